What follows belongs to an exercise in optimizing a design on an open flow for small area, a short achievable clock period and few clock cycles; a production flow would make more cautious choices. Where RTL was checked, it was by simulation tests only, not by an equivalence proof against the original. Runs are listed by start time; runs that overlapped did not see each other's results, and the first one shown may already differ from the original design. Some runs may be left out. An edit can pass the tests and still lose a function that they never use. Only the layout flow was run in runs 9, 10, 24 and 25; the RTL was not checked for function there. The clock port is modelled as an ideal driver, which makes a skipped or thinned clock tree look cheaper than it is; a real chip needs a root buffer or a tree. No activity file was given, so power comes from the tool's default toggle rates.

[design/flow/design.v]
`timescale 1ns / 1ps
`default_nettype none
module blur_unit #(
    parameter W = 16,
    parameter FREE = 0
) (
    input wire clk_in,
    input wire rst_in,
    input wire in_v,
    input wire [7:0] in_d,
    output logic out_v,
    output logic [7:0] out_d,
    output logic [2*$clog2(W)-1:0] out_addr,
    output logic sub_v  
);
    localparam XW = $clog2(W);
    logic [XW-1:0] ix, iy, fx;
    logic flushing;
    wire tok = in_v | flushing;
    logic [7:0] lb1 [0:W-1];
    logic [7:0] lb2 [0:W-1];
    always_ff @(posedge clk_in) begin
        if (FREE || tok) begin
            lb1[0] <= in_d;
            lb2[0] <= lb1[W-1];
            for (int k = 1; k < W; k++) begin
                lb1[k] <= lb1[k-1];
                lb2[k] <= lb2[k-1];
            end
        end
    end
    wire [7:0] mid = lb1[W-1];
    wire [7:0] top = (in_v && iy == 1) ? mid : lb2[W-1];
    wire [7:0] bot = flushing ? mid : in_d;
    wire [9:0] vsum = {2'b00, top} + {1'b0, mid, 1'b0} + {2'b00, bot};
    wire vtok = (in_v && iy != 0) || flushing;
    logic [9:0] vr;
    logic vv;
    logic [XW-1:0] vx;
    always_ff @(posedge clk_in) begin
        vr <= vsum;
        vx <= flushing ? fx : ix;
        if (rst_in) begin
            ix <= 0;
            iy <= 0;
            fx <= 0;
            flushing <= 0;
            vv <= 0;
        end else begin
            vv <= vtok;
            if (in_v) begin
                ix <= ix + 1'b1;
                if (ix == W-1) begin
                    iy <= iy + 1'b1;
                    if (iy == W-1) flushing <= 1;
                end
            end
            if (flushing) begin
                fx <= fx + 1'b1;
                if (fx == W-1) flushing <= 0;
            end
        end
    end
    logic [9:0] ha, hb;
    logic pend;
    wire [9:0] ta = (vx == 1) ? hb : ha;
    wire [9:0] tc = pend ? hb : vr;
    wire [11:0] hsum = {2'b00, ta} + {1'b0, hb, 1'b0} + {2'b00, tc};
    wire htok = (vv && vx != 0) || pend;
    wire [2*XW-1:0] next_addr = out_addr + out_v;
    always_ff @(posedge clk_in) begin
        if (FREE || vv) begin
            ha <= hb;
            hb <= vr;
        end
        out_d <= hsum[11:4];
        if (rst_in) begin
            pend <= 0;
            out_v <= 0;
            sub_v <= 0;
            out_addr <= 0;
        end else begin
            pend <= vv && vx == W-1;
            out_v <= htok;
            sub_v <= htok && !next_addr[0] && !next_addr[XW];
            out_addr <= next_addr;
        end
    end
endmodule
`default_nettype wire
`timescale 1ns / 1ps
`default_nettype none
module gaussian_pyramid #(
                    parameter BIT_DEPTH = 8,
                    parameter TOP_WIDTH = 16,
                    parameter TOP_HEIGHT = 16
                    ) (
                    input wire clk_in,
                    input wire rst_in,
                    output logic [$clog2(TOP_WIDTH * TOP_HEIGHT)-1:0] ext_read_addr,
                    output logic ext_read_addr_valid,
                    input wire [BIT_DEPTH-1:0] ext_pixel_in,
                    output logic [$clog2(TOP_WIDTH * TOP_HEIGHT)-1:0] O1L1_write_addr,
                    output logic O1L1_write_valid,
                    output logic [BIT_DEPTH-1:0] O1L1_pixel_out,
                    output logic [$clog2(TOP_WIDTH * TOP_HEIGHT)-1:0] O1L2_write_addr,
                    output logic O1L2_write_valid,
                    output logic [BIT_DEPTH-1:0] O1L2_pixel_out,
                    output logic [$clog2(TOP_WIDTH * TOP_HEIGHT)-1:0] O1L3_write_addr,
                    output logic O1L3_write_valid,
                    output logic [BIT_DEPTH-1:0] O1L3_pixel_out,
                    output logic [$clog2(TOP_WIDTH / 2 * TOP_HEIGHT / 2)-1:0] O2L1_write_addr,
                    output logic O2L1_write_valid,
                    output logic [BIT_DEPTH-1:0] O2L1_pixel_out,
                    output logic [$clog2(TOP_WIDTH / 2 * TOP_HEIGHT / 2)-1:0] O2L2_write_addr,
                    output logic O2L2_write_valid,
                    output logic [BIT_DEPTH-1:0] O2L2_pixel_out,
                    output logic [$clog2(TOP_WIDTH / 2 * TOP_HEIGHT / 2)-1:0] O2L3_write_addr,
                    output logic O2L3_write_valid,
                    output logic [BIT_DEPTH-1:0] O2L3_pixel_out,
                    output logic [$clog2(TOP_WIDTH / 4 * TOP_HEIGHT / 4)-1:0] O3L1_write_addr,
                    output logic O3L1_write_valid,
                    output logic [BIT_DEPTH-1:0] O3L1_pixel_out,
                    output logic [$clog2(TOP_WIDTH / 4 * TOP_HEIGHT / 4)-1:0] O3L2_write_addr,
                    output logic O3L2_write_valid,
                    output logic [BIT_DEPTH-1:0] O3L2_pixel_out,
                    output logic [$clog2(TOP_WIDTH / 4 * TOP_HEIGHT / 4)-1:0] O3L3_write_addr,
                    output logic O3L3_write_valid,
                    output logic [BIT_DEPTH-1:0] O3L3_pixel_out,
                    input wire start_in,
                    output logic pyramid_done
                    );
    logic rd_v1, rd_v2;
    always_ff @(posedge clk_in) begin
        if (rst_in) begin
            ext_read_addr_valid <= 0;
            ext_read_addr <= 0;
            rd_v1 <= 0;
            rd_v2 <= 0;
            O1L1_write_valid <= 0;
            O1L1_write_addr <= 0;
        end else begin
            if (start_in) ext_read_addr_valid <= 1;
            else if (ext_read_addr == 8'hff) ext_read_addr_valid <= 0;
            ext_read_addr <= ext_read_addr + ext_read_addr_valid;
            rd_v1 <= ext_read_addr_valid;
            rd_v2 <= rd_v1;
            O1L1_write_valid <= rd_v2;
            O1L1_write_addr <= O1L1_write_addr + O1L1_write_valid;
        end
        O1L1_pixel_out <= ext_pixel_in;
    end
    logic o1_sub, o1l2_sub, o2_sub, o2l2_sub, o3l2_sub, o3l3_sub;
    blur_unit #(.W(16), .FREE(1)) b1 (
        .clk_in(clk_in), .rst_in(rst_in),
        .in_v(O1L1_write_valid), .in_d(O1L1_pixel_out),
        .out_v(O1L2_write_valid), .out_d(O1L2_pixel_out), .out_addr(O1L2_write_addr),
        .sub_v(o1l2_sub));
    blur_unit #(.W(16), .FREE(1)) b2 (
        .clk_in(clk_in), .rst_in(rst_in),
        .in_v(O1L2_write_valid), .in_d(O1L2_pixel_out),
        .out_v(O1L3_write_valid), .out_d(O1L3_pixel_out), .out_addr(O1L3_write_addr),
        .sub_v(o1_sub));
    assign O2L1_write_valid = o1_sub;
    assign O2L1_pixel_out = O1L3_pixel_out;
    assign O2L1_write_addr = {O1L3_write_addr[7:5], O1L3_write_addr[3:1]};
    blur_unit #(.W(8), .FREE(0)) b3 (
        .clk_in(clk_in), .rst_in(rst_in),
        .in_v(o1_sub), .in_d(O1L3_pixel_out),
        .out_v(O2L2_write_valid), .out_d(O2L2_pixel_out), .out_addr(O2L2_write_addr),
        .sub_v(o2l2_sub));
    blur_unit #(.W(8), .FREE(0)) b4 (
        .clk_in(clk_in), .rst_in(rst_in),
        .in_v(O2L2_write_valid), .in_d(O2L2_pixel_out),
        .out_v(O2L3_write_valid), .out_d(O2L3_pixel_out), .out_addr(O2L3_write_addr),
        .sub_v(o2_sub));
    assign O3L1_write_valid = o2_sub;
    assign O3L1_pixel_out = O2L3_pixel_out;
    assign O3L1_write_addr = {O2L3_write_addr[5:4], O2L3_write_addr[2:1]};
    blur_unit #(.W(4), .FREE(0)) b5 (
        .clk_in(clk_in), .rst_in(rst_in),
        .in_v(o2_sub), .in_d(O2L3_pixel_out),
        .out_v(O3L2_write_valid), .out_d(O3L2_pixel_out), .out_addr(O3L2_write_addr),
        .sub_v(o3l2_sub));
    blur_unit #(.W(4), .FREE(0)) b6 (
        .clk_in(clk_in), .rst_in(rst_in),
        .in_v(O3L2_write_valid), .in_d(O3L2_pixel_out),
        .out_v(O3L3_write_valid), .out_d(O3L3_pixel_out), .out_addr(O3L3_write_addr),
        .sub_v(o3l3_sub));
    always_ff @(posedge clk_in) begin
        if (rst_in) pyramid_done <= 0;
        else pyramid_done <= O3L3_write_valid && O3L3_write_addr == 4'hf;
    end
endmodule
`default_nettype wire
[design/flow/run.sh]
#!/bin/bash
# synth_recipe.tcl (not shown) runs the flow's synth.tcl, then flattens the netlist and writes it again
# the make line also repeats each setting of config.mk as NAME=value (left out here)
make -C /OpenROAD-flow-scripts/flow DESIGN_CONFIG=/design/flow/config.mk WORK_HOME=/design/flow/orfs CLKGATE_MAP_FILE= SYNTH_SCRIPT=/design/flow/synth_recipe.tcl finish
[design/flow/config.mk]
export PLATFORM = sky130hd
export DESIGN_NAME = gaussian_pyramid
export DESIGN_NICKNAME = gaussian_pyramid
export VERILOG_FILES = /design/flow/design.v
export SDC_FILE = /design/flow/constraint.sdc
export NUM_CORES = 8
export LEC_CHECK = 0
export CAP_MARGIN = 20
export CORE_MARGIN = 2
export CORE_UTILIZATION = 40
export SLEW_MARGIN = 20
export SYNTH_MEMORY_MAX_BITS = 16384
[design/flow/constraint.sdc]
create_clock -name core_clock -period 10.0 [get_ports {clk_in}]
set_input_delay 2.0000 -clock core_clock [delete_from_list [all_inputs] [get_ports {clk_in}]]
set_output_delay 2.0000 -clock core_clock [all_outputs]
set_load 0.01 [all_outputs]
==> results of run 1 <==
worst register-to-register path: cells and delay by family, from the launching register on:
family                     cells  cell delay, ps
muxes                          1             410
AOI/OAI and AO/OA              5             910
adders and majority gates      3            1120
DFF                            1             660
and+or+nand+nor                1             540
registers in the layout, summed over array words and instances (netlist names), 32 cells and up:
register	cells
b2.lb2	128
b6.lb2	32
b2.lb1	128
b6.lb1	32
b4.lb1	64
b3.lb2	64
b4.lb2	64
b5.lb2	32
b5.lb1	32
b1.lb1	128
b1.lb2	128
b3.lb1	64
metal layers:
layer,up-vias,track usage,part of all wire
met1,9957,0.160,0.45
met2,333,0.202,0.47
met4,0,0.0514,0.026
met3,131,0.0291,0.045
li1,9848,-,-
met5,-,0,0
stage by stage:
stage / util / worst slack (ps) / cell area, um^2
global route: 0.474 / 5810 / 49800
detailed placement: 0.430 / 6160 / 45200
finish: 0.474 / 5940 / 49800
global placement: 0.430 / 6190 / 45200
CTS: 0.474 / 5860 / 49800
floorplan: - / 6630 / 42300
final cells by class:
| type | instances | area, um^2 |
|---|---|---|
| well taps | 1391 | 1740 |
| clock buffers | 184 | 3800 |
| multi-input cells | 1195 | 10800 |
| clock inverters | 57 | 820 |
| repair buffers | 162 | 1610 |
| fillers | 9002 | 55300 |
| flip-flops and latches | 1287 | 30400 |
| inverters | 186 | 698 |
path summary, 6_finish.rpt:
check | end | slack [ps] | cells after the start
setup reg to reg | b2.vr[9] | 6260 | 10
hold reg to reg | b2.lb2[7][0] | 310 | 0
hold / removal | b2.lb2[7][0] | 310 | 0
setup / recovery | O1L2_write_valid | 5940 | 1
power groups by stage:
stage | Combinational (mW) | Clock (mW) | Sequential, mW
2_1_floorplan | 2.33 | 0 | 6.74
3_3_place_gp | 3.04 | 0 | 6.96
3_5_place_dp | 3.11 | 0 | 6.98
4_1_cts | 3.15 | 5.22 | 6.90
5_1_grt | 3.55 | 5.42 | 6.96
6_report | 3.11 | 5.07 | 6.85
layout by cell type, fill, tap and decap left out, types with 23 or more instances in the layout:
cell             Yosys  final
clkbuf_1            31     30
nor2_1             162    162
nand2_1             52     52
o21ai_0             33     33
mux2_2             116    116
dfxtp_1            823    823
edfxtp_1           464    464
clkdlybuf4s50_1      0    154
nand3_1             39     39
ha_1               160    160
fa_1               102    102
inv_1              186    186
a21oi_1             77     77
a21o_1              23     23
xnor2_1             77     77
clkbuf_16            0    139
nor2b_1             30     30
mux2i_1            108    108
xor2_1              57     57
logic make-up after synthesis:
logic type                 synth area share
adders and majority gates            0.0956
DFF                                   0.719
muxes                                0.0565
AOI/OAI and AO/OA                    0.0324
xor gates and xnor gates             0.0278
and+or+nand+nor                      0.0424
buffers and inverters                0.0262
Yosys cell counts, drive strengths merged, types with 4 or more instances:
master | instances | share of area
a21o | 23 | 0.0041
a21oi | 79 | 0.0097
and3 | 11 | 0.0016
buf | 47 | 0.0070
clkbuf | 31 | 0.0028
dfxtp | 823 | 0.39
edfxtp | 464 | 0.33
fa | 102 | 0.048
ha | 160 | 0.047
inv | 186 | 0.017
mux2 | 116 | 0.031
mux2i | 108 | 0.026
nand2 | 52 | 0.0046
nand2b | 12 | 0.0018
nand3 | 39 | 0.0046
nand3b | 4 | 0.00071
nand4 | 12 | 0.0018
nor2 | 162 | 0.014
nor2b | 30 | 0.0044
nor3 | 16 | 0.0020
nor3b | 4 | 0.00083
nor4b | 4 | 0.0013
o21a | 12 | 0.0021
o21ai | 35 | 0.0041
o21bai | 13 | 0.0023
o31ai | 5 | 0.0017
o41ai | 4 | 0.00083
or2 | 7 | 0.0010
xnor2 | 77 | 0.016
xor2 | 57 | 0.012
==> impl_results.md, run 1 <==
- Relative slew margins: 0.300
- Max_cap viols: 0
- HP Start: b2.lb2[6][0]
- Buf/Inv on CP: 1
- Worst-path maximum fanout: 9
- Post-CTS Resized: 0
- Synth Instances: about 2.7k
- Layout area overhead: 17.9%
- DRT Pass-1 Iters: 4
- Reg2Reg Launch Point: b1.out_v
- Switching pwr: about 4 mW
- Share of layout cells above drive strength 1: 0.114
- Synth async-reset ratio: 0
- Max Transition Viols Final: 0
- Num CTS Buffers: roughly 130
- Vias: just over 20k
- Syn_nets: slightly above 3k
- Total gr overflow: 0
- Largest net degree at the start of global routing: 91
- Clock power frac: 0.337
- FF+latch count, synth: about 1.3k
- Post-synth EDFFs: between 400 and 500
- CP Cell Sequence: clkdlybuf4s50_1
- Critical Path Start: b1.out_v
- Crit path kind: reg -> out
- Hold buffers post-CTS: 0
- Worst Path Arrival: between 2000 and 2500 ps
- Vias/cell: approximately 4.5
- Setup_tns: 0 ps
- RSZ-0062 raised after global routing: no
- Core ar.: between 100,000 and 150,000 um^2
- Boundary Pins: between 150 and 200
- Req. time, crit path: roughly 8000 ps
- Total track usage: 0.124
- Yosys warnings: 10
- Max frequency: about 250 MHz
- Top FF cell, synth: dfxtp_1
- # DRC: 0
- Mapped Avg Cell Area: roughly 15 um^2
- PwrDens: about 300 nW/um^2
- Seq/Total Area, Yosys: 0.719
- Maximum vdd ir drop: between 0.2 and 0.3 mV
- IO Port Bufs: approximately 160
- Final setup violation count: 0
- Die area: around 110,000 um^2
- Layout Nets: ~3.2k
- Largest stage delay, worst path: approximately 670 ps
- Top Family by Delay on Critical Path: buffers and inverters
- Final cell count without fillers: around 4.5k
- CTS clk-pin slew, worst paths: approximately 60 ps
- Post-DRT Antenna Nets: 0
- Num Clock Sinks: about 1.3k
- Reg power frac: 0.456
- Initial drt markers: just under 900
- Clock Skew: ~22 ps
- DP HPWL: around 43 mm
- Int Pwr: about 11 mW
- CP max stage cell: clkdlybuf4s50_1
- Distinct cell type count after synthesis: 73
- Status: complete, no violations
- Vias in the first global route: roughly 21k
- Hold Fails Final Rpt: 0
- Startpoint Class: flop
- Placed cell count: 4,221
- Final GP Congestion: 0.775
- Setup bufs post-CTS: 0
- Total Power: 15.0 mW
- Antenna violations before repair: 2
- Worst-skew pair later-pin latency: 720 ps
- LEAKAGE: between 15 and 20 nW
- Horiz. Die Dim: around 330 um
- DRT Wirelength: about 66 mm
- Row count: about 120
- Worst Hold Slack: a little over 300 ps
- WL per Instance: roughly 15 um
- CTS tree: done
- Root Buffer: clkbuf_16
- Worst Tran Pin Value: 1050 ps
- Final min period: slightly above 4000 ps
- Initial Utilization: 0.402
- Buffer levels on the longest clock path: 3
- First-pass GRT wire length: around 110 mm
- Period Utilization, post-route: 0.406
- CP endpoint kind: output port
- Die height: 329 um
- Hold Crit Class: reg -> reg
- H-tree Lvls: 4
- Logic pwr share: 0.207
- Post-Syn Area: approximately 42,000 um^2
- Sw frac: 0.272
- N_diodes: 0
Testbench counts, summed over its fixed seeds: cycles 7,392.
==> inputs of run 2 (changes only) <==
--- a/design/flow/design.v
+++ b/design/flow/design.v
@@ -8,13 +8,16 @@
     input wire rst_in,
     input wire in_v,
     input wire [7:0] in_d,
+    input wire [2*$clog2(W)-1:0] in_addr,  
     output logic out_v,
     output logic [7:0] out_d,
     output logic [2*$clog2(W)-1:0] out_addr,
     output logic sub_v  
 );
     localparam XW = $clog2(W);
-    logic [XW-1:0] ix, iy, fx;
+    wire [XW-1:0] ix = in_addr[XW-1:0];
+    wire [XW-1:0] iy = in_addr[2*XW-1:XW];
+    logic [XW-1:0] fx;
     logic flushing;
     wire tok = in_v | flushing;
     logic [7:0] lb1 [0:W-1];
@@ -22,7 +25,7 @@
     always_ff @(posedge clk_in) begin
         if (FREE || tok) begin
             lb1[0] <= in_d;
-            lb2[0] <= lb1[W-1];
+            lb2[0] <= (iy == 0) ? in_d : lb1[W-1];
             for (int k = 1; k < W; k++) begin
                 lb1[k] <= lb1[k-1];
                 lb2[k] <= lb2[k-1];
@@ -30,31 +33,24 @@
         end
     end
     wire [7:0] mid = lb1[W-1];
-    wire [7:0] top = (in_v && iy == 1) ? mid : lb2[W-1];
+    wire [7:0] top = lb2[W-1];
     wire [7:0] bot = flushing ? mid : in_d;
     wire [9:0] vsum = {2'b00, top} + {1'b0, mid, 1'b0} + {2'b00, bot};
     wire vtok = (in_v && iy != 0) || flushing;
+    wire [XW-1:0] vxn = flushing ? fx : ix;
     logic [9:0] vr;
-    logic vv;
-    logic [XW-1:0] vx;
+    logic vv, vx0, vxl;
     always_ff @(posedge clk_in) begin
         vr <= vsum;
-        vx <= flushing ? fx : ix;
+        vx0 <= vxn == 0;
+        vxl <= vxn == W-1;
         if (rst_in) begin
-            ix <= 0;
-            iy <= 0;
             fx <= 0;
             flushing <= 0;
             vv <= 0;
         end else begin
             vv <= vtok;
-            if (in_v) begin
-                ix <= ix + 1'b1;
-                if (ix == W-1) begin
-                    iy <= iy + 1'b1;
-                    if (iy == W-1) flushing <= 1;
-                end
-            end
+            if (in_v && ix == W-1 && iy == W-1) flushing <= 1;
             if (flushing) begin
                 fx <= fx + 1'b1;
                 if (fx == W-1) flushing <= 0;
@@ -63,14 +59,13 @@
     end
     logic [9:0] ha, hb;
     logic pend;
-    wire [9:0] ta = (vx == 1) ? hb : ha;
     wire [9:0] tc = pend ? hb : vr;
-    wire [11:0] hsum = {2'b00, ta} + {1'b0, hb, 1'b0} + {2'b00, tc};
-    wire htok = (vv && vx != 0) || pend;
+    wire [11:0] hsum = {2'b00, ha} + {1'b0, hb, 1'b0} + {2'b00, tc};
+    wire htok = (vv && !vx0) || pend;
     wire [2*XW-1:0] next_addr = out_addr + out_v;
     always_ff @(posedge clk_in) begin
         if (FREE || vv) begin
-            ha <= hb;
+            ha <= vx0 ? vr : hb;
             hb <= vr;
         end
         out_d <= hsum[11:4];
@@ -80,7 +75,7 @@
             sub_v <= 0;
             out_addr <= 0;
         end else begin
-            pend <= vv && vx == W-1;
+            pend <= vv && vxl;
             out_v <= htok;
             sub_v <= htok && !next_addr[0] && !next_addr[XW];
             out_addr <= next_addr;
@@ -153,12 +148,12 @@
     logic o1_sub, o1l2_sub, o2_sub, o2l2_sub, o3l2_sub, o3l3_sub;
     blur_unit #(.W(16), .FREE(1)) b1 (
         .clk_in(clk_in), .rst_in(rst_in),
-        .in_v(O1L1_write_valid), .in_d(O1L1_pixel_out),
+        .in_v(O1L1_write_valid), .in_d(O1L1_pixel_out), .in_addr(O1L1_write_addr),
         .out_v(O1L2_write_valid), .out_d(O1L2_pixel_out), .out_addr(O1L2_write_addr),
         .sub_v(o1l2_sub));
     blur_unit #(.W(16), .FREE(1)) b2 (
         .clk_in(clk_in), .rst_in(rst_in),
-        .in_v(O1L2_write_valid), .in_d(O1L2_pixel_out),
+        .in_v(O1L2_write_valid), .in_d(O1L2_pixel_out), .in_addr(O1L2_write_addr),
         .out_v(O1L3_write_valid), .out_d(O1L3_pixel_out), .out_addr(O1L3_write_addr),
         .sub_v(o1_sub));
     assign O2L1_write_valid = o1_sub;
@@ -166,12 +161,12 @@
     assign O2L1_write_addr = {O1L3_write_addr[7:5], O1L3_write_addr[3:1]};
     blur_unit #(.W(8), .FREE(0)) b3 (
         .clk_in(clk_in), .rst_in(rst_in),
-        .in_v(o1_sub), .in_d(O1L3_pixel_out),
+        .in_v(o1_sub), .in_d(O1L3_pixel_out), .in_addr(O2L1_write_addr),
         .out_v(O2L2_write_valid), .out_d(O2L2_pixel_out), .out_addr(O2L2_write_addr),
         .sub_v(o2l2_sub));
     blur_unit #(.W(8), .FREE(0)) b4 (
         .clk_in(clk_in), .rst_in(rst_in),
-        .in_v(O2L2_write_valid), .in_d(O2L2_pixel_out),
+        .in_v(O2L2_write_valid), .in_d(O2L2_pixel_out), .in_addr(O2L2_write_addr),
         .out_v(O2L3_write_valid), .out_d(O2L3_pixel_out), .out_addr(O2L3_write_addr),
         .sub_v(o2_sub));
     assign O3L1_write_valid = o2_sub;
@@ -179,12 +174,12 @@
     assign O3L1_write_addr = {O2L3_write_addr[5:4], O2L3_write_addr[2:1]};
     blur_unit #(.W(4), .FREE(0)) b5 (
         .clk_in(clk_in), .rst_in(rst_in),
-        .in_v(o2_sub), .in_d(O2L3_pixel_out),
+        .in_v(o2_sub), .in_d(O2L3_pixel_out), .in_addr(O3L1_write_addr),
         .out_v(O3L2_write_valid), .out_d(O3L2_pixel_out), .out_addr(O3L2_write_addr),
         .sub_v(o3l2_sub));
     blur_unit #(.W(4), .FREE(0)) b6 (
         .clk_in(clk_in), .rst_in(rst_in),
-        .in_v(O3L2_write_valid), .in_d(O3L2_pixel_out),
+        .in_v(O3L2_write_valid), .in_d(O3L2_pixel_out), .in_addr(O3L2_write_addr),
         .out_v(O3L3_write_valid), .out_d(O3L3_pixel_out), .out_addr(O3L3_write_addr),
         .sub_v(o3l3_sub));
     always_ff @(posedge clk_in) begin
==> impl_results.md, run 2 <==
- RSZ-0062 raised after global routing: no (unchanged)
- Hold buffers post-CTS: 0 (unchanged)
- Dominant cell by count in the synthesized netlist: dfxtp_1 (unchanged)
- Layout area overhead: 17.1% (was 17.9%)
- Distinct cell type count after synthesis: 54 (was 73)
- Relative slew margins: 0.360 (was 0.300)
- Yosys warnings: 10 (unchanged)
- Req. time, crit path: 8000 ps (about the same)
- Post-CTS Resized: 0 (unchanged)
- Buffer levels on the longest clock path: 3 (unchanged)
- Hold Crit Class: reg -> reg (unchanged)
- CTS clk-pin slew, worst paths: 60 ps (about the same)
- Period Utilization, post-route: 0.397 (was 0.406)
- PwrDens: 309 nW/um^2 (was 301 nW/um^2)
- Ranking of synthesized cells by area: dfxtp_1, edfxtp_1, mux2_2, fa_1, ha_1 (was dfxtp_1, edfxtp_1, fa_1, ha_1, mux2_2)
- Horiz. Die Dim: 320 um (was 329 um)
- CP endpoint kind: output port (unchanged)
- Max frequency: 252 MHz (was 247 MHz)
- Num CTS Buffers: 120 (was 131)
- DP HPWL: 43.4 mm (was 42.7 mm)
- Total gr overflow: 0 (unchanged)
- Initial Utilization: 0.405 (was 0.402)
- Max_cap viols: 0 (unchanged)
- Maximum vdd ir drop: 0.189 mV (was 0.285 mV)
- Vias in the first global route: 19.4k (was 21.1k)
- Most frequent cells in the layout: dfxtp_1, edfxtp_1, mux2_2, clkdlybuf4s50_1, nor2_1 (was dfxtp_1, edfxtp_1, inv_1, nor2_1, ha_1)
- Commonest non-fill, non-tap cell in the layout: dfxtp_1 (unchanged)
- Post-DRT Antenna Nets: 0 (unchanged)
- Root Buffer: clkbuf_16 (unchanged)
- Largest stage delay, worst path: 800 ps (was 670 ps)
- Yosys top cell by area: dfxtp_1 (unchanged)
- Worst-path maximum fanout: 5 (was 9)
- Crit path kind: reg -> out (unchanged)
- LEAKAGE: 17.7 nW (was 19.3 nW)
- Top FF cell, synth: dfxtp_1 (unchanged)
- Hold Fails Final Rpt: 0 (unchanged)
- Post-Syn Area: 40,000 um^2 (was 42,300 um^2)
- Status: complete, no violations (unchanged)
- CP Cell Sequence: clkdlybuf4s50_1 (unchanged)
- Final Util: 0.474 (about the same)
- Multi-input gate area: 9790 um^2 (was 10,800 um^2)
- Synth async-reset ratio: 0 (unchanged)
- # DRC: 0 (unchanged)
- Commonest cells post-synth: dfxtp_1, edfxtp_1, mux2_2 (was dfxtp_1, edfxtp_1, inv_1)
- Mapped Avg Cell Area: 16.3 um^2 (was 15.4 um^2)
- Startpoint Class: flop (unchanged)
- Final setup violation count: 0 (unchanged)
- Final min period: 3970 ps (was 4060 ps)
- Antenna violations before repair: 2 (unchanged)
- FF+latch count, synth: 1,245 (was 1,287)
- Top-area cell type share of the netlist area: 0.391 (was 0.390)
- Syn_nets: 2,701 (was 3,019)
- Total track usage: 0.128 (was 0.124)
- Vias: 18.6k (was 20.3k)
- Row count: 115 (was 119)
- CTS tree: done (unchanged)
- Final GP Congestion: 0.774 (was 0.775)
- WL per Instance: 15.9 um (was 14.8 um)
- Boundary Pins: 156 (unchanged)
- Fill cell count: 8,319 (was 9,002)
- Buf/Inv on CP: 1 (unchanged)
- Core ar.: 98,700 um^2 (was 105,000 um^2)
- Vias/cell: 4.58 (was 4.54)
- Reg area: 29,600 um^2 (was 30,400 um^2)
- Num Clock Sinks: 1,245 (was 1,287)
- Die height: 320 um (was 329 um)
- Clock Skew: 35.9 ps (was 21.6 ps)
- First-pass GRT wire length: 104 mm (was 108 mm)
- Synth Instances: 2,456 (was 2,746)
- Initial drt markers: 980 (was 895)
- Worst-skew pair later-pin latency: 700 ps (was 720 ps)
- Largest net degree at the start of global routing: 94 (was 91)
- Max Transition Viols Final: 0 (unchanged)
- CP max stage cell: clkdlybuf4s50_1 (unchanged)
- IO Port Bufs: 155 (unchanged)
- Post-synth EDFFs: 464 (unchanged)
- DRT Pass-1 Iters: 4 (unchanged)
- Seq/Total Area, Yosys: 0.740 (was 0.719)
- Setup bufs post-CTS: 0 (unchanged)
- Worst Path Arrival: 1970 ps (was 2060 ps)
- Die area: 102,000 um^2 (was 108,000 um^2)
- Top Family by Delay on Critical Path: buffers and inverters (unchanged)
- Layout Nets: 2,925 (was 3,236)
- Worst Tran Pin Value: 958 ps (was 1050 ps)
- Share of layout cells above drive strength 1: 0.143 (was 0.114)
- Setup_tns: 0 ps (unchanged)
- DRT Wirelength: 64.6 mm (was 65.9 mm)
- H-tree Lvls: 3 (was 4)
[run 2: kinds of logic (layout without fill, tap and decap cells)]
group / count (synthesis) / after routing / share of synthesized area
other: 0 / 1 / 0
adders and majority gates: 234 / 234 / 0.0924
buffers and inverters: 139 / 460 / 0.0155
DFF: 1245 / 1245 / 0.740
xor gates and xnor gates: 115 / 115 / 0.0252
muxes: 216 / 216 / 0.0600
AOI/OAI and AO/OA: 192 / 192 / 0.0303
and+or+nand+nor: 315 / 315 / 0.0370
[run 2: layer usage]
metal / wire, um / global-route usage / vias up / share of wire
li1: - / - / 9028 / -
met1: 29200 / 0.168 / 9158 / 0.45
met2: 29600 / 0.205 / 325 / 0.46
met3: 4090 / 0.0370 / 121 / 0.063
met4: 1740 / 0.0423 / 0 / 0.027
met5: 0 / 0 / - / 0
[run 2: where the power goes]
part	total [mW]	switching [mW]	internal (mW)
logic	3.30	1.67	1.63
clock network	4.41	1.84	2.57
registers	6.75	0.479	6.27
total	14.5	3.99	10.5
[run 2: path summary, 6_finish.rpt]
kind | start | end | slack, ps | cells past startpoint
worst min-delay path | b1.lb2[4][6] | b1.lb2[5][6] | 290 | 0
worst max register to register | b4.flushing | b4.vr[7] | 6580 | 9
worst max-delay path | b4.out_d[4] | O3L1_pixel_out[4] | 6030 | 1
worst min register to register | b1.lb2[4][6] | b1.lb2[5][6] | 290 | 0
[run 2: final cells by class]
cell class,count,area share
flip-flops and latches,1245,0.632
multi-input cells,1072,0.209
clock buffers,165,0.0722
repair buffers,163,0.0345
well taps,1287,0.0344
clock inverters,54,0.0116
inverters,78,0.00626
diodes,1,0.0000535
[run 2: per-stage QoR]
stage          cells  area [um^2]  setup slack (ps)  total power [mW]  hold slack, ps
2_1_floorplan   2456        40000              6960              9.07             310
3_3_place_gp    3845        42900              6640              10.2             310
3_5_place_dp    3845        42900              6600              10.2             312
4_1_cts         4064        46800              5940              14.7             299
5_1_grt         4064        46800              5870              15.4             308
6_report        4065        46800              6030              14.5             293
Testbench counts for the RTL of run 2, summed over its fixed seeds: cycles 7,392.
==> inputs of run 3 (changes only) <==
==> design/flow/flow/run.sh (new file) <==
#!/bin/bash
set -euo pipefail
bash standard.sh \
  SETUP_SLACK_MARGIN=7 \
  "BUFFER_PORTS_ARGS=-buffer_cell sky130_fd_sc_hd__buf_2" \
  "CTS_ARGS=-sink_clustering_enable -repair_clock_nets -dont_use_dummy_load" \
  finish > standard_flow.log 2>&1
==> design/flow/standard.sh (new file) <==
#!/bin/bash
# synth_recipe.tcl (not shown) runs the flow's synth.tcl, then flattens the netlist and writes it again
# the make line also repeats each setting of config.mk as NAME=value (left out here)
make -C /OpenROAD-flow-scripts/flow DESIGN_CONFIG=/design/flow/config.mk WORK_HOME=/design/flow/orfs CLKGATE_MAP_FILE= SYNTH_SCRIPT=/design/flow/synth_recipe.tcl "${@:-finish}"
removed: design/flow/run.sh
==> impl_results.md, run 3 <==
- PwrDens: 294 nW/um^2 (was 309 nW/um^2)
- H-tree Lvls: 3 (unchanged)
- Antenna violations before repair: 0 (was 2)
- CP endpoint kind: output port (unchanged)
- Die area: 102,000 um^2 (unchanged)
- Max_cap viols: 0 (unchanged)
- First-pass GRT wire length: 107 mm (was 104 mm)
- Commonest non-fill, non-tap cell in the layout: dfxtp_1 (unchanged)
- DP Area: 42,100 um^2 (was 42,900 um^2)
- Yosys warnings: 10 (unchanged)
- Boundary Pins: 156 (unchanged)
- Ranking of synthesized cells by area: dfxtp_1, edfxtp_1, mux2_2, fa_1, ha_1 (unchanged)
- CP Cell Sequence: buf_8 (was clkdlybuf4s50_1)
- Final min period: 3240 ps (was 3970 ps)
- Final Util: 0.480 (was 0.474)
- Root Buffer: clkbuf_16 (unchanged)
- CTS tree: done (unchanged)
- Vias in the first global route: 19.6k (was 19.4k)
- Clock Skew: 38.9 ps (was 35.9 ps)
- Top-area cell type share of the netlist area: 0.391 (unchanged)
- LEAKAGE: 18.3 nW (was 17.7 nW)
- Worst-skew pair later-pin latency: 670 ps (was 700 ps)
- Buffer levels on the longest clock path: 3 (unchanged)
- Yosys top cell by area: dfxtp_1 (unchanged)
- Startpoint Class: flop (unchanged)
- Hold buffers post-CTS: 0 (unchanged)
- Max Transition Viols Final: 0 (unchanged)
- Synth async-reset ratio: 0 (unchanged)
- Total gr overflow: 0 (unchanged)
- Distinct cell type count after synthesis: 54 (unchanged)
- Design area: 47,300 um^2 (was 46,800 um^2)
- Maximum vdd ir drop: 0.161 mV (was 0.189 mV)
- Row count: 115 (unchanged)
- Crit Reg-Reg Endpoint: b3.vr[7] (was b4.vr[7])
- Synth Instances: 2,456 (unchanged)
- # DRC: 0 (unchanged)
- Hold Crit Class: reg -> reg (unchanged)
- RSZ-0062 raised after global routing: yes (was no)
- WL per Instance: 16.4 um (was 15.9 um)
- Mapped Avg Cell Area: 16.3 um^2 (unchanged)
- Worst-path maximum fanout: 5 (unchanged)
- Layout area overhead: 18.4% (was 17.1%)
- Multi-input gate area: 9840 um^2 (was 9790 um^2)
- Core ar.: 98,700 um^2 (unchanged)
- Fill cell count: 8,291 (was 8,319)
- Num CTS Buffers: 116 (was 120)
- Syn_nets: 2,701 (unchanged)
- Seq/Total Area, Yosys: 0.740 (unchanged)
- Initial drt markers: 992 (was 980)
- Max frequency: 308 MHz (was 252 MHz)
- DRT Pass-1 Iters: 6 (was 4)
- Buf/Inv on CP: 1 (unchanged)
- Top Family by Delay on Critical Path: flip-flops (was buffers and inverters)
- Vias: 19.1k (was 18.6k)
- Horiz. Die Dim: 320 um (unchanged)
- Worst Tran Pin Value: 1010 ps (was 958 ps)
- Die height: 320 um (unchanged)
- Worst Path Arrival: 1240 ps (was 1970 ps)
- Num Clock Sinks: 1,245 (unchanged)
- R2R cell count: 9 (unchanged)
- Critical path depth: 1 (unchanged)
- Status: complete, no violations (unchanged)
- Reg2Reg Launch Point: b3.lb1[7][1] (was b4.flushing)
- Period Utilization, post-route: 0.324 (was 0.397)
- Top FF cell, synth: dfxtp_1 (unchanged)
- Largest stage delay, worst path: 420 ps (was 800 ps)
- IO Port Bufs: 155 (unchanged)
- Crit path kind: reg -> out (unchanged)
- DRT Wirelength: 67.1 mm (was 64.6 mm)
- Post-DRT Antenna Nets: 0 (unchanged)
- Layout Nets: 3,051 (was 2,925)
- Most frequent cells in the layout: dfxtp_1, edfxtp_1, mux2_2, nor2_1, buf_4 (was dfxtp_1, edfxtp_1, mux2_2, clkdlybuf4s50_1, nor2_1)
- Total track usage: 0.133 (was 0.128)
- CP Capture Point: O3L1_pixel_out[3] (was O3L1_pixel_out[4])
- Share of layout cells above drive strength 1: 0.267 (was 0.143)
- Relative slew margins: 0.328 (was 0.360)
- Critical Path Start: b4.out_d[3] (was b4.out_d[4])
- Largest net degree at the start of global routing: 101 (was 94)
- Reg2Reg Setup Slack: 7120 ps (was 6580 ps)
- Commonest cells post-synth: dfxtp_1, edfxtp_1, mux2_2 (unchanged)
- DP HPWL: 43.1 mm (was 43.4 mm)
- Setup_tns: 0 ps (unchanged)
- CP max stage cell: dfxtp_4 (was clkdlybuf4s50_1)
- Final setup violation count: 0 (unchanged)
- Final GP Congestion: 0.766 (was 0.774)
- Req. time, crit path: 8000 ps (about the same)
- Initial Utilization: 0.405 (unchanged)
- N_diodes: 0 (was 1)
- Dominant cell by count in the synthesized netlist: dfxtp_1 (unchanged)
- CTS clk-pin slew, worst paths: 60 ps (about the same)
- Reg area: 30,000 um^2 (was 29,600 um^2)
- FF+latch count, synth: 1,245 (unchanged)
- Hold Fails Final Rpt: 0 (unchanged)
- Post-Syn Area: 40,000 um^2 (unchanged)
- Hold Path Depth: 0 (unchanged)
- Post-synth EDFFs: 464 (unchanged)
- Vias/cell: 4.67 (was 4.58)
-- run 3: cell counts after synthesis --
No cell type changed its count.
-- run 3: per-layer routing --
metal / vias up / routed length [um] / global-route usage
met5: - / 0 / 0
met4: 0 / 1620 / 0.0419
met3: 120 / 3800 / 0.0387
met2: 335 / 31000 / 0.211
met1: 9429 / 30700 / 0.175
li1: 9205 / - / -
-- run 3: how the worst min path moves through the flow --
stage / start / end / slack (ps)
finish: b2.lb1[5][4] / b2.lb1[6][4] / 300
global route: b2.lb2[6][6] / b2.lb2[7][6] / 310
CTS: b2.lb1[12][3] / b2.lb1[13][3] / 300
detailed placement: b2.lb2[14][1] / b2.lb2[15][1] / 310
global placement: b2.lb1[6][5] / b2.lb1[7][5] / 310
floorplan: b1.lb1[9][0] / b1.lb1[10][0] / 310
-- run 3: repair_timing --
item,4_1_cts,5_1_grt
gates resized for setup,389,26
setup endpoints to repair,177,171
setup buffers,108,22
-- run 3: final cells by class --
cell class,count,share of cell area
Clock buffer,116,0.0613
Inverter,78,0.00619
Multi-Input combinational cell,1072,0.208
Sequential cell,1245,0.633
Tap cell,1287,0.0340
Timing Repair Buffer,293,0.0574
-- run 3: worst register-to-register path, stage by stage (launching register included) --
cell and delay [ps]:
edfxtp_1 450, mux2_2 320, fa_1 440, ha_1 240, fa_1 410, a21o_1 190, a21oi_1 210, nor2_1 110
o31ai_2 230, a21boi_1 210
-- run 3: through the flow --
step	setup slack, ps	total power, mW	hold WS [ps]	cells
2_1_floorplan	7030	9.07	310	2456
3_3_place_gp	6630	9.93	310	3844
3_5_place_dp	6580	10.0	312	3844
4_1_cts	6650	14.1	300	4068
5_1_grt	6670	14.8	311	4091
6_report	6760	13.9	305	4091
-- run 3: kinds of logic after synthesis --
| family | after synthesis | synth area share |
|---|---|---|
| flip-flops | 1245 | 0.740 |
| AO/OA/AOI/OAI | 192 | 0.0303 |
| XOR/XNOR | 115 | 0.0252 |
| AND/OR/NAND/NOR | 315 | 0.0370 |
| multiplexers | 216 | 0.0600 |
| buffers and inverters | 139 | 0.0155 |
| adder cells (fa/ha/maj) | 234 | 0.0924 |
-- run 3: report_power, final --
group          leakage (nW)  switching [mW]  total (mW)  internal, mW
registers              10.8           0.474        6.79          6.32
clock network          1.43            1.62        3.63          2.02
logic                  6.08            1.74        3.49          1.75
==> inputs of run 4 (changes only) <==
==> design/flow/flow/run.sh (replaced) <==
#!/bin/bash
set -euo pipefail
bash standard.sh SETUP_SLACK_MARGIN=7 BUFFER_PORTS_ARGS=-buffer_cell\ sky130_fd_sc_hd__buf_2 CTS_ARGS=-sink_clustering_enable\ -repair_clock_nets\ -dont_use_dummy_load finish > standard_flow.log 2>&1
--- a/design/flow/config.mk
+++ b/design/flow/config.mk
@@ -7,6 +7,6 @@
 export LEC_CHECK = 0
 export CAP_MARGIN = 20
 export CORE_MARGIN = 2
-export CORE_UTILIZATION = 40
+export CORE_UTILIZATION = 60
 export SLEW_MARGIN = 20
 export SYNTH_MEMORY_MAX_BITS = 16384
==> impl_results.md, run 4 <==
- Max frequency: 316 MHz (was 308 MHz)
- Largest net degree at the start of global routing: 92 (was 101)
- Synth Instances: 2,456 (unchanged)
- Worst-skew pair later-pin latency: 680 ps (was 670 ps)
- Critical Path Start: b2.out_d[7] (was b4.out_d[3])
- Mapped Avg Cell Area: 16.3 um^2 (unchanged)
- Post-synth EDFFs: 464 (unchanged)
- Root Buffer: clkbuf_16 (unchanged)
- Die area: 68,700 um^2 (was 102,000 um^2)
- H-tree Lvls: 3 (unchanged)
- CP Cell Sequence: buf_6 (was buf_8)
- Yosys warnings: 10 (unchanged)
- Synth async-reset ratio: 0 (unchanged)
- Vias/cell: 5.19 (was 4.67)
- Vias: 19.0k (was 19.1k)
- Top FF cell, synth: dfxtp_1 (unchanged)
- Fill cell count: 4,185 (was 8,291)
- # DRC: 0 (unchanged)
- Status: complete, no violations (unchanged)
- Worst Tran Pin Value: 1040 ps (was 1010 ps)
- First-pass GRT wire length: 102 mm (was 107 mm)
- Hold Crit Class: reg -> reg (unchanged)
- Dominant cell by count in the synthesized netlist: dfxtp_1 (unchanged)
- Top-area cell type share of the netlist area: 0.391 (unchanged)
- RSZ-0062 raised after global routing: yes (unchanged)
- Initial drt markers: 1,046 (was 992)
- Met3 WL post-DR: 2.97 mm (was 3.80 mm)
- Startpoint Class: flop (unchanged)
- Max_cap viols: 0 (unchanged)
- Commonest cells post-synth: dfxtp_1, edfxtp_1, mux2_2 (unchanged)
- Total track usage: 0.190 (was 0.133)
- Reg2Reg Launch Point: O1L1_pixel_out[1] (was b3.lb1[7][1])
- Most frequent cells in the layout: dfxtp_1, edfxtp_1, mux2_2, nor2_1, buf_6 (was dfxtp_1, edfxtp_1, mux2_2, nor2_1, buf_4)
- CP max stage cell: dfxtp_4 (unchanged)
- WL per Instance: 17.5 um (was 16.4 um)
- IO Port Bufs: 155 (unchanged)
- Syn_nets: 2,701 (unchanged)
- Buf/Inv on CP: 1 (unchanged)
- WL met2: 31.1 mm (was 31.0 mm)
- Req. time, crit path: 8000 ps (about the same)
- DP HPWL: 40.2 mm (was 43.1 mm)
- Post-Syn Area: 40,000 um^2 (unchanged)
- Ranking of synthesized cells by area: dfxtp_1, edfxtp_1, mux2_2, fa_1, ha_1 (unchanged)
- Total gr overflow: 0 (unchanged)
- Antenna violations before repair: 1 (was 0)
- Vias in the first global route: 19.3k (was 19.6k)
- Initial Utilization: 0.607 (was 0.405)
- Worst-path maximum fanout: 5 (unchanged)
- Placed cell count: 3,421 (was 3,844)
- Final cell count without fillers: 3,662 (was 4,091)
- Crit path kind: reg -> out (unchanged)
- Final min period: 3170 ps (was 3240 ps)
- Maximum vdd ir drop: 0.196 mV (was 0.161 mV)
- Yosys top cell by area: dfxtp_1 (unchanged)
- CTS clk-pin slew, worst paths: 60 ps (about the same)
- CTS tree: done (unchanged)
- Fin worst setup slack: 6830 ps (was 6760 ps)
- Relative slew margins: 0.307 (was 0.328)
- Hold Fails Final Rpt: 0 (unchanged)
- Layout Nets: 3,045 (was 3,051)
- Period Utilization, post-route: 0.317 (was 0.324)
- PwrDens: 295 nW/um^2 (was 294 nW/um^2)
- CP endpoint kind: output port (unchanged)
- Die height: 262 um (was 320 um)
- Num Clock Sinks: 1,245 (unchanged)
- Pre-CTS WS: 6560 ps (was 6580 ps)
- Buffer levels on the longest clock path: 3 (unchanged)
- Largest stage delay, worst path: 420 ps (about the same)
- Share of layout cells above drive strength 1: 0.267 (about the same)
- Layout area overhead: 16.9% (was 18.4%)
- Num CTS Buffers: 114 (was 116)
- Distinct cell type count after synthesis: 54 (unchanged)
- Setup_tns: 0 ps (unchanged)
- Top Family by Delay on Critical Path: flip-flops (unchanged)
- Boundary Pins: 156 (unchanged)
- Top layer in use: met4 (unchanged)
- Max Transition Viols Final: 0 (unchanged)
- Row count: 94 (was 115)
- Clock Skew: 75.9 ps (was 38.9 ps)
- Seq/Total Area, Yosys: 0.740 (unchanged)
- Hold buffers post-CTS: 0 (unchanged)
- Worst Path Arrival: 1170 ps (was 1240 ps)
- FF+latch count, synth: 1,245 (unchanged)
- Final setup violation count: 0 (unchanged)
- Final GP Congestion: 0.776 (was 0.766)
- Core ar.: 65,900 um^2 (was 98,700 um^2)
- DRT Wirelength: 64.2 mm (was 67.1 mm)
- N_diodes: 0 (unchanged)
- Horiz. Die Dim: 262 um (was 320 um)
- HP Start: b1.lb2[3][3] (was b2.lb1[5][4])
- Post-DRT Antenna Nets: 0 (unchanged)
- Metal1 wirelength: 29.0 mm (was 30.7 mm)
- Commonest non-fill, non-tap cell in the layout: dfxtp_1 (unchanged)
- DRT Pass-1 Iters: 5 (was 6)
- LEAKAGE: 18.2 nW (was 18.3 nW)
[run 4: worst paths after layout]
kind	to	slack [ps]	cells after the start
setup / recovery	O2L1_pixel_out[7]	6830	1
hold / removal	b1.lb2[4][3]	280	0
setup reg to reg	b1.vr[7]	7110	11
hold reg to reg	b1.lb2[4][3]	280	0
[run 4: cells by family (layout without fill, tap and decap cells)]
family,Yosys count,count (layout),share of synthesized area
flops,1245,1245,0.740
simple gates,315,315,0.0370
fa+ha+maj,234,234,0.0924
mux,216,216,0.0600
compound gates,192,192,0.0303
buf+inv,139,481,0.0155
xor+xnor,115,115,0.0252
[run 4: metrics by stage]
step / hold slack, ps / total power [mW] / util / instance area [um^2]
after global routing: 280 / 14.6 / 0.709 / 46700
after detailed placement: 312 / 9.97 / 0.631 / 41600
after CTS: 272 / 13.9 / 0.705 / 46400
after global placement: 310 / 9.89 / 0.631 / 41600
final: 278 / 13.8 / 0.709 / 46700
after floorplan: 310 / 9.07 / - / 40000
[run 4: what timing repair did]
action / CTS / global route
pin swaps: 0 / 2
setup endpoints to repair: 168 / 171
resized for setup: 360 / 32
buffers inserted: 104 / 23
[run 4: metal layers]
layer	track usage	vias up
met5	0	-
met2	0.313	329
met4	0.0568	0
met1	0.260	9402
met3	0.0340	96
li1	-	9174
[run 4: area by class of cell]
cell class | instances | area (um^2) | area share
timing repair buffer | 289 | 2710 | 0.0580
multi-input combinational | 1072 | 9820 | 0.210
clock buffer | 114 | 2850 | 0.0611
tap | 864 | 1080 | 0.0231
inverter | 78 | 293 | 0.00627
sequential | 1245 | 30000 | 0.641
[run 4: report_power, final]
part           leakage [nW]  switching, mW  internal (mW)
sequential             10.8          0.473           6.32
combinational          6.06           1.66           1.74
clock                  1.40           1.61           1.98
==> inputs of run 5 (changes only) <==
--- a/design/flow/config.mk
+++ b/design/flow/config.mk
@@ -8,5 +8,6 @@
 export CAP_MARGIN = 20
 export CORE_MARGIN = 2
 export CORE_UTILIZATION = 60
+export PLACE_DENSITY = 0.75
 export SLEW_MARGIN = 20
 export SYNTH_MEMORY_MAX_BITS = 16384
==> impl_results.md, run 5 <==
- Largest stage delay, worst path: 410 ps (was 420 ps)
- Design area: 46,700 um^2 (about the same)
- Row count: 94 (unchanged)
- Vias in the first global route: 20.1k (was 19.3k)
- Commonest non-fill, non-tap cell in the layout: dfxtp_1 (unchanged)
- Horiz. Die Dim: 262 um (unchanged)
- Placed cell count: 3,420 (was 3,421)
- Yosys warnings: 10 (unchanged)
- Max_cap viols: 0 (unchanged)
- Crit path kind: reg -> out (unchanged)
- Setup_tns: 0 ps (unchanged)
- IO Port Bufs: 155 (unchanged)
- Synth Instances: 2,456 (unchanged)
- DRT Pass-1 Iters: 5 (unchanged)
- First-pass GRT wire length: 104 mm (was 102 mm)
- Worst Tran Pin Value: 1030 ps (was 1040 ps)
- Post-synth EDFFs: 464 (unchanged)
- CP endpoint kind: output port (unchanged)
- Buf/Inv on CP: 1 (unchanged)
- Hold Crit Class: reg -> reg (unchanged)
- Post-synthesis mux area share: 0.0600 (unchanged)
- Dominant cell by count in the synthesized netlist: dfxtp_1 (unchanged)
- CP max stage cell: dfxtp_4 (unchanged)
- Seq/Total Area, Yosys: 0.740 (unchanged)
- Yosys top cell by area: dfxtp_1 (unchanged)
- Relative slew margins: 0.310 (was 0.307)
- FF+latch count, synth: 1,245 (unchanged)
- Reg area: 30,000 um^2 (about the same)
- Total gr overflow: 0 (unchanged)
- Final min period: 3190 ps (was 3170 ps)
- Startpoint Class: flop (unchanged)
- Worst-path maximum fanout: 5 (unchanged)
- Total Power: 13.9 mW (was 13.8 mW)
- Top-area cell type share of the netlist area: 0.391 (unchanged)
- Top Family by Delay on Critical Path: flip-flops (unchanged)
- Hold Fails Final Rpt: 0 (unchanged)
- LEAKAGE: 18.3 nW (was 18.2 nW)
- Buffer levels on the longest clock path: 3 (unchanged)
- CTS tree: done (unchanged)
- # DRC: 0 (unchanged)
- Most frequent cells in the layout: dfxtp_1, edfxtp_1, mux2_2, nor2_1, buf_6 (unchanged)
- Die area: 68,700 um^2 (unchanged)
- CTS clk-pin slew, worst paths: 70 ps (was 60 ps)
- Worst-skew pair later-pin latency: 660 ps (was 680 ps)
- Layout Nets: 3,049 (was 3,045)
- Ranking of synthesized cells by area: dfxtp_1, edfxtp_1, mux2_2, fa_1, ha_1 (unchanged)
- Commonest cells post-synth: dfxtp_1, edfxtp_1, mux2_2 (unchanged)
- Multi-input gate area: 9860 um^2 (was 9820 um^2)
- Final setup violation count: 0 (unchanged)
- Largest family of logic cells by synthesized area: adder cells (unchanged)
- Distinct cell type count after synthesis: 54 (unchanged)
- Total track usage: 0.194 (was 0.190)
- Post-DRT Antenna Nets: 0 (unchanged)
- Adder-cell share of the synthesized area: 0.0924 (unchanged)
- Worst Hold Slack: 298 ps (was 278 ps)
- Initial drt markers: 1,179 (was 1,046)
- DP Area: 41,600 um^2 (about the same)
- Met2 Usage GRT: 0.332 (was 0.313)
- Vias: 19.3k (was 19.0k)
- RSZ-0062 raised after global routing: yes (unchanged)
- Max Transition Viols Final: 0 (unchanged)
- Num Clock Sinks: 1,245 (unchanged)
- Worst Path Arrival: 1190 ps (was 1170 ps)
- Num CTS Buffers: 113 (was 114)
- Gr busiest metal: met2 (unchanged)
- Final cell count without fillers: 3,666 (was 3,662)
- Layout area overhead: 16.9% (about the same)
- Root Buffer: clkbuf_16 (unchanged)
- Synth Area in XOR/XNOR: 0.0252 (unchanged)
- Top FF cell, synth: dfxtp_1 (unchanged)
- Fill cell count: 3,995 (was 4,185)
- CP Cell Sequence: buf_6 (unchanged)
- Final GP Congestion: 0.770 (was 0.776)
- Status: complete, no violations (unchanged)
- Largest net degree at the start of global routing: 101 (was 92)
- Met3 usage: 0.0346 (was 0.0340)
- DRT Wirelength: 65.6 mm (was 64.2 mm)
- Synth async-reset ratio: 0 (unchanged)
- Compound-Gate Fraction of Synth Area: 0.0303 (unchanged)
- Boundary Pins: 156 (unchanged)
- DP HPWL: 38.7 mm (was 40.2 mm)
- Syn_nets: 2,701 (unchanged)
- Antenna violations before repair: 1 (unchanged)
- PwrDens: 297 nW/um^2 (was 295 nW/um^2)
- Synth Area in Simple Gates: 0.0370 (unchanged)
- Core ar.: 65,900 um^2 (unchanged)
- N_diodes: 0 (unchanged)
- H-tree Lvls: 3 (unchanged)
- Die height: 262 um (unchanged)
- GRT met1 Usage: 0.254 (was 0.260)
- Maximum vdd ir drop: 0.216 mV (was 0.196 mV)
- Vias/cell: 5.27 (was 5.19)
- Mapped Avg Cell Area: 16.3 um^2 (unchanged)
- Initial Utilization: 0.607 (unchanged)
- Post-Syn Area: 40,000 um^2 (unchanged)
- WL per Instance: 17.9 um (was 17.5 um)
- Req. time, crit path: 8000 ps (about the same)
- Clock Skew: 46.4 ps (was 75.9 ps)
- Share of layout cells above drive strength 1: 0.268 (was 0.267)
- Max frequency: 313 MHz (was 316 MHz)
- Period Utilization, post-route: 0.319 (was 0.317)
==> run 5: cell counts after synthesis <==
Identical to the previous run, type by type.
==> run 5: layer usage <==
metal  routed length (um)  vias to the layer above
li1                     -                     9177
met3                 3140                      108
met5                    0                        -
met4                 1370                        0
met2                32500                      413
met1                28600                     9631
==> run 5: power breakdown <==
part	internal, mW	total, mW	switching, mW
registers	6.32	6.80	0.481
logic	1.75	3.49	1.74
clock network	1.97	3.58	1.61
==> run 5: cell families after synthesis <==
logic type | count (synthesis)
XOR/XNOR | 115
multiplexers | 216
buffers and inverters | 139
AND/OR/NAND/NOR | 315
flip-flops | 1245
adder cells (fa/ha/maj) | 234
AO/OA/AOI/OAI | 192
==> run 5: what timing repair did <==
item                                    in CTS  in global routing
hold buffers                                 0                  0
buffers inserted                           110                 22
hold endpoints to repair                     0                  0
resized for setup                          344                 36
pin swaps                                    0                  2
endpoints found under the setup margin     176                173
==> run 5: worst paths after layout <==
kind	start	end	slack, ps	depth (start not counted)
worst max-delay path	b2.out_d[1]	O1L3_pixel_out[1]	6810	1
worst min-delay path	b1.lb1[7][1]	b1.lb1[8][1]	300	0
worst max register to register	b3.out_d[1]	b4.vr[7]	7050	11
worst min register to register	b1.lb1[7][1]	b1.lb1[8][1]	300	0
==> run 5: layout make-up <==
type | instances | share of cell area
sequential | 1245 | 0.641
clock buffer | 113 | 0.0605
tap | 864 | 0.0231
timing repair buffer | 294 | 0.0584
multi-input combinational | 1072 | 0.211
inverter | 78 | 0.00626
==> run 5: per-stage QoR <==
step           worst slack (ps)  utilization
4_1_cts                    6770        0.705
2_1_floorplan              7030            -
6_report                   6810        0.710
3_3_place_gp               6690        0.631
5_1_grt                    6760        0.710
3_5_place_dp               6600        0.631
==> inputs of run 6 (changes only) <==
==> design/flow/flow/run.sh (replaced) <==
#!/bin/bash
set -euo pipefail
bash standard.sh SETUP_SLACK_MARGIN=7 BUFFER_PORTS_ARGS=-buffer_cell\ sky130_fd_sc_hd__buf_2 CTS_ARGS=-sink_clustering_enable\ -repair_clock_nets\ -dont_use_dummy_load\ -sink_clustering_size\ 25\ -sink_clustering_max_diameter\ 50 finish > standard_flow.log 2>&1
--- a/design/flow/config.mk
+++ b/design/flow/config.mk
@@ -7,7 +7,6 @@
 export LEC_CHECK = 0
 export CAP_MARGIN = 20
 export CORE_MARGIN = 2
-export CORE_UTILIZATION = 60
-export PLACE_DENSITY = 0.75
+export CORE_UTILIZATION = 70
 export SLEW_MARGIN = 20
 export SYNTH_MEMORY_MAX_BITS = 16384
==> impl_results.md, run 6 <==
- Worst Tran Pin Value: 1040 ps (was 1030 ps)
- Critical Path Start: b4.out_d[4] (was b2.out_d[1])
- Crit path kind: reg -> out (unchanged)
- CTS clk-pin slew, worst paths: 90 ps (was 70 ps)
- Vias/cell: 5.46 (was 5.27)
- Root Buffer: clkbuf_16 (unchanged)
- Logic pwr share: 0.264 (was 0.252)
- Share of layout cells above drive strength 1: 0.260 (was 0.268)
- DP HPWL: 40.0 mm (was 38.7 mm)
- Final cell count without fillers: 3,535 (was 3,666)
- Hold Fails Final Rpt: 0 (unchanged)
- Max_cap viols: 0 (unchanged)
- Top-area cell type share of the netlist area: 0.391 (unchanged)
- Max Transition Viols Final: 0 (unchanged)
- Buffer levels on the longest clock path: 3 (unchanged)
- Boundary Pins: 156 (unchanged)
- WL per Instance: 19.6 um (was 17.9 um)
- CP endpoint kind: output port (unchanged)
- Total track usage: 0.239 (was 0.194)
- Mapped Avg Cell Area: 16.3 um^2 (unchanged)
- Worst-path maximum fanout: 5 (unchanged)
- Sw frac: 0.283 (was 0.276)
- Distinct cell type count after synthesis: 54 (unchanged)
- Vias: 19.3k (about the same)
- Num Clock Sinks: 1,245 (unchanged)
- Synth Instances: 2,456 (unchanged)
- Core ar.: 56,400 um^2 (was 65,900 um^2)
- Num CTS Buffers: 83 (was 113)
- Commonest cells post-synth: dfxtp_1, edfxtp_1, mux2_2 (unchanged)
- Hold Crit Class: reg -> reg (unchanged)
- Most frequent cells in the layout: dfxtp_1, edfxtp_1, mux2_2, nor2_1, buf_4 (was dfxtp_1, edfxtp_1, mux2_2, nor2_1, buf_6)
- Initial drt markers: 1,062 (was 1,179)
- CP max stage cell: dfxtp_4 (unchanged)
- Post-synth EDFFs: 464 (unchanged)
- Max frequency: 315 MHz (was 313 MHz)
- Switching pwr: 3.76 mW (was 3.82 mW)
- Antenna violations before repair: 0 (was 1)
- N_diodes: 0 (unchanged)
- CP Cell Sequence: buf_6 (unchanged)
- Final GP Congestion: 0.787 (was 0.770)
- HP Start: b1.lb2[1][2] (was b1.lb1[7][1])
- Setup_tns: 0 ps (unchanged)
- Top FF cell, synth: dfxtp_1 (unchanged)
- Yosys warnings: 10 (unchanged)
- DRT Wirelength: 69.4 mm (was 65.6 mm)
- Layout Nets: 3,026 (was 3,049)
- Post-Syn Area: 40,000 um^2 (unchanged)
- Commonest non-fill, non-tap cell in the layout: dfxtp_1 (unchanged)
- Syn_nets: 2,701 (unchanged)
- Vias in the first global route: 20.1k (about the same)
- Final min period: 3170 ps (was 3190 ps)
- Synth async-reset ratio: 0 (unchanged)
- Dominant cell by count in the synthesized netlist: dfxtp_1 (unchanged)
- Initial Utilization: 0.709 (was 0.607)
- DRT Pass-1 Iters: 4 (was 5)
- Row count: 87 (was 94)
- Largest net degree at the start of global routing: 101 (unchanged)
- Worst-skew pair later-pin latency: 620 ps (was 660 ps)
- Die area: 59,000 um^2 (was 68,700 um^2)
- Top Family by Delay on Critical Path: flip-flops (unchanged)
- Relative slew margins: 0.304 (was 0.310)
- Post-DRT Antenna Nets: 0 (unchanged)
- Largest stage delay, worst path: 430 ps (was 410 ps)
- H-tree Lvls: 3 (unchanged)
- RSZ-0062 raised after global routing: yes (unchanged)
- Reg2Reg Launch Point: O1L1_pixel_out[1] (was b3.out_d[1])
- CTS tree: done (unchanged)
- Worst Hold Slack: 299 ps (was 298 ps)
- Req. time, crit path: 8000 ps (about the same)
- Die height: 243 um (was 262 um)
- Yosys top cell by area: dfxtp_1 (unchanged)
- Layout area overhead: 14.8% (was 16.9%)
- Maximum vdd ir drop: 0.221 mV (was 0.216 mV)
- Total gr overflow: 0 (unchanged)
- Period Utilization, post-route: 0.317 (was 0.319)
- Worst Path Arrival: 1170 ps (was 1190 ps)
- First-pass GRT wire length: 110 mm (was 104 mm)
- Horiz. Die Dim: 243 um (was 262 um)
- Final setup violation count: 0 (unchanged)
- LEAKAGE: 17.9 nW (was 18.3 nW)
- Status: complete, no violations (unchanged)
- Reg power frac: 0.511 (was 0.490)
- Clock power frac: 0.224 (was 0.258)
- Int Pwr: 9.54 mW (was 10.0 mW)
- Buf/Inv on CP: 1 (unchanged)
- PwrDens: 290 nW/um^2 (was 297 nW/um^2)
- Seq/Total Area, Yosys: 0.740 (unchanged)
- Startpoint Class: flop (unchanged)
- Ranking of synthesized cells by area: dfxtp_1, edfxtp_1, mux2_2, fa_1, ha_1 (unchanged)
- # DRC: 0 (unchanged)
- Clock Skew: 63.2 ps (was 46.4 ps)
- Hold buffers post-CTS: 0 (unchanged)
- FF+latch count, synth: 1,245 (unchanged)
- Placed cell count: 3,312 (was 3,420)
- IO Port Bufs: 155 (unchanged)
## run 6: cell count changes in the layout (fill, tap and decap cells not counted), moves of 4 or more
cell,previous run,this run
buf_6,143,137
clkbuf_16,113,83
buf_4,137,146
dfxtp_1,654,658
dfxtp_2,35,29
buf_2,13,17
## run 6: path summary, 6_finish.rpt
| kind | depth (start not counted) | to | slack, ps |
|---|---|---|---|
| worst max-delay path | 1 | O3L1_pixel_out[4] | 6830 |
| worst min-delay path | 0 | b1.lb2[2][2] | 300 |
| worst max register to register | 10 | b1.vr[7] | 7090 |
| worst min register to register | 0 | b1.lb2[2][2] | 300 |
## run 6: metrics by stage
step                      setup WS (ps)  utilization  area, um^2  total power, mW
final                              6830        0.814       45900             13.3
after global routing               6770        0.814       45900             14.0
after CTS                          6780        0.808       45600             13.3
after detailed placement           6670        0.735       41400             9.98
after global placement             6760        0.735       41400             9.86
after floorplan                    7030            -       40000             9.07
## run 6: layout make-up
class / instances / area (um^2)
Sequential cell: 1245 / 30000
Multi-Input combinational cell: 1072 / 9860
Clock buffer: 83 / 2080
Timing Repair Buffer: 301 / 2750
Tap cell: 756 / 946
Fill cell: 2918 / 10500
Inverter: 78 / 293
## run 6: repair_timing
item	4_1_cts	5_1_grt
resized for setup	361	21
buffers inserted	110	29
endpoints found under the setup margin	173	173
hold endpoints to repair	0	0
## run 6: cells by family after synthesis
| group | after synthesis | synth area share |
|---|---|---|
| adder cells (fa/ha/maj) | 234 | 0.0924 |
| XOR/XNOR | 115 | 0.0252 |
| multiplexers | 216 | 0.0600 |
| AND/OR/NAND/NOR | 315 | 0.0370 |
| flip-flops | 1245 | 0.740 |
| buffers and inverters | 139 | 0.0155 |
| AO/OA/AOI/OAI | 192 | 0.0303 |
## run 6: layer usage
layer,GRT usage,wire (um)
met5,0,0
met3,0.0414,3120
met1,0.317,29700
met4,0.0633,1710
met2,0.413,34900
## run 6: power groups by stage
stage / Sequential (mW) / Combinational (mW) / Clock, mW
after floorplan: 6.68 / 2.39 / 0
after global placement: 6.85 / 3.01 / 0
after detailed placement: 6.89 / 3.09 / 0
after CTS: 6.82 / 3.48 / 3.03
after global routing: 6.90 / 3.93 / 3.21
final: 6.80 / 3.52 / 2.98
==> inputs of run 7 (changes only) <==
==> design/flow/flow/run.sh (replaced) <==
#!/bin/bash
set -euo pipefail
bash standard.sh SETUP_SLACK_MARGIN=7 BUFFER_PORTS_ARGS=-buffer_cell\ sky130_fd_sc_hd__buf_2 CTS_ARGS=-sink_clustering_enable\ -repair_clock_nets\ -dont_use_dummy_load finish > standard_flow.log 2>&1
--- a/design/flow/config.mk
+++ b/design/flow/config.mk
@@ -7,6 +7,6 @@
 export LEC_CHECK = 0
 export CAP_MARGIN = 20
 export CORE_MARGIN = 2
-export CORE_UTILIZATION = 70
+export CORE_UTILIZATION = 75
 export SLEW_MARGIN = 20
 export SYNTH_MEMORY_MAX_BITS = 16384
==> impl_results.md, run 7 <==
- Final Util: 0.884 (was 0.814)
- WL per Instance: 25.3 um (was 19.6 um)
- Period Utilization, post-route: 0.326 (was 0.317)
- CP endpoint kind: output port (unchanged)
- Buffer levels on the longest clock path: 3 (unchanged)
- Crit path kind: reg -> out (unchanged)
- Worst-path maximum fanout: 4 (was 5)
- CP max stage cell: dfxtp_4 (unchanged)
- Final setup violation count: 0 (unchanged)
- Distinct cell type count after synthesis: 54 (unchanged)
- Final cell count without fillers: 3,499 (was 3,535)
- DP Area: 41,300 um^2 (was 41,400 um^2)
- Max Transition Viols Final: 0 (unchanged)
- RSZ-0062 raised after global routing: yes (unchanged)
- Hold buffers post-CTS: 0 (unchanged)
- Layout area overhead: 16.4% (was 14.8%)
- Num CTS Buffers: 109 (was 83)
- Hold Crit Class: reg -> reg (unchanged)
- Seq/Total Area, Yosys: 0.740 (unchanged)
- Top Family by Delay on Critical Path: flip-flops (unchanged)
- Boundary Pins: 156 (unchanged)
- Vias: 20.9k (was 19.3k)
- Vias in the first global route: 22.1k (was 20.1k)
- DP HPWL: 42.0 mm (was 40.0 mm)
- Dominant cell by count in the synthesized netlist: dfxtp_1 (unchanged)
- Root Buffer: clkbuf_16 (unchanged)
- Max_cap viols: 0 (unchanged)
- Total gr overflow: 0 (unchanged)
- Core ar.: 52,700 um^2 (was 56,400 um^2)
- Num Clock Sinks: 1,245 (unchanged)
- Row count: 84 (was 87)
- HP Start: b2.lb2[11][3] (was b1.lb2[1][2])
- # DRC: 0 (unchanged)
- Final min period: 3260 ps (was 3170 ps)
- Commonest non-fill, non-tap cell in the layout: dfxtp_1 (unchanged)
- Mapped Avg Cell Area: 16.3 um^2 (unchanged)
- Worst Tran Pin Value: 1040 ps (about the same)
- Vias/cell: 5.96 (was 5.46)
- Post-DRT Antenna Nets: 0 (unchanged)
- Maximum vdd ir drop: 0.270 mV (was 0.221 mV)
- Req. time, crit path: 8000 ps (about the same)
- DRT Pass-1 Iters: 6 (was 4)
- Status: complete, no violations (unchanged)
- CTS tree: done (unchanged)
- Syn_nets: 2,701 (unchanged)
- Initial Utilization: 0.759 (was 0.709)
- Relative slew margins: 0.309 (was 0.304)
- Worst-skew pair later-pin latency: 660 ps (was 620 ps)
- Die area: 55,200 um^2 (was 59,000 um^2)
- DRT Wirelength: 88.6 mm (was 69.4 mm)
- Placed cell count: 3,245 (was 3,312)
- IO Port Bufs: 155 (unchanged)
- Yosys warnings: 10 (unchanged)
- PwrDens: 311 nW/um^2 (was 290 nW/um^2)
- Reg2Reg Launch Point: O1L1_pixel_out[1] (unchanged)
- Hold Fails Final Rpt: 0 (unchanged)
- Horiz. Die Dim: 235 um (was 243 um)
- Largest net degree at the start of global routing: 87 (was 101)
- Most frequent cells in the layout: dfxtp_1, edfxtp_1, mux2_2, nor2_1, buf_4 (unchanged)
- Antenna violations before repair: 5 (was 0)
- Share of layout cells above drive strength 1: 0.273 (was 0.260)
- Pre-CTS WS: 6480 ps (was 6670 ps)
- Initial drt markers: 1,714 (was 1,062)
- Post-Syn Area: 40,000 um^2 (unchanged)
- Commonest cells post-synth: dfxtp_1, edfxtp_1, mux2_2 (unchanged)
- Synth async-reset ratio: 0 (unchanged)
- Fin worst setup slack: 6740 ps (was 6830 ps)
- H-tree Lvls: 3 (unchanged)
- Setup_tns: 0 ps (unchanged)
- Final GP Congestion: 0.775 (was 0.787)
- Top FF cell, synth: dfxtp_1 (unchanged)
- Yosys top cell by area: dfxtp_1 (unchanged)
- Layout Nets: 3,057 (was 3,026)
- Clock Skew: 70.9 ps (was 63.2 ps)
- Max frequency: 307 MHz (was 315 MHz)
- Ranking of synthesized cells by area: dfxtp_1, edfxtp_1, mux2_2, fa_1, ha_1 (unchanged)
- First-pass GRT wire length: 128 mm (was 110 mm)
- Worst Path Arrival: 1260 ps (was 1170 ps)
- Total Power: 14.5 mW (was 13.3 mW)
- Post-synth EDFFs: 464 (unchanged)
- Synth Instances: 2,456 (unchanged)
- CP Cell Sequence: buf_6 (unchanged)
- Critical Path Start: b2.out_d[4] (was b4.out_d[4])
- Worst Hold Slack: 284 ps (was 299 ps)
- CTS clk-pin slew, worst paths: 60 ps (was 90 ps)
- Total track usage: 0.306 (was 0.239)
- Buf/Inv on CP: 1 (unchanged)
- Startpoint Class: flop (unchanged)
- FF+latch count, synth: 1,245 (unchanged)
- Largest stage delay, worst path: 450 ps (was 430 ps)
- Die height: 235 um (was 243 um)
- LEAKAGE: 18.3 nW (was 17.9 nW)
- Design area: 46,500 um^2 (was 45,900 um^2)
- Top-area cell type share of the netlist area: 0.391 (unchanged)
## run 7: cell counts after synthesis
No cell type changed its count.
## run 7: cells by family (layout without fill, tap and decap cells)
kind of cell,Yosys count,after routing,synth area share
fa+ha+maj,234,234,0.0924
buf+inv,139,493,0.0155
flops,1245,1245,0.740
compound gates,192,192,0.0303
xor+xnor,115,115,0.0252
simple gates,315,315,0.0370
other cells,0,1,0
mux,216,216,0.0600
## run 7: final cells by class
class                   count  area (um^2)
clock buffers             109         2730
multi-input cells        1072         9880
flip-flops and latches   1245        30000
well taps                 688          861
diodes                      1         2.50
repair buffers            306         2800
inverters                  78          293
fillers                  1940         6110
## run 7: per-layer routing
metal  vias to the layer above  track usage  part of all wire
met5                         -            0           0.00030
met4                         4        0.135             0.056
met3                       361       0.0538             0.058
met2                       905        0.543              0.52
met1                     10400        0.367              0.37
li1                       9196            -                 -
## run 7: report_power, final
group / internal [mW] / total [mW] / switching [mW]
clock network: 1.91 / 3.63 / 1.72
logic: 1.83 / 3.92 / 2.09
registers: 6.31 / 6.90 / 0.585
total: 10.1 / 14.5 / 4.40
## run 7: worst paths after layout
check | slack (ps) | endpoint | depth (start not counted)
hold / removal | 280 | b2.lb2[12][3] | 0
setup / recovery | 6740 | O2L1_pixel_out[4] | 1
setup reg to reg | 6860 | b1.vr[7] | 10
hold reg to reg | 280 | b2.lb2[12][3] | 0
## run 7: what timing repair did
| item | 4_1_cts | 5_1_grt |
|---|---|---|
| gates resized for setup | 379 | 35 |
| pin swaps | 0 | 3 |
| endpoints found under the setup margin | 187 | 176 |
| setup buffers | 119 | 25 |
| cloned | 0 | 0 |
==> inputs of run 8 (changes only) <==
==> design/flow/flow/run.sh (replaced) <==
#!/bin/bash
set -euo pipefail
bash standard.sh SETUP_SLACK_MARGIN=7 BUFFER_PORTS_ARGS=-buffer_cell\ sky130_fd_sc_hd__buf_2 CTS_ARGS=-sink_clustering_enable\ -repair_clock_nets\ -dont_use_dummy_load\ -sink_clustering_size\ 30\ -sink_clustering_max_diameter\ 60 finish > standard_flow.log 2>&1
--- a/design/flow/config.mk
+++ b/design/flow/config.mk
@@ -7,6 +7,6 @@
 export LEC_CHECK = 0
 export CAP_MARGIN = 20
 export CORE_MARGIN = 2
-export CORE_UTILIZATION = 75
+export CORE_UTILIZATION = 60
 export SLEW_MARGIN = 20
 export SYNTH_MEMORY_MAX_BITS = 16384
==> impl_results.md, run 8 <==
- Reg area: 30,000 um^2 (about the same)
- Layout Nets: 2,997 (was 3,057)
- Final cell count without fillers: 3,615 (was 3,499)
- Die area: 68,700 um^2 (was 55,200 um^2)
- Crit path kind: reg -> out (unchanged)
- CTS clk-pin slew, worst paths: 100 ps (was 60 ps)
- Vias: 18.6k (was 20.9k)
- # DRC: 0 (unchanged)
- Multi-input gate area: 9830 um^2 (was 9880 um^2)
- Critical path depth: 1 (unchanged)
- Core ar.: 65,900 um^2 (was 52,700 um^2)
- Setup_tns: 0 ps (unchanged)
- Syn_nets: 2,701 (unchanged)
- Boundary Pins: 156 (unchanged)
- Max frequency: 316 MHz (was 307 MHz)
- RSZ-0062 raised after global routing: yes (unchanged)
- Distinct cell type count after synthesis: 54 (unchanged)
- Top Family by Delay on Critical Path: flip-flops (unchanged)
- DRT Wirelength: 62.5 mm (was 88.6 mm)
- Dominant cell by count in the synthesized netlist: dfxtp_1 (unchanged)
- Share of layout cells above drive strength 1: 0.255 (was 0.273)
- Placed cell count: 3,421 (was 3,245)
- Hold buffers post-CTS: 0 (unchanged)
- Yosys top cell by area: dfxtp_1 (unchanged)
- Top FF cell, synth: dfxtp_1 (unchanged)
- Largest net degree at the start of global routing: 92 (was 87)
- Mapped Avg Cell Area: 16.3 um^2 (unchanged)
- CP max stage cell: dfxtp_4 (unchanged)
- Req. time, crit path: 8000 ps (about the same)
- Synth Instances: 2,456 (unchanged)
- Layout area overhead: 13.9% (was 16.4%)
- Max Transition Viols Final: 0 (unchanged)
- Vias in the first global route: 18.8k (was 22.1k)
- Period Utilization, post-route: 0.317 (was 0.326)
- Startpoint Class: flop (unchanged)
- Post-synth EDFFs: 464 (unchanged)
- Pre-CTS WS: 6560 ps (was 6480 ps)
- Ranking of synthesized cells by area: dfxtp_1, edfxtp_1, mux2_2, fa_1, ha_1 (unchanged)
- Synth async-reset ratio: 0 (unchanged)
- H-tree Lvls: 3 (unchanged)
- Clock Skew: 55.5 ps (was 70.9 ps)
- Relative slew margins: 0.315 (was 0.309)
- Commonest non-fill, non-tap cell in the layout: dfxtp_1 (unchanged)
- Fill cell count: 4,351 (was 1,940)
- Row count: 94 (was 84)
- Buffer levels on the longest clock path: 3 (unchanged)
- Total Power: 12.8 mW (was 14.5 mW)
- Initial Utilization: 0.607 (was 0.759)
- Maximum vdd ir drop: 0.190 mV (was 0.270 mV)
- Most frequent cells in the layout: dfxtp_1, edfxtp_1, mux2_2, nor2_1, buf_6 (was dfxtp_1, edfxtp_1, mux2_2, nor2_1, buf_4)
- Worst-skew pair later-pin latency: 620 ps (was 660 ps)
- Final setup violation count: 0 (unchanged)
- Compound-Gate Fraction of Synth Area: 0.0303 (unchanged)
- Fin worst setup slack: 6830 ps (was 6740 ps)
- CP Cell Sequence: buf_6 (unchanged)
- Status: complete, no violations (unchanged)
- Worst-path maximum fanout: 3 (was 4)
- PwrDens: 282 nW/um^2 (was 311 nW/um^2)
- CP endpoint kind: output port (unchanged)
- Vias/cell: 5.15 (was 5.96)
- R2R cell count: 10 (unchanged)
- Max_cap viols: 0 (unchanged)
- Synth Area in Simple Gates: 0.0370 (unchanged)
- Buf/Inv on CP: 1 (unchanged)
- IO Port Bufs: 155 (unchanged)
- Largest stage delay, worst path: 420 ps (was 450 ps)
- Worst Path Arrival: 1170 ps (was 1260 ps)
- Initial drt markers: 1,037 (was 1,714)
- FF+latch count, synth: 1,245 (unchanged)
- Worst Hold Slack: 288 ps (was 284 ps)
- Total gr overflow: 0 (unchanged)
- DP HPWL: 40.2 mm (was 42.0 mm)
- CTS tree: done (unchanged)
- Root Buffer: clkbuf_16 (unchanged)
- Post-Syn Area: 40,000 um^2 (unchanged)
- WL per Instance: 17.3 um (was 25.3 um)
- Hold Fails Final Rpt: 0 (unchanged)
- Post-synthesis mux area share: 0.0600 (unchanged)
- LEAKAGE: 17.7 nW (was 18.3 nW)
- Post-DRT Antenna Nets: 0 (unchanged)
- Num CTS Buffers: 68 (was 109)
- Adder-cell share of the synthesized area: 0.0924 (unchanged)
- Die height: 262 um (was 235 um)
- Commonest cells post-synth: dfxtp_1, edfxtp_1, mux2_2 (unchanged)
- Synth Area in XOR/XNOR: 0.0252 (unchanged)
- Hold Path Depth: 0 (unchanged)
- Num Clock Sinks: 1,245 (unchanged)
- Final GP Congestion: 0.776 (was 0.775)
- Seq/Total Area, Yosys: 0.740 (unchanged)
- Hold Crit Class: reg -> reg (unchanged)
- First-pass GRT wire length: 99.1 mm (was 128 mm)
- Horiz. Die Dim: 262 um (was 235 um)
- Top-area cell type share of the netlist area: 0.391 (unchanged)
- Yosys warnings: 10 (unchanged)
- Largest family of logic cells by synthesized area: adder cells (unchanged)
- Antenna violations before repair: 1 (was 5)
- Worst Tran Pin Value: 1030 ps (was 1040 ps)
- DRT Pass-1 Iters: 6 (unchanged)
- Final min period: 3170 ps (was 3260 ps)
- Total track usage: 0.185 (was 0.306)
==> run 8: cell types whose count changed in the layout (fill, tap and decap cells not counted), moves of 3 or more <==
cell / before / now
fa_1: 99 / 102
a21oi_1: 63 / 66
clkbuf_16: 109 / 68
dfxtp_2: 28 / 41
dfxtp_1: 653 / 650
dfxtp_4: 100 / 90
buf_4: 151 / 131
fa_2: 3 / 0
==> run 8: timing repair <==
item                                    in CTS  in global routing
gates resized for setup                    362                 28
endpoints found under the setup margin     173                171
buffers inserted                           106                 19
pin swaps                                    0                  2
==> run 8: logic make-up (layout without fill, tap and decap cells) <==
logic type      count (synthesis)  count (layout)
mux                           216             216
flops                        1245            1245
xor+xnor                      115             115
compound gates                192             192
buf+inv                       139             433
fa+ha+maj                     234             234
other cells                     0               1
simple gates                  315             315
==> run 8: cell type report <==
type                            instances  share of cell area
Antenna cell                            1           0.0000549
Clock buffer                           68              0.0374
Inverter                               78             0.00643
Multi-Input combinational cell       1072               0.216
Sequential cell                      1245               0.658
Tap cell                              864              0.0237
Timing Repair Buffer                  287              0.0588
==> run 8: final timing paths <==
kind | to | from | slack (ps)
min reg2reg | b2.lb2[9][0] | b2.lb2[8][0] | 290
max | O1L3_pixel_out[4] | b2.out_d[4] | 6830
min | b2.lb2[9][0] | b2.lb2[8][0] | 290
max reg2reg | b5.vr[7] | b4.out_d[1] | 7110
==> run 8: through the flow <==
stage	instance area (um^2)	util
CTS	45300	0.688
finish	45500	0.692
floorplan	40000	-
global placement	41600	0.631
global route	45500	0.692
detailed placement	41600	0.631
==> run 8: layer usage <==
| layer | up-vias | track usage | wire, um |
|---|---|---|---|
| met4 | 0 | 0.0512 | 1150 |
| met2 | 255 | 0.305 | 29800 |
| li1 | 9079 | - | - |
| met1 | 9195 | 0.258 | 29200 |
| met5 | - | 0 | 0 |
| met3 | 79 | 0.0299 | 2320 |
==> run 8: power breakdown <==
group / leakage, nW / switching (mW) / total [mW] / internal, mW
Combinational: 6.04 / 1.67 / 3.41 / 1.74
Sequential: 10.8 / 0.470 / 6.78 / 6.31
Clock: 0.838 / 1.44 / 2.66 / 1.22
==> inputs of run 9 (changes only) <==
--- a/design/flow/design.v
+++ b/design/flow/design.v
@@ -21,35 +21,29 @@
     logic flushing;
     wire tok = in_v | flushing;
     logic [7:0] lb1 [0:W-1];
-    logic [7:0] lb2 [0:W-1];
+    logic [7:0] lb2 [0:W-2];
+    logic [9:0] p;
     always_ff @(posedge clk_in) begin
         if (FREE || tok) begin
             lb1[0] <= in_d;
             lb2[0] <= (iy == 0) ? in_d : lb1[W-1];
-            for (int k = 1; k < W; k++) begin
-                lb1[k] <= lb1[k-1];
-                lb2[k] <= lb2[k-1];
-            end
+            for (int k = 1; k < W; k++) lb1[k] <= lb1[k-1];
+            for (int k = 1; k < W-1; k++) lb2[k] <= lb2[k-1];
+            p <= {2'b00, lb2[W-2]} + {1'b0, lb1[W-2], 1'b0};
         end
     end
     wire [7:0] mid = lb1[W-1];
-    wire [7:0] top = lb2[W-1];
     wire [7:0] bot = flushing ? mid : in_d;
-    wire [9:0] vsum = {2'b00, top} + {1'b0, mid, 1'b0} + {2'b00, bot};
+    wire [9:0] v = p + {2'b00, bot};
     wire vtok = (in_v && iy != 0) || flushing;
-    wire [XW-1:0] vxn = flushing ? fx : ix;
-    logic [9:0] vr;
-    logic vv, vx0, vxl;
+    wire [XW-1:0] vx = flushing ? fx : ix;
+    wire vx0 = vx == 0;
+    wire vxl = vx == W-1;
     always_ff @(posedge clk_in) begin
-        vr <= vsum;
-        vx0 <= vxn == 0;
-        vxl <= vxn == W-1;
         if (rst_in) begin
             fx <= 0;
             flushing <= 0;
-            vv <= 0;
         end else begin
-            vv <= vtok;
             if (in_v && ix == W-1 && iy == W-1) flushing <= 1;
             if (flushing) begin
                 fx <= fx + 1'b1;
@@ -57,16 +51,17 @@
             end
         end
     end
-    logic [9:0] ha, hb;
+    logic [11:0] q;
+    logic [9:0] hb;
     logic pend;
-    wire [9:0] tc = pend ? hb : vr;
-    wire [11:0] hsum = {2'b00, ha} + {1'b0, hb, 1'b0} + {2'b00, tc};
-    wire htok = (vv && !vx0) || pend;
+    wire [9:0] tc = pend ? 10'd0 : v;
+    wire [11:0] hsum = q + {2'b00, tc};
+    wire htok = (vtok && !vx0) || pend;
     wire [2*XW-1:0] next_addr = out_addr + out_v;
     always_ff @(posedge clk_in) begin
-        if (FREE || vv) begin
-            ha <= vx0 ? vr : hb;
-            hb <= vr;
+        if (FREE || vtok) begin
+            q <= (vx0 ? 12'd0 : {2'b00, hb}) + {1'b0, v, 1'b0} + ((vx0 || vxl) ? {2'b00, v} : 12'd0);
+            hb <= v;
         end
         out_d <= hsum[11:4];
         if (rst_in) begin
@@ -75,7 +70,7 @@
             sub_v <= 0;
             out_addr <= 0;
         end else begin
-            pend <= vv && vxl;
+            pend <= vtok && vxl;
             out_v <= htok;
             sub_v <= htok && !next_addr[0] && !next_addr[XW];
             out_addr <= next_addr;
==> impl_results.md, run 9 <==
- Status: complete, no violations (unchanged)
- RSZ-0062 raised after global routing: yes (unchanged)
- Root Buffer: clkbuf_16 (unchanged)
- N_diodes: 0 (was 1)
- Layout area overhead: 21.1% (was 13.9%)
- Buffer levels on the longest clock path: 3 (unchanged)
- Design area: 52,000 um^2 (was 45,500 um^2)
- Num Clock Sinks: 1,191 (was 1,245)
- Total Power: 19.7 mW (was 12.8 mW)
- Boundary Pins: 156 (unchanged)
- Post-synth EDFFs: 480 (was 464)
- Top FF cell, synth: dfxtp_1 (unchanged)
- Hold Fails Final Rpt: 0 (unchanged)
- Final cell count without fillers: 4,480 (was 3,615)
- Final setup violation count: 0 (unchanged)
- Yosys warnings: 10 (unchanged)
- CP max stage cell: fa_1 (was dfxtp_4)
- Mapped Avg Cell Area: 13.7 um^2 (was 16.3 um^2)
- Synth Instances: 3,123 (was 2,456)
- Maximum vdd ir drop: 0.724 mV (was 0.190 mV)
- Total track usage: 0.210 (was 0.185)
- LEAKAGE: 20.7 nW (was 17.7 nW)
- Initial drt markers: 1,178 (was 1,037)
- Max frequency: 240 MHz (was 316 MHz)
- # DRC: 0 (unchanged)
- Horiz. Die Dim: 272 um (was 262 um)
- Worst Tran Pin Value: 1040 ps (was 1030 ps)
- Num CTS Buffers: 70 (was 68)
- Die area: 73,700 um^2 (was 68,700 um^2)
- Synth async-reset ratio: 0 (unchanged)
- Largest net degree at the start of global routing: 93 (was 92)
- Startpoint Class: flop (unchanged)
- First-pass GRT wire length: 124 mm (was 99.1 mm)
- Post-DRT Antenna Nets: 0 (unchanged)
- CTS clk-pin slew, worst paths: 100 ps (about the same)
- Req. time, crit path: 10,410 ps (was 8000 ps)
- Hold buffers post-CTS: 0 (unchanged)
- DRT Wirelength: 78.7 mm (was 62.5 mm)
- Top-area cell type share of the netlist area: 0.336 (was 0.391)
- PwrDens: 378 nW/um^2 (was 282 nW/um^2)
- DP Area: 45,600 um^2 (was 41,600 um^2)
- Layout Nets: 3,853 (was 2,997)
- Commonest cells post-synth: dfxtp_1, edfxtp_1, nor2_1 (was dfxtp_1, edfxtp_1, mux2_2)
- Seq/Total Area, Yosys: 0.667 (was 0.740)
- Most frequent cells in the layout: dfxtp_1, edfxtp_1, nor2_1, buf_4, ha_1 (was dfxtp_1, edfxtp_1, mux2_2, nor2_1, buf_6)
- Fill cell count: 4,523 (was 4,351)
- Worst Path Arrival: 4560 ps (was 1170 ps)
- Crit path kind: reg -> reg (was reg -> out)
- Max Transition Viols Final: 0 (unchanged)
- WL per Instance: 17.6 um (was 17.3 um)
- Core ar.: 71,100 um^2 (was 65,900 um^2)
- Max_cap viols: 0 (unchanged)
- Final GP Congestion: 0.823 (was 0.776)
- Yosys top cell by area: edfxtp_1 (was dfxtp_1)
- Vias in the first global route: 24.2k (was 18.8k)
- Largest registers: b1.lb1 (128), b2.lb1 (128)
- DP HPWL: 49.5 mm (was 40.2 mm)
- Top Family by Delay on Critical Path: adder cells (was flip-flops)
- Buf/Inv on CP: 1 (unchanged)
- DRT Pass-1 Iters: 5 (was 6)
- CP endpoint kind: flop (was output port)
- Period Utilization, post-route: 0.416 (was 0.317)
- Worst-path maximum fanout: 5 (was 3)
- Share of layout cells above drive strength 1: 0.325 (was 0.255)
- CTS tree: done (unchanged)
- Vias: 23.8k (was 18.6k)
- Antenna violations before repair: 0 (was 1)
- Row count: 98 (was 94)
- H-tree Lvls: 3 (unchanged)
- Dominant cell by count in the synthesized netlist: dfxtp_1 (unchanged)
- Post-Syn Area: 42,900 um^2 (was 40,000 um^2)
- Setup_tns: 0 ps (unchanged)
- Pre-CTS WS: 5270 ps (was 6560 ps)
- Vias/cell: 5.31 (was 5.15)
- Total gr overflow: 0 (unchanged)
- Clock Skew: 84.6 ps (was 55.5 ps)
- Hold Crit Class: reg -> reg (unchanged)
- Placed cell count: 4,172 (was 3,421)
- Die height: 272 um (was 262 um)
- FF+latch count, synth: 1,191 (was 1,245)
- Fin worst setup slack: 5840 ps (was 6830 ps)
- Initial Utilization: 0.604 (was 0.607)
- Distinct cell type count after synthesis: 76 (was 54)
- Relative slew margins: 0.304 (was 0.315)
- Commonest non-fill, non-tap cell in the layout: dfxtp_1 (unchanged)
- CP Cell Sequence: mux2_4 > ha_4 > inv_2 > fa_2 > nor2b_1 > o21ai_1 > nand2_1 > xnor2_2 > nor2_1 > fa_1 > ha_1 > nand2_2 > o21ai_2 > or4_4 > a2111o_1 > o311ai_1 (was buf_6)
- Ranking of synthesized cells by area: edfxtp_1, dfxtp_1, ha_1, fa_1, mux2_2 (was dfxtp_1, edfxtp_1, mux2_2, fa_1, ha_1)
- Worst-skew pair later-pin latency: 650 ps (was 620 ps)
- IO Port Bufs: 155 (unchanged)
- Final min period: 4160 ps (was 3170 ps)
- Largest stage delay, worst path: 450 ps (was 420 ps)
- Syn_nets: 3,444 (was 2,701)
[run 9: report_power, final]
group          total [mW]  internal (mW)  leakage, nW  switching, mW
Combinational        10.4           5.44         9.52           4.97
Clock                2.68           1.25        0.863           1.43
Sequential           6.57           6.18         10.3          0.389
[run 9: worst paths after layout]
check	from	end	slack, ps	depth (start not counted)
setup / recovery	b5.flushing	b5.q[10]	5840	16
hold / removal	b2.lb1[9][3]	b2.lb1[10][3]	300	0
setup reg to reg	b5.flushing	b5.q[10]	5840	16
hold reg to reg	b2.lb1[9][3]	b2.lb1[10][3]	300	0
[run 9: timing repair]
| item | in CTS | in global routing |
|---|---|---|
| buffers inserted | 170 | 68 |
| pin swaps | 165 | 196 |
| endpoints found under the setup margin | 262 | 251 |
| gates resized for setup | 460 | 257 |
[run 9: through the flow]
| stage | hold WS [ps] | utilization |
|---|---|---|
| after floorplan | 310 | - |
| after global placement | 310 | 0.641 |
| after detailed placement | 312 | 0.641 |
| after CTS | 297 | 0.707 |
| after global routing | 296 | 0.731 |
| final | 299 | 0.731 |
[run 9: layout make-up]
| type | instances | area, um^2 | area share |
|---|---|---|---|
| Clock buffer | 70 | 1750 | 0.0337 |
| Multi-Input combinational cell | 1667 | 15800 | 0.304 |
| Tap cell | 950 | 1190 | 0.0229 |
| Inverter | 198 | 743 | 0.0143 |
| Sequential cell | 1191 | 29000 | 0.558 |
| Timing Repair Buffer | 404 | 3510 | 0.0676 |
[run 9: per-layer routing]
metal,vias to the layer above,share of wire,track usage
met4,0,0.024,0.0584
met5,-,0,0
met1,11800,0.46,0.290
li1,11500,-,-
met3,133,0.032,0.0299
met2,355,0.49,0.350
[run 9: kinds of logic after synthesis]
| group | synth area share |
|---|---|
| muxes | 0.0329 |
| buffers and inverters | 0.0257 |
| AOI/OAI and AO/OA | 0.0527 |
| DFF | 0.667 |
| adders and majority gates | 0.103 |
| xor gates and xnor gates | 0.0357 |
| and+or+nand+nor | 0.0829 |
==> inputs of run 10 (changes only) <==
--- a/design/flow/design.v
+++ b/design/flow/design.v
@@ -51,16 +51,15 @@
             end
         end
     end
-    logic [11:0] q;
-    logic [9:0] hb;
+    logic [9:0] ha, hb;
     logic pend;
-    wire [9:0] tc = pend ? 10'd0 : v;
-    wire [11:0] hsum = q + {2'b00, tc};
+    wire [9:0] tc = pend ? hb : v;
+    wire [11:0] hsum = {2'b00, ha} + {1'b0, hb, 1'b0} + {2'b00, tc};
     wire htok = (vtok && !vx0) || pend;
     wire [2*XW-1:0] next_addr = out_addr + out_v;
     always_ff @(posedge clk_in) begin
         if (FREE || vtok) begin
-            q <= (vx0 ? 12'd0 : {2'b00, hb}) + {1'b0, v, 1'b0} + ((vx0 || vxl) ? {2'b00, v} : 12'd0);
+            ha <= vx0 ? v : hb;
             hb <= v;
         end
         out_d <= hsum[11:4];
==> impl_results.md, run 10 <==
- Status: complete, no violations (unchanged)
- Synth async-reset ratio: 0 (unchanged)
- Logic pwr share: 0.410 (was 0.530)
- DRT Pass-1 Iters: 5 (unchanged)
- Sw frac: 0.313 (was 0.345)
- Distinct cell type count after synthesis: 61 (was 76)
- Worst Hold Slack: 276 ps (was 299 ps)
- Setup_tns: 0 ps (unchanged)
- Row count: 95 (was 98)
- Post-Syn Area: 40,500 um^2 (was 42,900 um^2)
- CTS tree: done (unchanged)
- Seq/Total Area, Yosys: 0.700 (was 0.667)
- Vias/cell: 5.21 (was 5.31)
- Boundary Pins: 156 (unchanged)
- Startpoint Class: flop (unchanged)
- Post-synthesis mux area share: 0.0499 (was 0.0329)
- Vias: 21.0k (was 23.8k)
- Hold buffers post-CTS: 0 (unchanged)
- Antenna violations before repair: 1 (was 0)
- Final Util: 0.718 (was 0.731)
- Buffer levels on the longest clock path: 3 (unchanged)
- Worst Path Arrival: 4360 ps (was 4560 ps)
- Core ar.: 66,900 um^2 (was 71,100 um^2)
- CP Cell Sequence: mux2_4 > ha_4 > inv_2 > fa_2 > nor2b_2 > o21ai_2 > a21boi_2 > o21ai_2 > nor3b_4 > o31a_1 > fa_1 > inv_2 > ha_4 > and3_4 > a221o_1 > a21oi_2 > o21bai_1 > xor2_1 (was mux2_4 > ha_4 > inv_2 > fa_2 > nor2b_1 > o21ai_1 > nand2_1 > xnor2_2 > nor2_1 > fa_1 > ha_1 > nand2_2 > o21ai_2 > or4_4 > a2111o_1 > o311ai_1)
- CP max stage cell: fa_1 (unchanged)
- Relative slew margins: 0.328 (was 0.304)
- IO Port Bufs: 155 (unchanged)
- Crit path kind: reg -> reg (unchanged)
- Initial Utilization: 0.605 (was 0.604)
- Horiz. Die Dim: 264 um (was 272 um)
- Maximum vdd ir drop: 0.278 mV (was 0.724 mV)
- Worst-path maximum fanout: 5 (unchanged)
- Synth Area in Simple Gates: 0.0533 (was 0.0829)
- GRT met1 Usage: 0.282 (was 0.290)
- Clock Skew: 72.3 ps (was 84.6 ps)
- Hold Crit Class: reg -> reg (unchanged)
- Largest family of logic cells by synthesized area: adder cells (unchanged)
- DRT Wirelength: 69.0 mm (was 78.7 mm)
- Period Utilization, post-route: 0.388 (was 0.416)
- Adder-cell share of the synthesized area: 0.0846 (was 0.103)
- Post-DRT Antenna Nets: 0 (unchanged)
- DP Area: 42,700 um^2 (was 45,600 um^2)
- Yosys top cell by area: edfxtp_1 (unchanged)
- Clock power frac: 0.169 (was 0.136)
- Share of layout cells above drive strength 1: 0.290 (was 0.325)
- Met3 usage: 0.0313 (was 0.0299)
- Final cell count without fillers: 4,040 (was 4,480)
- Dominant cell by count in the synthesized netlist: dfxtp_1 (unchanged)
- Design area: 48,000 um^2 (was 52,000 um^2)
- Num CTS Buffers: 66 (was 70)
- LEAKAGE: 19.0 nW (was 20.7 nW)
- Reg power frac: 0.421 (was 0.334)
- Layout Nets: 3,413 (was 3,853)
- Compound-Gate Fraction of Synth Area: 0.0490 (was 0.0527)
- Largest registers: b1.lb1 (128), b2.lb1 (128) (unchanged)
- Most frequent cells in the layout: dfxtp_1, edfxtp_1, inv_1, buf_4, nor2_1 (was dfxtp_1, edfxtp_1, nor2_1, buf_4, ha_1)
- Yosys warnings: 10 (unchanged)
- Synth Instances: 2,821 (was 3,123)
- Max frequency: 258 MHz (was 240 MHz)
- Max Transition Viols Final: 0 (unchanged)
- Placed cell count: 3,790 (was 4,172)
- DP HPWL: 43.5 mm (was 49.5 mm)
- Max_cap viols: 0 (unchanged)
- Int Pwr: 10.4 mW (was 12.9 mW)
- Synth Area in XOR/XNOR: 0.0301 (was 0.0357)
- Top-area cell type share of the netlist area: 0.350 (was 0.336)
- PwrDens: 316 nW/um^2 (was 378 nW/um^2)
- Vias in the first global route: 21.4k (was 24.2k)
- Ranking of synthesized cells by area: edfxtp_1, dfxtp_1, ha_1, mux2_2, fa_1 (was edfxtp_1, dfxtp_1, ha_1, fa_1, mux2_2)
- Syn_nets: 3,066 (was 3,444)
- Hold Fails Final Rpt: 0 (unchanged)
- # DRC: 0 (unchanged)
- Worst-skew pair later-pin latency: 640 ps (was 650 ps)
- WL per Instance: 17.1 um (was 17.6 um)
- Post-synth EDFFs: 472 (was 480)
- Largest stage delay, worst path: 500 ps (was 450 ps)
- Gr busiest metal: met2 (unchanged)
- Initial drt markers: 1,316 (was 1,178)
- Final GP Congestion: 0.816 (was 0.823)
- Final min period: 3880 ps (was 4160 ps)
- Top Family by Delay on Critical Path: compound AO/OA/AOI/OAI gates (was adder cells)
- Layout area overhead: 18.8% (was 21.1%)
- Die area: 69,500 um^2 (was 73,700 um^2)
- Mapped Avg Cell Area: 14.3 um^2 (was 13.7 um^2)
- H-tree Lvls: 3 (unchanged)
- CTS clk-pin slew, worst paths: 110 ps (was 100 ps)
- Largest net degree at the start of global routing: 83 (was 93)
- Met2 Usage GRT: 0.327 (was 0.350)
- Req. time, crit path: 10,480 ps (was 10,410 ps)
- Reg2Reg Setup Slack: 6120 ps (was 5840 ps)
- First-pass GRT wire length: 111 mm (was 124 mm)
- Switching pwr: 4.75 mW (was 6.79 mW)
- Buf/Inv on CP: 2 (was 1)
- FF+latch count, synth: 1,179 (was 1,191)
- RSZ-0062 raised after global routing: yes (unchanged)
- Root Buffer: clkbuf_16 (unchanged)
- Die height: 264 um (was 272 um)
- Worst Tran Pin Value: 1010 ps (was 1040 ps)
- Num Clock Sinks: 1,179 (was 1,191)
- Commonest non-fill, non-tap cell in the layout: dfxtp_1 (unchanged)
- Total track usage: 0.199 (was 0.210)
- Total gr overflow: 0 (unchanged)
- Commonest cells post-synth: dfxtp_1, edfxtp_1, inv_1 (was dfxtp_1, edfxtp_1, nor2_1)
- Final setup violation count: 0 (unchanged)
- Top FF cell, synth: dfxtp_1 (unchanged)
- CP endpoint kind: flop (unchanged)
[run 10: cell types whose count changed after synthesis, moves of 30 or more]
cell / before / now
ha_1: 238 / 168
and2_1: 42 / 8
nor2_1: 270 / 159
nor2b_1: 76 / 45
xnor2_1: 115 / 85
mux2i_1: 25 / 62
inv_1: 198 / 256
[run 10: timing repair]
action | CTS | global route
resized for setup | 419 | 133
pin swaps | 99 | 73
endpoints found under the hold margin | 0 | 0
endpoints found under the setup margin | 196 | 195
setup buffers | 143 | 40
[run 10: cell type report]
cell class / instances / area [um^2]
diodes: 1 / 2.50
flip-flops and latches: 1179 / 28700
multi-input cells: 1318 / 12600
inverters: 256 / 961
repair buffers: 347 / 3020
well taps: 873 / 1090
fillers: 4356 / 18900
clock buffers: 66 / 1650
[run 10: final timing paths]
kind	start	to	cells past startpoint
worst max-delay path	b5.flushing	b5.out_d[5]	18
worst min-delay path	b1.lb2[12][1]	b1.lb2[13][1]	0
worst max register to register	b5.flushing	b5.out_d[5]	18
worst min register to register	b1.lb2[12][1]	b1.lb2[13][1]	0
[run 10: logic make-up after synthesis]
logic type	Yosys count
adder cells (fa/ha/maj)	234
XOR/XNOR	139
multiplexers	186
buffers and inverters	324
AO/OA/AOI/OAI	307
AND/OR/NAND/NOR	452
flip-flops	1179
[run 10: power groups by stage]
stage                     clock [mW]  sequential [mW]  combinational (mW)
after floorplan                    0             6.28                3.67
after global placement             0             6.43                4.45
after detailed placement           0             6.44                4.63
after CTS                       2.65             6.40                5.65
after global routing            2.81             6.47                6.90
final                           2.57             6.38                6.22
[run 10: metal layers]
metal | vias to the layer above | wire, um | part of all wire
met4 | 0 | 1450 | 0.021
li1 | 10300 | - | -
met1 | 10300 | 32400 | 0.47
met5 | - | 0 | 0
met2 | 313 | 32900 | 0.48
met3 | 97 | 2250 | 0.033
[run 10: through the flow]
stage | power (mW) | setup slack [ps]
after floorplan | 9.95 | 6080
after global placement | 10.9 | 5600
after detailed placement | 11.1 | 5490
after CTS | 14.7 | 6090
after global routing | 16.2 | 5960
final | 15.2 | 6120
==> inputs of run 11 (changes only) <==
==> design/flow/design.v: back to that of run 2 <==
==> design/flow/flow/run.sh (replaced) <==
#!/bin/bash
set -euo pipefail
bash standard.sh SETUP_SLACK_MARGIN=6.0 BUFFER_PORTS_ARGS=-buffer_cell\ sky130_fd_sc_hd__buf_2 CTS_ARGS=-sink_clustering_enable\ -repair_clock_nets\ -dont_use_dummy_load\ -sink_clustering_size\ 30\ -sink_clustering_max_diameter\ 60 finish > standard_flow.log 2>&1
==> impl_results.md, run 11 <==
- Status: complete, no violations (unchanged)
- Antenna violations before repair: 1 (unchanged)
- Max_cap viols: 0 (unchanged)
- Final GP Congestion: 0.796 (was 0.816)
- Synth Instances: 2,456 (was 2,821)
- Period Utilization, post-route: 0.345 (was 0.388)
- WL per Instance: 16.9 um (was 17.1 um)
- Initial drt markers: 1,047 (was 1,316)
- Syn_nets: 2,701 (was 3,066)
- Share of layout cells above drive strength 1: 0.166 (was 0.290)
- Hold buffers post-CTS: 0 (unchanged)
- Post-Syn Area: 40,000 um^2 (was 40,500 um^2)
- First-pass GRT wire length: 94.1 mm (was 111 mm)
- PwrDens: 287 nW/um^2 (was 316 nW/um^2)
- Mapped Avg Cell Area: 16.3 um^2 (was 14.3 um^2)
- CP max stage cell: dfxtp_1 (was fa_1)
- HP Start: b2.lb2[13][0] (was b1.lb2[12][1])
- Boundary Pins: 156 (unchanged)
- Num CTS Buffers: 67 (was 66)
- Top FF cell, synth: dfxtp_1 (unchanged)
- Root Buffer: clkbuf_16 (unchanged)
- Vias/cell: 5.18 (was 5.21)
- Reg2Reg Launch Point: b5.flushing (unchanged)
- Worst-skew pair later-pin latency: 620 ps (was 640 ps)
- Initial Utilization: 0.607 (was 0.605)
- Fill cell count: 4,641 (was 4,356)
- Yosys warnings: 10 (unchanged)
- Horiz. Die Dim: 262 um (was 264 um)
- Largest stage delay, worst path: 600 ps (was 500 ps)
- FF+latch count, synth: 1,245 (was 1,179)
- Max frequency: 290 MHz (was 258 MHz)
- Clock Skew: 59.8 ps (was 72.3 ps)
- CP endpoint kind: output port (was flop)
- Post-CTS Resized: 0 (was 419)
- Multi-input gate area: 9800 um^2 (was 12,600 um^2)
- Layout Nets: 2,871 (was 3,413)
- Layout area overhead: 8.18% (was 18.8%)
- Yosys top cell by area: dfxtp_1 (was edfxtp_1)
- Buf/Inv on CP: 1 (was 2)
- Num Clock Sinks: 1,245 (was 1,179)
- Distinct cell type count after synthesis: 54 (was 61)
- Hold Crit Class: reg -> reg (unchanged)
- Worst Path Arrival: 1450 ps (was 4360 ps)
- Top Family by Delay on Critical Path: flip-flops (was compound AO/OA/AOI/OAI gates)
- Crit path kind: reg -> out (was reg -> reg)
- Reg2Reg Setup Slack: 6670 ps (was 6120 ps)
- CP Cell Sequence: buf_2 (was mux2_4 > ha_4 > inv_2 > fa_2 > nor2b_2 > o21ai_2 > a21boi_2 > o21ai_2 > nor3b_4 > o31a_1 > fa_1 > inv_2 > ha_4 > and3_4 > a221o_1 > a21oi_2 > o21bai_1 > xor2_1)
- Vias in the first global route: 18.1k (was 21.4k)
- IO Port Bufs: 155 (unchanged)
- Die height: 262 um (was 264 um)
- Row count: 94 (was 95)
- Largest net degree at the start of global routing: 78 (was 83)
- Commonest non-fill, non-tap cell in the layout: dfxtp_1 (unchanged)
- Setup_tns: 0 ps (unchanged)
- CTS clk-pin slew, worst paths: 100 ps (was 110 ps)
- Ranking of synthesized cells by area: dfxtp_1, edfxtp_1, mux2_2, fa_1, ha_1 (was edfxtp_1, dfxtp_1, ha_1, mux2_2, fa_1)
- Post-synth EDFFs: 464 (was 472)
- RSZ-0062 raised after global routing: no (was yes)
- Setup bufs post-CTS: 0 (was 143)
- Req. time, crit path: 8000 ps (was 10,480 ps)
- Commonest cells post-synth: dfxtp_1, edfxtp_1, mux2_2 (was dfxtp_1, edfxtp_1, inv_1)
- Total track usage: 0.175 (was 0.199)
- DRT Wirelength: 58.8 mm (was 69.0 mm)
- Critical Path Start: b4.out_d[4] (was b5.flushing)
- Final min period: 3450 ps (was 3880 ps)
- Final setup violation count: 0 (unchanged)
- # DRC: 0 (unchanged)
- Worst-path maximum fanout: 5 (unchanged)
- Maximum vdd ir drop: 0.200 mV (was 0.278 mV)
- H-tree Lvls: 3 (unchanged)
- Post-DRT Antenna Nets: 0 (unchanged)
- Total gr overflow: 0 (unchanged)
- Relative slew margins: 0.328 (about the same)
- Dominant cell by count in the synthesized netlist: dfxtp_1 (unchanged)
- Top-area cell type share of the netlist area: 0.391 (was 0.350)
- N_diodes: 0 (was 1)
- DP HPWL: 39.8 mm (was 43.5 mm)
- CTS tree: done (unchanged)
- Vias: 18.1k (was 21.0k)
- Seq/Total Area, Yosys: 0.740 (was 0.700)
- Buffer levels on the longest clock path: 3 (unchanged)
- Worst Tran Pin Value: 1010 ps (about the same)
- Max Transition Viols Final: 0 (unchanged)
- Total Power: 12.4 mW (was 15.2 mW)
- DRT Pass-1 Iters: 4 (was 5)
- Most frequent cells in the layout: dfxtp_1, edfxtp_1, mux2_2, buf_2, nor2_1 (was dfxtp_1, edfxtp_1, inv_1, buf_4, nor2_1)
- Startpoint Class: flop (unchanged)
- Synth async-reset ratio: 0 (unchanged)
- LEAKAGE: 16.7 nW (was 19.0 nW)
- Die area: 68,700 um^2 (was 69,500 um^2)
- Hold Fails Final Rpt: 0 (unchanged)
- Core ar.: 65,900 um^2 (was 66,900 um^2)
- Reg area: 29,600 um^2 (was 28,700 um^2)
==> run 11: cell types whose count changed after synthesis, sizes merged, moves of 12 or more <==
| cell | previous run | this run |
|---|---|---|
| a21o | 43 | 13 |
| a21oi | 88 | 69 |
| dfxtp | 707 | 781 |
| fa | 66 | 102 |
| ha | 168 | 132 |
| inv | 256 | 78 |
| mux2 | 124 | 190 |
| mux2i | 62 | 26 |
| nand2 | 99 | 45 |
| nand2b | 20 | 2 |
| nand3 | 40 | 28 |
| nor2b | 45 | 21 |
| o21ai | 84 | 40 |
| xnor2 | 85 | 51 |
==> run 11: logic make-up (layout without fill, tap and decap cells) <==
logic type,after synthesis,in the layout,share of synthesized area
flip-flops,1245,1245,0.740
AND/OR/NAND/NOR,315,315,0.0370
adder cells (fa/ha/maj),234,234,0.0924
multiplexers,216,216,0.0600
AO/OA/AOI/OAI,192,192,0.0303
buffers and inverters,139,307,0.0155
XOR/XNOR,115,115,0.0252
==> run 11: final cells by class <==
cell class / instances / share of cell area
Clock buffer: 67 / 0.0388
Inverter: 78 / 0.00677
Multi-Input combinational cell: 1072 / 0.227
Sequential cell: 1245 / 0.684
Tap cell: 864 / 0.0250
Timing Repair Buffer: 162 / 0.0192
==> run 11: final timing paths <==
check | to | cells past startpoint
max | O3L1_pixel_out[4] | 1
min | b2.lb2[14][0] | 0
max reg2reg | b5.vr[9] | 9
min reg2reg | b2.lb2[14][0] | 0
==> run 11: per-stage QoR <==
step	instance area (um^2)	hold slack, ps	instances	utilization	setup slack [ps]
finish	43200	282	3488	0.657	6550
CTS	43200	285	3488	0.657	6490
global route	43200	290	3488	0.657	6400
floorplan	40000	310	2456	-	6960
global placement	41600	310	3421	0.631	6550
detailed placement	41600	312	3421	0.631	6510
==> run 11: per-layer routing <==
metal / global-route usage / part of all wire / vias to the layer above
li1: - / - / 8807
met1: 0.244 / 0.47 / 8907
met2: 0.284 / 0.47 / 240
met3: 0.0329 / 0.037 / 99
met4: 0.0494 / 0.024 / 0
met5: 0 / 0 / -
==> run 11: power by group <==
group	internal [mW]	total (mW)	switching [mW]	leakage, nW
Combinational	1.48	3.04	1.56	5.21
Clock	1.20	2.63	1.43	0.826
Sequential	6.26	6.76	0.493	10.7
Total	8.95	12.4	3.48	16.7
==> run 11: worst register-to-register path, cell delays in order, from the launching register on <==
cell and delay [ps]:
dfxtp_1 770, mux2_2 430, fa_1 480, ha_1 240, fa_1 410, a21o_1 170
a21oi_1 210, nor2_1 80, o31ai_1 260, a21oi_1 120
Testbench counts for the RTL of run 11, summed over its fixed seeds: cycles 7,392.
==> inputs of run 12 (changes only) <==
==> design/flow/flow/run.sh (replaced) <==
#!/bin/bash
set -euo pipefail
bash standard.sh SETUP_SLACK_MARGIN=6.5 BUFFER_PORTS_ARGS=-buffer_cell\ sky130_fd_sc_hd__buf_2 CTS_ARGS=-sink_clustering_enable\ -repair_clock_nets\ -dont_use_dummy_load\ -sink_clustering_size\ 30\ -sink_clustering_max_diameter\ 60 finish > standard_flow.log 2>&1
==> impl_results.md, run 12 <==
- Reg area: 29,600 um^2 (about the same)
- Root Buffer: clkbuf_16 (unchanged)
- Row count: 94 (unchanged)
- Num CTS Buffers: 67 (unchanged)
- Final GP Congestion: 0.796 (unchanged)
- Post-CTS Resized: 1 (was 0)
- Worst Tran Pin Value: 1010 ps (about the same)
- Post-synth EDFFs: 464 (unchanged)
- Crit Reg-Reg Endpoint: b4.out_d[6] (was b5.vr[9])
- Vias: 18.0k (was 18.1k)
- H-tree Lvls: 3 (unchanged)
- Yosys warnings: 10 (unchanged)
- Die area: 68,700 um^2 (unchanged)
- Critical path depth: 1 (unchanged)
- Vias/cell: 5.17 (was 5.18)
- Total track usage: 0.175 (unchanged)
- Crit path kind: reg -> out (unchanged)
- Reg2Reg Launch Point: b4.pend (was b5.flushing)
- R2R cell count: 8 (was 9)
- WL per Instance: 16.9 um (about the same)
- Synth Instances: 2,456 (unchanged)
- CTS tree: done (unchanged)
- Layout area overhead: 8.20% (was 8.18%)
- Post-DRT Antenna Nets: 0 (unchanged)
- Total gr overflow: 0 (unchanged)
- Setup_tns: 0 ps (unchanged)
- Synth async-reset ratio: 0 (unchanged)
- CP Capture Point: O2L3_pixel_out[5] (was O3L1_pixel_out[4])
- FF+latch count, synth: 1,245 (unchanged)
- Compound-Gate Fraction of Synth Area: 0.0303 (unchanged)
- Hold Fails Final Rpt: 0 (unchanged)
- DP HPWL: 39.8 mm (unchanged)
- Reg2Reg Setup Slack: 6870 ps (was 6670 ps)
- Die height: 262 um (unchanged)
- Fill cell count: 4,639 (was 4,641)
- Distinct cell type count after synthesis: 54 (unchanged)
- Antenna violations before repair: 1 (unchanged)
- Post-Syn Area: 40,000 um^2 (unchanged)
- Worst-skew pair later-pin latency: 620 ps (about the same)
- Dominant cell by count in the synthesized netlist: dfxtp_1 (unchanged)
- RSZ-0062 raised after global routing: no (unchanged)
- Synth Area in Simple Gates: 0.0370 (unchanged)
- CP max stage cell: dfxtp_1 (unchanged)
- Worst-path maximum fanout: 5 (unchanged)
- Num Clock Sinks: 1,245 (unchanged)
- Max frequency: 296 MHz (was 290 MHz)
- Horiz. Die Dim: 262 um (unchanged)
- # DRC: 0 (unchanged)
- Layout Nets: 2,871 (unchanged)
- Final setup violation count: 0 (unchanged)
- Status: complete, no violations (unchanged)
- DRT Wirelength: 58.8 mm (about the same)
- DRT Pass-1 Iters: 4 (unchanged)
- Boundary Pins: 156 (unchanged)
- Top Family by Delay on Critical Path: flip-flops (unchanged)
- Core ar.: 65,900 um^2 (unchanged)
- Buffer levels on the longest clock path: 3 (unchanged)
- Ranking of synthesized cells by area: dfxtp_1, edfxtp_1, mux2_2, fa_1, ha_1 (unchanged)
- Commonest non-fill, non-tap cell in the layout: dfxtp_1 (unchanged)
- Yosys top cell by area: dfxtp_1 (unchanged)
- Startpoint Class: flop (unchanged)
- Max Transition Viols Final: 0 (unchanged)
- Initial Utilization: 0.607 (unchanged)
- Clock Skew: 59.8 ps (about the same)
- IO Port Bufs: 155 (unchanged)
- Synth Area in XOR/XNOR: 0.0252 (unchanged)
- Max_cap viols: 0 (unchanged)
- Commonest cells post-synth: dfxtp_1, edfxtp_1, mux2_2 (unchanged)
- Mapped Avg Cell Area: 16.3 um^2 (unchanged)
- Buf/Inv on CP: 1 (unchanged)
- Adder-cell share of the synthesized area: 0.0924 (unchanged)
- Relative slew margins: 0.324 (was 0.328)
- Largest family of logic cells by synthesized area: adder cells (unchanged)
- Hold Crit Class: reg -> reg (unchanged)
- Req. time, crit path: 8000 ps (about the same)
- Worst Path Arrival: 1380 ps (was 1450 ps)
- Maximum vdd ir drop: 0.200 mV (unchanged)
- Top FF cell, synth: dfxtp_1 (unchanged)
- Post-synthesis mux area share: 0.0600 (unchanged)
- LEAKAGE: 16.7 nW (about the same)
- First-pass GRT wire length: 94.1 mm (unchanged)
- Initial drt markers: 1,041 (was 1,047)
- Vias in the first global route: 18.1k (unchanged)
- Largest stage delay, worst path: 580 ps (was 600 ps)
- Period Utilization, post-route: 0.338 (was 0.345)
- N_diodes: 0 (unchanged)
- Critical Path Start: b4.out_d[5] (was b4.out_d[4])
- Largest net degree at the start of global routing: 78 (unchanged)
- Syn_nets: 2,701 (unchanged)
- CTS clk-pin slew, worst paths: 100 ps (about the same)
- Total Power: 12.4 mW (about the same)
- Hold buffers post-CTS: 0 (unchanged)
- CP endpoint kind: output port (unchanged)
- Multi-input gate area: 9800 um^2 (unchanged)
- Seq/Total Area, Yosys: 0.740 (unchanged)
- Top-area cell type share of the netlist area: 0.391 (unchanged)
- PwrDens: 287 nW/um^2 (about the same)
- CP Cell Sequence: buf_2 (unchanged)
- Most frequent cells in the layout: dfxtp_1, edfxtp_1, mux2_2, buf_2, nor2_1 (unchanged)
- Setup bufs post-CTS: 0 (unchanged)
- Share of layout cells above drive strength 1: 0.169 (was 0.166)
- Final min period: 3380 ps (was 3450 ps)
## run 12: cell counts after synthesis
Identical to the previous run, type by type.
## run 12: logic make-up after synthesis
| family | count (synthesis) |
|---|---|
| xor+xnor | 115 |
| flops | 1245 |
| fa+ha+maj | 234 |
| buf+inv | 139 |
| compound gates | 192 |
| mux | 216 |
| simple gates | 315 |
## run 12: through the flow
step	utilization	hold WS (ps)	worst slack, ps	area (um^2)	cells
after floorplan	-	310	6960	40000	2456
after global placement	0.631	310	6550	41600	3421
after detailed placement	0.631	312	6510	41600	3421
after CTS	0.657	285	6520	43200	3488
after global routing	0.657	290	6540	43300	3488
final	0.657	282	6620	43300	3488
## run 12: layout make-up
class | instances | share of cell area
Clock buffer | 67 | 0.0388
Inverter | 78 | 0.00677
Multi-Input combinational cell | 1072 | 0.226
Sequential cell | 1245 | 0.684
Tap cell | 864 | 0.0250
Timing Repair Buffer | 162 | 0.0192
## run 12: where the power goes
part	internal [mW]	switching, mW	leakage [nW]
Combinational	1.48	1.56	5.21
Clock	1.20	1.43	0.826
Sequential	6.26	0.493	10.7
## run 12: how the worst min path moves through the flow
stage	startpoint	to	cells past startpoint
floorplan	b1.lb1[9][0]	b1.lb1[10][0]	0
global placement	b2.lb2[1][1]	b2.lb2[2][1]	0
detailed placement	b1.lb1[1][5]	b1.lb1[2][5]	0
CTS	b2.lb2[13][0]	b2.lb2[14][0]	0
global route	b1.lb2[5][2]	b1.lb2[6][2]	0
finish	b2.lb2[13][0]	b2.lb2[14][0]	0
## run 12: per-layer routing
| metal | GRT usage | share of wire |
|---|---|---|
| met5 | 0 | 0 |
| met4 | 0.0494 | 0.024 |
| met3 | 0.0329 | 0.037 |
| met2 | 0.284 | 0.47 |
| met1 | 0.244 | 0.47 |
==> inputs of run 13 (changes only) <==
==> design/flow/flow/run.sh (replaced) <==
#!/bin/bash
set -euo pipefail
bash standard.sh SETUP_SLACK_MARGIN=7.5 BUFFER_PORTS_ARGS=-buffer_cell\ sky130_fd_sc_hd__buf_2 CTS_ARGS=-sink_clustering_enable\ -repair_clock_nets\ -dont_use_dummy_load\ -sink_clustering_size\ 30\ -sink_clustering_max_diameter\ 60 finish > standard_flow.log 2>&1
==> impl_results.md, run 13 <==
- CP Cell Sequence: buf_6 (was buf_2)
- Worst-skew pair later-pin latency: 630 ps (was 620 ps)
- Core ar.: 65,900 um^2 (unchanged)
- Row count: 94 (unchanged)
- # DRC: 0 (unchanged)
- Post-DRT Antenna Nets: 0 (unchanged)
- Worst-path maximum fanout: 5 (unchanged)
- Total gr overflow: 0 (unchanged)
- Antenna violations before repair: 0 (was 1)
- Crit path kind: reg -> out (unchanged)
- Share of layout cells above drive strength 1: 0.338 (was 0.169)
- Compound-Gate Fraction of Synth Area: 0.0303 (unchanged)
- Fin worst setup slack: 6820 ps (was 6620 ps)
- Final setup violation count: 0 (unchanged)
- First-pass GRT wire length: 102 mm (was 94.1 mm)
- Synth Instances: 2,456 (unchanged)
- CTS clk-pin slew, worst paths: 100 ps (about the same)
- Vias/cell: 5.18 (was 5.17)
- Boundary Pins: 156 (unchanged)
- Worst Path Arrival: 1180 ps (was 1380 ps)
- N_diodes: 0 (unchanged)
- Post-Syn Area: 40,000 um^2 (unchanged)
- Largest family of logic cells by synthesized area: adder cells (unchanged)
- Layout area overhead: 19.1% (was 8.20%)
- Most frequent cells in the layout: dfxtp_1, edfxtp_1, buf_4, buf_6, mux2_2 (was dfxtp_1, edfxtp_1, mux2_2, buf_2, nor2_1)
- Req. time, crit path: 8000 ps (about the same)
- Initial Utilization: 0.607 (unchanged)
- Initial drt markers: 1,102 (was 1,041)
- Yosys warnings: 10 (unchanged)
- Layout Nets: 3,092 (was 2,871)
- Clock Skew: 63.3 ps (was 59.8 ps)
- Root Buffer: clkbuf_16 (unchanged)
- Horiz. Die Dim: 262 um (unchanged)
- Buffer levels on the longest clock path: 3 (unchanged)
- Final min period: 3180 ps (was 3380 ps)
- Reg area: 30,000 um^2 (was 29,600 um^2)
- WL per Instance: 17.9 um (was 16.9 um)
- RSZ-0062 raised after global routing: yes (was no)
- Max Transition Viols Final: 0 (unchanged)
- Post-synthesis mux area share: 0.0600 (unchanged)
- Setup_tns: 0 ps (unchanged)
- Mapped Avg Cell Area: 16.3 um^2 (unchanged)
- Largest net degree at the start of global routing: 101 (was 78)
- Fill cell count: 4,136 (was 4,639)
- Final GP Congestion: 0.770 (was 0.796)
- Pre-CTS WS: 6600 ps (was 6510 ps)
- Num Clock Sinks: 1,245 (unchanged)
- CTS tree: done (unchanged)
- Period Utilization, post-route: 0.318 (was 0.338)
- Total track usage: 0.192 (was 0.175)
- Hold Fails Final Rpt: 0 (unchanged)
- DRT Wirelength: 66.3 mm (was 58.8 mm)
- Top-area cell type share of the netlist area: 0.391 (unchanged)
- Commonest cells post-synth: dfxtp_1, edfxtp_1, mux2_2 (unchanged)
- IO Port Bufs: 155 (unchanged)
- Adder-cell share of the synthesized area: 0.0924 (unchanged)
- Worst Tran Pin Value: 1070 ps (was 1010 ps)
- Die height: 262 um (unchanged)
- DP HPWL: 40.2 mm (was 39.8 mm)
- H-tree Lvls: 3 (unchanged)
- Vias in the first global route: 19.4k (was 18.1k)
- PwrDens: 296 nW/um^2 (was 287 nW/um^2)
- Ranking of synthesized cells by area: dfxtp_1, edfxtp_1, mux2_2, fa_1, ha_1 (unchanged)
- Max_cap viols: 0 (unchanged)
- Die area: 68,700 um^2 (unchanged)
- Num CTS Buffers: 66 (was 67)
- FF+latch count, synth: 1,245 (unchanged)
- Hold buffers post-CTS: 0 (unchanged)
- Multi-input gate area: 11,000 um^2 (was 9800 um^2)
- Vias: 19.2k (was 18.0k)
- Top Family by Delay on Critical Path: flip-flops (unchanged)
- Syn_nets: 2,701 (unchanged)
- LEAKAGE: 18.3 nW (was 16.7 nW)
- Largest stage delay, worst path: 430 ps (was 580 ps)
- Startpoint Class: flop (unchanged)
- Synth Area in XOR/XNOR: 0.0252 (unchanged)
- Seq/Total Area, Yosys: 0.740 (unchanged)
- Synth Area in Simple Gates: 0.0370 (unchanged)
- Yosys top cell by area: dfxtp_1 (unchanged)
- Synth async-reset ratio: 0 (unchanged)
- Relative slew margins: 0.285 (was 0.324)
- Worst Hold Slack: 273 ps (was 282 ps)
- CP max stage cell: dfxtp_4 (was dfxtp_1)
- Hold Crit Class: reg -> reg (unchanged)
- Distinct cell type count after synthesis: 54 (unchanged)
- Top FF cell, synth: dfxtp_1 (unchanged)
- Status: complete, no violations (unchanged)
- Buf/Inv on CP: 1 (unchanged)
- Max frequency: 314 MHz (was 296 MHz)
- Commonest non-fill, non-tap cell in the layout: dfxtp_1 (unchanged)
- Post-synth EDFFs: 464 (unchanged)
- DRT Pass-1 Iters: 7 (was 4)
- Dominant cell by count in the synthesized netlist: dfxtp_1 (unchanged)
- Maximum vdd ir drop: 0.225 mV (was 0.200 mV)
- CP endpoint kind: output port (unchanged)
## run 13: worst paths after layout
path                            slack (ps)                end  cells past startpoint    startpoint
worst max-delay path                  6820  O2L1_pixel_out[6]                      1   b2.out_d[6]
worst min-delay path                   270       b1.lb2[6][5]                      0  b1.lb2[5][5]
worst max register to register        7220        b5.out_d[7]                      9       b5.pend
worst min register to register         270       b1.lb2[6][5]                      0  b1.lb2[5][5]
## run 13: routing by layer
layer / up-vias / global-route usage / routed length [um]
li1: 9258 / - / -
met1: 9561 / 0.265 / 30300
met2: 285 / 0.311 / 31600
met3: 94 / 0.0397 / 2770
met4: 0 / 0.0563 / 1630
met5: - / 0 / 0
## run 13: what timing repair did
item	in CTS	in global routing
gates resized for setup	408	174
setup endpoints to repair	478	203
cloned	0	0
setup buffers	172	50
pin swaps	57	108
## run 13: cell families (layout without fill, tap and decap cells)
kind of cell | count (synthesis) | after routing
DFF | 1245 | 1245
and+or+nand+nor | 315 | 315
adders and majority gates | 234 | 234
muxes | 216 | 216
AOI/OAI and AO/OA | 192 | 192
buffers and inverters | 139 | 528
xor gates and xnor gates | 115 | 115
## run 13: per-stage QoR
stage	power, mW	instances	util	area [um^2]
after global placement	9.99	3420	0.635	41800
final	14.1	3709	0.723	47600
after detailed placement	10.1	3420	0.635	41800
after CTS	13.4	3658	0.704	46300
after floorplan	9.22	2456	-	40400
after global routing	14.9	3709	0.723	47600
## run 13: cell type report
type                            count  area share
Sequential cell                  1245       0.629
Multi-Input combinational cell   1072       0.232
Timing Repair Buffer              384      0.0755
Clock buffer                       66      0.0347
Tap cell                          864      0.0227
Inverter                           78     0.00620
## run 13: report_power, final
part	total, mW	leakage (nW)	internal, mW	switching (mW)
logic	4.69	6.75	2.53	2.16
registers	6.77	10.8	6.31	0.469
clock network	2.62	0.813	1.18	1.44
==> inputs of run 14 (changes only) <==
==> design/flow/flow/run.sh (replaced) <==
#!/bin/bash
set -euo pipefail
bash standard.sh SETUP_SLACK_MARGIN=7 BUFFER_PORTS_ARGS=-buffer_cell\ sky130_fd_sc_hd__buf_2 CTS_ARGS=-sink_clustering_enable\ -repair_clock_nets\ -dont_use_dummy_load\ -sink_clustering_size\ 30\ -sink_clustering_max_diameter\ 60 finish > standard_flow.log 2>&1
--- a/design/flow/config.mk
+++ b/design/flow/config.mk
@@ -5,6 +5,7 @@
 export SDC_FILE = /design/flow/constraint.sdc
 export NUM_CORES = 8
 export LEC_CHECK = 0
+export ABC_AREA = 1
 export CAP_MARGIN = 20
 export CORE_MARGIN = 2
 export CORE_UTILIZATION = 60
==> impl_results.md, run 14 <==
- Max Transition Viols Final: 0 (unchanged)
- # DRC: 0 (unchanged)
- Hold buffers post-CTS: 0 (unchanged)
- First-pass GRT wire length: 108 mm (was 102 mm)
- Synth Area in XOR/XNOR: 0.0139 (was 0.0252)
- Final min period: 3140 ps (was 3180 ps)
- PwrDens: 288 nW/um^2 (was 296 nW/um^2)
- Mapped Avg Cell Area: 12.9 um^2 (was 16.3 um^2)
- Total track usage: 0.193 (was 0.192)
- Largest family of logic cells by synthesized area: adder cells (unchanged)
- Maximum vdd ir drop: 0.235 mV (was 0.225 mV)
- Final GP Congestion: 0.867 (was 0.770)
- Top Family by Delay on Critical Path: flip-flops (unchanged)
- Ranking of synthesized cells by area: dfxtp_1, edfxtp_1, fa_1, nand2_1, ha_1 (was dfxtp_1, edfxtp_1, mux2_2, fa_1, ha_1)
- Vias in the first global route: 21.7k (was 19.4k)
- CP Cell Sequence: buf_6 (unchanged)
- Compound-Gate Fraction of Synth Area: 0.0558 (was 0.0303)
- Horiz. Die Dim: 266 um (was 262 um)
- Worst-path maximum fanout: 4 (was 5)
- Final setup violation count: 0 (unchanged)
- Share of layout cells above drive strength 1: 0.140 (was 0.338)
- Setup_tns: 0 ps (unchanged)
- Fill cell count: 4,740 (was 4,136)
- Total Power: 13.3 mW (was 14.1 mW)
- Initial drt markers: 1,263 (was 1,102)
- Startpoint Class: flop (unchanged)
- DRT Wirelength: 66.7 mm (was 66.3 mm)
- Distinct cell type count after synthesis: 37 (was 54)
- Total gr overflow: 0 (unchanged)
- H-tree Lvls: 3 (unchanged)
- Status: complete, no violations (unchanged)
- Row count: 95 (was 94)
- CTS tree: done (unchanged)
- WL per Instance: 15.5 um (was 17.9 um)
- Adder-cell share of the synthesized area: 0.0900 (was 0.0924)
- Initial Utilization: 0.609 (was 0.607)
- Synth Instances: 3,172 (was 2,456)
- Layout Nets: 3,681 (was 3,092)
- Clock Skew: 66.9 ps (was 63.3 ps)
- Vias/cell: 5.08 (was 5.18)
- Max_cap viols: 0 (unchanged)
- DRT Pass-1 Iters: 7 (unchanged)
- Buffer levels on the longest clock path: 3 (unchanged)
- Root Buffer: clkbuf_16 (unchanged)
- Hold Fails Final Rpt: 0 (unchanged)
- FF+latch count, synth: 1,245 (unchanged)
- Post-DRT Antenna Nets: 0 (unchanged)
- Synth async-reset ratio: 0 (unchanged)
- Post-synth EDFFs: 464 (unchanged)
- Dominant cell by count in the synthesized netlist: dfxtp_1 (unchanged)
- Boundary Pins: 156 (unchanged)
- Relative slew margins: 0.269 (was 0.285)
- Layout area overhead: 12.7% (was 19.1%)
- Crit path kind: reg -> out (unchanged)
- Top-area cell type share of the netlist area: 0.381 (was 0.391)
- LEAKAGE: 19.1 nW (was 18.3 nW)
- DP HPWL: 44.1 mm (was 40.2 mm)
- Worst Path Arrival: 1140 ps (was 1180 ps)
- Commonest non-fill, non-tap cell in the layout: dfxtp_1 (unchanged)
- Antenna violations before repair: 2 (was 0)
- Period Utilization, post-route: 0.314 (was 0.318)
- Num Clock Sinks: 1,245 (unchanged)
- Yosys top cell by area: dfxtp_1 (unchanged)
- CP endpoint kind: output port (unchanged)
- Seq/Total Area, Yosys: 0.720 (was 0.740)
- Synth Area in Simple Gates: 0.0803 (was 0.0370)
- Worst-skew pair later-pin latency: 630 ps (about the same)
- Num CTS Buffers: 67 (was 66)
- Max frequency: 319 MHz (was 314 MHz)
- Post-synthesis mux area share: 0.000976 (was 0.0600)
- Core ar.: 67,400 um^2 (was 65,900 um^2)
- Hold Crit Class: reg -> reg (unchanged)
- Die area: 70,500 um^2 (was 68,700 um^2)
- Yosys warnings: 10 (unchanged)
- Syn_nets: 3,417 (was 2,701)
- CP max stage cell: dfxtp_4 (unchanged)
- IO Port Bufs: 155 (unchanged)
- Commonest cells post-synth: dfxtp_1, nand2_1, edfxtp_1 (was dfxtp_1, edfxtp_1, mux2_2)
- Largest stage delay, worst path: 410 ps (was 430 ps)
- Most frequent cells in the layout: dfxtp_1, nand2_1, edfxtp_1, inv_1, o21ai_0 (was dfxtp_1, edfxtp_1, buf_4, buf_6, mux2_2)
- CTS clk-pin slew, worst paths: 100 ps (about the same)
- Buf/Inv on CP: 1 (unchanged)
- Vias: 21.9k (was 19.2k)
- Top FF cell, synth: dfxtp_1 (unchanged)
- RSZ-0062 raised after global routing: yes (unchanged)
- Die height: 266 um (was 262 um)
- Worst Tran Pin Value: 1090 ps (was 1070 ps)
- Largest net degree at the start of global routing: 92 (was 101)
- Post-Syn Area: 41,000 um^2 (was 40,000 um^2)
- Req. time, crit path: 8000 ps (about the same)
## run 14: final timing paths
kind                startpoint           endpoint  slack (ps)  depth (start not counted)
setup / recovery   b2.out_d[3]  O2L1_pixel_out[3]        6860                          1
hold / removal    b1.lb2[8][5]       b1.lb2[9][5]         300                          0
setup reg to reg   b6.flushing           b6.vr[8]        7160                         10
hold reg to reg   b1.lb2[8][5]       b1.lb2[9][5]         300                          0
## run 14: metrics by stage
stage	cell area (um^2)	hold WS [ps]	setup WS, ps	std cells	util
after global routing	46200	309	6800	4308	0.686
after detailed placement	42600	312	6470	4130	0.632
final	46200	303	6860	4308	0.686
after floorplan	41000	310	7350	3172	-
after CTS	46100	300	6810	4292	0.684
after global placement	42600	310	6550	4130	0.632
## run 14: layout make-up
type	instances	area, um^2	share of cell area
Antenna cell	1	2.50	0.0000541
Clock buffer	67	1680	0.0363
Inverter	315	1190	0.0257
Multi-Input combinational cell	1536	9900	0.214
Sequential cell	1245	29900	0.646
Tap cell	873	1090	0.0236
Timing Repair Buffer	270	2510	0.0544
Timing Repair inverter	1	5.00	0.000108
## run 14: cells by family after synthesis
family / Yosys count
flops: 1245
simple gates: 803
compound gates: 430
buf+inv: 391
fa+ha+maj: 234
xor+xnor: 65
mux: 4
## run 14: timing repair
item | CTS | global route
endpoints found under the setup margin | 146 | 151
resized for setup | 320 | 15
buffers inserted | 95 | 14
gates cloned | 0 | 1
## run 14: layer usage
layer	global-route usage	vias up	part of all wire
met5	0	-	0
met2	0.309	330	0.46
li1	-	11000	-
met3	0.0404	115	0.043
met1	0.269	10500	0.47
met4	0.0557	0	0.024
## run 14: power by group
part | total (mW) | internal, mW | switching (mW)
logic | 3.93 | 1.69 | 2.25
registers | 6.75 | 6.31 | 0.437
clock network | 2.63 | 1.20 | 1.44
==> inputs of run 15 (changes only) <==
--- a/design/flow/config.mk
+++ b/design/flow/config.mk
@@ -5,7 +5,7 @@
 export SDC_FILE = /design/flow/constraint.sdc
 export NUM_CORES = 8
 export LEC_CHECK = 0
-export ABC_AREA = 1
+export ABC_CLOCK_PERIOD_IN_PS = 3000
 export CAP_MARGIN = 20
 export CORE_MARGIN = 2
 export CORE_UTILIZATION = 60
==> impl_results.md, run 15 <==
- Vias: 18.6k (was 21.9k)
- Total Power: 12.8 mW (was 13.3 mW)
- IO Port Bufs: 155 (unchanged)
- Initial drt markers: 1,037 (was 1,263)
- # DRC: 0 (unchanged)
- Largest net degree at the start of global routing: 92 (unchanged)
- First-pass GRT wire length: 99.1 mm (was 108 mm)
- Synth async-reset ratio: 0 (unchanged)
- Top-area cell type share of the netlist area: 0.391 (was 0.381)
- Syn_nets: 2,701 (was 3,417)
- Sw frac: 0.279 (was 0.309)
- Root Buffer: clkbuf_16 (unchanged)
- DP HPWL: 40.2 mm (was 44.1 mm)
- Period Utilization, post-route: 0.317 (was 0.314)
- Reg power frac: 0.528 (was 0.507)
- Yosys top cell by area: dfxtp_1 (unchanged)
- Layout area overhead: 13.9% (was 12.7%)
- Switching pwr: 3.58 mW (was 4.12 mW)
- Largest stage delay, worst path: 420 ps (was 410 ps)
- Buf/Inv on CP: 1 (unchanged)
- Total gr overflow: 0 (unchanged)
- Die area: 68,700 um^2 (was 70,500 um^2)
- Final min period: 3170 ps (was 3140 ps)
- Post-DRT Antenna Nets: 0 (unchanged)
- Commonest non-fill, non-tap cell in the layout: dfxtp_1 (unchanged)
- Yosys warnings: 10 (unchanged)
- Core ar.: 65,900 um^2 (was 67,400 um^2)
- Clock Skew: 55.5 ps (was 66.9 ps)
- Dominant cell by count in the synthesized netlist: dfxtp_1 (unchanged)
- FF+latch count, synth: 1,245 (unchanged)
- Layout Nets: 2,997 (was 3,681)
- Die height: 262 um (was 266 um)
- Antenna violations before repair: 1 (was 2)
- Max frequency: 316 MHz (was 319 MHz)
- Post-Syn Area: 40,000 um^2 (was 41,000 um^2)
- PwrDens: 282 nW/um^2 (was 288 nW/um^2)
- Final GP Congestion: 0.776 (was 0.867)
- Maximum vdd ir drop: 0.190 mV (was 0.235 mV)
- Hold Crit Class: reg -> reg (unchanged)
- Int Pwr: 9.26 mW (was 9.20 mW)
- Hold buffers post-CTS: 0 (unchanged)
- Synth Instances: 2,456 (was 3,172)
- CP max stage cell: dfxtp_4 (unchanged)
- Vias/cell: 5.15 (was 5.08)
- Final setup violation count: 0 (unchanged)
- Worst Tran Pin Value: 1030 ps (was 1090 ps)
- DRT Pass-1 Iters: 6 (was 7)
- Worst-path maximum fanout: 3 (was 4)
- CP Cell Sequence: buf_6 (unchanged)
- Relative slew margins: 0.315 (was 0.269)
- Crit path kind: reg -> out (unchanged)
- RSZ-0062 raised after global routing: yes (unchanged)
- Clock power frac: 0.207 (was 0.198)
- Max_cap viols: 0 (unchanged)
- Top FF cell, synth: dfxtp_1 (unchanged)
- Row count: 94 (was 95)
- Horiz. Die Dim: 262 um (was 266 um)
- Num Clock Sinks: 1,245 (unchanged)
- Req. time, crit path: 8000 ps (about the same)
- Post-synth EDFFs: 464 (unchanged)
- Mapped Avg Cell Area: 16.3 um^2 (was 12.9 um^2)
- DRT Wirelength: 62.5 mm (was 66.7 mm)
- Vias in the first global route: 18.8k (was 21.7k)
- Top Family by Delay on Critical Path: flip-flops (unchanged)
- CP endpoint kind: output port (unchanged)
- LEAKAGE: 17.7 nW (was 19.1 nW)
- Ranking of synthesized cells by area: dfxtp_1, edfxtp_1, mux2_2, fa_1, ha_1 (was dfxtp_1, edfxtp_1, fa_1, nand2_1, ha_1)
- Worst-skew pair later-pin latency: 620 ps (was 630 ps)
- Status: complete, no violations (unchanged)
- Total track usage: 0.185 (was 0.193)
- Startpoint Class: flop (unchanged)
- Share of layout cells above drive strength 1: 0.255 (was 0.140)
- Worst Path Arrival: 1170 ps (was 1140 ps)
- Setup_tns: 0 ps (unchanged)
- CTS tree: done (unchanged)
- Max Transition Viols Final: 0 (unchanged)
- WL per Instance: 17.3 um (was 15.5 um)
- Most frequent cells in the layout: dfxtp_1, edfxtp_1, mux2_2, nor2_1, buf_6 (was dfxtp_1, nand2_1, edfxtp_1, inv_1, o21ai_0)
- Hold Fails Final Rpt: 0 (unchanged)
- Num CTS Buffers: 68 (was 67)
- H-tree Lvls: 3 (unchanged)
- CTS clk-pin slew, worst paths: 100 ps (about the same)
- Initial Utilization: 0.607 (was 0.609)
- Commonest cells post-synth: dfxtp_1, edfxtp_1, mux2_2 (was dfxtp_1, nand2_1, edfxtp_1)
- Buffer levels on the longest clock path: 3 (unchanged)
- Logic pwr share: 0.265 (was 0.295)
- Seq/Total Area, Yosys: 0.740 (was 0.720)
- Distinct cell type count after synthesis: 54 (was 37)
- Boundary Pins: 156 (unchanged)
run 15: cell type report:
| class | count | area [um^2] |
|---|---|---|
| Timing Repair Buffer | 287 | 2680 |
| Sequential cell | 1245 | 30000 |
| Antenna cell | 1 | 2.50 |
| Inverter | 78 | 293 |
| Multi-Input combinational cell | 1072 | 9830 |
| Fill cell | 4351 | 20300 |
| Clock buffer | 68 | 1700 |
| Tap cell | 864 | 1080 |
run 15: final timing paths:
| kind | from | end | slack (ps) | depth (start not counted) |
|---|---|---|---|---|
| setup / recovery | b2.out_d[4] | O1L3_pixel_out[4] | 6830 | 1 |
| hold / removal | b2.lb2[8][0] | b2.lb2[9][0] | 290 | 0 |
| setup reg to reg | b4.out_d[1] | b5.vr[7] | 7110 | 10 |
| hold reg to reg | b2.lb2[8][0] | b2.lb2[9][0] | 290 | 0 |
run 15: layer usage:
layer,GRT usage,vias up,share of wire
li1,-,9079,-
met1,0.258,9195,0.47
met2,0.305,255,0.48
met3,0.0299,79,0.037
met4,0.0512,0,0.018
met5,0,-,0
run 15: per-stage QoR:
step | instance area (um^2) | instances | worst slack (ps) | util | hold slack [ps]
after floorplan | 40000 | 2456 | 7030 | - | 310
after global placement | 41600 | 3421 | 6610 | 0.631 | 310
after detailed placement | 41600 | 3421 | 6560 | 0.631 | 312
after CTS | 45300 | 3595 | 6780 | 0.688 | 288
after global routing | 45500 | 3614 | 6790 | 0.692 | 289
final | 45500 | 3615 | 6830 | 0.692 | 288
run 15: power groups by stage:
stage | clock (mW) | sequential [mW] | combinational, mW
floorplan | 0 | 6.68 | 2.39
global placement | 0 | 6.87 | 3.03
detailed placement | 0 | 6.90 | 3.07
CTS | 2.74 | 6.81 | 3.42
global route | 2.91 | 6.89 | 3.88
finish | 2.66 | 6.78 | 3.41
run 15: timing repair:
action / 4_1_cts / 5_1_grt
resized for setup: 362 / 28
setup endpoints to repair: 173 / 171
hold endpoints to repair: 0 / 0
buffers inserted: 106 / 19
pin swaps: 0 / 2
run 15: logic make-up after synthesis:
group / share of synthesized area
flip-flops: 0.740
AND/OR/NAND/NOR: 0.0370
adder cells (fa/ha/maj): 0.0924
multiplexers: 0.0600
AO/OA/AOI/OAI: 0.0303
buffers and inverters: 0.0155
XOR/XNOR: 0.0252
==> inputs of run 16 (changes only) <==
==> design/flow/flow/run.sh (replaced) <==
#!/bin/bash
set -euo pipefail
bash standard.sh SETUP_SLACK_MARGIN=7 BUFFER_PORTS_ARGS=-buffer_cell\ sky130_fd_sc_hd__buf_2 CTS_ARGS=-sink_clustering_enable\ -repair_clock_nets\ -dont_use_dummy_load\ -sink_clustering_size\ 20\ -sink_clustering_max_diameter\ 40 finish > standard_flow.log 2>&1
--- a/design/flow/config.mk
+++ b/design/flow/config.mk
@@ -5,7 +5,6 @@
 export SDC_FILE = /design/flow/constraint.sdc
 export NUM_CORES = 8
 export LEC_CHECK = 0
-export ABC_CLOCK_PERIOD_IN_PS = 3000
 export CAP_MARGIN = 20
 export CORE_MARGIN = 2
 export CORE_UTILIZATION = 60
==> impl_results.md, run 16 <==
- Worst Path Arrival: 1220 ps (was 1170 ps)
- Clock power frac: 0.280 (was 0.207)
- Mapped Avg Cell Area: 16.3 um^2 (unchanged)
- Share of layout cells above drive strength 1: 0.272 (was 0.255)
- Reg area: 30,000 um^2 (about the same)
- # DRC: 0 (unchanged)
- Antenna violations before repair: 1 (unchanged)
- Seq/Total Area, Yosys: 0.740 (unchanged)
- Top-area cell type share of the netlist area: 0.391 (unchanged)
- Vias in the first global route: 19.4k (was 18.8k)
- Boundary Pins: 156 (unchanged)
- Top FF cell, synth: dfxtp_1 (unchanged)
- Period Utilization, post-route: 0.322 (was 0.317)
- FF+latch count, synth: 1,245 (unchanged)
- Post-DRT Antenna Nets: 0 (unchanged)
- Max Transition Viols Final: 0 (unchanged)
- Placed cell count: 3,421 (unchanged)
- Setup_tns: 0 ps (unchanged)
- Int Pwr: 10.4 mW (was 9.26 mW)
- Horiz. Die Dim: 262 um (unchanged)
- Buffer levels on the longest clock path: 3 (unchanged)
- Initial drt markers: 1,074 (was 1,037)
- Logic pwr share: 0.241 (was 0.265)
- CTS clk-pin slew, worst paths: 60 ps (was 100 ps)
- WL per Instance: 17.4 um (was 17.3 um)
- Final min period: 3220 ps (was 3170 ps)
- Vias: 19.1k (was 18.6k)
- Fin worst setup slack: 6780 ps (was 6830 ps)
- PwrDens: 301 nW/um^2 (was 282 nW/um^2)
- Crit path kind: reg -> out (unchanged)
- Max frequency: 311 MHz (was 316 MHz)
- Reg power frac: 0.478 (was 0.528)
- CP max stage cell: dfxtp_4 (unchanged)
- Multi-input gate area: 9840 um^2 (was 9830 um^2)
- Post-synth EDFFs: 464 (unchanged)
- RSZ-0062 raised after global routing: yes (unchanged)
- Sw frac: 0.269 (was 0.279)
- Yosys warnings: 10 (unchanged)
- Largest stage delay, worst path: 400 ps (was 420 ps)
- Vias/cell: 5.18 (was 5.15)
- Switching pwr: 3.82 mW (was 3.58 mW)
- DRT Pass-1 Iters: 5 (was 6)
- Layout Nets: 3,066 (was 2,997)
- Row count: 94 (unchanged)
- Layout area overhead: 18.1% (was 13.9%)
- Most frequent cells in the layout: dfxtp_1, edfxtp_1, mux2_2, nor2_1, buf_6 (unchanged)
- Total gr overflow: 0 (unchanged)
- Status: complete, no violations (unchanged)
- Relative slew margins: 0.315 (about the same)
- Hold Crit Class: reg -> reg (unchanged)
- CP Cell Sequence: buf_6 (unchanged)
- Post-Syn Area: 40,000 um^2 (unchanged)
- Commonest non-fill, non-tap cell in the layout: dfxtp_1 (unchanged)
- CP endpoint kind: output port (unchanged)
- Num Clock Sinks: 1,245 (unchanged)
- Core ar.: 65,900 um^2 (unchanged)
- Req. time, crit path: 8000 ps (about the same)
- Hold Fails Final Rpt: 0 (unchanged)
- Num CTS Buffers: 133 (was 68)
- Buf/Inv on CP: 1 (unchanged)
- Synth Instances: 2,456 (unchanged)
- Initial Utilization: 0.607 (unchanged)
- Worst-path maximum fanout: 5 (was 3)
- Worst Tran Pin Value: 1030 ps (about the same)
- Final cell count without fillers: 3,683 (was 3,615)
- Distinct cell type count after synthesis: 54 (unchanged)
- H-tree Lvls: 4 (was 3)
- Total Power: 14.2 mW (was 12.8 mW)
- Fill cell count: 4,160 (was 4,351)
- LEAKAGE: 18.5 nW (was 17.7 nW)
- Yosys top cell by area: dfxtp_1 (unchanged)
- Maximum vdd ir drop: 0.195 mV (was 0.190 mV)
- Final setup violation count: 0 (unchanged)
- Largest net degree at the start of global routing: 92 (unchanged)
- Hold buffers post-CTS: 0 (unchanged)
- Total track usage: 0.191 (was 0.185)
- CTS tree: done (unchanged)
- Commonest cells post-synth: dfxtp_1, edfxtp_1, mux2_2 (unchanged)
- Final GP Congestion: 0.776 (unchanged)
- N_diodes: 0 (was 1)
- Startpoint Class: flop (unchanged)
- Syn_nets: 2,701 (unchanged)
- Clock Skew: 59.4 ps (was 55.5 ps)
- Die height: 262 um (unchanged)
- Worst-skew pair later-pin latency: 700 ps (was 620 ps)
- Dominant cell by count in the synthesized netlist: dfxtp_1 (unchanged)
- Die area: 68,700 um^2 (unchanged)
- DP HPWL: 40.2 mm (unchanged)
- Root Buffer: clkbuf_16 (unchanged)
- First-pass GRT wire length: 101 mm (was 99.1 mm)
- Max_cap viols: 0 (unchanged)
- Ranking of synthesized cells by area: dfxtp_1, edfxtp_1, mux2_2, fa_1, ha_1 (unchanged)
- Pre-CTS WS: 6560 ps (unchanged)
- Top Family by Delay on Critical Path: flip-flops (unchanged)
- IO Port Bufs: 155 (unchanged)
- DRT Wirelength: 64.1 mm (was 62.5 mm)
- Synth async-reset ratio: 0 (unchanged)
## run 16: cell counts after synthesis
Identical to the previous run, type by type.
## run 16: worst register-to-register path, stage by stage (launching register included)
cell and delay [ps]:
dfxtp_4 410, mux2_2 370, fa_1 440, ha_1 240, fa_1 420, a21o_1 170
a21oi_1 210, nor2_1 80, o31ai_1 270, a21boi_0 210
## run 16: power groups by stage
stage | Clock, mW | Sequential (mW) | Combinational, mW
3_5_place_dp | 0 | 6.90 | 3.07
5_1_grt | 4.28 | 6.90 | 3.89
4_1_cts | 4.08 | 6.83 | 3.43
3_3_place_gp | 0 | 6.87 | 3.03
2_1_floorplan | 0 | 6.68 | 2.39
6_report | 3.98 | 6.80 | 3.43
## run 16: final timing paths
path / cells after the start / end / slack, ps / startpoint
hold reg to reg: 0 / b2.lb2[14][7] / 290 / b2.lb2[13][7]
setup / recovery: 1 / O3L1_pixel_out[5] / 6780 / b4.out_d[5]
hold / removal: 0 / b2.lb2[14][7] / 290 / b2.lb2[13][7]
setup reg to reg: 9 / b2.vr[7] / 7100 / b2.flushing
## run 16: through the flow
step | util | hold slack (ps) | instance area [um^2]
4_1_cts | 0.712 | 282 | 46900
6_report | 0.717 | 286 | 47200
2_1_floorplan | - | 310 | 40000
3_5_place_dp | 0.631 | 312 | 41600
5_1_grt | 0.717 | 279 | 47200
3_3_place_gp | 0.631 | 310 | 41600
## run 16: final cells by class
type / instances / share of cell area
repair buffers: 291 / 0.0577
inverters: 78 / 0.00620
well taps: 864 / 0.0229
clock buffers: 133 / 0.0705
multi-input cells: 1072 / 0.208
flip-flops and latches: 1245 / 0.634
## run 16: per-layer routing
layer	up-vias	wire [um]	share of wire	track usage
met5	-	0	0	0
met4	0	1490	0.023	0.0725
met3	120	2810	0.044	0.0407
met2	335	30600	0.48	0.309
met1	9410	29100	0.45	0.257
li1	9222	-	-	-
## run 16: cell families (layout without fill, tap and decap cells)
group	Yosys count	after routing	share of synthesized area
and+or+nand+nor	315	315	0.0370
DFF	1245	1245	0.740
buffers and inverters	139	502	0.0155
adders and majority gates	234	234	0.0924
AOI/OAI and AO/OA	192	192	0.0303
xor gates and xnor gates	115	115	0.0252
muxes	216	216	0.0600
## run 16: timing repair
item,4_1_cts,5_1_grt
setup buffers,103,26
pin swaps,0,2
resized for setup,363,29
endpoints found under the setup margin,168,175
==> inputs of run 17 (changes only) <==
==> design/flow/flow/run.sh (replaced) <==
#!/bin/bash
set -euo pipefail
bash standard.sh SETUP_SLACK_MARGIN=7 BUFFER_PORTS_ARGS=-buffer_cell\ sky130_fd_sc_hd__buf_2 CTS_ARGS=-sink_clustering_enable\ -repair_clock_nets\ -dont_use_dummy_load\ -sink_clustering_size\ 30\ -sink_clustering_max_diameter\ 60\ -sink_clustering_levels\ 1 finish > standard_flow.log 2>&1
==> impl_results.md, run 17 <==
- CTS clk-pin slew, worst paths: 100 ps (was 60 ps)
- Relative slew margins: 0.315 (about the same)
- Share of layout cells above drive strength 1: 0.255 (was 0.272)
- Hold Crit Class: reg -> reg (unchanged)
- Core ar.: 65,900 um^2 (unchanged)
- Synth async-reset ratio: 0 (unchanged)
- Max Transition Viols Final: 0 (unchanged)
- Setup_tns: 0 ps (unchanged)
- Final GP Congestion: 0.776 (unchanged)
- Period Utilization, post-route: 0.317 (was 0.322)
- CP endpoint kind: output port (unchanged)
- Final setup violation count: 0 (unchanged)
- Max frequency: 316 MHz (was 311 MHz)
- Total track usage: 0.185 (was 0.191)
- Post-synth EDFFs: 464 (unchanged)
- Total gr overflow: 0 (unchanged)
- Largest family of logic cells by synthesized area: adder cells (unchanged)
- Commonest non-fill, non-tap cell in the layout: dfxtp_1 (unchanged)
- Boundary Pins: 156 (unchanged)
- Largest net degree at the start of global routing: 92 (unchanged)
- Worst Hold Slack: 288 ps (was 286 ps)
- Fill cell count: 4,351 (was 4,160)
- Num CTS Buffers: 68 (was 133)
- Post-synthesis mux area share: 0.0600 (unchanged)
- FF+latch count, synth: 1,245 (unchanged)
- Largest stage delay, worst path: 420 ps (was 400 ps)
- Hold Fails Final Rpt: 0 (unchanged)
- Worst-skew pair later-pin latency: 620 ps (was 700 ps)
- Num Clock Sinks: 1,245 (unchanged)
- H-tree Lvls: 3 (was 4)
- DP HPWL: 40.2 mm (unchanged)
- Distinct cell type count after synthesis: 54 (unchanged)
- Vias/cell: 5.15 (was 5.18)
- Max_cap viols: 0 (unchanged)
- Vias in the first global route: 18.8k (was 19.4k)
- Layout area overhead: 13.9% (was 18.1%)
- Top Family by Delay on Critical Path: flip-flops (unchanged)
- First-pass GRT wire length: 99.1 mm (was 101 mm)
- DRT Pass-1 Iters: 6 (was 5)
- CP Cell Sequence: buf_6 (unchanged)
- Vias: 18.6k (was 19.1k)
- Buffer levels on the longest clock path: 3 (unchanged)
- Clock Skew: 55.5 ps (was 59.4 ps)
- LEAKAGE: 17.7 nW (was 18.5 nW)
- Hold buffers post-CTS: 0 (unchanged)
- Synth Area in Simple Gates: 0.0370 (unchanged)
- Maximum vdd ir drop: 0.190 mV (was 0.195 mV)
- Worst-path maximum fanout: 3 (was 5)
- Final min period: 3170 ps (was 3220 ps)
- IO Port Bufs: 155 (unchanged)
- Worst Path Arrival: 1170 ps (was 1220 ps)
- Syn_nets: 2,701 (unchanged)
- CP max stage cell: dfxtp_4 (unchanged)
- Dominant cell by count in the synthesized netlist: dfxtp_1 (unchanged)
- Startpoint Class: flop (unchanged)
- Seq/Total Area, Yosys: 0.740 (unchanged)
- Buf/Inv on CP: 1 (unchanged)
- Initial drt markers: 1,037 (was 1,074)
- Most frequent cells in the layout: dfxtp_1, edfxtp_1, mux2_2, nor2_1, buf_6 (unchanged)
- Root Buffer: clkbuf_16 (unchanged)
- Synth Area in XOR/XNOR: 0.0252 (unchanged)
- # DRC: 0 (unchanged)
- PwrDens: 282 nW/um^2 (was 301 nW/um^2)
- Ranking of synthesized cells by area: dfxtp_1, edfxtp_1, mux2_2, fa_1, ha_1 (unchanged)
- Top-area cell type share of the netlist area: 0.391 (unchanged)
- Die area: 68,700 um^2 (unchanged)
- Mapped Avg Cell Area: 16.3 um^2 (unchanged)
- RSZ-0062 raised after global routing: yes (unchanged)
- Req. time, crit path: 8000 ps (about the same)
- Adder-cell share of the synthesized area: 0.0924 (unchanged)
- Status: complete, no violations (unchanged)
- Synth Instances: 2,456 (unchanged)
- WL per Instance: 17.3 um (was 17.4 um)
- Crit path kind: reg -> out (unchanged)
- Die height: 262 um (unchanged)
- Commonest cells post-synth: dfxtp_1, edfxtp_1, mux2_2 (unchanged)
- Post-Syn Area: 40,000 um^2 (unchanged)
- Top FF cell, synth: dfxtp_1 (unchanged)
- Compound-Gate Fraction of Synth Area: 0.0303 (unchanged)
- Horiz. Die Dim: 262 um (unchanged)
- Yosys top cell by area: dfxtp_1 (unchanged)
- DRT Wirelength: 62.5 mm (was 64.1 mm)
- Yosys warnings: 10 (unchanged)
- Antenna violations before repair: 1 (unchanged)
- Layout Nets: 2,997 (was 3,066)
- CTS tree: done (unchanged)
- Row count: 94 (unchanged)
- Initial Utilization: 0.607 (unchanged)
- Post-DRT Antenna Nets: 0 (unchanged)
- Worst Tran Pin Value: 1030 ps (about the same)
==> run 17: cell type report <==
class,count,area [um^2],area share
Multi-Input combinational cell,1072,9830,0.216
Sequential cell,1245,30000,0.658
Tap cell,864,1080,0.0237
Inverter,78,293,0.00643
Timing Repair Buffer,287,2680,0.0588
Clock buffer,68,1700,0.0374
Antenna cell,1,2.50,0.0000549
==> run 17: through the flow <==
stage / instance area, um^2 / cells / setup slack (ps) / power (mW) / util
final: 45500 / 3615 / 6830 / 12.8 / 0.692
after CTS: 45300 / 3595 / 6780 / 13.0 / 0.688
after global routing: 45500 / 3614 / 6790 / 13.7 / 0.692
after floorplan: 40000 / 2456 / 7030 / 9.07 / -
after detailed placement: 41600 / 3421 / 6560 / 9.97 / 0.631
after global placement: 41600 / 3421 / 6610 / 9.89 / 0.631
==> run 17: path summary, 6_finish.rpt <==
| check | from | endpoint | slack (ps) | depth (start not counted) |
|---|---|---|---|---|
| min reg2reg | b2.lb2[8][0] | b2.lb2[9][0] | 290 | 0 |
| min | b2.lb2[8][0] | b2.lb2[9][0] | 290 | 0 |
| max reg2reg | b4.out_d[1] | b5.vr[7] | 7110 | 10 |
| max | b2.out_d[4] | O1L3_pixel_out[4] | 6830 | 1 |
==> run 17: where the power goes <==
part / internal [mW] / switching, mW
Sequential: 6.31 / 0.470
Clock: 1.22 / 1.44
Combinational: 1.74 / 1.67
Total: 9.26 / 3.58
==> run 17: cells by family (layout without fill, tap and decap cells) <==
group                      after synthesis  count (layout)
DFF                                   1245            1245
adders and majority gates              234             234
buffers and inverters                  139             433
xor gates and xnor gates               115             115
muxes                                  216             216
and+or+nand+nor                        315             315
AOI/OAI and AO/OA                      192             192
other                                    0               1
==> run 17: repair_timing <==
item	4_1_cts	5_1_grt
cloned	0	0
endpoints found under the setup margin	173	171
gates resized for setup	362	28
pin swaps	0	2
buffers inserted	106	19
==> run 17: metal layers <==
layer  vias up  routed length (um)  global-route usage
met3        79                2320              0.0299
li1       9079                   -                   -
met2       255               29800               0.305
met4         0                1150              0.0512
met5         -                   0                   0
met1      9195               29200               0.258
==> inputs of run 18 (changes only) <==
==> design/flow/flow/run.sh (replaced) <==
#!/bin/bash
set -euo pipefail
bash standard.sh SETUP_SLACK_MARGIN=7 BUFFER_PORTS_ARGS=-buffer_cell\ sky130_fd_sc_hd__buf_2 CTS_ARGS=-sink_clustering_enable\ -repair_clock_nets\ -dont_use_dummy_load\ -sink_clustering_size\ 30\ -sink_clustering_max_diameter\ 60\ -distance_between_buffers\ 200 finish > standard_flow.log 2>&1
==> impl_results.md, run 18 <==
- Logic pwr share: 0.265 (about the same)
- Synth Instances: 2,456 (unchanged)
- CP max stage cell: dfxtp_4 (unchanged)
- Largest net degree at the start of global routing: 92 (unchanged)
- Total track usage: 0.185 (unchanged)
- Yosys warnings: 10 (unchanged)
- Core ar.: 65,900 um^2 (unchanged)
- Initial Utilization: 0.607 (unchanged)
- Syn_nets: 2,701 (unchanged)
- RSZ-0062 raised after global routing: yes (unchanged)
- Vias/cell: 5.15 (unchanged)
- Share of layout cells above drive strength 1: 0.255 (unchanged)
- Num CTS Buffers: 68 (unchanged)
- Commonest cells post-synth: dfxtp_1, edfxtp_1, mux2_2 (unchanged)
- Distinct cell type count after synthesis: 54 (unchanged)
- Relative slew margins: 0.315 (unchanged)
- Seq/Total Area, Yosys: 0.740 (unchanged)
- Layout area overhead: 13.9% (unchanged)
- Sw frac: 0.279 (unchanged)
- Commonest non-fill, non-tap cell in the layout: dfxtp_1 (unchanged)
- Most frequent cells in the layout: dfxtp_1, edfxtp_1, mux2_2, nor2_1, buf_6 (unchanged)
- Worst Path Arrival: 1170 ps (about the same)
- Horiz. Die Dim: 262 um (unchanged)
- Met3 WL post-DR: 2.32 mm (unchanged)
- Mapped Avg Cell Area: 16.3 um^2 (unchanged)
- DP HPWL: 40.2 mm (unchanged)
- WL per Instance: 17.3 um (unchanged)
- WL met2: 29.8 mm (unchanged)
- Worst-path maximum fanout: 3 (unchanged)
- Clock power frac: 0.207 (about the same)
- First-pass GRT wire length: 99.1 mm (unchanged)
- Vias: 18.6k (unchanged)
- Top Family by Delay on Critical Path: flip-flops (unchanged)
- DRT Pass-1 Iters: 6 (unchanged)
- Post-Syn Area: 40,000 um^2 (unchanged)
- Maximum vdd ir drop: 0.190 mV (unchanged)
- Post-DRT Antenna Nets: 0 (unchanged)
- Largest stage delay, worst path: 420 ps (about the same)
- Top FF cell, synth: dfxtp_1 (unchanged)
- Max Transition Viols Final: 0 (unchanged)
- H-tree Lvls: 3 (unchanged)
- Synth async-reset ratio: 0 (unchanged)
- LEAKAGE: 17.7 nW (unchanged)
- DRT Wirelength: 62.5 mm (unchanged)
- Critical Path Start: b2.out_d[4] (unchanged)
- Top-area cell type share of the netlist area: 0.391 (unchanged)
- # DRC: 0 (unchanged)
- Final min period: 3170 ps (unchanged)
- Hold Fails Final Rpt: 0 (unchanged)
- Num Clock Sinks: 1,245 (unchanged)
- Final GP Congestion: 0.776 (unchanged)
- Final setup violation count: 0 (unchanged)
- FF+latch count, synth: 1,245 (unchanged)
- IO Port Bufs: 155 (unchanged)
- Die height: 262 um (unchanged)
- Boundary Pins: 156 (unchanged)
- Dominant cell by count in the synthesized netlist: dfxtp_1 (unchanged)
- Clock Skew: 55.5 ps (unchanged)
- Yosys top cell by area: dfxtp_1 (unchanged)
- Row count: 94 (unchanged)
- Status: complete, no violations (unchanged)
- Antenna violations before repair: 1 (unchanged)
- Total gr overflow: 0 (unchanged)
- Vias in the first global route: 18.8k (unchanged)
- Buf/Inv on CP: 1 (unchanged)
- Reg power frac: 0.528 (about the same)
- Ranking of synthesized cells by area: dfxtp_1, edfxtp_1, mux2_2, fa_1, ha_1 (unchanged)
- HP Start: b2.lb2[8][0] (unchanged)
- Startpoint Class: flop (unchanged)
- Max frequency: 316 MHz (unchanged)
- Root Buffer: clkbuf_16 (unchanged)
- Worst Hold Slack: 288 ps (unchanged)
- Die area: 68,700 um^2 (unchanged)
- Top layer in use: met4 (unchanged)
- Post-synth EDFFs: 464 (unchanged)
- Max_cap viols: 0 (unchanged)
- Buffer levels on the longest clock path: 3 (unchanged)
- Worst-skew pair later-pin latency: 620 ps (about the same)
- Switching pwr: 3.58 mW (unchanged)
- Reg2Reg Launch Point: b4.out_d[1] (unchanged)
- CP Cell Sequence: buf_6 (unchanged)
- Crit path kind: reg -> out (unchanged)
- Initial drt markers: 1,037 (unchanged)
- CP endpoint kind: output port (unchanged)
- Setup_tns: 0 ps (unchanged)
- CTS tree: done (unchanged)
- Period Utilization, post-route: 0.317 (unchanged)
- Metal1 wirelength: 29.2 mm (unchanged)
- Req. time, crit path: 8000 ps (about the same)
- Worst Tran Pin Value: 1030 ps (unchanged)
- Hold Crit Class: reg -> reg (unchanged)
- CTS clk-pin slew, worst paths: 100 ps (about the same)
- Int Pwr: 9.26 mW (unchanged)
- PwrDens: 282 nW/um^2 (unchanged)
- Layout Nets: 2,997 (unchanged)
## run 18: cell counts after synthesis
Identical to the previous run, type by type.
## run 18: cell families (layout without fill, tap and decap cells)
kind of cell,after synthesis,count (layout),share of synthesized area
AOI/OAI and AO/OA,192,192,0.0303
xor gates and xnor gates,115,115,0.0252
adders and majority gates,234,234,0.0924
buffers and inverters,139,433,0.0155
DFF,1245,1245,0.740
muxes,216,216,0.0600
other,0,1,0
and+or+nand+nor,315,315,0.0370
## run 18: final timing paths
check | endpoint | slack, ps | depth (start not counted)
min reg2reg | b2.lb2[9][0] | 290 | 0
min | b2.lb2[9][0] | 290 | 0
max | O1L3_pixel_out[4] | 6830 | 1
max reg2reg | b5.vr[7] | 7110 | 10
## run 18: layer usage
metal  global-route usage  vias up
met3               0.0299       79
met5                    0        -
met1                0.258     9195
li1                     -     9079
met4               0.0512        0
met2                0.305      255
## run 18: area by class of cell
type	instances	area [um^2]
Sequential cell	1245	30000
Fill cell	4351	20300
Multi-Input combinational cell	1072	9830
Timing Repair Buffer	287	2680
Clock buffer	68	1700
Tap cell	864	1080
Inverter	78	293
Antenna cell	1	2.50
## run 18: power by group through the flow
stage | clock network, mW | registers, mW | logic [mW]
global route | 2.91 | 6.89 | 3.88
detailed placement | 0 | 6.90 | 3.07
floorplan | 0 | 6.68 | 2.39
global placement | 0 | 6.87 | 3.03
CTS | 2.74 | 6.81 | 3.42
finish | 2.66 | 6.78 | 3.41
## run 18: worst reg2reg max path, cell delays in order, from the launching register on
cell,delay (ps)
dfxtp_4,380
buf_4,140
mux2_2,270
fa_1,480
ha_1,240
fa_1,400
a21o_1,190
a21oi_2,170
nor2_1,80
o31ai_2,220
a21boi_0,220
## run 18: per-stage QoR
| stage | cell area, um^2 | power (mW) | worst slack [ps] | utilization | instances |
|---|---|---|---|---|---|
| 6_report | 45500 | 12.8 | 6830 | 0.692 | 3615 |
| 5_1_grt | 45500 | 13.7 | 6790 | 0.692 | 3614 |
| 4_1_cts | 45300 | 13.0 | 6780 | 0.688 | 3595 |
| 3_5_place_dp | 41600 | 9.97 | 6560 | 0.631 | 3421 |
| 3_3_place_gp | 41600 | 9.89 | 6610 | 0.631 | 3421 |
| 2_1_floorplan | 40000 | 9.07 | 7030 | - | 2456 |
## run 18: repair_timing
item	CTS	global route
cloned	0	0
gates resized for setup	362	28
setup endpoints to repair	173	171
pin swaps	0	2
hold buffers	0	0
buffers inserted	106	19
==> inputs of run 19 (changes only) <==
==> design/flow/flow/run.sh (replaced) <==
#!/bin/bash
set -euo pipefail
bash standard.sh SETUP_SLACK_MARGIN=6.8 BUFFER_PORTS_ARGS=-buffer_cell\ sky130_fd_sc_hd__buf_2 CTS_ARGS=-sink_clustering_enable\ -repair_clock_nets\ -dont_use_dummy_load\ -sink_clustering_size\ 30\ -sink_clustering_max_diameter\ 60 finish > standard_flow.log 2>&1
==> impl_results.md, run 19 <==
- CTS clk-pin slew, worst paths: 100 ps (about the same)
- CP max stage cell: dfxtp_4 (unchanged)
- Die height: 262 um (unchanged)
- Largest net degree at the start of global routing: 78 (was 92)
- Setup_tns: 0 ps (unchanged)
- Final setup violation count: 0 (unchanged)
- WL per Instance: 16.9 um (was 17.3 um)
- Row count: 94 (unchanged)
- Worst-skew pair later-pin latency: 620 ps (about the same)
- Worst Tran Pin Value: 1020 ps (was 1030 ps)
- Most frequent cells in the layout: dfxtp_1, edfxtp_1, mux2_2, nor2_1, ha_1 (was dfxtp_1, edfxtp_1, mux2_2, nor2_1, buf_6)
- Top FF cell, synth: dfxtp_1 (unchanged)
- Sw frac: 0.279 (about the same)
- IO Port Bufs: 155 (unchanged)
- Core ar.: 65,900 um^2 (unchanged)
- DRT Pass-1 Iters: 5 (was 6)
- Commonest non-fill, non-tap cell in the layout: dfxtp_1 (unchanged)
- Total gr overflow: 0 (unchanged)
- Yosys warnings: 10 (unchanged)
- Hold Path Depth: 0 (unchanged)
- Num Clock Sinks: 1,245 (unchanged)
- Mapped Avg Cell Area: 16.3 um^2 (unchanged)
- Synth Instances: 2,456 (unchanged)
- Startpoint Class: flop (unchanged)
- Buf/Inv on CP: 1 (unchanged)
- Int Pwr: 9.06 mW (was 9.26 mW)
- Max_cap viols: 0 (unchanged)
- Relative slew margins: 0.319 (was 0.315)
- Max frequency: 315 MHz (was 316 MHz)
- First-pass GRT wire length: 94.8 mm (was 99.1 mm)
- Distinct cell type count after synthesis: 54 (unchanged)
- Share of layout cells above drive strength 1: 0.215 (was 0.255)
- Vias/cell: 5.17 (was 5.15)
- Crit path kind: reg -> out (unchanged)
- Period Utilization, post-route: 0.317 (about the same)
- Num CTS Buffers: 67 (was 68)
- Post-DRT Antenna Nets: 0 (unchanged)
- Reg power frac: 0.539 (was 0.528)
- Antenna violations before repair: 0 (was 1)
- Layout Nets: 2,901 (was 2,997)
- Buffer levels on the longest clock path: 3 (unchanged)
- Largest stage delay, worst path: 440 ps (was 420 ps)
- Worst-path maximum fanout: 5 (was 3)
- Top Family by Delay on Critical Path: flip-flops (unchanged)
- Boundary Pins: 156 (unchanged)
- H-tree Lvls: 3 (unchanged)
- FF+latch count, synth: 1,245 (unchanged)
- Vias in the first global route: 18.2k (was 18.8k)
- LEAKAGE: 17.0 nW (was 17.7 nW)
- Ranking of synthesized cells by area: dfxtp_1, edfxtp_1, mux2_2, fa_1, ha_1 (unchanged)
- Post-Syn Area: 40,000 um^2 (unchanged)
- R2R cell count: 8 (was 10)
- PwrDens: 286 nW/um^2 (was 282 nW/um^2)
- Critical path depth: 1 (unchanged)
- Req. time, crit path: 8000 ps (about the same)
- Placed cell count: 3,421 (unchanged)
- Worst Path Arrival: 1170 ps (about the same)
- CP endpoint kind: output port (unchanged)
- Layout area overhead: 9.77% (was 13.9%)
- Root Buffer: clkbuf_16 (unchanged)
- Yosys top cell by area: dfxtp_1 (unchanged)
- Total track usage: 0.177 (was 0.185)
- Hold Crit Class: reg -> reg (unchanged)
- Syn_nets: 2,701 (unchanged)
- Die area: 68,700 um^2 (unchanged)
- DRT Wirelength: 59.5 mm (was 62.5 mm)
- Clock Skew: 58.9 ps (was 55.5 ps)
- Hold Fails Final Rpt: 0 (unchanged)
- # DRC: 0 (unchanged)
- Clock power frac: 0.209 (was 0.207)
- Hold buffers post-CTS: 0 (unchanged)
- Post-synth EDFFs: 464 (unchanged)
- CTS tree: done (unchanged)
- DP HPWL: 39.8 mm (was 40.2 mm)
- Commonest cells post-synth: dfxtp_1, edfxtp_1, mux2_2 (unchanged)
- Seq/Total Area, Yosys: 0.740 (unchanged)
- RSZ-0062 raised after global routing: yes (unchanged)
- Maximum vdd ir drop: 0.200 mV (was 0.190 mV)
- Status: complete, no violations (unchanged)
- Initial Utilization: 0.607 (unchanged)
- Top-area cell type share of the netlist area: 0.391 (unchanged)
- Initial drt markers: 962 (was 1,037)
- Logic pwr share: 0.252 (was 0.265)
- Horiz. Die Dim: 262 um (unchanged)
- CP Cell Sequence: buf_6 (unchanged)
- Final cell count without fillers: 3,518 (was 3,615)
- Dominant cell by count in the synthesized netlist: dfxtp_1 (unchanged)
- Final GP Congestion: 0.796 (was 0.776)
- Final min period: 3170 ps (about the same)
- Max Transition Viols Final: 0 (unchanged)
- Switching pwr: 3.50 mW (was 3.58 mW)
- Synth async-reset ratio: 0 (unchanged)
- N_diodes: 0 (was 1)
- Vias: 18.2k (was 18.6k)
run 19: cell counts after synthesis:
Identical to the previous run, type by type.
run 19: area by class of cell:
type,instances,area (um^2)
Clock buffer,67,1680
Fill cell,4571,22000
Inverter,78,293
Multi-Input combinational cell,1072,9800
Sequential cell,1245,29900
Tap cell,864,1080
Timing Repair Buffer,192,1170
run 19: final timing paths:
kind | to | slack (ps) | from
worst max-delay path | O3L1_pixel_out[4] | 6830 | b4.out_d[4]
worst min-delay path | b2.lb2[14][0] | 280 | b2.lb2[13][0]
worst max register to register | b2.out_d[6] | 6950 | b2.pend
worst min register to register | b2.lb2[14][0] | 280 | b2.lb2[13][0]
run 19: kinds of logic after synthesis:
logic type,after synthesis,synth area share
compound gates,192,0.0303
xor+xnor,115,0.0252
fa+ha+maj,234,0.0924
buf+inv,139,0.0155
flops,1245,0.740
mux,216,0.0600
simple gates,315,0.0370
run 19: metal layers:
| metal | wire length, um | share of wire | global-route usage | vias up |
|---|---|---|---|---|
| li1 | - | - | - | 8867 |
| met1 | 28100 | 0.47 | 0.246 | 8972 |
| met3 | 2100 | 0.035 | 0.0318 | 98 |
| met2 | 27900 | 0.47 | 0.287 | 251 |
| met4 | 1430 | 0.024 | 0.0493 | 0 |
| met5 | 0 | 0 | 0 | - |
run 19: timing repair:
item	in CTS	in global routing
hold endpoints to repair	0	0
buffers inserted	14	16
setup endpoints to repair	130	62
resized for setup	165	31
run 19: power by group through the flow:
stage               registers [mW]  logic [mW]  clock network [mW]
floorplan                     6.68        2.39                   0
global placement              6.88        3.03                   0
detailed placement            6.90        3.08                   0
CTS                           6.82        3.20                2.72
global route                  6.89        3.62                2.88
finish                        6.77        3.17                2.62
run 19: through the flow:
step	power (mW)	hold WS [ps]	util	setup slack [ps]	area, um^2
6_report	12.6	283	0.666	6830	43900
5_1_grt	13.4	290	0.666	6770	43900
4_1_cts	12.7	285	0.663	6780	43700
3_5_place_dp	9.99	312	0.631	6510	41600
3_3_place_gp	9.91	310	0.631	6550	41600
2_1_floorplan	9.07	310	-	6960	40000
==> inputs of run 20 (changes only) <==
==> design/flow/flow/run.sh (replaced) <==
#!/bin/bash
set -euo pipefail
bash standard.sh SETUP_SLACK_MARGIN=6.9 BUFFER_PORTS_ARGS=-buffer_cell\ sky130_fd_sc_hd__buf_2 CTS_ARGS=-sink_clustering_enable\ -repair_clock_nets\ -dont_use_dummy_load\ -sink_clustering_size\ 30\ -sink_clustering_max_diameter\ 60 finish > standard_flow.log 2>&1
==> impl_results.md, run 20 <==
- Vias: 18.6k (was 18.2k)
- Num Clock Sinks: 1,245 (unchanged)
- CP max stage cell: dfxtp_4 (unchanged)
- Initial drt markers: 1,046 (was 962)
- DP HPWL: 39.8 mm (unchanged)
- CP endpoint kind: output port (unchanged)
- Row count: 94 (unchanged)
- Distinct cell type count after synthesis: 54 (unchanged)
- Num CTS Buffers: 67 (unchanged)
- N_diodes: 0 (unchanged)
- FF+latch count, synth: 1,245 (unchanged)
- # DRC: 0 (unchanged)
- LEAKAGE: 17.6 nW (was 17.0 nW)
- Req. time, crit path: 8000 ps (about the same)
- CTS clk-pin slew, worst paths: 100 ps (about the same)
- Largest stage delay, worst path: 450 ps (was 440 ps)
- H-tree Lvls: 3 (unchanged)
- Core ar.: 65,900 um^2 (unchanged)
- CTS tree: done (unchanged)
- Yosys warnings: 10 (unchanged)
- Most frequent cells in the layout: dfxtp_1, edfxtp_1, mux2_2, nor2_1, ha_1 (unchanged)
- Relative slew margins: 0.320 (was 0.319)
- Final min period: 3190 ps (was 3170 ps)
- Max frequency: 314 MHz (was 315 MHz)
- Hold Crit Class: reg -> reg (unchanged)
- Setup_tns: 0 ps (unchanged)
- Boundary Pins: 156 (unchanged)
- Final setup violation count: 0 (unchanged)
- Share of layout cells above drive strength 1: 0.248 (was 0.215)
- Crit path kind: reg -> out (unchanged)
- Worst-skew pair later-pin latency: 620 ps (about the same)
- Die area: 68,700 um^2 (unchanged)
- Root Buffer: clkbuf_16 (unchanged)
- Post-Syn Area: 40,000 um^2 (unchanged)
- Worst Tran Pin Value: 1020 ps (about the same)
- Top-area cell type share of the netlist area: 0.391 (unchanged)
- Layout area overhead: 13.3% (was 9.77%)
- Vias in the first global route: 18.8k (was 18.2k)
- Antenna violations before repair: 0 (unchanged)
- Max Transition Viols Final: 0 (unchanged)
- Maximum vdd ir drop: 0.201 mV (was 0.200 mV)
- Largest net degree at the start of global routing: 78 (unchanged)
- First-pass GRT wire length: 98.2 mm (was 94.8 mm)
- Total track usage: 0.184 (was 0.177)
- Hold Fails Final Rpt: 0 (unchanged)
- Hold buffers post-CTS: 0 (unchanged)
- Syn_nets: 2,701 (unchanged)
- Max_cap viols: 0 (unchanged)
- Top FF cell, synth: dfxtp_1 (unchanged)
- Ranking of synthesized cells by area: dfxtp_1, edfxtp_1, mux2_2, fa_1, ha_1 (unchanged)
- Synth async-reset ratio: 0 (unchanged)
- RSZ-0062 raised after global routing: yes (unchanged)
- Buffer levels on the longest clock path: 3 (unchanged)
- Clock Skew: 60.8 ps (was 58.9 ps)
- Synth Instances: 2,456 (unchanged)
- WL per Instance: 17.2 um (was 16.9 um)
- Status: complete, no violations (unchanged)
- Worst Path Arrival: 1190 ps (was 1170 ps)
- DRT Wirelength: 62.1 mm (was 59.5 mm)
- Hold Path Depth: 0 (unchanged)
- R2R cell count: 7 (was 8)
- DRT Pass-1 Iters: 5 (unchanged)
- Period Utilization, post-route: 0.319 (was 0.317)
- Initial Utilization: 0.607 (unchanged)
- Mapped Avg Cell Area: 16.3 um^2 (unchanged)
- Vias/cell: 5.16 (was 5.17)
- Dominant cell by count in the synthesized netlist: dfxtp_1 (unchanged)
- PwrDens: 282 nW/um^2 (was 286 nW/um^2)
- Post-DRT Antenna Nets: 0 (unchanged)
- Horiz. Die Dim: 262 um (unchanged)
- Yosys top cell by area: dfxtp_1 (unchanged)
- Seq/Total Area, Yosys: 0.740 (unchanged)
- Total gr overflow: 0 (unchanged)
- Die height: 262 um (unchanged)
- Critical path depth: 1 (unchanged)
- Pre-CTS WS: 6510 ps (unchanged)
- Buf/Inv on CP: 1 (unchanged)
- CP Cell Sequence: buf_6 (unchanged)
- Final GP Congestion: 0.796 (unchanged)
- Commonest cells post-synth: dfxtp_1, edfxtp_1, mux2_2 (unchanged)
- Commonest non-fill, non-tap cell in the layout: dfxtp_1 (unchanged)
- Startpoint Class: flop (unchanged)
- Top Family by Delay on Critical Path: flip-flops (unchanged)
- Fin worst setup slack: 6810 ps (was 6830 ps)
- Layout Nets: 2,992 (was 2,901)
- Worst-path maximum fanout: 5 (unchanged)
- Post-synth EDFFs: 464 (unchanged)
- IO Port Bufs: 155 (unchanged)
run 20: final cells by class:
type	count	area (um^2)
clock buffers	67	1680
fillers	4391	20600
inverters	78	293
multi-input cells	1072	9810
flip-flops and latches	1245	29900
well taps	864	1080
repair buffers	283	2490
run 20: what timing repair did:
item	in CTS	in global routing
gates cloned	0	0
setup buffers	97	24
setup endpoints to repair	152	139
resized for setup	314	32
run 20: worst paths after layout:
check,startpoint,end,slack [ps]
max,b4.out_d[4],O3L1_pixel_out[4],6810
max reg2reg,b5.pend,b5.out_d[6],7060
min,b2.lb2[13][0],b2.lb2[14][0],280
min reg2reg,b2.lb2[13][0],b2.lb2[14][0],280
run 20: cells by family after synthesis:
| kind of cell | Yosys count | synth area share |
|---|---|---|
| and+or+nand+nor | 315 | 0.0370 |
| AOI/OAI and AO/OA | 192 | 0.0303 |
| DFF | 1245 | 0.740 |
| buffers and inverters | 139 | 0.0155 |
| xor gates and xnor gates | 115 | 0.0252 |
| adders and majority gates | 234 | 0.0924 |
| muxes | 216 | 0.0600 |
run 20: report_power, final:
group	internal, mW	total [mW]	switching (mW)
clock	1.20	2.63	1.43
sequential	6.30	6.77	0.466
combinational	1.71	3.38	1.66
run 20: stage by stage:
step | power [mW] | utilization | area, um^2 | hold WS [ps] | instances
2_1_floorplan | 9.07 | - | 40000 | 310 | 2456
6_report | 12.8 | 0.687 | 45300 | 283 | 3609
3_3_place_gp | 9.91 | 0.631 | 41600 | 310 | 3421
3_5_place_dp | 9.99 | 0.631 | 41600 | 312 | 3421
5_1_grt | 13.6 | 0.687 | 45300 | 290 | 3609
4_1_cts | 12.9 | 0.683 | 45000 | 285 | 3585
run 20: metal layers:
layer	vias to the layer above	GRT usage	part of all wire
met2	279	0.300	0.47
met5	-	0	0
met4	0	0.0516	0.024
li1	9063	-	-
met1	9191	0.254	0.46
met3	107	0.0347	0.039
==> inputs of run 21 (changes only) <==
==> design/flow/flow/run.sh (replaced) <==
#!/bin/bash
set -euo pipefail
bash standard.sh SETUP_SLACK_MARGIN=7 BUFFER_PORTS_ARGS=-buffer_cell\ sky130_fd_sc_hd__buf_4 CTS_ARGS=-sink_clustering_enable\ -repair_clock_nets\ -dont_use_dummy_load\ -sink_clustering_size\ 30\ -sink_clustering_max_diameter\ 60 finish > standard_flow.log 2>&1
==> impl_results.md, run 21 <==
- PwrDens: 279 nW/um^2 (was 282 nW/um^2)
- Design area: 45,500 um^2 (was 45,300 um^2)
- Row count: 94 (unchanged)
- Synth async-reset ratio: 0 (unchanged)
- Worst-skew pair later-pin latency: 670 ps (was 620 ps)
- Boundary Pins: 156 (unchanged)
- Distinct cell type count after synthesis: 54 (unchanged)
- Req. time, crit path: 8000 ps (about the same)
- N_diodes: 0 (unchanged)
- Status: complete, no violations (unchanged)
- Seq/Total Area, Yosys: 0.740 (unchanged)
- Max frequency: 310 MHz (was 314 MHz)
- DP Area: 42,000 um^2 (was 41,600 um^2)
- Largest stage delay, worst path: 430 ps (was 450 ps)
- Maximum vdd ir drop: 0.192 mV (was 0.201 mV)
- Share of layout cells above drive strength 1: 0.256 (was 0.248)
- H-tree Lvls: 2 (was 3)
- Mapped Avg Cell Area: 16.3 um^2 (unchanged)
- CP Cell Sequence: buf_6 (unchanged)
- Vias in the first global route: 18.8k (about the same)
- Final Util: 0.690 (was 0.687)
- Clock Skew: 79.0 ps (was 60.8 ps)
- Ranking of synthesized cells by area: dfxtp_1, edfxtp_1, mux2_2, fa_1, ha_1 (unchanged)
- FF+latch count, synth: 1,245 (unchanged)
- Final cell count without fillers: 3,616 (was 3,609)
- Total gr overflow: 0 (unchanged)
- Largest net degree at the start of global routing: 89 (was 78)
- Worst-path maximum fanout: 5 (unchanged)
- Layout Nets: 2,999 (was 2,992)
- CP max stage cell: dfxtp_4 (unchanged)
- CTS clk-pin slew, worst paths: 100 ps (about the same)
- DP HPWL: 40.0 mm (was 39.8 mm)
- Commonest cells post-synth: dfxtp_1, edfxtp_1, mux2_2 (unchanged)
- Final min period: 3220 ps (was 3190 ps)
- Syn_nets: 2,701 (unchanged)
- Worst Tran Pin Value: 1060 ps (was 1020 ps)
- Yosys warnings: 10 (unchanged)
- DRT Pass-1 Iters: 4 (was 5)
- Initial Utilization: 0.607 (unchanged)
- Reg area: 30,000 um^2 (was 29,900 um^2)
- First-pass GRT wire length: 99.4 mm (was 98.2 mm)
- Die height: 262 um (unchanged)
- Buffer levels on the longest clock path: 3 (unchanged)
- Num CTS Buffers: 59 (was 67)
- Root Buffer: clkbuf_16 (unchanged)
- Vias: 18.7k (was 18.6k)
- Synth Instances: 2,456 (unchanged)
- Placed cell count: 3,421 (unchanged)
- Fin worst setup slack: 6780 ps (was 6810 ps)
- Post-Syn Area: 40,000 um^2 (unchanged)
- Most frequent cells in the layout: dfxtp_1, edfxtp_1, mux2_2, nor2_1, buf_4 (was dfxtp_1, edfxtp_1, mux2_2, nor2_1, ha_1)
- Setup_tns: 0 ps (unchanged)
- Core ar.: 65,900 um^2 (unchanged)
- Post-DRT Antenna Nets: 0 (unchanged)
- CTS tree: done (unchanged)
- Post-synth EDFFs: 464 (unchanged)
- Dominant cell by count in the synthesized netlist: dfxtp_1 (unchanged)
- WL per Instance: 17.3 um (was 17.2 um)
- Yosys top cell by area: dfxtp_1 (unchanged)
- Fill cell count: 4,435 (was 4,391)
- Commonest non-fill, non-tap cell in the layout: dfxtp_1 (unchanged)
- DRT Wirelength: 62.4 mm (was 62.1 mm)
- Final setup violation count: 0 (unchanged)
- Vias/cell: 5.19 (was 5.16)
- Antenna violations before repair: 1 (was 0)
- LEAKAGE: 17.6 nW (about the same)
- Top FF cell, synth: dfxtp_1 (unchanged)
- RSZ-0062 raised after global routing: yes (unchanged)
- Period Utilization, post-route: 0.322 (was 0.319)
- Layout area overhead: 13.7% (was 13.3%)
- Crit path kind: reg -> out (unchanged)
- Hold Crit Class: reg -> reg (unchanged)
- Relative slew margins: 0.288 (was 0.320)
- # DRC: 0 (unchanged)
- IO Port Bufs: 155 (unchanged)
- Buf/Inv on CP: 1 (unchanged)
- Max_cap viols: 0 (unchanged)
- Initial drt markers: 1,080 (was 1,046)
- Worst Path Arrival: 1220 ps (was 1190 ps)
- Startpoint Class: flop (unchanged)
- Pre-CTS WS: 6580 ps (was 6510 ps)
- Final GP Congestion: 0.785 (was 0.796)
- Multi-input gate area: 9850 um^2 (was 9810 um^2)
- Total track usage: 0.184 (about the same)
- CP endpoint kind: output port (unchanged)
- Die area: 68,700 um^2 (unchanged)
- Hold Fails Final Rpt: 0 (unchanged)
- Max Transition Viols Final: 0 (unchanged)
- Top Family by Delay on Critical Path: flip-flops (unchanged)
- Num Clock Sinks: 1,245 (unchanged)
- Horiz. Die Dim: 262 um (unchanged)
- Top-area cell type share of the netlist area: 0.391 (unchanged)
==> run 21: cell types whose count changed in the layout (fill, tap and decap cells not counted), moves of 4 or more <==
cell	previous run	this run
buf_6	119	145
dfxtp_1	659	650
clkbuf_16	67	59
buf_4	130	152
dfxtp_4	85	93
buf_2	34	0
o31ai_1	9	5
o31ai_2	1	5
==> run 21: kinds of logic after synthesis <==
kind of cell | synth area share
XOR/XNOR | 0.0252
buffers and inverters | 0.0155
multiplexers | 0.0600
AO/OA/AOI/OAI | 0.0303
adder cells (fa/ha/maj) | 0.0924
flip-flops | 0.740
AND/OR/NAND/NOR | 0.0370
==> run 21: layer usage <==
| layer | wire length (um) | GRT usage | vias up |
|---|---|---|---|
| met2 | 29800 | 0.304 | 267 |
| met4 | 1400 | 0.0471 | 0 |
| met5 | 0 | 0 | - |
| li1 | - | - | 9081 |
| met3 | 2450 | 0.0304 | 94 |
| met1 | 28800 | 0.257 | 9307 |
==> run 21: through the flow <==
stage | hold slack (ps) | total power, mW
floorplan | 310 | 9.07
global placement | 310 | 9.98
detailed placement | 312 | 10.1
CTS | 278 | 12.8
global route | 287 | 13.5
finish | 281 | 12.7
==> run 21: final timing paths <==
path,slack [ps],to,start,cells after the start
setup / recovery,6780,O2L1_pixel_out[7],b2.out_d[7],1
hold reg to reg,280,b2.lb2[8][0],b2.lb2[7][0],0
setup reg to reg,7130,b2.vr[7],b2.flushing,9
hold / removal,280,b2.lb2[8][0],b2.lb2[7][0],0
==> run 21: repair_timing <==
action,in CTS,in global routing
hold buffers,0,0
resized for setup,362,24
buffers inserted,112,24
pin swaps,0,1
endpoints found under the setup margin,174,172
==> run 21: where the power goes <==
part / internal (mW) / switching, mW / total, mW
registers: 6.31 / 0.468 / 6.77
clock network: 1.05 / 1.41 / 2.46
logic: 1.76 / 1.69 / 3.46
==> run 21: area by class of cell <==
| cell class | instances | area share |
|---|---|---|
| inverter | 78 | 0.00644 |
| sequential | 1245 | 0.659 |
| clock buffer | 59 | 0.0325 |
| timing repair buffer | 298 | 0.0615 |
| multi-input combinational | 1072 | 0.217 |
| tap | 864 | 0.0238 |
==> inputs of run 22 (changes only) <==
==> design/flow/flow/run.sh (replaced) <==
#!/bin/bash
set -euo pipefail
bash standard.sh SETUP_SLACK_MARGIN=6.7 BUFFER_PORTS_ARGS=-buffer_cell\ sky130_fd_sc_hd__buf_2 CTS_ARGS=-sink_clustering_enable\ -repair_clock_nets\ -dont_use_dummy_load\ -sink_clustering_size\ 30\ -sink_clustering_max_diameter\ 60 finish > standard_flow.log 2>&1
==> impl_results.md, run 22 <==
- DP HPWL: 39.8 mm (was 40.0 mm)
- Reg area: 29,700 um^2 (was 30,000 um^2)
- Period Utilization, post-route: 0.324 (was 0.322)
- CP max stage cell: dfxtp_1 (was dfxtp_4)
- Commonest non-fill, non-tap cell in the layout: dfxtp_1 (unchanged)
- Worst-path maximum fanout: 4 (was 5)
- Ranking of synthesized cells by area: dfxtp_1, edfxtp_1, mux2_2, fa_1, ha_1 (unchanged)
- Syn_nets: 2,701 (unchanged)
- Yosys top cell by area: dfxtp_1 (unchanged)
- Boundary Pins: 156 (unchanged)
- DP Area: 41,600 um^2 (was 42,000 um^2)
- H-tree Lvls: 3 (was 2)
- Largest stage delay, worst path: 450 ps (was 430 ps)
- Total track usage: 0.175 (was 0.184)
- Initial Utilization: 0.607 (unchanged)
- Horiz. Die Dim: 262 um (unchanged)
- Post-synth EDFFs: 464 (unchanged)
- CTS tree: done (unchanged)
- WL per Instance: 16.9 um (was 17.3 um)
- Initial drt markers: 990 (was 1,080)
- DRT Wirelength: 58.8 mm (was 62.4 mm)
- Fill cell count: 4,641 (was 4,435)
- Startpoint Class: flop (unchanged)
- Num Clock Sinks: 1,245 (unchanged)
- Yosys warnings: 10 (unchanged)
- Max_cap viols: 0 (unchanged)
- IO Port Bufs: 155 (unchanged)
- Multi-input gate area: 9800 um^2 (was 9850 um^2)
- Vias in the first global route: 18.1k (was 18.8k)
- Status: complete, no violations (unchanged)
- Relative slew margins: 0.324 (was 0.288)
- CP Capture Point: O1L1_pixel_out[1] (was O2L1_pixel_out[7])
- Crit path kind: reg -> out (unchanged)
- Critical Path Start: O1L1_pixel_out[1] (was b2.out_d[7])
- Final Util: 0.658 (was 0.690)
- PwrDens: 287 nW/um^2 (was 279 nW/um^2)
- Buf/Inv on CP: 1 (unchanged)
- Worst Hold Slack: 283 ps (was 281 ps)
- RSZ-0062 raised after global routing: no (was yes)
- CP Cell Sequence: buf_2 (was buf_6)
- Req. time, crit path: 8000 ps (about the same)
- Most frequent cells in the layout: dfxtp_1, edfxtp_1, mux2_2, buf_2, nor2_1 (was dfxtp_1, edfxtp_1, mux2_2, nor2_1, buf_4)
- Layout Nets: 2,871 (was 2,999)
- Clock Skew: 59.9 ps (was 79.0 ps)
- Maximum vdd ir drop: 0.200 mV (was 0.192 mV)
- Max Transition Viols Final: 0 (unchanged)
- Final setup violation count: 0 (unchanged)
- Largest net degree at the start of global routing: 78 (was 89)
- Setup bufs post-CTS: 0 (was 112)
- Share of layout cells above drive strength 1: 0.186 (was 0.256)
- Crit Reg-Reg Endpoint: b4.out_d[6] (was b2.vr[7])
- Final min period: 3240 ps (was 3220 ps)
- Reg2Reg Launch Point: b4.pend (was b2.flushing)
- Post-Syn Area: 40,000 um^2 (unchanged)
- Dominant cell by count in the synthesized netlist: dfxtp_1 (unchanged)
- DRT Pass-1 Iters: 5 (was 4)
- Core ar.: 65,900 um^2 (unchanged)
- R2R cell count: 8 (was 9)
- Die height: 262 um (unchanged)
- Post-DRT Antenna Nets: 0 (unchanged)
- Synth Instances: 2,456 (unchanged)
- Hold Crit Class: reg -> reg (unchanged)
- Mapped Avg Cell Area: 16.3 um^2 (unchanged)
- Final GP Congestion: 0.796 (was 0.785)
- Seq/Total Area, Yosys: 0.740 (unchanged)
- Worst Path Arrival: 1240 ps (was 1220 ps)
- Total Power: 12.4 mW (was 12.7 mW)
- Design area: 43,300 um^2 (was 45,500 um^2)
- Top-area cell type share of the netlist area: 0.391 (unchanged)
- Layout area overhead: 8.42% (was 13.7%)
- Num CTS Buffers: 67 (was 59)
- Top Family by Delay on Critical Path: flip-flops (unchanged)
- CP endpoint kind: output port (unchanged)
- Commonest cells post-synth: dfxtp_1, edfxtp_1, mux2_2 (unchanged)
- Critical path depth: 1 (unchanged)
- Antenna violations before repair: 1 (unchanged)
- FF+latch count, synth: 1,245 (unchanged)
- Max frequency: 309 MHz (was 310 MHz)
- Synth async-reset ratio: 0 (unchanged)
- Vias/cell: 5.18 (was 5.19)
- CTS clk-pin slew, worst paths: 100 ps (about the same)
- Buffer levels on the longest clock path: 3 (unchanged)
- N_diodes: 0 (unchanged)
- Setup_tns: 0 ps (unchanged)
- Worst-skew pair later-pin latency: 620 ps (was 670 ps)
- Distinct cell type count after synthesis: 54 (unchanged)
- Hold Fails Final Rpt: 0 (unchanged)
- Reg2Reg Setup Slack: 6860 ps (was 7130 ps)
- Total gr overflow: 0 (unchanged)
- Vias: 18.1k (was 18.7k)
- Die area: 68,700 um^2 (unchanged)
- First-pass GRT wire length: 94.1 mm (was 99.4 mm)
- # DRC: 0 (unchanged)
- Root Buffer: clkbuf_16 (unchanged)
- Top FF cell, synth: dfxtp_1 (unchanged)
- Row count: 94 (unchanged)
- LEAKAGE: 16.8 nW (was 17.6 nW)
- Worst Tran Pin Value: 1010 ps (was 1060 ps)
[run 22: cell counts after synthesis]
Identical to the previous run, type by type.
[run 22: timing repair]
| item | 4_1_cts | 5_1_grt |
|---|---|---|
| cloned | 0 | 0 |
| gates resized for setup | 49 | 16 |
| hold buffers | 0 | 0 |
| pin swaps | 0 | 0 |
| setup endpoints to repair | 66 | 20 |
[run 22: logic make-up (layout without fill, tap and decap cells)]
| kind of cell | after synthesis | in the layout | share of synthesized area |
|---|---|---|---|
| adders and majority gates | 234 | 234 | 0.0924 |
| xor gates and xnor gates | 115 | 115 | 0.0252 |
| and+or+nand+nor | 315 | 315 | 0.0370 |
| AOI/OAI and AO/OA | 192 | 192 | 0.0303 |
| buffers and inverters | 139 | 307 | 0.0155 |
| muxes | 216 | 216 | 0.0600 |
| DFF | 1245 | 1245 | 0.740 |
[run 22: metal layers]
metal	routed length, um	GRT usage	share of wire
met1	27700	0.244	0.47
met2	27600	0.284	0.47
met3	2120	0.0329	0.036
met4	1440	0.0494	0.024
met5	0	0	0
[run 22: power by group]
group          leakage [nW]  internal, mW  switching, mW
Clock                 0.826          1.20           1.43
Sequential             10.7          6.28          0.491
Combinational          5.21          1.49           1.56
[run 22: how the worst min path moves through the flow]
stage,start,endpoint,slack [ps],cells after the start
after floorplan,b1.lb1[9][0],b1.lb1[10][0],310,0
after global placement,b2.lb2[1][1],b2.lb2[2][1],310,0
after detailed placement,b1.lb1[1][5],b1.lb1[2][5],310,0
after CTS,b2.lb2[13][0],b2.lb2[14][0],280,0
after global routing,b1.lb2[5][2],b1.lb2[6][2],290,0
final,b2.lb2[13][0],b2.lb2[14][0],280,0
[run 22: layout make-up]
type | instances | share of cell area
Sequential cell | 1245 | 0.684
Multi-Input combinational cell | 1072 | 0.226
Clock buffer | 67 | 0.0387
Tap cell | 864 | 0.0249
Timing Repair Buffer | 162 | 0.0192
Inverter | 78 | 0.00676
[run 22: metrics by stage]
stage / instances / worst slack (ps)
2_1_floorplan: 2456 / 6960
3_3_place_gp: 3421 / 6550
3_5_place_dp: 3421 / 6510
4_1_cts: 3488 / 6700
5_1_grt: 3488 / 6700
6_report: 3488 / 6760
==> inputs of run 23 (changes only) <==
==> design/flow/flow/run.sh (replaced) <==
#!/bin/bash
set -euo pipefail
bash standard.sh SETUP_SLACK_MARGIN=6.85 BUFFER_PORTS_ARGS=-buffer_cell\ sky130_fd_sc_hd__buf_2 CTS_ARGS=-sink_clustering_enable\ -repair_clock_nets\ -dont_use_dummy_load\ -sink_clustering_size\ 30\ -sink_clustering_max_diameter\ 60 finish > standard_flow.log 2>&1
==> impl_results.md, run 23 <==
- Vias in the first global route: 18.5k (was 18.1k)
- Most frequent cells in the layout: dfxtp_1, edfxtp_1, mux2_2, nor2_1, ha_1 (was dfxtp_1, edfxtp_1, mux2_2, buf_2, nor2_1)
- Reg area: 29,900 um^2 (was 29,700 um^2)
- CP max stage cell: dfxtp_4 (was dfxtp_1)
- Share of layout cells above drive strength 1: 0.237 (was 0.186)
- CP endpoint kind: output port (unchanged)
- Synth Area in Simple Gates: 0.0370 (unchanged)
- Setup_tns: 0 ps (unchanged)
- Post-DRT Antenna Nets: 0 (unchanged)
- Layout Nets: 2,963 (was 2,871)
- Final min period: 3180 ps (was 3240 ps)
- Die height: 262 um (unchanged)
- Largest family of logic cells by synthesized area: adder cells (unchanged)
- Commonest non-fill, non-tap cell in the layout: dfxtp_1 (unchanged)
- Dominant cell by count in the synthesized netlist: dfxtp_1 (unchanged)
- Logic pwr share: 0.260 (was 0.245)
- LEAKAGE: 17.4 nW (was 16.8 nW)
- Req. time, crit path: 8000 ps (about the same)
- Compound-Gate Fraction of Synth Area: 0.0303 (unchanged)
- Seq/Total Area, Yosys: 0.740 (unchanged)
- Crit Reg-Reg Endpoint: b4.out_d[6] (unchanged)
- Vias: 18.6k (was 18.1k)
- Total gr overflow: 0 (unchanged)
- Clock power frac: 0.207 (was 0.211)
- Int Pwr: 9.15 mW (was 8.96 mW)
- Worst Path Arrival: 1180 ps (was 1240 ps)
- HP Start: b2.lb2[13][0] (unchanged)
- Mapped Avg Cell Area: 16.3 um^2 (unchanged)
- Top FF cell, synth: dfxtp_1 (unchanged)
- DRT Wirelength: 61.1 mm (was 58.8 mm)
- Syn_nets: 2,701 (unchanged)
- Switching pwr: 3.54 mW (was 3.48 mW)
- Initial drt markers: 975 (was 990)
- Num CTS Buffers: 67 (unchanged)
- H-tree Lvls: 3 (unchanged)
- Startpoint Class: flop (unchanged)
- Buffer levels on the longest clock path: 3 (unchanged)
- Boundary Pins: 156 (unchanged)
- Top-area cell type share of the netlist area: 0.391 (unchanged)
- Synth Instances: 2,456 (unchanged)
- Max_cap viols: 0 (unchanged)
- Buf/Inv on CP: 1 (unchanged)
- Status: complete, no violations (unchanged)
- R2R cell count: 8 (unchanged)
- Synth async-reset ratio: 0 (unchanged)
- Max Transition Viols Final: 0 (unchanged)
- DP HPWL: 39.8 mm (unchanged)
- CTS clk-pin slew, worst paths: 100 ps (about the same)
- First-pass GRT wire length: 96.7 mm (was 94.1 mm)
- FF+latch count, synth: 1,245 (unchanged)
- Antenna violations before repair: 0 (was 1)
- Vias/cell: 5.18 (about the same)
- WL per Instance: 17.1 um (was 16.9 um)
- CTS tree: done (unchanged)
- Core ar.: 65,900 um^2 (unchanged)
- Final setup violation count: 0 (unchanged)
- PwrDens: 284 nW/um^2 (was 287 nW/um^2)
- Initial Utilization: 0.607 (unchanged)
- Final GP Congestion: 0.796 (unchanged)
- Reg2Reg Setup Slack: 7050 ps (was 6860 ps)
- Hold Fails Final Rpt: 0 (unchanged)
- Die area: 68,700 um^2 (unchanged)
- Hold Path Depth: 0 (unchanged)
- Ranking of synthesized cells by area: dfxtp_1, edfxtp_1, mux2_2, fa_1, ha_1 (unchanged)
- Yosys top cell by area: dfxtp_1 (unchanged)
- Commonest cells post-synth: dfxtp_1, edfxtp_1, mux2_2 (unchanged)
- Hold Crit Class: reg -> reg (unchanged)
- Post-synthesis mux area share: 0.0600 (unchanged)
- Synth Area in XOR/XNOR: 0.0252 (unchanged)
- Largest net degree at the start of global routing: 78 (unchanged)
- DRT Pass-1 Iters: 5 (unchanged)
- Top Family by Delay on Critical Path: flip-flops (unchanged)
- N_diodes: 0 (unchanged)
- Distinct cell type count after synthesis: 54 (unchanged)
- CP Cell Sequence: buf_6 (was buf_2)
- IO Port Bufs: 155 (unchanged)
- Crit path kind: reg -> out (unchanged)
- Period Utilization, post-route: 0.318 (was 0.324)
- Maximum vdd ir drop: 0.201 mV (was 0.200 mV)
- Largest stage delay, worst path: 440 ps (was 450 ps)
- Root Buffer: clkbuf_16 (unchanged)
- Clock Skew: 60.0 ps (was 59.9 ps)
- Worst-skew pair later-pin latency: 620 ps (about the same)
- Num Clock Sinks: 1,245 (unchanged)
- Endpoint, Worst Hold: b2.lb2[14][0] (unchanged)
- Layout area overhead: 11.8% (was 8.42%)
- Row count: 94 (unchanged)
- Horiz. Die Dim: 262 um (unchanged)
- Post-synth EDFFs: 464 (unchanged)
- Reg power frac: 0.533 (was 0.544)
- RSZ-0062 raised after global routing: yes (was no)
- Sw frac: 0.279 (was 0.280)
- Max frequency: 314 MHz (was 309 MHz)
- Reg2Reg Launch Point: b4.pend (unchanged)
- Worst-path maximum fanout: 5 (was 4)
- Relative slew margins: 0.323 (was 0.324)
- Worst Tran Pin Value: 1020 ps (was 1010 ps)
- Adder-cell share of the synthesized area: 0.0924 (unchanged)
- Total track usage: 0.181 (was 0.175)
- Final Util: 0.679 (was 0.658)
- Yosys warnings: 10 (unchanged)
- Fill cell count: 4,489 (was 4,641)
- Multi-input gate area: 9800 um^2 (unchanged)
- Post-Syn Area: 40,000 um^2 (unchanged)
- # DRC: 0 (unchanged)
[run 23: changes by cell type in the layout (fill, tap and decap cells not counted), sizes merged]
| cell | change |
|---|---|
| buf | +92 |
[run 23: worst reg2reg max path, cell delays in order (launching register included)]
cell and delay, ps:
dfxtp_2 510, mux2_2 400, fa_1 500, ha_1 290, nand2_1 60, o31a_1 290, o311a_1 380, nor3_2 250
xor2_1 200
[run 23: cells by family after synthesis]
kind of cell	count (synthesis)
AOI/OAI and AO/OA	192
xor gates and xnor gates	115
adders and majority gates	234
buffers and inverters	139
DFF	1245
muxes	216
and+or+nand+nor	315
[run 23: power by group through the flow]
| stage | clock [mW] | combinational (mW) | sequential [mW] |
|---|---|---|---|
| 5_1_grt | 2.88 | 3.75 | 6.88 |
| 2_1_floorplan | 0 | 2.39 | 6.68 |
| 6_report | 2.63 | 3.30 | 6.76 |
| 4_1_cts | 2.72 | 3.32 | 6.80 |
| 3_5_place_dp | 0 | 3.08 | 6.90 |
| 3_3_place_gp | 0 | 3.03 | 6.88 |
[run 23: worst max path at each step]
stage | startpoint | end | cells after the start
2_1_floorplan | b3.flushing | b3.lb1[0][0] | 3
3_3_place_gp | rst_in | b4.sub_v | 4
3_5_place_dp | rst_in | b4.sub_v | 4
4_1_cts | b2.out_d[1] | O1L3_pixel_out[1] | 1
5_1_grt | b4.out_d[4] | O3L1_pixel_out[4] | 1
6_report | b4.out_d[4] | O3L1_pixel_out[4] | 1
[run 23: what timing repair did]
item	4_1_cts	5_1_grt
resized for setup	230	46
buffers inserted	70	22
hold buffers	0	0
endpoints found under the setup margin	142	92
[run 23: layout make-up]
type                            count  area share
Clock buffer                       67      0.0375
Inverter                           78     0.00655
Multi-Input combinational cell   1072       0.219
Sequential cell                  1245       0.670
Tap cell                          864      0.0242
Timing Repair Buffer              254      0.0431
[run 23: metrics by stage]
| step | instance area, um^2 | setup slack, ps | power (mW) | std cells | hold slack, ps |
|---|---|---|---|---|---|
| after floorplan | 40000 | 6960 | 9.07 | 2456 | 310 |
| after global placement | 41600 | 6550 | 9.91 | 3421 | 310 |
| after detailed placement | 41600 | 6510 | 9.99 | 3421 | 312 |
| after CTS | 44400 | 6780 | 12.8 | 3558 | 285 |
| after global routing | 44700 | 6770 | 13.5 | 3580 | 290 |
| final | 44700 | 6820 | 12.7 | 3580 | 283 |
[run 23: layer usage]
layer  track usage  wire length (um)  up-vias
li1              -                 -     8998
met1         0.251             28400     9167
met2         0.294             28800      283
met3        0.0332              2360      104
met4        0.0508              1450        0
met5             0                 0        -
==> inputs of run 24 (changes only) <==
--- a/design/flow/design.v
+++ b/design/flow/design.v
@@ -21,35 +21,29 @@
     logic flushing;
     wire tok = in_v | flushing;
     logic [7:0] lb1 [0:W-1];
-    logic [7:0] lb2 [0:W-1];
+    logic [7:0] lb2 [0:W-2];
+    logic [9:0] p;
     always_ff @(posedge clk_in) begin
         if (FREE || tok) begin
             lb1[0] <= in_d;
             lb2[0] <= (iy == 0) ? in_d : lb1[W-1];
-            for (int k = 1; k < W; k++) begin
-                lb1[k] <= lb1[k-1];
-                lb2[k] <= lb2[k-1];
-            end
+            for (int k = 1; k < W; k++) lb1[k] <= lb1[k-1];
+            for (int k = 1; k < W-1; k++) lb2[k] <= lb2[k-1];
+            p <= {2'b00, lb2[W-2]} + {1'b0, lb1[W-2], 1'b0};
         end
     end
     wire [7:0] mid = lb1[W-1];
-    wire [7:0] top = lb2[W-1];
     wire [7:0] bot = flushing ? mid : in_d;
-    wire [9:0] vsum = {2'b00, top} + {1'b0, mid, 1'b0} + {2'b00, bot};
+    wire [9:0] v = p + {2'b00, bot};
     wire vtok = (in_v && iy != 0) || flushing;
-    wire [XW-1:0] vxn = flushing ? fx : ix;
-    logic [9:0] vr;
-    logic vv, vx0, vxl;
+    wire [XW-1:0] vx = flushing ? fx : ix;
+    wire vx0 = vx == 0;
+    wire vxl = vx == W-1;
     always_ff @(posedge clk_in) begin
-        vr <= vsum;
-        vx0 <= vxn == 0;
-        vxl <= vxn == W-1;
         if (rst_in) begin
             fx <= 0;
             flushing <= 0;
-            vv <= 0;
         end else begin
-            vv <= vtok;
             if (in_v && ix == W-1 && iy == W-1) flushing <= 1;
             if (flushing) begin
                 fx <= fx + 1'b1;
@@ -59,14 +53,15 @@
     end
     logic [9:0] ha, hb;
     logic pend;
-    wire [9:0] tc = pend ? hb : vr;
-    wire [11:0] hsum = {2'b00, ha} + {1'b0, hb, 1'b0} + {2'b00, tc};
-    wire htok = (vv && !vx0) || pend;
+    wire [9:0] t3 = pend ? hb : p;
+    wire [7:0] t4 = pend ? 8'd0 : bot;
+    wire [11:0] hsum = {2'b00, ha} + {1'b0, hb, 1'b0} + {2'b00, t3} + {4'b0000, t4};
+    wire htok = (vtok && !vx0) || pend;
     wire [2*XW-1:0] next_addr = out_addr + out_v;
     always_ff @(posedge clk_in) begin
-        if (FREE || vv) begin
-            ha <= vx0 ? vr : hb;
-            hb <= vr;
+        if (FREE || vtok) begin
+            ha <= vx0 ? v : hb;
+            hb <= v;
         end
         out_d <= hsum[11:4];
         if (rst_in) begin
@@ -75,7 +70,7 @@
             sub_v <= 0;
             out_addr <= 0;
         end else begin
-            pend <= vv && vxl;
+            pend <= vtok && vxl;
             out_v <= htok;
             sub_v <= htok && !next_addr[0] && !next_addr[XW];
             out_addr <= next_addr;
==> design/flow/flow/run.sh (replaced) <==
#!/bin/bash
set -euo pipefail
bash standard.sh SETUP_SLACK_MARGIN=6.75 BUFFER_PORTS_ARGS=-buffer_cell\ sky130_fd_sc_hd__buf_2 CTS_ARGS=-sink_clustering_enable\ -repair_clock_nets\ -dont_use_dummy_load\ -sink_clustering_size\ 30\ -sink_clustering_max_diameter\ 60 finish > standard_flow.log 2>&1
==> impl_results.md, run 24 <==
- Yosys warnings: 10 (unchanged)
- Status: complete, no violations (unchanged)
- WL met2: 34.5 mm (was 28.8 mm)
- DRT Pass-1 Iters: 6 (was 5)
- Total track usage: 0.197 (was 0.181)
- Met3 WL post-DR: 2.57 mm (was 2.36 mm)
- FF+latch count, synth: 1,179 (was 1,245)
- PwrDens: 289 nW/um^2 (was 284 nW/um^2)
- RSZ-0062 raised after global routing: yes (unchanged)
- IO Port Bufs: 155 (unchanged)
- Max_cap viols: 0 (unchanged)
- Mapped Avg Cell Area: 14.9 um^2 (was 16.3 um^2)
- Maximum vdd ir drop: 0.232 mV (was 0.201 mV)
- CP max stage cell: fa_1 (was dfxtp_4)
- Worst Tran Pin Value: 1020 ps (about the same)
- # DRC: 0 (unchanged)
- Relative slew margins: 0.318 (was 0.323)
- Startpoint Class: flop (unchanged)
- Boundary Pins: 156 (unchanged)
- Initial Utilization: 0.606 (was 0.607)
- Largest stage delay, worst path: 560 ps (was 440 ps)
- Commonest cells post-synth: dfxtp_1, edfxtp_1, mux2_2 (unchanged)
- Synth async-reset ratio: 0 (unchanged)
- Horiz. Die Dim: 267 um (was 262 um)
- Max frequency: 288 MHz (was 314 MHz)
- Distinct cell type count after synthesis: 77 (was 54)
- Final GP Congestion: 0.807 (was 0.796)
- Final min period: 3470 ps (was 3180 ps)
- Core ar.: 68,600 um^2 (was 65,900 um^2)
- Die height: 267 um (was 262 um)
- Most frequent cells in the layout: dfxtp_1, edfxtp_1, mux2_2, ha_1, nor2_1 (was dfxtp_1, edfxtp_1, mux2_2, nor2_1, ha_1)
- LEAKAGE: 18.2 nW (was 17.4 nW)
- Top FF cell, synth: dfxtp_1 (unchanged)
- Die area: 71,300 um^2 (was 68,700 um^2)
- Hold buffers post-CTS: 0 (unchanged)
- Largest registers: b1.lb1 (128), b2.lb1 (128)
- Top layer in use: met4 (unchanged)
- CTS tree: done (unchanged)
- DP HPWL: 46.1 mm (was 39.8 mm)
- Clock Skew: 73.2 ps (was 60.0 ps)
- Total gr overflow: 0 (unchanged)
- Layout Nets: 3,329 (was 2,963)
- Vias/cell: 5.26 (was 5.18)
- CP endpoint kind: flop (was output port)
- Initial drt markers: 1,032 (was 975)
- Critical Path Start: b3.flushing (was b4.out_d[4])
- Setup_tns: 0 ps (unchanged)
- Hold Crit Class: reg -> reg (unchanged)
- Max Transition Viols Final: 0 (unchanged)
- H-tree Lvls: 3 (unchanged)
- Post-Syn Area: 41,500 um^2 (was 40,000 um^2)
- Hold Fails Final Rpt: 0 (unchanged)
- DRT Wirelength: 69.3 mm (was 61.1 mm)
- Syn_nets: 3,101 (was 2,701)
- Dominant cell by count in the synthesized netlist: dfxtp_1 (unchanged)
- CTS clk-pin slew, worst paths: 100 ps (about the same)
- Yosys top cell by area: edfxtp_1 (was dfxtp_1)
- Vias in the first global route: 21.7k (was 18.5k)
- Crit path kind: reg -> reg (was reg -> out)
- Buffer levels on the longest clock path: 3 (unchanged)
- Largest net degree at the start of global routing: 86 (was 78)
- First-pass GRT wire length: 111 mm (was 96.7 mm)
- Post-DRT Antenna Nets: 0 (unchanged)
- Share of layout cells above drive strength 1: 0.235 (was 0.237)
- Req. time, crit path: 10,440 ps (was 8000 ps)
- Metal1 wirelength: 30.2 mm (was 28.4 mm)
- Top Family by Delay on Critical Path: adder cells (was flip-flops)
- Worst-skew pair later-pin latency: 640 ps (was 620 ps)
- Reg2Reg Launch Point: b3.flushing (was b4.pend)
- Buf/Inv on CP: 0 (was 1)
- CP Cell Sequence: mux2_4 > nor2b_4 > fa_1 > fa_1 > ha_4 > a21oi_2 > nor2b_1 > or3_4 > o31ai_4 > o21ai_2 > o311a_1 (was buf_6)
- WL per Instance: 17.5 um (was 17.1 um)
- Commonest non-fill, non-tap cell in the layout: dfxtp_1 (unchanged)
- Antenna violations before repair: 0 (unchanged)
- Seq/Total Area, Yosys: 0.682 (was 0.740)
- Num Clock Sinks: 1,179 (was 1,245)
- Top-area cell type share of the netlist area: 0.341 (was 0.391)
- Worst Path Arrival: 3920 ps (was 1180 ps)
- Row count: 96 (was 94)
- Final Util: 0.677 (was 0.679)
- HP Start: b1.lb2[14][0] (was b2.lb2[13][0])
- N_diodes: 0 (unchanged)
- Root Buffer: clkbuf_16 (unchanged)
- Ranking of synthesized cells by area: edfxtp_1, dfxtp_1, ha_1, mux2_2, fa_1 (was dfxtp_1, edfxtp_1, mux2_2, fa_1, ha_1)
- Vias: 20.8k (was 18.6k)
- Period Utilization, post-route: 0.347 (was 0.318)
- Worst-path maximum fanout: 5 (unchanged)
- Final setup violation count: 0 (unchanged)
- Layout area overhead: 11.8% (about the same)
- Synth Instances: 2,796 (was 2,456)
- Num CTS Buffers: 68 (was 67)
- Post-synth EDFFs: 472 (was 464)
- Most used cell, CP: fa_1
-- run 24: changes by cell type after synthesis, moves of 31 or more --
| cell | previous run | this run |
|---|---|---|
| dfxtp_1 | 781 | 707 |
| ha_1 | 132 | 192 |
| inv_1 | 78 | 141 |
| nand2_1 | 45 | 76 |
| nor2b_1 | 21 | 83 |
| xnor2_1 | 51 | 107 |
-- run 24: area by class of cell --
type	count	area (um^2)
multi-input cells	1405	13100
inverters	141	529
well taps	931	1160
fillers	4842	22200
clock buffers	68	1700
repair buffers	229	1390
flip-flops and latches	1179	28500
-- run 24: timing repair --
item / 4_1_cts / 5_1_grt
pin swaps: 43 / 66
buffers inserted: 35 / 30
setup endpoints to repair: 138 / 49
gates resized for setup: 179 / 84
-- run 24: cell families (layout without fill, tap and decap cells) --
kind of cell	Yosys count	in the layout	share of synthesized area
AOI/OAI and AO/OA	294	294	0.0463
xor gates and xnor gates	152	152	0.0321
adders and majority gates	294	294	0.107
buffers and inverters	212	438	0.0223
DFF	1179	1179	0.682
muxes	210	210	0.0565
and+or+nand+nor	455	455	0.0539
-- run 24: stage by stage --
| stage | power [mW] | area [um^2] | setup slack, ps | hold WS [ps] | instances |
|---|---|---|---|---|---|
| global placement | 10.1 | 43400 | 6040 | 309 | 3820 |
| floorplan | 9.22 | 41800 | 6650 | 310 | 2796 |
| finish | 13.4 | 46400 | 6530 | 276 | 3953 |
| detailed placement | 10.2 | 43400 | 5980 | 312 | 3820 |
| CTS | 13.2 | 45900 | 6520 | 273 | 3923 |
| global route | 14.3 | 46400 | 6450 | 270 | 3953 |
-- run 24: worst reg2reg max path, delay by kind of cell, from the launching register on --
kind            cells  cell delay, ps
fa+ha+maj           3            1280
compound gates      4             760
simple gates        3             580
flops               1             400
mux                 1             320
-- run 24: final timing paths --
kind | end | slack (ps) | depth (start not counted)
worst max-delay path | b3.out_d[7] | 6530 | 11
worst min-delay path | b1.p[0] | 280 | 0
worst max register to register | b3.out_d[7] | 6530 | 11
worst min register to register | b1.p[0] | 280 | 0
-- run 24: report_power, final --
group,switching [mW],internal [mW]
clock network,1.40,1.21
registers,0.397,5.92
logic,2.25,2.24
total,4.05,9.37
-- run 24: metal layers --
layer / GRT usage / vias to the layer above
li1: - / 10100
met1: 0.253 / 10300
met2: 0.341 / 299
met3: 0.0354 / 108
met4: 0.0613 / 0
met5: 0 / -
==> inputs of run 25 (changes only) <==
==> design/flow/flow/run.sh (replaced) <==
#!/bin/bash
set -euo pipefail
bash standard.sh SETUP_SLACK_MARGIN=7 BUFFER_PORTS_ARGS=-buffer_cell\ sky130_fd_sc_hd__buf_2 CTS_ARGS=-sink_clustering_enable\ -repair_clock_nets\ -dont_use_dummy_load\ -sink_clustering_size\ 30\ -sink_clustering_max_diameter\ 60 finish > standard_flow.log 2>&1
==> impl_results.md, run 25 <==
- Gr busiest metal: met2 (unchanged)
- First-pass GRT wire length: 116 mm (was 111 mm)
- WL per Instance: 17.9 um (was 17.5 um)
- Max Transition Viols Final: 0 (unchanged)
- Post-DRT Antenna Nets: 0 (unchanged)
- Vias in the first global route: 22.2k (was 21.7k)
- Total gr overflow: 0 (unchanged)
- Buffer levels on the longest clock path: 3 (unchanged)
- # DRC: 0 (unchanged)
- Antenna violations before repair: 0 (unchanged)
- Horiz. Die Dim: 267 um (unchanged)
- Worst-skew pair later-pin latency: 630 ps (was 640 ps)
- Core ar.: 68,600 um^2 (unchanged)
- Top-area cell type share of the netlist area: 0.341 (unchanged)
- DRT Pass-1 Iters: 5 (was 6)
- Boundary Pins: 156 (unchanged)
- Synth async-reset ratio: 0 (unchanged)
- Num CTS Buffers: 67 (was 68)
- CP endpoint kind: flop (unchanged)
- Period Utilization, post-route: 0.338 (was 0.347)
- Syn_nets: 3,101 (unchanged)
- Req. time, crit path: 10,520 ps (was 10,440 ps)
- Yosys warnings: 10 (unchanged)
- Final setup violation count: 0 (unchanged)
- Initial Utilization: 0.606 (unchanged)
- Worst Path Arrival: 3900 ps (was 3920 ps)
- Met2 Usage GRT: 0.360 (was 0.341)
- Largest net degree at the start of global routing: 78 (was 86)
- Maximum vdd ir drop: 0.230 mV (was 0.232 mV)
- N_diodes: 0 (unchanged)
- DRT Wirelength: 72.9 mm (was 69.3 mm)
- Startpoint Class: flop (unchanged)
- Commonest cells post-synth: dfxtp_1, edfxtp_1, mux2_2 (unchanged)
- Top FF cell, synth: dfxtp_1 (unchanged)
- Crit path kind: reg -> reg (unchanged)
- Max_cap viols: 0 (unchanged)
- Die area: 71,300 um^2 (unchanged)
- H-tree Lvls: 3 (unchanged)
- Hold Crit Class: reg -> reg (unchanged)
- IO Port Bufs: 155 (unchanged)
- Most frequent cells in the layout: dfxtp_1, edfxtp_1, mux2_2, ha_1, buf_6 (was dfxtp_1, edfxtp_1, mux2_2, ha_1, nor2_1)
- Vias: 21.4k (was 20.8k)
- Status: complete, no violations (unchanged)
- FF+latch count, synth: 1,179 (unchanged)
- Layout Nets: 3,447 (was 3,329)
- Met3 usage: 0.0337 (was 0.0354)
- Root Buffer: clkbuf_16 (unchanged)
- Placed cell count: 3,820 (unchanged)
- Setup_tns: 0 ps (unchanged)
- Relative slew margins: 0.359 (was 0.318)
- Die height: 267 um (unchanged)
- Seq/Total Area, Yosys: 0.682 (unchanged)
- Layout area overhead: 17.4% (was 11.8%)
- Mapped Avg Cell Area: 14.9 um^2 (unchanged)
- Worst-path maximum fanout: 7 (was 5)
- Distinct cell type count after synthesis: 77 (unchanged)
- Share of layout cells above drive strength 1: 0.290 (was 0.235)
- PwrDens: 294 nW/um^2 (was 289 nW/um^2)
- CTS clk-pin slew, worst paths: 110 ps (was 100 ps)
- Commonest non-fill, non-tap cell in the layout: dfxtp_1 (unchanged)
- Final cell count without fillers: 4,071 (was 3,953)
- Final min period: 3380 ps (was 3470 ps)
- Final GP Congestion: 0.809 (was 0.807)
- RSZ-0062 raised after global routing: yes (unchanged)
- Ranking of synthesized cells by area: edfxtp_1, dfxtp_1, ha_1, mux2_2, fa_1 (unchanged)
- Largest registers: b1.lb1 (128), b2.lb1 (128) (unchanged)
- Total track usage: 0.207 (was 0.197)
- GRT met1 Usage: 0.272 (was 0.253)
- LEAKAGE: 19.1 nW (was 18.2 nW)
- Post-Syn Area: 41,500 um^2 (unchanged)
- Max frequency: 296 MHz (was 288 MHz)
- Yosys top cell by area: edfxtp_1 (unchanged)
- Row count: 96 (unchanged)
- Post-synth EDFFs: 472 (unchanged)
- Vias/cell: 5.25 (was 5.26)
- Synth Instances: 2,796 (unchanged)
- Worst Tran Pin Value: 961 ps (was 1020 ps)
- CTS tree: done (unchanged)
- DP HPWL: 47.2 mm (was 46.1 mm)
- Initial drt markers: 954 (was 1,032)
- Clock Skew: 68.0 ps (was 73.2 ps)
- Num Clock Sinks: 1,179 (unchanged)
- Hold buffers post-CTS: 0 (unchanged)
- Dominant cell by count in the synthesized netlist: dfxtp_1 (unchanged)
- Hold Fails Final Rpt: 0 (unchanged)
## run 25: cell counts after synthesis
No cell type changed its count.
## run 25: area by class of cell
cell class | instances | area [um^2]
inverter | 141 | 529
timing repair buffer | 348 | 3270
fill | 4525 | 19800
tap | 931 | 1160
sequential | 1179 | 28700
clock buffer | 67 | 1680
multi-input combinational | 1405 | 13400
## run 25: metrics by stage
step / hold slack (ps) / setup WS (ps) / instance area [um^2] / total power, mW / utilization
after floorplan: 310 / 6650 / 42200 / 9.42 / -
after CTS: 281 / 6670 / 48000 / 13.9 / 0.700
final: 290 / 6620 / 48800 / 14.3 / 0.711
after detailed placement: 312 / 5950 / 43700 / 10.4 / 0.637
after global routing: 281 / 6520 / 48800 / 15.2 / 0.711
after global placement: 310 / 6050 / 43700 / 10.3 / 0.637
## run 25: cell families after synthesis
family / count (synthesis) / share of synthesized area
simple gates: 455 / 0.0539
buf+inv: 212 / 0.0223
xor+xnor: 152 / 0.0321
mux: 210 / 0.0565
fa+ha+maj: 294 / 0.107
flops: 1179 / 0.682
compound gates: 294 / 0.0463
## run 25: timing repair
action,4_1_cts,5_1_grt
gates resized for setup,439,90
buffers inserted,142,42
gates cloned,0,0
pin swaps,55,56
setup endpoints to repair,206,196
## run 25: worst max-delay path, cell delays in order, from the launching register on
cell     delay, ps
dfxtp_4        450
buf_12         120
mux2_4         300
nor2b_1        150
fa_1           530
inv_1           60
fa_1           520
inv_1           60
ha_4           260
a21oi_1        150
nor2_1          70
o31a_1         310
nor2_1         150
xnor2_1        130
## run 25: power breakdown
part / switching (mW) / leakage (nW) / total, mW / internal [mW]
Clock: 1.39 / 0.826 / 2.59 / 1.19
Sequential: 0.400 / 10.2 / 6.33 / 5.93
Combinational: 2.49 / 8.07 / 5.41 / 2.92
## run 25: worst paths after layout
path	from	endpoint	slack (ps)	depth (start not counted)
worst max-delay path	b2.flushing	b2.out_d[6]	6620	13
worst min-delay path	b2.lb2[12][7]	b2.lb2[13][7]	290	0
worst max register to register	b2.flushing	b2.out_d[6]	6620	13
worst min register to register	b2.lb2[12][7]	b2.lb2[13][7]	290	0
## run 25: routing by layer
| layer | share of wire | vias up | wire length [um] |
|---|---|---|---|
| met5 | 0 | - | 0 |
| met4 | 0.021 | 0 | 1540 |
| met3 | 0.032 | 109 | 2340 |
| met2 | 0.50 | 267 | 36600 |
| met1 | 0.44 | 10600 | 32400 |
| li1 | - | 10400 | - |
==> inputs of run 26 (changes only) <==
==> design/flow/design.v: back to that of run 2 <==
==> design/flow/flow/run.sh (replaced) <==
#!/bin/bash
set -euo pipefail
bash standard.sh SETUP_SLACK_MARGIN=6.75 BUFFER_PORTS_ARGS=-buffer_cell\ sky130_fd_sc_hd__buf_2 CTS_ARGS=-sink_clustering_enable\ -repair_clock_nets\ -dont_use_dummy_load\ -sink_clustering_size\ 30\ -sink_clustering_max_diameter\ 60 finish > standard_flow.log 2>&1
==> impl_results.md, run 26 <==
- Most frequent cells in the layout: dfxtp_1, edfxtp_1, mux2_2, nor2_1, buf_2 (was dfxtp_1, edfxtp_1, mux2_2, ha_1, buf_6)
- H-tree Lvls: 3 (unchanged)
- Logic pwr share: 0.245 (was 0.377)
- Setup_tns: 0 ps (unchanged)
- Hold Fails Final Rpt: 0 (unchanged)
- Yosys warnings: 10 (unchanged)
- Critical path depth: 1 (was 13)
- DRT Pass-1 Iters: 4 (was 5)
- DP Area: 41,600 um^2 (was 43,700 um^2)
- CP Capture Point: O3L1_pixel_out[4] (was b2.out_d[6])
- # DRC: 0 (unchanged)
- Row count: 94 (was 96)
- CTS clk-pin slew, worst paths: 100 ps (was 110 ps)
- CP max stage cell: dfxtp_4 (was fa_1)
- Die area: 68,700 um^2 (was 71,300 um^2)
- Period Utilization, post-route: 0.319 (was 0.338)
- Req. time, crit path: 8000 ps (was 10,520 ps)
- Worst-skew pair later-pin latency: 620 ps (was 630 ps)
- RSZ-0062 raised after global routing: no (was yes)
- Distinct cell type count after synthesis: 54 (was 77)
- Dominant cell by count in the synthesized netlist: dfxtp_1 (unchanged)
- Crit path kind: reg -> out (was reg -> reg)
- Vias/cell: 5.18 (was 5.25)
- Horiz. Die Dim: 262 um (was 267 um)
- Post-Syn Area: 40,000 um^2 (was 41,500 um^2)
- DP HPWL: 39.8 mm (was 47.2 mm)
- Top FF cell, synth: dfxtp_1 (unchanged)
- Total Power: 12.5 mW (was 14.3 mW)
- Antenna violations before repair: 1 (was 0)
- Reg power frac: 0.545 (was 0.442)
- Vias: 18.1k (was 21.4k)
- Maximum vdd ir drop: 0.200 mV (was 0.230 mV)
- IO Port Bufs: 155 (unchanged)
- Max_cap viols: 0 (unchanged)
- Die height: 262 um (was 267 um)
- Hold buffers post-CTS: 0 (unchanged)
- Buf/Inv on CP: 1 (was 3)
- Relative slew margins: 0.319 (was 0.359)
- Setup bufs post-CTS: 0 (was 142)
- Clock power frac: 0.211 (was 0.181)
- Yosys top cell by area: dfxtp_1 (was edfxtp_1)
- Reg2Reg Launch Point: b6.pend (was b2.flushing)
- Worst Path Arrival: 1190 ps (was 3900 ps)
- FF+latch count, synth: 1,245 (was 1,179)
- Reg2Reg Setup Slack: 6920 ps (was 6620 ps)
- CTS tree: done (unchanged)
- Commonest cells post-synth: dfxtp_1, edfxtp_1, mux2_2 (unchanged)
- Largest net degree at the start of global routing: 78 (unchanged)
- Initial Utilization: 0.607 (was 0.606)
- Syn_nets: 2,701 (was 3,101)
- Worst Hold Slack: 283 ps (was 290 ps)
- Pre-CTS WS: 6510 ps (was 5950 ps)
- Final Util: 0.660 (was 0.711)
- Vias in the first global route: 18.1k (was 22.2k)
- Seq/Total Area, Yosys: 0.740 (was 0.682)
- Mapped Avg Cell Area: 16.3 um^2 (was 14.9 um^2)
- Critical Path Start: b4.out_d[4] (was b2.flushing)
- Ranking of synthesized cells by area: dfxtp_1, edfxtp_1, mux2_2, fa_1, ha_1 (was edfxtp_1, dfxtp_1, ha_1, mux2_2, fa_1)
- Top Family by Delay on Critical Path: flip-flops (was adder cells)
- Core ar.: 65,900 um^2 (was 68,600 um^2)
- Fin worst setup slack: 6810 ps (was 6620 ps)
- Placed cell count: 3,421 (was 3,820)
- Final min period: 3190 ps (was 3380 ps)
- Boundary Pins: 156 (unchanged)
- Clock Skew: 60.0 ps (was 68.0 ps)
- N_diodes: 0 (unchanged)
- Share of layout cells above drive strength 1: 0.199 (was 0.290)
- Buffer levels on the longest clock path: 3 (unchanged)
- Max Transition Viols Final: 0 (unchanged)
- Max frequency: 314 MHz (was 296 MHz)
- Post-DRT Antenna Nets: 0 (unchanged)
- Startpoint Class: flop (unchanged)
- WL per Instance: 16.9 um (was 17.9 um)
- Initial drt markers: 1,021 (was 954)
- Synth async-reset ratio: 0 (unchanged)
- Status: complete, no violations (unchanged)
- Synth Instances: 2,456 (was 2,796)
- LEAKAGE: 16.8 nW (was 19.1 nW)
- CP endpoint kind: output port (was flop)
- Total gr overflow: 0 (unchanged)
- Top-area cell type share of the netlist area: 0.391 (was 0.341)
- R2R cell count: 8 (was 13)
- Design area: 43,400 um^2 (was 48,800 um^2)
- Final cell count without fillers: 3,488 (was 4,071)
- Final setup violation count: 0 (unchanged)
- Worst-path maximum fanout: 5 (was 7)
- Int Pwr: 8.98 mW (was 10.0 mW)
- First-pass GRT wire length: 94.1 mm (was 116 mm)
- Hold Crit Class: reg -> reg (unchanged)
- PwrDens: 287 nW/um^2 (was 294 nW/um^2)
- Crit Reg-Reg Endpoint: b6.out_d[5] (was b2.out_d[6])
- Num CTS Buffers: 67 (unchanged)
- Commonest non-fill, non-tap cell in the layout: dfxtp_1 (unchanged)
- Layout Nets: 2,871 (was 3,447)
- Root Buffer: clkbuf_16 (unchanged)
- Switching pwr: 3.48 mW (was 4.28 mW)
- Layout area overhead: 8.67% (was 17.4%)
- Worst Tran Pin Value: 1020 ps (was 961 ps)
- Total track usage: 0.175 (was 0.207)
- Largest stage delay, worst path: 430 ps (was 530 ps)
- Sw frac: 0.279 (was 0.299)
- CP Cell Sequence: buf_4 (was buf_12 > mux2_4 > nor2b_1 > fa_1 > inv_1 > fa_1 > inv_1 > ha_4 > a21oi_1 > nor2_1 > o31a_1 > nor2_1 > xnor2_1)
- Num Clock Sinks: 1,245 (was 1,179)
- Final GP Congestion: 0.796 (was 0.809)
- Post-synth EDFFs: 464 (was 472)
- DRT Wirelength: 58.8 mm (was 72.9 mm)
## run 26: changes by cell type after synthesis, sizes merged, moves of 14 or more
cell	delta
dfxtp	+74
inv	-63
nor2b	-62
ha	-60
xnor2	-56
nand2	-31
o21ai	-26
a21oi	-23
a21o	-20
xor2	+19
nand2b	-14
## run 26: what timing repair did
| action | CTS | global route |
|---|---|---|
| gates resized for setup | 83 | 40 |
| endpoints found under the setup margin | 100 | 48 |
| cloned | 0 | 0 |
## run 26: layout make-up
| cell class | count | area, um^2 |
|---|---|---|
| Fill cell | 4619 | 22400 |
| Clock buffer | 67 | 1680 |
| Tap cell | 864 | 1080 |
| Timing Repair Buffer | 162 | 841 |
| Sequential cell | 1245 | 29800 |
| Inverter | 78 | 293 |
| Multi-Input combinational cell | 1072 | 9800 |
## run 26: cell families (layout without fill, tap and decap cells)
kind of cell / after synthesis / count (layout) / share of synthesized area
buffers and inverters: 139 / 307 / 0.0155
xor gates and xnor gates: 115 / 115 / 0.0252
muxes: 216 / 216 / 0.0600
and+or+nand+nor: 315 / 315 / 0.0370
AOI/OAI and AO/OA: 192 / 192 / 0.0303
adders and majority gates: 234 / 234 / 0.0924
DFF: 1245 / 1245 / 0.740
## run 26: power by group through the flow
stage	logic, mW	registers, mW	clock network [mW]
2_1_floorplan	2.39	6.68	0
3_3_place_gp	3.03	6.88	0
3_5_place_dp	3.08	6.90	0
4_1_cts	3.11	6.83	2.72
5_1_grt	3.50	6.91	2.88
6_report	3.05	6.78	2.62
## run 26: per-layer routing
layer / track usage / vias up / wire, um
met5: 0 / - / 0
met4: 0.0493 / 0 / 1440
met3: 0.0329 / 98 / 2280
met2: 0.285 / 250 / 27500
met1: 0.243 / 8923 / 27500
li1: - / 8809 / -
## run 26: worst min-delay path by stage
stage	end	slack, ps	from	cells after the start
floorplan	b1.lb1[10][0]	310	b1.lb1[9][0]	0
global placement	b2.lb2[2][1]	310	b2.lb2[1][1]	0
detailed placement	b1.lb1[2][5]	310	b1.lb1[1][5]	0
CTS	b2.lb2[14][0]	280	b2.lb2[13][0]	0
global route	b1.lb2[6][2]	290	b1.lb2[5][2]	0
finish	b2.lb2[14][0]	280	b2.lb2[13][0]	0
## run 26: worst register-to-register path: cells and delay by family, from the launching register on
kind,cells,cell delay [ps]
simple gates,1,220
xor+xnor,1,130
flops,1,640
compound gates,3,840
mux,1,420
fa+ha+maj,2,770
Testbench counts for the RTL of run 26, summed over its fixed seeds: cycles 7,392.
==> inputs of run 27 (changes only) <==
--- a/design/flow/config.mk
+++ b/design/flow/config.mk
@@ -7,6 +7,6 @@
 export LEC_CHECK = 0
 export CAP_MARGIN = 20
 export CORE_MARGIN = 2
-export CORE_UTILIZATION = 60
+export CORE_UTILIZATION = 65
 export SLEW_MARGIN = 20
 export SYNTH_MEMORY_MAX_BITS = 16384
==> impl_results.md, run 27 <==
- DP HPWL: 39.8 mm (about the same)
- CP max stage cell: dfxtp_4 (unchanged)
- Max_cap viols: 0 (unchanged)
- Most frequent cells in the layout: dfxtp_1, edfxtp_1, mux2_2, nor2_1, ha_1 (was dfxtp_1, edfxtp_1, mux2_2, nor2_1, buf_2)
- Worst-path maximum fanout: 5 (unchanged)
- # DRC: 0 (unchanged)
- H-tree Lvls: 2 (was 3)
- Yosys warnings: 10 (unchanged)
- Crit Reg-Reg Endpoint: b4.out_d[7] (was b6.out_d[5])
- Hold Fails Final Rpt: 0 (unchanged)
- Pre-CTS WS: 6550 ps (was 6510 ps)
- Post-Syn Area: 40,000 um^2 (unchanged)
- Worst Path Arrival: 1210 ps (was 1190 ps)
- Final min period: 3210 ps (was 3190 ps)
- Relative slew margins: 0.314 (was 0.319)
- Vias in the first global route: 18.3k (was 18.1k)
- Num CTS Buffers: 56 (was 67)
- Horiz. Die Dim: 252 um (was 262 um)
- Top-area cell type share of the netlist area: 0.391 (unchanged)
- Hold Path Depth: 0 (unchanged)
- Startpoint Class: flop (unchanged)
- Die area: 63,500 um^2 (was 68,700 um^2)
- DRT Pass-1 Iters: 5 (was 4)
- Synth Instances: 2,456 (unchanged)
- Root Buffer: clkbuf_16 (unchanged)
- Ranking of synthesized cells by area: dfxtp_1, edfxtp_1, mux2_2, fa_1, ha_1 (unchanged)
- Post-synthesis mux area share: 0.0600 (unchanged)
- Buffer levels on the longest clock path: 3 (unchanged)
- Crit path kind: reg -> out (unchanged)
- Worst-skew pair later-pin latency: 650 ps (was 620 ps)
- CTS clk-pin slew, worst paths: 100 ps (about the same)
- Initial drt markers: 937 (was 1,021)
- Total gr overflow: 0 (unchanged)
- Post-DRT Antenna Nets: 0 (unchanged)
- Dominant cell by count in the synthesized netlist: dfxtp_1 (unchanged)
- Worst Hold Slack: 315 ps (was 283 ps)
- Die height: 252 um (was 262 um)
- RSZ-0062 raised after global routing: yes (was no)
- Setup_tns: 0 ps (unchanged)
- PwrDens: 284 nW/um^2 (was 287 nW/um^2)
- Top FF cell, synth: dfxtp_1 (unchanged)
- N_diodes: 0 (unchanged)
- CP Cell Sequence: buf_6 (was buf_4)
- CP endpoint kind: output port (unchanged)
- Share of layout cells above drive strength 1: 0.202 (was 0.199)
- Total track usage: 0.192 (was 0.175)
- Largest stage delay, worst path: 440 ps (was 430 ps)
- Top Family by Delay on Critical Path: flip-flops (unchanged)
- Core ar.: 60,600 um^2 (was 65,900 um^2)
- FF+latch count, synth: 1,245 (unchanged)
- Max frequency: 312 MHz (was 314 MHz)
- DRT Wirelength: 60.1 mm (was 58.8 mm)
- Mapped Avg Cell Area: 16.3 um^2 (unchanged)
- Boundary Pins: 156 (unchanged)
- Layout Nets: 2,870 (was 2,871)
- Status: complete, no violations (unchanged)
- HP Start: b2.lb2[9][1] (was b2.lb2[13][0])
- R2R cell count: 8 (unchanged)
- Hold Crit Class: reg -> reg (unchanged)
- Hold buffers post-CTS: 0 (unchanged)
- Adder-cell share of the synthesized area: 0.0924 (unchanged)
- Fin worst setup slack: 6790 ps (was 6810 ps)
- Commonest cells post-synth: dfxtp_1, edfxtp_1, mux2_2 (unchanged)
- Post-synth EDFFs: 464 (unchanged)
- Buf/Inv on CP: 1 (unchanged)
- Synth Area in Simple Gates: 0.0370 (unchanged)
- IO Port Bufs: 155 (unchanged)
- Syn_nets: 2,701 (unchanged)
- Seq/Total Area, Yosys: 0.740 (unchanged)
- Compound-Gate Fraction of Synth Area: 0.0303 (unchanged)
- First-pass GRT wire length: 96.2 mm (was 94.1 mm)
- Req. time, crit path: 8000 ps (about the same)
- Vias/cell: 5.34 (was 5.18)
- Vias: 18.2k (was 18.1k)
- Num Clock Sinks: 1,245 (unchanged)
- Antenna violations before repair: 1 (unchanged)
- Worst Tran Pin Value: 1020 ps (about the same)
- Yosys top cell by area: dfxtp_1 (unchanged)
- Total Power: 12.3 mW (was 12.5 mW)
- Maximum vdd ir drop: 0.234 mV (was 0.200 mV)
- Distinct cell type count after synthesis: 54 (unchanged)
- Final setup violation count: 0 (unchanged)
- Layout area overhead: 8.31% (was 8.67%)
- Initial Utilization: 0.660 (was 0.607)
- Largest net degree at the start of global routing: 98 (was 78)
- Endpoint, Worst Hold: b2.lb2[10][1] (was b2.lb2[14][0])
- Clock Skew: 72.5 ps (was 60.0 ps)
- Period Utilization, post-route: 0.321 (was 0.319)
- Commonest non-fill, non-tap cell in the layout: dfxtp_1 (unchanged)
- WL per Instance: 17.7 um (was 16.9 um)
- Largest family of logic cells by synthesized area: adder cells (unchanged)
- LEAKAGE: 16.7 nW (was 16.8 nW)
- Synth Area in XOR/XNOR: 0.0252 (unchanged)
- Row count: 90 (was 94)
- CTS tree: done (unchanged)
- Reg2Reg Launch Point: b4.pend (was b6.pend)
- Reg2Reg Setup Slack: 6910 ps (was 6920 ps)
- Final GP Congestion: 0.790 (was 0.796)
- Synth async-reset ratio: 0 (unchanged)
- Max Transition Viols Final: 0 (unchanged)
run 27: cell count changes in the layout (fill, tap and decap cells not counted), moves of 2 or more:
cell / change
buf_2: -20
buf_4: +18
buf_6: +14
clkbuf_16: -11
clkbuf_4: -2
dfxtp_1: -10
dfxtp_2: -5
dfxtp_4: +15
run 27: kinds of logic (layout without fill, tap and decap cells):
kind of cell / Yosys count / in the layout
buf+inv: 139 / 306
flops: 1245 / 1245
fa+ha+maj: 234 / 234
mux: 216 / 216
xor+xnor: 115 / 115
compound gates: 192 / 192
simple gates: 315 / 315
run 27: cell type report:
| class | count | area, um^2 |
|---|---|---|
| Sequential cell | 1245 | 29800 |
| Clock buffer | 56 | 1400 |
| Tap cell | 782 | 978 |
| Timing Repair Buffer | 172 | 1020 |
| Fill cell | 3932 | 17300 |
| Inverter | 78 | 293 |
| Multi-Input combinational cell | 1072 | 9800 |
run 27: worst max-delay path by stage:
stage	start	endpoint	cells after the start
2_1_floorplan	b3.flushing	b3.lb1[0][0]	3
3_3_place_gp	rst_in	b4.sub_v	4
3_5_place_dp	rst_in	b4.sub_v	4
4_1_cts	b2.out_d[1]	O2L1_pixel_out[1]	1
5_1_grt	b2.out_d[6]	O2L1_pixel_out[6]	1
6_report	b2.out_d[6]	O2L1_pixel_out[6]	1
run 27: report_power, final:
group	internal (mW)	switching (mW)	total, mW
Clock	0.998	1.39	2.39
Combinational	1.54	1.59	3.14
Sequential	6.29	0.499	6.79
Total	8.83	3.49	12.3
run 27: per-stage QoR:
step | instance area (um^2) | util | std cells
floorplan | 40000 | - | 2456
global placement | 41500 | 0.684 | 3338
CTS | 43200 | 0.713 | 3403
finish | 43300 | 0.715 | 3405
global route | 43300 | 0.715 | 3405
detailed placement | 41500 | 0.684 | 3338
run 27: per-layer routing:
metal | global-route usage | wire length [um] | share of wire
met1 | 0.268 | 27700 | 0.46
met2 | 0.320 | 28900 | 0.48
met3 | 0.0311 | 2360 | 0.039
met4 | 0.0465 | 1160 | 0.019
met5 | 0 | 0 | 0
run 27: what timing repair did:
action	CTS	global route
setup buffers	9	2
resized for setup	141	29
endpoints found under the setup margin	117	44
==> inputs of run 28 (changes only) <==
==> design/flow/flow/run.sh (replaced) <==
#!/bin/bash
set -euo pipefail
bash standard.sh SETUP_SLACK_MARGIN=6.75 BUFFER_PORTS_ARGS=-buffer_cell\ sky130_fd_sc_hd__buf_2 CTS_ARGS=-sink_clustering_enable\ -repair_clock_nets\ -dont_use_dummy_load\ -sink_clustering_size\ 35\ -sink_clustering_max_diameter\ 65 finish > standard_flow.log 2>&1
--- a/design/flow/config.mk
+++ b/design/flow/config.mk
@@ -7,6 +7,6 @@
 export LEC_CHECK = 0
 export CAP_MARGIN = 20
 export CORE_MARGIN = 2
-export CORE_UTILIZATION = 65
+export CORE_UTILIZATION = 60
 export SLEW_MARGIN = 20
 export SYNTH_MEMORY_MAX_BITS = 16384
==> impl_results.md, run 28 <==
- Status: complete, no violations (unchanged)
- Antenna violations before repair: 1 (unchanged)
- Reg power frac: 0.555 (was 0.551)
- CTS tree: done (unchanged)
- Worst Path Arrival: 1200 ps (was 1210 ps)
- CP endpoint kind: output port (unchanged)
- Clock Skew: 66.1 ps (was 72.5 ps)
- Post-DRT Antenna Nets: 0 (unchanged)
- # DRC: 0 (unchanged)
- Vias: 18.0k (was 18.2k)
- Placed cell count: 3,421 (was 3,338)
- Top FF cell, synth: dfxtp_1 (unchanged)
- GRT met1 Usage: 0.246 (was 0.268)
- Worst-skew pair later-pin latency: 650 ps (about the same)
- Die height: 262 um (was 252 um)
- Critical Path Start: b5.out_d[1] (was b2.out_d[6])
- Die area: 68,700 um^2 (was 63,500 um^2)
- Layout Nets: 2,871 (was 2,870)
- Commonest non-fill, non-tap cell in the layout: dfxtp_1 (unchanged)
- Met2 Usage GRT: 0.286 (was 0.320)
- Worst Tran Pin Value: 1020 ps (about the same)
- Total track usage: 0.174 (was 0.192)
- PwrDens: 282 nW/um^2 (was 284 nW/um^2)
- Worst-path maximum fanout: 4 (was 5)
- Worst Hold Slack: 289 ps (was 315 ps)
- FF+latch count, synth: 1,245 (unchanged)
- LEAKAGE: 16.7 nW (about the same)
- N_diodes: 0 (unchanged)
- RSZ-0062 raised after global routing: yes (unchanged)
- Final GP Congestion: 0.796 (was 0.790)
- Req. time, crit path: 8000 ps (about the same)
- Clock power frac: 0.191 (was 0.194)
- Max frequency: 313 MHz (was 312 MHz)
- IO Port Bufs: 155 (unchanged)
- Hold buffers post-CTS: 0 (unchanged)
- Buffer levels on the longest clock path: 3 (unchanged)
- Met3 usage: 0.0252 (was 0.0311)
- Row count: 94 (was 90)
- Root Buffer: clkbuf_16 (unchanged)
- Switching pwr: 3.45 mW (was 3.49 mW)
- Max_cap viols: 0 (unchanged)
- Gr busiest metal: met2 (unchanged)
- H-tree Lvls: 2 (unchanged)
- Period Utilization, post-route: 0.320 (was 0.321)
- Initial drt markers: 998 (was 937)
- Share of layout cells above drive strength 1: 0.204 (was 0.202)
- Final min period: 3200 ps (was 3210 ps)
- Yosys top cell by area: dfxtp_1 (unchanged)
- Int Pwr: 8.77 mW (was 8.83 mW)
- Max Transition Viols Final: 0 (unchanged)
- Design area: 43,300 um^2 (about the same)
- Boundary Pins: 156 (unchanged)
- Distinct cell type count after synthesis: 54 (unchanged)
- DRT Wirelength: 59.1 mm (was 60.1 mm)
- DRT Pass-1 Iters: 4 (was 5)
- Crit path kind: reg -> out (unchanged)
- Post-Syn Area: 40,000 um^2 (unchanged)
- Post-synth EDFFs: 464 (unchanged)
- CP Cell Sequence: buf_2 (was buf_6)
- Relative slew margins: 0.320 (was 0.314)
- Top-area cell type share of the netlist area: 0.391 (unchanged)
- Dominant cell by count in the synthesized netlist: dfxtp_1 (unchanged)
- WL per Instance: 16.9 um (was 17.7 um)
- Total gr overflow: 0 (unchanged)
- Buf/Inv on CP: 1 (unchanged)
- Ranking of synthesized cells by area: dfxtp_1, edfxtp_1, mux2_2, fa_1, ha_1 (unchanged)
- Layout area overhead: 8.34% (was 8.31%)
- Yosys warnings: 10 (unchanged)
- Vias/cell: 5.17 (was 5.34)
- Num Clock Sinks: 1,245 (unchanged)
- Horiz. Die Dim: 262 um (was 252 um)
- Synth async-reset ratio: 0 (unchanged)
- DP HPWL: 39.8 mm (about the same)
- Pre-CTS WS: 6510 ps (was 6550 ps)
- Vias in the first global route: 18.0k (was 18.3k)
- CP max stage cell: dfxtp_1 (was dfxtp_4)
- Num CTS Buffers: 53 (was 56)
- Synth Instances: 2,456 (unchanged)
- Largest net degree at the start of global routing: 78 (was 98)
- Final setup violation count: 0 (unchanged)
- Commonest cells post-synth: dfxtp_1, edfxtp_1, mux2_2 (unchanged)
- Core ar.: 65,900 um^2 (was 60,600 um^2)
- Startpoint Class: flop (unchanged)
- First-pass GRT wire length: 94.0 mm (was 96.2 mm)
- Hold Crit Class: reg -> reg (unchanged)
- Maximum vdd ir drop: 0.208 mV (was 0.234 mV)
- Reg2Reg Launch Point: b6.pend (was b4.pend)
- Fin worst setup slack: 6800 ps (was 6790 ps)
- Seq/Total Area, Yosys: 0.740 (unchanged)
- CTS clk-pin slew, worst paths: 120 ps (was 100 ps)
- Sw frac: 0.282 (was 0.283)
- Setup_tns: 0 ps (unchanged)
- Mapped Avg Cell Area: 16.3 um^2 (unchanged)
- Largest stage delay, worst path: 420 ps (was 440 ps)
- Most frequent cells in the layout: dfxtp_1, edfxtp_1, mux2_2, nor2_1, buf_2 (was dfxtp_1, edfxtp_1, mux2_2, nor2_1, ha_1)
- Hold Fails Final Rpt: 0 (unchanged)
- HP Start: b1.lb2[5][2] (was b2.lb2[9][1])
- Top Family by Delay on Critical Path: flip-flops (unchanged)
- Final cell count without fillers: 3,488 (was 3,405)
- Initial Utilization: 0.607 (was 0.660)
- Logic pwr share: 0.254 (was 0.255)
- DP Area: 41,600 um^2 (was 41,500 um^2)
- Syn_nets: 2,701 (unchanged)
[run 28: what timing repair did]
action / 4_1_cts / 5_1_grt
setup endpoints to repair: 117 / 39
pin swaps: 0 / 0
resized for setup: 134 / 24
setup buffers: 8 / 6
[run 28: metal layers]
metal	part of all wire	wire length [um]	vias to the layer above
met1	0.47	27800	8911
met4	0.022	1310	0
met2	0.47	27700	244
met5	0	0	-
met3	0.039	2290	79
li1	-	-	8807
[run 28: metrics by stage]
stage	power, mW	util
2_1_floorplan	9.07	-
3_3_place_gp	9.91	0.631
3_5_place_dp	9.99	0.631
4_1_cts	12.4	0.656
5_1_grt	13.0	0.658
6_report	12.2	0.658
[run 28: worst paths after layout]
path	end	slack (ps)	depth (start not counted)
max reg2reg	b6.out_d[5]	6920	8
max	O3L2_pixel_out[1]	6800	1
min reg2reg	b1.lb2[6][2]	290	0
min	b1.lb2[6][2]	290	0
[run 28: area by class of cell]
type / count / area [um^2]
timing repair buffer: 176 / 1020
multi-input combinational: 1072 / 9800
inverter: 78 / 293
clock buffer: 53 / 1330
tap: 864 / 1080
sequential: 1245 / 29800
fill: 4624 / 22600
[run 28: kinds of logic after synthesis]
family,after synthesis,share of synthesized area
DFF,1245,0.740
xor gates and xnor gates,115,0.0252
AOI/OAI and AO/OA,192,0.0303
adders and majority gates,234,0.0924
and+or+nand+nor,315,0.0370
buffers and inverters,139,0.0155
muxes,216,0.0600
[run 28: power by group through the flow]
stage | clock network [mW] | registers, mW | logic, mW
3_5_place_dp | 0 | 6.90 | 3.08
4_1_cts | 2.43 | 6.81 | 3.17
5_1_grt | 2.58 | 6.90 | 3.56
6_report | 2.33 | 6.78 | 3.11
2_1_floorplan | 0 | 6.68 | 2.39
3_3_place_gp | 0 | 6.88 | 3.03
==> inputs of run 29 (changes only) <==
==> design/flow/flow/run.sh (replaced) <==
#!/bin/bash
set -euo pipefail
bash standard.sh SETUP_SLACK_MARGIN=6.75 BUFFER_PORTS_ARGS=-buffer_cell\ sky130_fd_sc_hd__buf_2 CTS_ARGS=-sink_clustering_enable\ -repair_clock_nets\ -dont_use_dummy_load\ -sink_clustering_size\ 40\ -sink_clustering_max_diameter\ 55 finish > standard_flow.log 2>&1
==> impl_results.md, run 29 <==
- Req. time, crit path: 8000 ps (about the same)
- Root Buffer: clkbuf_16 (unchanged)
- Synth async-reset ratio: 0 (unchanged)
- Clock power frac: 0.221 (was 0.191)
- Row count: 94 (unchanged)
- Worst-skew pair later-pin latency: 650 ps (about the same)
- Num Clock Sinks: 1,245 (unchanged)
- Yosys top cell by area: dfxtp_1 (unchanged)
- Layout area overhead: 9.18% (was 8.34%)
- Initial drt markers: 990 (was 998)
- WL per Instance: 16.9 um (about the same)
- CP endpoint kind: output port (unchanged)
- PwrDens: 289 nW/um^2 (was 282 nW/um^2)
- Top FF cell, synth: dfxtp_1 (unchanged)
- Yosys warnings: 10 (unchanged)
- Top Family by Delay on Critical Path: flip-flops (unchanged)
- Final GP Congestion: 0.796 (unchanged)
- Ranking of synthesized cells by area: dfxtp_1, edfxtp_1, mux2_2, fa_1, ha_1 (unchanged)
- Switching pwr: 3.52 mW (was 3.45 mW)
- CP Cell Sequence: buf_2 (unchanged)
- Largest net degree at the start of global routing: 78 (unchanged)
- Vias: 18.2k (was 18.0k)
- Mapped Avg Cell Area: 16.3 um^2 (unchanged)
- Largest stage delay, worst path: 440 ps (was 420 ps)
- Commonest cells post-synth: dfxtp_1, edfxtp_1, mux2_2 (unchanged)
- IO Port Bufs: 155 (unchanged)
- Int Pwr: 9.11 mW (was 8.77 mW)
- Core ar.: 65,900 um^2 (unchanged)
- Antenna violations before repair: 1 (unchanged)
- # DRC: 0 (unchanged)
- Commonest non-fill, non-tap cell in the layout: dfxtp_1 (unchanged)
- DRT Pass-1 Iters: 6 (was 4)
- Reg2Reg Setup Slack: 6910 ps (was 6920 ps)
- Worst-path maximum fanout: 4 (unchanged)
- Status: complete, no violations (unchanged)
- Hold Fails Final Rpt: 0 (unchanged)
- Reg2Reg Launch Point: b6.pend (unchanged)
- Buffer levels on the longest clock path: 3 (unchanged)
- H-tree Lvls: 3 (was 2)
- Final setup violation count: 0 (unchanged)
- Max_cap viols: 0 (unchanged)
- Total gr overflow: 0 (unchanged)
- Dominant cell by count in the synthesized netlist: dfxtp_1 (unchanged)
- N_diodes: 0 (unchanged)
- CP max stage cell: dfxtp_1 (unchanged)
- DRT Wirelength: 59.1 mm (about the same)
- Horiz. Die Dim: 262 um (unchanged)
- Most frequent cells in the layout: dfxtp_1, edfxtp_1, mux2_2, nor2_1, buf_2 (unchanged)
- Critical Path Start: b3.out_d[3] (was b5.out_d[1])
- Sw frac: 0.278 (was 0.282)
- Hold Crit Class: reg -> reg (unchanged)
- Initial Utilization: 0.607 (unchanged)
- Setup_tns: 0 ps (unchanged)
- Boundary Pins: 156 (unchanged)
- Synth Instances: 2,456 (unchanged)
- Worst Tran Pin Value: 1010 ps (was 1020 ps)
- Max Transition Viols Final: 0 (unchanged)
- Distinct cell type count after synthesis: 54 (unchanged)
- Syn_nets: 2,701 (unchanged)
- LEAKAGE: 16.9 nW (was 16.7 nW)
- Startpoint Class: flop (unchanged)
- Crit path kind: reg -> out (unchanged)
- Period Utilization, post-route: 0.319 (was 0.320)
- Top-area cell type share of the netlist area: 0.391 (unchanged)
- HP Start: b2.lb2[1][0] (was b1.lb2[5][2])
- CTS tree: done (unchanged)
- Post-Syn Area: 40,000 um^2 (unchanged)
- DP HPWL: 39.8 mm (unchanged)
- Maximum vdd ir drop: 0.196 mV (was 0.208 mV)
- Final Util: 0.663 (was 0.658)
- CTS clk-pin slew, worst paths: 110 ps (was 120 ps)
- Layout Nets: 2,880 (was 2,871)
- Die height: 262 um (unchanged)
- Seq/Total Area, Yosys: 0.740 (unchanged)
- Post-synth EDFFs: 464 (unchanged)
- Vias/cell: 5.19 (was 5.17)
- Die area: 68,700 um^2 (unchanged)
- Reg power frac: 0.537 (was 0.555)
- FF+latch count, synth: 1,245 (unchanged)
- Vias in the first global route: 18.1k (was 18.0k)
- Buf/Inv on CP: 1 (unchanged)
- Final min period: 3190 ps (was 3200 ps)
- Num CTS Buffers: 75 (was 53)
- Share of layout cells above drive strength 1: 0.202 (was 0.204)
- First-pass GRT wire length: 94.4 mm (was 94.0 mm)
- Relative slew margins: 0.326 (was 0.320)
- RSZ-0062 raised after global routing: no (was yes)
- Total track usage: 0.176 (was 0.174)
- Worst Path Arrival: 1190 ps (was 1200 ps)
- Clock Skew: 60.7 ps (was 66.1 ps)
- Max frequency: 313 MHz (about the same)
- Post-DRT Antenna Nets: 0 (unchanged)
- Logic pwr share: 0.242 (was 0.254)
==> run 29: final cells by class <==
| type | count | area (um^2) |
|---|---|---|
| timing repair buffer | 163 | 848 |
| multi-input combinational | 1072 | 9800 |
| fill | 4592 | 22200 |
| sequential | 1245 | 29800 |
| inverter | 78 | 293 |
| tap | 864 | 1080 |
| clock buffer | 75 | 1880 |
==> run 29: cell families after synthesis <==
family | share of synthesized area
XOR/XNOR | 0.0252
flip-flops | 0.740
AO/OA/AOI/OAI | 0.0303
buffers and inverters | 0.0155
adder cells (fa/ha/maj) | 0.0924
AND/OR/NAND/NOR | 0.0370
multiplexers | 0.0600
==> run 29: repair_timing <==
| action | 4_1_cts | 5_1_grt |
|---|---|---|
| pin swaps | 0 | 0 |
| gates resized for setup | 80 | 42 |
| hold endpoints to repair | 0 | 0 |
| hold buffers | 0 | 0 |
| setup endpoints to repair | 98 | 51 |
| buffers inserted | 1 | 0 |
==> run 29: worst reg2reg max path, cell delays in order (launching register included) <==
cell,delay (ps)
dfxtp_1,650
mux2_2,420
fa_1,480
ha_1,290
and3b_1,220
a2111oi_4,430
o21ai_0,200
a21oi_1,210
xnor2_1,130
==> run 29: metal layers <==
layer / global-route usage / wire length (um) / vias to the layer above
met1: 0.244 / 27500 / 8974
met4: 0.0483 / 1270 / 0
met2: 0.286 / 27900 / 264
met5: 0 / 0 / -
met3: 0.0340 / 2490 / 91
li1: - / - / 8831
==> run 29: worst paths after layout <==
check | end | depth (start not counted)
worst min register to register | b2.lb2[2][0] | 0
worst max register to register | b6.out_d[5] | 8
worst max-delay path | O2L2_pixel_out[3] | 1
worst min-delay path | b2.lb2[2][0] | 0
==> run 29: power groups by stage <==
stage,Clock (mW),Combinational [mW],Sequential (mW)
final,2.79,3.05,6.79
after CTS,2.88,3.12,6.83
after global placement,0,3.03,6.88
after detailed placement,0,3.08,6.90
after floorplan,0,2.39,6.68
after global routing,3.05,3.50,6.90
==> run 29: metrics by stage <==
stage	setup WS (ps)	cells	instance area, um^2	hold slack [ps]	total power [mW]
floorplan	6960	2456	40000	310	9.07
global placement	6550	3421	41600	310	9.91
detailed placement	6510	3421	41600	312	9.99
CTS	6750	3497	43600	263	12.8
global route	6750	3497	43600	264	13.5
finish	6810	3497	43600	263	12.6
==> inputs of run 30 (changes only) <==
==> design/flow/flow/run.sh (replaced) <==
#!/bin/bash
set -euo pipefail
bash standard.sh SETUP_SLACK_MARGIN=6.75 BUFFER_PORTS_ARGS=-buffer_cell\ sky130_fd_sc_hd__buf_2 CTS_ARGS=-sink_clustering_enable\ -repair_clock_nets\ -dont_use_dummy_load\ -sink_clustering_size\ 30\ -sink_clustering_max_diameter\ 60\ -tree_buf\ sky130_fd_sc_hd__clkbuf_8 finish > standard_flow.log 2>&1
==> impl_results.md, run 30 <==
- Status: complete, no violations (unchanged)
- Vias: 18.1k (was 18.2k)
- Top-area cell type share of the netlist area: 0.391 (unchanged)
- CP max stage cell: dfxtp_4 (was dfxtp_1)
- Final min period: 3190 ps (about the same)
- PwrDens: 287 nW/um^2 (was 289 nW/um^2)
- Commonest non-fill, non-tap cell in the layout: dfxtp_1 (unchanged)
- Largest stage delay, worst path: 430 ps (was 440 ps)
- FF+latch count, synth: 1,245 (unchanged)
- Period Utilization, post-route: 0.319 (about the same)
- Largest net degree at the start of global routing: 78 (unchanged)
- Hold Fails Final Rpt: 0 (unchanged)
- Syn_nets: 2,701 (unchanged)
- DP HPWL: 39.8 mm (unchanged)
- Mapped Avg Cell Area: 16.3 um^2 (unchanged)
- Logic pwr share: 0.245 (was 0.242)
- Root Buffer: clkbuf_16 (unchanged)
- DP Area: 41,600 um^2 (unchanged)
- Boundary Pins: 156 (unchanged)
- Setup bufs post-CTS: 0 (was 1)
- Ranking of synthesized cells by area: dfxtp_1, edfxtp_1, mux2_2, fa_1, ha_1 (unchanged)
- Row count: 94 (unchanged)
- Worst-path maximum fanout: 5 (was 4)
- Top Family by Delay on Critical Path: flip-flops (unchanged)
- Switching pwr: 3.48 mW (was 3.52 mW)
- # DRC: 0 (unchanged)
- Die area: 68,700 um^2 (unchanged)
- Post-DRT Antenna Nets: 0 (unchanged)
- Final GP Congestion: 0.796 (unchanged)
- CP endpoint kind: output port (unchanged)
- Initial drt markers: 1,021 (was 990)
- Final setup violation count: 0 (unchanged)
- Post-synth EDFFs: 464 (unchanged)
- Num CTS Buffers: 67 (was 75)
- Int Pwr: 8.98 mW (was 9.11 mW)
- Sw frac: 0.279 (was 0.278)
- Distinct cell type count after synthesis: 54 (unchanged)
- Top FF cell, synth: dfxtp_1 (unchanged)
- Worst Tran Pin Value: 1020 ps (was 1010 ps)
- N_diodes: 0 (unchanged)
- Hold buffers post-CTS: 0 (unchanged)
- Req. time, crit path: 8000 ps (about the same)
- Worst-skew pair later-pin latency: 620 ps (was 650 ps)
- Yosys warnings: 10 (unchanged)
- Max_cap viols: 0 (unchanged)
- Initial Utilization: 0.607 (unchanged)
- Antenna violations before repair: 1 (unchanged)
- Seq/Total Area, Yosys: 0.740 (unchanged)
- Max Transition Viols Final: 0 (unchanged)
- Commonest cells post-synth: dfxtp_1, edfxtp_1, mux2_2 (unchanged)
- Max frequency: 314 MHz (was 313 MHz)
- Synth Instances: 2,456 (unchanged)
- WL per Instance: 16.9 um (about the same)
- First-pass GRT wire length: 94.1 mm (was 94.4 mm)
- Synth async-reset ratio: 0 (unchanged)
- Total track usage: 0.175 (was 0.176)
- Startpoint Class: flop (unchanged)
- CP Cell Sequence: buf_4 (was buf_2)
- Dominant cell by count in the synthesized netlist: dfxtp_1 (unchanged)
- Reg power frac: 0.545 (was 0.537)
- Crit path kind: reg -> out (unchanged)
- CTS clk-pin slew, worst paths: 100 ps (was 110 ps)
- IO Port Bufs: 155 (unchanged)
- Relative slew margins: 0.319 (was 0.326)
- CTS tree: done (unchanged)
- Post-Syn Area: 40,000 um^2 (unchanged)
- Share of layout cells above drive strength 1: 0.199 (was 0.202)
- Clock Skew: 60.0 ps (was 60.7 ps)
- RSZ-0062 raised after global routing: no (unchanged)
- H-tree Lvls: 3 (unchanged)
- Vias/cell: 5.18 (was 5.19)
- Worst Path Arrival: 1190 ps (about the same)
- Design area: 43,400 um^2 (was 43,600 um^2)
- Hold Crit Class: reg -> reg (unchanged)
- Setup_tns: 0 ps (unchanged)
- LEAKAGE: 16.8 nW (was 16.9 nW)
- Clock power frac: 0.211 (was 0.221)
- Layout area overhead: 8.67% (was 9.18%)
- Maximum vdd ir drop: 0.200 mV (was 0.196 mV)
- Die height: 262 um (unchanged)
- Num Clock Sinks: 1,245 (unchanged)
- DRT Wirelength: 58.8 mm (was 59.1 mm)
- Horiz. Die Dim: 262 um (unchanged)
- Core ar.: 65,900 um^2 (unchanged)
- DRT Pass-1 Iters: 4 (was 6)
- Buf/Inv on CP: 1 (unchanged)
- Yosys top cell by area: dfxtp_1 (unchanged)
- Total gr overflow: 0 (unchanged)
- Layout Nets: 2,871 (was 2,880)
- Most frequent cells in the layout: dfxtp_1, edfxtp_1, mux2_2, nor2_1, buf_2 (unchanged)
- Buffer levels on the longest clock path: 3 (unchanged)
- Vias in the first global route: 18.1k (about the same)
-- run 30: cell counts after synthesis --
No cell type changed its count.
-- run 30: layout make-up --
class	count	area, um^2
inverter	78	293
timing repair buffer	162	841
clock buffer	67	1680
fill	4619	22400
sequential	1245	29800
tap	864	1080
multi-input combinational	1072	9800
-- run 30: power by group through the flow --
stage                     sequential, mW  combinational (mW)  clock, mW
after floorplan                     6.68                2.39          0
after global routing                6.91                3.50       2.88
after CTS                           6.83                3.11       2.72
after detailed placement            6.90                3.08          0
after global placement              6.88                3.03          0
final                               6.78                3.05       2.62
-- run 30: cell families (layout without fill, tap and decap cells) --
family / Yosys count / after routing / synth area share
AO/OA/AOI/OAI: 192 / 192 / 0.0303
XOR/XNOR: 115 / 115 / 0.0252
flip-flops: 1245 / 1245 / 0.740
AND/OR/NAND/NOR: 315 / 315 / 0.0370
buffers and inverters: 139 / 307 / 0.0155
multiplexers: 216 / 216 / 0.0600
adder cells (fa/ha/maj): 234 / 234 / 0.0924
-- run 30: per-layer routing --
layer  part of all wire  vias to the layer above  track usage
met3              0.039                       98       0.0329
met4              0.025                        0       0.0493
li1                   -                     8809            -
met5                  0                        -            0
met2               0.47                      250        0.285
met1               0.47                     8923        0.243
-- run 30: final timing paths --
kind	depth (start not counted)	end	startpoint	slack (ps)
worst max register to register	8	b6.out_d[5]	b6.pend	6920
worst min register to register	0	b2.lb2[14][0]	b2.lb2[13][0]	280
worst min-delay path	0	b2.lb2[14][0]	b2.lb2[13][0]	280
worst max-delay path	1	O3L1_pixel_out[4]	b4.out_d[4]	6810
-- run 30: through the flow --
stage	utilization	total power, mW	hold slack [ps]	instances	setup WS [ps]
3_3_place_gp	0.631	9.91	310	3421	6550
4_1_cts	0.658	12.7	285	3488	6750
3_5_place_dp	0.631	9.99	312	3421	6510
2_1_floorplan	-	9.07	310	2456	6960
5_1_grt	0.660	13.3	290	3488	6750
6_report	0.660	12.5	283	3488	6810
-- run 30: repair_timing --
action,CTS,global route
pin swaps,0,0
resized for setup,83,40
setup endpoints to repair,100,48
==> inputs of run 31 (changes only) <==
==> design/flow/flow/run.sh (replaced) <==
#!/bin/bash
set -euo pipefail
bash standard.sh "POST_CTS_TCL=$PWD/flow/post_cts.tcl" SETUP_SLACK_MARGIN=6.9 BUFFER_PORTS_ARGS=-buffer_cell\ sky130_fd_sc_hd__buf_2 CTS_ARGS=-sink_clustering_enable\ -repair_clock_nets\ -dont_use_dummy_load\ -sink_clustering_size\ 30\ -sink_clustering_max_diameter\ 60 finish > standard_flow.log 2>&1
==> design/flow/flow/post_cts.tcl (new file) <==
# Rebuild the top of the clock tree with one buffer level less: the clock
# port drives four buffers (one per quadrant of the leaf buffers), each of
# which drives the leaf buffers of its quadrant directly. Leaf buffers and
# their flip-flops stay as CTS built them, so the tree stays balanced.
set block [ord::get_db_block]
set clk_port_net [[$block findBTerm clk_in] getNet]
set master [[ord::get_db] findMaster sky130_fd_sc_hd__clkbuf_16]

# the buffers the port drives, then every buffer level down to the leaves
proc drv_buffers {net} {
  set res {}
  foreach it [$net getITerms] {
    if {[$it isInputSignal]} {
      set inst [$it getInst]
      if {[string match "sky130_fd_sc_hd__clkbuf*" [[$inst getMaster] getName]]} { lappend res $inst }
    }
  }
  return $res
}
proc out_net {inst} {
  foreach it [$inst getITerms] { if {[$it isOutputSignal]} { return [$it getNet] } }
}
set upper {}
set level [drv_buffers $clk_port_net]
set leaves {}
# descend until the next level drives no more clock buffers
while {1} {
  set next {}
  foreach b $level { set next [concat $next [drv_buffers [out_net $b]]] }
  if {[llength $next] == 0} { set leaves $level; break }
  set upper [concat $upper $level]
  set level $next
}
puts "post_cts: [llength $upper] upper buffers, [llength $leaves] leaf buffers"
if {[llength $upper] == 0} { return }

# split leaves into four groups: by median x, then by median y in each half
proc med {vals} { set s [lsort -integer $vals]; return [lindex $s [expr {[llength $s]/2}]] }
proc cx {i} { set b [$i getBBox]; return [expr {([$b xMin]+[$b xMax])/2}] }
proc cy {i} { set b [$i getBBox]; return [expr {([$b yMin]+[$b yMax])/2}] }
set xs {}; foreach l $leaves { lappend xs [cx $l] }
set mx [med $xs]
set halves [list {} {}]
foreach l $leaves { if {[cx $l] < $mx} { lset halves 0 [concat [lindex $halves 0] $l] } else { lset halves 1 [concat [lindex $halves 1] $l] } }
set groups {}
foreach h $halves {
  set ys {}; foreach l $h { lappend ys [cy $l] }
  set my [med $ys]
  set lo {}; set hi {}
  foreach l $h { if {[cy $l] < $my} { lappend lo $l } else { lappend hi $l } }
  lappend groups $lo $hi
}

# remove the upper levels
foreach b $upper {
  set n [out_net $b]
  odb::dbInst_destroy $b
  if {$n ne "NULL" && $n ne ""} { odb::dbNet_destroy $n }
}
# new roots
set gi 0
foreach g $groups {
  if {[llength $g] == 0} { continue }
  set sx 0; set sy 0
  foreach l $g { set sx [expr {$sx + [cx $l]}]; set sy [expr {$sy + [cy $l]}] }
  set sx [expr {$sx / [llength $g]}]; set sy [expr {$sy / [llength $g]}]
  set name "clkroot_${gi}_clk_in"
  set inst [odb::dbInst_create $block $master $name]
  set net [odb::dbNet_create $block "clknet_root_${gi}_clk_in"]
  $net setSigType CLOCK
  $inst setLocation $sx $sy
  $inst setPlacementStatus PLACED
  foreach it [$inst getITerms] {
    set mt [[$it getMTerm] getName]
    if {$mt eq "A"} { $it connect $clk_port_net }
    if {$mt eq "X"} { $it connect $net }
  }
  foreach l $g {
    foreach it [$l getITerms] { if {[$it isInputSignal]} { $it disconnect; $it connect $net } }
  }
  incr gi
}
puts "post_cts: $gi root buffers"
detailed_placement
check_placement -verbose
estimate_parasitics -placement
==> impl_results.md, run 31 <==
- Status: complete, no violations (unchanged)
- Layout area overhead: 12.6% (was 8.67%)
- Vias: 18.5k (was 18.1k)
- Dominant cell by count in the synthesized netlist: dfxtp_1 (unchanged)
- Pre-CTS WS: 6510 ps (unchanged)
- Synth async-reset ratio: 0 (unchanged)
- Core ar.: 65,900 um^2 (unchanged)
- LEAKAGE: 17.5 nW (was 16.8 nW)
- CTS clk-pin slew, worst paths: 100 ps (about the same)
- RSZ-0062 raised after global routing: no (unchanged)
- Distinct cell type count after synthesis: 54 (unchanged)
- Row count: 94 (unchanged)
- DRT Wirelength: 61.6 mm (was 58.8 mm)
- Final GP Congestion: 0.796 (unchanged)
- Req. time, crit path: 8000 ps (about the same)
- Setup_tns: 0 ps (unchanged)
- Hold Path Depth: 0 (unchanged)
- Seq/Total Area, Yosys: 0.740 (unchanged)
- DP Area: 41,600 um^2 (unchanged)
- Largest net degree at the start of global routing: 78 (unchanged)
- Fin worst setup slack: 6940 ps (was 6810 ps)
- Ranking of synthesized cells by area: dfxtp_1, edfxtp_1, mux2_2, fa_1, ha_1 (unchanged)
- Worst Path Arrival: 1060 ps (was 1190 ps)
- Vias in the first global route: 18.7k (was 18.1k)
- Final setup violation count: 0 (unchanged)
- Final cell count without fillers: 3,596 (was 3,488)
- Max Transition Viols Final: 0 (unchanged)
- Crit path kind: reg -> out (unchanged)
- Share of layout cells above drive strength 1: 0.243 (was 0.199)
- Hold Fails Final Rpt: 0 (unchanged)
- Initial drt markers: 984 (was 1,021)
- WL per Instance: 17.1 um (was 16.9 um)
- Initial Utilization: 0.607 (unchanged)
- Largest stage delay, worst path: 450 ps (was 430 ps)
- Num Clock Sinks: 1,245 (unchanged)
- Layout Nets: 2,979 (was 2,871)
- CP Cell Sequence: buf_6 (was buf_4)
- Antenna violations before repair: 0 (was 1)
- Yosys top cell by area: dfxtp_1 (unchanged)
- N_diodes: 0 (unchanged)
- Syn_nets: 2,701 (unchanged)
- Worst-skew pair later-pin latency: 460 ps (was 620 ps)
- Top-area cell type share of the netlist area: 0.391 (unchanged)
- Total gr overflow: 0 (unchanged)
- Commonest cells post-synth: dfxtp_1, edfxtp_1, mux2_2 (unchanged)
- Mapped Avg Cell Area: 16.3 um^2 (unchanged)
- DRT Pass-1 Iters: 7 (was 4)
- Reg2Reg Setup Slack: 7060 ps (was 6920 ps)
- FF+latch count, synth: 1,245 (unchanged)
- Total track usage: 0.182 (was 0.175)
- Critical path depth: 1 (unchanged)
- Vias/cell: 5.16 (was 5.18)
- DP HPWL: 39.8 mm (unchanged)
- Placed cell count: 3,421 (unchanged)
- Hold Crit Class: reg -> reg (unchanged)
- Commonest non-fill, non-tap cell in the layout: dfxtp_1 (unchanged)
- Design area: 45,000 um^2 (was 43,400 um^2)
- CP endpoint kind: output port (unchanged)
- IO Port Bufs: 155 (unchanged)
- Most frequent cells in the layout: dfxtp_1, edfxtp_1, mux2_2, nor2_1, ha_1 (was dfxtp_1, edfxtp_1, mux2_2, nor2_1, buf_2)
- Die height: 262 um (unchanged)
- Boundary Pins: 156 (unchanged)
- Worst Hold Slack: 286 ps (was 283 ps)
- Worst Tran Pin Value: 1020 ps (about the same)
- CP max stage cell: dfxtp_4 (unchanged)
- Synth Instances: 2,456 (unchanged)
- Period Utilization, post-route: 0.306 (was 0.319)
- # DRC: 0 (unchanged)
- Startpoint Class: flop (unchanged)
- First-pass GRT wire length: 98.0 mm (was 94.1 mm)
- Max frequency: 327 MHz (was 314 MHz)
- Horiz. Die Dim: 262 um (unchanged)
- Max_cap viols: 0 (unchanged)
- Worst-path maximum fanout: 5 (unchanged)
- Final min period: 3060 ps (was 3190 ps)
- Top FF cell, synth: dfxtp_1 (unchanged)
- Relative slew margins: 0.317 (was 0.319)
- R2R cell count: 7 (was 8)
- Maximum vdd ir drop: 0.200 mV (about the same)
- Clock Skew: 46.6 ps (was 60.0 ps)
- Post-DRT Antenna Nets: 0 (unchanged)
- Buf/Inv on CP: 1 (unchanged)
- Post-Syn Area: 40,000 um^2 (unchanged)
- Die area: 68,700 um^2 (unchanged)
- Post-synth EDFFs: 464 (unchanged)
- Top Family by Delay on Critical Path: flip-flops (unchanged)
- Yosys warnings: 10 (unchanged)
- PwrDens: 280 nW/um^2 (was 287 nW/um^2)
run 31: cell type report, clock buffers not listed:
cell class / count / area, um^2
tap: 864 / 1080
multi-input combinational: 1072 / 9810
sequential: 1245 / 29900
timing repair buffer: 275 / 2350
buffer: 4 / 100
fill: 4423 / 20900
inverter: 78 / 293
run 31: worst paths after layout:
path                start           endpoint
min          b2.lb2[1][0]       b2.lb2[2][0]
max           b4.out_d[4]  O3L1_pixel_out[4]
min reg2reg  b2.lb2[1][0]       b2.lb2[2][0]
max reg2reg       b5.pend        b5.out_d[6]
run 31: per-stage QoR:
stage	power, mW	util
2_1_floorplan	9.07	-
3_3_place_gp	9.91	0.631
3_5_place_dp	9.99	0.631
5_1_grt	13.4	0.683
6_report	12.6	0.683
run 31: logic make-up (layout without fill, tap and decap cells):
group / count (synthesis) / count (layout) / share of synthesized area
AO/OA/AOI/OAI: 192 / 192 / 0.0303
XOR/XNOR: 115 / 115 / 0.0252
adder cells (fa/ha/maj): 234 / 234 / 0.0924
buffers and inverters: 139 / 415 / 0.0155
flip-flops: 1245 / 1245 / 0.740
multiplexers: 216 / 216 / 0.0600
AND/OR/NAND/NOR: 315 / 315 / 0.0370
run 31: power breakdown:
| group | internal (mW) | total, mW | switching (mW) |
|---|---|---|---|
| combinational | 1.70 | 3.36 | 1.66 |
| clock | 1.10 | 2.49 | 1.39 |
| sequential | 6.30 | 6.77 | 0.468 |
| total | 9.10 | 12.6 | 3.52 |
run 31: per-layer routing:
layer	vias up	track usage	part of all wire
li1	9035	-	-
met1	9152	0.254	0.47
met2	268	0.300	0.47
met3	89	0.0325	0.042
met4	0	0.0421	0.021
met5	-	0	0
==> inputs of run 32 (changes only) <==
==> design/flow/flow/run.sh (replaced) <==
#!/bin/bash
set -euo pipefail
bash standard.sh "POST_CTS_TCL=$PWD/flow/post_cts.tcl" SETUP_SLACK_MARGIN=7.0 BUFFER_PORTS_ARGS=-buffer_cell\ sky130_fd_sc_hd__buf_2 CTS_ARGS=-sink_clustering_enable\ -repair_clock_nets\ -dont_use_dummy_load\ -sink_clustering_size\ 30\ -sink_clustering_max_diameter\ 60 finish > standard_flow.log 2>&1
==> impl_results.md, run 32 <==
- Critical Path Start: b2.out_d[4] (was b4.out_d[4])
- CTS clk-pin slew, worst paths: 100 ps (about the same)
- Ranking of synthesized cells by area: dfxtp_1, edfxtp_1, mux2_2, fa_1, ha_1 (unchanged)
- Boundary Pins: 156 (unchanged)
- Top FF cell, synth: dfxtp_1 (unchanged)
- Worst Path Arrival: 1030 ps (was 1060 ps)
- Distinct cell type count after synthesis: 54 (unchanged)
- Post-DRT Antenna Nets: 0 (unchanged)
- DRT Wirelength: 62.3 mm (was 61.6 mm)
- Worst-path maximum fanout: 3 (was 5)
- Largest stage delay, worst path: 430 ps (was 450 ps)
- PwrDens: 280 nW/um^2 (about the same)
- # DRC: 0 (unchanged)
- Max_cap viols: 0 (unchanged)
- Antenna violations before repair: 1 (was 0)
- Period Utilization, post-route: 0.303 (was 0.306)
- Initial Utilization: 0.607 (unchanged)
- Vias in the first global route: 18.8k (was 18.7k)
- R2R cell count: 10 (was 7)
- N_diodes: 0 (unchanged)
- Post-Syn Area: 40,000 um^2 (unchanged)
- Layout area overhead: 13.4% (was 12.6%)
- Worst-skew pair later-pin latency: 470 ps (was 460 ps)
- CP Cell Sequence: buf_6 (unchanged)
- Vias/cell: 5.17 (was 5.16)
- Buf/Inv on CP: 1 (unchanged)
- Crit path kind: reg -> out (unchanged)
- LEAKAGE: 17.6 nW (was 17.5 nW)
- Mapped Avg Cell Area: 16.3 um^2 (unchanged)
- Top-area cell type share of the netlist area: 0.391 (unchanged)
- Commonest cells post-synth: dfxtp_1, edfxtp_1, mux2_2 (unchanged)
- Pre-CTS WS: 6560 ps (was 6510 ps)
- Initial drt markers: 1,030 (was 984)
- Horiz. Die Dim: 262 um (unchanged)
- First-pass GRT wire length: 99.0 mm (was 98.0 mm)
- IO Port Bufs: 155 (unchanged)
- Commonest non-fill, non-tap cell in the layout: dfxtp_1 (unchanged)
- Crit Reg-Reg Endpoint: b5.vr[7] (was b5.out_d[6])
- RSZ-0062 raised after global routing: yes (was no)
- FF+latch count, synth: 1,245 (unchanged)
- Die height: 262 um (unchanged)
- Critical path depth: 1 (unchanged)
- Clock Skew: 43.6 ps (was 46.6 ps)
- Yosys top cell by area: dfxtp_1 (unchanged)
- Maximum vdd ir drop: 0.257 mV (was 0.200 mV)
- Startpoint Class: flop (unchanged)
- DP Area: 41,600 um^2 (about the same)
- Vias: 18.6k (was 18.5k)
- Setup_tns: 0 ps (unchanged)
- Top Family by Delay on Critical Path: flip-flops (unchanged)
- CP Capture Point: O1L3_pixel_out[4] (was O3L1_pixel_out[4])
- Req. time, crit path: 8000 ps (about the same)
- Hold Crit Class: reg -> reg (unchanged)
- Syn_nets: 2,701 (unchanged)
- Post-synth EDFFs: 464 (unchanged)
- Status: complete, no violations (unchanged)
- Synth async-reset ratio: 0 (unchanged)
- Total gr overflow: 0 (unchanged)
- Num Clock Sinks: 1,245 (unchanged)
- Max Transition Viols Final: 0 (unchanged)
- DRT Pass-1 Iters: 5 (was 7)
- Share of layout cells above drive strength 1: 0.249 (was 0.243)
- Worst Hold Slack: 286 ps (about the same)
- Core ar.: 65,900 um^2 (unchanged)
- Die area: 68,700 um^2 (unchanged)
- Reg2Reg Launch Point: b4.out_d[1] (was b5.pend)
- Seq/Total Area, Yosys: 0.740 (unchanged)
- CP max stage cell: dfxtp_4 (unchanged)
- Final GP Congestion: 0.776 (was 0.796)
- Largest net degree at the start of global routing: 92 (was 78)
- Relative slew margins: 0.316 (was 0.317)
- Synth Instances: 2,456 (unchanged)
- DP HPWL: 40.2 mm (was 39.8 mm)
- Dominant cell by count in the synthesized netlist: dfxtp_1 (unchanged)
- Layout Nets: 2,985 (was 2,979)
- CP endpoint kind: output port (unchanged)
- HP Start: b2.lb2[8][0] (was b2.lb2[1][0])
- Most frequent cells in the layout: dfxtp_1, edfxtp_1, mux2_2, nor2_1, buf_6 (was dfxtp_1, edfxtp_1, mux2_2, nor2_1, ha_1)
- WL per Instance: 17.3 um (was 17.1 um)
- Placed cell count: 3,421 (unchanged)
- Total track usage: 0.184 (was 0.182)
- Max frequency: 330 MHz (was 327 MHz)
- Row count: 94 (unchanged)
- Hold Fails Final Rpt: 0 (unchanged)
- Worst Tran Pin Value: 1030 ps (was 1020 ps)
- Final setup violation count: 0 (unchanged)
- Final min period: 3030 ps (was 3060 ps)
- Final cell count without fillers: 3,602 (was 3,596)
- Fin worst setup slack: 6970 ps (was 6940 ps)
- Design area: 45,300 um^2 (was 45,000 um^2)
- Reg2Reg Setup Slack: 7120 ps (was 7060 ps)
- Yosys warnings: 10 (unchanged)
-- run 32: cell counts after synthesis --
No cell type changed its count.
-- run 32: how the worst min path moves through the flow --
| stage | endpoint | depth (start not counted) |
|---|---|---|
| 3_5_place_dp | b1.lb1[9][0] | 0 |
| 2_1_floorplan | b1.lb1[10][0] | 0 |
| 6_report | b2.lb2[9][0] | 0 |
| 3_3_place_gp | b2.lb1[6][1] | 0 |
| 5_1_grt | b2.lb2[9][0] | 0 |
-- run 32: kinds of logic after synthesis --
group | after synthesis | synth area share
xor+xnor | 115 | 0.0252
fa+ha+maj | 234 | 0.0924
simple gates | 315 | 0.0370
mux | 216 | 0.0600
flops | 1245 | 0.740
buf+inv | 139 | 0.0155
compound gates | 192 | 0.0303
-- run 32: final cells by class, clock buffers not listed --
class                           count  area, um^2
Tap cell                          864        1080
Fill cell                        4370       20500
Timing Repair Buffer              280        2600
Buffer                              4         100
Multi-Input combinational cell   1072        9830
Inverter                           78         293
Sequential cell                  1245       30000
-- run 32: metrics by stage --
step,total power [mW],util
2_1_floorplan,9.07,-
3_3_place_gp,9.89,0.631
3_5_place_dp,9.97,0.631
5_1_grt,13.5,0.688
6_report,12.7,0.688
-- run 32: report_power, final --
group | total [mW] | switching (mW) | leakage, nW | internal, mW
Sequential | 6.77 | 0.468 | 10.8 | 6.31
Clock | 2.52 | 1.41 | 0.776 | 1.11
Combinational | 3.40 | 1.67 | 6.00 | 1.73
Total | 12.7 | 3.54 | 17.6 | 9.15
-- run 32: metal layers --
metal / up-vias / part of all wire / track usage
met4: 0 / 0.021 / 0.0488
met5: - / 0 / 0
li1: 9052 / - / -
met2: 258 / 0.48 / 0.306
met3: 90 / 0.037 / 0.0258
met1: 9210 / 0.46 / 0.257
==> inputs of run 33 (changes only) <==
==> design/flow/flow/run.sh (replaced) <==
#!/bin/bash
set -euo pipefail
bash standard.sh "POST_CTS_TCL=$PWD/flow/post_cts.tcl" SETUP_SLACK_MARGIN=6.75 BUFFER_PORTS_ARGS=-buffer_cell\ sky130_fd_sc_hd__buf_2 CTS_ARGS=-sink_clustering_enable\ -repair_clock_nets\ -dont_use_dummy_load\ -sink_clustering_size\ 30\ -sink_clustering_max_diameter\ 60 finish > standard_flow.log 2>&1
==> impl_results.md, run 33 <==
- First-pass GRT wire length: 93.9 mm (was 99.0 mm)
- Total Power: 12.3 mW (was 12.7 mW)
- Layout area overhead: 8.21% (was 13.4%)
- Antenna violations before repair: 1 (unchanged)
- Buf/Inv on CP: 1 (unchanged)
- Initial drt markers: 954 (was 1,030)
- Vias: 18.0k (was 18.6k)
- Dominant cell by count in the synthesized netlist: dfxtp_1 (unchanged)
- CTS clk-pin slew, worst paths: 100 ps (about the same)
- Total track usage: 0.173 (was 0.184)
- Fin worst setup slack: 6920 ps (was 6970 ps)
- Seq/Total Area, Yosys: 0.740 (unchanged)
- Row count: 94 (unchanged)
- WL per Instance: 16.9 um (was 17.3 um)
- Worst Path Arrival: 1080 ps (was 1030 ps)
- Status: complete, no violations (unchanged)
- Boundary Pins: 156 (unchanged)
- Crit path kind: reg -> out (unchanged)
- Synth async-reset ratio: 0 (unchanged)
- Final Util: 0.657 (was 0.688)
- Final min period: 3080 ps (was 3030 ps)
- Top-area cell type share of the netlist area: 0.391 (unchanged)
- Worst Hold Slack: 287 ps (was 286 ps)
- Largest stage delay, worst path: 450 ps (was 430 ps)
- Core ar.: 65,900 um^2 (unchanged)
- Fill cell count: 4,645 (was 4,370)
- Yosys warnings: 10 (unchanged)
- Share of layout cells above drive strength 1: 0.191 (was 0.249)
- Commonest cells post-synth: dfxtp_1, edfxtp_1, mux2_2 (unchanged)
- Maximum vdd ir drop: 0.212 mV (was 0.257 mV)
- IO Port Bufs: 155 (unchanged)
- Post-synth EDFFs: 464 (unchanged)
- Max_cap viols: 0 (unchanged)
- Layout Nets: 2,866 (was 2,985)
- Period Utilization, post-route: 0.308 (was 0.303)
- Ranking of synthesized cells by area: dfxtp_1, edfxtp_1, mux2_2, fa_1, ha_1 (unchanged)
- Relative slew margins: 0.324 (was 0.316)
- Syn_nets: 2,701 (unchanged)
- Reg area: 29,700 um^2 (was 30,000 um^2)
- Sw frac: 0.279 (about the same)
- Clock Skew: 46.4 ps (was 43.6 ps)
- Logic pwr share: 0.247 (was 0.268)
- Top FF cell, synth: dfxtp_1 (unchanged)
- Reg power frac: 0.551 (was 0.534)
- Req. time, crit path: 8000 ps (about the same)
- Pre-CTS WS: 6510 ps (was 6560 ps)
- Vias in the first global route: 18.1k (was 18.8k)
- Worst Tran Pin Value: 1010 ps (was 1030 ps)
- Final GP Congestion: 0.796 (was 0.776)
- Final setup violation count: 0 (unchanged)
- Startpoint Class: flop (unchanged)
- Die height: 262 um (unchanged)
- FF+latch count, synth: 1,245 (unchanged)
- DP HPWL: 39.8 mm (was 40.2 mm)
- Setup_tns: 0 ps (unchanged)
- Top Family by Delay on Critical Path: flip-flops (unchanged)
- LEAKAGE: 16.7 nW (was 17.6 nW)
- CP Cell Sequence: buf_2 (was buf_6)
- N_diodes: 0 (unchanged)
- Num Clock Sinks: 1,245 (unchanged)
- Commonest non-fill, non-tap cell in the layout: dfxtp_1 (unchanged)
- Hold Crit Class: reg -> reg (unchanged)
- Die area: 68,700 um^2 (unchanged)
- Total gr overflow: 0 (unchanged)
- Max frequency: 324 MHz (was 330 MHz)
- Vias/cell: 5.17 (about the same)
- Max Transition Viols Final: 0 (unchanged)
- Post-Syn Area: 40,000 um^2 (unchanged)
- Most frequent cells in the layout: dfxtp_1, edfxtp_1, mux2_2, buf_2, nor2_1 (was dfxtp_1, edfxtp_1, mux2_2, nor2_1, buf_6)
- Worst-path maximum fanout: 4 (was 3)
- Post-DRT Antenna Nets: 0 (unchanged)
- RSZ-0062 raised after global routing: no (was yes)
- CP max stage cell: dfxtp_1 (was dfxtp_4)
- Mapped Avg Cell Area: 16.3 um^2 (unchanged)
- Horiz. Die Dim: 262 um (unchanged)
- Worst-skew pair later-pin latency: 450 ps (was 470 ps)
- Distinct cell type count after synthesis: 54 (unchanged)
- Switching pwr: 3.44 mW (was 3.54 mW)
- Largest net degree at the start of global routing: 78 (was 92)
- Yosys top cell by area: dfxtp_1 (unchanged)
- DRT Wirelength: 58.7 mm (was 62.3 mm)
- CP endpoint kind: output port (unchanged)
- PwrDens: 285 nW/um^2 (was 280 nW/um^2)
- Hold Fails Final Rpt: 0 (unchanged)
- Multi-input gate area: 9800 um^2 (was 9830 um^2)
- Clock power frac: 0.202 (was 0.198)
- Synth Instances: 2,456 (unchanged)
- Initial Utilization: 0.607 (unchanged)
- # DRC: 0 (unchanged)
- Int Pwr: 8.87 mW (was 9.15 mW)
- DRT Pass-1 Iters: 4 (was 5)
-- run 33: cell counts after synthesis --
No cell type changed its count.
-- run 33: worst paths after layout --
path                            cells after the start         start  slack, ps                to
worst max-delay path                                1      b4.sub_v       6920  O3L1_write_valid
worst min-delay path                                0  b2.lb2[1][0]        290      b2.lb2[2][0]
worst min register to register                      0  b2.lb2[1][0]        290      b2.lb2[2][0]
worst max register to register                      8       b6.pend       6920       b6.out_d[5]
-- run 33: final cells by class, clock buffers not listed --
type | count | area share
Inverter | 78 | 0.00677
Timing Repair Buffer | 162 | 0.0193
Sequential cell | 1245 | 0.687
Multi-Input combinational cell | 1072 | 0.226
Buffer | 4 | 0.00231
Tap cell | 864 | 0.0250
-- run 33: cells by family after synthesis --
kind of cell	after synthesis	synth area share
flip-flops	1245	0.740
adder cells (fa/ha/maj)	234	0.0924
buffers and inverters	139	0.0155
AO/OA/AOI/OAI	192	0.0303
XOR/XNOR	115	0.0252
AND/OR/NAND/NOR	315	0.0370
multiplexers	216	0.0600
-- run 33: power groups by stage --
stage / clock network [mW] / registers, mW / logic (mW)
2_1_floorplan: 0 / 6.68 / 2.39
5_1_grt: 2.73 / 6.90 / 3.49
6_report: 2.49 / 6.78 / 3.05
3_3_place_gp: 0 / 6.88 / 3.03
3_5_place_dp: 0 / 6.90 / 3.08
-- run 33: stage by stage --
step / std cells / area (um^2)
final: 3483 / 43300
after global placement: 3421 / 41600
after global routing: 3483 / 43300
after floorplan: 2456 / 40000
after detailed placement: 3421 / 41600
-- run 33: layer usage --
metal / GRT usage / wire (um) / vias to the layer above
met1: 0.243 / 27700 / 8882
met5: 0 / 0 / -
li1: - / - / 8799
met3: 0.0305 / 2300 / 85
met2: 0.285 / 27500 / 226
met4: 0.0395 / 1220 / 0
==> inputs of run 34 (changes only) <==
==> design/flow/flow/run.sh (replaced) <==
#!/bin/bash
set -euo pipefail
bash standard.sh "POST_CTS_TCL=$PWD/flow/post_cts.tcl" SETUP_SLACK_MARGIN=6.8 BUFFER_PORTS_ARGS=-buffer_cell\ sky130_fd_sc_hd__buf_2 CTS_ARGS=-sink_clustering_enable\ -repair_clock_nets\ -dont_use_dummy_load\ -sink_clustering_size\ 30\ -sink_clustering_max_diameter\ 60 finish > standard_flow.log 2>&1
==> impl_results.md, run 34 <==
- Status: complete, no violations (unchanged)
- Post-DRT Antenna Nets: 0 (unchanged)
- Final cell count without fillers: 3,500 (was 3,483)
- DP Area: 41,600 um^2 (unchanged)
- Largest net degree at the start of global routing: 78 (unchanged)
- Yosys warnings: 10 (unchanged)
- Design area: 43,600 um^2 (was 43,300 um^2)
- Total gr overflow: 0 (unchanged)
- Mapped Avg Cell Area: 16.3 um^2 (unchanged)
- Ranking of synthesized cells by area: dfxtp_1, edfxtp_1, mux2_2, fa_1, ha_1 (unchanged)
- Syn_nets: 2,701 (unchanged)
- Startpoint Class: primary input (was flop)
- Initial Utilization: 0.607 (unchanged)
- # DRC: 0 (unchanged)
- N_diodes: 0 (unchanged)
- RSZ-0062 raised after global routing: yes (was no)
- Total track usage: 0.175 (was 0.173)
- Commonest non-fill, non-tap cell in the layout: dfxtp_1 (unchanged)
- CTS clk-pin slew, worst paths: 100 ps (about the same)
- Boundary Pins: 156 (unchanged)
- Row count: 94 (unchanged)
- Post-Syn Area: 40,000 um^2 (unchanged)
- Post-synth EDFFs: 464 (unchanged)
- Top Family by Delay on Critical Path: buffers and inverters (was flip-flops)
- Pre-CTS WS: 6510 ps (unchanged)
- LEAKAGE: 16.8 nW (was 16.7 nW)
- PwrDens: 284 nW/um^2 (was 285 nW/um^2)
- Die height: 262 um (unchanged)
- Horiz. Die Dim: 262 um (unchanged)
- Hold Fails Final Rpt: 0 (unchanged)
- Largest stage delay, worst path: 650 ps (was 450 ps)
- Most frequent cells in the layout: dfxtp_1, edfxtp_1, mux2_2, nor2_1, buf_2 (was dfxtp_1, edfxtp_1, mux2_2, buf_2, nor2_1)
- Total Power: 12.4 mW (was 12.3 mW)
- WL per Instance: 16.9 um (about the same)
- Clock Skew: 45.0 ps (was 46.4 ps)
- Synth async-reset ratio: 0 (unchanged)
- Worst Tran Pin Value: 1010 ps (about the same)
- Setup_tns: 0 ps (unchanged)
- Hold Crit Class: reg -> reg (unchanged)
- Top FF cell, synth: dfxtp_1 (unchanged)
- Final GP Congestion: 0.796 (unchanged)
- Final Util: 0.662 (was 0.657)
- DRT Wirelength: 59.2 mm (was 58.7 mm)
- Final setup violation count: 0 (unchanged)
- Period Utilization, post-route: 0.305 (was 0.308)
- Seq/Total Area, Yosys: 0.740 (unchanged)
- Relative slew margins: 0.324 (about the same)
- Max_cap viols: 0 (unchanged)
- Core ar.: 65,900 um^2 (unchanged)
- Layout Nets: 2,883 (was 2,866)
- Vias/cell: 5.19 (was 5.17)
- Worst Hold Slack: 287 ps (about the same)
- Max frequency: 328 MHz (was 324 MHz)
- FF+latch count, synth: 1,245 (unchanged)
- Dominant cell by count in the synthesized netlist: dfxtp_1 (unchanged)
- Req. time, crit path: 10,350 ps (was 8000 ps)
- Worst-skew pair later-pin latency: 450 ps (about the same)
- Max Transition Viols Final: 0 (unchanged)
- Distinct cell type count after synthesis: 54 (unchanged)
- Antenna violations before repair: 1 (unchanged)
- Fin worst setup slack: 6950 ps (was 6920 ps)
- Share of layout cells above drive strength 1: 0.208 (was 0.191)
- Final min period: 3050 ps (was 3080 ps)
- Worst Path Arrival: 3400 ps (was 1080 ps)
- Die area: 68,700 um^2 (unchanged)
- Placed cell count: 3,421 (unchanged)
- Yosys top cell by area: dfxtp_1 (unchanged)
- Num Clock Sinks: 1,245 (unchanged)
- Vias: 18.2k (was 18.0k)
- Commonest cells post-synth: dfxtp_1, edfxtp_1, mux2_2 (unchanged)
- Most used cell, CP: buf_4
- Buf/Inv on CP: 2 (was 1)
- Layout area overhead: 9.10% (was 8.21%)
- IO Port Bufs: 155 (unchanged)
- DP HPWL: 39.8 mm (unchanged)
- CP max stage cell: buf_4 (was dfxtp_1)
- Initial drt markers: 943 (was 954)
- CP endpoint kind: flop (was output port)
- Vias in the first global route: 18.2k (was 18.1k)
- Top-area cell type share of the netlist area: 0.391 (unchanged)
- Synth Instances: 2,456 (unchanged)
- CP Cell Sequence: buf_4 > buf_4 > nor2_1 > and3b_1 (was buf_2)
- DRT Pass-1 Iters: 4 (unchanged)
- Worst-path maximum fanout: 71 (was 4)
- Crit path kind: in -> reg (was reg -> out)
- Maximum vdd ir drop: 0.214 mV (was 0.212 mV)
- First-pass GRT wire length: 94.6 mm (was 93.9 mm)
==> run 34: logic make-up (layout without fill, tap and decap cells) <==
kind of cell | Yosys count | in the layout | share of synthesized area
compound gates | 192 | 192 | 0.0303
xor+xnor | 115 | 115 | 0.0252
fa+ha+maj | 234 | 234 | 0.0924
buf+inv | 139 | 319 | 0.0155
flops | 1245 | 1245 | 0.740
mux | 216 | 216 | 0.0600
simple gates | 315 | 315 | 0.0370
==> run 34: worst register-to-register path, cell delays in order, from the launching register on <==
cell,delay [ps]
dfxtp_1,720
mux2_2,420
fa_1,440
ha_1,360
a21o_1,190
a21oi_1,140
o31ai_1,130
a311oi_1,420
xnor2_1,160
==> run 34: area by class of cell, clock buffers not listed <==
class	count	area, um^2
Inverter	78	293
Timing Repair Buffer	179	1070
Sequential cell	1245	29800
Tap cell	864	1080
Multi-Input combinational cell	1072	9800
Buffer	4	100
Fill cell	4594	22300
==> run 34: worst paths after layout <==
path | start | endpoint | slack, ps | cells after the start
worst min register to register | b2.lb2[1][0] | b2.lb2[2][0] | 290 | 0
worst min-delay path | b2.lb2[1][0] | b2.lb2[2][0] | 290 | 0
worst max register to register | b2.pend | b2.out_d[6] | 6960 | 8
worst max-delay path | rst_in | b4.sub_v | 6950 | 4
==> run 34: power by group <==
part           switching (mW)  internal [mW]  total (mW)
logic                    1.59           1.55        3.14
clock network            1.39           1.10        2.49
registers               0.485           6.29        6.78
==> run 34: metal layers <==
metal	up-vias	GRT usage	share of wire
met2	253	0.288	0.47
met3	89	0.0294	0.038
met5	-	0	0
met1	8973	0.246	0.47
li1	8835	-	-
met4	0	0.0395	0.021
==> inputs of run 35 (changes only) <==
==> design/flow/flow/run.sh (replaced) <==
#!/bin/bash
set -euo pipefail
bash standard.sh "POST_CTS_TCL=$PWD/flow/post_cts.tcl" SETUP_SLACK_MARGIN=6.85 BUFFER_PORTS_ARGS=-buffer_cell\ sky130_fd_sc_hd__buf_2 CTS_ARGS=-sink_clustering_enable\ -repair_clock_nets\ -dont_use_dummy_load\ -sink_clustering_size\ 30\ -sink_clustering_max_diameter\ 60 finish > standard_flow.log 2>&1
==> impl_results.md, run 35 <==
- Status: complete, no violations (unchanged)
- Row count: 94 (unchanged)
- PwrDens: 282 nW/um^2 (was 284 nW/um^2)
- Crit Reg-Reg Endpoint: b5.out_d[6] (was b2.out_d[6])
- N_diodes: 0 (unchanged)
- Total gr overflow: 0 (unchanged)
- Horiz. Die Dim: 262 um (unchanged)
- Largest stage delay, worst path: 440 ps (was 650 ps)
- Final Util: 0.674 (was 0.662)
- Post-DRT Antenna Nets: 0 (unchanged)
- Top FF cell, synth: dfxtp_1 (unchanged)
- Hold Fails Final Rpt: 0 (unchanged)
- Vias: 18.5k (was 18.2k)
- Placed cell count: 3,421 (unchanged)
- Yosys warnings: 10 (unchanged)
- Final setup violation count: 0 (unchanged)
- Max frequency: 328 MHz (about the same)
- WL per Instance: 17.0 um (was 16.9 um)
- Buf/Inv on CP: 1 (was 2)
- # DRC: 0 (unchanged)
- Ranking of synthesized cells by area: dfxtp_1, edfxtp_1, mux2_2, fa_1, ha_1 (unchanged)
- Hold Crit Class: reg -> reg (unchanged)
- Initial drt markers: 970 (was 943)
- Endpoint, Worst Hold: b2.lb2[2][0] (unchanged)
- Distinct cell type count after synthesis: 54 (unchanged)
- Post-Syn Area: 40,000 um^2 (unchanged)
- Yosys top cell by area: dfxtp_1 (unchanged)
- Seq/Total Area, Yosys: 0.740 (unchanged)
- Vias/cell: 5.18 (was 5.19)
- HP Start: b2.lb2[1][0] (unchanged)
- Worst Path Arrival: 1050 ps (was 3400 ps)
- Final cell count without fillers: 3,569 (was 3,500)
- CP Cell Sequence: buf_6 (was buf_4 > buf_4 > nor2_1 > and3b_1)
- IO Port Bufs: 155 (unchanged)
- Largest net degree at the start of global routing: 78 (unchanged)
- Boundary Pins: 156 (unchanged)
- Reg2Reg Setup Slack: 7060 ps (was 6960 ps)
- Final GP Congestion: 0.796 (unchanged)
- Die area: 68,700 um^2 (unchanged)
- Worst-path maximum fanout: 5 (was 71)
- Setup_tns: 0 ps (unchanged)
- Worst Tran Pin Value: 1010 ps (about the same)
- DRT Pass-1 Iters: 8 (was 4)
- CP max stage cell: dfxtp_4 (was buf_4)
- Commonest non-fill, non-tap cell in the layout: dfxtp_1 (unchanged)
- Reg2Reg Launch Point: b5.pend (was b2.pend)
- Core ar.: 65,900 um^2 (unchanged)
- Commonest cells post-synth: dfxtp_1, edfxtp_1, mux2_2 (unchanged)
- FF+latch count, synth: 1,245 (unchanged)
- First-pass GRT wire length: 96.5 mm (was 94.6 mm)
- Num Clock Sinks: 1,245 (unchanged)
- Vias in the first global route: 18.5k (was 18.2k)
- Startpoint Class: flop (was primary input)
- Post-synth EDFFs: 464 (unchanged)
- Req. time, crit path: 8000 ps (was 10,350 ps)
- Worst-skew pair later-pin latency: 460 ps (was 450 ps)
- Maximum vdd ir drop: 0.200 mV (was 0.214 mV)
- Layout area overhead: 11.0% (was 9.10%)
- CP endpoint kind: output port (was flop)
- Top-area cell type share of the netlist area: 0.391 (unchanged)
- Mapped Avg Cell Area: 16.3 um^2 (unchanged)
- Max Transition Viols Final: 0 (unchanged)
- Syn_nets: 2,701 (unchanged)
- Period Utilization, post-route: 0.305 (about the same)
- Total track usage: 0.179 (was 0.175)
- Synth async-reset ratio: 0 (unchanged)
- Crit path kind: reg -> out (was in -> reg)
- Share of layout cells above drive strength 1: 0.233 (was 0.208)
- DP HPWL: 39.8 mm (unchanged)
- Relative slew margins: 0.327 (was 0.324)
- DRT Wirelength: 60.8 mm (was 59.2 mm)
- CTS clk-pin slew, worst paths: 100 ps (about the same)
- Hold Path Depth: 0 (unchanged)
- Initial Utilization: 0.607 (unchanged)
- Most frequent cells in the layout: dfxtp_1, edfxtp_1, mux2_2, nor2_1, ha_1 (was dfxtp_1, edfxtp_1, mux2_2, nor2_1, buf_2)
- Antenna violations before repair: 0 (was 1)
- Max_cap viols: 0 (unchanged)
- Synth Instances: 2,456 (unchanged)
- Die height: 262 um (unchanged)
- RSZ-0062 raised after global routing: no (was yes)
- R2R cell count: 7 (was 8)
- Final min period: 3050 ps (about the same)
- Layout Nets: 2,952 (was 2,883)
- Dominant cell by count in the synthesized netlist: dfxtp_1 (unchanged)
- Clock Skew: 46.3 ps (was 45.0 ps)
- Top Family by Delay on Critical Path: flip-flops (was buffers and inverters)
- LEAKAGE: 17.3 nW (was 16.8 nW)
==> run 35: cell counts after synthesis <==
Identical to the previous run, type by type.
==> run 35: how the worst max path moves through the flow <==
stage,slack (ps),to,startpoint,cells after the start
after global routing,6850,b1.out_d[6],b1.pend,8
final,6950,O3L1_pixel_out[4],b4.out_d[4],1
after floorplan,6960,b3.lb1[0][0],b3.flushing,3
after global placement,6550,b4.sub_v,rst_in,4
after detailed placement,6510,b4.sub_v,rst_in,4
==> run 35: layout make-up, clock buffers not listed <==
cell class	instances	area [um^2]
multi-input combinational	1072	9800
inverter	78	293
tap	864	1080
fill	4521	21500
timing repair buffer	248	1750
sequential	1245	29900
buffer	4	100
==> run 35: metrics by stage <==
stage               cell area, um^2  hold slack (ps)  total power [mW]  setup slack (ps)
finish                        44400              285              12.5              6950
global route                  44400              291              13.3              6850
floorplan                     40000              310              9.07              6960
detailed placement            41600              312              9.99              6510
global placement              41600              310              9.91              6550
==> run 35: kinds of logic (layout without fill, tap and decap cells) <==
group           Yosys count  after routing  synth area share
mux                     216            216            0.0600
xor+xnor                115            115            0.0252
simple gates            315            315            0.0370
flops                  1245           1245             0.740
fa+ha+maj               234            234            0.0924
buf+inv                 139            388            0.0155
compound gates          192            192            0.0303
==> run 35: report_power, final <==
| part | leakage [nW] | total (mW) | internal (mW) | switching [mW] |
|---|---|---|---|---|
| Sequential | 10.8 | 6.76 | 6.30 | 0.462 |
| Clock | 0.764 | 2.49 | 1.10 | 1.39 |
| Combinational | 5.72 | 3.26 | 1.62 | 1.64 |
| Total | 17.3 | 12.5 | 9.02 | 3.49 |
==> run 35: metal layers <==
layer / global-route usage / up-vias / wire [um]
met3: 0.0308 / 93 / 2440
met5: 0 / - / 0
met1: 0.251 / 9134 / 28400
met4: 0.0411 / 0 / 1260
li1: - / 8981 / -
met2: 0.294 / 286 / 28700
==> inputs of run 36 (changes only) <==
==> design/flow/flow/run.sh (replaced) <==
#!/bin/bash
set -euo pipefail
bash standard.sh "POST_CTS_TCL=$PWD/flow/post_cts.tcl" SETUP_SLACK_MARGIN=6.75 BUFFER_PORTS_ARGS=-buffer_cell\ sky130_fd_sc_hd__buf_2 CTS_ARGS=-sink_clustering_enable\ -repair_clock_nets\ -dont_use_dummy_load\ -sink_clustering_size\ 40\ -sink_clustering_max_diameter\ 55 finish > standard_flow.log 2>&1
==> impl_results.md, run 36 <==
- WL per Instance: 16.9 um (was 17.0 um)
- Hold Fails Final Rpt: 0 (unchanged)
- DP HPWL: 39.8 mm (unchanged)
- N_diodes: 0 (unchanged)
- Top Family by Delay on Critical Path: flip-flops (unchanged)
- Post-synth EDFFs: 464 (unchanged)
- Worst-skew pair later-pin latency: 500 ps (was 460 ps)
- Commonest non-fill, non-tap cell in the layout: dfxtp_1 (unchanged)
- Num Clock Sinks: 1,245 (unchanged)
- Max_cap viols: 0 (unchanged)
- DP Area: 41,600 um^2 (unchanged)
- Dominant cell by count in the synthesized netlist: dfxtp_1 (unchanged)
- Vias: 18.1k (was 18.5k)
- Fill cell count: 4,621 (was 4,521)
- Pre-CTS WS: 6510 ps (unchanged)
- Seq/Total Area, Yosys: 0.740 (unchanged)
- Status: complete, no violations (unchanged)
- Share of layout cells above drive strength 1: 0.193 (was 0.233)
- CTS clk-pin slew, worst paths: 110 ps (was 100 ps)
- Synth Instances: 2,456 (unchanged)
- Antenna violations before repair: 1 (was 0)
- DRT Pass-1 Iters: 6 (was 8)
- Worst Path Arrival: 1120 ps (was 1050 ps)
- Commonest cells post-synth: dfxtp_1, edfxtp_1, mux2_2 (unchanged)
- Die area: 68,700 um^2 (unchanged)
- Setup_tns: 0 ps (unchanged)
- Hold Crit Class: reg -> reg (unchanged)
- Startpoint Class: flop (unchanged)
- Boundary Pins: 156 (unchanged)
- Layout Nets: 2,875 (was 2,952)
- Met3 WL post-DR: 2.42 mm (was 2.44 mm)
- Die height: 262 um (unchanged)
- Total Power: 12.5 mW (about the same)
- Mapped Avg Cell Area: 16.3 um^2 (unchanged)
- Buf/Inv on CP: 1 (unchanged)
- Max Transition Viols Final: 0 (unchanged)
- Post-Syn Area: 40,000 um^2 (unchanged)
- Fin worst setup slack: 6880 ps (was 6950 ps)
- Vias/cell: 5.19 (was 5.18)
- Core ar.: 65,900 um^2 (unchanged)
- Initial drt markers: 960 (was 970)
- IO Port Bufs: 155 (unchanged)
- Relative slew margins: 0.321 (was 0.327)
- FF+latch count, synth: 1,245 (unchanged)
- CP max stage cell: dfxtp_1 (was dfxtp_4)
- Total track usage: 0.174 (was 0.179)
- Top layer in use: met4 (unchanged)
- Top-area cell type share of the netlist area: 0.391 (unchanged)
- Initial Utilization: 0.607 (unchanged)
- Max frequency: 321 MHz (was 328 MHz)
- Syn_nets: 2,701 (unchanged)
- Post-DRT Antenna Nets: 0 (unchanged)
- Final Util: 0.660 (was 0.674)
- Synth async-reset ratio: 0 (unchanged)
- Most frequent cells in the layout: dfxtp_1, edfxtp_1, mux2_2, buf_2, nor2_1 (was dfxtp_1, edfxtp_1, mux2_2, nor2_1, ha_1)
- Top FF cell, synth: dfxtp_1 (unchanged)
- Maximum vdd ir drop: 0.196 mV (was 0.200 mV)
- # DRC: 0 (unchanged)
- Largest stage delay, worst path: 450 ps (was 440 ps)
- Req. time, crit path: 8000 ps (about the same)
- First-pass GRT wire length: 94.2 mm (was 96.5 mm)
- Yosys warnings: 10 (unchanged)
- PwrDens: 287 nW/um^2 (was 282 nW/um^2)
- Crit path kind: reg -> out (unchanged)
- DRT Wirelength: 59.1 mm (was 60.8 mm)
- RSZ-0062 raised after global routing: no (unchanged)
- LEAKAGE: 16.8 nW (was 17.3 nW)
- Vias in the first global route: 18.1k (was 18.5k)
- Distinct cell type count after synthesis: 54 (unchanged)
- Ranking of synthesized cells by area: dfxtp_1, edfxtp_1, mux2_2, fa_1, ha_1 (unchanged)
- Row count: 94 (unchanged)
- CP Cell Sequence: buf_2 (was buf_6)
- WL met2: 27.8 mm (was 28.7 mm)
- CP endpoint kind: output port (unchanged)
- Largest net degree at the start of global routing: 78 (unchanged)
- Final min period: 3120 ps (was 3050 ps)
- Design area: 43,500 um^2 (was 44,400 um^2)
- Horiz. Die Dim: 262 um (unchanged)
- Total gr overflow: 0 (unchanged)
- Layout area overhead: 8.72% (was 11.0%)
- Clock Skew: 89.2 ps (was 46.3 ps)
- Period Utilization, post-route: 0.312 (was 0.305)
- Final setup violation count: 0 (unchanged)
- Worst-path maximum fanout: 4 (was 5)
- Yosys top cell by area: dfxtp_1 (unchanged)
- Worst Tran Pin Value: 1020 ps (was 1010 ps)
- Final GP Congestion: 0.796 (unchanged)
- Metal1 wirelength: 27.7 mm (was 28.4 mm)
run 36: cell counts after synthesis:
Identical to the previous run, type by type.
run 36: path summary, 6_finish.rpt:
| path | from | end | slack [ps] | cells after the start |
|---|---|---|---|---|
| max | b5.out_d[4] | O3L2_pixel_out[4] | 6880 | 1 |
| min | b2.lb2[1][0] | b2.lb2[2][0] | 260 | 0 |
| max reg2reg | b6.pend | b6.out_d[5] | 6920 | 8 |
| min reg2reg | b2.lb2[1][0] | b2.lb2[2][0] | 260 | 0 |
run 36: layout make-up, clock buffers not listed:
class | count | area, um^2 | share of cell area
Buffer | 4 | 100 | 0.00230
Inverter | 78 | 293 | 0.00674
Multi-Input combinational cell | 1072 | 9800 | 0.225
Sequential cell | 1245 | 29700 | 0.683
Tap cell | 864 | 1080 | 0.0249
Timing Repair Buffer | 163 | 843 | 0.0194
run 36: power breakdown:
part           switching, mW  leakage [nW]  total, mW  internal [mW]
sequential             0.495          10.7       6.78           6.29
clock                   1.42         0.863       2.65           1.23
combinational           1.56          5.21       3.05           1.49
run 36: kinds of logic (layout without fill, tap and decap cells):
kind of cell             count (synthesis)  count (layout)  share of synthesized area
AO/OA/AOI/OAI                          192             192                     0.0303
XOR/XNOR                               115             115                     0.0252
adder cells (fa/ha/maj)                234             234                     0.0924
buffers and inverters                  139             311                     0.0155
flip-flops                            1245            1245                      0.740
multiplexers                           216             216                     0.0600
AND/OR/NAND/NOR                        315             315                     0.0370
run 36: per-layer routing:
metal,GRT usage,vias to the layer above
li1,-,8816
met1,0.244,8958
met2,0.286,249
met3,0.0318,86
met4,0.0383,0
met5,0,-
run 36: stage by stage:
step           cells  hold slack, ps
2_1_floorplan   2456             310
5_1_grt         3492             264
3_5_place_dp    3421             312
3_3_place_gp    3421             310
6_report        3492             262
==> inputs of run 37 (changes only) <==
==> design/flow/flow/run.sh (replaced) <==
#!/bin/bash
set -euo pipefail
bash standard.sh "POST_CTS_TCL=$PWD/flow/post_cts.tcl" SETUP_SLACK_MARGIN=6.75 BUFFER_PORTS_ARGS=-buffer_cell\ sky130_fd_sc_hd__buf_2 CTS_ARGS=-sink_clustering_enable\ -repair_clock_nets\ -dont_use_dummy_load\ -sink_clustering_size\ 25\ -sink_clustering_max_diameter\ 50 finish > standard_flow.log 2>&1
==> impl_results.md, run 37 <==
- Yosys warnings: 10 (unchanged)
- Largest net degree at the start of global routing: 78 (unchanged)
- Ranking of synthesized cells by area: dfxtp_1, edfxtp_1, mux2_2, fa_1, ha_1 (unchanged)
- Dominant cell by count in the synthesized netlist: dfxtp_1 (unchanged)
- Pre-CTS WS: 6510 ps (unchanged)
- Num Clock Sinks: 1,245 (unchanged)
- Post-Syn Area: 40,000 um^2 (unchanged)
- Horiz. Die Dim: 262 um (unchanged)
- Hold Crit Class: reg -> reg (unchanged)
- Most frequent cells in the layout: dfxtp_1, edfxtp_1, mux2_2, nor2_1, buf_2 (was dfxtp_1, edfxtp_1, mux2_2, buf_2, nor2_1)
- Crit Reg-Reg Endpoint: b6.out_d[5] (unchanged)
- Final min period: 3130 ps (was 3120 ps)
- DP HPWL: 39.8 mm (unchanged)
- CP Cell Sequence: buf_4 (was buf_2)
- Worst Path Arrival: 1130 ps (was 1120 ps)
- CP endpoint kind: output port (unchanged)
- LEAKAGE: 17.1 nW (was 16.8 nW)
- Layout Nets: 2,898 (was 2,875)
- WL per Instance: 16.9 um (about the same)
- Die area: 68,700 um^2 (unchanged)
- Top Family by Delay on Critical Path: flip-flops (unchanged)
- Hold Fails Final Rpt: 0 (unchanged)
- Startpoint Class: flop (unchanged)
- Fin worst setup slack: 6870 ps (was 6880 ps)
- Core ar.: 65,900 um^2 (unchanged)
- Seq/Total Area, Yosys: 0.740 (unchanged)
- Design area: 44,100 um^2 (was 43,500 um^2)
- Vias/cell: 5.20 (was 5.19)
- Status: complete, no violations (unchanged)
- Max frequency: 320 MHz (was 321 MHz)
- Commonest non-fill, non-tap cell in the layout: dfxtp_1 (unchanged)
- Endpoint, Worst Hold: b2.lb2[2][0] (unchanged)
- First-pass GRT wire length: 95.6 mm (was 94.2 mm)
- Top-area cell type share of the netlist area: 0.391 (unchanged)
- Total gr overflow: 0 (unchanged)
- Worst-path maximum fanout: 5 (was 4)
- Largest stage delay, worst path: 430 ps (was 450 ps)
- Row count: 94 (unchanged)
- Maximum vdd ir drop: 0.184 mV (was 0.196 mV)
- Buf/Inv on CP: 1 (unchanged)
- Relative slew margins: 0.318 (was 0.321)
- Reg2Reg Launch Point: b6.pend (unchanged)
- Worst-skew pair later-pin latency: 530 ps (was 500 ps)
- PwrDens: 293 nW/um^2 (was 287 nW/um^2)
- Hold Path Depth: 0 (unchanged)
- Die height: 262 um (unchanged)
- Boundary Pins: 156 (unchanged)
- DRT Wirelength: 59.5 mm (was 59.1 mm)
- Final GP Congestion: 0.796 (unchanged)
- N_diodes: 0 (unchanged)
- Post-DRT Antenna Nets: 0 (unchanged)
- Max Transition Viols Final: 0 (unchanged)
- Antenna violations before repair: 1 (unchanged)
- Vias: 18.3k (was 18.1k)
- CP max stage cell: dfxtp_4 (was dfxtp_1)
- Top FF cell, synth: dfxtp_1 (unchanged)
- Total track usage: 0.177 (was 0.174)
- Initial Utilization: 0.607 (unchanged)
- HP Start: b2.lb2[1][0] (unchanged)
- Setup_tns: 0 ps (unchanged)
- Syn_nets: 2,701 (unchanged)
- Critical Path Start: b4.out_d[4] (was b5.out_d[4])
- Yosys top cell by area: dfxtp_1 (unchanged)
- R2R cell count: 8 (unchanged)
- Clock Skew: 62.1 ps (was 89.2 ps)
- FF+latch count, synth: 1,245 (unchanged)
- IO Port Bufs: 155 (unchanged)
- Period Utilization, post-route: 0.313 (was 0.312)
- Commonest cells post-synth: dfxtp_1, edfxtp_1, mux2_2 (unchanged)
- Max_cap viols: 0 (unchanged)
- # DRC: 0 (unchanged)
- Distinct cell type count after synthesis: 54 (unchanged)
- Reg2Reg Setup Slack: 6910 ps (was 6920 ps)
- Worst Tran Pin Value: 1020 ps (about the same)
- DRT Pass-1 Iters: 4 (was 6)
- Initial drt markers: 1,016 (was 960)
- Mapped Avg Cell Area: 16.3 um^2 (unchanged)
- Share of layout cells above drive strength 1: 0.206 (was 0.193)
- Synth Instances: 2,456 (unchanged)
- CTS clk-pin slew, worst paths: 90 ps (was 110 ps)
- Synth async-reset ratio: 0 (unchanged)
- Req. time, crit path: 8000 ps (about the same)
- Crit path kind: reg -> out (unchanged)
- RSZ-0062 raised after global routing: no (unchanged)
- Vias in the first global route: 18.5k (was 18.1k)
- Post-synth EDFFs: 464 (unchanged)
- Layout area overhead: 10.2% (was 8.72%)
- Fill cell count: 4,554 (was 4,621)
- DP Area: 41,600 um^2 (unchanged)
- Final setup violation count: 0 (unchanged)
## run 37: per-stage QoR
| step | hold WS, ps | std cells | util | total power [mW] |
|---|---|---|---|---|
| after floorplan | 310 | 2456 | - | 9.07 |
| after global placement | 310 | 3421 | 0.631 | 9.91 |
| after detailed placement | 312 | 3421 | 0.631 | 9.99 |
| after global routing | 291 | 3515 | 0.669 | 13.7 |
| final | 283 | 3515 | 0.669 | 12.9 |
## run 37: how the worst max path moves through the flow
| stage | end | slack (ps) | depth (start not counted) |
|---|---|---|---|
| 3_3_place_gp | b4.sub_v | 6550 | 4 |
| 2_1_floorplan | b3.lb1[0][0] | 6960 | 3 |
| 3_5_place_dp | b4.sub_v | 6510 | 4 |
| 6_report | O3L1_pixel_out[4] | 6870 | 1 |
| 5_1_grt | b6.out_d[5] | 6750 | 8 |
## run 37: kinds of logic after synthesis
family,Yosys count,synth area share
xor+xnor,115,0.0252
fa+ha+maj,234,0.0924
mux,216,0.0600
compound gates,192,0.0303
simple gates,315,0.0370
buf+inv,139,0.0155
flops,1245,0.740
## run 37: metal layers
layer,wire [um],global-route usage,vias up
li1,-,-,8875
met1,27700,0.246,9063
met2,28200,0.291,261
met3,2380,0.0319,88
met4,1130,0.0419,0
met5,0,0,-
## run 37: cell type report, clock buffers not listed
type,instances,area (um^2),share of cell area
buffer,4,100,0.00227
sequential,1245,29700,0.675
tap,864,1080,0.0245
multi-input combinational,1072,9800,0.222
timing repair buffer,166,891,0.0202
inverter,78,293,0.00665
## run 37: power by group
part           leakage [nW]  internal [mW]  switching, mW
sequential             10.7           6.29          0.492
combinational          5.23           1.50           1.57
clock                  1.11           1.56           1.47
==> inputs of run 38 (changes only) <==
==> design/flow/flow/run.sh (replaced) <==
#!/bin/bash
set -euo pipefail
bash standard.sh "POST_CTS_TCL=$PWD/flow/post_cts.tcl" SETUP_SLACK_MARGIN=6.6 BUFFER_PORTS_ARGS=-buffer_cell\ sky130_fd_sc_hd__buf_2 CTS_ARGS=-sink_clustering_enable\ -repair_clock_nets\ -dont_use_dummy_load\ -sink_clustering_size\ 30\ -sink_clustering_max_diameter\ 60 finish > standard_flow.log 2>&1
==> impl_results.md, run 38 <==
- Commonest non-fill, non-tap cell in the layout: dfxtp_1 (unchanged)
- Period Utilization, post-route: 0.322 (was 0.313)
- Dominant cell by count in the synthesized netlist: dfxtp_1 (unchanged)
- Vias: 18.0k (was 18.3k)
- FF+latch count, synth: 1,245 (unchanged)
- Hold Fails Final Rpt: 0 (unchanged)
- Synth Area in XOR/XNOR: 0.0252 (unchanged)
- Initial Utilization: 0.607 (unchanged)
- Layout area overhead: 7.92% (was 10.2%)
- Adder-cell share of the synthesized area: 0.0924 (unchanged)
- Syn_nets: 2,701 (unchanged)
- Yosys top cell by area: dfxtp_1 (unchanged)
- Post-synthesis mux area share: 0.0600 (unchanged)
- DP HPWL: 39.8 mm (unchanged)
- Final setup violation count: 0 (unchanged)
- Mapped Avg Cell Area: 16.3 um^2 (unchanged)
- Max_cap viols: 0 (unchanged)
- GRT met1 Usage: 0.244 (was 0.246)
- Worst Tran Pin Value: 1010 ps (was 1020 ps)
- Clock power frac: 0.202 (was 0.235)
- Horiz. Die Dim: 262 um (unchanged)
- Vias/cell: 5.17 (was 5.20)
- Row count: 94 (unchanged)
- Share of layout cells above drive strength 1: 0.170 (was 0.206)
- Worst Hold Slack: 287 ps (was 283 ps)
- Top-area cell type share of the netlist area: 0.391 (unchanged)
- Distinct cell type count after synthesis: 54 (unchanged)
- RSZ-0062 raised after global routing: no (unchanged)
- HP Start: b2.lb2[1][0] (unchanged)
- LEAKAGE: 16.7 nW (was 17.1 nW)
- Largest net degree at the start of global routing: 78 (unchanged)
- Most frequent cells in the layout: dfxtp_1, edfxtp_1, mux2_2, buf_2, nor2_1 (was dfxtp_1, edfxtp_1, mux2_2, nor2_1, buf_2)
- Num Clock Sinks: 1,245 (unchanged)
- Post-synth EDFFs: 464 (unchanged)
- Sw frac: 0.280 (was 0.274)
- Relative slew margins: 0.324 (was 0.318)
- Seq/Total Area, Yosys: 0.740 (unchanged)
- Total track usage: 0.173 (was 0.177)
- DRT Wirelength: 58.6 mm (was 59.5 mm)
- N_diodes: 0 (unchanged)
- Switching pwr: 3.44 mW (was 3.54 mW)
- Buf/Inv on CP: 1 (unchanged)
- Largest family of logic cells by synthesized area: adder cells (unchanged)
- Final GP Congestion: 0.796 (unchanged)
- Initial drt markers: 947 (was 1,016)
- Met3 usage: 0.0305 (was 0.0319)
- CTS clk-pin slew, worst paths: 100 ps (was 90 ps)
- First-pass GRT wire length: 93.8 mm (was 95.6 mm)
- Reg2Reg Launch Point: b5.pend (was b6.pend)
- Worst Path Arrival: 1220 ps (was 1130 ps)
- Fill cell count: 4,645 (was 4,554)
- Critical Path Start: b2.out_addr[5] (was b4.out_d[4])
- Core ar.: 65,900 um^2 (unchanged)
- Top FF cell, synth: dfxtp_1 (unchanged)
- Largest stage delay, worst path: 560 ps (was 430 ps)
- Post-DRT Antenna Nets: 0 (unchanged)
- Crit path kind: reg -> out (unchanged)
- WL per Instance: 16.8 um (was 16.9 um)
- Yosys warnings: 10 (unchanged)
- Antenna violations before repair: 1 (unchanged)
- Compound-Gate Fraction of Synth Area: 0.0303 (unchanged)
- Commonest cells post-synth: dfxtp_1, edfxtp_1, mux2_2 (unchanged)
- Worst-skew pair later-pin latency: 450 ps (was 530 ps)
- Status: complete, no violations (unchanged)
- Pre-CTS WS: 6510 ps (unchanged)
- # DRC: 0 (unchanged)
- Post-Syn Area: 40,000 um^2 (unchanged)
- Reg2Reg Setup Slack: 6880 ps (was 6910 ps)
- Final min period: 3220 ps (was 3130 ps)
- Maximum vdd ir drop: 0.211 mV (was 0.184 mV)
- Gr busiest metal: met2 (unchanged)
- Logic pwr share: 0.248 (was 0.239)
- Worst-path maximum fanout: 7 (was 5)
- Req. time, crit path: 8000 ps (about the same)
- Top Family by Delay on Critical Path: flip-flops (unchanged)
- Boundary Pins: 156 (unchanged)
- Setup_tns: 0 ps (unchanged)
- Die area: 68,700 um^2 (unchanged)
- Max frequency: 311 MHz (was 320 MHz)
- CP endpoint kind: output port (unchanged)
- Fin worst setup slack: 6780 ps (was 6870 ps)
- Vias in the first global route: 18.1k (was 18.5k)
- Total gr overflow: 0 (unchanged)
- CP Cell Sequence: buf_2 (was buf_4)
- Synth async-reset ratio: 0 (unchanged)
- Reg power frac: 0.550 (was 0.526)
- Clock Skew: 46.2 ps (was 62.1 ps)
- Startpoint Class: flop (unchanged)
- Synth Area in Simple Gates: 0.0370 (unchanged)
- Int Pwr: 8.85 mW (was 9.35 mW)
- DRT Pass-1 Iters: 5 (was 4)
- Max Transition Viols Final: 0 (unchanged)
- CP max stage cell: dfxtp_1 (was dfxtp_4)
- IO Port Bufs: 155 (unchanged)
- Synth Instances: 2,456 (unchanged)
- Layout Nets: 2,866 (was 2,898)
- Hold Crit Class: reg -> reg (unchanged)
- Ranking of synthesized cells by area: dfxtp_1, edfxtp_1, mux2_2, fa_1, ha_1 (unchanged)
- Die height: 262 um (unchanged)
- Met2 Usage GRT: 0.284 (was 0.291)
- PwrDens: 285 nW/um^2 (was 293 nW/um^2)
[run 38: worst reg2reg max path: stages (launching register included)]
cell     delay (ps)
dfxtp_1         670
mux2_2          410
fa_1            450
ha_1            360
and3_1          190
a311o_1         390
a311o_1         390
xor2_1          140
[run 38: cell type report, clock buffers not listed]
cell class	count	area, um^2	area share
well taps	864	1080	0.0251
multi-input cells	1072	9800	0.227
repair buffers	162	831	0.0193
plain buffers	4	100	0.00232
inverters	78	293	0.00679
flip-flops and latches	1245	29600	0.686
[run 38: per-stage QoR]
step / cells / power [mW] / utilization / instance area, um^2
2_1_floorplan: 2456 / 9.07 / - / 40000
5_1_grt: 3483 / 13.1 / 0.655 / 43100
3_5_place_dp: 3421 / 9.99 / 0.631 / 41600
3_3_place_gp: 3421 / 9.91 / 0.631 / 41600
6_report: 3483 / 12.3 / 0.655 / 43100
[run 38: power groups by stage]
stage | logic, mW | clock network, mW | registers [mW]
global route | 3.49 | 2.73 | 6.88
floorplan | 2.39 | 0 | 6.68
global placement | 3.03 | 0 | 6.88
detailed placement | 3.08 | 0 | 6.90
finish | 3.04 | 2.49 | 6.76
[run 38: per-layer routing]
layer	wire [um]	part of all wire	up-vias
met3	2400	0.041	85
met2	27500	0.47	234
li1	-	-	8801
met5	0	0	-
met1	27500	0.47	8874
met4	1220	0.021	0
[run 38: cells by family (layout without fill, tap and decap cells)]
group	Yosys count	count (layout)
buffers and inverters	139	302
muxes	216	216
adders and majority gates	234	234
and+or+nand+nor	315	315
xor gates and xnor gates	115	115
AOI/OAI and AO/OA	192	192
DFF	1245	1245
[run 38: worst paths after layout]
path / depth (start not counted) / end
setup / recovery: 1 / O1L3_write_addr[5]
hold / removal: 0 / b2.lb2[2][0]
setup reg to reg: 7 / b5.out_d[6]
hold reg to reg: 0 / b2.lb2[2][0]
==> inputs of run 39 (changes only) <==
==> design/flow/flow/run.sh (replaced) <==
#!/bin/bash
set -euo pipefail
bash standard.sh "POST_CTS_TCL=$PWD/flow/post_cts.tcl" SETUP_SLACK_MARGIN=6.7 BUFFER_PORTS_ARGS=-buffer_cell\ sky130_fd_sc_hd__buf_2 CTS_ARGS=-sink_clustering_enable\ -repair_clock_nets\ -dont_use_dummy_load\ -sink_clustering_size\ 30\ -sink_clustering_max_diameter\ 60 finish > standard_flow.log 2>&1
==> impl_results.md, run 39 <==
- Max_cap viols: 0 (unchanged)
- DP Area: 41,600 um^2 (unchanged)
- Design area: 43,200 um^2 (was 43,100 um^2)
- DRT Wirelength: 58.6 mm (about the same)
- Synth Instances: 2,456 (unchanged)
- DRT Pass-1 Iters: 4 (was 5)
- N_diodes: 0 (unchanged)
- Boundary Pins: 156 (unchanged)
- Max frequency: 320 MHz (was 311 MHz)
- RSZ-0062 raised after global routing: no (unchanged)
- Final cell count without fillers: 3,483 (unchanged)
- Seq/Total Area, Yosys: 0.740 (unchanged)
- Most frequent cells in the layout: dfxtp_1, edfxtp_1, mux2_2, buf_2, nor2_1 (unchanged)
- Core ar.: 65,900 um^2 (unchanged)
- Distinct cell type count after synthesis: 54 (unchanged)
- Top-area cell type share of the netlist area: 0.391 (unchanged)
- Most used cell, CP: a311o_1
- CTS clk-pin slew, worst paths: 100 ps (about the same)
- Vias: 18.0k (about the same)
- Layout Nets: 2,866 (unchanged)
- Share of layout cells above drive strength 1: 0.180 (was 0.170)
- IO Port Bufs: 155 (unchanged)
- Initial drt markers: 968 (was 947)
- Setup_tns: 0 ps (unchanged)
- Total track usage: 0.173 (about the same)
- Hold Crit Class: reg -> reg (unchanged)
- Buf/Inv on CP: 0 (was 1)
- Post-Syn Area: 40,000 um^2 (unchanged)
- Commonest cells post-synth: dfxtp_1, edfxtp_1, mux2_2 (unchanged)
- Req. time, crit path: 10,340 ps (was 8000 ps)
- Vias in the first global route: 18.1k (about the same)
- FF+latch count, synth: 1,245 (unchanged)
- Antenna violations before repair: 1 (unchanged)
- Row count: 94 (unchanged)
- CP max stage cell: dfxtp_1 (unchanged)
- PwrDens: 285 nW/um^2 (about the same)
- Worst-skew pair later-pin latency: 450 ps (about the same)
- Worst Path Arrival: 3460 ps (was 1220 ps)
- Num Clock Sinks: 1,245 (unchanged)
- Top Family by Delay on Critical Path: adder cells (was flip-flops)
- # DRC: 0 (unchanged)
- Total gr overflow: 0 (unchanged)
- DP HPWL: 39.8 mm (unchanged)
- Post-DRT Antenna Nets: 0 (unchanged)
- Hold Fails Final Rpt: 0 (unchanged)
- CP endpoint kind: flop (was output port)
- WL per Instance: 16.8 um (about the same)
- Mapped Avg Cell Area: 16.3 um^2 (unchanged)
- Worst-path maximum fanout: 11 (was 7)
- Total Power: 12.3 mW (about the same)
- Yosys warnings: 10 (unchanged)
- Largest net degree at the start of global routing: 78 (unchanged)
- Status: complete, no violations (unchanged)
- Worst Tran Pin Value: 1010 ps (about the same)
- Die height: 262 um (unchanged)
- Largest stage delay, worst path: 670 ps (was 560 ps)
- Relative slew margins: 0.324 (about the same)
- Syn_nets: 2,701 (unchanged)
- Ranking of synthesized cells by area: dfxtp_1, edfxtp_1, mux2_2, fa_1, ha_1 (unchanged)
- Yosys top cell by area: dfxtp_1 (unchanged)
- Horiz. Die Dim: 262 um (unchanged)
- Final setup violation count: 0 (unchanged)
- Fin worst setup slack: 6880 ps (was 6780 ps)
- Final min period: 3120 ps (was 3220 ps)
- Die area: 68,700 um^2 (unchanged)
- Final GP Congestion: 0.796 (unchanged)
- Crit path kind: reg -> reg (was reg -> out)
- Synth async-reset ratio: 0 (unchanged)
- Vias/cell: 5.17 (about the same)
- Startpoint Class: flop (unchanged)
- First-pass GRT wire length: 93.9 mm (was 93.8 mm)
- Period Utilization, post-route: 0.312 (was 0.322)
- LEAKAGE: 16.7 nW (about the same)
- Initial Utilization: 0.607 (unchanged)
- Dominant cell by count in the synthesized netlist: dfxtp_1 (unchanged)
- Commonest non-fill, non-tap cell in the layout: dfxtp_1 (unchanged)
- CP Cell Sequence: mux2_2 > fa_1 > ha_1 > and3_1 > a311o_1 > a311o_1 > xor2_1 (was buf_2)
- Clock Skew: 45.9 ps (was 46.2 ps)
- Top FF cell, synth: dfxtp_1 (unchanged)
- Layout area overhead: 8.07% (was 7.92%)
- Max Transition Viols Final: 0 (unchanged)
- Post-synth EDFFs: 464 (unchanged)
- Pre-CTS WS: 6510 ps (unchanged)
- Placed cell count: 3,421 (unchanged)
- Fill cell count: 4,645 (unchanged)
- Maximum vdd ir drop: 0.212 mV (was 0.211 mV)
[run 39: cell counts after synthesis]
No cell type changed its count.
[run 39: layer usage]
metal / vias to the layer above / wire, um / track usage
met1: 8890 / 27600 / 0.244
met5: - / 0 / 0
li1: 8802 / - / -
met2: 245 / 27500 / 0.284
met4: 0 / 1220 / 0.0397
met3: 85 / 2360 / 0.0305
[run 39: path summary, 6_finish.rpt]
check | start | slack, ps | endpoint | depth (start not counted)
setup reg to reg | b5.pend | 6880 | b5.out_d[6] | 7
hold reg to reg | b2.lb2[1][0] | 290 | b2.lb2[2][0] | 0
hold / removal | b2.lb2[1][0] | 290 | b2.lb2[2][0] | 0
setup / recovery | b5.pend | 6880 | b5.out_d[6] | 7
[run 39: kinds of logic (layout without fill, tap and decap cells)]
group | after synthesis | after routing | synth area share
AO/OA/AOI/OAI | 192 | 192 | 0.0303
XOR/XNOR | 115 | 115 | 0.0252
adder cells (fa/ha/maj) | 234 | 234 | 0.0924
buffers and inverters | 139 | 302 | 0.0155
flip-flops | 1245 | 1245 | 0.740
multiplexers | 216 | 216 | 0.0600
AND/OR/NAND/NOR | 315 | 315 | 0.0370
[run 39: layout make-up, clock buffers not listed]
cell class	instances	area (um^2)	area share
Buffer	4	100	0.00232
Inverter	78	293	0.00678
Multi-Input combinational cell	1072	9800	0.227
Sequential cell	1245	29700	0.686
Tap cell	864	1080	0.0250
Timing Repair Buffer	162	831	0.0192
[run 39: power by group]
| part | switching [mW] | internal, mW |
|---|---|---|
| Clock | 1.39 | 1.10 |
| Combinational | 1.56 | 1.49 |
| Sequential | 0.493 | 6.28 |
[run 39: stage by stage]
| stage | utilization | hold slack [ps] |
|---|---|---|
| finish | 0.656 | 287 |
| global route | 0.656 | 291 |
| detailed placement | 0.631 | 312 |
| global placement | 0.631 | 310 |
| floorplan | - | 310 |
==> inputs of run 40 (changes only) <==
==> design/flow/flow/run.sh (replaced) <==
#!/bin/bash
set -euo pipefail
bash standard.sh "POST_CTS_TCL=$PWD/flow/post_cts.tcl" SETUP_SLACK_MARGIN=6.75 BUFFER_PORTS_ARGS=-buffer_cell\ sky130_fd_sc_hd__buf_2 CTS_ARGS=-sink_clustering_enable\ -repair_clock_nets\ -dont_use_dummy_load\ -sink_clustering_size\ 30\ -sink_clustering_max_diameter\ 60 finish > standard_flow.log 2>&1
--- a/design/flow/config.mk
+++ b/design/flow/config.mk
@@ -7,6 +7,6 @@
 export LEC_CHECK = 0
 export CAP_MARGIN = 20
 export CORE_MARGIN = 2
-export CORE_UTILIZATION = 60
+export CORE_UTILIZATION = 70
 export SLEW_MARGIN = 20
 export SYNTH_MEMORY_MAX_BITS = 16384
==> impl_results.md, run 40 <==
- Horiz. Die Dim: 243 um (was 262 um)
- First-pass GRT wire length: 96.8 mm (was 93.9 mm)
- Yosys top cell by area: dfxtp_1 (unchanged)
- Crit path kind: reg -> reg (unchanged)
- IO Port Bufs: 155 (unchanged)
- Synth Instances: 2,456 (unchanged)
- Setup_tns: 0 ps (unchanged)
- Top Family by Delay on Critical Path: adder cells (unchanged)
- Num Clock Sinks: 1,245 (unchanged)
- Layout area overhead: 7.49% (was 8.07%)
- CTS clk-pin slew, worst paths: 110 ps (was 100 ps)
- Seq/Total Area, Yosys: 0.740 (unchanged)
- # DRC: 0 (unchanged)
- Buf/Inv on CP: 0 (unchanged)
- Max_cap viols: 0 (unchanged)
- Final setup violation count: 0 (unchanged)
- Dominant cell by count in the synthesized netlist: dfxtp_1 (unchanged)
- Syn_nets: 2,701 (unchanged)
- Post-synth EDFFs: 464 (unchanged)
- Distinct cell type count after synthesis: 54 (unchanged)
- Commonest non-fill, non-tap cell in the layout: dfxtp_1 (unchanged)
- Post-DRT Antenna Nets: 0 (unchanged)
- RSZ-0062 raised after global routing: no (unchanged)
- Synth async-reset ratio: 0 (unchanged)
- Antenna violations before repair: 1 (unchanged)
- Row count: 87 (was 94)
- Max frequency: 324 MHz (was 320 MHz)
- Largest stage delay, worst path: 680 ps (was 670 ps)
- Ranking of synthesized cells by area: dfxtp_1, edfxtp_1, mux2_2, fa_1, ha_1 (unchanged)
- Post-Syn Area: 40,000 um^2 (unchanged)
- Period Utilization, post-route: 0.309 (was 0.312)
- Startpoint Class: flop (unchanged)
- CP endpoint kind: flop (unchanged)
- DP HPWL: 40.4 mm (was 39.8 mm)
- Die height: 243 um (was 262 um)
- Commonest cells post-synth: dfxtp_1, edfxtp_1, mux2_2 (unchanged)
- Core ar.: 56,400 um^2 (was 65,900 um^2)
- Total track usage: 0.207 (was 0.173)
- FF+latch count, synth: 1,245 (unchanged)
- DRT Wirelength: 59.9 mm (was 58.6 mm)
- PwrDens: 283 nW/um^2 (was 285 nW/um^2)
- Layout Nets: 2,859 (was 2,866)
- WL per Instance: 17.8 um (was 16.8 um)
- Max Transition Viols Final: 0 (unchanged)
- CP max stage cell: dfxtp_1 (unchanged)
- Final min period: 3090 ps (was 3120 ps)
- Maximum vdd ir drop: 0.225 mV (was 0.212 mV)
- Final GP Congestion: 0.814 (was 0.796)
- Yosys warnings: 10 (unchanged)
- Vias: 18.2k (was 18.0k)
- Worst Tran Pin Value: 992 ps (was 1010 ps)
- Die area: 59,000 um^2 (was 68,700 um^2)
- Hold Crit Class: reg -> reg (unchanged)
- Status: complete, no violations (unchanged)
- Largest net degree at the start of global routing: 93 (was 78)
- LEAKAGE: 16.6 nW (was 16.7 nW)
- Mapped Avg Cell Area: 16.3 um^2 (unchanged)
- Total gr overflow: 0 (unchanged)
- Clock Skew: 51.5 ps (was 45.9 ps)
- N_diodes: 0 (unchanged)
- Top FF cell, synth: dfxtp_1 (unchanged)
- Final Util: 0.762 (was 0.656)
- Boundary Pins: 156 (unchanged)
- Vias/cell: 5.40 (was 5.17)
- Initial drt markers: 889 (was 968)
- Most frequent cells in the layout: dfxtp_1, edfxtp_1, mux2_2, nor2_1, buf_2 (was dfxtp_1, edfxtp_1, mux2_2, buf_2, nor2_1)
- Req. time, crit path: 10,380 ps (was 10,340 ps)
- Relative slew margins: 0.336 (was 0.324)
- Initial Utilization: 0.709 (was 0.607)
- Worst-skew pair later-pin latency: 450 ps (about the same)
- Top-area cell type share of the netlist area: 0.391 (unchanged)
- Hold Fails Final Rpt: 0 (unchanged)
- Vias in the first global route: 18.3k (was 18.1k)
- Worst Path Arrival: 3460 ps (about the same)
- Worst-path maximum fanout: 11 (unchanged)
- CP Cell Sequence: mux2_2 > fa_1 > ha_1 > nand2_1 > o31a_1 > o311a_1 > nor3_2 > xor2_1 (was mux2_2 > fa_1 > ha_1 > and3_1 > a311o_1 > a311o_1 > xor2_1)
- DRT Pass-1 Iters: 5 (was 4)
- Share of layout cells above drive strength 1: 0.193 (was 0.180)
[run 40: cell counts after synthesis]
Identical to the previous run, type by type.
[run 40: worst reg2reg max path, delay by kind of cell (launching register included)]
family          cells  cell delay, ps
fa+ha+maj           2             770
flops               1             680
compound gates      2             670
mux                 1             420
simple gates        2             330
xor+xnor            1             160
[run 40: area by class of cell, clock buffers not listed]
class,instances,area (um^2)
tap,756,946
inverter,78,293
multi-input combinational,1072,9800
sequential,1245,29700
timing repair buffer,164,867
buffer,4,100
fill,3346,13400
[run 40: routing by layer]
metal,share of wire,track usage,up-vias
met3,0.046,0.0321,78
li1,-,-,8793
met5,0,0,-
met4,0.018,0.0498,0
met1,0.46,0.294,9023
met2,0.48,0.343,293
[run 40: logic make-up after synthesis]
logic type | count (synthesis) | synth area share
flip-flops | 1245 | 0.740
AND/OR/NAND/NOR | 315 | 0.0370
adder cells (fa/ha/maj) | 234 | 0.0924
multiplexers | 216 | 0.0600
AO/OA/AOI/OAI | 192 | 0.0303
buffers and inverters | 139 | 0.0155
XOR/XNOR | 115 | 0.0252
[run 40: worst paths after layout]
kind | cells past startpoint | slack, ps | end | startpoint
setup / recovery | 8 | 6910 | b4.out_d[6] | b4.pend
hold / removal | 0 | 300 | b1.lb2[2][5] | b1.lb2[1][5]
setup reg to reg | 8 | 6910 | b4.out_d[6] | b4.pend
hold reg to reg | 0 | 300 | b1.lb2[2][5] | b1.lb2[1][5]
[run 40: per-stage QoR]
stage	cells	total power, mW	setup slack, ps	cell area [um^2]	hold slack (ps)
after floorplan	2456	9.07	6960	40000	310
after global placement	3312	9.87	6720	41400	310
after detailed placement	3312	9.99	6680	41400	312
after global routing	3368	12.9	6760	43000	313
final	3368	12.2	6910	43000	298
[run 40: report_power, final]
part,leakage (nW),total (mW),internal (mW),switching [mW]
sequential,10.7,6.78,6.29,0.491
clock,0.653,2.30,0.949,1.35
combinational,5.23,3.09,1.50,1.60
==> inputs of run 41 (changes only) <==
--- a/design/flow/config.mk
+++ b/design/flow/config.mk
@@ -7,6 +7,6 @@
 export LEC_CHECK = 0
 export CAP_MARGIN = 20
 export CORE_MARGIN = 2
-export CORE_UTILIZATION = 70
+export CORE_UTILIZATION = 50
 export SLEW_MARGIN = 20
 export SYNTH_MEMORY_MAX_BITS = 16384
==> impl_results.md, run 41 <==
- # DRC: 0 (unchanged)
- CP max stage cell: dfxtp_2 (was dfxtp_1)
- R2R cell count: 9 (was 8)
- Seq/Total Area, Yosys: 0.740 (unchanged)
- Largest stage delay, worst path: 450 ps (was 680 ps)
- Final min period: 3080 ps (was 3090 ps)
- Hold Crit Class: reg -> reg (unchanged)
- Total Power: 12.5 mW (was 12.2 mW)
- Req. time, crit path: 8000 ps (was 10,380 ps)
- CTS clk-pin slew, worst paths: 70 ps (was 110 ps)
- First-pass GRT wire length: 97.0 mm (was 96.8 mm)
- Initial drt markers: 993 (was 889)
- CP endpoint kind: output port (was flop)
- Post-Syn Area: 40,000 um^2 (unchanged)
- Horiz. Die Dim: 287 um (was 243 um)
- IO Port Bufs: 155 (unchanged)
- Vias in the first global route: 18.6k (was 18.3k)
- Crit path kind: reg -> out (was reg -> reg)
- Yosys warnings: 10 (unchanged)
- Top-area cell type share of the netlist area: 0.391 (unchanged)
- Buf/Inv on CP: 1 (was 0)
- Max frequency: 325 MHz (was 324 MHz)
- Hold Path Depth: 0 (unchanged)
- Startpoint Class: flop (unchanged)
- Setup_tns: 0 ps (unchanged)
- Largest net degree at the start of global routing: 101 (was 93)
- Core ar.: 79,100 um^2 (was 56,400 um^2)
- Synth Instances: 2,456 (unchanged)
- Layout Nets: 2,877 (was 2,859)
- Syn_nets: 2,701 (unchanged)
- LEAKAGE: 16.8 nW (was 16.6 nW)
- Post-DRT Antenna Nets: 0 (unchanged)
- Period Utilization, post-route: 0.308 (was 0.309)
- N_diodes: 0 (unchanged)
- Final setup violation count: 0 (unchanged)
- Row count: 103 (was 87)
- Boundary Pins: 156 (unchanged)
- CP Cell Sequence: buf_2 (was mux2_2 > fa_1 > ha_1 > nand2_1 > o31a_1 > o311a_1 > nor3_2 > xor2_1)
- Hold Fails Final Rpt: 0 (unchanged)
- Commonest non-fill, non-tap cell in the layout: dfxtp_1 (unchanged)
- Antenna violations before repair: 1 (unchanged)
- DP HPWL: 39.6 mm (was 40.4 mm)
- WL per Instance: 16.2 um (was 17.8 um)
- Placed cell count: 3,607 (was 3,312)
- Total gr overflow: 0 (unchanged)
- Distinct cell type count after synthesis: 54 (unchanged)
- PwrDens: 286 nW/um^2 (was 283 nW/um^2)
- Most frequent cells in the layout: dfxtp_1, edfxtp_1, mux2_2, nor2_1, buf_2 (unchanged)
- Num Clock Sinks: 1,245 (unchanged)
- Mapped Avg Cell Area: 16.3 um^2 (unchanged)
- Worst Tran Pin Value: 1030 ps (was 992 ps)
- Dominant cell by count in the synthesized netlist: dfxtp_1 (unchanged)
- Initial Utilization: 0.505 (was 0.709)
- Layout area overhead: 9.51% (was 7.49%)
- Maximum vdd ir drop: 0.172 mV (was 0.225 mV)
- DRT Wirelength: 59.5 mm (was 59.9 mm)
- Final GP Congestion: 0.780 (was 0.814)
- DRT Pass-1 Iters: 5 (unchanged)
- Die height: 287 um (was 243 um)
- Top FF cell, synth: dfxtp_1 (unchanged)
- Max Transition Viols Final: 0 (unchanged)
- Worst-skew pair later-pin latency: 490 ps (was 450 ps)
- Vias: 18.1k (was 18.2k)
- Die area: 82,200 um^2 (was 59,000 um^2)
- Share of layout cells above drive strength 1: 0.199 (was 0.193)
- Top Family by Delay on Critical Path: flip-flops (was adder cells)
- Yosys top cell by area: dfxtp_1 (unchanged)
- Synth async-reset ratio: 0 (unchanged)
- Critical path depth: 1 (was 8)
- FF+latch count, synth: 1,245 (unchanged)
- Vias/cell: 4.93 (was 5.40)
- Worst Path Arrival: 1080 ps (was 3460 ps)
- Final cell count without fillers: 3,680 (was 3,368)
- Max_cap viols: 0 (unchanged)
- Status: complete, no violations (unchanged)
- Total track usage: 0.146 (was 0.207)
- Relative slew margins: 0.314 (was 0.336)
- Worst-path maximum fanout: 6 (was 11)
- Final Util: 0.553 (was 0.762)
- RSZ-0062 raised after global routing: no (unchanged)
- Ranking of synthesized cells by area: dfxtp_1, edfxtp_1, mux2_2, fa_1, ha_1 (unchanged)
- Commonest cells post-synth: dfxtp_1, edfxtp_1, mux2_2 (unchanged)
- Post-synth EDFFs: 464 (unchanged)
- Clock Skew: 54.5 ps (was 51.5 ps)
==> run 41: cell counts after synthesis <==
No cell type changed its count.
==> run 41: worst paths after layout <==
path	startpoint	endpoint	slack, ps
max	b2.out_addr[3]	O1L3_write_addr[3]	6920
min	b2.lb1[4][6]	b2.lb1[5][6]	290
max reg2reg	b4.flushing	b4.vr[7]	6930
min reg2reg	b2.lb1[4][6]	b2.lb1[5][6]	290
==> run 41: logic make-up after synthesis <==
family,count (synthesis),share of synthesized area
flops,1245,0.740
fa+ha+maj,234,0.0924
xor+xnor,115,0.0252
mux,216,0.0600
compound gates,192,0.0303
buf+inv,139,0.0155
simple gates,315,0.0370
==> run 41: final cells by class, clock buffers not listed <==
| type | instances | area, um^2 |
|---|---|---|
| plain buffers | 4 | 100 |
| fillers | 6365 | 35400 |
| inverters | 78 | 293 |
| multi-input cells | 1072 | 9790 |
| flip-flops and latches | 1245 | 29700 |
| well taps | 1050 | 1310 |
| repair buffers | 163 | 847 |
==> run 41: report_power, final <==
part,leakage (nW),total (mW),switching [mW],internal (mW)
clock network,0.887,2.70,1.44,1.26
registers,10.7,6.78,0.488,6.30
logic,5.21,3.05,1.56,1.49
total,16.8,12.5,3.49,9.05
==> run 41: through the flow <==
stage / cell area (um^2) / worst slack [ps] / hold WS [ps]
6_report: 43800 / 6920 / 291
3_5_place_dp: 41800 / 6640 / 312
2_1_floorplan: 40000 / 6960 / 310
3_3_place_gp: 41800 / 6670 / 310
5_1_grt: 43800 / 6750 / 289
==> run 41: metal layers <==
layer  vias up  part of all wire  GRT usage
met5         -                 0          0
met4         0             0.019     0.0368
met3        65             0.042     0.0262
met2       266              0.47      0.240
met1      8970              0.47      0.203
li1       8823                 -          -

## port drivers added, routing unchanged
In the flow no input, the clock included, has a driving cell. The finished layouts below were timed again as built, in two steps. Step 1 (the two cells are an assumption about what drives the block):
set clk [get_ports {clk_in}]
set_driving_cell -lib_cell sky130_fd_sc_hd__clkbuf_16 $clk
set_driving_cell -lib_cell sky130_fd_sc_hd__buf_2 [delete_from_list [all_inputs] $clk]
Step 2 adds t to the input delays and takes it off the output delays; t is the mean of the earliest and latest rising clock arrival at the registers after step 1. Input paths then give back, and output paths get back, about the clock's delay inside the block. Slacks: ideal ports / drivers / drivers and shift; pairs: ideal ports / drivers.
| run | t (ns) | setup slack, ns | worst hold slack (ns) |
|---|---|---|---|
| run 1 | 0.780 | 5.944 / 5.877 / 6.225 | 0.309 / 0.309 / 0.309 |
| run 2 | 0.742 | 6.027 / 5.965 / 6.582 | 0.293 / 0.293 / 0.293 |
| run 3 | 0.717 | 6.755 / 6.693 / 6.925 | 0.305 / 0.305 / 0.305 |
| run 4 | 0.703 | 6.831 / 6.769 / 6.523 | 0.278 / 0.278 / 0.278 |
| run 5 | 0.695 | 6.809 / 6.750 / 6.998 | 0.298 / 0.298 / 0.298 |
| run 6 | 0.655 | 6.826 / 6.767 / 6.906 | 0.299 / 0.299 / 0.299 |
| run 7 | 0.700 | 6.741 / 6.681 / 6.479 | 0.284 / 0.284 / 0.284 |
| run 8 | 0.653 | 6.832 / 6.771 / 6.547 | 0.288 / 0.288 / 0.288 |
| run 9 | 0.678 | 5.841 / 5.841 / 5.841 | 0.299 / 0.299 / 0.299 |
| run 10 | 0.656 | 6.124 / 6.124 / 6.124 | 0.276 / 0.276 / 0.276 |
| run 11 | 0.655 | 6.553 / 6.489 / 6.472 | 0.282 / 0.282 / 0.282 |
| run 12 | 0.656 | 6.617 / 6.554 / 6.471 | 0.282 / 0.282 / 0.282 |
| run 13 | 0.662 | 6.817 / 6.749 / 6.895 | 0.273 / 0.273 / 0.273 |
| run 14 | 0.656 | 6.863 / 6.803 / 6.733 | 0.303 / 0.303 / 0.303 |
| run 15 | 0.653 | 6.832 / 6.771 / 6.547 | 0.288 / 0.288 / 0.288 |
| run 16 | 0.738 | 6.781 / 6.719 / 6.541 | 0.286 / 0.286 / 0.286 |
| run 17 | 0.653 | 6.832 / 6.771 / 6.547 | 0.288 / 0.288 / 0.288 |
| run 18 | 0.653 | 6.832 / 6.771 / 6.547 | 0.288 / 0.288 / 0.288 |
| run 19 | 0.655 | 6.826 / 6.763 / 6.478 | 0.283 / 0.283 / 0.283 |
| run 20 | 0.655 | 6.812 / 6.747 / 6.471 | 0.283 / 0.283 / 0.283 |
| run 21 | 0.691 | 6.777 / 6.715 / 6.559 | 0.281 / 0.281 / 0.281 |
| run 22 | 0.655 | 6.761 / 6.698 / 6.479 | 0.283 / 0.283 / 0.283 |
| run 23 | 0.655 | 6.817 / 6.753 / 6.465 | 0.283 / 0.283 / 0.283 |
| run 24 | 0.662 | 6.526 / 6.526 / 6.363 | 0.276 / 0.276 / 0.276 |
| run 25 | 0.664 | 6.622 / 6.622 / 6.512 | 0.290 / 0.290 / 0.290 |
| run 26 | 0.656 | 6.812 / 6.749 / 6.476 | 0.283 / 0.283 / 0.283 |
| run 27 | 0.673 | 6.791 / 6.731 / 6.567 | 0.315 / 0.315 / 0.315 |
| run 28 | 0.676 | 6.801 / 6.737 / 6.452 | 0.289 / 0.289 / 0.289 |
| run 29 | 0.671 | 6.809 / 6.745 / 6.447 | 0.263 / 0.263 / 0.263 |
| run 30 | 0.656 | 6.812 / 6.749 / 6.476 | 0.283 / 0.283 / 0.283 |
| run 31 | 0.571 | 6.944 / 6.812 / 6.678 | 0.286 / 0.286 / 0.286 |
| run 32 | 0.572 | 6.969 / 6.839 / 6.746 | 0.286 / 0.287 / 0.287 |
| run 33 | 0.569 | 6.918 / 6.788 / 6.498 | 0.287 / 0.287 / 0.287 |
| run 34 | 0.570 | 6.950 / 6.824 / 6.487 | 0.287 / 0.287 / 0.287 |
| run 35 | 0.572 | 6.950 / 6.819 / 6.485 | 0.285 / 0.285 / 0.285 |
| run 36 | 0.603 | 6.880 / 6.747 / 6.467 | 0.262 / 0.262 / 0.262 |
| run 37 | 0.619 | 6.874 / 6.743 / 6.491 | 0.283 / 0.283 / 0.283 |
| run 38 | 0.569 | 6.783 / 6.653 / 6.509 | 0.287 / 0.287 / 0.287 |
| run 39 | 0.569 | 6.879 / 6.751 / 6.499 | 0.287 / 0.287 / 0.287 |
| run 40 | 0.549 | 6.914 / 6.792 / 6.663 | 0.298 / 0.298 / 0.298 |
| run 41 | 0.595 | 6.921 / 6.787 / 6.931 | 0.291 / 0.291 / 0.291 |
After both steps setup and hold are still met in every run listed. For run 35, which loses most, drivers alone change the setup slack by -0.131 ns; drivers and shift together by -0.465 ns.
